Context: an optimization exercise on an open-source flow, tuned for small area and a short achievable clock period. The choices shown serve that exercise and are no tape-out recipe. RTL that was checked went through simulation tests only; none was proved equivalent to the original. Runs are listed by start time; runs that overlapped did not see each other's results, and the first one shown may already differ from the original design. Not every run is shown, and edits may drop behaviour that the tests do not exercise. Function not checked in runs 1 to 6, 10, 11, 14, 17, 18 and 22 to 24: the RTL went through the layout flow alone.

<file path="flow/design.v">
`timescale 1ns/1ps
module fir(
	input			clk_100k,
	input			rst_n,
	input 	signed [8:0]	samp_in,
	output 	signed [8:0]	fir_out	
);
wire	signed [15:0]	b[0:20];
reg	signed [8:0]	samp[0:20]; 
wire signed [24:0]	mult[0:20];
wire signed [33:0]	sum;
assign b[0] = 16'h0312;
assign b[1] = 16'h03F8;
assign b[2] = 16'h0694;
assign b[3] = 16'h0AAD;
assign b[4] = 16'h0FE6;
assign b[5] = 16'h15BC;
assign b[6] = 16'h1B9F;
assign b[7] = 16'h20F9;
assign b[8] = 16'h2539;
assign b[9] = 16'h27F6;
assign b[10] = 16'h28E9;
assign b[11] = 16'h27F6;
assign b[12] = 16'h2539;
assign b[13] = 16'h20F9;
assign b[14] = 16'h1B9F;
assign b[15] = 16'h15BC;
assign b[16] = 16'h0FE6;
assign b[17] = 16'h0AAD;
assign b[18] = 16'h0694;
assign b[19] = 16'h03F8;
assign b[20] = 16'h0312;
integer i;
always @(posedge clk_100k or negedge rst_n) begin
	if(!rst_n) begin
		for(i=20;i>=0;i=i-1)begin
			samp[i] <= 0;
		end
	end
	else begin  
		for(i=20;i>0;i=i-1)begin
			samp[i] <= samp[i-1];
		end
		samp[0] <= samp_in;
	end
end
genvar j;
for(j=0;j<=20;j=j+1)begin
	assign mult[j] = $signed(samp[j])*$signed(b[j]);
end
assign sum = mult[0]+mult[1]+mult[2]+mult[3]+mult[4]+mult[5]+mult[6]+mult[7]+mult[8]+mult[9]+mult[10]+mult[11]+mult[12]+mult[13]+mult[14]+mult[15]+mult[16]+mult[17]+mult[18]+mult[19]+mult[20];
assign fir_out = sum[24:16];
endmodule
</file>
<file path="flow/run.sh">
#!/bin/bash
# synth_recipe.tcl (not shown) runs the flow's synth.tcl, then flattens the netlist and writes it again
# the make line also repeats each setting of config.mk as NAME=value (left out here)
make -C /OpenROAD-flow-scripts/flow DESIGN_CONFIG=/design/flow/config.mk WORK_HOME=/design/flow/orfs CLKGATE_MAP_FILE= SYNTH_SCRIPT=/design/flow/synth_recipe.tcl finish
</file>
<file path="flow/config.mk">
export PLATFORM = sky130hd
export DESIGN_NAME = fir
export DESIGN_NICKNAME = fir
export VERILOG_FILES = /design/flow/design.v
export SDC_FILE = /design/flow/constraint.sdc
export NUM_CORES = 4
export LEC_CHECK = 0
export CAP_MARGIN = 20
export CORE_MARGIN = 2
export CORE_UTILIZATION = 40
export SLEW_MARGIN = 20
</file>
<file path="flow/constraint.sdc">
create_clock -name core_clock -period 16.0 [get_ports {clk_100k}]
set_input_delay 3.2000 -clock core_clock [delete_from_list [all_inputs] [get_ports {clk_100k}]]
set_output_delay 3.2000 -clock core_clock [all_outputs]
set_load 0.01 [all_outputs]
</file>
==> results of run 1 <==
per-layer routing:
layer / GRT usage, % / vias up / routed length (microns)
met4: 5.26 / 0 / 3830
met5: 0 / - / 0
met1: 29.1 / 16900 / 62000
met2: 35.5 / 638 / 65900
met3: 2.68 / 134 / 5960
li1: - / 15400 / -
timing repair:
action	4_1_cts	5_1_grt
pin swaps	6	71
gates resized for setup	20	144
buffers inserted	5	38
setup endpoints to repair	8	9
final cells by class:
cell class / instances / share of cell area, %
timing repair buffer: 108 / 1.51
clock buffer: 17 / 0.735
multi-input combinational: 3204 / 75.2
tap: 1768 / 3.82
clock inverter: 13 / 0.231
sequential: 189 / 8.21
inverter: 1579 / 10.3
cells in the mapped netlist (19+ instances only):
cell type / n / area share [%]
sky130_fd_sc_hd__nor2b_1: 20 / 0.23
sky130_fd_sc_hd__o21ai_0: 54 / 0.50
sky130_fd_sc_hd__xnor2_1: 118 / 1.9
sky130_fd_sc_hd__nand3_1: 26 / 0.24
sky130_fd_sc_hd__a21oi_1: 127 / 1.2
sky130_fd_sc_hd__inv_1: 1579 / 11
sky130_fd_sc_hd__fa_1: 1108 / 41
sky130_fd_sc_hd__o21a_1: 30 / 0.42
sky130_fd_sc_hd__nand2_1: 58 / 0.41
sky130_fd_sc_hd__nand2b_1: 21 / 0.24
sky130_fd_sc_hd__nor3_1: 19 / 0.18
sky130_fd_sc_hd__nor2_1: 85 / 0.59
sky130_fd_sc_hd__a21o_1: 58 / 0.81
sky130_fd_sc_hd__or2_2: 27 / 0.31
sky130_fd_sc_hd__xor2_1: 87 / 1.4
sky130_fd_sc_hd__ha_1: 1175 / 27
sky130_fd_sc_hd__dfrtp_1: 189 / 8.8
cells by family after synthesis:
group           count (synthesis)
compound gates                392
xor+xnor                      205
fa+ha+maj                    2284
buf+inv                      1585
flops                         189
mux                             7
simple gates                  316
stage by stage:
stage          TNS [ns]  worst slack (ns)  utilization [%]
2_1_floorplan         0              1.27                -
6_report              0             0.319             43.4
5_1_grt          -0.249           -0.0890             43.4
4_1_cts         -0.0680           -0.0680             42.8
3_3_place_gp          0             0.182             42.3
3_5_place_dp          0           0.00339             42.3
final timing paths:
path	to	slack [ns]	cells past startpoint
worst max-delay path	fir_out[8]	0.32	40
worst min-delay path	samp[16][5]	0.44	0
worst max register to register	samp[11][1]	14.89	0
worst min register to register	samp[16][5]	0.44	0
max in group asynchronous	samp[11][3]	11.24	3
min in group asynchronous	samp[0][6]	2.61	1
cell usage in the layout, fill, tap and decap left out, types with 25 or more instances in the layout:
cell and instances:
sky130_fd_sc_hd__nand3_1 25, sky130_fd_sc_hd__nand2_1 58, sky130_fd_sc_hd__fa_1 1081, sky130_fd_sc_hd__xor2_1 84, sky130_fd_sc_hd__or2_2 27, sky130_fd_sc_hd__dfrtp_1 168
sky130_fd_sc_hd__a21o_1 58, sky130_fd_sc_hd__buf_4 85, sky130_fd_sc_hd__o21a_1 30, sky130_fd_sc_hd__xnor2_1 107, sky130_fd_sc_hd__ha_1 1151, sky130_fd_sc_hd__o21ai_0 48
sky130_fd_sc_hd__fa_2 27, sky130_fd_sc_hd__inv_1 1569, sky130_fd_sc_hd__a21oi_1 114, sky130_fd_sc_hd__nor2_1 85
critical path, delay by kind of cell (launching register included):
kind | cells | cell delay [ns]
buffers and inverters | 10 | 0.86
XOR/XNOR | 2 | 0.26
AND/OR/NAND/NOR | 1 | 0.10
flip-flops | 1 | 0.41
adder cells (fa/ha/maj) | 18 | 8.50
AO/OA/AOI/OAI | 9 | 1.80
==> impl.org, run 1 <==
** Floorplanning
- The initial utilization of the core area, before any placement, comes to 40.2%.
- The die covers roughly 0.14 sq mm.
- Die outline width :: ~370 microns
- In this run the vertical extent of the chip is 370 microns.
- The region available for standard cell placement spans 0.133 sq mm.
- IO Pins :: 20
- Number of rows in the core area :: between 100 and 150

** Placed design
- RD Place Congestion :: ~0.93
- Port Buffer Count :: 19
- The HPWL after detailed placement is between 100 and 150 mm.
- # placed instances :: 6805
- In this run the cell area measured after placement is approximately 0.056 sq mm.

** Worst setup path
- STA puts the critical path data arrival time at 12.48 ns.
- Worst path most repeated cell :: sky130_fd_sc_hd__fa_1
- Critical Path Start Type :: flop
- Required time of the worst setup path :: 12.80 ns
- Crit Path Category :: flop to output port
- The worst register-to-register path begins at samp[10][1].
- Slowest stage cell on the critical path :: sky130_fd_sc_hd__fa_2
- In this design, the stage delay of the slowest critical-path cell is 0.65 ns.
- Tracing the worst setup path back leads to its startpoint at samp[9][0].
- The worst setup path is captured at an output port.
- Largest driver fanout on the critical path :: 4

** Synthesis
- Of the total synthesized cell area, the portion taken by AND, OR, NAND and NOR gates is under 10%.
- The cell count after synthesis came out at 4978.
- Of the post-synthesis cell area, the part taken by muxes is less than 1%.
- Dominant combinational cell family by area after synthesis :: adder cells
- In this run, synthesis produced a sequential element count of between 150 and 200.
- Yosys printed 2 warnings.
- Post-synthesis compound-gate area fraction :: 4.82%
- Sequential-to-total area share from yosys stat :: under 10%
- Main synth FF type :: sky130_fd_sc_hd__dfrtp_1
- The synthesized netlist occupies a cell area of between 0.05 and 0.06 sq mm.
- The synthesized netlist devotes approximately 3.3% of its cell area to XOR and XNOR gates.
- Number of enable flip-flop cells after synthesis :: 0
- Yosys mapped the design onto 71 distinct sky130hd cell types.
- Mean area per synthesized cell :: 10.8 sq um
- In the synthesized netlist the async set-or-reset flop fraction comes to between 90% and 100%.
- Synthesized-area fraction occupied by adder cells :: 68.8%

** Cells and area
- Final #Nets :: 7393
- 0 antenna diodes ended up in the layout.
- Summing all multi-input logic gate instances after layout gives around 0.044 sq mm.
- Total non-filler cell area in the finished layout :: between 0.05 and 0.06 sq mm
- Area Overhead vs Synth :: 7.95%
- Layout cells sized above 1 :: 5.87%
- Biggest register :: samp
- Largest registers :: samp: 189 flops
- Register area :: between 0.004 and 0.005 sq mm
- Total of fill cells in the finished design :: around 13000
- The register with the most flip-flops in the layout has roughly 190 of them.
- Once layout is complete, the cells apart from fillers number between 6000 and 7000.

** Route
- Detailed routing inserted a total of about 33000 vias.
- The detail route stage leaves a number of antenna-violating nets equal to 0.
- WL/cell :: roughly 20 microns
- Number of DRC violations after detailed-routing iteration 0 :: between 1500 and 2000
- In the routed design, unresolved DRC markers number 0.
- Final Routed Wirelength :: approximately 140 mm
- For this run, the detailed router's first-pass iteration total came to 5.
- Ratio of routed vias to standard cells :: slightly below 5

** STA
- In the finished design, the share of the clock period the worst path needs comes to a little over nine tenths.
- Transition time of the tightest slew-check pin :: around 0.89 ns
- Setup repair after global routing could not meet its margin everywhere.
- Maximum frequency from static timing analysis :: ~64 MHz
- On the final layout, the worst clock skew is 0.0213 ns.
- The worst path needs 15.68 ns of the cycle, external delays included.
- The final count of pins violating max slew was 0.
- Number of setup violations in the final report :: 0
- Worst-case headroom to the max-slew limit :: 40.9%
- Worst Hold Slack :: between 0.4 and 0.5 ns
- The hold violation count in the final report came to 0.

** Worst hold path
- Class of the most critical hold timing path :: flop to flop
- HP Start :: samp[15][5]

** Clocking
- CTS built an H-tree with a depth of 4.
- TritonCTS clock tree :: done
- Clock Path Buffers :: 2
- TritonCTS buffer count :: 17
- Clock-pin slew was measured on the worst setup and hold paths at approximately 0.090 ns.
- CTS Root Buffer Type :: sky130_fd_sc_hd__clkbuf_16
- CTS Sinks :: approximately 190
- In this run, post-CTS hold repair placed 0 buffers.
- At the later pin of the worst-skew pair, clock insertion delay measures between 0.5 and 0.6 ns.

** Job
- Max_cap viols :: 0

** Global routing
- Via count of the first global-routing pass :: 36600
- Entering global routing, the biggest net connects between 70 and 80 pins.
- After global routing the overflow that remains totals 0.
- Antenna violations before repair :: 6
- Global-route wire length before repair :: roughly 220 mm
- Global-route usage over all layers :: 21.2%

** Run status
- Status :: no timing/DRC/antenna violations
Power of run 1 is not shown: default switching activity piles up to over one toggle a cycle in this logic, so the estimate is an artifact.
==> run 2: changes to the inputs <==
==> flow/design.v (replaced) <==
`timescale 1ns/1ps
module fir(
	input			clk_100k,
	input			rst_n,
	input 	signed [8:0]	samp_in,
	output 	signed [8:0]	fir_out
);
reg [8:0] x0, x1, x2, x3, x4, x5, x6, x7, x8, x9, x10, x11, x12, x13, x14, x15, x16, x17, x18;
reg [24:0] ra, rb;
wire [9:0] u2 = {x0[8],x0} + {x16[8],x16};
wire [9:0] u3 = {x1[8],x1} + {x15[8],x15};
wire [9:0] u4 = {x2[8],x2} + {x14[8],x14};
wire [9:0] u5 = {x3[8],x3} + {x13[8],x13};
wire [9:0] u6 = {x4[8],x4} + {x12[8],x12};
wire [9:0] u7 = {x5[8],x5} + {x11[8],x11};
wire [9:0] u8 = {x6[8],x6} + {x10[8],x10};
wire [9:0] u9 = {x7[8],x7} + {x9[8],x9};
wire r1_s = 1'b1 ^ x8[0] ^ u3[0];
wire r1_c = (1'b1 & x8[0]) | (1'b1 & u3[0]) | (x8[0] & u3[0]);
wire r2_s = ~u6[0] ^ u7[0] ^ u8[0];
wire r2_c = (~u6[0] & u7[0]) | (~u6[0] & u8[0]) | (u7[0] & u8[0]);
wire r3_s = x18[0] ^ x8[1] ^ u3[1];
wire r3_c = (x18[0] & x8[1]) | (x18[0] & u3[1]) | (x8[1] & u3[1]);
wire r4_s = ~u4[0] ^ ~u6[1] ^ u7[1];
wire r4_c = (~u4[0] & ~u6[1]) | (~u4[0] & u7[1]) | (~u6[1] & u7[1]);
wire r5_s = u8[1] ^ ~u9[0] ^ r1_c;
wire r5_c = (u8[1] & ~u9[0]) | (u8[1] & r1_c) | (~u9[0] & r1_c);
wire r6_s = r2_c ^ r3_s ^ r4_s;
wire r6_c = (r2_c & r3_s) | (r2_c & r4_s) | (r3_s & r4_s);
wire r7_s = 1'b1 ^ x18[1] ^ x8[2];
wire r7_c = (1'b1 & x18[1]) | (1'b1 & x8[2]) | (x18[1] & x8[2]);
wire r8_s = r7_s ^ u2[0] ^ u3[2];
wire r8_c = (r7_s & u2[0]) | (r7_s & u3[2]) | (u2[0] & u3[2]);
wire r9_s = ~u3[0] ^ ~u4[1] ^ ~u5[0];
wire r9_c = (~u3[0] & ~u4[1]) | (~u3[0] & ~u5[0]) | (~u4[1] & ~u5[0]);
wire r10_s = ~u6[2] ^ u7[2] ^ u8[2];
wire r10_c = (~u6[2] & u7[2]) | (~u6[2] & u8[2]) | (u7[2] & u8[2]);
wire r11_s = ~u9[1] ^ r3_c ^ r4_c;
wire r11_c = (~u9[1] & r3_c) | (~u9[1] & r4_c) | (r3_c & r4_c);
wire r12_s = r8_s ^ r9_s ^ r10_s;
wire r12_c = (r8_s & r9_s) | (r8_s & r10_s) | (r9_s & r10_s);
wire r13_s = r5_c ^ r6_c ^ r11_s;
wire r13_c = (r5_c & r6_c) | (r5_c & r11_s) | (r6_c & r11_s);
wire r14_s = ~x17[0] ^ x18[2] ^ x8[3];
wire r14_c = (~x17[0] & x18[2]) | (~x17[0] & x8[3]) | (x18[2] & x8[3]);
wire r15_s = x8[0] ^ r7_c ^ r14_s;
wire r15_c = (x8[0] & r7_c) | (x8[0] & r14_s) | (r7_c & r14_s);
wire r16_s = u2[1] ^ u3[3] ^ ~u3[1];
wire r16_c = (u2[1] & u3[3]) | (u2[1] & ~u3[1]) | (u3[3] & ~u3[1]);
wire r17_s = ~u4[2] ^ u4[0] ^ ~u5[1];
wire r17_c = (~u4[2] & u4[0]) | (~u4[2] & ~u5[1]) | (u4[0] & ~u5[1]);
wire r18_s = ~u6[3] ^ u7[3] ^ ~u7[0];
wire r18_c = (~u6[3] & u7[3]) | (~u6[3] & ~u7[0]) | (u7[3] & ~u7[0]);
wire r19_s = u8[3] ^ ~u8[0] ^ ~u9[2];
wire r19_c = (u8[3] & ~u8[0]) | (u8[3] & ~u9[2]) | (~u8[0] & ~u9[2]);
wire r20_s = ~u9[0] ^ r15_s ^ r8_c;
wire r20_c = (~u9[0] & r15_s) | (~u9[0] & r8_c) | (r15_s & r8_c);
wire r21_s = r9_c ^ r10_c ^ r16_s;
wire r21_c = (r9_c & r10_c) | (r9_c & r16_s) | (r10_c & r16_s);
wire r22_s = r17_s ^ r18_s ^ r19_s;
wire r22_c = (r17_s & r18_s) | (r17_s & r19_s) | (r18_s & r19_s);
wire r23_s = r11_c ^ r12_c ^ r20_s;
wire r23_c = (r11_c & r12_c) | (r11_c & r20_s) | (r12_c & r20_s);
wire r24_s = r21_s ^ r22_s ^ r13_c;
wire r24_c = (r21_s & r22_s) | (r21_s & r13_c) | (r22_s & r13_c);
wire r25_s = r23_s ^ r24_s ^ ~samp_in[0];
wire r25_c = (r23_s & r24_s) | (r23_s & ~samp_in[0]) | (r24_s & ~samp_in[0]);
wire r26_s = ~x17[1] ^ x18[3] ^ x18[0];
wire r26_c = (~x17[1] & x18[3]) | (~x17[1] & x18[0]) | (x18[3] & x18[0]);
wire r27_s = x8[4] ^ x8[1] ^ r14_c;
wire r27_c = (x8[4] & x8[1]) | (x8[4] & r14_c) | (x8[1] & r14_c);
wire r28_s = r26_s ^ r15_c ^ r27_s;
wire r28_c = (r26_s & r15_c) | (r26_s & r27_s) | (r15_c & r27_s);
wire r29_s = u2[2] ^ u2[0] ^ u3[4];
wire r29_c = (u2[2] & u2[0]) | (u2[2] & u3[4]) | (u2[0] & u3[4]);
wire r30_s = ~u3[2] ^ ~u3[0] ^ ~u4[3];
wire r30_c = (~u3[2] & ~u3[0]) | (~u3[2] & ~u4[3]) | (~u3[0] & ~u4[3]);
wire r31_s = u4[1] ^ ~u5[2] ^ ~u6[4];
wire r31_c = (u4[1] & ~u5[2]) | (u4[1] & ~u6[4]) | (~u5[2] & ~u6[4]);
wire r32_s = u7[4] ^ ~u7[1] ^ u8[4];
wire r32_c = (u7[4] & ~u7[1]) | (u7[4] & u8[4]) | (~u7[1] & u8[4]);
wire r33_s = ~u8[1] ^ ~u9[3] ^ ~u9[1];
wire r33_c = (~u8[1] & ~u9[3]) | (~u8[1] & ~u9[1]) | (~u9[3] & ~u9[1]);
wire r34_s = r28_s ^ r16_c ^ r17_c;
wire r34_c = (r28_s & r16_c) | (r28_s & r17_c) | (r16_c & r17_c);
wire r35_s = r18_c ^ r19_c ^ r29_s;
wire r35_c = (r18_c & r19_c) | (r18_c & r29_s) | (r19_c & r29_s);
wire r36_s = r30_s ^ r31_s ^ r32_s;
wire r36_c = (r30_s & r31_s) | (r30_s & r32_s) | (r31_s & r32_s);
wire r37_s = r33_s ^ r20_c ^ r21_c;
wire r37_c = (r33_s & r20_c) | (r33_s & r21_c) | (r20_c & r21_c);
wire r38_s = r22_c ^ r34_s ^ r35_s;
wire r38_c = (r22_c & r34_s) | (r22_c & r35_s) | (r34_s & r35_s);
wire r39_s = r36_s ^ r23_c ^ r37_s;
wire r39_c = (r36_s & r23_c) | (r36_s & r37_s) | (r23_c & r37_s);
wire r40_s = r38_s ^ r24_c ^ r39_s;
wire r40_c = (r38_s & r24_c) | (r38_s & r39_s) | (r24_c & r39_s);
wire r41_s = ~samp_in[1] ^ r40_s ^ r25_c;
wire r41_c = (~samp_in[1] & r40_s) | (~samp_in[1] & r25_c) | (r40_s & r25_c);
wire r42_s = ~x17[2] ^ x18[4] ^ x18[1];
wire r42_c = (~x17[2] & x18[4]) | (~x17[2] & x18[1]) | (x18[4] & x18[1]);
wire r43_s = x8[5] ^ x8[2] ^ ~x8[0];
wire r43_c = (x8[5] & x8[2]) | (x8[5] & ~x8[0]) | (x8[2] & ~x8[0]);
wire r44_s = r26_c ^ r42_s ^ r43_s;
wire r44_c = (r26_c & r42_s) | (r26_c & r43_s) | (r42_s & r43_s);
wire r45_s = r27_c ^ u2[3] ^ u2[1];
wire r45_c = (r27_c & u2[3]) | (r27_c & u2[1]) | (u2[3] & u2[1]);
wire r46_s = u3[5] ^ ~u3[3] ^ ~u3[1];
wire r46_c = (u3[5] & ~u3[3]) | (u3[5] & ~u3[1]) | (~u3[3] & ~u3[1]);
wire r47_s = ~u4[4] ^ u4[2] ^ ~u4[0];
wire r47_c = (~u4[4] & u4[2]) | (~u4[4] & ~u4[0]) | (u4[2] & ~u4[0]);
wire r48_s = ~u5[3] ^ ~u6[5] ^ u6[0];
wire r48_c = (~u5[3] & ~u6[5]) | (~u5[3] & u6[0]) | (~u6[5] & u6[0]);
wire r49_s = u7[5] ^ ~u7[2] ^ u8[5];
wire r49_c = (u7[5] & ~u7[2]) | (u7[5] & u8[5]) | (~u7[2] & u8[5]);
wire r50_s = ~u8[2] ^ ~u9[4] ^ ~u9[2];
wire r50_c = (~u8[2] & ~u9[4]) | (~u8[2] & ~u9[2]) | (~u9[4] & ~u9[2]);
wire r51_s = r44_s ^ r28_c ^ r29_c;
wire r51_c = (r44_s & r28_c) | (r44_s & r29_c) | (r28_c & r29_c);
wire r52_s = r30_c ^ r31_c ^ r32_c;
wire r52_c = (r30_c & r31_c) | (r30_c & r32_c) | (r31_c & r32_c);
wire r53_s = r33_c ^ r45_s ^ r46_s;
wire r53_c = (r33_c & r45_s) | (r33_c & r46_s) | (r45_s & r46_s);
wire r54_s = r47_s ^ r48_s ^ r49_s;
wire r54_c = (r47_s & r48_s) | (r47_s & r49_s) | (r48_s & r49_s);
wire r55_s = r50_s ^ r34_c ^ r35_c;
wire r55_c = (r50_s & r34_c) | (r50_s & r35_c) | (r34_c & r35_c);
wire r56_s = r36_c ^ r51_s ^ r52_s;
wire r56_c = (r36_c & r51_s) | (r36_c & r52_s) | (r51_s & r52_s);
wire r57_s = r53_s ^ r54_s ^ r37_c;
wire r57_c = (r53_s & r54_s) | (r53_s & r37_c) | (r54_s & r37_c);
wire r58_s = r38_c ^ r55_s ^ r56_s;
wire r58_c = (r38_c & r55_s) | (r38_c & r56_s) | (r55_s & r56_s);
wire r59_s = r39_c ^ r57_s ^ r58_s;
wire r59_c = (r39_c & r57_s) | (r39_c & r58_s) | (r57_s & r58_s);
wire r60_s = ~samp_in[2] ^ r40_c ^ r59_s;
wire r60_c = (~samp_in[2] & r40_c) | (~samp_in[2] & r59_s) | (r40_c & r59_s);
wire r61_s = ~x17[3] ^ x18[5] ^ x18[2];
wire r61_c = (~x17[3] & x18[5]) | (~x17[3] & x18[2]) | (x18[5] & x18[2]);
wire r62_s = x8[6] ^ x8[3] ^ ~x8[1];
wire r62_c = (x8[6] & x8[3]) | (x8[6] & ~x8[1]) | (x8[3] & ~x8[1]);
wire r63_s = r42_c ^ r43_c ^ r61_s;
wire r63_c = (r42_c & r43_c) | (r42_c & r61_s) | (r43_c & r61_s);
wire r64_s = r62_s ^ r44_c ^ u2[4];
wire r64_c = (r62_s & r44_c) | (r62_s & u2[4]) | (r44_c & u2[4]);
wire r65_s = u2[2] ^ u3[6] ^ ~u3[4];
wire r65_c = (u2[2] & u3[6]) | (u2[2] & ~u3[4]) | (u3[6] & ~u3[4]);
wire r66_s = ~u3[2] ^ ~u3[0] ^ ~u4[5];
wire r66_c = (~u3[2] & ~u3[0]) | (~u3[2] & ~u4[5]) | (~u3[0] & ~u4[5]);
wire r67_s = u4[3] ^ ~u4[1] ^ ~u5[4];
wire r67_c = (u4[3] & ~u4[1]) | (u4[3] & ~u5[4]) | (~u4[1] & ~u5[4]);
wire r68_s = ~u5[0] ^ ~u6[6] ^ u6[1];
wire r68_c = (~u5[0] & ~u6[6]) | (~u5[0] & u6[1]) | (~u6[6] & u6[1]);
wire r69_s = u7[6] ^ ~u7[3] ^ u8[6];
wire r69_c = (u7[6] & ~u7[3]) | (u7[6] & u8[6]) | (~u7[3] & u8[6]);
wire r70_s = ~u8[3] ^ u8[0] ^ ~u9[5];
wire r70_c = (~u8[3] & u8[0]) | (~u8[3] & ~u9[5]) | (u8[0] & ~u9[5]);
wire r71_s = ~u9[3] ^ r63_s ^ r45_c;
wire r71_c = (~u9[3] & r63_s) | (~u9[3] & r45_c) | (r63_s & r45_c);
wire r72_s = r46_c ^ r47_c ^ r48_c;
wire r72_c = (r46_c & r47_c) | (r46_c & r48_c) | (r47_c & r48_c);
wire r73_s = r49_c ^ r50_c ^ r64_s;
wire r73_c = (r49_c & r50_c) | (r49_c & r64_s) | (r50_c & r64_s);
wire r74_s = r65_s ^ r66_s ^ r67_s;
wire r74_c = (r65_s & r66_s) | (r65_s & r67_s) | (r66_s & r67_s);
wire r75_s = r68_s ^ r69_s ^ r70_s;
wire r75_c = (r68_s & r69_s) | (r68_s & r70_s) | (r69_s & r70_s);
wire r76_s = r51_c ^ r52_c ^ r53_c;
wire r76_c = (r51_c & r52_c) | (r51_c & r53_c) | (r52_c & r53_c);
wire r77_s = r54_c ^ r71_s ^ r72_s;
wire r77_c = (r54_c & r71_s) | (r54_c & r72_s) | (r71_s & r72_s);
wire r78_s = r73_s ^ r74_s ^ r75_s;
wire r78_c = (r73_s & r74_s) | (r73_s & r75_s) | (r74_s & r75_s);
wire r79_s = r55_c ^ r56_c ^ r76_s;
wire r79_c = (r55_c & r56_c) | (r55_c & r76_s) | (r56_c & r76_s);
wire r80_s = r77_s ^ r78_s ^ r57_c;
wire r80_c = (r77_s & r78_s) | (r77_s & r57_c) | (r78_s & r57_c);
wire r81_s = r58_c ^ r79_s ^ ~samp_in[3];
wire r81_c = (r58_c & r79_s) | (r58_c & ~samp_in[3]) | (r79_s & ~samp_in[3]);
wire r82_s = r80_s ^ r59_c ^ r81_s;
wire r82_c = (r80_s & r59_c) | (r80_s & r81_s) | (r59_c & r81_s);
wire r83_s = 1'b1 ^ ~x17[4] ^ x18[6];
wire r83_c = (1'b1 & ~x17[4]) | (1'b1 & x18[6]) | (~x17[4] & x18[6]);
wire r84_s = x18[3] ^ x8[7] ^ x8[4];
wire r84_c = (x18[3] & x8[7]) | (x18[3] & x8[4]) | (x8[7] & x8[4]);
wire r85_s = ~x8[2] ^ r61_c ^ r62_c;
wire r85_c = (~x8[2] & r61_c) | (~x8[2] & r62_c) | (r61_c & r62_c);
wire r86_s = r83_s ^ r84_s ^ r63_c;
wire r86_c = (r83_s & r84_s) | (r83_s & r63_c) | (r84_s & r63_c);
wire r87_s = r85_s ^ u2[5] ^ u2[3];
wire r87_c = (r85_s & u2[5]) | (r85_s & u2[3]) | (u2[5] & u2[3]);
wire r88_s = u2[0] ^ u3[7] ^ ~u3[5];
wire r88_c = (u2[0] & u3[7]) | (u2[0] & ~u3[5]) | (u3[7] & ~u3[5]);
wire r89_s = ~u3[3] ^ ~u3[1] ^ ~u4[6];
wire r89_c = (~u3[3] & ~u3[1]) | (~u3[3] & ~u4[6]) | (~u3[1] & ~u4[6]);
wire r90_s = u4[4] ^ ~u4[2] ^ ~u5[5];
wire r90_c = (u4[4] & ~u4[2]) | (u4[4] & ~u5[5]) | (~u4[2] & ~u5[5]);
wire r91_s = ~u5[1] ^ ~u6[7] ^ u6[2];
wire r91_c = (~u5[1] & ~u6[7]) | (~u5[1] & u6[2]) | (~u6[7] & u6[2]);
wire r92_s = ~u6[0] ^ u7[7] ^ ~u7[4];
wire r92_c = (~u6[0] & u7[7]) | (~u6[0] & ~u7[4]) | (u7[7] & ~u7[4]);
wire r93_s = u8[7] ^ ~u8[4] ^ u8[1];
wire r93_c = (u8[7] & ~u8[4]) | (u8[7] & u8[1]) | (~u8[4] & u8[1]);
wire r94_s = ~u9[6] ^ ~u9[4] ^ r86_s;
wire r94_c = (~u9[6] & ~u9[4]) | (~u9[6] & r86_s) | (~u9[4] & r86_s);
wire r95_s = r64_c ^ r65_c ^ r66_c;
wire r95_c = (r64_c & r65_c) | (r64_c & r66_c) | (r65_c & r66_c);
wire r96_s = r67_c ^ r68_c ^ r69_c;
wire r96_c = (r67_c & r68_c) | (r67_c & r69_c) | (r68_c & r69_c);
wire r97_s = r70_c ^ r87_s ^ r88_s;
wire r97_c = (r70_c & r87_s) | (r70_c & r88_s) | (r87_s & r88_s);
wire r98_s = r89_s ^ r90_s ^ r91_s;
wire r98_c = (r89_s & r90_s) | (r89_s & r91_s) | (r90_s & r91_s);
wire r99_s = r92_s ^ r93_s ^ r71_c;
wire r99_c = (r92_s & r93_s) | (r92_s & r71_c) | (r93_s & r71_c);
wire r100_s = r72_c ^ r73_c ^ r74_c;
wire r100_c = (r72_c & r73_c) | (r72_c & r74_c) | (r73_c & r74_c);
wire r101_s = r75_c ^ r94_s ^ r95_s;
wire r101_c = (r75_c & r94_s) | (r75_c & r95_s) | (r94_s & r95_s);
wire r102_s = r96_s ^ r97_s ^ r98_s;
wire r102_c = (r96_s & r97_s) | (r96_s & r98_s) | (r97_s & r98_s);
wire r103_s = r76_c ^ r77_c ^ r99_s;
wire r103_c = (r76_c & r77_c) | (r76_c & r99_s) | (r77_c & r99_s);
wire r104_s = r78_c ^ r100_s ^ r101_s;
wire r104_c = (r78_c & r100_s) | (r78_c & r101_s) | (r100_s & r101_s);
wire r105_s = r102_s ^ r79_c ^ r103_s;
wire r105_c = (r102_s & r79_c) | (r102_s & r103_s) | (r79_c & r103_s);
wire r106_s = r104_s ^ r80_c ^ ~samp_in[4];
wire r106_c = (r104_s & r80_c) | (r104_s & ~samp_in[4]) | (r80_c & ~samp_in[4]);
wire r107_s = r105_s ^ r81_c ^ r106_s;
wire r107_c = (r105_s & r81_c) | (r105_s & r106_s) | (r81_c & r106_s);
wire r108_s = ~x17[5] ^ x18[7] ^ x18[4];
wire r108_c = (~x17[5] & x18[7]) | (~x17[5] & x18[4]) | (x18[7] & x18[4]);
wire r109_s = ~x18[0] ^ ~x8[8] ^ x8[5];
wire r109_c = (~x18[0] & ~x8[8]) | (~x18[0] & x8[5]) | (~x8[8] & x8[5]);
wire r110_s = ~x8[3] ^ x8[0] ^ r83_c;
wire r110_c = (~x8[3] & x8[0]) | (~x8[3] & r83_c) | (x8[0] & r83_c);
wire r111_s = r84_c ^ r108_s ^ r109_s;
wire r111_c = (r84_c & r108_s) | (r84_c & r109_s) | (r108_s & r109_s);
wire r112_s = r85_c ^ r110_s ^ u2[6];
wire r112_c = (r85_c & r110_s) | (r85_c & u2[6]) | (r110_s & u2[6]);
wire r113_s = u2[4] ^ u2[1] ^ u3[8];
wire r113_c = (u2[4] & u2[1]) | (u2[4] & u3[8]) | (u2[1] & u3[8]);
wire r114_s = ~u3[6] ^ ~u3[4] ^ ~u3[2];
wire r114_c = (~u3[6] & ~u3[4]) | (~u3[6] & ~u3[2]) | (~u3[4] & ~u3[2]);
wire r115_s = ~u3[0] ^ ~u4[7] ^ u4[5];
wire r115_c = (~u3[0] & ~u4[7]) | (~u3[0] & u4[5]) | (~u4[7] & u4[5]);
wire r116_s = ~u4[3] ^ ~u5[6] ^ ~u5[2];
wire r116_c = (~u4[3] & ~u5[6]) | (~u4[3] & ~u5[2]) | (~u5[6] & ~u5[2]);
wire r117_s = ~u6[8] ^ u6[3] ^ ~u6[1];
wire r117_c = (~u6[8] & u6[3]) | (~u6[8] & ~u6[1]) | (u6[3] & ~u6[1]);
wire r118_s = u7[8] ^ ~u7[5] ^ u7[0];
wire r118_c = (u7[8] & ~u7[5]) | (u7[8] & u7[0]) | (~u7[5] & u7[0]);
wire r119_s = u8[8] ^ ~u8[5] ^ u8[2];
wire r119_c = (u8[8] & ~u8[5]) | (u8[8] & u8[2]) | (~u8[5] & u8[2]);
wire r120_s = u8[0] ^ ~u9[7] ^ ~u9[5];
wire r120_c = (u8[0] & ~u9[7]) | (u8[0] & ~u9[5]) | (~u9[7] & ~u9[5]);
wire r121_s = r111_s ^ r86_c ^ r87_c;
wire r121_c = (r111_s & r86_c) | (r111_s & r87_c) | (r86_c & r87_c);
wire r122_s = r88_c ^ r89_c ^ r90_c;
wire r122_c = (r88_c & r89_c) | (r88_c & r90_c) | (r89_c & r90_c);
wire r123_s = r91_c ^ r92_c ^ r93_c;
wire r123_c = (r91_c & r92_c) | (r91_c & r93_c) | (r92_c & r93_c);
wire r124_s = r112_s ^ r113_s ^ r114_s;
wire r124_c = (r112_s & r113_s) | (r112_s & r114_s) | (r113_s & r114_s);
wire r125_s = r115_s ^ r116_s ^ r117_s;
wire r125_c = (r115_s & r116_s) | (r115_s & r117_s) | (r116_s & r117_s);
wire r126_s = r118_s ^ r119_s ^ r120_s;
wire r126_c = (r118_s & r119_s) | (r118_s & r120_s) | (r119_s & r120_s);
wire r127_s = r94_c ^ r95_c ^ r96_c;
wire r127_c = (r94_c & r95_c) | (r94_c & r96_c) | (r95_c & r96_c);
wire r128_s = r97_c ^ r98_c ^ r121_s;
wire r128_c = (r97_c & r98_c) | (r97_c & r121_s) | (r98_c & r121_s);
wire r129_s = r122_s ^ r123_s ^ r124_s;
wire r129_c = (r122_s & r123_s) | (r122_s & r124_s) | (r123_s & r124_s);
wire r130_s = r125_s ^ r126_s ^ r99_c;
wire r130_c = (r125_s & r126_s) | (r125_s & r99_c) | (r126_s & r99_c);
wire r131_s = r100_c ^ r101_c ^ r127_s;
wire r131_c = (r100_c & r101_c) | (r100_c & r127_s) | (r101_c & r127_s);
wire r132_s = r102_c ^ r128_s ^ r129_s;
wire r132_c = (r102_c & r128_s) | (r102_c & r129_s) | (r128_s & r129_s);
wire r133_s = r103_c ^ r130_s ^ r104_c;
wire r133_c = (r103_c & r130_s) | (r103_c & r104_c) | (r130_s & r104_c);
wire r134_s = r131_s ^ r132_s ^ ~samp_in[5];
wire r134_c = (r131_s & r132_s) | (r131_s & ~samp_in[5]) | (r132_s & ~samp_in[5]);
wire r135_s = r105_c ^ r133_s ^ r106_c;
wire r135_c = (r105_c & r133_s) | (r105_c & r106_c) | (r133_s & r106_c);
wire r136_s = r134_s ^ r107_c ^ r135_s;
wire r136_c = (r134_s & r107_c) | (r134_s & r135_s) | (r107_c & r135_s);
wire r137_s = ~x17[6] ^ ~x18[8] ^ x18[5];
wire r137_c = (~x17[6] & ~x18[8]) | (~x17[6] & x18[5]) | (~x18[8] & x18[5]);
wire r138_s = ~x18[1] ^ x8[6] ^ ~x8[4];
wire r138_c = (~x18[1] & x8[6]) | (~x18[1] & ~x8[4]) | (x8[6] & ~x8[4]);
wire r139_s = x8[1] ^ r108_c ^ r109_c;
wire r139_c = (x8[1] & r108_c) | (x8[1] & r109_c) | (r108_c & r109_c);
wire r140_s = r137_s ^ r138_s ^ r110_c;
wire r140_c = (r137_s & r138_s) | (r137_s & r110_c) | (r138_s & r110_c);
wire r141_s = r111_c ^ r139_s ^ u2[7];
wire r141_c = (r111_c & r139_s) | (r111_c & u2[7]) | (r139_s & u2[7]);
wire r142_s = u2[5] ^ u2[2] ^ ~u2[0];
wire r142_c = (u2[5] & u2[2]) | (u2[5] & ~u2[0]) | (u2[2] & ~u2[0]);
wire r143_s = ~u3[9] ^ ~u3[7] ^ ~u3[5];
wire r143_c = (~u3[9] & ~u3[7]) | (~u3[9] & ~u3[5]) | (~u3[7] & ~u3[5]);
wire r144_s = ~u3[3] ^ ~u3[1] ^ ~u4[8];
wire r144_c = (~u3[3] & ~u3[1]) | (~u3[3] & ~u4[8]) | (~u3[1] & ~u4[8]);
wire r145_s = u4[6] ^ ~u4[4] ^ ~u5[7];
wire r145_c = (u4[6] & ~u4[4]) | (u4[6] & ~u5[7]) | (~u4[4] & ~u5[7]);
wire r146_s = ~u5[3] ^ ~u5[0] ^ u6[9];
wire r146_c = (~u5[3] & ~u5[0]) | (~u5[3] & u6[9]) | (~u5[0] & u6[9]);
wire r147_s = u6[4] ^ ~u6[2] ^ ~u7[9];
wire r147_c = (u6[4] & ~u6[2]) | (u6[4] & ~u7[9]) | (~u6[2] & ~u7[9]);
wire r148_s = ~u7[6] ^ u7[1] ^ ~u8[9];
wire r148_c = (~u7[6] & u7[1]) | (~u7[6] & ~u8[9]) | (u7[1] & ~u8[9]);
wire r149_s = ~u8[6] ^ u8[3] ^ u8[1];
wire r149_c = (~u8[6] & u8[3]) | (~u8[6] & u8[1]) | (u8[3] & u8[1]);
wire r150_s = ~u9[8] ^ ~u9[6] ^ r140_s;
wire r150_c = (~u9[8] & ~u9[6]) | (~u9[8] & r140_s) | (~u9[6] & r140_s);
wire r151_s = r112_c ^ r113_c ^ r114_c;
wire r151_c = (r112_c & r113_c) | (r112_c & r114_c) | (r113_c & r114_c);
wire r152_s = r115_c ^ r116_c ^ r117_c;
wire r152_c = (r115_c & r116_c) | (r115_c & r117_c) | (r116_c & r117_c);
wire r153_s = r118_c ^ r119_c ^ r120_c;
wire r153_c = (r118_c & r119_c) | (r118_c & r120_c) | (r119_c & r120_c);
wire r154_s = r141_s ^ r142_s ^ r143_s;
wire r154_c = (r141_s & r142_s) | (r141_s & r143_s) | (r142_s & r143_s);
wire r155_s = r144_s ^ r145_s ^ r146_s;
wire r155_c = (r144_s & r145_s) | (r144_s & r146_s) | (r145_s & r146_s);
wire r156_s = r147_s ^ r148_s ^ r149_s;
wire r156_c = (r147_s & r148_s) | (r147_s & r149_s) | (r148_s & r149_s);
wire r157_s = r121_c ^ r122_c ^ r123_c;
wire r157_c = (r121_c & r122_c) | (r121_c & r123_c) | (r122_c & r123_c);
wire r158_s = r150_s ^ r124_c ^ r125_c;
wire r158_c = (r150_s & r124_c) | (r150_s & r125_c) | (r124_c & r125_c);
wire r159_s = r126_c ^ r151_s ^ r152_s;
wire r159_c = (r126_c & r151_s) | (r126_c & r152_s) | (r151_s & r152_s);
wire r160_s = r153_s ^ r154_s ^ r155_s;
wire r160_c = (r153_s & r154_s) | (r153_s & r155_s) | (r154_s & r155_s);
wire r161_s = r156_s ^ r127_c ^ r128_c;
wire r161_c = (r156_s & r127_c) | (r156_s & r128_c) | (r127_c & r128_c);
wire r162_s = r157_s ^ r129_c ^ r158_s;
wire r162_c = (r157_s & r129_c) | (r157_s & r158_s) | (r129_c & r158_s);
wire r163_s = r159_s ^ r160_s ^ r130_c;
wire r163_c = (r159_s & r160_s) | (r159_s & r130_c) | (r160_s & r130_c);
wire r164_s = r131_c ^ r161_s ^ r132_c;
wire r164_c = (r131_c & r161_s) | (r131_c & r132_c) | (r161_s & r132_c);
wire r165_s = r162_s ^ r163_s ^ ~samp_in[6];
wire r165_c = (r162_s & r163_s) | (r162_s & ~samp_in[6]) | (r163_s & ~samp_in[6]);
wire r166_s = r133_c ^ r164_s ^ r134_c;
wire r166_c = (r133_c & r164_s) | (r133_c & r134_c) | (r164_s & r134_c);
wire r167_s = r165_s ^ r135_c ^ r166_s;
wire r167_c = (r165_s & r135_c) | (r165_s & r166_s) | (r135_c & r166_s);
wire r168_s = 1'b1 ^ ~x17[7] ^ x17[0];
wire r168_c = (1'b1 & ~x17[7]) | (1'b1 & x17[0]) | (~x17[7] & x17[0]);
wire r169_s = x18[6] ^ ~x18[2] ^ x18[0];
wire r169_c = (x18[6] & ~x18[2]) | (x18[6] & x18[0]) | (~x18[2] & x18[0]);
wire r170_s = x8[7] ^ ~x8[5] ^ x8[2];
wire r170_c = (x8[7] & ~x8[5]) | (x8[7] & x8[2]) | (~x8[5] & x8[2]);
wire r171_s = r137_c ^ r138_c ^ r168_s;
wire r171_c = (r137_c & r138_c) | (r137_c & r168_s) | (r138_c & r168_s);
wire r172_s = r169_s ^ r170_s ^ r139_c;
wire r172_c = (r169_s & r170_s) | (r169_s & r139_c) | (r170_s & r139_c);
wire r173_s = u2[8] ^ u2[6] ^ u2[3];
wire r173_c = (u2[8] & u2[6]) | (u2[8] & u2[3]) | (u2[6] & u2[3]);
wire r174_s = ~u2[1] ^ ~u3[8] ^ ~u3[6];
wire r174_c = (~u2[1] & ~u3[8]) | (~u2[1] & ~u3[6]) | (~u3[8] & ~u3[6]);
wire r175_s = ~u3[4] ^ ~u3[2] ^ ~u3[0];
wire r175_c = (~u3[4] & ~u3[2]) | (~u3[4] & ~u3[0]) | (~u3[2] & ~u3[0]);
wire r176_s = u4[9] ^ u4[7] ^ ~u4[5];
wire r176_c = (u4[9] & u4[7]) | (u4[9] & ~u4[5]) | (u4[7] & ~u4[5]);
wire r177_s = ~u5[8] ^ ~u5[4] ^ ~u5[1];
wire r177_c = (~u5[8] & ~u5[4]) | (~u5[8] & ~u5[1]) | (~u5[4] & ~u5[1]);
wire r178_s = u6[5] ^ ~u6[3] ^ ~u6[0];
wire r178_c = (u6[5] & ~u6[3]) | (u6[5] & ~u6[0]) | (~u6[3] & ~u6[0]);
wire r179_s = ~u7[7] ^ u7[2] ^ ~u8[7];
wire r179_c = (~u7[7] & u7[2]) | (~u7[7] & ~u8[7]) | (u7[2] & ~u8[7]);
wire r180_s = u8[4] ^ u8[2] ^ u8[0];
wire r180_c = (u8[4] & u8[2]) | (u8[4] & u8[0]) | (u8[2] & u8[0]);
wire r181_s = u9[9] ^ ~u9[7] ^ r171_s;
wire r181_c = (u9[9] & ~u9[7]) | (u9[9] & r171_s) | (~u9[7] & r171_s);
wire r182_s = r140_c ^ r172_s ^ r141_c;
wire r182_c = (r140_c & r172_s) | (r140_c & r141_c) | (r172_s & r141_c);
wire r183_s = r142_c ^ r143_c ^ r144_c;
wire r183_c = (r142_c & r143_c) | (r142_c & r144_c) | (r143_c & r144_c);
wire r184_s = r145_c ^ r146_c ^ r147_c;
wire r184_c = (r145_c & r146_c) | (r145_c & r147_c) | (r146_c & r147_c);
wire r185_s = r148_c ^ r149_c ^ r173_s;
wire r185_c = (r148_c & r149_c) | (r148_c & r173_s) | (r149_c & r173_s);
wire r186_s = r174_s ^ r175_s ^ r176_s;
wire r186_c = (r174_s & r175_s) | (r174_s & r176_s) | (r175_s & r176_s);
wire r187_s = r177_s ^ r178_s ^ r179_s;
wire r187_c = (r177_s & r178_s) | (r177_s & r179_s) | (r178_s & r179_s);
wire r188_s = r180_s ^ r181_s ^ r150_c;
wire r188_c = (r180_s & r181_s) | (r180_s & r150_c) | (r181_s & r150_c);
wire r189_s = r151_c ^ r152_c ^ r153_c;
wire r189_c = (r151_c & r152_c) | (r151_c & r153_c) | (r152_c & r153_c);
wire r190_s = r154_c ^ r155_c ^ r156_c;
wire r190_c = (r154_c & r155_c) | (r154_c & r156_c) | (r155_c & r156_c);
wire r191_s = r182_s ^ r183_s ^ r184_s;
wire r191_c = (r182_s & r183_s) | (r182_s & r184_s) | (r183_s & r184_s);
wire r192_s = r185_s ^ r186_s ^ r187_s;
wire r192_c = (r185_s & r186_s) | (r185_s & r187_s) | (r186_s & r187_s);
wire r193_s = r157_c ^ r188_s ^ r158_c;
wire r193_c = (r157_c & r188_s) | (r157_c & r158_c) | (r188_s & r158_c);
wire r194_s = r159_c ^ r189_s ^ r160_c;
wire r194_c = (r159_c & r189_s) | (r159_c & r160_c) | (r189_s & r160_c);
wire r195_s = r190_s ^ r191_s ^ r192_s;
wire r195_c = (r190_s & r191_s) | (r190_s & r192_s) | (r191_s & r192_s);
wire r196_s = r161_c ^ r162_c ^ r193_s;
wire r196_c = (r161_c & r162_c) | (r161_c & r193_s) | (r162_c & r193_s);
wire r197_s = r194_s ^ r195_s ^ r163_c;
wire r197_c = (r194_s & r195_s) | (r194_s & r163_c) | (r195_s & r163_c);
wire r198_s = ~samp_in[7] ^ samp_in[0] ^ r164_c;
wire r198_c = (~samp_in[7] & samp_in[0]) | (~samp_in[7] & r164_c) | (samp_in[0] & r164_c);
wire r199_s = r196_s ^ r197_s ^ r165_c;
wire r199_c = (r196_s & r197_s) | (r196_s & r165_c) | (r197_s & r165_c);
wire r200_s = r198_s ^ r166_c ^ r199_s;
wire r200_c = (r198_s & r166_c) | (r198_s & r199_s) | (r166_c & r199_s);
wire r201_s = x17[8] ^ x17[1] ^ x18[7];
wire r201_c = (x17[8] & x17[1]) | (x17[8] & x18[7]) | (x17[1] & x18[7]);
wire r202_s = ~x18[3] ^ x18[1] ^ ~x8[8];
wire r202_c = (~x18[3] & x18[1]) | (~x18[3] & ~x8[8]) | (x18[1] & ~x8[8]);
wire r203_s = ~x8[6] ^ x8[3] ^ x8[0];
wire r203_c = (~x8[6] & x8[3]) | (~x8[6] & x8[0]) | (x8[3] & x8[0]);
wire r204_s = r168_c ^ r169_c ^ r170_c;
wire r204_c = (r168_c & r169_c) | (r168_c & r170_c) | (r169_c & r170_c);
wire r205_s = r201_s ^ r202_s ^ r203_s;
wire r205_c = (r201_s & r202_s) | (r201_s & r203_s) | (r202_s & r203_s);
wire r206_s = r171_c ^ r204_s ^ ~u2[9];
wire r206_c = (r171_c & r204_s) | (r171_c & ~u2[9]) | (r204_s & ~u2[9]);
wire r207_s = u2[7] ^ u2[4] ^ ~u2[2];
wire r207_c = (u2[7] & u2[4]) | (u2[7] & ~u2[2]) | (u2[4] & ~u2[2]);
wire r208_s = u2[0] ^ u3[9] ^ ~u3[7];
wire r208_c = (u2[0] & u3[9]) | (u2[0] & ~u3[7]) | (u3[9] & ~u3[7]);
wire r209_s = ~u3[5] ^ ~u3[3] ^ ~u3[1];
wire r209_c = (~u3[5] & ~u3[3]) | (~u3[5] & ~u3[1]) | (~u3[3] & ~u3[1]);
wire r210_s = u4[8] ^ ~u4[6] ^ u5[9];
wire r210_c = (u4[8] & ~u4[6]) | (u4[8] & u5[9]) | (~u4[6] & u5[9]);
wire r211_s = ~u5[5] ^ ~u5[2] ^ ~u5[0];
wire r211_c = (~u5[5] & ~u5[2]) | (~u5[5] & ~u5[0]) | (~u5[2] & ~u5[0]);
wire r212_s = u6[6] ^ ~u6[4] ^ ~u6[1];
wire r212_c = (u6[6] & ~u6[4]) | (u6[6] & ~u6[1]) | (~u6[4] & ~u6[1]);
wire r213_s = ~u7[8] ^ u7[3] ^ ~u8[8];
wire r213_c = (~u7[8] & u7[3]) | (~u7[8] & ~u8[8]) | (u7[3] & ~u8[8]);
wire r214_s = u8[5] ^ u8[3] ^ u8[1];
wire r214_c = (u8[5] & u8[3]) | (u8[5] & u8[1]) | (u8[3] & u8[1]);
wire r215_s = ~u9[8] ^ u9[0] ^ r205_s;
wire r215_c = (~u9[8] & u9[0]) | (~u9[8] & r205_s) | (u9[0] & r205_s);
wire r216_s = r172_c ^ r173_c ^ r174_c;
wire r216_c = (r172_c & r173_c) | (r172_c & r174_c) | (r173_c & r174_c);
wire r217_s = r175_c ^ r176_c ^ r177_c;
wire r217_c = (r175_c & r176_c) | (r175_c & r177_c) | (r176_c & r177_c);
wire r218_s = r178_c ^ r179_c ^ r180_c;
wire r218_c = (r178_c & r179_c) | (r178_c & r180_c) | (r179_c & r180_c);
wire r219_s = r181_c ^ r206_s ^ r207_s;
wire r219_c = (r181_c & r206_s) | (r181_c & r207_s) | (r206_s & r207_s);
wire r220_s = r208_s ^ r209_s ^ r210_s;
wire r220_c = (r208_s & r209_s) | (r208_s & r210_s) | (r209_s & r210_s);
wire r221_s = r211_s ^ r212_s ^ r213_s;
wire r221_c = (r211_s & r212_s) | (r211_s & r213_s) | (r212_s & r213_s);
wire r222_s = r214_s ^ r215_s ^ r182_c;
wire r222_c = (r214_s & r215_s) | (r214_s & r182_c) | (r215_s & r182_c);
wire r223_s = r183_c ^ r184_c ^ r185_c;
wire r223_c = (r183_c & r184_c) | (r183_c & r185_c) | (r184_c & r185_c);
wire r224_s = r186_c ^ r187_c ^ r216_s;
wire r224_c = (r186_c & r187_c) | (r186_c & r216_s) | (r187_c & r216_s);
wire r225_s = r217_s ^ r218_s ^ r219_s;
wire r225_c = (r217_s & r218_s) | (r217_s & r219_s) | (r218_s & r219_s);
wire r226_s = r220_s ^ r221_s ^ r188_c;
wire r226_c = (r220_s & r221_s) | (r220_s & r188_c) | (r221_s & r188_c);
wire r227_s = r189_c ^ r190_c ^ r191_c;
wire r227_c = (r189_c & r190_c) | (r189_c & r191_c) | (r190_c & r191_c);
wire r228_s = r222_s ^ r192_c ^ r223_s;
wire r228_c = (r222_s & r192_c) | (r222_s & r223_s) | (r192_c & r223_s);
wire r229_s = r224_s ^ r225_s ^ r226_s;
wire r229_c = (r224_s & r225_s) | (r224_s & r226_s) | (r225_s & r226_s);
wire r230_s = r193_c ^ r194_c ^ r227_s;
wire r230_c = (r193_c & r194_c) | (r193_c & r227_s) | (r194_c & r227_s);
wire r231_s = r195_c ^ r228_s ^ r229_s;
wire r231_c = (r195_c & r228_s) | (r195_c & r229_s) | (r228_s & r229_s);
wire r232_s = samp_in[8] ^ samp_in[1] ^ r196_c;
wire r232_c = (samp_in[8] & samp_in[1]) | (samp_in[8] & r196_c) | (samp_in[1] & r196_c);
wire r233_s = r230_s ^ r197_c ^ r231_s;
wire r233_c = (r230_s & r197_c) | (r230_s & r231_s) | (r197_c & r231_s);
wire r234_s = r198_c ^ r232_s ^ r199_c;
wire r234_c = (r198_c & r232_s) | (r198_c & r199_c) | (r232_s & r199_c);
wire r235_s = r233_s ^ r200_c ^ r234_s;
wire r235_c = (r233_s & r200_c) | (r233_s & r234_s) | (r200_c & r234_s);
wire r236_s = x17[2] ^ ~x18[8] ^ ~x18[4];
wire r236_c = (x17[2] & ~x18[8]) | (x17[2] & ~x18[4]) | (~x18[8] & ~x18[4]);
wire r237_s = x18[2] ^ ~x8[7] ^ x8[4];
wire r237_c = (x18[2] & ~x8[7]) | (x18[2] & x8[4]) | (~x8[7] & x8[4]);
wire r238_s = x8[1] ^ r201_c ^ r202_c;
wire r238_c = (x8[1] & r201_c) | (x8[1] & r202_c) | (r201_c & r202_c);
wire r239_s = r203_c ^ r236_s ^ r237_s;
wire r239_c = (r203_c & r236_s) | (r203_c & r237_s) | (r236_s & r237_s);
wire r240_s = r204_c ^ r205_c ^ r238_s;
wire r240_c = (r204_c & r205_c) | (r204_c & r238_s) | (r205_c & r238_s);
wire r241_s = u2[8] ^ u2[5] ^ ~u2[3];
wire r241_c = (u2[8] & u2[5]) | (u2[8] & ~u2[3]) | (u2[5] & ~u2[3]);
wire r242_s = u2[1] ^ ~u3[8] ^ ~u3[6];
wire r242_c = (u2[1] & ~u3[8]) | (u2[1] & ~u3[6]) | (~u3[8] & ~u3[6]);
wire r243_s = ~u3[4] ^ ~u3[2] ^ u3[0];
wire r243_c = (~u3[4] & ~u3[2]) | (~u3[4] & u3[0]) | (~u3[2] & u3[0]);
wire r244_s = ~u4[9] ^ ~u4[7] ^ u4[0];
wire r244_c = (~u4[9] & ~u4[7]) | (~u4[9] & u4[0]) | (~u4[7] & u4[0]);
wire r245_s = ~u5[6] ^ ~u5[3] ^ ~u5[1];
wire r245_c = (~u5[6] & ~u5[3]) | (~u5[6] & ~u5[1]) | (~u5[3] & ~u5[1]);
wire r246_s = u6[7] ^ ~u6[5] ^ ~u6[2];
wire r246_c = (u6[7] & ~u6[5]) | (u6[7] & ~u6[2]) | (~u6[5] & ~u6[2]);
wire r247_s = u7[9] ^ u7[4] ^ u8[9];
wire r247_c = (u7[9] & u7[4]) | (u7[9] & u8[9]) | (u7[4] & u8[9]);
wire r248_s = u8[6] ^ u8[4] ^ u8[2];
wire r248_c = (u8[6] & u8[4]) | (u8[6] & u8[2]) | (u8[4] & u8[2]);
wire r249_s = u9[9] ^ u9[1] ^ r239_s;
wire r249_c = (u9[9] & u9[1]) | (u9[9] & r239_s) | (u9[1] & r239_s);
wire r250_s = r240_s ^ r206_c ^ r207_c;
wire r250_c = (r240_s & r206_c) | (r240_s & r207_c) | (r206_c & r207_c);
wire r251_s = r208_c ^ r209_c ^ r210_c;
wire r251_c = (r208_c & r209_c) | (r208_c & r210_c) | (r209_c & r210_c);
wire r252_s = r211_c ^ r212_c ^ r213_c;
wire r252_c = (r211_c & r212_c) | (r211_c & r213_c) | (r212_c & r213_c);
wire r253_s = r214_c ^ r215_c ^ r241_s;
wire r253_c = (r214_c & r215_c) | (r214_c & r241_s) | (r215_c & r241_s);
wire r254_s = r242_s ^ r243_s ^ r244_s;
wire r254_c = (r242_s & r243_s) | (r242_s & r244_s) | (r243_s & r244_s);
wire r255_s = r245_s ^ r246_s ^ r247_s;
wire r255_c = (r245_s & r246_s) | (r245_s & r247_s) | (r246_s & r247_s);
wire r256_s = r248_s ^ r249_s ^ r216_c;
wire r256_c = (r248_s & r249_s) | (r248_s & r216_c) | (r249_s & r216_c);
wire r257_s = r217_c ^ r218_c ^ r219_c;
wire r257_c = (r217_c & r218_c) | (r217_c & r219_c) | (r218_c & r219_c);
wire r258_s = r220_c ^ r221_c ^ r250_s;
wire r258_c = (r220_c & r221_c) | (r220_c & r250_s) | (r221_c & r250_s);
wire r259_s = r251_s ^ r252_s ^ r253_s;
wire r259_c = (r251_s & r252_s) | (r251_s & r253_s) | (r252_s & r253_s);
wire r260_s = r254_s ^ r255_s ^ r222_c;
wire r260_c = (r254_s & r255_s) | (r254_s & r222_c) | (r255_s & r222_c);
wire r261_s = r223_c ^ r224_c ^ r256_s;
wire r261_c = (r223_c & r224_c) | (r223_c & r256_s) | (r224_c & r256_s);
wire r262_s = r225_c ^ r257_s ^ r258_s;
wire r262_c = (r225_c & r257_s) | (r225_c & r258_s) | (r257_s & r258_s);
wire r263_s = r259_s ^ r226_c ^ r227_c;
wire r263_c = (r259_s & r226_c) | (r259_s & r227_c) | (r226_c & r227_c);
wire r264_s = r260_s ^ r228_c ^ r261_s;
wire r264_c = (r260_s & r228_c) | (r260_s & r261_s) | (r228_c & r261_s);
wire r265_s = r262_s ^ r229_c ^ samp_in[2];
wire r265_c = (r262_s & r229_c) | (r262_s & samp_in[2]) | (r229_c & samp_in[2]);
wire r266_s = r230_c ^ r263_s ^ r264_s;
wire r266_c = (r230_c & r263_s) | (r230_c & r264_s) | (r263_s & r264_s);
wire r267_s = r231_c ^ r232_c ^ r265_s;
wire r267_c = (r231_c & r232_c) | (r231_c & r265_s) | (r232_c & r265_s);
wire r268_s = r266_s ^ r233_c ^ r267_s;
wire r268_c = (r266_s & r233_c) | (r266_s & r267_s) | (r233_c & r267_s);
wire r269_s = r234_c ^ r268_s ^ r235_c;
wire r269_c = (r234_c & r268_s) | (r234_c & r235_c) | (r268_s & r235_c);
wire r270_s = 1'b1 ^ x17[3] ^ ~x18[5];
wire r270_c = (1'b1 & x17[3]) | (1'b1 & ~x18[5]) | (x17[3] & ~x18[5]);
wire r271_s = x18[3] ^ x8[8] ^ x8[5];
wire r271_c = (x18[3] & x8[8]) | (x18[3] & x8[5]) | (x8[8] & x8[5]);
wire r272_s = x8[2] ^ x8[0] ^ r236_c;
wire r272_c = (x8[2] & x8[0]) | (x8[2] & r236_c) | (x8[0] & r236_c);
wire r273_s = r237_c ^ r270_s ^ r271_s;
wire r273_c = (r237_c & r270_s) | (r237_c & r271_s) | (r270_s & r271_s);
wire r274_s = r238_c ^ r239_c ^ r272_s;
wire r274_c = (r238_c & r239_c) | (r238_c & r272_s) | (r239_c & r272_s);
wire r275_s = ~u2[9] ^ u2[6] ^ ~u2[4];
wire r275_c = (~u2[9] & u2[6]) | (~u2[9] & ~u2[4]) | (u2[6] & ~u2[4]);
wire r276_s = u2[2] ^ u3[9] ^ ~u3[7];
wire r276_c = (u2[2] & u3[9]) | (u2[2] & ~u3[7]) | (u3[9] & ~u3[7]);
wire r277_s = ~u3[5] ^ ~u3[3] ^ u3[1];
wire r277_c = (~u3[5] & ~u3[3]) | (~u3[5] & u3[1]) | (~u3[3] & u3[1]);
wire r278_s = ~u4[8] ^ u4[1] ^ ~u5[7];
wire r278_c = (~u4[8] & u4[1]) | (~u4[8] & ~u5[7]) | (u4[1] & ~u5[7]);
wire r279_s = ~u5[4] ^ ~u5[2] ^ u5[0];
wire r279_c = (~u5[4] & ~u5[2]) | (~u5[4] & u5[0]) | (~u5[2] & u5[0]);
wire r280_s = u6[8] ^ ~u6[6] ^ ~u6[3];
wire r280_c = (u6[8] & ~u6[6]) | (u6[8] & ~u6[3]) | (~u6[6] & ~u6[3]);
wire r281_s = u6[0] ^ u7[5] ^ u7[0];
wire r281_c = (u6[0] & u7[5]) | (u6[0] & u7[0]) | (u7[5] & u7[0]);
wire r282_s = u8[7] ^ u8[5] ^ u8[3];
wire r282_c = (u8[7] & u8[5]) | (u8[7] & u8[3]) | (u8[5] & u8[3]);
wire r283_s = u8[0] ^ u9[2] ^ u9[0];
wire r283_c = (u8[0] & u9[2]) | (u8[0] & u9[0]) | (u9[2] & u9[0]);
wire r284_s = r273_s ^ r240_c ^ r274_s;
wire r284_c = (r273_s & r240_c) | (r273_s & r274_s) | (r240_c & r274_s);
wire r285_s = r241_c ^ r242_c ^ r243_c;
wire r285_c = (r241_c & r242_c) | (r241_c & r243_c) | (r242_c & r243_c);
wire r286_s = r244_c ^ r245_c ^ r246_c;
wire r286_c = (r244_c & r245_c) | (r244_c & r246_c) | (r245_c & r246_c);
wire r287_s = r247_c ^ r248_c ^ r249_c;
wire r287_c = (r247_c & r248_c) | (r247_c & r249_c) | (r248_c & r249_c);
wire r288_s = r275_s ^ r276_s ^ r277_s;
wire r288_c = (r275_s & r276_s) | (r275_s & r277_s) | (r276_s & r277_s);
wire r289_s = r278_s ^ r279_s ^ r280_s;
wire r289_c = (r278_s & r279_s) | (r278_s & r280_s) | (r279_s & r280_s);
wire r290_s = r281_s ^ r282_s ^ r283_s;
wire r290_c = (r281_s & r282_s) | (r281_s & r283_s) | (r282_s & r283_s);
wire r291_s = r250_c ^ r251_c ^ r252_c;
wire r291_c = (r250_c & r251_c) | (r250_c & r252_c) | (r251_c & r252_c);
wire r292_s = r253_c ^ r254_c ^ r255_c;
wire r292_c = (r253_c & r254_c) | (r253_c & r255_c) | (r254_c & r255_c);
wire r293_s = r284_s ^ r285_s ^ r286_s;
wire r293_c = (r284_s & r285_s) | (r284_s & r286_s) | (r285_s & r286_s);
wire r294_s = r287_s ^ r288_s ^ r289_s;
wire r294_c = (r287_s & r288_s) | (r287_s & r289_s) | (r288_s & r289_s);
wire r295_s = r290_s ^ r256_c ^ r257_c;
wire r295_c = (r290_s & r256_c) | (r290_s & r257_c) | (r256_c & r257_c);
wire r296_s = r258_c ^ r291_s ^ r259_c;
wire r296_c = (r258_c & r291_s) | (r258_c & r259_c) | (r291_s & r259_c);
wire r297_s = r292_s ^ r293_s ^ r294_s;
wire r297_c = (r292_s & r293_s) | (r292_s & r294_s) | (r293_s & r294_s);
wire r298_s = r260_c ^ r261_c ^ r295_s;
wire r298_c = (r260_c & r261_c) | (r260_c & r295_s) | (r261_c & r295_s);
wire r299_s = r262_c ^ r296_s ^ r297_s;
wire r299_c = (r262_c & r296_s) | (r262_c & r297_s) | (r296_s & r297_s);
wire r300_s = r263_c ^ samp_in[3] ^ r264_c;
wire r300_c = (r263_c & samp_in[3]) | (r263_c & r264_c) | (samp_in[3] & r264_c);
wire r301_s = r298_s ^ r299_s ^ r265_c;
wire r301_c = (r298_s & r299_s) | (r298_s & r265_c) | (r299_s & r265_c);
wire r302_s = r266_c ^ r300_s ^ r267_c;
wire r302_c = (r266_c & r300_s) | (r266_c & r267_c) | (r300_s & r267_c);
wire r303_s = r301_s ^ r268_c ^ r302_s;
wire r303_c = (r301_s & r268_c) | (r301_s & r302_s) | (r268_c & r302_s);
wire r304_s = x17[4] ^ ~x18[6] ^ x18[4];
wire r304_c = (x17[4] & ~x18[6]) | (x17[4] & x18[4]) | (~x18[6] & x18[4]);
wire r305_s = x8[6] ^ x8[3] ^ x8[1];
wire r305_c = (x8[6] & x8[3]) | (x8[6] & x8[1]) | (x8[3] & x8[1]);
wire r306_s = r270_c ^ r271_c ^ r304_s;
wire r306_c = (r270_c & r271_c) | (r270_c & r304_s) | (r271_c & r304_s);
wire r307_s = r305_s ^ r272_c ^ r273_c;
wire r307_c = (r305_s & r272_c) | (r305_s & r273_c) | (r272_c & r273_c);
wire r308_s = u2[7] ^ ~u2[5] ^ u2[3];
wire r308_c = (u2[7] & ~u2[5]) | (u2[7] & u2[3]) | (~u2[5] & u2[3]);
wire r309_s = ~u3[8] ^ ~u3[6] ^ ~u3[4];
wire r309_c = (~u3[8] & ~u3[6]) | (~u3[8] & ~u3[4]) | (~u3[6] & ~u3[4]);
wire r310_s = u3[2] ^ u4[9] ^ u4[2];
wire r310_c = (u3[2] & u4[9]) | (u3[2] & u4[2]) | (u4[9] & u4[2]);
wire r311_s = ~u5[8] ^ ~u5[5] ^ ~u5[3];
wire r311_c = (~u5[8] & ~u5[5]) | (~u5[8] & ~u5[3]) | (~u5[5] & ~u5[3]);
wire r312_s = u5[1] ^ ~u6[9] ^ ~u6[7];
wire r312_c = (u5[1] & ~u6[9]) | (u5[1] & ~u6[7]) | (~u6[9] & ~u6[7]);
wire r313_s = ~u6[4] ^ u6[1] ^ u7[6];
wire r313_c = (~u6[4] & u6[1]) | (~u6[4] & u7[6]) | (u6[1] & u7[6]);
wire r314_s = u7[1] ^ u8[8] ^ u8[6];
wire r314_c = (u7[1] & u8[8]) | (u7[1] & u8[6]) | (u8[8] & u8[6]);
wire r315_s = u8[4] ^ u8[1] ^ u9[3];
wire r315_c = (u8[4] & u8[1]) | (u8[4] & u9[3]) | (u8[1] & u9[3]);
wire r316_s = u9[1] ^ r306_s ^ r274_c;
wire r316_c = (u9[1] & r306_s) | (u9[1] & r274_c) | (r306_s & r274_c);
wire r317_s = r307_s ^ r275_c ^ r276_c;
wire r317_c = (r307_s & r275_c) | (r307_s & r276_c) | (r275_c & r276_c);
wire r318_s = r277_c ^ r278_c ^ r279_c;
wire r318_c = (r277_c & r278_c) | (r277_c & r279_c) | (r278_c & r279_c);
wire r319_s = r280_c ^ r281_c ^ r282_c;
wire r319_c = (r280_c & r281_c) | (r280_c & r282_c) | (r281_c & r282_c);
wire r320_s = r283_c ^ r308_s ^ r309_s;
wire r320_c = (r283_c & r308_s) | (r283_c & r309_s) | (r308_s & r309_s);
wire r321_s = r310_s ^ r311_s ^ r312_s;
wire r321_c = (r310_s & r311_s) | (r310_s & r312_s) | (r311_s & r312_s);
wire r322_s = r313_s ^ r314_s ^ r315_s;
wire r322_c = (r313_s & r314_s) | (r313_s & r315_s) | (r314_s & r315_s);
wire r323_s = r284_c ^ r285_c ^ r286_c;
wire r323_c = (r284_c & r285_c) | (r284_c & r286_c) | (r285_c & r286_c);
wire r324_s = r287_c ^ r316_s ^ r288_c;
wire r324_c = (r287_c & r316_s) | (r287_c & r288_c) | (r316_s & r288_c);
wire r325_s = r289_c ^ r290_c ^ r317_s;
wire r325_c = (r289_c & r290_c) | (r289_c & r317_s) | (r290_c & r317_s);
wire r326_s = r318_s ^ r319_s ^ r320_s;
wire r326_c = (r318_s & r319_s) | (r318_s & r320_s) | (r319_s & r320_s);
wire r327_s = r321_s ^ r322_s ^ r291_c;
wire r327_c = (r321_s & r322_s) | (r321_s & r291_c) | (r322_s & r291_c);
wire r328_s = r292_c ^ r293_c ^ r323_s;
wire r328_c = (r292_c & r293_c) | (r292_c & r323_s) | (r293_c & r323_s);
wire r329_s = r294_c ^ r324_s ^ r325_s;
wire r329_c = (r294_c & r324_s) | (r294_c & r325_s) | (r324_s & r325_s);
wire r330_s = r326_s ^ r295_c ^ r327_s;
wire r330_c = (r326_s & r295_c) | (r326_s & r327_s) | (r295_c & r327_s);
wire r331_s = r296_c ^ r328_s ^ r297_c;
wire r331_c = (r296_c & r328_s) | (r296_c & r297_c) | (r328_s & r297_c);
wire r332_s = r329_s ^ samp_in[4] ^ r298_c;
wire r332_c = (r329_s & samp_in[4]) | (r329_s & r298_c) | (samp_in[4] & r298_c);
wire r333_s = r330_s ^ r299_c ^ r331_s;
wire r333_c = (r330_s & r299_c) | (r330_s & r331_s) | (r299_c & r331_s);
wire r334_s = r300_c ^ r332_s ^ r333_s;
wire r334_c = (r300_c & r332_s) | (r300_c & r333_s) | (r332_s & r333_s);
wire r335_s = r301_c ^ r334_s ^ r302_c;
wire r335_c = (r301_c & r334_s) | (r301_c & r302_c) | (r334_s & r302_c);
wire r336_s = x17[5] ^ ~x18[7] ^ x18[5];
wire r336_c = (x17[5] & ~x18[7]) | (x17[5] & x18[5]) | (~x18[7] & x18[5]);
wire r337_s = x8[7] ^ x8[4] ^ x8[2];
wire r337_c = (x8[7] & x8[4]) | (x8[7] & x8[2]) | (x8[4] & x8[2]);
wire r338_s = r304_c ^ r305_c ^ r336_s;
wire r338_c = (r304_c & r305_c) | (r304_c & r336_s) | (r305_c & r336_s);
wire r339_s = r337_s ^ r306_c ^ u2[8];
wire r339_c = (r337_s & r306_c) | (r337_s & u2[8]) | (r306_c & u2[8]);
wire r340_s = ~u2[6] ^ u2[4] ^ u3[9];
wire r340_c = (~u2[6] & u2[4]) | (~u2[6] & u3[9]) | (u2[4] & u3[9]);
wire r341_s = ~u3[7] ^ ~u3[5] ^ u3[3];
wire r341_c = (~u3[7] & ~u3[5]) | (~u3[7] & u3[3]) | (~u3[5] & u3[3]);
wire r342_s = u4[3] ^ u5[9] ^ ~u5[6];
wire r342_c = (u4[3] & u5[9]) | (u4[3] & ~u5[6]) | (u5[9] & ~u5[6]);
wire r343_s = ~u5[4] ^ u5[2] ^ ~u6[8];
wire r343_c = (~u5[4] & u5[2]) | (~u5[4] & ~u6[8]) | (u5[2] & ~u6[8]);
wire r344_s = ~u6[5] ^ u6[2] ^ u7[7];
wire r344_c = (~u6[5] & u6[2]) | (~u6[5] & u7[7]) | (u6[2] & u7[7]);
wire r345_s = u7[2] ^ ~u8[9] ^ u8[7];
wire r345_c = (u7[2] & ~u8[9]) | (u7[2] & u8[7]) | (~u8[9] & u8[7]);
wire r346_s = u8[5] ^ u8[2] ^ u9[4];
wire r346_c = (u8[5] & u8[2]) | (u8[5] & u9[4]) | (u8[2] & u9[4]);
wire r347_s = u9[2] ^ r338_s ^ r307_c;
wire r347_c = (u9[2] & r338_s) | (u9[2] & r307_c) | (r338_s & r307_c);
wire r348_s = r308_c ^ r309_c ^ r310_c;
wire r348_c = (r308_c & r309_c) | (r308_c & r310_c) | (r309_c & r310_c);
wire r349_s = r311_c ^ r312_c ^ r313_c;
wire r349_c = (r311_c & r312_c) | (r311_c & r313_c) | (r312_c & r313_c);
wire r350_s = r314_c ^ r315_c ^ r339_s;
wire r350_c = (r314_c & r315_c) | (r314_c & r339_s) | (r315_c & r339_s);
wire r351_s = r340_s ^ r341_s ^ r342_s;
wire r351_c = (r340_s & r341_s) | (r340_s & r342_s) | (r341_s & r342_s);
wire r352_s = r343_s ^ r344_s ^ r345_s;
wire r352_c = (r343_s & r344_s) | (r343_s & r345_s) | (r344_s & r345_s);
wire r353_s = r346_s ^ r316_c ^ r317_c;
wire r353_c = (r346_s & r316_c) | (r346_s & r317_c) | (r316_c & r317_c);
wire r354_s = r318_c ^ r319_c ^ r347_s;
wire r354_c = (r318_c & r319_c) | (r318_c & r347_s) | (r319_c & r347_s);
wire r355_s = r320_c ^ r321_c ^ r322_c;
wire r355_c = (r320_c & r321_c) | (r320_c & r322_c) | (r321_c & r322_c);
wire r356_s = r348_s ^ r349_s ^ r350_s;
wire r356_c = (r348_s & r349_s) | (r348_s & r350_s) | (r349_s & r350_s);
wire r357_s = r351_s ^ r352_s ^ r323_c;
wire r357_c = (r351_s & r352_s) | (r351_s & r323_c) | (r352_s & r323_c);
wire r358_s = r324_c ^ r325_c ^ r353_s;
wire r358_c = (r324_c & r325_c) | (r324_c & r353_s) | (r325_c & r353_s);
wire r359_s = r354_s ^ r326_c ^ r355_s;
wire r359_c = (r354_s & r326_c) | (r354_s & r355_s) | (r326_c & r355_s);
wire r360_s = r356_s ^ r327_c ^ r328_c;
wire r360_c = (r356_s & r327_c) | (r356_s & r328_c) | (r327_c & r328_c);
wire r361_s = r357_s ^ r329_c ^ r358_s;
wire r361_c = (r357_s & r329_c) | (r357_s & r358_s) | (r329_c & r358_s);
wire r362_s = r359_s ^ r330_c ^ samp_in[5];
wire r362_c = (r359_s & r330_c) | (r359_s & samp_in[5]) | (r330_c & samp_in[5]);
wire r363_s = r360_s ^ r331_c ^ r361_s;
wire r363_c = (r360_s & r331_c) | (r360_s & r361_s) | (r331_c & r361_s);
wire r364_s = r332_c ^ r362_s ^ r333_c;
wire r364_c = (r332_c & r362_s) | (r332_c & r333_c) | (r362_s & r333_c);
wire r365_s = r363_s ^ r334_c ^ r364_s;
wire r365_c = (r363_s & r334_c) | (r363_s & r364_s) | (r334_c & r364_s);
wire r366_s = 1'b1 ^ x17[6] ^ x18[8];
wire r366_c = (1'b1 & x17[6]) | (1'b1 & x18[8]) | (x17[6] & x18[8]);
wire r367_s = x18[6] ^ ~x8[8] ^ x8[5];
wire r367_c = (x18[6] & ~x8[8]) | (x18[6] & x8[5]) | (~x8[8] & x8[5]);
wire r368_s = x8[3] ^ r336_c ^ r337_c;
wire r368_c = (x8[3] & r336_c) | (x8[3] & r337_c) | (r336_c & r337_c);
wire r369_s = r366_s ^ r367_s ^ r338_c;
wire r369_c = (r366_s & r367_s) | (r366_s & r338_c) | (r367_s & r338_c);
wire r370_s = r368_s ^ ~u2[9] ^ ~u2[7];
wire r370_c = (r368_s & ~u2[9]) | (r368_s & ~u2[7]) | (~u2[9] & ~u2[7]);
wire r371_s = u2[5] ^ ~u3[8] ^ ~u3[6];
wire r371_c = (u2[5] & ~u3[8]) | (u2[5] & ~u3[6]) | (~u3[8] & ~u3[6]);
wire r372_s = u3[4] ^ u4[4] ^ ~u5[7];
wire r372_c = (u3[4] & u4[4]) | (u3[4] & ~u5[7]) | (u4[4] & ~u5[7]);
wire r373_s = ~u5[5] ^ u5[3] ^ u6[9];
wire r373_c = (~u5[5] & u5[3]) | (~u5[5] & u6[9]) | (u5[3] & u6[9]);
wire r374_s = ~u6[6] ^ u6[3] ^ u7[8];
wire r374_c = (~u6[6] & u6[3]) | (~u6[6] & u7[8]) | (u6[3] & u7[8]);
wire r375_s = u7[3] ^ u8[8] ^ u8[6];
wire r375_c = (u7[3] & u8[8]) | (u7[3] & u8[6]) | (u8[8] & u8[6]);
wire r376_s = u8[3] ^ u9[5] ^ u9[3];
wire r376_c = (u8[3] & u9[5]) | (u8[3] & u9[3]) | (u9[5] & u9[3]);
wire r377_s = r369_s ^ r339_c ^ r340_c;
wire r377_c = (r369_s & r339_c) | (r369_s & r340_c) | (r339_c & r340_c);
wire r378_s = r341_c ^ r342_c ^ r343_c;
wire r378_c = (r341_c & r342_c) | (r341_c & r343_c) | (r342_c & r343_c);
wire r379_s = r344_c ^ r345_c ^ r346_c;
wire r379_c = (r344_c & r345_c) | (r344_c & r346_c) | (r345_c & r346_c);
wire r380_s = r370_s ^ r371_s ^ r372_s;
wire r380_c = (r370_s & r371_s) | (r370_s & r372_s) | (r371_s & r372_s);
wire r381_s = r373_s ^ r374_s ^ r375_s;
wire r381_c = (r373_s & r374_s) | (r373_s & r375_s) | (r374_s & r375_s);
wire r382_s = r376_s ^ r347_c ^ r348_c;
wire r382_c = (r376_s & r347_c) | (r376_s & r348_c) | (r347_c & r348_c);
wire r383_s = r349_c ^ r350_c ^ r351_c;
wire r383_c = (r349_c & r350_c) | (r349_c & r351_c) | (r350_c & r351_c);
wire r384_s = r352_c ^ r377_s ^ r378_s;
wire r384_c = (r352_c & r377_s) | (r352_c & r378_s) | (r377_s & r378_s);
wire r385_s = r379_s ^ r380_s ^ r381_s;
wire r385_c = (r379_s & r380_s) | (r379_s & r381_s) | (r380_s & r381_s);
wire r386_s = r353_c ^ r354_c ^ r355_c;
wire r386_c = (r353_c & r354_c) | (r353_c & r355_c) | (r354_c & r355_c);
wire r387_s = r382_s ^ r356_c ^ r383_s;
wire r387_c = (r382_s & r356_c) | (r382_s & r383_s) | (r356_c & r383_s);
wire r388_s = r384_s ^ r385_s ^ r357_c;
wire r388_c = (r384_s & r385_s) | (r384_s & r357_c) | (r385_s & r357_c);
wire r389_s = r358_c ^ r359_c ^ r386_s;
wire r389_c = (r358_c & r359_c) | (r358_c & r386_s) | (r359_c & r386_s);
wire r390_s = r387_s ^ r360_c ^ r388_s;
wire r390_c = (r387_s & r360_c) | (r387_s & r388_s) | (r360_c & r388_s);
wire r391_s = samp_in[6] ^ r361_c ^ r389_s;
wire r391_c = (samp_in[6] & r361_c) | (samp_in[6] & r389_s) | (r361_c & r389_s);
wire r392_s = r362_c ^ r390_s ^ r363_c;
wire r392_c = (r362_c & r390_s) | (r362_c & r363_c) | (r390_s & r363_c);
wire r393_s = r391_s ^ r364_c ^ r392_s;
wire r393_c = (r391_s & r364_c) | (r391_s & r392_s) | (r364_c & r392_s);
wire r394_s = 1'b1 ^ x17[7] ^ x18[7];
wire r394_c = (1'b1 & x17[7]) | (1'b1 & x18[7]) | (x17[7] & x18[7]);
wire r395_s = x8[6] ^ x8[4] ^ r366_c;
wire r395_c = (x8[6] & x8[4]) | (x8[6] & r366_c) | (x8[4] & r366_c);
wire r396_s = r367_c ^ r394_s ^ r368_c;
wire r396_c = (r367_c & r394_s) | (r367_c & r368_c) | (r394_s & r368_c);
wire r397_s = r395_s ^ ~u2[8] ^ u2[6];
wire r397_c = (r395_s & ~u2[8]) | (r395_s & u2[6]) | (~u2[8] & u2[6]);
wire r398_s = u3[9] ^ ~u3[7] ^ u3[5];
wire r398_c = (u3[9] & ~u3[7]) | (u3[9] & u3[5]) | (~u3[7] & u3[5]);
wire r399_s = u4[5] ^ ~u5[8] ^ ~u5[6];
wire r399_c = (u4[5] & ~u5[8]) | (u4[5] & ~u5[6]) | (~u5[8] & ~u5[6]);
wire r400_s = u5[4] ^ ~u6[7] ^ u6[4];
wire r400_c = (u5[4] & ~u6[7]) | (u5[4] & u6[4]) | (~u6[7] & u6[4]);
wire r401_s = ~u7[9] ^ u7[4] ^ ~u8[9];
wire r401_c = (~u7[9] & u7[4]) | (~u7[9] & ~u8[9]) | (u7[4] & ~u8[9]);
wire r402_s = u8[7] ^ u8[4] ^ u9[6];
wire r402_c = (u8[7] & u8[4]) | (u8[7] & u9[6]) | (u8[4] & u9[6]);
wire r403_s = u9[4] ^ r369_c ^ r396_s;
wire r403_c = (u9[4] & r369_c) | (u9[4] & r396_s) | (r369_c & r396_s);
wire r404_s = r370_c ^ r371_c ^ r372_c;
wire r404_c = (r370_c & r371_c) | (r370_c & r372_c) | (r371_c & r372_c);
wire r405_s = r373_c ^ r374_c ^ r375_c;
wire r405_c = (r373_c & r374_c) | (r373_c & r375_c) | (r374_c & r375_c);
wire r406_s = r376_c ^ r397_s ^ r398_s;
wire r406_c = (r376_c & r397_s) | (r376_c & r398_s) | (r397_s & r398_s);
wire r407_s = r399_s ^ r400_s ^ r401_s;
wire r407_c = (r399_s & r400_s) | (r399_s & r401_s) | (r400_s & r401_s);
wire r408_s = r402_s ^ r377_c ^ r378_c;
wire r408_c = (r402_s & r377_c) | (r402_s & r378_c) | (r377_c & r378_c);
wire r409_s = r379_c ^ r403_s ^ r380_c;
wire r409_c = (r379_c & r403_s) | (r379_c & r380_c) | (r403_s & r380_c);
wire r410_s = r381_c ^ r404_s ^ r405_s;
wire r410_c = (r381_c & r404_s) | (r381_c & r405_s) | (r404_s & r405_s);
wire r411_s = r406_s ^ r407_s ^ r382_c;
wire r411_c = (r406_s & r407_s) | (r406_s & r382_c) | (r407_s & r382_c);
wire r412_s = r383_c ^ r384_c ^ r408_s;
wire r412_c = (r383_c & r384_c) | (r383_c & r408_s) | (r384_c & r408_s);
wire r413_s = r385_c ^ r409_s ^ r410_s;
wire r413_c = (r385_c & r409_s) | (r385_c & r410_s) | (r409_s & r410_s);
wire r414_s = r386_c ^ r411_s ^ r387_c;
wire r414_c = (r386_c & r411_s) | (r386_c & r387_c) | (r411_s & r387_c);
wire r415_s = r412_s ^ r413_s ^ r388_c;
wire r415_c = (r412_s & r413_s) | (r412_s & r388_c) | (r413_s & r388_c);
wire r416_s = samp_in[7] ^ r389_c ^ r414_s;
wire r416_c = (samp_in[7] & r389_c) | (samp_in[7] & r414_s) | (r389_c & r414_s);
wire r417_s = r390_c ^ r415_s ^ r391_c;
wire r417_c = (r390_c & r415_s) | (r390_c & r391_c) | (r415_s & r391_c);
wire r418_s = r416_s ^ r392_c ^ r417_s;
wire r418_c = (r416_s & r392_c) | (r416_s & r417_s) | (r392_c & r417_s);
wire r419_s = 1'b1 ^ ~x17[8] ^ ~x18[8];
wire r419_c = (1'b1 & ~x17[8]) | (1'b1 & ~x18[8]) | (~x17[8] & ~x18[8]);
wire r420_s = x8[7] ^ x8[5] ^ r394_c;
wire r420_c = (x8[7] & x8[5]) | (x8[7] & r394_c) | (x8[5] & r394_c);
wire r421_s = r419_s ^ r395_c ^ r420_s;
wire r421_c = (r419_s & r395_c) | (r419_s & r420_s) | (r395_c & r420_s);
wire r422_s = u2[9] ^ u2[7] ^ ~u3[8];
wire r422_c = (u2[9] & u2[7]) | (u2[9] & ~u3[8]) | (u2[7] & ~u3[8]);
wire r423_s = u3[6] ^ u4[6] ^ u5[9];
wire r423_c = (u3[6] & u4[6]) | (u3[6] & u5[9]) | (u4[6] & u5[9]);
wire r424_s = ~u5[7] ^ u5[5] ^ ~u6[8];
wire r424_c = (~u5[7] & u5[5]) | (~u5[7] & ~u6[8]) | (u5[5] & ~u6[8]);
wire r425_s = u6[5] ^ u7[5] ^ u8[8];
wire r425_c = (u6[5] & u7[5]) | (u6[5] & u8[8]) | (u7[5] & u8[8]);
wire r426_s = u8[5] ^ u9[7] ^ u9[5];
wire r426_c = (u8[5] & u9[7]) | (u8[5] & u9[5]) | (u9[7] & u9[5]);
wire r427_s = r396_c ^ r421_s ^ r397_c;
wire r427_c = (r396_c & r421_s) | (r396_c & r397_c) | (r421_s & r397_c);
wire r428_s = r398_c ^ r399_c ^ r400_c;
wire r428_c = (r398_c & r399_c) | (r398_c & r400_c) | (r399_c & r400_c);
wire r429_s = r401_c ^ r402_c ^ r422_s;
wire r429_c = (r401_c & r402_c) | (r401_c & r422_s) | (r402_c & r422_s);
wire r430_s = r423_s ^ r424_s ^ r425_s;
wire r430_c = (r423_s & r424_s) | (r423_s & r425_s) | (r424_s & r425_s);
wire r431_s = r426_s ^ r403_c ^ r404_c;
wire r431_c = (r426_s & r403_c) | (r426_s & r404_c) | (r403_c & r404_c);
wire r432_s = r405_c ^ r406_c ^ r407_c;
wire r432_c = (r405_c & r406_c) | (r405_c & r407_c) | (r406_c & r407_c);
wire r433_s = r427_s ^ r428_s ^ r429_s;
wire r433_c = (r427_s & r428_s) | (r427_s & r429_s) | (r428_s & r429_s);
wire r434_s = r430_s ^ r408_c ^ r409_c;
wire r434_c = (r430_s & r408_c) | (r430_s & r409_c) | (r408_c & r409_c);
wire r435_s = r410_c ^ r431_s ^ r432_s;
wire r435_c = (r410_c & r431_s) | (r410_c & r432_s) | (r431_s & r432_s);
wire r436_s = r433_s ^ r411_c ^ r412_c;
wire r436_c = (r433_s & r411_c) | (r433_s & r412_c) | (r411_c & r412_c);
wire r437_s = r434_s ^ r413_c ^ r435_s;
wire r437_c = (r434_s & r413_c) | (r434_s & r435_s) | (r413_c & r435_s);
wire r438_s = ~samp_in[8] ^ r414_c ^ r436_s;
wire r438_c = (~samp_in[8] & r414_c) | (~samp_in[8] & r436_s) | (r414_c & r436_s);
wire r439_s = r437_s ^ r415_c ^ r416_c;
wire r439_c = (r437_s & r415_c) | (r437_s & r416_c) | (r415_c & r416_c);
wire r440_s = r438_s ^ r417_c ^ r439_s;
wire r440_c = (r438_s & r417_c) | (r438_s & r439_s) | (r417_c & r439_s);
wire r441_s = 1'b1 ^ ~x8[8] ^ x8[6];
wire r441_c = (1'b1 & ~x8[8]) | (1'b1 & x8[6]) | (~x8[8] & x8[6]);
wire r442_s = r419_c ^ r441_s ^ r420_c;
wire r442_c = (r419_c & r441_s) | (r419_c & r420_c) | (r441_s & r420_c);
wire r443_s = u2[8] ^ u3[9] ^ u3[7];
wire r443_c = (u2[8] & u3[9]) | (u2[8] & u3[7]) | (u3[9] & u3[7]);
wire r444_s = u4[7] ^ ~u5[8] ^ u5[6];
wire r444_c = (u4[7] & ~u5[8]) | (u4[7] & u5[6]) | (~u5[8] & u5[6]);
wire r445_s = u6[9] ^ u6[6] ^ u7[6];
wire r445_c = (u6[9] & u6[6]) | (u6[9] & u7[6]) | (u6[6] & u7[6]);
wire r446_s = ~u8[9] ^ u8[6] ^ u9[8];
wire r446_c = (~u8[9] & u8[6]) | (~u8[9] & u9[8]) | (u8[6] & u9[8]);
wire r447_s = u9[6] ^ r421_c ^ r442_s;
wire r447_c = (u9[6] & r421_c) | (u9[6] & r442_s) | (r421_c & r442_s);
wire r448_s = r422_c ^ r423_c ^ r424_c;
wire r448_c = (r422_c & r423_c) | (r422_c & r424_c) | (r423_c & r424_c);
wire r449_s = r425_c ^ r426_c ^ r443_s;
wire r449_c = (r425_c & r426_c) | (r425_c & r443_s) | (r426_c & r443_s);
wire r450_s = r444_s ^ r445_s ^ r446_s;
wire r450_c = (r444_s & r445_s) | (r444_s & r446_s) | (r445_s & r446_s);
wire r451_s = r427_c ^ r428_c ^ r447_s;
wire r451_c = (r427_c & r428_c) | (r427_c & r447_s) | (r428_c & r447_s);
wire r452_s = r429_c ^ r430_c ^ r448_s;
wire r452_c = (r429_c & r430_c) | (r429_c & r448_s) | (r430_c & r448_s);
wire r453_s = r449_s ^ r450_s ^ r431_c;
wire r453_c = (r449_s & r450_s) | (r449_s & r431_c) | (r450_s & r431_c);
wire r454_s = r432_c ^ r451_s ^ r433_c;
wire r454_c = (r432_c & r451_s) | (r432_c & r433_c) | (r451_s & r433_c);
wire r455_s = r452_s ^ r434_c ^ r453_s;
wire r455_c = (r452_s & r434_c) | (r452_s & r453_s) | (r434_c & r453_s);
wire r456_s = r435_c ^ r454_s ^ r436_c;
wire r456_c = (r435_c & r454_s) | (r435_c & r436_c) | (r454_s & r436_c);
wire r457_s = r455_s ^ r437_c ^ r438_c;
wire r457_c = (r455_s & r437_c) | (r455_s & r438_c) | (r437_c & r438_c);
wire r458_s = r456_s ^ r439_c ^ r457_s;
wire r458_c = (r456_s & r439_c) | (r456_s & r457_s) | (r439_c & r457_s);
wire r459_s = x8[7] ^ r441_c ^ ~u2[9];
wire r459_c = (x8[7] & r441_c) | (x8[7] & ~u2[9]) | (r441_c & ~u2[9]);
wire r460_s = u3[8] ^ u4[8] ^ u5[9];
wire r460_c = (u3[8] & u4[8]) | (u3[8] & u5[9]) | (u4[8] & u5[9]);
wire r461_s = u5[7] ^ u6[7] ^ u7[7];
wire r461_c = (u5[7] & u6[7]) | (u5[7] & u7[7]) | (u6[7] & u7[7]);
wire r462_s = u8[7] ^ ~u9[9] ^ u9[7];
wire r462_c = (u8[7] & ~u9[9]) | (u8[7] & u9[7]) | (~u9[9] & u9[7]);
wire r463_s = r442_c ^ r443_c ^ r444_c;
wire r463_c = (r442_c & r443_c) | (r442_c & r444_c) | (r443_c & r444_c);
wire r464_s = r445_c ^ r446_c ^ r459_s;
wire r464_c = (r445_c & r446_c) | (r445_c & r459_s) | (r446_c & r459_s);
wire r465_s = r460_s ^ r461_s ^ r462_s;
wire r465_c = (r460_s & r461_s) | (r460_s & r462_s) | (r461_s & r462_s);
wire r466_s = r447_c ^ r448_c ^ r449_c;
wire r466_c = (r447_c & r448_c) | (r447_c & r449_c) | (r448_c & r449_c);
wire r467_s = r450_c ^ r463_s ^ r464_s;
wire r467_c = (r450_c & r463_s) | (r450_c & r464_s) | (r463_s & r464_s);
wire r468_s = r465_s ^ r451_c ^ r452_c;
wire r468_c = (r465_s & r451_c) | (r465_s & r452_c) | (r451_c & r452_c);
wire r469_s = r466_s ^ r467_s ^ r453_c;
wire r469_c = (r466_s & r467_s) | (r466_s & r453_c) | (r467_s & r453_c);
wire r470_s = r454_c ^ r468_s ^ r455_c;
wire r470_c = (r454_c & r468_s) | (r454_c & r455_c) | (r468_s & r455_c);
wire r471_s = r469_s ^ r456_c ^ r470_s;
wire r471_c = (r469_s & r456_c) | (r469_s & r470_s) | (r456_c & r470_s);
wire r472_s = r457_c ^ r471_s ^ r458_c;
wire r472_c = (r457_c & r471_s) | (r457_c & r458_c) | (r471_s & r458_c);
wire r473_s = 1'b1 ^ ~x8[8] ^ ~u3[9];
wire r473_c = (1'b1 & ~x8[8]) | (1'b1 & ~u3[9]) | (~x8[8] & ~u3[9]);
wire r474_s = ~u4[9] ^ u5[8] ^ u6[8];
wire r474_c = (~u4[9] & u5[8]) | (~u4[9] & u6[8]) | (u5[8] & u6[8]);
wire r475_s = u7[8] ^ u8[8] ^ u9[8];
wire r475_c = (u7[8] & u8[8]) | (u7[8] & u9[8]) | (u8[8] & u9[8]);
wire r476_s = r459_c ^ r460_c ^ r461_c;
wire r476_c = (r459_c & r460_c) | (r459_c & r461_c) | (r460_c & r461_c);
wire r477_s = r462_c ^ r473_s ^ r474_s;
wire r477_c = (r462_c & r473_s) | (r462_c & r474_s) | (r473_s & r474_s);
wire r478_s = r475_s ^ r463_c ^ r464_c;
wire r478_c = (r475_s & r463_c) | (r475_s & r464_c) | (r463_c & r464_c);
wire r479_s = r465_c ^ r476_s ^ r477_s;
wire r479_c = (r465_c & r476_s) | (r465_c & r477_s) | (r476_s & r477_s);
wire r480_s = r466_c ^ r467_c ^ r478_s;
wire r480_c = (r466_c & r467_c) | (r466_c & r478_s) | (r467_c & r478_s);
wire r481_s = r479_s ^ r468_c ^ r480_s;
wire r481_c = (r479_s & r468_c) | (r479_s & r480_s) | (r468_c & r480_s);
wire r482_s = r469_c ^ r481_s ^ r470_c;
wire r482_c = (r469_c & r481_s) | (r469_c & r470_c) | (r481_s & r470_c);
wire r483_s = r482_s ^ r471_c ^ r472_c;
wire r483_c = (r482_s & r471_c) | (r482_s & r472_c) | (r471_c & r472_c);
wire r484_s = 1'b1 ^ ~u5[9] ^ ~u6[9];
wire r484_c = (1'b1 & ~u5[9]) | (1'b1 & ~u6[9]) | (~u5[9] & ~u6[9]);
wire r485_s = ~u7[9] ^ ~u8[9] ^ ~u9[9];
wire r485_c = (~u7[9] & ~u8[9]) | (~u7[9] & ~u9[9]) | (~u8[9] & ~u9[9]);
wire r486_s = r473_c ^ r474_c ^ r475_c;
wire r486_c = (r473_c & r474_c) | (r473_c & r475_c) | (r474_c & r475_c);
wire r487_s = r484_s ^ r485_s ^ r476_c;
wire r487_c = (r484_s & r485_s) | (r484_s & r476_c) | (r485_s & r476_c);
wire r488_s = r477_c ^ r486_s ^ r478_c;
wire r488_c = (r477_c & r486_s) | (r477_c & r478_c) | (r486_s & r478_c);
wire r489_s = r487_s ^ r479_c ^ r480_c;
wire r489_c = (r487_s & r479_c) | (r487_s & r480_c) | (r479_c & r480_c);
wire r490_s = r488_s ^ r481_c ^ r489_s;
wire r490_c = (r488_s & r481_c) | (r488_s & r489_s) | (r481_c & r489_s);
wire r491_s = r490_s ^ r482_c ^ r483_c;
wire r491_c = (r490_s & r482_c) | (r490_s & r483_c) | (r482_c & r483_c);
wire r492_s = 1'b1 ^ r484_c ^ r485_c;
wire r492_c = (1'b1 & r484_c) | (1'b1 & r485_c) | (r484_c & r485_c);
wire r493_s = r486_c ^ r492_s ^ r487_c;
wire r493_c = (r486_c & r492_s) | (r486_c & r487_c) | (r492_s & r487_c);
wire r494_s = r488_c ^ r493_s ^ r489_c;
wire r494_c = (r488_c & r493_s) | (r488_c & r489_c) | (r493_s & r489_c);
wire r495_s = r490_c ^ r494_s ^ r491_c;
wire r495_c = (r490_c & r494_s) | (r490_c & r491_c) | (r494_s & r491_c);
wire r496_s = 1'b1 ^ r492_c ^ r493_c;
wire r497_s = r496_s ^ r494_c ^ r495_c;
wire [24:0] na = {r497_s, r495_s, r491_s, r483_s, r472_s, r440_c, r418_c, r393_c, r365_c, r365_s, r303_c, r303_s, r269_s, r235_s, r167_c, r136_c, r136_s, r82_c, r60_c, r60_s, r41_s, r25_s, r12_s, r5_s, r1_s};
wire [24:0] nb = {1'b0, 1'b0, 1'b0, 1'b0, 1'b0, r458_s, r440_s, r418_s, r393_s, r335_c, r335_s, r269_c, 1'b0, 1'b0, r200_s, r167_s, 1'b0, r107_s, r82_s, r41_c, 1'b0, 1'b0, r13_s, r6_s, r2_s};
wire f1_s = ra[1] ^ rb[1] ^ samp_in[0];
wire f1_c = (ra[1] & rb[1]) | (ra[1] & samp_in[0]) | (rb[1] & samp_in[0]);
wire f2_s = ra[2] ^ rb[2] ^ samp_in[1];
wire f2_c = (ra[2] & rb[2]) | (ra[2] & samp_in[1]) | (rb[2] & samp_in[1]);
wire f3_s = ra[3] ^ samp_in[2] ^ f2_c;
wire f3_c = (ra[3] & samp_in[2]) | (ra[3] & f2_c) | (samp_in[2] & f2_c);
wire f4_s = ra[4] ^ samp_in[3] ^ samp_in[0];
wire f4_c = (ra[4] & samp_in[3]) | (ra[4] & samp_in[0]) | (samp_in[3] & samp_in[0]);
wire f5_s = ra[5] ^ rb[5] ^ samp_in[4];
wire f5_c = (ra[5] & rb[5]) | (ra[5] & samp_in[4]) | (rb[5] & samp_in[4]);
wire f6_s = samp_in[1] ^ f4_c ^ f5_s;
wire f6_c = (samp_in[1] & f4_c) | (samp_in[1] & f5_s) | (f4_c & f5_s);
wire f7_s = ra[6] ^ rb[6] ^ samp_in[5];
wire f7_c = (ra[6] & rb[6]) | (ra[6] & samp_in[5]) | (rb[6] & samp_in[5]);
wire f8_s = samp_in[2] ^ f5_c ^ f7_s;
wire f8_c = (samp_in[2] & f5_c) | (samp_in[2] & f7_s) | (f5_c & f7_s);
wire f9_s = ra[7] ^ rb[7] ^ samp_in[6];
wire f9_c = (ra[7] & rb[7]) | (ra[7] & samp_in[6]) | (rb[7] & samp_in[6]);
wire f10_s = samp_in[3] ^ f7_c ^ f9_s;
wire f10_c = (samp_in[3] & f7_c) | (samp_in[3] & f9_s) | (f7_c & f9_s);
wire f11_s = 1'b1 ^ ra[8] ^ samp_in[7];
wire f11_c = (1'b1 & ra[8]) | (1'b1 & samp_in[7]) | (ra[8] & samp_in[7]);
wire f12_s = samp_in[4] ^ ~samp_in[0] ^ f9_c;
wire f12_c = (samp_in[4] & ~samp_in[0]) | (samp_in[4] & f9_c) | (~samp_in[0] & f9_c);
wire f13_s = f11_s ^ f10_c ^ f12_s;
wire f13_c = (f11_s & f10_c) | (f11_s & f12_s) | (f10_c & f12_s);
wire f14_s = 1'b1 ^ ra[9] ^ rb[9];
wire f14_c = (1'b1 & ra[9]) | (1'b1 & rb[9]) | (ra[9] & rb[9]);
wire f15_s = f14_s ^ ~samp_in[8] ^ samp_in[5];
wire f15_c = (f14_s & ~samp_in[8]) | (f14_s & samp_in[5]) | (~samp_in[8] & samp_in[5]);
wire f16_s = ~samp_in[1] ^ f11_c ^ f15_s;
wire f16_c = (~samp_in[1] & f11_c) | (~samp_in[1] & f15_s) | (f11_c & f15_s);
wire f17_s = f12_c ^ f16_s ^ f13_c;
wire f17_c = (f12_c & f16_s) | (f12_c & f13_c) | (f16_s & f13_c);
wire f18_s = 1'b1 ^ ra[10] ^ rb[10];
wire f18_c = (1'b1 & ra[10]) | (1'b1 & rb[10]) | (ra[10] & rb[10]);
wire f19_s = f14_c ^ f18_s ^ samp_in[6];
wire f19_c = (f14_c & f18_s) | (f14_c & samp_in[6]) | (f18_s & samp_in[6]);
wire f20_s = ~samp_in[2] ^ samp_in[0] ^ f15_c;
wire f20_c = (~samp_in[2] & samp_in[0]) | (~samp_in[2] & f15_c) | (samp_in[0] & f15_c);
wire f21_s = f19_s ^ f16_c ^ f20_s;
wire f21_c = (f19_s & f16_c) | (f19_s & f20_s) | (f16_c & f20_s);
wire f22_s = 1'b1 ^ ra[11] ^ f18_c;
wire f22_c = (1'b1 & ra[11]) | (1'b1 & f18_c) | (ra[11] & f18_c);
wire f23_s = f22_s ^ samp_in[7] ^ ~samp_in[3];
wire f23_c = (f22_s & samp_in[7]) | (f22_s & ~samp_in[3]) | (samp_in[7] & ~samp_in[3]);
wire f24_s = samp_in[1] ^ f19_c ^ f23_s;
wire f24_c = (samp_in[1] & f19_c) | (samp_in[1] & f23_s) | (f19_c & f23_s);
wire f25_s = f20_c ^ f24_s ^ f21_c;
wire f25_c = (f20_c & f24_s) | (f20_c & f21_c) | (f24_s & f21_c);
wire f26_s = ra[12] ^ f22_c ^ ~samp_in[8];
wire f26_c = (ra[12] & f22_c) | (ra[12] & ~samp_in[8]) | (f22_c & ~samp_in[8]);
wire f27_s = ~samp_in[4] ^ samp_in[2] ^ f23_c;
wire f27_c = (~samp_in[4] & samp_in[2]) | (~samp_in[4] & f23_c) | (samp_in[2] & f23_c);
wire f28_s = f26_s ^ f24_c ^ f27_s;
wire f28_c = (f26_s & f24_c) | (f26_s & f27_s) | (f24_c & f27_s);
wire f29_s = 1'b1 ^ ra[13] ^ rb[13];
wire f29_c = (1'b1 & ra[13]) | (1'b1 & rb[13]) | (ra[13] & rb[13]);
wire f30_s = f29_s ^ ~samp_in[5] ^ samp_in[3];
wire f30_c = (f29_s & ~samp_in[5]) | (f29_s & samp_in[3]) | (~samp_in[5] & samp_in[3]);
wire f31_s = f26_c ^ f30_s ^ f27_c;
wire f31_c = (f26_c & f30_s) | (f26_c & f27_c) | (f30_s & f27_c);
wire f32_s = 1'b1 ^ ra[14] ^ rb[14];
wire f32_c = (1'b1 & ra[14]) | (1'b1 & rb[14]) | (ra[14] & rb[14]);
wire f33_s = f29_c ^ f32_s ^ ~samp_in[6];
wire f33_c = (f29_c & f32_s) | (f29_c & ~samp_in[6]) | (f32_s & ~samp_in[6]);
wire f34_s = samp_in[4] ^ f30_c ^ f33_s;
wire f34_c = (samp_in[4] & f30_c) | (samp_in[4] & f33_s) | (f30_c & f33_s);
wire f35_s = 1'b1 ^ ra[15] ^ rb[15];
wire f35_c = (1'b1 & ra[15]) | (1'b1 & rb[15]) | (ra[15] & rb[15]);
wire f36_s = f32_c ^ f35_s ^ ~samp_in[7];
wire f36_c = (f32_c & f35_s) | (f32_c & ~samp_in[7]) | (f35_s & ~samp_in[7]);
wire f37_s = samp_in[5] ^ f33_c ^ f36_s;
wire f37_c = (samp_in[5] & f33_c) | (samp_in[5] & f36_s) | (f33_c & f36_s);
wire f38_s = ra[16] ^ rb[16] ^ f35_c;
wire f38_c = (ra[16] & rb[16]) | (ra[16] & f35_c) | (rb[16] & f35_c);
wire f39_s = f38_s ^ samp_in[8] ^ samp_in[6];
wire f39_c = (f38_s & samp_in[8]) | (f38_s & samp_in[6]) | (samp_in[8] & samp_in[6]);
wire f40_s = f36_c ^ f39_s ^ f37_c;
wire f40_c = (f36_c & f39_s) | (f36_c & f37_c) | (f39_s & f37_c);
wire f41_s = 1'b1 ^ ra[17] ^ rb[17];
wire f41_c = (1'b1 & ra[17]) | (1'b1 & rb[17]) | (ra[17] & rb[17]);
wire f42_s = f41_s ^ f38_c ^ samp_in[7];
wire f42_c = (f41_s & f38_c) | (f41_s & samp_in[7]) | (f38_c & samp_in[7]);
wire f43_s = f39_c ^ f42_s ^ f40_c;
wire f43_c = (f39_c & f42_s) | (f39_c & f40_c) | (f42_s & f40_c);
wire f44_s = ra[18] ^ rb[18] ^ f41_c;
wire f44_c = (ra[18] & rb[18]) | (ra[18] & f41_c) | (rb[18] & f41_c);
wire f45_s = f44_s ^ ~samp_in[8] ^ f42_c;
wire f45_c = (f44_s & ~samp_in[8]) | (f44_s & f42_c) | (~samp_in[8] & f42_c);
wire f46_s = 1'b1 ^ ra[19] ^ rb[19];
wire f46_c = (1'b1 & ra[19]) | (1'b1 & rb[19]) | (ra[19] & rb[19]);
wire f47_s = f46_s ^ f44_c ^ f45_c;
wire f47_c = (f46_s & f44_c) | (f46_s & f45_c) | (f44_c & f45_c);
wire f48_s = 1'b1 ^ ra[20] ^ f46_c;
wire f48_c = (1'b1 & ra[20]) | (1'b1 & f46_c) | (ra[20] & f46_c);
wire f49_s = 1'b1 ^ ra[21] ^ f48_c;
wire f49_c = (1'b1 & ra[21]) | (1'b1 & f48_c) | (ra[21] & f48_c);
wire f50_s = 1'b1 ^ ra[22] ^ f49_c;
wire f50_c = (1'b1 & ra[22]) | (1'b1 & f49_c) | (ra[22] & f49_c);
wire f51_s = 1'b1 ^ ra[23] ^ f50_c;
wire f51_c = (1'b1 & ra[23]) | (1'b1 & f50_c) | (ra[23] & f50_c);
wire f52_s = 1'b1 ^ ra[24] ^ f51_c;
wire [24:0] fa = {f52_s, f51_s, f50_s, f49_s, f48_s, f47_s, f45_s, f43_s, f40_s, f34_c, f34_s, f28_c, f28_s, f25_s, f21_s, f17_s, f13_s, f8_c, f6_c, f6_s, f4_s, f3_s, f1_c, f1_s, ra[0]};
wire [24:0] fb = {1'b0, 1'b0, 1'b0, 1'b0, f47_c, 1'b0, f43_c, 1'b0, 1'b0, f37_s, f31_c, f31_s, f25_c, 1'b0, f17_c, 1'b0, 1'b0, f10_s, f8_s, 1'b0, f3_c, 1'b0, f2_s, 1'b0, rb[0]};
wire [8:0] lo = {1'b0, fa[7:0]} + {1'b0, fb[7:0]};
wire cK = lo[8];
reg [16:0] oa, ob;
reg oc;
always @(posedge clk_100k or negedge rst_n) begin
	if (!rst_n) begin
		x0 <= 9'd0; x1 <= 9'd0; x2 <= 9'd0; x3 <= 9'd0; x4 <= 9'd0; x5 <= 9'd0; x6 <= 9'd0; x7 <= 9'd0; x8 <= 9'd0; x9 <= 9'd0; x10 <= 9'd0; x11 <= 9'd0; x12 <= 9'd0; x13 <= 9'd0; x14 <= 9'd0; x15 <= 9'd0; x16 <= 9'd0; x17 <= 9'd0; x18 <= 9'd0;
		ra <= 25'd0; rb <= 25'd0; oc <= 1'b0;
		oa <= 17'd0; ob <= 17'd0;
	end else begin
		x0 <= samp_in; x1 <= x0; x2 <= x1; x3 <= x2; x4 <= x3; x5 <= x4; x6 <= x5; x7 <= x6; x8 <= x7; x9 <= x8; x10 <= x9; x11 <= x10; x12 <= x11; x13 <= x12; x14 <= x13; x15 <= x14; x16 <= x15; x17 <= x16; x18 <= x17;
		ra <= na; rb <= nb; oc <= cK;
		oa <= fa[24:8]; ob <= fb[24:8];
	end
end
wire [16:0] s = oa + ob + {{16{1'b0}}, oc};
assign fir_out = s[16:8];
endmodule
==> run 2 against run 1 <==
Highest routed layer unchanged; clock-buffer cell count is 20 higher; global-route usage up 3.4 points; largest cell class unchanged; core utilization is 1.3 points higher; still clean; worst hold slack worse by 0.071 ns; area after synthesis shrank 59%; sequential share of layout area rose by 16 points; via count decreased by 62%; register-to-register slack lost 7.2 ns; cell count fell by 62%; synthesized cell count down 64%; first-iteration DRC count fell by 50%; setup slack gained 7.4 ns.
==> impl.org, run 2 <==
** Global routing
- Antenna violations before repair :: 1
- Via count of the first global-routing pass :: around 14000
- GRT Residual Overflow :: 0
- Pin count of the biggest net entering global routing :: 105
- The first global-routing pass estimated between 90 and 100 mm of wire.
- Global-route usage over all layers :: roughly 25%

** Worst setup path
- Critical Path End Type :: flop
- Critical Path Start Type :: flop
- WP data arrival :: 8.75 ns
- Largest driver fanout on the critical path :: 5
- The critical path in this run is classified as flop to flop.
- Data on the critical path is required at its endpoint by approximately 16 ns.

** Route
- Highest metal layer with signal wires :: met4
- In the routed layout, each cell is associated on average with a via count of roughly 4.7.
- In the routed design, unresolved DRC markers number 0.
- The first detailed-routing pass took 5 iterations.
- The final route contains about 12000 vias.
- For this block, wires on met1 add up to around 27 mm.
- Antenna Violating Nets Remaining :: 0
- In the final routed layout, each cell accounts on average for about 25 microns.
- Wires add up to 66.7 mm.
- Routed length on met3 :: 5.22 mm
- Detail Route met2 WL :: 31.9 mm
- Number of DRC violations after detailed-routing iteration 0 :: 865

** Cells and area
- The register with the most flip-flops in the final layout is ra.
- Leaving out fill and tap cells, the most frequent cell in the layout is sky130_fd_sc_hd__inv_1.
- Finished Layout Cells :: between 2000 and 3000
- Final #Nets :: 2527
- Area Overhead vs Synth :: 10.7%
- Measured on the finished design, the core utilization comes to 44.7%.
- Cells with a size suffix above 1 make up under 10% of the layout.
- Count of inserted antenna diode cells :: 0
- Leaving out fill and tap cells, the most frequent cells in the layout are sky130_fd_sc_hd__inv_1, sky130_fd_sc_hd__fa_1, sky130_fd_sc_hd__dfrtp_1, sky130_fd_sc_hd__ha_1, sky130_fd_sc_hd__xnor2_1.
- Largest register FFs :: 25
- The largest registers in the layout are ra: 25 flops, oa: 17 flops, rb: 14 flops.

** STA
- Crit share post-route :: 51.9%
- The worst pin sits at a relative slew slack of 20.2%.
- Setup violations remaining at the end of the flow were counted as 0.
- For this run, the top clock speed supported by timing is 120 MHz.
- Final setup skew :: approximately 0.026 ns
- Transition time of the tightest slew-check pin :: ~1.2 ns
- Setup repair after global routing left no endpoint under its margin.
- Final hold violation count :: 0
- In the final timing run, aggregate negative setup slack is 0 ns.
- Final max-slew violation count :: 0
- The routed design could run at a clock period as short as between 8 and 9 ns.

** Clocking
- In this run the clock root is driven by a sky130_fd_sc_hd__clkbuf_16.
- Number of H-tree levels :: 1
- The clock net in this run drives a total of between 200 and 250 sinks.
- Clock insertion delay at the later pin of the skew report :: 0.59 ns
- TritonCTS built the clock tree.
- Clock slew at the register clock pins of the worst setup and hold paths :: 0.06 ns
- TritonCTS buffer count :: 27
- Post-CTS setup buffer count :: 0
- Hold Buf Count CTS :: 0
- Number of gates resized after cts :: 0
- Clock Path Buffers :: 3

** Synthesis
- Ranked by instance count, the synthesized netlist is headed by sky130_fd_sc_hd__inv_1, sky130_fd_sc_hd__fa_1, sky130_fd_sc_hd__dfrtp_1, sky130_fd_sc_hd__ha_1, sky130_fd_sc_hd__xnor2_1.
- After synthesis the netlist holds a flip-flop and latch count of between 200 and 250.
- Mean area per synthesized cell :: between 10 and 15 sq um
- Summed over its instances, the top area cell type makes up 46.9% of the synthesized netlist area.
- Sequential elements use a little over a quarter of the synthesized area.
- Yosys warnings :: 1
- Yosys top cell by area :: sky130_fd_sc_hd__fa_1
- Top area cells in the synthesized netlist :: sky130_fd_sc_hd__fa_1, sky130_fd_sc_hd__dfrtp_1, sky130_fd_sc_hd__inv_1, sky130_fd_sc_hd__ha_1, sky130_fd_sc_hd__xnor2_1
- Counting flops with a built-in enable in the synthesized netlist gives 0.
- Cell area after synthesis :: roughly 0.022 sq mm
- Share of synthesized flip-flops with an asynchronous set or reset :: 100%
- By instance count, the leading cell after synthesis is sky130_fd_sc_hd__inv_1.
- Main synth FF type :: sky130_fd_sc_hd__dfrtp_1
- Counting every instance in the synthesized netlist gives about 1800.
- Synthesis instantiated between 50 and 60 different standard cells from the library.

** Floorplanning
- The die covers ~0.057 sq mm.
- Die Height :: between 200 and 250 microns
- Core Box Area :: approximately 0.055 sq mm
- Starting density of the core :: 40.4%
- The floorplan has 86 rows.
- Die outline width :: roughly 240 microns
- 20 I/O pins were placed.

** Placed design
- In this run the tool buffered the top-level ports with 19 buffer cells.
- The congestion estimate from routability-driven global placement came to about 1.
- After legalization and detailed placement, the total HPWL measured ~60 mm.
- Counting tap cells, the placed design contains a total of around 2600 instances.

** Run status
- Status :: no timing/DRC/antenna violations

** Worst hold path
- Class of the most critical hold timing path :: flop to flop

** Job
- Max_cap viols :: 0
run 2: worst paths after layout:
kind                        start      to  slack, ns  depth (start not counted)
min in group asynchronous   rst_n   oa[3]       2.67                          1
hold / removal             x17[6]  x18[6]       0.37                          0
max in group asynchronous   rst_n  x18[3]      11.06                          3
setup / recovery            x6[0]  ra[23]       7.69                         24
hold reg to reg            x17[6]  x18[6]       0.37                          0
setup reg to reg            x6[0]  ra[23]       7.69                         24
run 2: cell families after synthesis:
kind of cell             Yosys count  synth area share, %
buffers and inverters            648                 10.9
adder cells (fa/ha/maj)          638                 53.5
flip-flops                       236                 26.6
AO/OA/AOI/OAI                    141                 4.31
XOR/XNOR                          84                 3.38
AND/OR/NAND/NOR                   54                 1.11
multiplexers                       2                0.169
run 2: metal layers:
| layer | GRT usage (%) | up-vias |
|---|---|---|
| li1 | - | 5259 |
| met5 | 0 | - |
| met3 | 6.97 | 99 |
| met4 | 7.18 | 0 |
| met2 | 40.0 | 380 |
| met1 | 32.2 | 6661 |
run 2: critical path, cell delays in order, from the launching register on:
cell,delay (ns)
sky130_fd_sc_hd__dfrtp_1,0.38
sky130_fd_sc_hd__ha_1,0.25
sky130_fd_sc_hd__fa_1,0.42
sky130_fd_sc_hd__a21o_1,0.18
sky130_fd_sc_hd__a21oi_1,0.23
sky130_fd_sc_hd__o21bai_1,0.13
sky130_fd_sc_hd__a21oi_1,0.22
sky130_fd_sc_hd__o21ai_0,0.14
sky130_fd_sc_hd__xor2_1,0.87
sky130_fd_sc_hd__inv_1,0.26
sky130_fd_sc_hd__fa_1,0.56
sky130_fd_sc_hd__fa_1,0.45
sky130_fd_sc_hd__fa_1,0.43
sky130_fd_sc_hd__fa_1,0.43
sky130_fd_sc_hd__fa_1,0.52
sky130_fd_sc_hd__fa_1,0.41
sky130_fd_sc_hd__fa_1,0.38
sky130_fd_sc_hd__inv_1,0.09
sky130_fd_sc_hd__fa_1,0.16
sky130_fd_sc_hd__inv_1,0.04
sky130_fd_sc_hd__fa_1,0.37
sky130_fd_sc_hd__fa_1,0.39
sky130_fd_sc_hd__fa_1,0.38
sky130_fd_sc_hd__inv_1,0.08
sky130_fd_sc_hd__fa_1,0.41
run 2: stage by stage:
step	hold WS (ns)	setup WS [ns]	instance area, sq um
3_3_place_gp	0.360	7.88	23600
3_5_place_dp	0.362	7.69	23600
2_1_floorplan	0.354	8.67	22200
5_1_grt	0.373	7.22	24600
6_report	0.367	7.69	24600
4_1_cts	0.365	7.65	24600
run 2: area by class of cell:
class / count / area [sq um]
clock buffers: 37 / 753
clock inverters: 13 / 265
fillers: 5044 / 30400
inverters: 647 / 2430
multi-input cells: 919 / 13900
flip-flops and latches: 236 / 5910
well taps: 748 / 936
repair buffers: 47 / 405
Power of run 2 is left out for the same reason.
==> run 3: changes to the inputs <==
==> flow/design.v (replaced) <==
`timescale 1ns/1ps
module fir(
	input			clk_100k,
	input			rst_n,
	input 	signed [8:0]	samp_in,
	output 	signed [8:0]	fir_out
);
reg [8:0] x0, x1, x2, x3, x4, x5, x6, x7, x8, x9, x10, x11, x12, x13, x14, x15, x16, x17, x18;
reg rq0_0, rq0_1, rq1_0, rq1_1, rq2_0, rq2_1, rq3_0, rq4_0, rq5_0, rq5_1, rq6_0, rq6_1, rq7_0, rq7_1, rq8_0, rq9_0, rq9_1, rq10_0, rq10_1, rq11_0, rq12_0, rq13_0, rq13_1, rq14_0, rq14_1, rq15_0, rq15_1, rq16_0, rq16_1, rq17_0, rq17_1, rq18_0, rq18_1, rq19_0, rq19_1, rq20_0, rq21_0, rq22_0, rq23_0, rq24_0;
wire [9:0] u2 = {x0[8],x0} + {x16[8],x16};
wire [9:0] u3 = {x1[8],x1} + {x15[8],x15};
wire [9:0] u4 = {x2[8],x2} + {x14[8],x14};
wire [9:0] u5 = {x3[8],x3} + {x13[8],x13};
wire [9:0] u6 = {x4[8],x4} + {x12[8],x12};
wire [9:0] u7 = {x5[8],x5} + {x11[8],x11};
wire [9:0] u8 = {x6[8],x6} + {x10[8],x10};
wire [9:0] u9 = {x7[8],x7} + {x9[8],x9};
wire r1_s, r1_c;
fir_fa r1_fa (1'b1, x8[0], u3[0], r1_s, r1_c);
wire r2_s, r2_c;
fir_fa r2_fa ({~u6[0]}, u7[0], u8[0], r2_s, r2_c);
wire r3_s, r3_c;
fir_fa r3_fa (x18[0], x8[1], u3[1], r3_s, r3_c);
wire r4_s, r4_c;
fir_fa r4_fa (u4[0], u6[1], u9[0], r4_s, r4_c);
wire r5_s, r5_c;
fir_fa r5_fa (u7[1], u8[1], r1_c, r5_s, r5_c);
wire r6_s, r6_c;
fir_fa r6_fa (r2_c, r3_s, {~r4_s}, r6_s, r6_c);
wire r7_s, r7_c;
fir_fa r7_fa (1'b1, x18[1], x8[2], r7_s, r7_c);
wire r8_s, r8_c;
fir_fa r8_fa (r7_s, u2[0], u3[2], r8_s, r8_c);
wire r9_s, r9_c;
fir_fa r9_fa (u3[0], u4[1], u5[0], r9_s, r9_c);
wire r10_s, r10_c;
fir_fa r10_fa ({~u6[2]}, u7[2], u8[2], r10_s, r10_c);
wire r11_s, r11_c;
fir_fa r11_fa (r3_c, r8_s, r10_s, r11_s, r11_c);
wire r12_s, r12_c;
fir_fa r12_fa (u9[1], r4_c, r9_s, r12_s, r12_c);
wire r13_s, r13_c;
fir_fa r13_fa (r5_c, r6_c, r11_s, r13_s, r13_c);
wire r14_s, r14_c;
fir_fa r14_fa (x18[2], x8[3], x8[0], r14_s, r14_c);
wire r15_s, r15_c;
fir_fa r15_fa ({~x17[0]}, r7_c, r14_s, r15_s, r15_c);
wire r16_s, r16_c;
fir_fa r16_fa (r15_s, u2[1], u3[3], r16_s, r16_c);
wire r17_s, r17_c;
fir_fa r17_fa (u4[0], u7[3], u8[3], r17_s, r17_c);
wire r18_s, r18_c;
fir_fa r18_fa (u3[1], u4[2], u5[1], r18_s, r18_c);
wire r19_s, r19_c;
fir_fa r19_fa (u6[3], u7[0], u8[0], r19_s, r19_c);
wire r20_s, r20_c;
fir_fa r20_fa (u9[2], u9[0], r9_c, r20_s, r20_c);
wire r21_s, r21_c;
fir_fa r21_fa (r8_c, r10_c, r16_s, r21_s, r21_c);
wire r22_s, r22_c;
fir_fa r22_fa ({~r17_s}, r18_s, r19_s, r22_s, r22_c);
wire r23_s, r23_c;
fir_fa r23_fa (r12_c, r20_s, r22_s, r23_s, r23_c);
wire r24_s, r24_c;
fir_fa r24_fa (r11_c, r21_s, r13_c, r24_s, r24_c);
wire r25_s, r25_c;
fir_fa r25_fa (r23_s, {~r24_s}, samp_in[0], r25_s, r25_c);
wire r26_s, r26_c;
fir_fa r26_fa (x18[3], x18[0], x8[4], r26_s, r26_c);
wire r27_s, r27_c;
fir_fa r27_fa (x8[1], r14_c, r26_s, r27_s, r27_c);
wire r28_s, r28_c;
fir_fa r28_fa (r15_c, r27_s, u2[2], r28_s, r28_c);
wire r29_s, r29_c;
fir_fa r29_fa (u2[0], u3[4], u4[1], r29_s, r29_c);
wire r30_s, r30_c;
fir_fa r30_fa (x17[1], u3[2], u3[0], r30_s, r30_c);
wire r31_s, r31_c;
fir_fa r31_fa (u4[3], u5[2], u6[4], r31_s, r31_c);
wire r32_s, r32_c;
fir_fa r32_fa (u7[1], u8[1], u9[3], r32_s, r32_c);
wire r33_s, r33_c;
fir_fa r33_fa (u7[4], u8[4], {~u9[1]}, r33_s, r33_c);
wire r34_s, r34_c;
fir_fa r34_fa (r16_c, r17_c, r28_s, r34_s, r34_c);
wire r35_s, r35_c;
fir_fa r35_fa (r18_c, r19_c, r30_s, r35_s, r35_c);
wire r36_s, r36_c;
fir_fa r36_fa ({~r29_s}, r31_s, r32_s, r36_s, r36_c);
wire r37_s, r37_c;
fir_fa r37_fa (r33_s, r21_c, r34_s, r37_s, r37_c);
wire r38_s, r38_c;
fir_fa r38_fa (r20_c, r22_c, r35_s, r38_s, r38_c);
wire r39_s, r39_c;
fir_fa r39_fa (r36_s, r23_c, r38_s, r39_s, r39_c);
wire r40_s, r40_c;
fir_fa r40_fa (r37_s, r24_c, {~r39_s}, r40_s, r40_c);
wire r41_s, r41_c;
fir_fa r41_fa (samp_in[1], {~r40_s}, r25_c, r41_s, r41_c);
wire r42_s, r42_c;
fir_fa r42_fa (x18[4], x18[1], x8[5], r42_s, r42_c);
wire r43_s, r43_c;
fir_fa r43_fa (x17[2], {~x8[2]}, x8[0], r43_s, r43_c);
wire r44_s, r44_c;
fir_fa r44_fa (r26_c, r42_s, {~r43_s}, r44_s, r44_c);
wire r45_s, r45_c;
fir_fa r45_fa (r27_c, r44_s, u2[3], r45_s, r45_c);
wire r46_s, r46_c;
fir_fa r46_fa (u2[1], u3[5], u4[2], r46_s, r46_c);
wire r47_s, r47_c;
fir_fa r47_fa (u6[0], u7[5], u8[5], r47_s, r47_c);
wire r48_s, r48_c;
fir_fa r48_fa (u3[3], u3[1], u4[4], r48_s, r48_c);
wire r49_s, r49_c;
fir_fa r49_fa (u4[0], u5[3], u6[5], r49_s, r49_c);
wire r50_s, r50_c;
fir_fa r50_fa (u7[2], u8[2], u9[4], r50_s, r50_c);
wire r51_s, r51_c;
fir_fa r51_fa (r28_c, r29_c, r33_c, r51_s, r51_c);
wire r52_s, r52_c;
fir_fa r52_fa (u9[2], r30_c, r31_c, r52_s, r52_c);
wire r53_s, r53_c;
fir_fa r53_fa (r45_s, r46_s, r47_s, r53_s, r53_c);
wire r54_s, r54_c;
fir_fa r54_fa (r32_c, r48_s, r49_s, r54_s, r54_c);
wire r55_s, r55_c;
fir_fa r55_fa (r50_s, r35_c, r36_c, r55_s, r55_c);
wire r56_s, r56_c;
fir_fa r56_fa (r34_c, r51_s, r53_s, r56_s, r56_c);
wire r57_s, r57_c;
fir_fa r57_fa (r52_s, r54_s, r38_c, r57_s, r57_c);
wire r58_s, r58_c;
fir_fa r58_fa (r37_c, {~r55_s}, r56_s, r58_s, r58_c);
wire r59_s, r59_c;
fir_fa r59_fa (r39_c, r57_s, samp_in[2], r59_s, r59_c);
wire r60_s, r60_c;
fir_fa r60_fa (r58_s, r40_c, {~r59_s}, r60_s, r60_c);
wire r61_s, r61_c;
fir_fa r61_fa (x18[5], x18[2], x8[6], r61_s, r61_c);
wire r62_s, r62_c;
fir_fa r62_fa (x17[3], {~x8[3]}, x8[1], r62_s, r62_c);
wire r63_s, r63_c;
fir_fa r63_fa (r42_c, {~r43_c}, r61_s, r63_s, r63_c);
wire r64_s, r64_c;
fir_fa r64_fa (r44_c, r63_s, u2[4], r64_s, r64_c);
wire r65_s, r65_c;
fir_fa r65_fa (u2[2], u3[6], u4[3], r65_s, r65_c);
wire r66_s, r66_c;
fir_fa r66_fa (u6[1], u7[6], u8[6], r66_s, r66_c);
wire r67_s, r67_c;
fir_fa r67_fa (r62_s, u3[4], u3[2], r67_s, r67_c);
wire r68_s, r68_c;
fir_fa r68_fa (u3[0], u4[5], u4[1], r68_s, r68_c);
wire r69_s, r69_c;
fir_fa r69_fa (u5[4], u5[0], u6[6], r69_s, r69_c);
wire r70_s, r70_c;
fir_fa r70_fa (u7[3], u8[3], u9[5], r70_s, r70_c);
wire r71_s, r71_c;
fir_fa r71_fa (u8[0], r45_c, r46_c, r71_s, r71_c);
wire r72_s, r72_c;
fir_fa r72_fa (u9[3], r48_c, r49_c, r72_s, r72_c);
wire r73_s, r73_c;
fir_fa r73_fa (r47_c, r64_s, r65_s, r73_s, r73_c);
wire r74_s, r74_c;
fir_fa r74_fa (r50_c, r67_s, r68_s, r74_s, r74_c);
wire r75_s, r75_c;
fir_fa r75_fa ({~r66_s}, r69_s, r70_s, r75_s, r75_c);
wire r76_s, r76_c;
fir_fa r76_fa (r51_c, r53_c, r71_s, r76_s, r76_c);
wire r77_s, r77_c;
fir_fa r77_fa (r52_c, r54_c, r72_s, r77_s, r77_c);
wire r78_s, r78_c;
fir_fa r78_fa ({~r73_s}, r74_s, r75_s, r78_s, r78_c);
wire r79_s, r79_c;
fir_fa r79_fa (r55_c, r77_s, r78_s, r79_s, r79_c);
wire r80_s, r80_c;
fir_fa r80_fa (r56_c, r76_s, r58_c, r80_s, r80_c);
wire r81_s, r81_c;
fir_fa r81_fa (r57_c, r79_s, samp_in[3], r81_s, r81_c);
wire r82_s, r82_c;
fir_fa r82_fa ({~r80_s}, r59_c, r81_s, r82_s, r82_c);
wire r83_s, r83_c;
fir_fa r83_fa (1'b1, x18[6], x18[3], r83_s, r83_c);
wire r84_s, r84_c;
fir_fa r84_fa ({~x17[4]}, x8[7], x8[4], r84_s, r84_c);
wire r85_s, r85_c;
fir_fa r85_fa (r61_c, r83_s, r84_s, r85_s, r85_c);
wire r86_s, r86_c;
fir_fa r86_fa (x8[2], r62_c, {~r63_c}, r86_s, r86_c);
wire r87_s, r87_c;
fir_fa r87_fa (r85_s, u2[5], u2[3], r87_s, r87_c);
wire r88_s, r88_c;
fir_fa r88_fa (u2[0], u3[7], u4[4], r88_s, r88_c);
wire r89_s, r89_c;
fir_fa r89_fa (u6[2], u7[7], u8[7], r89_s, r89_c);
wire r90_s, r90_c;
fir_fa r90_fa (u3[5], u3[3], u3[1], r90_s, r90_c);
wire r91_s, r91_c;
fir_fa r91_fa (u4[6], u4[2], u5[5], r91_s, r91_c);
wire r92_s, r92_c;
fir_fa r92_fa (u5[1], u6[7], u6[0], r92_s, r92_c);
wire r93_s, r93_c;
fir_fa r93_fa (u7[4], u8[4], u9[6], r93_s, r93_c);
wire r94_s, r94_c;
fir_fa r94_fa (u8[1], r64_c, r65_c, r94_s, r94_c);
wire r95_s, r95_c;
fir_fa r95_fa (u9[4], r86_s, r67_c, r95_s, r95_c);
wire r96_s, r96_c;
fir_fa r96_fa (r68_c, r69_c, r70_c, r96_s, r96_c);
wire r97_s, r97_c;
fir_fa r97_fa (r66_c, r87_s, r88_s, r97_s, r97_c);
wire r98_s, r98_c;
fir_fa r98_fa (r90_s, r91_s, r92_s, r98_s, r98_c);
wire r99_s, r99_c;
fir_fa r99_fa (r89_s, r71_c, r73_c, r99_s, r99_c);
wire r100_s, r100_c;
fir_fa r100_fa (r93_s, r72_c, r74_c, r100_s, r100_c);
wire r101_s, r101_c;
fir_fa r101_fa (r75_c, r95_s, r96_s, r101_s, r101_c);
wire r102_s, r102_c;
fir_fa r102_fa (r94_s, r97_s, {~r98_s}, r102_s, r102_c);
wire r103_s, r103_c;
fir_fa r103_fa (r77_c, r78_c, r100_s, r103_s, r103_c);
wire r104_s, r104_c;
fir_fa r104_fa (r76_c, r99_s, r102_s, r104_s, r104_c);
wire r105_s, r105_c;
fir_fa r105_fa (r101_s, r79_c, r103_s, r105_s, r105_c);
wire r106_s, r106_c;
fir_fa r106_fa (r104_s, {~samp_in[4]}, r80_c, r106_s, r106_c);
wire r107_s, r107_c;
fir_fa r107_fa (r105_s, r81_c, {~r106_s}, r107_s, r107_c);
wire r108_s, r108_c;
fir_fa r108_fa (x18[7], x18[4], x8[5], r108_s, r108_c);
wire r109_s, r109_c;
fir_fa r109_fa (x17[5], x18[0], x8[8], r109_s, r109_c);
wire r110_s, r110_c;
fir_fa r110_fa (x8[0], r83_c, r84_c, r110_s, r110_c);
wire r111_s, r111_c;
fir_fa r111_fa (x8[3], {~r108_s}, r109_s, r111_s, r111_c);
wire r112_s, r112_c;
fir_fa r112_fa (r85_c, r110_s, u2[6], r112_s, r112_c);
wire r113_s, r113_c;
fir_fa r113_fa (u2[4], u2[1], u3[8], r113_s, r113_c);
wire r114_s, r114_c;
fir_fa r114_fa (u4[5], u6[3], u7[8], r114_s, r114_c);
wire r115_s, r115_c;
fir_fa r115_fa (u7[0], u8[8], u8[2], r115_s, r115_c);
wire r116_s, r116_c;
fir_fa r116_fa (r111_s, u3[6], u3[4], r116_s, r116_c);
wire r117_s, r117_c;
fir_fa r117_fa (u3[2], u3[0], u4[7], r117_s, r117_c);
wire r118_s, r118_c;
fir_fa r118_fa (u4[3], u5[6], u5[2], r118_s, r118_c);
wire r119_s, r119_c;
fir_fa r119_fa (u6[8], u6[1], u7[5], r119_s, r119_c);
wire r120_s, r120_c;
fir_fa r120_fa (u8[5], u9[7], u9[5], r120_s, r120_c);
wire r121_s, r121_c;
fir_fa r121_fa (u8[0], r87_c, r88_c, r121_s, r121_c);
wire r122_s, r122_c;
fir_fa r122_fa (r86_c, r90_c, r91_c, r122_s, r122_c);
wire r123_s, r123_c;
fir_fa r123_fa (r89_c, r112_s, r113_s, r123_s, r123_c);
wire r124_s, r124_c;
fir_fa r124_fa (r92_c, r93_c, r116_s, r124_s, r124_c);
wire r125_s, r125_c;
fir_fa r125_fa (r117_s, r118_s, r119_s, r125_s, r125_c);
wire r126_s, r126_c;
fir_fa r126_fa (r114_s, r115_s, {~r120_s}, r126_s, r126_c);
wire r127_s, r127_c;
fir_fa r127_fa (r94_c, r97_c, r121_s, r127_s, r127_c);
wire r128_s, r128_c;
fir_fa r128_fa (r95_c, r96_c, r98_c, r128_s, r128_c);
wire r129_s, r129_c;
fir_fa r129_fa (r122_s, r124_s, r125_s, r129_s, r129_c);
wire r130_s, r130_c;
fir_fa r130_fa (r123_s, r126_s, r99_c, r130_s, r130_c);
wire r131_s, r131_c;
fir_fa r131_fa (r100_c, r101_c, r128_s, r131_s, r131_c);
wire r132_s, r132_c;
fir_fa r132_fa (r102_c, r127_s, {~r129_s}, r132_s, r132_c);
wire r133_s, r133_c;
fir_fa r133_fa (r130_s, r104_c, r132_s, r133_s, r133_c);
wire r134_s, r134_c;
fir_fa r134_fa (r103_c, r131_s, samp_in[5], r134_s, r134_c);
wire r135_s, r135_c;
fir_fa r135_fa (r105_c, {~r133_s}, r134_s, r135_s, r135_c);
wire r136_s, r136_c;
fir_fa r136_fa ({~r106_c}, r135_s, r107_c, r136_s, r136_c);
wire r137_s, r137_c;
fir_fa r137_fa (x18[5], x8[6], x8[1], r137_s, r137_c);
wire r138_s, r138_c;
fir_fa r138_fa (x17[6], x18[8], x18[1], r138_s, r138_c);
wire r139_s, r139_c;
fir_fa r139_fa (x8[4], r109_c, r138_s, r139_s, r139_c);
wire r140_s, r140_c;
fir_fa r140_fa (r108_c, r137_s, r110_c, r140_s, r140_c);
wire r141_s, r141_c;
fir_fa r141_fa (u2[7], u2[5], u2[2], r141_s, r141_c);
wire r142_s, r142_c;
fir_fa r142_fa (u4[6], u6[9], u6[4], r142_s, r142_c);
wire r143_s, r143_c;
fir_fa r143_fa (u7[1], u8[3], u8[1], r143_s, r143_c);
wire r144_s, r144_c;
fir_fa r144_fa (r111_c, r139_s, u2[0], r144_s, r144_c);
wire r145_s, r145_c;
fir_fa r145_fa (u3[9], u3[7], u3[5], r145_s, r145_c);
wire r146_s, r146_c;
fir_fa r146_fa (u3[3], u3[1], u4[8], r146_s, r146_c);
wire r147_s, r147_c;
fir_fa r147_fa (u4[4], u5[7], u5[3], r147_s, r147_c);
wire r148_s, r148_c;
fir_fa r148_fa (u5[0], u6[2], u7[9], r148_s, r148_c);
wire r149_s, r149_c;
fir_fa r149_fa (u7[6], u8[9], u8[6], r149_s, r149_c);
wire r150_s, r150_c;
fir_fa r150_fa (u9[8], u9[6], {~r140_s}, r150_s, r150_c);
wire r151_s, r151_c;
fir_fa r151_fa (r112_c, r113_c, r114_c, r151_s, r151_c);
wire r152_s, r152_c;
fir_fa r152_fa (r116_c, r117_c, r118_c, r152_s, r152_c);
wire r153_s, r153_c;
fir_fa r153_fa (r115_c, r141_s, r142_s, r153_s, r153_c);
wire r154_s, r154_c;
fir_fa r154_fa (r119_c, r120_c, r144_s, r154_s, r154_c);
wire r155_s, r155_c;
fir_fa r155_fa (r145_s, r146_s, r147_s, r155_s, r155_c);
wire r156_s, r156_c;
fir_fa r156_fa ({~r143_s}, r148_s, r149_s, r156_s, r156_c);
wire r157_s, r157_c;
fir_fa r157_fa (r121_c, r123_c, r126_c, r157_s, r157_c);
wire r158_s, r158_c;
fir_fa r158_fa (r150_s, r122_c, r124_c, r158_s, r158_c);
wire r159_s, r159_c;
fir_fa r159_fa (r125_c, r152_s, r154_s, r159_s, r159_c);
wire r160_s, r160_c;
fir_fa r160_fa (r151_s, r153_s, {~r155_s}, r160_s, r160_c);
wire r161_s, r161_c;
fir_fa r161_fa (r156_s, r128_c, r129_c, r161_s, r161_c);
wire r162_s, r162_c;
fir_fa r162_fa (r127_c, r157_s, r160_s, r162_s, r162_c);
wire r163_s, r163_c;
fir_fa r163_fa (r158_s, r159_s, r131_c, r163_s, r163_c);
wire r164_s, r164_c;
fir_fa r164_fa (r130_c, r132_c, r162_s, r164_s, r164_c);
wire r165_s, r165_c;
fir_fa r165_fa (r161_s, samp_in[6], r163_s, r165_s, r165_c);
wire r166_s, r166_c;
fir_fa r166_fa (r133_c, r164_s, {~r134_c}, r166_s, r166_c);
wire r167_s, r167_c;
fir_fa r167_fa (r165_s, r135_c, {~r166_s}, r167_s, r167_c);
wire r168_s, r168_c;
fir_fa r168_fa (1'b1, x17[0], x18[6], r168_s, r168_c);
wire r169_s, r169_c;
fir_fa r169_fa (x18[0], x8[7], x8[2], r169_s, r169_c);
wire r170_s, r170_c;
fir_fa r170_fa (x17[7], x18[2], x8[5], r170_s, r170_c);
wire r171_s, r171_c;
fir_fa r171_fa (r137_c, r168_s, r169_s, r171_s, r171_c);
wire r172_s, r172_c;
fir_fa r172_fa (r138_c, r170_s, r139_c, r172_s, r172_c);
wire r173_s, r173_c;
fir_fa r173_fa (r171_s, u2[8], u2[6], r173_s, r173_c);
wire r174_s, r174_c;
fir_fa r174_fa (u2[3], u4[9], u4[7], r174_s, r174_c);
wire r175_s, r175_c;
fir_fa r175_fa (u6[5], u7[2], u8[4], r175_s, r175_c);
wire r176_s, r176_c;
fir_fa r176_fa (u8[2], u8[0], u9[9], r176_s, r176_c);
wire r177_s, r177_c;
fir_fa r177_fa (u2[1], u3[8], u3[6], r177_s, r177_c);
wire r178_s, r178_c;
fir_fa r178_fa (u3[4], u3[2], u3[0], r178_s, r178_c);
wire r179_s, r179_c;
fir_fa r179_fa (u4[5], u5[8], u5[4], r179_s, r179_c);
wire r180_s, r180_c;
fir_fa r180_fa (u5[1], u6[3], u6[0], r180_s, r180_c);
wire r181_s, r181_c;
fir_fa r181_fa (u7[7], u8[7], u9[7], r181_s, r181_c);
wire r182_s, r182_c;
fir_fa r182_fa (r140_c, r141_c, r142_c, r182_s, r182_c);
wire r183_s, r183_c;
fir_fa r183_fa (r172_s, r144_c, r145_c, r183_s, r183_c);
wire r184_s, r184_c;
fir_fa r184_fa (r146_c, r147_c, r148_c, r184_s, r184_c);
wire r185_s, r185_c;
fir_fa r185_fa (r143_c, r173_s, r174_s, r185_s, r185_c);
wire r186_s, r186_c;
fir_fa r186_fa (r149_c, r177_s, r178_s, r186_s, r186_c);
wire r187_s, r187_c;
fir_fa r187_fa (r179_s, r180_s, r181_s, r187_s, r187_c);
wire r188_s, r188_c;
fir_fa r188_fa (r175_s, r176_s, {~r150_c}, r188_s, r188_c);
wire r189_s, r189_c;
fir_fa r189_fa (r151_c, r153_c, r182_s, r189_s, r189_c);
wire r190_s, r190_c;
fir_fa r190_fa (r152_c, r154_c, r155_c, r190_s, r190_c);
wire r191_s, r191_c;
fir_fa r191_fa (r156_c, r183_s, r184_s, r191_s, r191_c);
wire r192_s, r192_c;
fir_fa r192_fa ({~r185_s}, r186_s, r187_s, r192_s, r192_c);
wire r193_s, r193_c;
fir_fa r193_fa (r188_s, r157_c, r160_c, r193_s, r193_c);
wire r194_s, r194_c;
fir_fa r194_fa (r158_c, r159_c, r190_s, r194_s, r194_c);
wire r195_s, r195_c;
fir_fa r195_fa ({~r189_s}, r191_s, r192_s, r195_s, r195_c);
wire r196_s, r196_c;
fir_fa r196_fa (r161_c, r194_s, r195_s, r196_s, r196_c);
wire r197_s, r197_c;
fir_fa r197_fa (r162_c, r193_s, samp_in[0], r197_s, r197_c);
wire r198_s, r198_c;
fir_fa r198_fa (samp_in[7], r163_c, r196_s, r198_s, r198_c);
wire r199_s, r199_c;
fir_fa r199_fa (r164_c, r197_s, {~r165_c}, r199_s, r199_c);
wire r200_s, r200_c;
fir_fa r200_fa (r166_c, {~r198_s}, r199_s, r200_s, r200_c);
wire r201_s, r201_c;
fir_fa r201_fa (x17[8], x17[1], x18[7], r201_s, r201_c);
wire r202_s, r202_c;
fir_fa r202_fa (x18[1], x8[3], x8[0], r202_s, r202_c);
wire r203_s, r203_c;
fir_fa r203_fa (x18[3], x8[8], x8[6], r203_s, r203_c);
wire r204_s, r204_c;
fir_fa r204_fa (r168_c, r169_c, r201_s, r204_s, r204_c);
wire r205_s, r205_c;
fir_fa r205_fa (r170_c, {~r202_s}, r203_s, r205_s, r205_c);
wire r206_s, r206_c;
fir_fa r206_fa (r171_c, r204_s, u2[7], r206_s, r206_c);
wire r207_s, r207_c;
fir_fa r207_fa (u2[4], u2[0], u3[9], r207_s, r207_c);
wire r208_s, r208_c;
fir_fa r208_fa (u4[8], u5[9], u6[6], r208_s, r208_c);
wire r209_s, r209_c;
fir_fa r209_fa (u7[3], u8[5], u8[3], r209_s, r209_c);
wire r210_s, r210_c;
fir_fa r210_fa (r205_s, u2[9], u2[2], r210_s, r210_c);
wire r211_s, r211_c;
fir_fa r211_fa (u3[7], u3[5], u3[3], r211_s, r211_c);
wire r212_s, r212_c;
fir_fa r212_fa (u3[1], u4[6], u5[5], r212_s, r212_c);
wire r213_s, r213_c;
fir_fa r213_fa (u5[2], u5[0], u6[4], r213_s, r213_c);
wire r214_s, r214_c;
fir_fa r214_fa (u6[1], u7[8], u8[8], r214_s, r214_c);
wire r215_s, r215_c;
fir_fa r215_fa (u8[1], {~u9[8]}, u9[0], r215_s, r215_c);
wire r216_s, r216_c;
fir_fa r216_fa (r173_c, r174_c, r175_c, r216_s, r216_c);
wire r217_s, r217_c;
fir_fa r217_fa (r172_c, r177_c, r178_c, r217_s, r217_c);
wire r218_s, r218_c;
fir_fa r218_fa (r179_c, r180_c, r181_c, r218_s, r218_c);
wire r219_s, r219_c;
fir_fa r219_fa (r176_c, r206_s, r207_s, r219_s, r219_c);
wire r220_s, r220_c;
fir_fa r220_fa (r208_s, r209_s, r215_s, r220_s, r220_c);
wire r221_s, r221_c;
fir_fa r221_fa (r210_s, r211_s, r212_s, r221_s, r221_c);
wire r222_s, r222_c;
fir_fa r222_fa (r213_s, r214_s, r183_c, r222_s, r222_c);
wire r223_s, r223_c;
fir_fa r223_fa (r182_c, r185_c, r216_s, r223_s, r223_c);
wire r224_s, r224_c;
fir_fa r224_fa (r184_c, r186_c, r187_c, r224_s, r224_c);
wire r225_s, r225_c;
fir_fa r225_fa (r217_s, r218_s, r221_s, r225_s, r225_c);
wire r226_s, r226_c;
fir_fa r226_fa (r219_s, r220_s, r188_c, r226_s, r226_c);
wire r227_s, r227_c;
fir_fa r227_fa (r190_c, r191_c, r222_s, r227_s, r227_c);
wire r228_s, r228_c;
fir_fa r228_fa (r192_c, r224_s, r225_s, r228_s, r228_c);
wire r229_s, r229_c;
fir_fa r229_fa (r189_c, r223_s, r226_s, r229_s, r229_c);
wire r230_s, r230_c;
fir_fa r230_fa (r194_c, r227_s, r195_c, r230_s, r230_c);
wire r231_s, r231_c;
fir_fa r231_fa (r193_c, r229_s, samp_in[8], r231_s, r231_c);
wire r232_s, r232_c;
fir_fa r232_fa (r228_s, r196_c, r230_s, r232_s, r232_c);
wire r233_s, r233_c;
fir_fa r233_fa (samp_in[1], r197_c, r231_s, r233_s, r233_c);
wire r234_s, r234_c;
fir_fa r234_fa (r198_c, r232_s, {~r233_s}, r234_s, r234_c);
wire r235_s, r235_c;
fir_fa r235_fa (r199_c, {~r234_s}, r200_c, r235_s, r235_c);
wire r236_s, r236_c;
fir_fa r236_fa (x17[2], x18[2], x8[4], r236_s, r236_c);
wire r237_s, r237_c;
fir_fa r237_fa (x18[8], x18[4], x8[7], r237_s, r237_c);
wire r238_s, r238_c;
fir_fa r238_fa (x8[1], r201_c, r202_c, r238_s, r238_c);
wire r239_s, r239_c;
fir_fa r239_fa (r203_c, {~r236_s}, r237_s, r239_s, r239_c);
wire r240_s, r240_c;
fir_fa r240_fa (r204_c, {~r205_c}, r238_s, r240_s, r240_c);
wire r241_s, r241_c;
fir_fa r241_fa (u2[8], u2[5], u2[1], r241_s, r241_c);
wire r242_s, r242_c;
fir_fa r242_fa (u3[0], u4[0], u6[7], r242_s, r242_c);
wire r243_s, r243_c;
fir_fa r243_fa (u7[9], u7[4], u8[9], r243_s, r243_c);
wire r244_s, r244_c;
fir_fa r244_fa (u8[6], u8[4], u8[2], r244_s, r244_c);
wire r245_s, r245_c;
fir_fa r245_fa (r239_s, u2[3], u3[8], r245_s, r245_c);
wire r246_s, r246_c;
fir_fa r246_fa (u3[6], u3[4], u3[2], r246_s, r246_c);
wire r247_s, r247_c;
fir_fa r247_fa (u4[9], u4[7], u5[6], r247_s, r247_c);
wire r248_s, r248_c;
fir_fa r248_fa (u5[3], u5[1], u6[5], r248_s, r248_c);
wire r249_s, r249_c;
fir_fa r249_fa ({~u6[2]}, u9[9], u9[1], r249_s, r249_c);
wire r250_s, r250_c;
fir_fa r250_fa (r240_s, r206_c, r207_c, r250_s, r250_c);
wire r251_s, r251_c;
fir_fa r251_fa (r208_c, r209_c, r215_c, r251_s, r251_c);
wire r252_s, r252_c;
fir_fa r252_fa (r210_c, r211_c, r212_c, r252_s, r252_c);
wire r253_s, r253_c;
fir_fa r253_fa (r241_s, r242_s, r243_s, r253_s, r253_c);
wire r254_s, r254_c;
fir_fa r254_fa (r213_c, r214_c, r245_s, r254_s, r254_c);
wire r255_s, r255_c;
fir_fa r255_fa (r246_s, r247_s, r248_s, r255_s, r255_c);
wire r256_s, r256_c;
fir_fa r256_fa (r244_s, r249_s, r216_c, r256_s, r256_c);
wire r257_s, r257_c;
fir_fa r257_fa (r219_c, r220_c, r250_s, r257_s, r257_c);
wire r258_s, r258_c;
fir_fa r258_fa (r217_c, r218_c, r221_c, r258_s, r258_c);
wire r259_s, r259_c;
fir_fa r259_fa (r252_s, r254_s, r255_s, r259_s, r259_c);
wire r260_s, r260_c;
fir_fa r260_fa (r251_s, r253_s, r223_c, r260_s, r260_c);
wire r261_s, r261_c;
fir_fa r261_fa (r222_c, r224_c, r225_c, r261_s, r261_c);
wire r262_s, r262_c;
fir_fa r262_fa (r256_s, r257_s, r226_c, r262_s, r262_c);
wire r263_s, r263_c;
fir_fa r263_fa (r258_s, r259_s, r227_c, r263_s, r263_c);
wire r264_s, r264_c;
fir_fa r264_fa (r260_s, r229_c, r262_s, r264_s, r264_c);
wire r265_s, r265_c;
fir_fa r265_fa (r228_c, r261_s, {~samp_in[2]}, r265_s, r265_c);
wire r266_s, r266_c;
fir_fa r266_fa (r263_s, r230_c, r265_s, r266_s, r266_c);
wire r267_s, r267_c;
fir_fa r267_fa (r264_s, r231_c, {~r232_c}, r267_s, r267_c);
wire r268_s, r268_c;
fir_fa r268_fa (r233_c, {~r266_s}, r267_s, r268_s, r268_c);
wire r269_s, r269_c;
fir_fa r269_fa ({~r234_c}, r268_s, r235_c, r269_s, r269_c);
wire r270_s, r270_c;
fir_fa r270_fa (1'b1, x17[3], x18[3], r270_s, r270_c);
wire r271_s, r271_c;
fir_fa r271_fa (x8[8], x8[5], x8[2], r271_s, r271_c);
wire r272_s, r272_c;
fir_fa r272_fa (x8[0], r236_c, r270_s, r272_s, r272_c);
wire r273_s, r273_c;
fir_fa r273_fa (x18[5], r237_c, {~r271_s}, r273_s, r273_c);
wire r274_s, r274_c;
fir_fa r274_fa (r238_c, r272_s, u2[6], r274_s, r274_c);
wire r275_s, r275_c;
fir_fa r275_fa (u2[2], u3[9], u3[1], r275_s, r275_c);
wire r276_s, r276_c;
fir_fa r276_fa (u4[1], u5[0], u6[8], r276_s, r276_c);
wire r277_s, r277_c;
fir_fa r277_fa (u6[0], u7[5], u7[0], r277_s, r277_c);
wire r278_s, r278_c;
fir_fa r278_fa (u8[7], u8[5], u8[3], r278_s, r278_c);
wire r279_s, r279_c;
fir_fa r279_fa (u8[0], u9[2], u9[0], r279_s, r279_c);
wire r280_s, r280_c;
fir_fa r280_fa (r239_c, r273_s, u2[9], r280_s, r280_c);
wire r281_s, r281_c;
fir_fa r281_fa (u2[4], u3[7], u3[5], r281_s, r281_c);
wire r282_s, r282_c;
fir_fa r282_fa (u3[3], u4[8], u5[7], r282_s, r282_c);
wire r283_s, r283_c;
fir_fa r283_fa (u5[4], u5[2], u6[6], r283_s, r283_c);
wire r284_s, r284_c;
fir_fa r284_fa (r240_c, r241_c, r242_c, r284_s, r284_c);
wire r285_s, r285_c;
fir_fa r285_fa (r243_c, r244_c, r249_c, r285_s, r285_c);
wire r286_s, r286_c;
fir_fa r286_fa (u6[3], r245_c, r246_c, r286_s, r286_c);
wire r287_s, r287_c;
fir_fa r287_fa (r274_s, r275_s, r276_s, r287_s, r287_c);
wire r288_s, r288_c;
fir_fa r288_fa (r277_s, r278_s, r279_s, r288_s, r288_c);
wire r289_s, r289_c;
fir_fa r289_fa (r247_c, r248_c, r280_s, r289_s, r289_c);
wire r290_s, r290_c;
fir_fa r290_fa (r281_s, r282_s, r283_s, r290_s, r290_c);
wire r291_s, r291_c;
fir_fa r291_fa (r250_c, r251_c, r253_c, r291_s, r291_c);
wire r292_s, r292_c;
fir_fa r292_fa (r252_c, r254_c, r255_c, r292_s, r292_c);
wire r293_s, r293_c;
fir_fa r293_fa (r284_s, r285_s, r287_s, r293_s, r293_c);
wire r294_s, r294_c;
fir_fa r294_fa (r286_s, r289_s, r290_s, r294_s, r294_c);
wire r295_s, r295_c;
fir_fa r295_fa (r288_s, r256_c, r257_c, r295_s, r295_c);
wire r296_s, r296_c;
fir_fa r296_fa (r258_c, r259_c, r292_s, r296_s, r296_c);
wire r297_s, r297_c;
fir_fa r297_fa (r291_s, r293_s, {~r294_s}, r297_s, r297_c);
wire r298_s, r298_c;
fir_fa r298_fa (r260_c, r295_s, r262_c, r298_s, r298_c);
wire r299_s, r299_c;
fir_fa r299_fa (r261_c, r296_s, {~r297_s}, r299_s, r299_c);
wire r300_s, r300_c;
fir_fa r300_fa (samp_in[3], r264_c, r298_s, r300_s, r300_c);
wire r301_s, r301_c;
fir_fa r301_fa (r263_c, r299_s, r265_c, r301_s, r301_c);
wire r302_s, r302_c;
fir_fa r302_fa ({~r300_s}, r266_c, r301_s, r302_s, r302_c);
wire r303_s, r303_c;
fir_fa r303_fa (r267_c, {~r302_s}, r268_c, r303_s, r303_c);
wire r304_s, r304_c;
fir_fa r304_fa (x17[4], x18[4], x8[6], r304_s, r304_c);
wire r305_s, r305_c;
fir_fa r305_fa ({~x18[6]}, x8[3], x8[1], r305_s, r305_c);
wire r306_s, r306_c;
fir_fa r306_fa (r270_c, r271_c, r304_s, r306_s, r306_c);
wire r307_s, r307_c;
fir_fa r307_fa (r305_s, r272_c, r306_s, r307_s, r307_c);
wire r308_s, r308_c;
fir_fa r308_fa (u2[7], u2[3], u3[2], r308_s, r308_c);
wire r309_s, r309_c;
fir_fa r309_fa (u4[9], u4[2], u5[1], r309_s, r309_c);
wire r310_s, r310_c;
fir_fa r310_fa (u6[1], u7[6], u7[1], r310_s, r310_c);
wire r311_s, r311_c;
fir_fa r311_fa (u8[8], u8[6], u8[4], r311_s, r311_c);
wire r312_s, r312_c;
fir_fa r312_fa (u8[1], u9[3], u9[1], r312_s, r312_c);
wire r313_s, r313_c;
fir_fa r313_fa (r273_c, u2[5], u3[8], r313_s, r313_c);
wire r314_s, r314_c;
fir_fa r314_fa (u3[6], u3[4], u5[8], r314_s, r314_c);
wire r315_s, r315_c;
fir_fa r315_fa (u5[5], u5[3], u6[9], r315_s, r315_c);
wire r316_s, r316_c;
fir_fa r316_fa (r307_s, r274_c, r275_c, r316_s, r316_c);
wire r317_s, r317_c;
fir_fa r317_fa (r276_c, r277_c, r278_c, r317_s, r317_c);
wire r318_s, r318_c;
fir_fa r318_fa (u6[7], u6[4], r280_c, r318_s, r318_c);
wire r319_s, r319_c;
fir_fa r319_fa (r281_c, r282_c, r283_c, r319_s, r319_c);
wire r320_s, r320_c;
fir_fa r320_fa (r279_c, r308_s, r309_s, r320_s, r320_c);
wire r321_s, r321_c;
fir_fa r321_fa (r310_s, r311_s, r312_s, r321_s, r321_c);
wire r322_s, r322_c;
fir_fa r322_fa (r313_s, r314_s, r315_s, r322_s, r322_c);
wire r323_s, r323_c;
fir_fa r323_fa (r284_c, r285_c, r287_c, r323_s, r323_c);
wire r324_s, r324_c;
fir_fa r324_fa (r288_c, r316_s, r317_s, r324_s, r324_c);
wire r325_s, r325_c;
fir_fa r325_fa (r286_c, r289_c, r290_c, r325_s, r325_c);
wire r326_s, r326_c;
fir_fa r326_fa (r318_s, r319_s, r322_s, r326_s, r326_c);
wire r327_s, r327_c;
fir_fa r327_fa (r320_s, r321_s, r291_c, r327_s, r327_c);
wire r328_s, r328_c;
fir_fa r328_fa (r293_c, r323_s, r324_s, r328_s, r328_c);
wire r329_s, r329_c;
fir_fa r329_fa (r292_c, r294_c, r325_s, r329_s, r329_c);
wire r330_s, r330_c;
fir_fa r330_fa (r295_c, r327_s, r297_c, r330_s, r330_c);
wire r331_s, r331_c;
fir_fa r331_fa (r326_s, r296_c, r329_s, r331_s, r331_c);
wire r332_s, r332_c;
fir_fa r332_fa (r328_s, samp_in[4], r298_c, r332_s, r332_c);
wire r333_s, r333_c;
fir_fa r333_fa (r299_c, {~r330_s}, r331_s, r333_s, r333_c);
wire r334_s, r334_c;
fir_fa r334_fa (r300_c, r332_s, {~r333_s}, r334_s, r334_c);
wire r335_s, r335_c;
fir_fa r335_fa (r301_c, {~r334_s}, r302_c, r335_s, r335_c);
wire r336_s, r336_c;
fir_fa r336_fa (x17[5], x18[5], x8[7], r336_s, r336_c);
wire r337_s, r337_c;
fir_fa r337_fa ({~x18[7]}, x8[4], x8[2], r337_s, r337_c);
wire r338_s, r338_c;
fir_fa r338_fa (r304_c, r305_c, r336_s, r338_s, r338_c);
wire r339_s, r339_c;
fir_fa r339_fa (r337_s, r306_c, r338_s, r339_s, r339_c);
wire r340_s, r340_c;
fir_fa r340_fa (u2[8], u2[4], u3[9], r340_s, r340_c);
wire r341_s, r341_c;
fir_fa r341_fa (u3[3], u4[3], u5[9], r341_s, r341_c);
wire r342_s, r342_c;
fir_fa r342_fa (u5[2], u6[2], u7[7], r342_s, r342_c);
wire r343_s, r343_c;
fir_fa r343_fa (u7[2], u8[7], u8[5], r343_s, r343_c);
wire r344_s, r344_c;
fir_fa r344_fa (u8[2], u9[4], u9[2], r344_s, r344_c);
wire r345_s, r345_c;
fir_fa r345_fa (u2[6], u3[7], u3[5], r345_s, r345_c);
wire r346_s, r346_c;
fir_fa r346_fa (u5[6], u5[4], u6[8], r346_s, r346_c);
wire r347_s, r347_c;
fir_fa r347_fa (r307_c, r339_s, r308_c, r347_s, r347_c);
wire r348_s, r348_c;
fir_fa r348_fa (r309_c, r310_c, r311_c, r348_s, r348_c);
wire r349_s, r349_c;
fir_fa r349_fa (u6[5], u8[9], r313_c, r349_s, r349_c);
wire r350_s, r350_c;
fir_fa r350_fa (r312_c, r340_s, r341_s, r350_s, r350_c);
wire r351_s, r351_c;
fir_fa r351_fa (r342_s, r343_s, r344_s, r351_s, r351_c);
wire r352_s, r352_c;
fir_fa r352_fa (r314_c, r315_c, r345_s, r352_s, r352_c);
wire r353_s, r353_c;
fir_fa r353_fa (r346_s, r318_c, r319_c, r353_s, r353_c);
wire r354_s, r354_c;
fir_fa r354_fa (r316_c, r317_c, r320_c, r354_s, r354_c);
wire r355_s, r355_c;
fir_fa r355_fa (r321_c, r347_s, r348_s, r355_s, r355_c);
wire r356_s, r356_c;
fir_fa r356_fa (r322_c, r349_s, r352_s, r356_s, r356_c);
wire r357_s, r357_c;
fir_fa r357_fa (r350_s, r351_s, r323_c, r357_s, r357_c);
wire r358_s, r358_c;
fir_fa r358_fa (r325_c, r353_s, r326_c, r358_s, r358_c);
wire r359_s, r359_c;
fir_fa r359_fa (r324_c, r354_s, r355_s, r359_s, r359_c);
wire r360_s, r360_c;
fir_fa r360_fa (r327_c, r328_c, r357_s, r360_s, r360_c);
wire r361_s, r361_c;
fir_fa r361_fa (r356_s, r329_c, r358_s, r361_s, r361_c);
wire r362_s, r362_c;
fir_fa r362_fa (r359_s, samp_in[5], r330_c, r362_s, r362_c);
wire r363_s, r363_c;
fir_fa r363_fa (r331_c, {~r360_s}, r361_s, r363_s, r363_c);
wire r364_s, r364_c;
fir_fa r364_fa (r332_c, r362_s, {~r333_c}, r364_s, r364_c);
wire r365_s, r365_c;
fir_fa r365_fa ({~r363_s}, r334_c, r364_s, r365_s, r365_c);
wire r366_s, r366_c;
fir_fa r366_fa (1'b1, x17[6], x18[8], r366_s, r366_c);
wire r367_s, r367_c;
fir_fa r367_fa (x18[6], x8[5], x8[3], r367_s, r367_c);
wire r368_s, r368_c;
fir_fa r368_fa (r336_c, r337_c, r366_s, r368_s, r368_c);
wire r369_s, r369_c;
fir_fa r369_fa (r367_s, r338_c, r368_s, r369_s, r369_c);
wire r370_s, r370_c;
fir_fa r370_fa (u2[5], u3[4], u4[4], r370_s, r370_c);
wire r371_s, r371_c;
fir_fa r371_fa (u5[3], u6[9], u6[3], r371_s, r371_c);
wire r372_s, r372_c;
fir_fa r372_fa (u7[8], u7[3], u8[8], r372_s, r372_c);
wire r373_s, r373_c;
fir_fa r373_fa (u8[6], u8[3], u9[5], r373_s, r373_c);
wire r374_s, r374_c;
fir_fa r374_fa (x8[8], u2[9], u2[7], r374_s, r374_c);
wire r375_s, r375_c;
fir_fa r375_fa (u3[8], u3[6], u5[7], r375_s, r375_c);
wire r376_s, r376_c;
fir_fa r376_fa (u5[5], u6[6], {~u9[3]}, r376_s, r376_c);
wire r377_s, r377_c;
fir_fa r377_fa (r339_c, r369_s, r340_c, r377_s, r377_c);
wire r378_s, r378_c;
fir_fa r378_fa (r341_c, r342_c, r343_c, r378_s, r378_c);
wire r379_s, r379_c;
fir_fa r379_fa (r344_c, r370_s, r371_s, r379_s, r379_c);
wire r380_s, r380_c;
fir_fa r380_fa (r345_c, r346_c, r374_s, r380_s, r380_c);
wire r381_s, r381_c;
fir_fa r381_fa (r372_s, r373_s, {~r375_s}, r381_s, r381_c);
wire r382_s, r382_c;
fir_fa r382_fa (r347_c, r348_c, r350_c, r382_s, r382_c);
wire r383_s, r383_c;
fir_fa r383_fa (r351_c, r377_s, r378_s, r383_s, r383_c);
wire r384_s, r384_c;
fir_fa r384_fa (r376_s, r349_c, r352_c, r384_s, r384_c);
wire r385_s, r385_c;
fir_fa r385_fa (r379_s, {~r380_s}, r381_s, r385_s, r385_c);
wire r386_s, r386_c;
fir_fa r386_fa (r354_c, r355_c, r382_s, r386_s, r386_c);
wire r387_s, r387_c;
fir_fa r387_fa (r353_c, r356_c, r384_s, r387_s, r387_c);
wire r388_s, r388_c;
fir_fa r388_fa (r383_s, r385_s, r357_c, r388_s, r388_c);
wire r389_s, r389_c;
fir_fa r389_fa ({~r358_c}, r359_c, r386_s, r389_s, r389_c);
wire r390_s, r390_c;
fir_fa r390_fa (samp_in[6], r360_c, r388_s, r390_s, r390_c);
wire r391_s, r391_c;
fir_fa r391_fa (r387_s, r361_c, {~r389_s}, r391_s, r391_c);
wire r392_s, r392_c;
fir_fa r392_fa (r362_c, r390_s, {~r363_c}, r392_s, r392_c);
wire r393_s, r393_c;
fir_fa r393_fa ({~r391_s}, r364_c, r392_s, r393_s, r393_c);
wire r394_s, r394_c;
fir_fa r394_fa (1'b1, x17[7], x18[7], r394_s, r394_c);
wire r395_s, r395_c;
fir_fa r395_fa (x8[6], x8[4], r366_c, r395_s, r395_c);
wire r396_s, r396_c;
fir_fa r396_fa (r367_c, r394_s, r368_c, r396_s, r396_c);
wire r397_s, r397_c;
fir_fa r397_fa (r395_s, u2[6], u3[9], r397_s, r397_c);
wire r398_s, r398_c;
fir_fa r398_fa (u3[5], u4[5], u5[4], r398_s, r398_c);
wire r399_s, r399_c;
fir_fa r399_fa (u6[4], u7[4], u8[7], r399_s, r399_c);
wire r400_s, r400_c;
fir_fa r400_fa (u8[4], u9[6], u9[4], r400_s, r400_c);
wire r401_s, r401_c;
fir_fa r401_fa (u2[8], u3[7], u5[8], r401_s, r401_c);
wire r402_s, r402_c;
fir_fa r402_fa (u5[6], u6[7], u7[9], r402_s, r402_c);
wire r403_s, r403_c;
fir_fa r403_fa (r396_s, r369_c, r370_c, r403_s, r403_c);
wire r404_s, r404_c;
fir_fa r404_fa (r371_c, r372_c, r373_c, r404_s, r404_c);
wire r405_s, r405_c;
fir_fa r405_fa (u8[9], r374_c, r375_c, r405_s, r405_c);
wire r406_s, r406_c;
fir_fa r406_fa (r397_s, r398_s, r399_s, r406_s, r406_c);
wire r407_s, r407_c;
fir_fa r407_fa (r376_c, r401_s, r402_s, r407_s, r407_c);
wire r408_s, r408_c;
fir_fa r408_fa (r400_s, r377_c, r378_c, r408_s, r408_c);
wire r409_s, r409_c;
fir_fa r409_fa (r379_c, r381_c, r403_s, r409_s, r409_c);
wire r410_s, r410_c;
fir_fa r410_fa (r380_c, r405_s, r407_s, r410_s, r410_c);
wire r411_s, r411_c;
fir_fa r411_fa (r404_s, r406_s, r382_c, r411_s, r411_c);
wire r412_s, r412_c;
fir_fa r412_fa (r383_c, r408_s, r385_c, r412_s, r412_c);
wire r413_s, r413_c;
fir_fa r413_fa (r384_c, {~r409_s}, r410_s, r413_s, r413_c);
wire r414_s, r414_c;
fir_fa r414_fa (r386_c, r411_s, r412_s, r414_s, r414_c);
wire r415_s, r415_c;
fir_fa r415_fa (r387_c, r413_s, {~samp_in[7]}, r415_s, r415_c);
wire r416_s, r416_c;
fir_fa r416_fa (r388_c, r389_c, r414_s, r416_s, r416_c);
wire r417_s, r417_c;
fir_fa r417_fa (r415_s, {~r390_c}, r391_c, r417_s, r417_c);
wire r418_s, r418_c;
fir_fa r418_fa (r416_s, r392_c, {~r417_s}, r418_s, r418_c);
wire r419_s, r419_c;
fir_fa r419_fa (1'b1, x8[7], x8[5], r419_s, r419_c);
wire r420_s, r420_c;
fir_fa r420_fa (x17[8], x18[8], {~r394_c}, r420_s, r420_c);
wire r421_s, r421_c;
fir_fa r421_fa (r419_s, r395_c, {~r420_s}, r421_s, r421_c);
wire r422_s, r422_c;
fir_fa r422_fa (u2[9], u2[7], u3[6], r422_s, r422_c);
wire r423_s, r423_c;
fir_fa r423_fa (u4[6], u5[9], u5[5], r423_s, r423_c);
wire r424_s, r424_c;
fir_fa r424_fa (u6[5], u7[5], u8[8], r424_s, r424_c);
wire r425_s, r425_c;
fir_fa r425_fa (u8[5], u9[7], u9[5], r425_s, r425_c);
wire r426_s, r426_c;
fir_fa r426_fa (u3[8], u5[7], u6[8], r426_s, r426_c);
wire r427_s, r427_c;
fir_fa r427_fa (r396_c, r421_s, r397_c, r427_s, r427_c);
wire r428_s, r428_c;
fir_fa r428_fa (r398_c, r399_c, r400_c, r428_s, r428_c);
wire r429_s, r429_c;
fir_fa r429_fa (r422_s, r423_s, r424_s, r429_s, r429_c);
wire r430_s, r430_c;
fir_fa r430_fa (r401_c, r402_c, r426_s, r430_s, r430_c);
wire r431_s, r431_c;
fir_fa r431_fa (r425_s, r403_c, r404_c, r431_s, r431_c);
wire r432_s, r432_c;
fir_fa r432_fa (r406_c, r427_s, r428_s, r432_s, r432_c);
wire r433_s, r433_c;
fir_fa r433_fa (r405_c, r407_c, r430_s, r433_s, r433_c);
wire r434_s, r434_c;
fir_fa r434_fa (r429_s, r408_c, r409_c, r434_s, r434_c);
wire r435_s, r435_c;
fir_fa r435_fa (r431_s, {~r410_c}, r432_s, r435_s, r435_c);
wire r436_s, r436_c;
fir_fa r436_fa (r411_c, r412_c, r434_s, r436_s, r436_c);
wire r437_s, r437_c;
fir_fa r437_fa (r433_s, r413_c, {~r435_s}, r437_s, r437_c);
wire r438_s, r438_c;
fir_fa r438_fa ({~samp_in[8]}, r414_c, r436_s, r438_s, r438_c);
wire r439_s, r439_c;
fir_fa r439_fa (r437_s, r415_c, {~r416_c}, r439_s, r439_c);
wire r440_s, r440_c;
fir_fa r440_fa ({~r438_s}, r417_c, r439_s, r440_s, r440_c);
wire r441_s, r441_c;
fir_fa r441_fa (1'b1, {~x8[8]}, x8[6], r441_s, r441_c);
wire r442_s, r442_c;
fir_fa r442_fa (r419_c, r441_s, {~r420_c}, r442_s, r442_c);
wire r443_s, r443_c;
fir_fa r443_fa (u2[8], u3[9], u3[7], r443_s, r443_c);
wire r444_s, r444_c;
fir_fa r444_fa (u4[7], u5[6], u6[9], r444_s, r444_c);
wire r445_s, r445_c;
fir_fa r445_fa (u6[6], u7[6], u8[6], r445_s, r445_c);
wire r446_s, r446_c;
fir_fa r446_fa (u5[8], u8[9], {~u9[8]}, r446_s, r446_c);
wire r447_s, r447_c;
fir_fa r447_fa (u9[6], r421_c, r442_s, r447_s, r447_c);
wire r448_s, r448_c;
fir_fa r448_fa (r422_c, r423_c, r424_c, r448_s, r448_c);
wire r449_s, r449_c;
fir_fa r449_fa (r425_c, r443_s, r444_s, r449_s, r449_c);
wire r450_s, r450_c;
fir_fa r450_fa (r426_c, {~r445_s}, r446_s, r450_s, r450_c);
wire r451_s, r451_c;
fir_fa r451_fa (r447_s, r427_c, r428_c, r451_s, r451_c);
wire r452_s, r452_c;
fir_fa r452_fa (r429_c, r448_s, r449_s, r452_s, r452_c);
wire r453_s, r453_c;
fir_fa r453_fa (r431_c, r432_c, r451_s, r453_s, r453_c);
wire r454_s, r454_c;
fir_fa r454_fa (r430_c, r450_s, r433_c, r454_s, r454_c);
wire r455_s, r455_c;
fir_fa r455_fa (r452_s, r434_c, r435_c, r455_s, r455_c);
wire r456_s, r456_c;
fir_fa r456_fa (r453_s, r436_c, r455_s, r456_s, r456_c);
wire r457_s, r457_c;
fir_fa r457_fa (r454_s, r437_c, {~r438_c}, r457_s, r457_c);
wire r458_s, r458_c;
fir_fa r458_fa ({~r456_s}, r439_c, r457_s, r458_s, r458_c);
wire r459_s, r459_c;
fir_fa r459_fa (x8[7], r441_c, u3[8], r459_s, r459_c);
wire r460_s, r460_c;
fir_fa r460_fa (u4[8], u5[9], u5[7], r460_s, r460_c);
wire r461_s, r461_c;
fir_fa r461_fa (u6[7], u7[7], u8[7], r461_s, r461_c);
wire r462_s, r462_c;
fir_fa r462_fa (u2[9], u9[9], {~u9[7]}, r462_s, r462_c);
wire r463_s, r463_c;
fir_fa r463_fa (r442_c, r443_c, r444_c, r463_s, r463_c);
wire r464_s, r464_c;
fir_fa r464_fa (r445_c, r459_s, r460_s, r464_s, r464_c);
wire r465_s, r465_c;
fir_fa r465_fa (r446_c, {~r461_s}, r462_s, r465_s, r465_c);
wire r466_s, r466_c;
fir_fa r466_fa (r447_c, r448_c, r449_c, r466_s, r466_c);
wire r467_s, r467_c;
fir_fa r467_fa ({~r450_c}, r463_s, r464_s, r467_s, r467_c);
wire r468_s, r468_c;
fir_fa r468_fa (r451_c, r452_c, r466_s, r468_s, r468_c);
wire r469_s, r469_c;
fir_fa r469_fa ({~r465_s}, r467_s, r453_c, r469_s, r469_c);
wire r470_s, r470_c;
fir_fa r470_fa (r468_s, r455_c, r469_s, r470_s, r470_c);
wire r471_s, r471_c;
fir_fa r471_fa ({~r454_c}, r456_c, r470_s, r471_s, r471_c);
wire r472_s, r472_c;
fir_fa r472_fa (r457_c, {~r471_s}, r458_c, r472_s, r472_c);
wire r473_s, r473_c;
fir_fa r473_fa (1'b1, u5[8], u6[8], r473_s, r473_c);
wire r474_s, r474_c;
fir_fa r474_fa (u7[8], u8[8], u9[8], r474_s, r474_c);
wire r475_s, r475_c;
fir_fa r475_fa (x8[8], u3[9], u4[9], r475_s, r475_c);
wire r476_s, r476_c;
fir_fa r476_fa (r459_c, r460_c, r461_c, r476_s, r476_c);
wire r477_s, r477_c;
fir_fa r477_fa ({~r462_c}, r473_s, r474_s, r477_s, r477_c);
wire r478_s, r478_c;
fir_fa r478_fa (r463_c, r464_c, r476_s, r478_s, r478_c);
wire r479_s, r479_c;
fir_fa r479_fa (r475_s, r465_c, {~r477_s}, r479_s, r479_c);
wire r480_s, r480_c;
fir_fa r480_fa (r466_c, r467_c, r478_s, r480_s, r480_c);
wire r481_s, r481_c;
fir_fa r481_fa ({~r479_s}, r468_c, r480_s, r481_s, r481_c);
wire r482_s, r482_c;
fir_fa r482_fa (r469_c, r481_s, r470_c, r482_s, r482_c);
wire r483_s, r483_c;
fir_fa r483_fa (r482_s, r471_c, {~r472_c}, r483_s, r483_c);
wire r484_s, r484_c;
fir_fa r484_fa (1'b0, u5[9], u6[9], r484_s, r484_c);
wire r485_s, r485_c;
fir_fa r485_fa (u7[9], u8[9], u9[9], r485_s, r485_c);
wire r486_s, r486_c;
fir_fa r486_fa (r475_c, r484_s, r485_s, r486_s, r486_c);
wire r487_s, r487_c;
fir_fa r487_fa (r473_c, r474_c, r476_c, r487_s, r487_c);
wire r488_s, r488_c;
fir_fa r488_fa (r477_c, r478_c, r487_s, r488_s, r488_c);
wire r489_s, r489_c;
fir_fa r489_fa (r486_s, r479_c, {~r480_c}, r489_s, r489_c);
wire r490_s, r490_c;
fir_fa r490_fa (r488_s, r481_c, {~r489_s}, r490_s, r490_c);
wire r491_s, r491_c;
fir_fa r491_fa (r490_s, r482_c, r483_c, r491_s, r491_c);
wire r492_s, r492_c;
fir_fa r492_fa (1'b0, r484_c, r485_c, r492_s, r492_c);
wire r493_s, r493_c;
fir_fa r493_fa (r486_c, r492_s, {~r487_c}, r493_s, r493_c);
wire r494_s, r494_c;
fir_fa r494_fa ({~r488_c}, r493_s, r489_c, r494_s, r494_c);
wire r495_s, r495_c;
fir_fa r495_fa (r490_c, {~r494_s}, r491_c, r495_s, r495_c);
wire r496_s = 1'b0 ^ r492_c ^ r493_c;
wire r497_s = r496_s ^ r494_c ^ {~r495_c};
wire f1_s, f1_c;
fir_fa f1_fa (rq1_0, rq1_1, samp_in[0], f1_s, f1_c);
wire f2_s, f2_c;
fir_fa f2_fa ({~rq2_0}, rq2_1, samp_in[1], f2_s, f2_c);
wire f3_s, f3_c;
fir_fa f3_fa ({~rq3_0}, samp_in[2], f2_c, f3_s, f3_c);
wire f4_s, f4_c;
fir_fa f4_fa ({~rq4_0}, samp_in[3], samp_in[0], f4_s, f4_c);
wire f5_s, f5_c;
fir_fa f5_fa (rq5_1, samp_in[4], samp_in[1], f5_s, f5_c);
wire f6_s, f6_c;
fir_fa f6_fa ({~rq5_0}, f4_c, f5_s, f6_s, f6_c);
wire f7_s, f7_c;
fir_fa f7_fa (rq6_0, samp_in[5], samp_in[2], f7_s, f7_c);
wire f8_s, f8_c;
fir_fa f8_fa ({~rq6_1}, f5_c, f7_s, f8_s, f8_c);
wire f9_s, f9_c;
fir_fa f9_fa (rq7_0, rq7_1, {~samp_in[6]}, f9_s, f9_c);
wire f10_s, f10_c;
fir_fa f10_fa (samp_in[3], f7_c, {~f9_s}, f10_s, f10_c);
wire f11_s, f11_c;
fir_fa f11_fa (1'b1, samp_in[7], samp_in[4], f11_s, f11_c);
wire f12_s, f12_c;
fir_fa f12_fa (rq8_0, samp_in[0], f9_c, f12_s, f12_c);
wire f13_s, f13_c;
fir_fa f13_fa (f11_s, f10_c, {~f12_s}, f13_s, f13_c);
wire f14_s, f14_c;
fir_fa f14_fa (1'b0, rq9_0, rq9_1, f14_s, f14_c);
wire f15_s, f15_c;
fir_fa f15_fa (f14_s, samp_in[8], samp_in[1], f15_s, f15_c);
wire f16_s, f16_c;
fir_fa f16_fa (samp_in[5], f11_c, {~f15_s}, f16_s, f16_c);
wire f17_s, f17_c;
fir_fa f17_fa ({~f12_c}, f16_s, f13_c, f17_s, f17_c);
wire f18_s, f18_c;
fir_fa f18_fa (1'b1, {~rq10_0}, rq10_1, f18_s, f18_c);
wire f19_s, f19_c;
fir_fa f19_fa (f18_s, samp_in[6], samp_in[0], f19_s, f19_c);
wire f20_s, f20_c;
fir_fa f20_fa (f14_c, samp_in[2], f15_c, f20_s, f20_c);
wire f21_s, f21_c;
fir_fa f21_fa (f19_s, f16_c, {~f20_s}, f21_s, f21_c);
wire f22_s, f22_c;
fir_fa f22_fa (1'b1, rq11_0, f18_c, f22_s, f22_c);
wire f23_s, f23_c;
fir_fa f23_fa (f22_s, samp_in[7], samp_in[1], f23_s, f23_c);
wire f24_s, f24_c;
fir_fa f24_fa ({~samp_in[3]}, f19_c, f23_s, f24_s, f24_c);
wire f25_s, f25_c;
fir_fa f25_fa ({~f20_c}, f24_s, f21_c, f25_s, f25_c);
wire f26_s, f26_c;
fir_fa f26_fa (rq12_0, f22_c, samp_in[2], f26_s, f26_c);
wire f27_s, f27_c;
fir_fa f27_fa (samp_in[8], samp_in[4], {~f23_c}, f27_s, f27_c);
wire f28_s, f28_c;
fir_fa f28_fa (f26_s, f24_c, {~f27_s}, f28_s, f28_c);
wire f29_s, f29_c;
fir_fa f29_fa (1'b1, rq13_0, rq13_1, f29_s, f29_c);
wire f30_s, f30_c;
fir_fa f30_fa (f29_s, {~samp_in[5]}, samp_in[3], f30_s, f30_c);
wire f31_s, f31_c;
fir_fa f31_fa (f26_c, f30_s, {~f27_c}, f31_s, f31_c);
wire f32_s, f32_c;
fir_fa f32_fa (1'b1, {~rq14_0}, rq14_1, f32_s, f32_c);
wire f33_s, f33_c;
fir_fa f33_fa (f29_c, f32_s, samp_in[4], f33_s, f33_c);
wire f34_s, f34_c;
fir_fa f34_fa ({~samp_in[6]}, f30_c, f33_s, f34_s, f34_c);
wire f35_s, f35_c;
fir_fa f35_fa (1'b1, rq15_0, {~rq15_1}, f35_s, f35_c);
wire f36_s, f36_c;
fir_fa f36_fa (f32_c, f35_s, samp_in[5], f36_s, f36_c);
wire f37_s, f37_c;
fir_fa f37_fa ({~samp_in[7]}, f33_c, f36_s, f37_s, f37_c);
wire f38_s, f38_c;
fir_fa f38_fa (rq16_0, rq16_1, f35_c, f38_s, f38_c);
wire f39_s, f39_c;
fir_fa f39_fa (f38_s, samp_in[8], samp_in[6], f39_s, f39_c);
wire f40_s, f40_c;
fir_fa f40_fa (f36_c, f39_s, f37_c, f40_s, f40_c);
wire f41_s, f41_c;
fir_fa f41_fa (1'b1, rq17_0, rq17_1, f41_s, f41_c);
wire f42_s, f42_c;
fir_fa f42_fa (f41_s, f38_c, samp_in[7], f42_s, f42_c);
wire f43_s, f43_c;
fir_fa f43_fa (f39_c, f42_s, f40_c, f43_s, f43_c);
wire f44_s, f44_c;
fir_fa f44_fa (rq18_0, {~rq18_1}, f41_c, f44_s, f44_c);
wire f45_s, f45_c;
fir_fa f45_fa (f44_s, {~samp_in[8]}, f42_c, f45_s, f45_c);
wire f46_s, f46_c;
fir_fa f46_fa (1'b0, rq19_0, rq19_1, f46_s, f46_c);
wire f47_s, f47_c;
fir_fa f47_fa ({~f46_s}, f44_c, f45_c, f47_s, f47_c);
wire f48_s, f48_c;
fir_fa f48_fa (1'b0, rq20_0, f46_c, f48_s, f48_c);
wire f49_s, f49_c;
fir_fa f49_fa (1'b1, rq21_0, {~f48_c}, f49_s, f49_c);
wire f50_s, f50_c;
fir_fa f50_fa (1'b1, rq22_0, f49_c, f50_s, f50_c);
wire f51_s, f51_c;
fir_fa f51_fa (1'b1, rq23_0, f50_c, f51_s, f51_c);
wire f52_s = 1'b1 ^ {~rq24_0} ^ f51_c;
wire [24:0] fa = {f52_s, f51_s, f50_s, f49_s, {~f48_s}, f47_s, f45_s, f43_s, f40_s, f34_c, f34_s, f28_c, f28_s, f25_s, f21_s, f17_s, f13_s, f8_c, f6_c, f6_s, f4_s, f3_s, f1_c, f1_s, rq0_0};
wire [24:0] fb = {1'b0, 1'b0, 1'b0, 1'b0, f47_c, 1'b0, f43_c, 1'b0, 1'b0, f37_s, f31_c, f31_s, f25_c, 1'b0, f17_c, 1'b0, 1'b0, f10_s, f8_s, 1'b0, f3_c, 1'b0, f2_s, 1'b0, rq0_1};
wire [8:0] lo = {1'b0, fa[7:0]} + {1'b0, fb[7:0]};
reg [16:0] oa, ob;
reg oc;
always @(posedge clk_100k or negedge rst_n) begin
	if (!rst_n) begin
		x0 <= 9'd0; x1 <= 9'd0; x2 <= 9'd0; x3 <= 9'd0; x4 <= 9'd0; x5 <= 9'd0; x6 <= 9'd0; x7 <= 9'd0; x8 <= 9'd0; x9 <= 9'd0; x10 <= 9'd0; x11 <= 9'd0; x12 <= 9'd0; x13 <= 9'd0; x14 <= 9'd0; x15 <= 9'd0; x16 <= 9'd0; x17 <= 9'd0; x18 <= 9'd0;
		rq0_0 <= 1'b0;
		rq0_1 <= 1'b0;
		rq1_0 <= 1'b0;
		rq1_1 <= 1'b0;
		rq2_0 <= 1'b1;
		rq2_1 <= 1'b0;
		rq3_0 <= 1'b1;
		rq4_0 <= 1'b1;
		rq5_0 <= 1'b1;
		rq5_1 <= 1'b0;
		rq6_0 <= 1'b0;
		rq6_1 <= 1'b1;
		rq7_0 <= 1'b1;
		rq7_1 <= 1'b1;
		rq8_0 <= 1'b1;
		rq9_0 <= 1'b1;
		rq9_1 <= 1'b1;
		rq10_0 <= 1'b1;
		rq10_1 <= 1'b0;
		rq11_0 <= 1'b0;
		rq12_0 <= 1'b0;
		rq13_0 <= 1'b0;
		rq13_1 <= 1'b0;
		rq14_0 <= 1'b1;
		rq14_1 <= 1'b0;
		rq15_0 <= 1'b0;
		rq15_1 <= 1'b1;
		rq16_0 <= 1'b0;
		rq16_1 <= 1'b0;
		rq17_0 <= 1'b0;
		rq17_1 <= 1'b0;
		rq18_0 <= 1'b0;
		rq18_1 <= 1'b1;
		rq19_0 <= 1'b1;
		rq19_1 <= 1'b1;
		rq20_0 <= 1'b1;
		rq21_0 <= 1'b0;
		rq22_0 <= 1'b0;
		rq23_0 <= 1'b0;
		rq24_0 <= 1'b1;
		oa <= 17'd0; ob <= 17'd0; oc <= 1'b0;
	end else begin
		x0 <= samp_in; x1 <= x0; x2 <= x1; x3 <= x2; x4 <= x3; x5 <= x4; x6 <= x5; x7 <= x6; x8 <= x7; x9 <= x8; x10 <= x9; x11 <= x10; x12 <= x11; x13 <= x12; x14 <= x13; x15 <= x14; x16 <= x15; x17 <= x16; x18 <= x17;
		rq0_0 <= r1_s;
		rq0_1 <= r2_s;
		rq1_0 <= r5_s;
		rq1_1 <= r6_s;
		rq2_0 <= r12_s;
		rq2_1 <= r13_s;
		rq3_0 <= r25_s;
		rq4_0 <= r41_s;
		rq5_0 <= r41_c;
		rq5_1 <= r60_s;
		rq6_0 <= r60_c;
		rq6_1 <= r82_s;
		rq7_0 <= r82_c;
		rq7_1 <= r107_s;
		rq8_0 <= r136_s;
		rq9_0 <= r167_s;
		rq9_1 <= r136_c;
		rq10_0 <= r167_c;
		rq10_1 <= r200_s;
		rq11_0 <= r235_s;
		rq12_0 <= r269_s;
		rq13_0 <= r303_s;
		rq13_1 <= r269_c;
		rq14_0 <= r335_s;
		rq14_1 <= r303_c;
		rq15_0 <= r365_s;
		rq15_1 <= r335_c;
		rq16_0 <= r365_c;
		rq16_1 <= r393_s;
		rq17_0 <= r393_c;
		rq17_1 <= r418_s;
		rq18_0 <= r418_c;
		rq18_1 <= r440_s;
		rq19_0 <= r440_c;
		rq19_1 <= r458_s;
		rq20_0 <= r472_s;
		rq21_0 <= r483_s;
		rq22_0 <= r491_s;
		rq23_0 <= r495_s;
		rq24_0 <= r497_s;
		oa <= fa[24:8]; ob <= fb[24:8]; oc <= lo[8];
	end
end
wire [16:0] s = oa + ob + {{16{1'b0}}, oc};
assign fir_out = s[16:8];
endmodule
module fir_fa(input a, input b, input c, output s, output co);
assign {co, s} = a + b + c;
endmodule
--- a/flow/config.mk
+++ b/flow/config.mk
@@ -9,3 +9,5 @@
 export CORE_MARGIN = 2
-export CORE_UTILIZATION = 40
+export CORE_UTILIZATION = 65
 export SLEW_MARGIN = 20
+export SYNTH_HIERARCHICAL = 1
+export SYNTH_MINIMUM_KEEP_SIZE = 0
==> run 3 against run 2 <==
Critical path depth rose by 2; clock skew is 0.0054 ns lower; design area decreased by 7.7%; die area is 42% lower; fmax rose by 9.0%.
==> impl.org, run 3 <==
** Floorplanning
- The initialized floorplan defines 65 standard-cell rows.
- Area of the die :: 0.0330 sq mm
- Die Height :: ~180 microns
- Core Box Area :: ~0.031 sq mm
- Pin placement for this block handled 20 I/O pins.
- For this configuration, the core starts out at a cell density of between 60% and 70%.
- From left edge to right edge, the die measures about 180 microns.

** Clocking
- Hold Buf Count CTS :: 0
- In this run the post-CTS setup repair buffer count came out at 0.
- Clock Path Buffers :: 3
- The number of gates resized after CTS was 0.
- TritonCTS clock tree :: done
- CTS Sinks :: approximately 240
- At the later pin of the worst-skew pair, clock insertion delay measures between 0.5 and 0.6 ns.
- Number of H-tree levels :: 1
- TritonCTS buffer count :: 26
- The root buffer cell chosen for the clock tree is sky130_fd_sc_hd__clkbuf_16.
- After clock tree synthesis, the clock-pin slew on the worst setup and hold paths is 0.07 ns.

** Synthesis
- Averaged over all synthesized cells, the footprint is around 15 sq um.
- After synthesis, the share of flip-flops with an asynchronous set or reset is 100%.
- Most frequently used cell type in the post-synthesis netlist :: sky130_fd_sc_hd__fa_1
- For this run, the number of Yosys warnings is 7.
- Commonest cells post-synth :: sky130_fd_sc_hd__fa_1, sky130_fd_sc_hd__dfrtp_1, sky130_fd_sc_hd__inv_1, sky130_fd_sc_hd__ha_1, sky130_fd_sc_hd__nor2_1
- For this run, the leading register cell type out of synthesis is sky130_fd_sc_hd__dfrtp_1.
- Yosys attributes the largest share of cell area to sky130_fd_sc_hd__fa_1, sky130_fd_sc_hd__dfrtp_1, sky130_fd_sc_hd__ha_1, sky130_fd_sc_hd__inv_1, sky130_fd_sc_hd__dfstp_2.
- The synthesized design spends more area on one cell type than any other, namely sky130_fd_sc_hd__fa_1.
- After synthesis, the largest area contributor takes up between 50% and 60% of total cell area.
- In this run, synthesis inferred 0 flip-flops with an integrated enable.
- Number of flip-flops and latches in the synthesized netlist :: 236
- Of the synthesized area, sequential elements account for 28.9%.
- After synthesis, the netlist uses 37 different library cells.
- Number of standard cells after synthesis :: around 1300
- The mapped netlist covers slightly above 0.02 sq mm.

** Global routing
- Global routing consumed, over all layers together, 35.8% of the routing resources.
- Entering global routing, the biggest net connects 89 pins.
- Via count of the first global-routing pass :: 12800
- Antenna violations before repair :: 3
- The first global-routing pass estimated 81.2 mm of wire.
- GRT Residual Overflow :: 0

** STA
- The hold violation count in the final report came to 0.
- Worst-case headroom to the max-slew limit :: 20.3%
- Number of setup violations in the final report :: 0
- Setup repair after global routing left no endpoint under its margin.
- Maximum frequency from static timing analysis :: between 100 and 150 MHz
- Subtracting the final worst setup slack from the clock period gives between 7 and 8 ns.
- Accumulated negative setup slack :: 0 ns
- Clock skew on the completed layout was measured at roughly 0.021 ns.
- Crit share post-route :: between 40% and 50%
- At the pin with the least slew margin, the transition time is about 1.2 ns.
- The final count of pins violating max slew is 0.

** Route
- For this run, design rule violations remaining after detail routing come to 0.
- Dividing the detail-routed wire length by the instance count gives approximately 29 microns.
- For this run, the detailed router's first-pass iteration total came to 5.
- Number of DRC violations after detailed-routing iteration 0 :: approximately 850
- Final Routed Wirelength :: between 50 and 60 mm
- Dividing the detail-routed via count by the number of cells gives just under 6.
- Summing over every cut layer, the via total after detailed routing is between 10000 and 15000.
- Antenna Violating Nets Remaining :: 0

** Cells and area
- Final #Nets :: around 2100
- Biggest register :: oa
- The number of antenna diodes in the final layout is 0.
- Leaving out fill and tap cells, the most frequent cell in the layout is sky130_fd_sc_hd__fa_1.
- Layout cells sized above 1 :: 10.6%
- Leading cell types in the layout, fill and taps excluded :: sky130_fd_sc_hd__fa_1, sky130_fd_sc_hd__dfrtp_1, sky130_fd_sc_hd__inv_1, sky130_fd_sc_hd__ha_1, sky130_fd_sc_hd__nor2_1
- The register with the most flip-flops in the layout has 17 of them.
- After filler insertion, the fill cell instance count of the layout stands at approximately 2100.
- Relative to the synthesized area, the layout overhead comes to 10.6%.

** Worst hold path
- The worst hold path passes through 0 cells.
- Min-Delay Endpoint :: x16[7]
- HP Start :: x15[7]
- The worst hold path belongs to the class flop to flop.

** Worst setup path
- The worst setup path is captured at a flop.
- R2r endpoint :: rq24_0
- Largest driver fanout on the critical path :: 7
- Crit Path Category :: flop to flop
- For the worst setup path, the data required time is 16.49 ns.
- Register-to-register setup slack :: 8.38 ns
- Data on the critical path arrives at its endpoint at 8.11 ns.
- Launching point of the worst reg2reg path :: x1[0]
- The worst setup path is launched from a flop.
- FF-to-FF path depth :: 26

** Placed design
- DP Wirelength :: approximately 44 mm
- Port Buffer Count :: 19
- RD Place Congestion :: 1.02

** Job
- Max-cap violations in this run came to 0.

** Run status
- Status :: no timing/DRC/antenna violations
==> run 3: cell types whose count changed after synthesis, sizes merged, moves of 22 or more <==
cell,change
a21oi,-35
ha,-35
nor3,+22
inv,-489
fa,+34
nor2,+46
==> run 3: routing by layer <==
metal / vias up / track usage [%] / share of wire [%]
li1: 4371 / - / -
met1: 5957 / 48.4 / 38
met5: - / 0 / 0
met3: 135 / 11.7 / 10
met4: 0 / 12.5 / 4.7
met2: 466 / 55.9 / 47
==> run 3: critical path, stage by stage, from the launching register on <==
cell and delay, ns:
sky130_fd_sc_hd__dfrtp_1 0.36, sky130_fd_sc_hd__ha_1 0.20, sky130_fd_sc_hd__inv_1 0.07, sky130_fd_sc_hd__fa_1 0.40, sky130_fd_sc_hd__nor2b_1 0.22, sky130_fd_sc_hd__o21ai_2 0.09, sky130_fd_sc_hd__a21boi_1 0.23, sky130_fd_sc_hd__o21a_1 0.17
sky130_fd_sc_hd__o41a_1 0.18, sky130_fd_sc_hd__xor2_2 0.72, sky130_fd_sc_hd__fa_1 0.53, sky130_fd_sc_hd__inv_1 0.08, sky130_fd_sc_hd__fa_1 0.43, sky130_fd_sc_hd__fa_1 0.39, sky130_fd_sc_hd__fa_1 0.40, sky130_fd_sc_hd__fa_1 0.54
sky130_fd_sc_hd__fa_1 0.17, sky130_fd_sc_hd__inv_1 0.05, sky130_fd_sc_hd__fa_1 0.49, sky130_fd_sc_hd__fa_1 0.18, sky130_fd_sc_hd__fa_1 0.16, sky130_fd_sc_hd__inv_1 0.04, sky130_fd_sc_hd__fa_1 0.37, sky130_fd_sc_hd__fa_1 0.38
sky130_fd_sc_hd__fa_1 0.38, sky130_fd_sc_hd__xnor2_1 0.19, sky130_fd_sc_hd__xnor2_1 0.13
==> run 3: per-stage QoR <==
stage | utilization (%) | setup WS (ns) | area [sq um] | instances | hold slack, ns
2_1_floorplan | - | 8.90 | 20600 | 1353 | 0.357
4_1_cts | 72.5 | 8.20 | 22700 | 1872 | 0.372
6_report | 72.6 | 8.38 | 22700 | 1872 | 0.377
3_3_place_gp | 69.7 | 8.26 | 21800 | 1825 | 0.359
3_5_place_dp | 69.7 | 8.19 | 21800 | 1825 | 0.366
5_1_grt | 72.6 | 7.97 | 22700 | 1872 | 0.382
==> run 3: kinds of logic (layout without fill, tap and decap cells) <==
logic type / after synthesis / count (layout) / synth area share, %
AOI/OAI and AO/OA: 98 / 98 / 3.58
xor gates and xnor gates: 60 / 60 / 2.56
adders and majority gates: 637 / 637 / 59.0
buffers and inverters: 158 / 275 / 2.89
DFF: 236 / 236 / 28.9
other: 2 / 25 / 0.0366
and+or+nand+nor: 139 / 139 / 3.03
==> run 3: worst max path at each step <==
stage	start	to
finish	x1[0]	rq24_0
global route	x5[1]	rq24_0
CTS	x6[1]	rq24_0
detailed placement	x6[1]	rq24_0
global placement	x6[1]	rq24_0
floorplan	x1[1]	rq24_0
==> run 3: layout make-up <==
cell class                 count  area (sq um)  area share (%)
clock buffer                  31           709            3.12
inverter                     158           593            2.61
clock inverter                16           154           0.677
timing repair buffer          70           578            2.54
tap                          402           503            2.21
multi-input combinational    959         14300            62.7
sequential                   236          5930            26.1
==> run 3: modules after synthesis (local to each module, per instance) <==
module,cells,times used
fir,784,1
fir_fa,1,546
Power of run 3 is left out for the same reason.
==> run 4: changes to the inputs <==
--- a/flow/config.mk
+++ b/flow/config.mk
@@ -9,3 +9,3 @@
 export CORE_MARGIN = 2
-export CORE_UTILIZATION = 65
+export CORE_UTILIZATION = 40
 export SLEW_MARGIN = 20
==> run 4 against run 3 <==
Still clean on timing, DRC and antenna; routed wire length increased by 6.0%; cell count increased by 15%; critical path depth unchanged; first-iteration DRC count decreased by 10%; register-to-register slack got worse by 0.05 ns; synthesized cell count unchanged; sequential share of layout area decreased by 0.53 points; setup slack got worse by 0.049 ns; area after synthesis unchanged; critical path type unchanged.
==> impl.org, run 4 <==
** Floorplanning
- Area of the die :: approximately 0.053 sq mm
- For this configuration, the core starts out at a cell density of around two fifths.
- Die Height :: 231 microns
- IO Pins :: 20
- In this run the core area contains 83 standard-cell rows.
- In this run the standard cell core region covers about 0.051 sq mm.
- Die outline width :: around 230 microns

** Synthesis
- Number of standard cells after synthesis :: ~1300
- In this run the mean area of a mapped cell was 15.4 sq um.
- Cell area after synthesis :: just over 0.02 sq mm
- Main synth FF type :: sky130_fd_sc_hd__dfrtp_1
- Yosys warnings :: 7
- In this run, synthesis produced a sequential element count of ~240.
- Sequential-to-total area share from yosys stat :: roughly 29%
- Share of synthesized flip-flops with an asynchronous set or reset :: between 90% and 100%
- The number of different library cells used by synthesis comes to 37.
- Number of enable flip-flop cells after synthesis :: 0
- Top area cells in the synthesized netlist :: sky130_fd_sc_hd__fa_1, sky130_fd_sc_hd__dfrtp_1, sky130_fd_sc_hd__ha_1, sky130_fd_sc_hd__inv_1, sky130_fd_sc_hd__dfstp_2
- Commonest cells post-synth :: sky130_fd_sc_hd__fa_1, sky130_fd_sc_hd__dfrtp_1, sky130_fd_sc_hd__inv_1, sky130_fd_sc_hd__ha_1, sky130_fd_sc_hd__nor2_1
- Of the post-synthesis cell area, the dominant cell type holds between 50% and 60%.
- Most frequently used cell type in the post-synthesis netlist :: sky130_fd_sc_hd__fa_1
- Of all cell types, the one taking the most synthesized area is sky130_fd_sc_hd__fa_1.

** Clocking
- Clock slew at the register clock pins of the worst setup and hold paths :: 0.06 ns
- Clock Path Buffers :: 3
- The later pin in the worst-skew pair is clocked with a latency of between 0.5 and 0.6 ns.
- The number of hold buffers added after CTS was 0.
- TritonCTS buffer count :: 27
- In this run the number of H-tree levels came out at 1.
- Post-CTS setup buffer count :: 0
- CTS placed an instance of sky130_fd_sc_hd__clkbuf_16 at the clock tree root.
- In this run, post-CTS repair resized a total of 0 instances.
- CTS Sinks :: 236
- TritonCTS clock tree :: done

** Route
- For this run, design rule violations remaining after detail routing come to 0.
- Detailed routing inserted a total of 10900 vias.
- After detailed routing, the average wire length per cell comes to 26.6 microns.
- The first detailed-routing pass ran for 5 iterations.
- For this block, the routed nets add up to between 50 and 60 mm of wire.
- Number of DRC violations after detailed-routing iteration 0 :: roughly 760
- Ratio of routed vias to standard cells :: around 5
- Antenna Violating Nets Remaining :: 0

** STA
- Worst Hold Slack :: around 0.37 ns
- In this run the tightest slew margin relative to its limit is between 20 and 25%.
- Accumulated negative setup slack :: 0 ns
- Final max-slew violation count :: 0
- On the final layout, the worst clock skew is ~0.015 ns.
- In the finished design, the share of the clock period the worst path needs comes to between 40% and 50%.
- Setup repair after global routing left no endpoint under its margin.
- Setup violations remaining at the end of the flow were counted as 0.
- Maximum frequency from static timing analysis :: about 130 MHz
- Final critical path time including I/O delays and setup :: 7.67 ns
- After layout, the worst setup slack is 8.33 ns.
- Transition time of the tightest slew-check pin :: 1.13 ns
- Final hold violation count :: 0

** Worst setup path
- For the worst flop-to-flop path, the logic depth is 26.
- Launching point of the worst reg2reg path :: x1[0]
- Critical Path Start Type :: flop
- Largest driver fanout on the critical path :: 7
- Required time of the worst setup path :: around 16 ns
- STA classifies the critical path endpoint as a flop.
- The critical path starts at x1[0].
- WP data arrival :: between 8 and 9 ns
- Crit Path Category :: flop to flop

** Cells and area
- Commonest non-fill, non-tap cell in the layout :: sky130_fd_sc_hd__fa_1
- The top cell types in the final layout, fill and taps aside, are sky130_fd_sc_hd__fa_1, sky130_fd_sc_hd__dfrtp_1, sky130_fd_sc_hd__inv_1, sky130_fd_sc_hd__ha_1, sky130_fd_sc_hd__nor2_1.
- Layout cells sized above 1 :: a little over a tenth
- Area Overhead vs Synth :: 12.9%
- Registers take just under 0.006 sq mm.
- Total of fill cells in the finished design :: approximately 4500
- The register with the most flip-flops in the layout has 17 of them.
- Count of inserted antenna diode cells :: 0
- Counting flops per register, the top entry is oa.
- After the last flow step, the layout net total stands at approximately 2100.
- Measured on the finished design, the core utilization comes to 45.5%.
- Combined area of the multi-input logic cells :: ~0.014 sq mm

** Worst hold path
- Number of stages on the worst hold path :: 0
- HP Start :: x16[4]
- The tightest min-delay check is of the flop to flop type.

** Job
- The tool flagged a number of max-cap violations equal to 0.

** Global routing
- The number of antenna violations at the first check in global routing came to 1.
- Via count of the first global-routing pass :: between 10000 and 15000
- Pin count of the biggest net entering global routing :: approximately 100
- The first global-routing pass estimated about 85 mm of wire.
- Global-route usage over all layers :: a little under a quarter
- GRT Residual Overflow :: 0

** Placed design
- RD Place Congestion :: around 1
- DP Wirelength :: approximately 47 mm
- Input and output buffers added on the ports amount to 19.
- Worst setup slack before clock tree synthesis :: 8.36 ns

** Run status
- The flow ran to the end and the layout has no timing, DRC or antenna violations.
==> run 4: changes by cell type in the layout (fill, tap and decap cells not counted), sizes merged <==
cell | previous run | this run
inv | 158 | 159
clkinvlp | 2 | 1
buf | 52 | 53
bufinv | 2 | 3
clkinv | 12 | 6
clkbuf | 31 | 38
==> run 4: layer usage <==
layer / vias to the layer above / wire (microns) / track usage [%]
li1: 4366 / - / -
met1: 6159 / 24500 / 32.1
met2: 310 / 27600 / 36.7
met3: 83 / 3140 / 4.31
met4: 0 / 1900 / 6.27
met5: - / 0 / 0
==> run 4: modules after synthesis (local to each module, per instance) <==
| module | area [sq um] | times used | flops+latches |
|---|---|---|---|
| fir | 9610 | 1 | 236 |
| fir_fa | 20.0 | 546 | 0 |
==> run 4: critical path: stages (launching register included) <==
cell	delay [ns]
sky130_fd_sc_hd__dfrtp_1	0.35
sky130_fd_sc_hd__ha_1	0.20
sky130_fd_sc_hd__inv_1	0.06
sky130_fd_sc_hd__fa_1	0.41
sky130_fd_sc_hd__nor2b_1	0.17
sky130_fd_sc_hd__o21ai_2	0.08
sky130_fd_sc_hd__a21boi_1	0.23
sky130_fd_sc_hd__o21a_1	0.19
sky130_fd_sc_hd__o41a_1	0.18
sky130_fd_sc_hd__xor2_2	0.73
sky130_fd_sc_hd__fa_1	0.54
sky130_fd_sc_hd__inv_1	0.08
sky130_fd_sc_hd__fa_1	0.43
sky130_fd_sc_hd__fa_1	0.40
sky130_fd_sc_hd__fa_1	0.40
sky130_fd_sc_hd__fa_1	0.55
sky130_fd_sc_hd__fa_1	0.17
sky130_fd_sc_hd__inv_1	0.05
sky130_fd_sc_hd__fa_1	0.50
sky130_fd_sc_hd__fa_1	0.20
sky130_fd_sc_hd__fa_1	0.17
sky130_fd_sc_hd__inv_1	0.05
sky130_fd_sc_hd__fa_1	0.37
sky130_fd_sc_hd__fa_1	0.38
sky130_fd_sc_hd__fa_1	0.39
sky130_fd_sc_hd__xnor2_1	0.17
sky130_fd_sc_hd__xnor2_1	0.14
==> run 4: cells by family (layout without fill, tap and decap cells) <==
| family | count (synthesis) | in the layout | synth area share, % |
|---|---|---|---|
| compound gates | 98 | 98 | 3.58 |
| xor+xnor | 60 | 60 | 2.56 |
| fa+ha+maj | 637 | 637 | 59.0 |
| buf+inv | 158 | 278 | 2.89 |
| flops | 236 | 236 | 28.9 |
| other cells | 2 | 25 | 0.0366 |
| simple gates | 139 | 139 | 3.03 |
==> run 4: worst paths after layout <==
| kind | to | slack (ns) |
|---|---|---|
| worst min register to register | x17[4] | 0.37 |
| worst max register to register | rq24_0 | 8.33 |
| min in group asynchronous | ob[5] | 2.64 |
| worst min-delay path | x17[4] | 0.37 |
| worst max-delay path | rq24_0 | 8.33 |
| max in group asynchronous | x4[3] | 12.04 |
==> run 4: cell type report <==
cell class	count	share of cell area, %
Clock buffer	38	3.35
Clock inverter	11	0.637
Timing Repair Buffer	71	2.57
Tap cell	680	3.67
Multi-Input combinational cell	959	61.6
Inverter	158	2.56
Sequential cell	236	25.6
==> run 4: per-stage QoR <==
step                cell area [sq um]  instances
floorplan                       20600       1353
finish                          23200       2153
CTS                             23200       2152
global route                    23200       2153
global placement                22200       2103
detailed placement              22200       2103
Power of run 4 is left out for the same reason.
## Run 5: large edit since run 4, in outline
flow/design.v: 1212 -> 1357 lines; modules unchanged: 1
  fir: edited, 1208 -> 1350 lines, shown in part
  fir_ha: new, 3 lines
==> module fir as of run 5, first 27 of 1350 lines <==
module fir(
	input			clk_100k,
	input			rst_n,
	input 	signed [8:0]	samp_in,
	output 	signed [8:0]	fir_out
);
reg [8:0] x0, x1, x2, x3, x4, x5, x6, x7, x8, x9, x10, x11, x12, x13, x14, x15, x16, x17;
reg rq2_0_0, rq2_0_1, rq2_1_0, rq2_2_0, rq2_2_1, rq2_3_0, rq2_4_0, rq2_5_0, rq2_6_0, rq2_6_1, rq2_7_0, rq2_7_1, rq2_8_0, rq2_8_1, rq2_9_0, rq2_10_0, rq2_10_1, rq2_11_0, rq2_11_1, rq2_12_0, rq2_12_1, rq2_13_0, rq2_13_1, rq2_14_0, rq2_14_1, rq2_15_0, rq2_16_0, rq2_16_1, rq2_17_0, rq2_17_1, rq2_18_0, rq2_18_1, rq2_19_0, rq2_19_1, rq2_20_0, rq2_20_1, rq2_21_0, rq2_21_1, rq2_22_0, rq2_22_1, rq2_23_0, rq2_23_1, rq2_24_0, rq2_24_1, rq1_0_0, rq1_0_1, rq1_1_0, rq1_2_0, rq1_3_0, rq1_3_1, rq1_4_0, rq1_5_0, rq1_5_1, rq1_6_0, rq1_7_0, rq1_8_0, rq1_8_1, rq1_9_0, rq1_9_1, rq1_10_0, rq1_11_0, rq1_12_0, rq1_12_1, rq1_13_0, rq1_13_1, rq1_14_0, rq1_14_1, rq1_15_0, rq1_15_1, rq1_16_0, rq1_16_1, rq1_17_0, rq1_17_1, rq1_18_0, rq1_18_1, rq1_19_0, rq1_20_0, rq1_20_1, rq1_21_0, rq1_21_1, rq1_22_0, rq1_22_1, rq1_23_0, rq1_23_1, rq1_24_0;
wire [9:0] u2_6 = {x3[8],x3} + {x11[8],x11};
wire [9:0] u2_7 = {x4[8],x4} + {x10[8],x10};
wire [9:0] u2_8 = {x5[8],x5} + {x9[8],x9};
wire [9:0] u2_9 = {x6[8],x6} + {x8[8],x8};
wire [9:0] u1_2 = {x0[8],x0} + {x16[8],x16};
wire [9:0] u1_3 = {x1[8],x1} + {x15[8],x15};
wire [9:0] u1_4 = {x2[8],x2} + {x14[8],x14};
wire [9:0] u1_5 = {x3[8],x3} + {x13[8],x13};
wire h2_1_s, h2_1_c;
fir_fa h2_1_fa (1'b1, x7[0], u2_7[0], h2_1_s, h2_1_c);
wire h2_2_s, h2_2_c;
fir_ha h2_2_ha ({~u2_6[0]}, u2_8[0], h2_2_s, h2_2_c);
wire h2_3_s, h2_3_c;
fir_fa h2_3_fa (1'b1, x7[1], x17[0], h2_3_s, h2_3_c);
wire h2_4_s, h2_4_c;
fir_fa h2_4_fa (h2_3_s, u2_7[1], u2_8[1], h2_4_s, h2_4_c);
wire h2_5_s, h2_5_c;
fir_fa h2_5_fa (u2_6[1], u2_9[0], {~h2_2_c}, h2_5_s, h2_5_c);
wire h2_6_s, h2_6_c;
==> module fir_ha as of run 5 <==
module fir_ha(input a, input b, output s, output co);
assign {co, s} = a + b;
endmodule
--- a/flow/config.mk
+++ b/flow/config.mk
@@ -9,3 +9,3 @@
 export CORE_MARGIN = 2
-export CORE_UTILIZATION = 40
+export CORE_UTILIZATION = 65
 export SLEW_MARGIN = 20
==> run 5 against run 4 <==
First-iteration DRC count is 25% lower; sequential cell count is 41 higher; design area is 7.0% higher; synthesized cell count is 9.9% higher; critical endpoint is now fir_out[8]; fmax is 25% higher; still clean.
==> impl.org, run 5 <==
** Run status
- The run finished with no timing, DRC or antenna violations.

** Floorplanning
- Starting density of the core :: between 60% and 70%
- The floorplan step defined a die boundary enclosing approximately 0.036 sq mm.
- The die is 190 microns wide.
- IO Pins :: 20
- The core region is about 0.034 sq mm.
- Die Height :: roughly 190 microns
- The initialized floorplan defines 68 standard-cell rows.

** Synthesis
- The synthesized netlist devotes about 4.7% of its cell area to compound gates.
- Number of standard cells after synthesis :: approximately 1500
- Proportion of netlist area held by the largest area contributor :: 50.0%
- Synthesis instantiated 48 different standard cells from the library.
- Yosys warnings :: 7
- Of the synthesized area, sequential elements account for a little under a third.
- The synthesized netlist devotes 2.61% of its cell area to XOR and XNOR gates.
- Among all flip-flop cells after synthesis, the most frequent one is sky130_fd_sc_hd__dfrtp_1.
- Number of enable flip-flop cells after synthesis :: 0
- A synthesized cell averages 15.4 sq um.
- Synthesized-area fraction occupied by adder cells :: a little under three fifths
- By area, the combinational part of the netlist is dominated by adder cells.
- Portion of netlist area occupied by mux cells :: 0%
- In the post-synthesis netlist, the cell with the most instances is sky130_fd_sc_hd__fa_1.
- Summing the areas of all and, or, nand and nor instances in the mapped netlist gives roughly 2.4% of the synthesized area.
- In this run, synthesis produced a sequential element count of roughly 280.
- Of all cell types, the one taking the most synthesized area is sky130_fd_sc_hd__fa_1.
- Top area cells in the synthesized netlist :: sky130_fd_sc_hd__fa_1, sky130_fd_sc_hd__dfrtp_1, sky130_fd_sc_hd__ha_1, sky130_fd_sc_hd__dfstp_2, sky130_fd_sc_hd__inv_1
- After synthesis, the most frequently instantiated cells are sky130_fd_sc_hd__fa_1, sky130_fd_sc_hd__dfrtp_1, sky130_fd_sc_hd__inv_1, sky130_fd_sc_hd__ha_1, sky130_fd_sc_hd__nor2_1.
- Cell area after synthesis :: about 0.022 sq mm
- Of all flip-flops after synthesis, the portion carrying an async set or reset was 100%.

** Worst hold path
- Min-Delay Endpoint :: x13[5]
- The tightest min-delay check is of the flop to flop type.
- HP Start :: x12[5]
- Along the worst hold path, the cell count comes to 0.

** Global routing
- Antenna violations before repair :: 0
- Pin count of the biggest net entering global routing :: between 100 and 150
- Via count of the first global-routing pass :: between 10000 and 15000
- Global-route usage over all layers :: between 30% and 40%
- The first global-routing pass estimated a little over 80 mm of wire.
- Global routing finished with a remaining overflow of 0.

** Worst setup path
- Crit Path Category :: flop to output port
- In this run the critical register-to-register path is launched from x5[1].
- For flop-to-flop paths, the worst setup slack is 10.03 ns.
- Largest driver fanout on the critical path :: 5
- Critical Path End Type :: output port
- R2r endpoint :: rq2_15_0
- The worst setup path is launched from a flop.
- Required time of the worst setup path :: between 10 and 15 ns
- FF-to-FF path depth :: 13
- WP data arrival :: 2.96 ns

** Route
- The routed layout has roughly 12000 vias.
- The final layout contains routed wiring with a total length of ~53 mm.
- Ratio of routed vias to standard cells :: ~5.7
- Once detail routing completed, the nets flagged for antenna violations numbered 0.
- WL/cell :: ~26 microns
- The pre-antenna-repair detailed-routing pass consisted of 5 iterations.
- After the first detailed-routing iteration, the DRC count stood at between 500 and 600.
- In the routed design, unresolved DRC markers number 0.

** Cells and area
- Biggest register :: oa
- Final #Nets :: 2267
- The finished cells cover about 0.025 sq mm.
- Layout cells sized above 1 :: approximately a tenth
- Leaving out fill and tap cells, the most frequent cell in the layout is sky130_fd_sc_hd__fa_1.
- Largest register FFs :: 17
- Largest registers :: oa: 17 flops, ob: 12 flops
- Leading cell types in the layout, fill and taps excluded :: sky130_fd_sc_hd__fa_1, sky130_fd_sc_hd__dfrtp_1, sky130_fd_sc_hd__inv_1, sky130_fd_sc_hd__ha_1, sky130_fd_sc_hd__nor2_1
- Relative to the synthesized area, the layout overhead comes to 10.5%.
- The repair_antennas step left the layout with diodes totalling 0.
- Leaving out filler cells and counting taps, the final layout contains 2067.
- Final core area utilization :: around 72%

** Job
- Max_cap viols :: 0

** STA
- Setup repair after global routing left no endpoint under its margin.
- Timing would allow up to 162 MHz.
- Final setup skew :: between 0.02 and 0.025 ns
- The hold violation count in the final report came to 0.
- Subtracting the final worst setup slack from the clock period gives just over 6 ns.
- The final count of pins violating max slew was 0.
- Number of setup violations in the final report :: 0
- Measured against its own limit, the worst slew margin works out to a little under a quarter.
- Crit share post-route :: between 30% and 40%
- Accumulated negative setup slack :: 0 ns
- At the pin with the least slew margin, the transition time is between 1 and 1.5 ns.

** Clocking
- TritonCTS created 34 clock buffers.
- The clock net in this run drives a total of 277 sinks.
- The number of gates resized after CTS was 0.
- After clock tree synthesis, the setup repair step added 0 buffers.
- Number of H-tree levels :: 2
- Clock slew at the register clock pins of the worst setup and hold paths :: about 0.060 ns
- The number of hold buffers added after CTS was 0.
- TritonCTS clock tree :: done
- Clock insertion delay at the later pin of the skew report :: between 0.5 and 0.6 ns
- CTS Root Buffer Type :: sky130_fd_sc_hd__clkbuf_16
- Clock Path Buffers :: 3

** Placed design
- In this run, placement finished with an instance count of 2007.
- Routability-driven placement finished with a final weighted congestion of about 1.0.
- Buffers placed on the I/O ports in this run total 19.
- Summed over all nets, the half-perimeter wirelength after detailed placement is around 44 mm.
- In this run the cell area measured after placement is about 0.024 sq mm.
-- run 5: cell count changes after synthesis, moves of 12 or more --
cell and change:
sky130_fd_sc_hd__a21oi_1 +17, sky130_fd_sc_hd__dfrtp_1 +28, sky130_fd_sc_hd__dfstp_2 +13, sky130_fd_sc_hd__ha_1 +24, sky130_fd_sc_hd__inv_1 +38, sky130_fd_sc_hd__nand2_1 -12, sky130_fd_sc_hd__nor3_1 -13
-- run 5: worst max path at each step --
stage	startpoint	endpoint	slack, ns
CTS	oa[0]	fir_out[8]	9.78
finish	oa[0]	fir_out[8]	9.84
global placement	x3[1]	rq1_11_0	10.20
floorplan	x1[1]	rq1_11_0	10.28
detailed placement	x0[0]	rq1_11_0	10.15
global route	oa[0]	fir_out[8]	9.71
-- run 5: logic make-up after synthesis --
logic type,after synthesis
other,2
AOI/OAI and AO/OA,135
adders and majority gates,668
buffers and inverters,197
and+or+nand+nor,116
DFF,277
xor gates and xnor gates,67
-- run 5: final cells by class --
type | instances | area [sq um]
Clock inverter | 17 | 268
Multi-Input combinational cell | 1024 | 14900
Clock buffer | 43 | 915
Tap cell | 455 | 569
Inverter | 196 | 736
Timing Repair Buffer | 55 | 465
Sequential cell | 277 | 6970
Fill cell | 2268 | 9480
-- run 5: routing by layer --
layer  track usage (%)  up-vias  routed length [microns]
li1                  -     4821                        -
met1              40.2     6456                    20300
met2              55.7      350                    27300
met3              6.42      147                     2670
met4              16.0        0                     3070
met5                 0        -                        0
-- run 5: critical path, stage by stage, from the launching register on --
cell                              delay, ns
sky130_fd_sc_hd__dfrtp_1               0.36
sky130_fd_sc_hd__ha_1                  0.30
sky130_fd_sc_hd__a211oi_2              0.36
sky130_fd_sc_hd__o31ai_4               0.17
sky130_fd_sc_hd__a2111oi_2             0.38
sky130_fd_sc_hd__nor3_1                0.12
sky130_fd_sc_hd__xnor2_1               0.16
sky130_fd_sc_hd__clkdlybuf4s50_1       0.56
-- run 5: per-stage QoR --
| stage | hold WS (ns) | worst slack [ns] |
|---|---|---|
| after floorplan | 0.331 | 10.28 |
| after global placement | 0.332 | 10.20 |
| after detailed placement | 0.338 | 10.15 |
| after CTS | 0.351 | 9.78 |
| after global routing | 0.354 | 9.71 |
| final | 0.349 | 9.84 |
-- run 5: Yosys stat by module (local to each module, per instance) --
module	copies in the design	flip-flops and latches
fir_fa	553	0
fir_ha	19	0
fir	1	277
Power of run 5 is left out for the same reason.
==> run 6: changes to the inputs <==
==> flow/flow/run.sh (new file) <==
#!/bin/bash
# The standard layout (standard.sh), with repair_timing asked to keep a setup margin:
# the constraints are unchanged, the margin only makes the timing repair work harder.
set -euo pipefail
MARGIN=${MARGIN:-11}
sed "s|\"\${@:-finish}\"|SETUP_SLACK_MARGIN=$MARGIN \"\${@:-finish}\"|" standard.sh > margin.sh
grep -q "SETUP_SLACK_MARGIN=$MARGIN" margin.sh
bash margin.sh > layout.log 2>&1
==> flow/standard.sh (new file) <==
#!/bin/bash
# synth_recipe.tcl (not shown) runs the flow's synth.tcl, then flattens the netlist and writes it again
# the make line also repeats each setting of config.mk as NAME=value (left out here)
make -C /OpenROAD-flow-scripts/flow DESIGN_CONFIG=/design/flow/config.mk WORK_HOME=/design/flow/orfs CLKGATE_MAP_FILE= SYNTH_SCRIPT=/design/flow/synth_recipe.tcl "${@:-finish}"
removed: flow/run.sh
==> run 6 against run 5 <==
Synthesized cell count stayed put; routed wire length rose by 3.2%; highest routed layer unchanged; sequential share of layout area shrank 1.7 points; still clean on timing, DRC and antenna; non-clock buffer count rose by 64; die area did not move; via count grew 3.0%; worst hold slack barely moved; fmax increased by 10%.
==> impl.org, run 6 <==
** Synthesis
- During synthesis, Yosys emitted a total of 7 warnings.
- Cell area after synthesis :: roughly 0.022 sq mm
- Synth cell types :: 48
- Yosys instantiated no cell more often than sky130_fd_sc_hd__fa_1.
- sky130_fd_sc_hd__fa_1 takes more of the synthesized area than any other cell.
- Counting flops with an async set or reset pin after synthesis yields a share of 100%.
- Top area cells in the synthesized netlist :: sky130_fd_sc_hd__fa_1, sky130_fd_sc_hd__dfrtp_1, sky130_fd_sc_hd__ha_1, sky130_fd_sc_hd__dfstp_2, sky130_fd_sc_hd__inv_1
- Commonest cells post-synth :: sky130_fd_sc_hd__fa_1, sky130_fd_sc_hd__dfrtp_1, sky130_fd_sc_hd__inv_1, sky130_fd_sc_hd__ha_1, sky130_fd_sc_hd__nor2_1
- Number of standard cells after synthesis :: around 1500
- Yosys mapped a number of flops with a built-in enable equal to 0.
- Each instance of the synthesized netlist takes up on average 15.4 sq um.
- After synthesis the netlist holds a flip-flop and latch count of approximately 280.
- Main synth FF type :: sky130_fd_sc_hd__dfrtp_1
- Proportion of netlist area held by the largest area contributor :: between 50% and 60%
- Sequential-to-total area share from yosys stat :: between 30 and 40%

** Floorplanning
- In this run the core area contains 68 standard-cell rows.
- Once the floorplan was initialized, standard cells occupied 65.5% of the core.
- In this run the horizontal extent of the chip is 190 microns.
- IO Pins :: 20
- In this run the standard cell core region covers around 0.034 sq mm.
- In this run the vertical extent of the chip is 190 microns.
- Area of the die :: 0.0361 sq mm

** Clocking
- TritonCTS buffer count :: 29
- After clock tree synthesis, the clock-pin slew on the worst setup and hold paths is about 0.060 ns.
- The root buffer cell chosen for the clock tree is sky130_fd_sc_hd__clkbuf_16.
- Hold Buf Count CTS :: 0
- CTS Sinks :: approximately 280
- TritonCTS clock tree :: done
- Clock latency on the worst-skew pair, taken at its later pin, is about 0.59 ns.
- Number of H-tree levels :: 1
- Clock Path Buffers :: 3

** Cells and area
- Of the cells placed in the final design, the portion with a size suffix greater than 1 is between 20 and 30%.
- Area Overhead vs Synth :: 17.8%
- Largest registers :: oa: 17 flops, ob: 12 flops
- Biggest register :: oa
- Total of fill cells in the finished design :: 1997
- The library cell used most frequently in the layout, excluding fill and tap cells, is sky130_fd_sc_hd__fa_1.
- Largest register FFs :: 17
- Final #Nets :: between 2000 and 2500
- In the layout the commonest cells are sky130_fd_sc_hd__fa_1, sky130_fd_sc_hd__dfrtp_1, sky130_fd_sc_hd__inv_1, sky130_fd_sc_hd__fa_2, sky130_fd_sc_hd__ha_1.
- 0 antenna diodes ended up in the layout.

** Route
- The detailed router placed ~12000 vias in this run.
- In this run the remaining antenna-violating nets after routing total 0.
- Final Routed Wirelength :: between 50 and 60 mm
- WL/cell :: around 26 microns
- Using the TritonRoute via totals, the vias-per-cell ratio works out to about 5.7.
- Number of DRC violations after detailed routing :: 0
- The pre-antenna-repair detailed-routing pass consisted of 7 iterations.
- Number of DRC violations after detailed-routing iteration 0 :: 665

** Worst setup path
- Required time of the worst setup path :: roughly 13 ns
- Largest driver fanout on the critical path :: 5
- The critical path is of the flop to output port type.
- Data arrives at the worst endpoint at approximately 2.4 ns.
- STA classifies the critical path startpoint as a flop.
- Critical Path End Type :: output port

** STA
- For the final database, setup skew stands at 0.0473 ns.
- Static timing analysis puts the maximum clock frequency at 179 MHz.
- Hold timing on the final database bottoms out at a slack of roughly 0.35 ns.
- For the finished layout, the period the worst path requires is 5.59 ns.
- Accumulated negative setup slack :: 0 ns
- The final count of pins violating max slew was 0.
- Setup violations remaining at the end of the flow were counted as 0.
- At the pin with the least slew margin, the transition time is 1.06 ns.
- Worst-case headroom to the max-slew limit :: between 20 and 30%
- Of the available clock period, the critical path in the final layout requires a little over a third.
- RSZ-0062 raised after global routing :: true
- The hold violation count in the final report is 0.

** Global routing
- The first global-routing pass estimated approximately 84 mm of wire.
- Entering global routing, the biggest net connects around 180 pins.
- Global-route usage over all layers :: around a third
- Via count of the first global-routing pass :: 14300
- Antenna violations before repair :: 2
- Global routing finished with a remaining overflow of 0.

** Run status
- Status :: no timing/DRC/antenna violations

** Placed design
- The congestion estimate from routability-driven global placement came to roughly 1.0.
- Port Buffer Count :: 19
- Summed over all nets, the half-perimeter wirelength after detailed placement is around 44 mm.

** Job
- Max_cap viols :: 0

** Worst hold path
- Class of the most critical hold timing path :: flop to flop
-- run 6: cell counts after synthesis --
Identical to the previous run, type by type.
-- run 6: final cells by class --
cell class | instances | area, sq um | area share (%)
Clock buffer | 38 | 800 | 3.02
Sequential cell | 277 | 6980 | 26.4
Tap cell | 455 | 569 | 2.15
Inverter | 196 | 736 | 2.78
Timing Repair Buffer | 119 | 1000 | 3.79
Clock inverter | 16 | 168 | 0.634
Multi-Input combinational cell | 1024 | 16200 | 61.3
-- run 6: worst max-delay path, cell delays in order (launching register included) --
cell and delay, ns:
sky130_fd_sc_hd__dfrtp_1 0.36, sky130_fd_sc_hd__ha_1 0.30, sky130_fd_sc_hd__a211oi_2 0.25, sky130_fd_sc_hd__o31ai_4 0.08, sky130_fd_sc_hd__buf_6 0.15, sky130_fd_sc_hd__a2111oi_4 0.30
sky130_fd_sc_hd__nor3_2 0.08, sky130_fd_sc_hd__xnor2_1 0.13, sky130_fd_sc_hd__buf_2 0.14
-- run 6: kinds of logic after synthesis --
family	count (synthesis)	synth area share [%]
fa+ha+maj	668	56.0
flops	277	31.0
buf+inv	197	3.30
compound gates	135	4.71
simple gates	116	2.36
xor+xnor	67	2.61
other cells	2	0.0334
-- run 6: stage by stage --
step	setup WS (ns)	area (sq um)	utilization (%)	cells
3_5_place_dp	10.24	23700	69.0	1993
5_1_grt	10.31	26500	77.2	2125
4_1_cts	10.40	26000	75.8	2097
3_3_place_gp	10.26	23700	69.0	1993
6_report	10.41	26500	77.2	2125
2_1_floorplan	10.69	22700	-	1498
-- run 6: worst paths after layout --
kind / from / end / slack (ns) / depth (start not counted)
max: ob[0] / fir_out[8] / 10.41 / 8
min: x12[5] / x13[5] / 0.35 / 0
max reg2reg: x1[0] / rq1_11_0 / 10.59 / 17
min reg2reg: x12[5] / x13[5] / 0.35 / 0
max in group asynchronous: rst_n / x3[1] / 11.90 / 2
min in group asynchronous: rst_n / oa[14] / 2.63 / 1
-- run 6: Yosys stat by module, one instance, submodules excluded --
module / copies in the design / cells / flip-flops and latches / cell area (sq um)
fir_fa: 553 / 1 / 0 / 20.0
fir_ha: 19 / 1 / 0 / 12.5
fir: 1 / 890 / 277 / 11200
-- run 6: timing repair --
item,4_1_cts,5_1_grt
hold endpoints to repair,0,0
buffers inserted,50,28
pin swaps,100,55
endpoints found under the setup margin,62,53
cloned,0,0
gates resized for setup,261,59
-- run 6: routing by layer --
metal	wire (microns)	part of all wire, %	track usage, %	up-vias
met5	0	0	0	-
met2	27900	51	55.8	431
met3	2990	5.4	5.28	162
li1	-	-	-	4938
met4	3490	6.4	16.8	0
met1	20500	37	41.2	6601
Power of run 6 is left out for the same reason.
==> run 7: changes to the inputs <==
--- a/flow/design.v
+++ b/flow/design.v
@@ -18,3 +18,3 @@
 wire h2_1_s, h2_1_c;
-fir_fa h2_1_fa (1'b1, x7[0], u2_7[0], h2_1_s, h2_1_c);
+assign {h2_1_c, h2_1_s} = 1'b1 + x7[0] + u2_7[0];
 wire h2_2_s, h2_2_c;
@@ -22,3 +22,3 @@
 wire h2_3_s, h2_3_c;
-fir_fa h2_3_fa (1'b1, x7[1], x17[0], h2_3_s, h2_3_c);
+assign {h2_3_c, h2_3_s} = 1'b1 + x7[1] + x17[0];
 wire h2_4_s, h2_4_c;
@@ -92,3 +92,3 @@
 wire h2_38_s, h2_38_c;
-fir_fa h2_38_fa (1'b1, x7[6], x7[3], h2_38_s, h2_38_c);
+assign {h2_38_c, h2_38_s} = 1'b1 + x7[6] + x7[3];
 wire h2_39_s, h2_39_c;
@@ -118,3 +118,3 @@
 wire h2_51_s, h2_51_c;
-fir_fa h2_51_fa (1'b1, x7[7], x7[4], h2_51_s, h2_51_c);
+assign {h2_51_c, h2_51_s} = 1'b1 + x7[7] + x7[4];
 wire h2_52_s, h2_52_c;
@@ -246,3 +246,3 @@
 wire h2_115_s, h2_115_c;
-fir_fa h2_115_fa (1'b1, x7[3], x7[0], h2_115_s, h2_115_c);
+assign {h2_115_c, h2_115_s} = 1'b1 + x7[3] + x7[0];
 wire h2_116_s, h2_116_c;
@@ -350,3 +350,3 @@
 wire h2_167_s, h2_167_c;
-fir_fa h2_167_fa (1'b1, x7[6], x7[3], h2_167_s, h2_167_c);
+assign {h2_167_c, h2_167_s} = 1'b1 + x7[6] + x7[3];
 wire h2_168_s, h2_168_c;
@@ -384,3 +384,3 @@
 wire h2_184_s, h2_184_c;
-fir_fa h2_184_fa (1'b1, x7[7], x7[4], h2_184_s, h2_184_c);
+assign {h2_184_c, h2_184_s} = 1'b1 + x7[7] + x7[4];
 wire h2_185_s, h2_185_c;
@@ -418,3 +418,3 @@
 wire h2_201_s, h2_201_c;
-fir_fa h2_201_fa (1'b1, x7[5], x7[3], h2_201_s, h2_201_c);
+assign {h2_201_c, h2_201_s} = 1'b1 + x7[5] + x7[3];
 wire h2_202_s, h2_202_c;
@@ -450,3 +450,3 @@
 wire h2_217_s, h2_217_c;
-fir_fa h2_217_fa (1'b1, x7[6], x7[4], h2_217_s, h2_217_c);
+assign {h2_217_c, h2_217_s} = 1'b1 + x7[6] + x7[4];
 wire h2_218_s, h2_218_c;
@@ -478,3 +478,3 @@
 wire h2_231_s, h2_231_c;
-fir_fa h2_231_fa (1'b1, x7[7], x7[5], h2_231_s, h2_231_c);
+assign {h2_231_c, h2_231_s} = 1'b1 + x7[7] + x7[5];
 wire h2_232_s, h2_232_c;
@@ -536,3 +536,3 @@
 wire h2_260_s, h2_260_c;
-fir_fa h2_260_fa (1'b1, u2_6[8], u2_7[8], h2_260_s, h2_260_c);
+assign {h2_260_c, h2_260_s} = 1'b1 + u2_6[8] + u2_7[8];
 wire h2_261_s, h2_261_c;
@@ -556,3 +556,3 @@
 wire h2_270_s, h2_270_c;
-fir_fa h2_270_fa (1'b1, {~h2_266_c}, h2_267_c, h2_270_s, h2_270_c);
+assign {h2_270_c, h2_270_s} = 1'b1 + {~h2_266_c} + h2_267_c;
 wire h2_271_s, h2_271_c;
@@ -562,3 +562,3 @@
 wire h1_2_s, h1_2_c;
-fir_fa h1_2_fa (1'b1, rq2_1_0, h1_1_c, h1_2_s, h1_2_c);
+assign {h1_2_c, h1_2_s} = 1'b1 + rq2_1_0 + h1_1_c;
 wire h1_3_s, h1_3_c;
@@ -574,3 +574,3 @@
 wire h1_8_s, h1_8_c;
-fir_fa h1_8_fa (1'b1, u1_2[1], u1_3[3], h1_8_s, h1_8_c);
+assign {h1_8_c, h1_8_s} = 1'b1 + u1_2[1] + u1_3[3];
 wire h1_9_s, h1_9_c;
@@ -584,3 +584,3 @@
 wire h1_13_s, h1_13_c;
-fir_fa h1_13_fa (1'b1, u1_2[2], u1_2[0], h1_13_s, h1_13_c);
+assign {h1_13_c, h1_13_s} = 1'b1 + u1_2[2] + u1_2[0];
 wire h1_14_s, h1_14_c;
@@ -598,3 +598,3 @@
 wire h1_20_s, h1_20_c;
-fir_fa h1_20_fa (1'b1, u1_2[3], u1_2[1], h1_20_s, h1_20_c);
+assign {h1_20_c, h1_20_s} = 1'b1 + u1_2[3] + u1_2[1];
 wire h1_21_s, h1_21_c;
@@ -634,3 +634,3 @@
 wire h1_38_s, h1_38_c;
-fir_fa h1_38_fa (1'b1, rq2_7_0, {~rq2_7_1}, h1_38_s, h1_38_c);
+assign {h1_38_c, h1_38_s} = 1'b1 + rq2_7_0 + {~rq2_7_1};
 wire h1_39_s, h1_39_c;
@@ -658,3 +658,3 @@
 wire h1_50_s, h1_50_c;
-fir_fa h1_50_fa (1'b0, rq2_8_0, rq2_8_1, h1_50_s, h1_50_c);
+assign {h1_50_c, h1_50_s} = 1'b0 + rq2_8_0 + rq2_8_1;
 wire h1_51_s, h1_51_c;
@@ -684,3 +684,3 @@
 wire h1_63_s, h1_63_c;
-fir_fa h1_63_fa (1'b0, rq2_9_0, h1_50_c, h1_63_s, h1_63_c);
+assign {h1_63_c, h1_63_s} = 1'b0 + rq2_9_0 + h1_50_c;
 wire h1_64_s, h1_64_c;
@@ -806,3 +806,3 @@
 wire h1_124_s, h1_124_c;
-fir_fa h1_124_fa (1'b1, rq2_13_0, {~rq2_13_1}, h1_124_s, h1_124_c);
+assign {h1_124_c, h1_124_s} = 1'b1 + rq2_13_0 + {~rq2_13_1};
 wire h1_125_s, h1_125_c;
@@ -838,3 +838,3 @@
 wire h1_140_s, h1_140_c;
-fir_fa h1_140_fa (1'b1, {~rq2_14_0}, rq2_14_1, h1_140_s, h1_140_c);
+assign {h1_140_c, h1_140_s} = 1'b1 + {~rq2_14_0} + rq2_14_1;
 wire h1_141_s, h1_141_c;
@@ -894,3 +894,3 @@
 wire h1_168_s, h1_168_c;
-fir_fa h1_168_fa (1'b1, rq2_16_0, rq2_16_1, h1_168_s, h1_168_c);
+assign {h1_168_c, h1_168_s} = 1'b1 + rq2_16_0 + rq2_16_1;
 wire h1_169_s, h1_169_c;
@@ -918,3 +918,3 @@
 wire h1_180_s, h1_180_c;
-fir_fa h1_180_fa (1'b1, rq2_17_0, rq2_17_1, h1_180_s, h1_180_c);
+assign {h1_180_c, h1_180_s} = 1'b1 + rq2_17_0 + rq2_17_1;
 wire h1_181_s, h1_181_c;
@@ -960,3 +960,3 @@
 wire h1_201_s, h1_201_c;
-fir_fa h1_201_fa (1'b1, rq2_19_0, rq2_19_1, h1_201_s, h1_201_c);
+assign {h1_201_c, h1_201_s} = 1'b1 + rq2_19_0 + rq2_19_1;
 wire h1_202_s, h1_202_c;
@@ -1002,3 +1002,3 @@
 wire h1_222_s, h1_222_c;
-fir_fa h1_222_fa (1'b1, rq2_22_0, rq2_22_1, h1_222_s, h1_222_c);
+assign {h1_222_c, h1_222_s} = 1'b1 + rq2_22_0 + rq2_22_1;
 wire h1_223_s, h1_223_c;
@@ -1016,3 +1016,3 @@
 wire h0_1_s, h0_1_c;
-fir_fa h0_1_fa (1'b0, x0[0], rq1_3_1, h0_1_s, h0_1_c);
+assign {h0_1_c, h0_1_s} = 1'b0 + x0[0] + rq1_3_1;
 wire h0_2_s, h0_2_c;
@@ -1042,3 +1042,3 @@
 wire h0_14_s, h0_14_c;
-fir_fa h0_14_fa (1'b0, x0[5], rq1_8_1, h0_14_s, h0_14_c);
+assign {h0_14_c, h0_14_s} = 1'b0 + x0[5] + rq1_8_1;
 wire h0_15_s, h0_15_c;
@@ -1050,3 +1050,3 @@
 wire h0_18_s, h0_18_c;
-fir_fa h0_18_fa (1'b0, x0[6], rq1_9_0, h0_18_s, h0_18_c);
+assign {h0_18_c, h0_18_s} = 1'b0 + x0[6] + rq1_9_0;
 wire h0_19_s, h0_19_c;
@@ -1060,3 +1060,3 @@
 wire h0_23_s, h0_23_c;
-fir_fa h0_23_fa (1'b0, x0[7], rq1_10_0, h0_23_s, h0_23_c);
+assign {h0_23_c, h0_23_s} = 1'b0 + x0[7] + rq1_10_0;
 wire h0_24_s, h0_24_c;
@@ -1090,3 +1090,3 @@
 wire h0_38_s, h0_38_c;
-fir_fa h0_38_fa (1'b1, x0[3], rq1_13_0, h0_38_s, h0_38_c);
+assign {h0_38_c, h0_38_s} = 1'b1 + x0[3] + rq1_13_0;
 wire h0_39_s, h0_39_c;
@@ -1100,3 +1100,3 @@
 wire h0_43_s, h0_43_c;
-fir_fa h0_43_fa (1'b1, x0[4], rq1_14_1, h0_43_s, h0_43_c);
+assign {h0_43_c, h0_43_s} = 1'b1 + x0[4] + rq1_14_1;
 wire h0_44_s, h0_44_c;
@@ -1110,3 +1110,3 @@
 wire h0_48_s, h0_48_c;
-fir_fa h0_48_fa (1'b0, rq1_15_0, rq1_15_1, h0_48_s, h0_48_c);
+assign {h0_48_c, h0_48_s} = 1'b0 + rq1_15_0 + rq1_15_1;
 wire h0_49_s, h0_49_c;
@@ -1128,3 +1128,3 @@
 wire h0_57_s, h0_57_c;
-fir_fa h0_57_fa (1'b0, rq1_17_0, rq1_17_1, h0_57_s, h0_57_c);
+assign {h0_57_c, h0_57_s} = 1'b0 + rq1_17_0 + rq1_17_1;
 wire h0_58_s, h0_58_c;
@@ -1136,3 +1136,3 @@
 wire h0_61_s, h0_61_c;
-fir_fa h0_61_fa (1'b0, x0[8], rq1_18_1, h0_61_s, h0_61_c);
+assign {h0_61_c, h0_61_s} = 1'b0 + x0[8] + rq1_18_1;
 wire h0_62_s, h0_62_c;
@@ -1148,3 +1148,3 @@
 wire h0_67_s, h0_67_c;
-fir_fa h0_67_fa (1'b1, {~rq1_20_0}, rq1_20_1, h0_67_s, h0_67_c);
+assign {h0_67_c, h0_67_s} = 1'b1 + {~rq1_20_0} + rq1_20_1;
 wire h0_68_s, h0_68_c;
@@ -1152,3 +1152,3 @@
 wire h0_69_s, h0_69_c;
-fir_fa h0_69_fa (1'b1, rq1_21_0, {~rq1_21_1}, h0_69_s, h0_69_c);
+assign {h0_69_c, h0_69_s} = 1'b1 + rq1_21_0 + {~rq1_21_1};
 wire h0_70_s, h0_70_c;
@@ -1156,3 +1156,3 @@
 wire h0_71_s, h0_71_c;
-fir_fa h0_71_fa (1'b1, rq1_22_0, rq1_22_1, h0_71_s, h0_71_c);
+assign {h0_71_c, h0_71_s} = 1'b1 + rq1_22_0 + rq1_22_1;
 wire h0_72_s, h0_72_c;
@@ -1160,3 +1160,3 @@
 wire h0_73_s, h0_73_c;
-fir_fa h0_73_fa (1'b1, rq1_23_0, rq1_23_1, h0_73_s, h0_73_c);
+assign {h0_73_c, h0_73_s} = 1'b1 + rq1_23_0 + rq1_23_1;
 wire h0_74_s, h0_74_c;
@@ -1166,4 +1166,5 @@
 wire [24:0] fb = {h0_75_s, h0_72_c, 1'b0, h0_68_c, h0_66_c, {~h0_64_c}, 1'b0, h0_56_c, h0_56_s, h0_47_c, 1'b0, {~h0_37_c}, 1'b0, h0_27_c, h0_27_s, 1'b0, h0_13_c, 1'b0, h0_7_c, 1'b0, h0_4_s, samp_in[2], samp_in[1], samp_in[0], rq1_0_1};
-wire [8:0] lo = {1'b0, fa[7:0]} + {1'b0, fb[7:0]};
-reg [16:0] oa, ob;
+wire [16:0] lo = {1'b0, fa[15:0]} + {1'b0, fb[15:0]};
+wire [8:0] hs = fa[24:16] + fb[24:16];
+reg [8:0] oh;
 reg oc;
@@ -1257,3 +1258,3 @@
 		rq1_24_0 <= 1'b0;
-		oa <= 17'd0; ob <= 17'd0; oc <= 1'b0;
+		oh <= 9'd0; oc <= 1'b0;
 	end else begin
@@ -1345,7 +1346,7 @@
 		rq1_24_0 <= h1_229_s;
-		oa <= fa[24:8]; ob <= fb[24:8]; oc <= lo[8];
+		oh <= hs; oc <= lo[16];
 	end
 end
-wire [16:0] s = oa + ob + {{16{1'b0}}, oc};
-assign fir_out = s[16:8];
+wire [8:0] s = oh + {{8{1'b0}}, oc};
+assign fir_out = s[8:0];
 endmodule
--- a/flow/config.mk
+++ b/flow/config.mk
@@ -10,2 +10,3 @@
 export CORE_UTILIZATION = 65
+export CTS_BUF_LIST = sky130_fd_sc_hd__clkbuf_4 sky130_fd_sc_hd__clkbuf_8
 export SLEW_MARGIN = 20
==> run 7 against run 6 <==
Still clean on timing, DRC and antenna; core utilization rose by 0.75 points; clock skew fell by 0.018 ns; synthesized cell count rose by 6.6%; critical endpoint is now rq2_15_0.
==> impl.org, run 7 <==
** Worst setup path
- Of all nets on the critical path, the largest fanout is 5.
- STA classifies the critical path endpoint as a flop.
- Startpoint of the most critical setup path :: x3[1]
- Critical Path Start Type :: flop
- The worst register-to-register path begins at x3[1].
- The endpoint identified for the worst register-to-register timing path is rq2_15_0.
- Data on the critical path arrives at its endpoint at between 5 and 6 ns.
- Crit Path Category :: flop to flop
- Endpoint of the worst setup timing path :: rq2_15_0
- Measured in cells, the most critical reg-to-reg path has a length of 15.
- Worst path most repeated cell :: sky130_fd_sc_hd__fa_2
- Slowest stage cell on the critical path :: sky130_fd_sc_hd__fa_2
- Chain of cells forming the critical path :: buf_6 > fa_2 > a21oi_2 > o211ai_1 > or3_4 > a31oi_4 > xnor2_4 > fa_2 > fa_2 > inv_2 > fa_2 > fa_1 > inv_1 > fa_2 > fa_2
- STA puts the critical path data required time at 16.56 ns.
- Register-to-register setup slack :: about 11 ns
- The largest single stage delay on the critical path is around 0.54 ns.

** Synthesis
- Proportion of netlist area held by the largest area contributor :: a little under half
- Mean area per synthesized cell :: approximately 14 sq um
- Number of flip-flops and latches in the synthesized netlist :: ~260
- The synthesized netlist occupies a cell area of between 0.02 and 0.025 sq mm.
- Top area cells in the synthesized netlist :: sky130_fd_sc_hd__fa_1, sky130_fd_sc_hd__dfrtp_1, sky130_fd_sc_hd__ha_1, sky130_fd_sc_hd__inv_1, sky130_fd_sc_hd__dfstp_2
- After synthesis, the share of flip-flops with an asynchronous set or reset is 100%.
- Yosys warnings :: 7
- Yosys top cell by area :: sky130_fd_sc_hd__fa_1
- Most frequently used cell type in the post-synthesis netlist :: sky130_fd_sc_hd__fa_1
- Synthesis handed over a netlist of approximately 1600 instances.
- By count the netlist is led by sky130_fd_sc_hd__fa_1, sky130_fd_sc_hd__inv_1, sky130_fd_sc_hd__dfrtp_1, sky130_fd_sc_hd__ha_1, sky130_fd_sc_hd__xnor2_1.
- Sequential-to-total area share from yosys stat :: ~30%
- Among all flip-flop cells after synthesis, the most frequent one is sky130_fd_sc_hd__dfrtp_1.
- Number of enable flip-flop cells after synthesis :: 0
- Synth cell types :: between 40 and 50

** Global routing
- Via count of the first global-routing pass :: about 15000
- Global-route usage over all layers :: about a third
- Global-route wire length before repair :: ~85 mm
- The total overflow left after global routing is 0.
- Entering global routing, the biggest net connects 80 pins.
- The number of antenna violations at the first check in global routing is 0.

** STA
- Setup slack closes at about 11 ns.
- Of the available clock period, the critical path in the final layout requires roughly a third.
- For the pin with the worst max-slew slack, the measured transition is around 1.0 ns.
- Final max-slew violation count :: 0
- Maximum frequency from static timing analysis :: around 190 MHz
- The worst path needs ~5.4 ns of the cycle, external delays included.
- Number of setup violations in the final report :: 0
- RSZ-0062 raised after global routing :: true
- For the final database, setup skew stands at between 0.02 and 0.03 ns.
- Final hold violation count :: 0
- The worst pin sits at a relative slew slack of between 30% and 40%.
- Setup total negative slack on the finished layout was measured at 0 ns.

** Placed design
- Port Buffer Count :: 19
- The congestion estimate from routability-driven global placement came to approximately 1.0.
- DP Wirelength :: 43.9 mm
- Worst setup slack before clock tree synthesis :: around 9.2 ns

** Worst hold path
- Class of the most critical hold timing path :: flop to flop
- The startpoint identified for the worst hold timing path is x12[8].

** Cells and area
- Commonest non-fill, non-tap cell in the layout :: sky130_fd_sc_hd__fa_1
- Final #Nets :: around 2400
- In the final layout, the share of cells above drive strength 1 is between 20% and 30%.
- Combined area of the multi-input logic cells :: 0.0156 sq mm
- From synthesis to final layout, the design area changed by 18.3%.
- Total of fill cells in the finished design :: ~2000
- Summing all flip-flop and latch instances after layout gives roughly 0.0065 sq mm.
- Leading cell types in the layout, fill and taps excluded :: sky130_fd_sc_hd__fa_1, sky130_fd_sc_hd__inv_1, sky130_fd_sc_hd__dfrtp_1, sky130_fd_sc_hd__ha_1, sky130_fd_sc_hd__buf_4
- Cells fill ~78% of the core in the end.

** Clocking
- Clock-pin slew was measured on the worst setup and hold paths at 0.07 ns.
- The clock passes through at most 3 buffers.
- TritonCTS built the clock tree.
- At the later pin of the worst-skew pair, clock insertion delay measures ~0.64 ns.
- TritonCTS created 47 clock buffers.
- Number of H-tree levels :: 2
- CTS Root Buffer Type :: sky130_fd_sc_hd__clkbuf_8
- The tree built by TritonCTS fans out to roughly 260 sinks.

** Run status
- The run finished with no timing, DRC or antenna violations.

** Floorplanning
- In this run the horizontal extent of the chip is ~190 microns.
- IO Pins :: 20
- The die covers ~0.035 sq mm.
- Core Box Area :: approximately 0.033 sq mm
- Die Height :: 188 microns
- Row generation in the floorplan step produced 67 rows.
- For this configuration, the core starts out at a cell density of 65.9%.

** Job
- Max_cap viols :: 0

** Route
- Count of vias placed by the detailed router :: ~13000
- Number of detailed-routing iterations run before antenna repair :: 4
- Ratio of routed vias to standard cells :: approximately 5.7
- Antenna Violating Nets Remaining :: 0
- Summed over all layers, the routed wires come to about 55 mm.
- Number of DRC violations after detailed-routing iteration 0 :: 630
- WL/cell :: 24.7 microns
- In the routed design, unresolved DRC markers number 0.
-- run 7: changes by cell type after synthesis, moves of 7 or more --
cell                       before  now
sky130_fd_sc_hd__and3_1         0   10
sky130_fd_sc_hd__o41ai_2        7    0
sky130_fd_sc_hd__inv_1        196  300
sky130_fd_sc_hd__nand3_1        3   26
sky130_fd_sc_hd__dfrtp_1      246  226
sky130_fd_sc_hd__ha_1         107  145
sky130_fd_sc_hd__o211ai_1       1   11
sky130_fd_sc_hd__or3_1          9    1
sky130_fd_sc_hd__a21o_1        20   12
sky130_fd_sc_hd__a21oi_1       26   33
sky130_fd_sc_hd__fa_1         561  524
-- run 7: through the flow --
step	instance area, sq um	hold WS, ns	instances
6_report	26100	0.337	2238
5_1_grt	26100	0.352	2237
3_5_place_dp	23200	0.336	2056
3_3_place_gp	23200	0.332	2056
4_1_cts	25500	0.339	2200
2_1_floorplan	22200	0.331	1558
-- run 7: layout make-up --
class | count | area share, %
multi-input cells | 1001 | 60.0
clock inverters | 12 | 0.552
clock buffers | 72 | 3.51
inverters | 300 | 4.34
flip-flops and latches | 257 | 24.9
repair buffers | 147 | 4.57
well taps | 448 | 2.15
diodes | 1 | 0.00960
-- run 7: cells by family after synthesis --
kind of cell | share of synthesized area (%)
adders and majority gates | 55.8
buffers and inverters | 5.11
DFF | 29.4
and+or+nand+nor | 2.84
AOI/OAI and AO/OA | 3.87
xor gates and xnor gates | 2.98
-- run 7: repair_timing --
action,in CTS,in global routing
hold buffers,0,0
cloned,0,0
endpoints found under the setup margin,69,55
setup buffers,60,37
gates resized for setup,263,66
pin swaps,110,88
-- run 7: per-module statistics from Yosys (local to each module, per instance) --
module  cell area, sq um  flops+latches  times used  cells
fir                11500            257           1   1024
fir_fa              20.0              0         515      1
fir_ha              12.5              0          19      1
-- run 7: how the worst min path moves through the flow --
stage / cells after the start / to / slack [ns]
2_1_floorplan: 0 / x13[0] / 0.33
3_3_place_gp: 0 / x13[5] / 0.33
3_5_place_dp: 0 / x13[8] / 0.34
4_1_cts: 0 / x13[8] / 0.34
5_1_grt: 0 / x13[0] / 0.35
6_report: 0 / x13[8] / 0.34
-- run 7: metal layers --
layer	vias to the layer above	share of wire, %	track usage, %
met1	6803	36	40.2
met4	0	6.4	19.1
met2	461	52	58.0
met5	-	0	0
met3	179	4.9	5.41
li1	5213	-	-
-- run 7: worst max-delay path, delay by kind of cell (launching register included) --
family / cells / cell delay [ns]
adder cells (fa/ha/maj): 7 / 3.20
AO/OA/AOI/OAI: 3 / 0.71
flip-flops: 1 / 0.49
AND/OR/NAND/NOR: 1 / 0.43
buffers and inverters: 3 / 0.24
XOR/XNOR: 1 / 0.19
Power of run 7 is left out for the same reason.
==> run 8: changes to the inputs <==
--- a/flow/flow/run.sh
+++ b/flow/flow/run.sh
@@ -4,3 +4,3 @@
 set -euo pipefail
-MARGIN=${MARGIN:-11}
+MARGIN=${MARGIN:-11.5}
 sed "s|\"\${@:-finish}\"|SETUP_SLACK_MARGIN=$MARGIN \"\${@:-finish}\"|" standard.sh > margin.sh
==> run 8 against run 7 <==
Global-route usage grew 1.2 points; die area is the same; area after synthesis is the same; worst hold slack gained 0.015 ns; cell count shrank 0.45%; sequential share of layout area shrank 0.44 points; design area grew 1.8%; clock skew grew 0.012 ns; non-clock buffer count shrank 13; critical path type is now primary input to flop; highest routed layer unchanged.
==> impl.org, run 8 <==
** STA
- In this run the tightest slew margin relative to its limit is between 40% and 50%.
- Final setup skew :: between 0.04 and 0.05 ns
- Crit share post-route :: roughly a third
- The final count of pins violating max slew came to 0.
- Number of setup violations in the final report :: 0
- Accumulated negative setup slack :: 0 ns
- The hold violation count in the final report is 0.
- Maximum frequency from static timing analysis :: roughly 180 MHz
- Setup repair after global routing could not meet its margin everywhere.
- At the pin with the least slew margin, the transition time is between 0.8 and 0.9 ns.
- For the finished layout, the period the worst path requires is 5.42 ns.

** Synthesis
- Mean area per synthesized cell :: 14.1 sq um
- The synthesized design contains 0 enable-type register cells.
- Of the synthesized area, sequential elements account for between 20% and 30%.
- Of the post-synthesis cell area, the dominant cell type holds 47.6%.
- Of all flip-flops after synthesis, the portion carrying an async set or reset was 100%.
- Cell area after synthesis :: 0.0220 sq mm
- Number of flip-flops and latches in the synthesized netlist :: roughly 260
- Sorting the synthesized cells by how often they occur yields sky130_fd_sc_hd__fa_1, sky130_fd_sc_hd__inv_1, sky130_fd_sc_hd__dfrtp_1, sky130_fd_sc_hd__ha_1, sky130_fd_sc_hd__xnor2_1.
- Among all flip-flop cells after synthesis, the most frequent one is sky130_fd_sc_hd__dfrtp_1.
- In the post-synthesis netlist, the biggest area contributors are sky130_fd_sc_hd__fa_1, sky130_fd_sc_hd__dfrtp_1, sky130_fd_sc_hd__ha_1, sky130_fd_sc_hd__inv_1, sky130_fd_sc_hd__dfstp_2.
- Yosys top cell by area :: sky130_fd_sc_hd__fa_1
- Yosys warnings :: 7
- Number of standard cells after synthesis :: between 1500 and 2000
- Synth cell types :: between 40 and 50
- Most frequently used cell type in the post-synthesis netlist :: sky130_fd_sc_hd__fa_1

** Global routing
- Across every metal layer, demand over resource in global routing totals a little over a third.
- GRT Residual Overflow :: 0
- Global-route wire length before repair :: 87.5 mm
- Antenna violations before repair :: 0
- Via count of the first global-routing pass :: between 15000 and 20000
- Pin count of the biggest net entering global routing :: 75

** Placed design
- Cell area reported after detailed placement :: roughly 0.024 sq mm
- The HPWL after detailed placement is 44.5 mm.
- Routability-driven placement finished with a final weighted congestion of just under 1.
- In this run the tool buffered the top-level ports with 19 buffer cells.

** Cells and area
- The library cell used most frequently in the layout, excluding fill and tap cells, is sky130_fd_sc_hd__fa_1.
- The net count of the finished layout is roughly 2400.
- Compared with the post-synthesis result, the final layout area differs by 20.4%.
- The number of antenna diodes in the final layout is 0.
- Total non-filler cell area in the finished layout :: approximately 0.027 sq mm
- Leading cell types in the layout, fill and taps excluded :: sky130_fd_sc_hd__fa_1, sky130_fd_sc_hd__inv_1, sky130_fd_sc_hd__dfrtp_1, sky130_fd_sc_hd__fa_2, sky130_fd_sc_hd__ha_1
- Final core area utilization :: 79.3%
- Layout cells sized above 1 :: ~32%

** Route
- Detail Route met2 WL :: 29.5 mm
- Routed length on met3 :: around 2.6 mm
- Number of DRC violations after detailed-routing iteration 0 :: 813
- Total routed wire length on the met1 layer :: just over 20 mm
- WL/cell :: 25.5 microns
- Number of DRC violations after detailed routing :: 0
- The first TritonRoute pass finished after 5 iterations.
- Ratio of routed vias to standard cells :: 5.68
- After detailed routing, no signal wire sits above met4.
- Summing over every cut layer, the via total after detailed routing is approximately 13000.
- Final Routed Wirelength :: around 57 mm
- In this run the remaining antenna-violating nets after routing total 0.

** Worst setup path
- Chain of cells forming the critical path :: buf_12 > fa_1 > fa_2 > fa_1 > ha_2 > inv_2 > fa_2 > nor2_4 > a2111oi_4 > nor3_2 > buf_4 > a31oi_2 > xnor2_1
- Crit Path Category :: primary input to flop
- WP data arrival :: 5.97 ns
- STA puts the critical path data required time at between 15 and 20 ns.
- Largest driver fanout on the critical path :: 2
- Critical Path Start Type :: primary input
- CP delay by family, top :: adder cells
- CP Buf/Inv Count :: 3
- The worst setup path is captured at a flop.
- The slowest stage of the critical path is the sky130_fd_sc_hd__fa_1 cell.
- The largest single stage delay on the critical path is 0.49 ns.

** Job
- Max-cap violations in this run came to 0.

** Clocking
- Hold Buf Count CTS :: 0
- CTS Sinks :: between 200 and 300
- TritonCTS built the clock tree.
- After clock tree synthesis, the clock-pin slew on the worst setup and hold paths is about 0.06 ns.
- The H-tree was split into 2 levels.
- Clock Path Buffers :: 3
- CTS Root Buffer Type :: sky130_fd_sc_hd__clkbuf_8
- Clock insertion delay at the later pin of the skew report :: roughly 0.65 ns
- TritonCTS buffer count :: 47

** Floorplanning
- Area of the die :: approximately 0.035 sq mm
- The floorplan step defined a core boundary enclosing between 0.03 and 0.04 sq mm.
- The die is between 150 and 200 microns tall.
- IO Pins :: 20
- Starting density of the core :: about two thirds
- Number of rows in the core area :: 67
- Die outline width :: 188 microns

** Run status
- The run finished with no timing, DRC or antenna violations.

** Worst hold path
- The worst hold path belongs to the class flop to flop.
[run 8: cell counts after synthesis]
Identical to the previous run, type by type.
[run 8: path summary, 6_finish.rpt]
path                       startpoint        to  slack, ns  depth (start not counted)
max reg2reg                     x4[0]  rq2_12_1      10.67                         16
min                            x12[0]    x13[0]       0.35                          0
min reg2reg                    x12[0]    x13[0]       0.35                          0
max in group asynchronous       rst_n     x3[3]      11.92                          3
min in group asynchronous       rst_n     oh[8]       2.51                          1
max                        samp_in[5]     oh[8]      10.58                         13
[run 8: kinds of logic (layout without fill, tap and decap cells)]
| group | Yosys count | count (layout) | share of synthesized area [%] |
|---|---|---|---|
| adders and majority gates | 669 | 669 | 55.8 |
| DFF | 257 | 257 | 29.4 |
| buffers and inverters | 300 | 522 | 5.11 |
| xor gates and xnor gates | 75 | 75 | 2.98 |
| and+or+nand+nor | 135 | 135 | 2.84 |
| AOI/OAI and AO/OA | 122 | 122 | 3.87 |
[run 8: metrics by stage]
stage	hold WS [ns]	setup slack [ns]	cells
floorplan	0.331	10.18	1558
global placement	0.332	9.25	2046
finish	0.353	10.58	2228
CTS	0.349	10.58	2200
detailed placement	0.336	9.20	2046
global route	0.364	10.46	2228
[run 8: per-layer routing]
layer	track usage (%)	vias up
met5	0	-
met4	22.4	0
met3	5.24	214
met2	59.3	449
met1	41.6	6784
li1	-	5203
[run 8: area by class of cell]
| cell class | count | area, sq um |
|---|---|---|
| clock buffers | 71 | 933 |
| clock inverters | 17 | 163 |
| fillers | 1833 | 6920 |
| inverters | 300 | 1130 |
| multi-input cells | 1001 | 16100 |
| flip-flops and latches | 257 | 6480 |
| well taps | 448 | 561 |
| repair buffers | 134 | 1180 |
[run 8: Yosys stat by module, one instance, submodules excluded]
module,times used,cells inside,flops+latches
fir_ha,19,1,0
fir_fa,515,1,0
fir,1,1024,257
[run 8: what timing repair did]
item / CTS / global route
buffers inserted: 66 / 28
pin swaps: 129 / 73
endpoints found under the setup margin: 131 / 133
gates resized for setup: 271 / 56
Power of run 8 is left out for the same reason.
==> run 9: changes to the inputs <==
--- a/flow/flow/run.sh
+++ b/flow/flow/run.sh
@@ -4,3 +4,3 @@
 set -euo pipefail
-MARGIN=${MARGIN:-11.5}
+MARGIN=${MARGIN:-11}
 sed "s|\"\${@:-finish}\"|SETUP_SLACK_MARGIN=$MARGIN \"\${@:-finish}\"|" standard.sh > margin.sh
--- a/flow/config.mk
+++ b/flow/config.mk
@@ -10,3 +10,5 @@
 export CORE_UTILIZATION = 65
-export CTS_BUF_LIST = sky130_fd_sc_hd__clkbuf_4 sky130_fd_sc_hd__clkbuf_8
+export CTS_BUF_LIST = sky130_fd_sc_hd__clkbuf_8 sky130_fd_sc_hd__clkbuf_16
+export CTS_CLUSTER_DIAMETER = 80
+export CTS_CLUSTER_SIZE = 30
 export SLEW_MARGIN = 20
==> run 9 against run 8 <==
Synthesized cell count unchanged; die area unchanged; sequential cell count unchanged; routed wire length down 4.0%; critical path type unchanged; critical endpoint unchanged.
==> impl.org, run 9 <==
** Run status
- The flow ran to the end and the layout has no timing, DRC or antenna violations.

** Placed design
- RD Place Congestion :: 0.996
- At the placement stage, the worst setup path has a slack of about 9 ns.
- DP Wirelength :: between 40 and 50 mm
- Port Buffer Count :: 19

** Clocking
- TritonCTS clock tree :: done
- The cell sitting at the root of the clock tree is a sky130_fd_sc_hd__clkbuf_16.
- CTS built an H-tree with a depth of 1.
- TritonCTS created 19 clock buffers.
- After clock tree synthesis, the clock-pin slew on the worst setup and hold paths is approximately 0.10 ns.
- The longest clock path from root to sink contains 3 buffers.
- The tree built by TritonCTS fans out to ~260 sinks.
- Clock insertion delay at the later pin of the skew report :: 0.54 ns

** Synthesis
- Mean area per synthesized cell :: about 14 sq um
- Yosys warnings :: 7
- Summed over all instances, the cell type with the most area after synthesis is sky130_fd_sc_hd__fa_1.
- Number of standard cells after synthesis :: approximately 1600
- Cell area after synthesis :: roughly 0.022 sq mm
- The share of the Yosys chip area taken by registers is roughly 30%.
- The netlist uses 42 different library cells.
- After synthesis, the largest area contributor takes up a little under half of total cell area.
- In this run, synthesis produced a sequential element count of 257.
- Yosys instantiated no cell more often than sky130_fd_sc_hd__fa_1.
- Among all flip-flop cells after synthesis, the most frequent one is sky130_fd_sc_hd__dfrtp_1.
- Number of enable flip-flop cells after synthesis :: 0
- By count the netlist is led by sky130_fd_sc_hd__fa_1, sky130_fd_sc_hd__inv_1, sky130_fd_sc_hd__dfrtp_1, sky130_fd_sc_hd__ha_1, sky130_fd_sc_hd__xnor2_1.
- Ranked by total cell area, the synthesized netlist is headed by sky130_fd_sc_hd__fa_1, sky130_fd_sc_hd__dfrtp_1, sky130_fd_sc_hd__ha_1, sky130_fd_sc_hd__inv_1, sky130_fd_sc_hd__dfstp_2.
- Share of synthesized flip-flops with an asynchronous set or reset :: between 90% and 100%

** Route
- The detailed router finished its first iteration with about 700 violations.
- Antenna Violating Nets Remaining :: 0
- The first detailed-routing pass ran for 5 iterations.
- Count of vias placed by the detailed router :: approximately 13000
- Final Routed Wirelength :: around 55 mm
- After detailed routing, the average wire length per cell comes to 24.9 microns.
- For this run, design rule violations remaining after detail routing come to 0.
- After detailed routing, the number of vias per cell comes to approximately 5.7.

** Worst hold path
- The path class of the tightest hold or removal check is flop to flop.
- The path with the worst hold slack has its endpoint at x13[8].
- Number of stages on the worst hold path :: 0
- In this run the most critical hold path is launched from x12[8].

** STA
- The final critical path takes up between 30% and 40% of the cycle.
- Accumulated negative setup slack :: 0 ns
- Timing would allow up to 185 MHz.
- Final critical path time including I/O delays and setup :: 5.40 ns
- Setup violations remaining at the end of the flow were counted as 0.
- The final count of pins violating max slew came to 0.
- The hold violation count in the final report was 0.
- RSZ-0062 raised after global routing :: true
- Worst-case headroom to the max-slew limit :: between 30% and 40%
- The worst path meets setup with around 11 ns of slack.
- Final setup skew :: 0.0365 ns
- Transition time of the tightest slew-check pin :: between 0.9 and 1 ns

** Cells and area
- Compared with the post-synthesis result, the final layout area differs by 16.9%.
- Final #Nets :: between 2000 and 2500
- Summing all multi-input logic gate instances after layout gives approximately 0.016 sq mm.
- In the final layout, the share of cells above drive strength 1 is 26.7%.
- Leading cell types in the layout, fill and taps excluded :: sky130_fd_sc_hd__fa_1, sky130_fd_sc_hd__inv_1, sky130_fd_sc_hd__dfrtp_1, sky130_fd_sc_hd__ha_1, sky130_fd_sc_hd__fa_2
- Total of fill cells in the finished design :: just over 2000
- Register area :: between 0.006 and 0.007 sq mm
- Leaving out fill and tap cells, the most frequent cell in the layout is sky130_fd_sc_hd__fa_1.

** Worst setup path
- The critical path in this run is classified as primary input to flop.
- Launching point of the worst reg2reg path :: x3[0]
- FF-to-FF path depth :: 15
- Register-to-register setup slack :: roughly 11 ns
- Critical Path End Type :: flop
- For the worst setup path, the data arrival time is 5.82 ns.
- Critical Path Start Type :: primary input
- R2r endpoint :: rq2_15_0
- Largest driver fanout on the critical path :: 2
- Tracing the worst setup path back leads to its startpoint at samp_in[5].
- Required time of the worst setup path :: approximately 16 ns

** Floorplanning
- Die outline width :: between 150 and 200 microns
- The initial utilization of the core area, before any placement, comes to about two thirds.
- Area of the die :: ~0.035 sq mm
- Row generation in the floorplan step produced 67 rows.
- Die Height :: approximately 190 microns
- Pin placement for this block handled 20 I/O pins.
- The core region is roughly 0.033 sq mm.

** Global routing
- The via count of the first global-routing pass is 14300.
- The first global-routing pass estimated 83.9 mm of wire.
- For met2 alone, demand over resource in global routing was around three fifths.
- Global routing consumed, on the met1 layer, about two fifths of the routing resources.
- Global-route usage over all layers :: roughly a third
- For this run the aggregate overflow at the end of global routing stands at 0.
- Antenna violations before repair :: 0
- M3 GR Usage :: just under 4%
- GR peak layer :: met2
- Entering global routing, the biggest net connects 80 pins.

** Job
- Max_cap viols :: 0
## run 9: cell counts after synthesis
No cell type changed its count.
## run 9: per-module statistics from Yosys, one instance, submodules excluded
module  times used  cells  area [sq um]  flops+latches
fir              1   1024         11500            257
fir_fa         515      1          20.0              0
fir_ha          19      1          12.5              0
## run 9: final cells by class
| type | instances | area share [%] |
|---|---|---|
| multi-input cells | 1001 | 60.7 |
| flip-flops and latches | 257 | 25.2 |
| repair buffers | 148 | 4.86 |
| inverters | 300 | 4.39 |
| well taps | 448 | 2.18 |
| clock buffers | 19 | 1.85 |
| clock inverters | 14 | 0.845 |
| diodes | 1 | 0.00971 |
## run 9: worst max-delay path, cell delays in order
cell                        delay (ns)
sky130_fd_sc_hd__buf_12           0.10
sky130_fd_sc_hd__fa_1             0.45
sky130_fd_sc_hd__fa_2             0.35
sky130_fd_sc_hd__fa_1             0.49
sky130_fd_sc_hd__ha_2             0.19
sky130_fd_sc_hd__inv_2            0.04
sky130_fd_sc_hd__fa_2             0.36
sky130_fd_sc_hd__nor2_4           0.15
sky130_fd_sc_hd__a2111oi_4        0.08
sky130_fd_sc_hd__nor3_2           0.15
sky130_fd_sc_hd__a31oi_1          0.12
sky130_fd_sc_hd__xnor2_1          0.14
## run 9: through the flow
stage                     cell area (sq um)  util (%)  cells  hold slack, ns
after floorplan                       22200         -   1558           0.331
after global placement                23200      69.4   2056           0.332
after detailed placement              23200      69.4   2056           0.336
after CTS                             25300      75.5   2147           0.359
after global routing                  25800      77.0   2187           0.366
final                                 25800      77.0   2188           0.355
## run 9: logic make-up after synthesis
logic type | share of synthesized area [%]
fa+ha+maj | 55.8
buf+inv | 5.11
flops | 29.4
simple gates | 2.84
compound gates | 3.87
xor+xnor | 2.98
## run 9: timing repair
action | 4_1_cts | 5_1_grt
pin swaps | 123 | 83
resized for setup | 285 | 53
hold buffers | 0 | 0
setup endpoints to repair | 68 | 55
buffers inserted | 58 | 40
## run 9: worst max path at each step
stage / to / slack (ns) / depth (start not counted)
after floorplan: oh[8] / 10.18 / 11
after global placement: oh[8] / 9.27 / 12
after detailed placement: oh[8] / 9.24 / 12
after CTS: oh[8] / 10.54 / 12
after global routing: oh[6] / 10.48 / 12
final: oh[8] / 10.60 / 12
## run 9: layer usage
| layer | wire [microns] | part of all wire (%) |
|---|---|---|
| met3 | 2610 | 4.8 |
| met2 | 28400 | 52 |
| met5 | 0 | 0 |
| met4 | 3700 | 6.8 |
| met1 | 19800 | 36 |
Power of run 9 is left out for the same reason.
==> run 10: changes to the inputs <==
--- a/flow/design.v
+++ b/flow/design.v
@@ -1018,150 +1018,160 @@
 wire h0_2_s, h0_2_c;
-fir_ha h0_2_ha (rq1_3_0, {~h0_1_s}, h0_2_s, h0_2_c);
+fir_ha h0_2_ha ({~x0[1]}, {~rq1_4_0}, h0_2_s, h0_2_c);
 wire h0_3_s, h0_3_c;
-fir_fa h0_3_fa (x0[1], rq1_4_0, h0_1_c, h0_3_s, h0_3_c);
+fir_fa h0_3_fa (x0[2], rq1_5_0, {~rq1_5_1}, h0_3_s, h0_3_c);
 wire h0_4_s, h0_4_c;
-fir_fa h0_4_fa (h0_2_c, samp_in[3], samp_in[0], h0_4_s, h0_4_c);
+fir_ha h0_4_ha ({~x0[3]}, rq1_6_0, h0_4_s, h0_4_c);
 wire h0_5_s, h0_5_c;
-fir_fa h0_5_fa (x0[2], rq1_5_0, {~rq1_5_1}, h0_5_s, h0_5_c);
+fir_fa h0_5_fa ({~x0[4]}, rq1_7_0, h0_4_c, h0_5_s, h0_5_c);
 wire h0_6_s, h0_6_c;
-fir_fa h0_6_fa (h0_5_s, h0_3_c, {~samp_in[4]}, h0_6_s, h0_6_c);
+fir_fa h0_6_fa (x0[5], {~rq1_8_0}, rq1_8_1, h0_6_s, h0_6_c);
 wire h0_7_s, h0_7_c;
-fir_fa h0_7_fa (samp_in[1], h0_4_c, {~h0_6_s}, h0_7_s, h0_7_c);
+fir_fa h0_7_fa (x0[6], rq1_9_0, rq1_9_1, h0_7_s, h0_7_c);
 wire h0_8_s, h0_8_c;
-fir_fa h0_8_fa (x0[3], {~rq1_6_0}, h0_5_c, h0_8_s, h0_8_c);
+fir_fa h0_8_fa (x0[7], {~x0[0]}, rq1_10_0, h0_8_s, h0_8_c);
 wire h0_9_s, h0_9_c;
-fir_fa h0_9_fa ({~h0_8_s}, samp_in[5], samp_in[2], h0_9_s, h0_9_c);
+assign {h0_9_c, h0_9_s} = 1'b1 + x0[8] + x0[1];
 wire h0_10_s, h0_10_c;
-fir_ha h0_10_ha ({~h0_6_c}, h0_9_s, h0_10_s, h0_10_c);
+fir_fa h0_10_fa (rq1_11_0, h0_8_c, {~h0_9_s}, h0_10_s, h0_10_c);
 wire h0_11_s, h0_11_c;
-fir_fa h0_11_fa (x0[4], {~rq1_7_0}, h0_8_c, h0_11_s, h0_11_c);
+assign {h0_11_c, h0_11_s} = 1'b1 + x0[2] + rq1_12_0;
 wire h0_12_s, h0_12_c;
-fir_fa h0_12_fa ({~h0_11_s}, samp_in[6], samp_in[3], h0_12_s, h0_12_c);
+fir_fa h0_12_fa ({~rq1_12_1}, h0_9_c, h0_11_s, h0_12_s, h0_12_c);
 wire h0_13_s, h0_13_c;
-fir_fa h0_13_fa (h0_9_c, h0_12_s, h0_10_c, h0_13_s, h0_13_c);
+assign {h0_13_c, h0_13_s} = 1'b1 + x0[3] + rq1_13_0;
 wire h0_14_s, h0_14_c;
-assign {h0_14_c, h0_14_s} = 1'b0 + x0[5] + rq1_8_1;
+fir_fa h0_14_fa (rq1_13_1, h0_11_c, h0_13_s, h0_14_s, h0_14_c);
 wire h0_15_s, h0_15_c;
-fir_fa h0_15_fa ({~rq1_8_0}, h0_14_s, h0_11_c, h0_15_s, h0_15_c);
+assign {h0_15_c, h0_15_s} = 1'b1 + x0[4] + rq1_14_1;
 wire h0_16_s, h0_16_c;
-fir_fa h0_16_fa ({~h0_15_s}, samp_in[7], samp_in[4], h0_16_s, h0_16_c);
+fir_fa h0_16_fa ({~rq1_14_0}, h0_13_c, h0_15_s, h0_16_s, h0_16_c);
 wire h0_17_s, h0_17_c;
-fir_fa h0_17_fa ({~samp_in[0]}, h0_12_c, h0_16_s, h0_17_s, h0_17_c);
+assign {h0_17_c, h0_17_s} = 1'b0 + rq1_15_0 + rq1_15_1;
 wire h0_18_s, h0_18_c;
-assign {h0_18_c, h0_18_s} = 1'b0 + x0[6] + rq1_9_0;
+fir_fa h0_18_fa (x0[5], h0_15_c, {~h0_17_s}, h0_18_s, h0_18_c);
 wire h0_19_s, h0_19_c;
-fir_fa h0_19_fa (rq1_9_1, h0_14_c, h0_18_s, h0_19_s, h0_19_c);
+assign {h0_19_c, h0_19_s} = 1'b0 + rq1_16_0 + rq1_16_1;
 wire h0_20_s, h0_20_c;
-fir_fa h0_20_fa (h0_19_s, h0_15_c, samp_in[8], h0_20_s, h0_20_c);
+fir_fa h0_20_fa ({~x0[6]}, h0_17_c, h0_19_s, h0_20_s, h0_20_c);
 wire h0_21_s, h0_21_c;
-fir_fa h0_21_fa (samp_in[5], {~samp_in[1]}, h0_16_c, h0_21_s, h0_21_c);
+assign {h0_21_c, h0_21_s} = 1'b0 + rq1_17_0 + rq1_17_1;
 wire h0_22_s, h0_22_c;
-fir_fa h0_22_fa ({~h0_20_s}, h0_17_c, h0_21_s, h0_22_s, h0_22_c);
+fir_fa h0_22_fa ({~x0[7]}, h0_19_c, h0_21_s, h0_22_s, h0_22_c);
 wire h0_23_s, h0_23_c;
-assign {h0_23_c, h0_23_s} = 1'b0 + x0[7] + rq1_10_0;
+fir_fa h0_23_fa (x0[8], {~rq1_18_0}, rq1_18_1, h0_23_s, h0_23_c);
 wire h0_24_s, h0_24_c;
-fir_fa h0_24_fa ({~x0[0]}, h0_18_c, h0_23_s, h0_24_s, h0_24_c);
+fir_ha h0_24_ha ({~h0_21_c}, {~h0_23_s}, h0_24_s, h0_24_c);
 wire h0_25_s, h0_25_c;
-fir_fa h0_25_fa (h0_19_c, h0_24_s, samp_in[2], h0_25_s, h0_25_c);
+assign {h0_25_c, h0_25_s} = 1'b1 + rq1_19_0 + {~h0_23_c};
 wire h0_26_s, h0_26_c;
-fir_fa h0_26_fa (samp_in[6], samp_in[0], {~h0_20_c}, h0_26_s, h0_26_c);
+assign {h0_26_c, h0_26_s} = 1'b1 + {~rq1_20_0} + rq1_20_1;
 wire h0_27_s, h0_27_c;
-fir_fa h0_27_fa ({~h0_25_s}, h0_21_c, h0_26_s, h0_27_s, h0_27_c);
+assign {h0_27_c, h0_27_s} = 1'b1 + rq1_21_0 + {~rq1_21_1};
 wire h0_28_s, h0_28_c;
-fir_fa h0_28_fa (x0[8], x0[1], {~rq1_11_0}, h0_28_s, h0_28_c);
+assign {h0_28_c, h0_28_s} = 1'b1 + rq1_22_0 + rq1_22_1;
 wire h0_29_s, h0_29_c;
-fir_fa h0_29_fa (h0_23_c, {~h0_28_s}, h0_24_c, h0_29_s, h0_29_c);
-wire h0_30_s, h0_30_c;
-fir_fa h0_30_fa (h0_29_s, {~samp_in[7]}, samp_in[3], h0_30_s, h0_30_c);
-wire h0_31_s, h0_31_c;
-fir_fa h0_31_fa ({~samp_in[1]}, h0_25_c, h0_30_s, h0_31_s, h0_31_c);
-wire h0_32_s, h0_32_c;
-fir_ha h0_32_ha (h0_26_c, {~h0_31_s}, h0_32_s, h0_32_c);
-wire h0_33_s, h0_33_c;
-fir_fa h0_33_fa (x0[2], rq1_12_0, {~rq1_12_1}, h0_33_s, h0_33_c);
-wire h0_34_s, h0_34_c;
-fir_fa h0_34_fa (h0_28_c, h0_33_s, {~h0_29_c}, h0_34_s, h0_34_c);
-wire h0_35_s, h0_35_c;
-fir_fa h0_35_fa ({~h0_34_s}, samp_in[8], samp_in[4], h0_35_s, h0_35_c);
-wire h0_36_s, h0_36_c;
-fir_fa h0_36_fa ({~samp_in[2]}, h0_30_c, h0_35_s, h0_36_s, h0_36_c);
-wire h0_37_s, h0_37_c;
-fir_fa h0_37_fa (h0_31_c, h0_36_s, {~h0_32_c}, h0_37_s, h0_37_c);
-wire h0_38_s, h0_38_c;
-assign {h0_38_c, h0_38_s} = 1'b1 + x0[3] + rq1_13_0;
-wire h0_39_s, h0_39_c;
-fir_fa h0_39_fa (rq1_13_1, h0_33_c, h0_38_s, h0_39_s, h0_39_c);
-wire h0_40_s, h0_40_c;
-fir_fa h0_40_fa (h0_39_s, h0_34_c, samp_in[3], h0_40_s, h0_40_c);
-wire h0_41_s, h0_41_c;
-fir_fa h0_41_fa (samp_in[5], h0_35_c, {~h0_40_s}, h0_41_s, h0_41_c);
-wire h0_42_s, h0_42_c;
-fir_ha h0_42_ha ({~h0_36_c}, {~h0_41_s}, h0_42_s, h0_42_c);
-wire h0_43_s, h0_43_c;
-assign {h0_43_c, h0_43_s} = 1'b1 + x0[4] + rq1_14_1;
-wire h0_44_s, h0_44_c;
-fir_fa h0_44_fa ({~rq1_14_0}, h0_38_c, h0_43_s, h0_44_s, h0_44_c);
-wire h0_45_s, h0_45_c;
-fir_fa h0_45_fa (h0_39_c, h0_44_s, samp_in[4], h0_45_s, h0_45_c);
-wire h0_46_s, h0_46_c;
-fir_fa h0_46_fa ({~samp_in[6]}, h0_40_c, h0_45_s, h0_46_s, h0_46_c);
-wire h0_47_s, h0_47_c;
-fir_fa h0_47_fa ({~h0_41_c}, h0_46_s, h0_42_c, h0_47_s, h0_47_c);
-wire h0_48_s, h0_48_c;
-assign {h0_48_c, h0_48_s} = 1'b0 + rq1_15_0 + rq1_15_1;
-wire h0_49_s, h0_49_c;
-fir_fa h0_49_fa (x0[5], h0_43_c, {~h0_48_s}, h0_49_s, h0_49_c);
-wire h0_50_s, h0_50_c;
-fir_fa h0_50_fa (h0_44_c, h0_49_s, samp_in[5], h0_50_s, h0_50_c);
-wire h0_51_s, h0_51_c;
-fir_fa h0_51_fa ({~samp_in[7]}, h0_45_c, h0_50_s, h0_51_s, h0_51_c);
-wire h0_52_s, h0_52_c;
-fir_ha h0_52_ha (h0_46_c, h0_51_s, h0_52_s, h0_52_c);
-wire h0_53_s, h0_53_c;
-fir_fa h0_53_fa ({~x0[6]}, rq1_16_0, rq1_16_1, h0_53_s, h0_53_c);
-wire h0_54_s, h0_54_c;
-fir_fa h0_54_fa (h0_48_c, h0_53_s, {~h0_49_c}, h0_54_s, h0_54_c);
-wire h0_55_s, h0_55_c;
-fir_fa h0_55_fa ({~h0_54_s}, samp_in[8], samp_in[6], h0_55_s, h0_55_c);
-wire h0_56_s, h0_56_c;
-fir_fa h0_56_fa (h0_50_c, h0_55_s, h0_51_c, h0_56_s, h0_56_c);
-wire h0_57_s, h0_57_c;
-assign {h0_57_c, h0_57_s} = 1'b0 + rq1_17_0 + rq1_17_1;
-wire h0_58_s, h0_58_c;
-fir_fa h0_58_fa ({~x0[7]}, h0_53_c, h0_57_s, h0_58_s, h0_58_c);
-wire h0_59_s, h0_59_c;
-fir_fa h0_59_fa (h0_58_s, h0_54_c, {~samp_in[7]}, h0_59_s, h0_59_c);
-wire h0_60_s, h0_60_c;
-fir_ha h0_60_ha (h0_55_c, {~h0_59_s}, h0_60_s, h0_60_c);
-wire h0_61_s, h0_61_c;
-assign {h0_61_c, h0_61_s} = 1'b0 + x0[8] + rq1_18_1;
-wire h0_62_s, h0_62_c;
-fir_fa h0_62_fa ({~rq1_18_0}, h0_57_c, h0_61_s, h0_62_s, h0_62_c);
-wire h0_63_s, h0_63_c;
-fir_fa h0_63_fa (h0_58_c, h0_62_s, samp_in[8], h0_63_s, h0_63_c);
-wire h0_64_s, h0_64_c;
-fir_fa h0_64_fa (h0_59_c, h0_63_s, {~h0_60_c}, h0_64_s, h0_64_c);
-wire h0_65_s, h0_65_c;
-fir_fa h0_65_fa ({~rq1_19_0}, h0_61_c, h0_62_c, h0_65_s, h0_65_c);
-wire h0_66_s, h0_66_c;
-fir_ha h0_66_ha ({~h0_65_s}, {~h0_63_c}, h0_66_s, h0_66_c);
-wire h0_67_s, h0_67_c;
-assign {h0_67_c, h0_67_s} = 1'b1 + {~rq1_20_0} + rq1_20_1;
-wire h0_68_s, h0_68_c;
-fir_ha h0_68_ha (h0_67_s, {~h0_65_c}, h0_68_s, h0_68_c);
-wire h0_69_s, h0_69_c;
-assign {h0_69_c, h0_69_s} = 1'b1 + rq1_21_0 + {~rq1_21_1};
-wire h0_70_s, h0_70_c;
-fir_ha h0_70_ha (h0_67_c, h0_69_s, h0_70_s, h0_70_c);
-wire h0_71_s, h0_71_c;
-assign {h0_71_c, h0_71_s} = 1'b1 + rq1_22_0 + rq1_22_1;
-wire h0_72_s, h0_72_c;
-fir_fa h0_72_fa (h0_69_c, h0_71_s, h0_70_c, h0_72_s, h0_72_c);
-wire h0_73_s, h0_73_c;
-assign {h0_73_c, h0_73_s} = 1'b1 + rq1_23_0 + rq1_23_1;
-wire h0_74_s, h0_74_c;
-fir_ha h0_74_ha (h0_71_c, h0_73_s, h0_74_s, h0_74_c);
-wire h0_75_s = 1'b1 ^ rq1_24_0 ^ h0_73_c;
-wire [24:0] fa = {h0_74_c, h0_74_s, h0_72_s, h0_70_s, h0_68_s, h0_66_s, {~h0_64_s}, h0_60_s, h0_52_c, h0_52_s, h0_47_s, h0_42_s, {~h0_37_s}, h0_32_s, h0_22_c, h0_22_s, h0_17_s, h0_13_s, h0_10_s, h0_7_s, {~h0_3_s}, h0_2_s, rq1_2_0, rq1_1_0, rq1_0_0};
-wire [24:0] fb = {h0_75_s, h0_72_c, 1'b0, h0_68_c, h0_66_c, {~h0_64_c}, 1'b0, h0_56_c, h0_56_s, h0_47_c, 1'b0, {~h0_37_c}, 1'b0, h0_27_c, h0_27_s, 1'b0, h0_13_c, 1'b0, h0_7_c, 1'b0, h0_4_s, samp_in[2], samp_in[1], samp_in[0], rq1_0_1};
+assign {h0_29_c, h0_29_s} = 1'b1 + rq1_23_0 + rq1_23_1;
+wire h0_30_s = 1'b1 ^ rq1_24_0 ^ h0_29_c;
+wire [24:0] e0 = {h0_30_s, h0_28_c, h0_27_c, h0_26_c, h0_26_s, h0_24_c, h0_24_s, {~h0_20_c}, h0_18_c, h0_16_c, h0_14_c, h0_12_c, {~h0_10_c}, {~h0_10_s}, {~h0_7_c}, {~h0_6_c}, {~h0_6_s}, h0_5_s, h0_4_s, h0_2_c, h0_2_s, rq1_3_0, rq1_2_0, rq1_1_0, rq1_0_0} + {1'b0, h0_29_s, h0_28_s, h0_27_s, h0_25_c, h0_25_s, {~h0_22_c}, {~h0_22_s}, {~h0_20_s}, h0_18_s, h0_16_s, h0_14_s, h0_12_s, 1'b0, {~h0_8_s}, {~h0_7_s}, h0_5_c, 1'b0, {~h0_3_c}, {~h0_3_s}, {~h0_1_c}, {~h0_1_s}, 1'b0, 1'b0, rq1_0_1};
+reg [13:0] tl;
+always @* begin
+	case (samp_in[3:0])
+	4'd0: tl = 14'd0;
+	4'd1: tl = 14'd786;
+	4'd2: tl = 14'd1572;
+	4'd3: tl = 14'd2358;
+	4'd4: tl = 14'd3144;
+	4'd5: tl = 14'd3930;
+	4'd6: tl = 14'd4716;
+	4'd7: tl = 14'd5502;
+	4'd8: tl = 14'd6288;
+	4'd9: tl = 14'd7074;
+	4'd10: tl = 14'd7860;
+	4'd11: tl = 14'd8646;
+	4'd12: tl = 14'd9432;
+	4'd13: tl = 14'd10218;
+	4'd14: tl = 14'd11004;
+	4'd15: tl = 14'd11790;
+	endcase
+end
+reg [14:0] th;
+always @* begin
+	case (samp_in[8:4])
+	5'd0: th = 15'd0;
+	5'd1: th = 15'd786;
+	5'd2: th = 15'd1572;
+	5'd3: th = 15'd2358;
+	5'd4: th = 15'd3144;
+	5'd5: th = 15'd3930;
+	5'd6: th = 15'd4716;
+	5'd7: th = 15'd5502;
+	5'd8: th = 15'd6288;
+	5'd9: th = 15'd7074;
+	5'd10: th = 15'd7860;
+	5'd11: th = 15'd8646;
+	5'd12: th = 15'd9432;
+	5'd13: th = 15'd10218;
+	5'd14: th = 15'd11004;
+	5'd15: th = 15'd11790;
+	5'd16: th = 15'd20192;
+	5'd17: th = 15'd20978;
+	5'd18: th = 15'd21764;
+	5'd19: th = 15'd22550;
+	5'd20: th = 15'd23336;
+	5'd21: th = 15'd24122;
+	5'd22: th = 15'd24908;
+	5'd23: th = 15'd25694;
+	5'd24: th = 15'd26480;
+	5'd25: th = 15'd27266;
+	5'd26: th = 15'd28052;
+	5'd27: th = 15'd28838;
+	5'd28: th = 15'd29624;
+	5'd29: th = 15'd30410;
+	5'd30: th = 15'd31196;
+	5'd31: th = 15'd31982;
+	endcase
+end
+wire g_1_s, g_1_c;
+fir_fa g_1_fa (e0[4], tl[4], th[0], g_1_s, g_1_c);
+wire g_2_s, g_2_c;
+fir_fa g_2_fa (e0[5], tl[5], th[1], g_2_s, g_2_c);
+wire g_3_s, g_3_c;
+fir_fa g_3_fa (e0[6], tl[6], th[2], g_3_s, g_3_c);
+wire g_4_s, g_4_c;
+fir_fa g_4_fa (e0[7], tl[7], th[3], g_4_s, g_4_c);
+wire g_5_s, g_5_c;
+fir_fa g_5_fa (e0[8], tl[8], th[4], g_5_s, g_5_c);
+wire g_6_s, g_6_c;
+fir_fa g_6_fa (e0[9], tl[9], th[5], g_6_s, g_6_c);
+wire g_7_s, g_7_c;
+fir_fa g_7_fa (e0[10], tl[10], th[6], g_7_s, g_7_c);
+wire g_8_s, g_8_c;
+fir_fa g_8_fa (e0[11], tl[11], th[7], g_8_s, g_8_c);
+wire g_9_s, g_9_c;
+fir_fa g_9_fa (e0[12], tl[12], th[8], g_9_s, g_9_c);
+wire g_10_s, g_10_c;
+fir_fa g_10_fa (e0[13], tl[13], th[9], g_10_s, g_10_c);
+wire g_11_s, g_11_c;
+fir_ha g_11_ha (e0[14], th[10], g_11_s, g_11_c);
+wire g_12_s, g_12_c;
+fir_fa g_12_fa (e0[15], th[11], g_11_c, g_12_s, g_12_c);
+wire g_13_s, g_13_c;
+fir_ha g_13_ha (e0[16], th[12], g_13_s, g_13_c);
+wire g_14_s, g_14_c;
+fir_fa g_14_fa (e0[17], th[13], g_13_c, g_14_s, g_14_c);
+wire g_15_s, g_15_c;
+assign {g_15_c, g_15_s} = 1'b1 + e0[18] + {~th[14]};
+wire g_16_s, g_16_c;
+assign {g_16_c, g_16_s} = 1'b1 + e0[19];
+wire g_17_s, g_17_c;
+assign {g_17_c, g_17_s} = 1'b1 + e0[20] + g_16_c;
+wire g_18_s, g_18_c;
+assign {g_18_c, g_18_s} = 1'b1 + e0[21];
+wire g_19_s, g_19_c;
+assign {g_19_c, g_19_s} = 1'b1 + e0[22] + g_18_c;
+wire g_20_s, g_20_c;
+assign {g_20_c, g_20_s} = 1'b1 + e0[23];
+wire g_21_s = 1'b1 ^ e0[24] ^ g_20_c;
+wire [24:0] fa = {g_21_s, g_20_s, g_19_s, g_18_s, g_17_s, g_16_s, g_15_s, g_14_s, g_13_s, g_12_s, g_11_s, g_9_c, g_8_c, g_7_c, g_6_c, g_5_c, g_4_c, g_3_c, g_2_c, g_1_c, g_1_s, e0[3], e0[2], e0[1], e0[0]};
+wire [24:0] fb = {1'b0, g_19_c, 1'b0, g_17_c, 1'b0, g_15_c, g_14_c, 1'b0, g_12_c, 1'b0, g_10_c, g_10_s, g_9_s, g_8_s, g_7_s, g_6_s, g_5_s, g_4_s, g_3_s, g_2_s, 1'b0, tl[3], tl[2], tl[1], tl[0]};
 wire [16:0] lo = {1'b0, fa[15:0]} + {1'b0, fb[15:0]};
==> run 10 against run 9 <==
Non-clock buffer count rose by 61; routed wire length grew 9.0%; fmax decreased by 0.76%; highest routed layer unchanged; setup slack worse by 0.041 ns; first-iteration DRC count fell by 7.8%; sequential share of layout area fell by 1.6 points.
==> impl.org, run 10 <==
** Run status
- The run finished with no timing, DRC or antenna violations.

** Clocking
- For the worst-skew pair, the clock arrives at the later sink with an insertion delay of approximately 0.57 ns.
- CTS Root Buffer Type :: sky130_fd_sc_hd__clkbuf_16
- The clock passes through at most 3 buffers.
- Number of H-tree levels :: 1
- TritonCTS built the clock tree.
- CTS Sinks :: 257
- Clock slew at the register clock pins of the worst setup and hold paths :: around 0.11 ns
- Hold Buf Count CTS :: 0
- TritonCTS buffer count :: 18

** Cells and area
- Layout cells sized above 1 :: around 31%
- Count of inserted antenna diode cells :: 0
- The top cell types in the final layout, fill and taps aside, are sky130_fd_sc_hd__fa_1, sky130_fd_sc_hd__inv_1, sky130_fd_sc_hd__dfrtp_1, sky130_fd_sc_hd__buf_4, sky130_fd_sc_hd__ha_1.
- Final #Nets :: 2627
- Area Overhead vs Synth :: 20.0%
- Cells fill between 70% and 80% of the core in the end.
- The filler cells instantiated in the layout total between 1500 and 2000.
- Commonest non-fill, non-tap cell in the layout :: sky130_fd_sc_hd__fa_1

** STA
- Setup repair after global routing could not meet its margin everywhere.
- Timing would allow up to roughly 180 MHz.
- Worst-case headroom to the max-slew limit :: under 10%
- Final setup skew :: between 0.06 and 0.07 ns
- Setup violations remaining at the end of the flow were counted as 0.
- The final count of pins violating max slew came to 0.
- Crit share post-route :: ~34%
- After layout, the minimum clock period comes to approximately 5.4 ns.
- Accumulated negative setup slack :: 0 ns
- The hold violation count in the final report is 0.
- Transition time of the tightest slew-check pin :: 1.36 ns

** Global routing
- GRT Residual Overflow :: 0
- In the global route stage, overall resource usage came out at 34.4%.
- The number of antenna violations at the first check in global routing came to 0.
- The via count of the first global-routing pass was roughly 16000.
- The first global-routing pass estimated just over 90 mm of wire.
- Pin count of the biggest net entering global routing :: approximately 120

** Floorplanning
- Row generation in the floorplan step produced 68 rows.
- Die Height :: 192 microns
- IO Pins :: 20
- Starting density of the core :: ~66%
- The core region is around 0.035 sq mm.
- Measured along the x axis, the die boundary spans about 190 microns.
- The floorplan step defined a die boundary enclosing around 0.037 sq mm.

** Synthesis
- The synthesized design contains approximately 260 register bits.
- Most frequently used cell type in the post-synthesis netlist :: sky130_fd_sc_hd__fa_1
- Number of enable flip-flop cells after synthesis :: 0
- Among all flip-flop cells after synthesis, the most frequent one is sky130_fd_sc_hd__dfrtp_1.
- Share of synthesized flip-flops with an asynchronous set or reset :: 100%
- Yosys printed 7 warnings.
- Yosys top cell by area :: sky130_fd_sc_hd__fa_1
- After synthesis the cells add up to about 0.023 sq mm.
- Sequential cells were found to cover 28.3% of the synthesized design area.
- Number of standard cells after synthesis :: 1717
- Mean area per synthesized cell :: 13.3 sq um
- Synth cell types :: 59
- After synthesis, the cell types taking the most area are sky130_fd_sc_hd__fa_1, sky130_fd_sc_hd__dfrtp_1, sky130_fd_sc_hd__ha_1, sky130_fd_sc_hd__inv_1, sky130_fd_sc_hd__dfstp_2.
- Of the post-synthesis cell area, the dominant cell type holds a little over two fifths.
- In the synthesized netlist, the cells that appear most often are sky130_fd_sc_hd__fa_1, sky130_fd_sc_hd__inv_1, sky130_fd_sc_hd__dfrtp_1, sky130_fd_sc_hd__ha_1, sky130_fd_sc_hd__a21oi_1.

** Route
- The detailed router finished its first iteration with 628 violations.
- WL/cell :: 24.7 microns
- Number of DRC violations after detailed routing :: 0
- Count of vias placed by the detailed router :: roughly 14000
- For this block, the routed nets add up to ~59 mm of wire.
- Ratio of routed vias to standard cells :: roughly 5.7
- Number of detailed-routing iterations run before antenna repair :: 5
- Once detail routing completed, the nets flagged for antenna violations numbered 0.

** Worst setup path
- In this run the worst path has a maximum fanout of 4.
- CP Buf/Inv Count :: 6
- Data on the critical path is required at its endpoint by 16.40 ns.
- The worst setup path is captured at a flop.
- By startpoint and endpoint, the worst setup path is classified as flop to flop.
- Worst path most repeated cell :: sky130_fd_sc_hd__fa_2
- The slowest stage of the critical path belongs to the cell sky130_fd_sc_hd__fa_1.
- The worst setup path is launched from a flop.
- WP data arrival :: 5.84 ns
- In this design, the stage delay of the slowest critical-path cell is 0.49 ns.
- The signal on the critical path passes through ha_4 > inv_2 > fa_2 > inv_2 > a21oi_2 > o21bai_2 > a21oi_2 > o21bai_2 > a21o_1 > a21oi_4 > xnor2_4 > buf_4 > buf_6 > buf_6 > fa_2 > fa_2 > fa_2 > fa_1 > inv_1 > fa_1 > ha_2 > fa_1.
- CP delay by family, top :: adder cells

** Placed design
- RD Place Congestion :: ~1
- The HPWL after detailed placement is approximately 44 mm.
- Port Buffer Count :: 19

** Worst hold path
- The path class of the tightest hold or removal check is flop to flop.

** Job
- Max_cap viols :: 0
==> run 10: cell type report <==
class,instances,area (sq um),share of cell area (%)
timing repair buffer,209,1780,6.49
tap,455,569,2.07
multi-input combinational,1106,16600,60.5
clock buffer,18,450,1.64
sequential,257,6480,23.6
inverter,347,1320,4.79
clock inverter,14,240,0.875
==> run 10: path summary, 6_finish.rpt <==
| kind | startpoint | to | slack (ns) | cells after the start |
|---|---|---|---|---|
| worst min register to register | x12[6] | x13[6] | 0.36 | 0 |
| min in group asynchronous | rst_n | x0[0] | 2.72 | 1 |
| worst max-delay path | x1[0] | rq1_19_0 | 10.56 | 22 |
| worst max register to register | x1[0] | rq1_19_0 | 10.56 | 22 |
| max in group asynchronous | rst_n | x1[6] | 11.75 | 2 |
| worst min-delay path | x12[6] | x13[6] | 0.36 | 0 |
==> run 10: logic make-up (layout without fill, tap and decap cells) <==
kind of cell    after synthesis  after routing  share of synthesized area (%)
flops                       257            257                           28.3
simple gates                109            109                           2.39
compound gates              208            208                           5.85
buf+inv                     354            588                           5.81
other cells                   1              1                         0.0164
fa+ha+maj                   677            677                           53.3
mux                          11             11                          0.509
xor+xnor                    100            100                           3.83
==> run 10: metal layers <==
metal	track usage [%]	part of all wire, %	wire length (microns)
met1	42.0	37	21900
met2	61.2	52	30900
met3	4.33	4.5	2700
met4	16.4	6.6	3910
met5	0	0	0
==> run 10: timing repair <==
item | 4_1_cts | 5_1_grt
setup endpoints to repair | 75 | 57
pin swaps | 120 | 104
buffers inserted | 106 | 53
gates resized for setup | 289 | 117
gates cloned | 1 | 0
==> run 10: metrics by stage <==
step | std cells | hold WS (ns) | area, sq um | setup slack [ns]
finish | 2406 | 0.359 | 27500 | 10.56
floorplan | 1717 | 0.331 | 23200 | 10.70
CTS | 2353 | 0.360 | 26600 | 10.63
global placement | 2214 | 0.331 | 24200 | 9.30
global route | 2406 | 0.367 | 27500 | 10.43
detailed placement | 2214 | 0.335 | 24200 | 9.27
==> run 10: modules after synthesis, one instance, submodules excluded <==
module	cells inside	area [sq um]
fir_ha	1	12.5
fir_fa	1	20.0
fir	1214	12900
Power of run 10 is left out for the same reason.
==> run 11: changes to the inputs <==
--- a/flow/design.v
+++ b/flow/design.v
@@ -1060,7 +1060,7 @@
 wire h0_23_s, h0_23_c;
-fir_fa h0_23_fa (x0[8], {~rq1_18_0}, rq1_18_1, h0_23_s, h0_23_c);
+assign {h0_23_c, h0_23_s} = 1'b0 + x0[8] + rq1_18_1;
 wire h0_24_s, h0_24_c;
-fir_ha h0_24_ha ({~h0_21_c}, {~h0_23_s}, h0_24_s, h0_24_c);
+fir_fa h0_24_fa ({~rq1_18_0}, h0_21_c, h0_23_s, h0_24_s, h0_24_c);
 wire h0_25_s, h0_25_c;
-assign {h0_25_c, h0_25_s} = 1'b1 + rq1_19_0 + {~h0_23_c};
+fir_ha h0_25_ha (rq1_19_0, {~h0_23_c}, h0_25_s, h0_25_c);
 wire h0_26_s, h0_26_c;
@@ -1074,3 +1074,3 @@
 wire h0_30_s = 1'b1 ^ rq1_24_0 ^ h0_29_c;
-wire [24:0] e0 = {h0_30_s, h0_28_c, h0_27_c, h0_26_c, h0_26_s, h0_24_c, h0_24_s, {~h0_20_c}, h0_18_c, h0_16_c, h0_14_c, h0_12_c, {~h0_10_c}, {~h0_10_s}, {~h0_7_c}, {~h0_6_c}, {~h0_6_s}, h0_5_s, h0_4_s, h0_2_c, h0_2_s, rq1_3_0, rq1_2_0, rq1_1_0, rq1_0_0} + {1'b0, h0_29_s, h0_28_s, h0_27_s, h0_25_c, h0_25_s, {~h0_22_c}, {~h0_22_s}, {~h0_20_s}, h0_18_s, h0_16_s, h0_14_s, h0_12_s, 1'b0, {~h0_8_s}, {~h0_7_s}, h0_5_c, 1'b0, {~h0_3_c}, {~h0_3_s}, {~h0_1_c}, {~h0_1_s}, 1'b0, 1'b0, rq1_0_1};
+wire [24:0] e0 = {h0_30_s, h0_28_c, h0_27_c, h0_26_c, h0_26_s, h0_25_s, {~h0_22_c}, {~h0_20_c}, h0_18_c, h0_16_c, h0_14_c, h0_12_c, {~h0_10_c}, {~h0_10_s}, {~h0_7_c}, {~h0_6_c}, {~h0_6_s}, h0_5_s, h0_4_s, h0_2_c, h0_2_s, rq1_3_0, rq1_2_0, rq1_1_0, rq1_0_0} + {1'b0, h0_29_s, h0_28_s, h0_27_s, h0_25_c, {~h0_24_c}, {~h0_24_s}, {~h0_22_s}, {~h0_20_s}, h0_18_s, h0_16_s, h0_14_s, h0_12_s, 1'b0, {~h0_8_s}, {~h0_7_s}, h0_5_c, 1'b0, {~h0_3_c}, {~h0_3_s}, {~h0_1_c}, {~h0_1_s}, 1'b0, 1'b0, rq1_0_1};
 reg [13:0] tl;
@@ -1099,79 +1099,68 @@
 	case (samp_in[8:4])
-	5'd0: th = 15'd0;
-	5'd1: th = 15'd786;
-	5'd2: th = 15'd1572;
-	5'd3: th = 15'd2358;
-	5'd4: th = 15'd3144;
-	5'd5: th = 15'd3930;
-	5'd6: th = 15'd4716;
-	5'd7: th = 15'd5502;
-	5'd8: th = 15'd6288;
-	5'd9: th = 15'd7074;
-	5'd10: th = 15'd7860;
-	5'd11: th = 15'd8646;
-	5'd12: th = 15'd9432;
-	5'd13: th = 15'd10218;
-	5'd14: th = 15'd11004;
-	5'd15: th = 15'd11790;
-	5'd16: th = 15'd20192;
-	5'd17: th = 15'd20978;
-	5'd18: th = 15'd21764;
-	5'd19: th = 15'd22550;
-	5'd20: th = 15'd23336;
-	5'd21: th = 15'd24122;
-	5'd22: th = 15'd24908;
-	5'd23: th = 15'd25694;
-	5'd24: th = 15'd26480;
-	5'd25: th = 15'd27266;
-	5'd26: th = 15'd28052;
-	5'd27: th = 15'd28838;
-	5'd28: th = 15'd29624;
-	5'd29: th = 15'd30410;
-	5'd30: th = 15'd31196;
-	5'd31: th = 15'd31982;
+	5'd0: th = 15'd16384;
+	5'd1: th = 15'd17170;
+	5'd2: th = 15'd17956;
+	5'd3: th = 15'd18742;
+	5'd4: th = 15'd19528;
+	5'd5: th = 15'd20314;
+	5'd6: th = 15'd21100;
+	5'd7: th = 15'd21886;
+	5'd8: th = 15'd22672;
+	5'd9: th = 15'd23458;
+	5'd10: th = 15'd24244;
+	5'd11: th = 15'd25030;
+	5'd12: th = 15'd25816;
+	5'd13: th = 15'd26602;
+	5'd14: th = 15'd27388;
+	5'd15: th = 15'd28174;
+	5'd16: th = 15'd3808;
+	5'd17: th = 15'd4594;
+	5'd18: th = 15'd5380;
+	5'd19: th = 15'd6166;
+	5'd20: th = 15'd6952;
+	5'd21: th = 15'd7738;
+	5'd22: th = 15'd8524;
+	5'd23: th = 15'd9310;
+	5'd24: th = 15'd10096;
+	5'd25: th = 15'd10882;
+	5'd26: th = 15'd11668;
+	5'd27: th = 15'd12454;
+	5'd28: th = 15'd13240;
+	5'd29: th = 15'd14026;
+	5'd30: th = 15'd14812;
+	5'd31: th = 15'd15598;
 	endcase
 end
-wire g_1_s, g_1_c;
-fir_fa g_1_fa (e0[4], tl[4], th[0], g_1_s, g_1_c);
-wire g_2_s, g_2_c;
-fir_fa g_2_fa (e0[5], tl[5], th[1], g_2_s, g_2_c);
-wire g_3_s, g_3_c;
-fir_fa g_3_fa (e0[6], tl[6], th[2], g_3_s, g_3_c);
 wire g_4_s, g_4_c;
-fir_fa g_4_fa (e0[7], tl[7], th[3], g_4_s, g_4_c);
+fir_fa g_4_fa (e0[4], tl[4], th[0], g_4_s, g_4_c);
 wire g_5_s, g_5_c;
-fir_fa g_5_fa (e0[8], tl[8], th[4], g_5_s, g_5_c);
+fir_fa g_5_fa (e0[5], tl[5], th[1], g_5_s, g_5_c);
 wire g_6_s, g_6_c;
-fir_fa g_6_fa (e0[9], tl[9], th[5], g_6_s, g_6_c);
+fir_fa g_6_fa (e0[6], tl[6], th[2], g_6_s, g_6_c);
 wire g_7_s, g_7_c;
-fir_fa g_7_fa (e0[10], tl[10], th[6], g_7_s, g_7_c);
+fir_fa g_7_fa (e0[7], tl[7], th[3], g_7_s, g_7_c);
 wire g_8_s, g_8_c;
-fir_fa g_8_fa (e0[11], tl[11], th[7], g_8_s, g_8_c);
+fir_fa g_8_fa (e0[8], tl[8], th[4], g_8_s, g_8_c);
 wire g_9_s, g_9_c;
-fir_fa g_9_fa (e0[12], tl[12], th[8], g_9_s, g_9_c);
+fir_fa g_9_fa (e0[9], tl[9], th[5], g_9_s, g_9_c);
 wire g_10_s, g_10_c;
-fir_fa g_10_fa (e0[13], tl[13], th[9], g_10_s, g_10_c);
+fir_fa g_10_fa (e0[10], tl[10], th[6], g_10_s, g_10_c);
 wire g_11_s, g_11_c;
-fir_ha g_11_ha (e0[14], th[10], g_11_s, g_11_c);
+fir_fa g_11_fa (e0[11], tl[11], th[7], g_11_s, g_11_c);
 wire g_12_s, g_12_c;
-fir_fa g_12_fa (e0[15], th[11], g_11_c, g_12_s, g_12_c);
+fir_fa g_12_fa (e0[12], tl[12], th[8], g_12_s, g_12_c);
 wire g_13_s, g_13_c;
-fir_ha g_13_ha (e0[16], th[12], g_13_s, g_13_c);
+fir_fa g_13_fa (e0[13], tl[13], th[9], g_13_s, g_13_c);
 wire g_14_s, g_14_c;
-fir_fa g_14_fa (e0[17], th[13], g_13_c, g_14_s, g_14_c);
+fir_ha g_14_ha (e0[14], th[10], g_14_s, g_14_c);
 wire g_15_s, g_15_c;
-assign {g_15_c, g_15_s} = 1'b1 + e0[18] + {~th[14]};
+fir_ha g_15_ha (e0[15], th[11], g_15_s, g_15_c);
 wire g_16_s, g_16_c;
-assign {g_16_c, g_16_s} = 1'b1 + e0[19];
+fir_ha g_16_ha (e0[16], th[12], g_16_s, g_16_c);
 wire g_17_s, g_17_c;
-assign {g_17_c, g_17_s} = 1'b1 + e0[20] + g_16_c;
+fir_ha g_17_ha (e0[17], th[13], g_17_s, g_17_c);
 wire g_18_s, g_18_c;
-assign {g_18_c, g_18_s} = 1'b1 + e0[21];
-wire g_19_s, g_19_c;
-assign {g_19_c, g_19_s} = 1'b1 + e0[22] + g_18_c;
-wire g_20_s, g_20_c;
-assign {g_20_c, g_20_s} = 1'b1 + e0[23];
-wire g_21_s = 1'b1 ^ e0[24] ^ g_20_c;
-wire [24:0] fa = {g_21_s, g_20_s, g_19_s, g_18_s, g_17_s, g_16_s, g_15_s, g_14_s, g_13_s, g_12_s, g_11_s, g_9_c, g_8_c, g_7_c, g_6_c, g_5_c, g_4_c, g_3_c, g_2_c, g_1_c, g_1_s, e0[3], e0[2], e0[1], e0[0]};
-wire [24:0] fb = {1'b0, g_19_c, 1'b0, g_17_c, 1'b0, g_15_c, g_14_c, 1'b0, g_12_c, 1'b0, g_10_c, g_10_s, g_9_s, g_8_s, g_7_s, g_6_s, g_5_s, g_4_s, g_3_s, g_2_s, 1'b0, tl[3], tl[2], tl[1], tl[0]};
+fir_ha g_18_ha (e0[18], th[14], g_18_s, g_18_c);
+wire [24:0] fa = {e0[24], e0[23], e0[22], e0[21], e0[20], e0[19], g_18_s, g_17_s, g_16_s, g_15_s, g_14_s, g_13_s, g_12_s, g_11_s, g_10_s, g_9_s, g_8_s, g_7_s, g_6_s, g_5_s, g_4_s, e0[3], e0[2], e0[1], e0[0]};
+wire [24:0] fb = {1'b0, 1'b0, 1'b0, 1'b0, 1'b0, g_18_c, g_17_c, g_16_c, g_15_c, g_14_c, g_13_c, g_12_c, g_11_c, g_10_c, g_9_c, g_8_c, g_7_c, g_6_c, g_5_c, g_4_c, 1'b0, tl[3], tl[2], tl[1], tl[0]};
 wire [16:0] lo = {1'b0, fa[15:0]} + {1'b0, fb[15:0]};
--- a/flow/config.mk
+++ b/flow/config.mk
@@ -11,4 +11,4 @@
 export CTS_BUF_LIST = sky130_fd_sc_hd__clkbuf_8 sky130_fd_sc_hd__clkbuf_16
-export CTS_CLUSTER_DIAMETER = 80
-export CTS_CLUSTER_SIZE = 30
+export CTS_CLUSTER_DIAMETER = 60
+export CTS_CLUSTER_SIZE = 20
 export SLEW_MARGIN = 20
==> run 11 against run 10 <==
Setup slack lost 0.068 ns; area after synthesis grew 0.13%; critical path depth shrank 9; register-to-register slack lost 0.07 ns; largest cell class unchanged.
==> impl.org, run 11 <==
** Clocking
- Buffers inserted during clock tree synthesis total 27.
- Number of H-tree levels :: 1
- Buffers inserted to repair hold after CTS numbered 0.
- CTS Root Buffer Type :: sky130_fd_sc_hd__clkbuf_16
- CTS Sinks :: 257
- Clock Path Buffers :: 3
- Clock insertion delay at the later pin of the skew report :: approximately 0.58 ns
- Clock-pin slew was measured on the worst setup and hold paths at about 0.08 ns.
- TritonCTS built the clock tree.

** Placed design
- Detailed placement finished with a half-perimeter wire length of around 45 mm.
- RD Place Congestion :: just over 1
- Before CTS, the worst setup slack after placement is 9.23 ns.
- During placement, the flow inserted port buffers numbering 19.

** Synthesis
- Most frequently used cell type in the post-synthesis netlist :: sky130_fd_sc_hd__fa_1
- The cell count after synthesis came out at ~1700.
- Sequential-to-total area share from yosys stat :: between 20% and 30%
- Number of enable flip-flop cells after synthesis :: 0
- During synthesis, Yosys emitted a total of 7 warnings.
- After synthesis, the cell types taking the most area are sky130_fd_sc_hd__fa_1, sky130_fd_sc_hd__dfrtp_1, sky130_fd_sc_hd__ha_1, sky130_fd_sc_hd__inv_1, sky130_fd_sc_hd__dfstp_2.
- Yosys top cell by area :: sky130_fd_sc_hd__fa_1
- The synthesized netlist contains 58 unique library cells.
- Of all flip-flops after synthesis, the portion carrying an async set or reset was between 90% and 100%.
- Proportion of netlist area held by the largest area contributor :: 43.3%
- Commonest cells post-synth :: sky130_fd_sc_hd__fa_1, sky130_fd_sc_hd__inv_1, sky130_fd_sc_hd__dfrtp_1, sky130_fd_sc_hd__ha_1, sky130_fd_sc_hd__a21oi_1
- Mean area per synthesized cell :: 13.3 sq um
- The synthesized design contains approximately 260 register bits.
- For this run, the leading register cell type out of synthesis is sky130_fd_sc_hd__dfrtp_1.
- The mapped netlist covers 0.0229 sq mm.

** Global routing
- Entering global routing, the biggest net connects around 130 pins.
- The number of antenna violations at the first check in global routing is 2.
- The via count of the first global-routing pass was roughly 16000.
- Global routing consumed, over all layers together, about a third of the routing resources.
- The first global-routing pass estimated 90.1 mm of wire.
- GRT Residual Overflow :: 0

** Floorplanning
- Die outline width :: 192 microns
- Die Height :: 192 microns
- Number of rows in the core area :: just under 70
- The core region is between 0.03 and 0.04 sq mm.
- Starting density of the core :: 66.2%
- The floorplan step defined a die boundary enclosing approximately 0.037 sq mm.
- 20 I/O pins were placed.

** Cells and area
- Area Overhead vs Synth :: 18.0%
- The multi-input combinational cells in the finished layout cover a total of between 0.015 and 0.02 sq mm.
- Count of inserted antenna diode cells :: 0
- Across the whole layout, storage elements account for 0.00648 sq mm.
- The net count of the finished layout is 2606.
- The filler cells instantiated in the layout total about 2000.
- Layout cells sized above 1 :: about 29%
- The library cell used most frequently in the layout, excluding fill and tap cells, is sky130_fd_sc_hd__fa_1.
- In the layout the commonest cells are sky130_fd_sc_hd__fa_1, sky130_fd_sc_hd__inv_1, sky130_fd_sc_hd__dfrtp_1, sky130_fd_sc_hd__ha_1, sky130_fd_sc_hd__buf_4.

** Route
- The count of nets left with antenna violations once routing finished came out at 0.
- Final Routed Wirelength :: roughly 59 mm
- The first detailed-routing pass ran for 5 iterations.
- Dividing the detail-routed via count by the number of cells gives 5.73.
- In the final routed layout, each cell accounts on average for between 20 and 25 microns.
- Number of DRC violations after detailed routing :: 0
- Detailed routing inserted a total of around 14000 vias.
- After the first detailed-routing iteration, the DRC count stood at between 800 and 900.

** Worst setup path
- Worst path most repeated cell :: sky130_fd_sc_hd__fa_2
- STA classifies the critical path endpoint as a flop.
- Crit Path Category :: flop to flop
- Largest driver fanout on the critical path :: 5
- Required time of the worst setup path :: 16.50 ns
- Largest stage delay, worst path :: roughly 0.87 ns
- Slowest stage cell on the critical path :: sky130_fd_sc_hd__xnor2_1
- Data arrives at the worst endpoint at around 6.0 ns.
- Critical Path Start Type :: flop
- Counting both buffers and inverters, the worst setup path holds a total of 2.
- Chain of cells forming the critical path :: ha_1 > inv_1 > nor2_1 > nor2_1 > xnor2_1 > fa_1 > fa_1 > fa_1 > fa_2 > inv_2 > fa_2 > fa_2 > fa_2
- CP delay by family, top :: adder cells

** STA
- Final hold violation count :: 0
- Across all setup checks in the final design, the least slack found is roughly 10 ns.
- Crit share post-route :: between 30% and 40%
- Between clock sinks in the finished design, the worst skew comes to around 0.019 ns.
- Accumulated negative setup slack :: 0 ns
- Setup repair after global routing could not meet its margin everywhere.
- Final critical path time including I/O delays and setup :: between 5 and 6 ns
- The final count of pins violating max slew is 0.
- Transition time of the tightest slew-check pin :: ~1.1 ns
- For this run, the top clock speed supported by timing is between 150 and 200 MHz.
- Number of setup violations in the final report :: 0
- Worst-case headroom to the max-slew limit :: between 20% and 30%

** Worst hold path
- The tightest min-delay check is of the flop to flop type.

** Job
- Max_cap viols :: 0

** Run status
- The run finished with no timing, DRC or antenna violations.
## run 11: final cells by class
type	count	area share [%]
clock buffer	29	2.60
clock inverter	20	0.870
inverter	347	4.83
multi-input combinational	1114	60.2
sequential	257	24.0
tap	455	2.11
timing repair buffer	172	5.44
## run 11: cells by family (layout without fill, tap and decap cells)
family                     after synthesis  count (layout)  synth area share [%]
adders and majority gates              676             676                  53.2
AOI/OAI and AO/OA                      207             207                  5.87
other                                    1               1                0.0164
muxes                                    9               9                 0.415
xor gates and xnor gates               101             101                  3.89
buffers and inverters                  358             568                  5.88
DFF                                    257             257                  28.2
and+or+nand+nor                        120             120                  2.51
## run 11: worst register-to-register path, cell delays in order, from the launching register on
cell and delay, ns:
sky130_fd_sc_hd__dfrtp_1 0.52, sky130_fd_sc_hd__ha_1 0.39, sky130_fd_sc_hd__inv_1 0.06, sky130_fd_sc_hd__nor2_1 0.10, sky130_fd_sc_hd__nor2_1 0.07, sky130_fd_sc_hd__xnor2_1 0.87, sky130_fd_sc_hd__fa_1 0.60, sky130_fd_sc_hd__fa_1 0.43
sky130_fd_sc_hd__fa_1 0.52, sky130_fd_sc_hd__fa_2 0.56, sky130_fd_sc_hd__inv_2 0.04, sky130_fd_sc_hd__fa_2 0.40, sky130_fd_sc_hd__fa_2 0.36, sky130_fd_sc_hd__fa_2 0.53
## run 11: repair_timing
item | CTS | global route
setup buffers | 87 | 35
setup endpoints to repair | 78 | 60
pin swaps | 129 | 76
gates resized for setup | 308 | 62
## run 11: stage by stage
step	area, sq um	std cells	hold slack [ns]	util [%]
2_1_floorplan	23200	1729	0.331	-
6_report	27000	2394	0.349	78.0
5_1_grt	27000	2394	0.356	78.0
3_5_place_dp	24100	2222	0.336	69.7
3_3_place_gp	24100	2222	0.333	69.7
4_1_cts	26600	2358	0.352	76.8
## run 11: metal layers
layer	part of all wire, %	track usage (%)	wire (microns)	up-vias
met4	6.1	17.0	3630	0
met2	53	60.3	31200	429
met1	37	40.9	21900	7353
met5	0	0	0	-
li1	-	-	-	5740
met3	4.4	5.06	2610	190
## run 11: per-module statistics from Yosys, one instance, submodules excluded
| module | flops+latches | cell area [sq um] |
|---|---|---|
| fir | 257 | 12900 |
| fir_fa | 0 | 20.0 |
| fir_ha | 0 | 12.5 |
## run 11: worst paths after layout
kind	from	end	slack [ns]	cells past startpoint
worst max-delay path	x16[3]	rq1_11_0	10.49	13
worst min-delay path	x12[2]	x13[2]	0.35	0
worst max register to register	x16[3]	rq1_11_0	10.49	13
worst min register to register	x12[2]	x13[2]	0.35	0
max in group asynchronous	rst_n	x16[1]	11.75	2
min in group asynchronous	rst_n	oh[8]	2.75	1
Power of run 11 is left out for the same reason.
==> run 12: changes to the inputs <==
==> flow/design.v: back to that of run 7 <==
--- a/flow/config.mk
+++ b/flow/config.mk
@@ -16 +16,2 @@
 export SYNTH_MINIMUM_KEEP_SIZE = 0
+export TNS_END_PERCENT = 10
==> run 12 against run 11 <==
Still clean on timing, DRC and antenna; core utilization fell by 3.4 points; register-to-register slack improved by 0.09 ns; setup slack better by 0.093 ns; largest cell class unchanged.
==> impl.org, run 12 <==
** Run status
- Status :: no timing/DRC/antenna violations

** STA
- Maximum frequency from static timing analysis :: about 180 MHz
- For the pin with the worst max-slew slack, the measured transition is around 1.2 ns.
- Number of setup violations in the final report :: 0
- Setup repair after global routing could not meet its margin everywhere.
- Summed over all failing endpoints, the final setup total negative slack is 0 ns.
- The worst pin sits at a relative slew slack of 22.2%.
- Crit share post-route :: 33.9%
- The final count of pins violating max slew came to 0.
- Final setup skew :: between 0.02 and 0.025 ns
- Final hold violation count :: 0
- Final critical path time including I/O delays and setup :: about 5.4 ns

** Synthesis
- Mean area per synthesized cell :: 14.1 sq um
- Among all flip-flop cells after synthesis, the most frequent one is sky130_fd_sc_hd__dfrtp_1.
- After synthesis, the netlist uses 42 different library cells.
- After synthesis, the share of flip-flops with an asynchronous set or reset is between 90% and 100%.
- Number of standard cells after synthesis :: around 1600
- Yosys warnings :: 7
- Yosys top cell by area :: sky130_fd_sc_hd__fa_1
- The synthesized design contains between 200 and 300 register bits.
- Number of enable flip-flop cells after synthesis :: 0
- By area the synthesized netlist is led by sky130_fd_sc_hd__fa_1, sky130_fd_sc_hd__dfrtp_1, sky130_fd_sc_hd__ha_1, sky130_fd_sc_hd__inv_1, sky130_fd_sc_hd__dfstp_2.
- Sequential cells were found to cover 29.4% of the synthesized design area.
- Among all cell types in the netlist, the one instantiated most often is sky130_fd_sc_hd__fa_1.
- Cell area after synthesis :: between 0.02 and 0.025 sq mm
- The top cell type by area accounts for a little under half of the synthesized area.
- Commonest cells post-synth :: sky130_fd_sc_hd__fa_1, sky130_fd_sc_hd__inv_1, sky130_fd_sc_hd__dfrtp_1, sky130_fd_sc_hd__ha_1, sky130_fd_sc_hd__xnor2_1

** Floorplanning
- In this run the horizontal extent of the chip is between 150 and 200 microns.
- Die Height :: approximately 190 microns
- For this configuration, the core starts out at a cell density of between 60 and 70%.
- Pin placement for this block handled 20 I/O pins.
- In this run the standard cell core region covers 0.0334 sq mm.
- The die covers about 0.035 sq mm.
- Row generation in the floorplan step produced 67 rows.

** Clocking
- TritonCTS buffer count :: 23
- Buffers inserted to repair hold after CTS numbered 0.
- Number of H-tree levels :: 1
- Clock insertion delay at the later pin of the skew report :: 0.54 ns
- Clock Path Buffers :: 3
- TritonCTS clock tree :: done
- CTS Sinks :: around 260
- Clock slew at the register clock pins of the worst setup and hold paths :: around 0.080 ns
- CTS placed an instance of sky130_fd_sc_hd__clkbuf_16 at the clock tree root.

** Worst setup path
- Largest stage delay, worst path :: between 0.4 and 0.5 ns
- STA classifies the critical path startpoint as a flop.
- Walking the worst path, the cells encountered are ha_2 > fa_2 > a21oi_2 > o211ai_1 > or3_4 > a31oi_4 > xnor2_4 > buf_4 > fa_1 > fa_1 > fa_1 > fa_1 > inv_1 > fa_1 > fa_1.
- R2r endpoint :: rq2_11_1
- The critical path is of the flop to flop type.
- FF-to-FF path depth :: 15
- The startpoint identified for the worst register-to-register timing path is x3[0].
- Required time of the worst setup path :: 16.41 ns
- In this run the worst path has a maximum fanout of 3.
- In this run the number of cells on the critical path is 15.
- For flop-to-flop paths, the worst setup slack is around 11 ns.
- Critical Path End Type :: flop
- CP delay by family, top :: adder cells
- Slowest stage cell on the critical path :: sky130_fd_sc_hd__fa_1
- Counting stages on the worst path, the most repeated cell is sky130_fd_sc_hd__fa_1.
- STA puts the critical path data arrival time at 5.83 ns.
- The critical path contains buffers and inverters numbering 2 combined.

** Route
- Count of vias placed by the detailed router :: ~12000
- The detailed router finished its first iteration with 594 violations.
- Ratio of routed vias to standard cells :: approximately 5.7
- The first detailed-routing pass ran for 5 iterations.
- Final Routed Wirelength :: 53.5 mm
- In this run the remaining antenna-violating nets after routing total 0.
- In the routed design, unresolved DRC markers number 0.
- WL/cell :: ~25 microns

** Worst hold path
- Min-Delay Endpoint :: x13[6]
- The tightest min-delay check is of the flop to flop type.
- The worst hold path begins at x12[6].
- Along the worst hold path, the cell count comes to 0.

** Global routing
- Pin count of the biggest net entering global routing :: roughly 170
- Via count of the first global-routing pass :: between 10000 and 15000
- After global routing the overflow that remains totals 0.
- The first global-routing pass estimated 82.4 mm of wire.
- Antenna violations before repair :: 1
- Global-route usage over all layers :: between 30% and 40%

** Cells and area
- The top cell types in the final layout, fill and taps aside, are sky130_fd_sc_hd__fa_1, sky130_fd_sc_hd__inv_1, sky130_fd_sc_hd__dfrtp_1, sky130_fd_sc_hd__ha_1, sky130_fd_sc_hd__buf_4.
- Area Overhead vs Synth :: 13.3%
- Count of inserted antenna diode cells :: 0
- Commonest non-fill, non-tap cell in the layout :: sky130_fd_sc_hd__fa_1
- Total of fill cells in the finished design :: 2078
- The post-route netlist has 19.0% of its cells at a drive strength greater than 1.
- Final #Nets :: approximately 2400

** Job
- Across the run, the number of max-cap violations was 0.

** Placed design
- DP Wirelength :: ~44 mm
- Port Buffer Count :: 19
- RD Place Congestion :: 1.05
[run 12: changes by cell type after synthesis, sizes merged, moves of 8 or more]
cell and delta:
inv -47, a21oi -36, ha -35, fa +28, o21bai -26, o21ai -23
nand3 +15, xnor2 -13, xor2 -13, nand2 -12, nor2 +11, clkbuf -9
a21o -8, and3 +8
[run 12: stage by stage]
| stage | hold slack, ns | instance area [sq um] | cells | setup WS, ns | utilization [%] |
|---|---|---|---|---|---|
| 3_3_place_gp | 0.332 | 23100 | 2060 | 9.27 | 69.0 |
| 3_5_place_dp | 0.335 | 23100 | 2060 | 9.24 | 69.0 |
| 2_1_floorplan | 0.331 | 22000 | 1558 | 10.18 | - |
| 4_1_cts | 0.353 | 24400 | 2120 | 10.48 | 72.8 |
| 6_report | 0.351 | 25000 | 2155 | 10.58 | 74.7 |
| 5_1_grt | 0.360 | 25000 | 2155 | 10.49 | 74.7 |
[run 12: routing by layer]
layer | vias up | share of wire (%) | global-route usage (%)
met5 | - | 0 | 0
met4 | 0 | 6.2 | 16.3
met3 | 157 | 5.0 | 4.51
met2 | 395 | 52 | 56.7
met1 | 6581 | 37 | 40.0
li1 | 5075 | - | -
[run 12: kinds of logic (layout without fill, tap and decap cells)]
family	after synthesis	count (layout)	share of synthesized area [%]
adders and majority gates	669	669	55.8
buffers and inverters	300	449	5.11
DFF	257	257	29.4
and+or+nand+nor	135	135	2.84
AOI/OAI and AO/OA	122	122	3.87
xor gates and xnor gates	75	75	2.98
[run 12: worst max path at each step]
stage / slack (ns) / from / endpoint
final: 10.58 / x3[0] / rq2_11_1
after CTS: 10.48 / x2[0] / rq1_13_1
after global placement: 9.27 / samp_in[5] / oh[8]
after detailed placement: 9.24 / samp_in[5] / oh[8]
after global routing: 10.49 / samp_in[5] / oh[6]
after floorplan: 10.18 / samp_in[5] / oh[8]
[run 12: modules after synthesis, one instance, submodules excluded]
module  times used  flip-flops and latches  cells inside  cell area [sq um]
fir_fa         515                       0             1               20.0
fir              1                     257          1024              11500
fir_ha          19                       0             1               12.5
[run 12: area by class of cell]
| class | instances | area (sq um) | area share (%) |
|---|---|---|---|
| Sequential cell | 257 | 6480 | 25.9 |
| Multi-Input combinational cell | 1001 | 15100 | 60.6 |
| Clock inverter | 17 | 170 | 0.681 |
| Inverter | 300 | 1130 | 4.53 |
| Tap cell | 448 | 561 | 2.24 |
| Timing Repair Buffer | 108 | 921 | 3.69 |
| Clock buffer | 24 | 589 | 2.36 |
[run 12: timing repair]
action / 4_1_cts / 5_1_grt
resized for setup: 128 / 85
setup buffers: 19 / 35
setup endpoints to repair: 67 / 61
pin swaps: 37 / 50
Power of run 12 is left out for the same reason.
## Run 13: large edit since run 12, in outline
flow/design.v: 1358 -> 1346 lines; modules unchanged: 2
  fir: edited, 1351 -> 1339 lines, shown in part
==> module fir as of run 13, first 27 of 1339 lines <==
module fir(
	input			clk_100k,
	input			rst_n,
	input 	signed [8:0]	samp_in,
	output 	signed [8:0]	fir_out
);
reg [8:0] x0, x1, x2, x3, x4, x5, x6, x7, x8, x9, x10, x11, x12, x13, x14, x15, x16, x17;
reg rq2_0_0, rq2_0_1, rq2_1_0, rq2_2_0, rq2_2_1, rq2_3_0, rq2_4_0, rq2_5_0, rq2_6_0, rq2_7_0, rq2_7_1, rq2_8_0, rq2_8_1, rq2_9_0, rq2_10_0, rq2_10_1, rq2_11_0, rq2_11_1, rq2_12_0, rq2_12_1, rq2_13_0, rq2_13_1, rq2_14_0, rq2_14_1, rq2_15_0, rq2_16_0, rq2_16_1, rq2_17_0, rq2_17_1, rq2_18_0, rq2_18_1, rq2_19_0, rq2_20_0, rq2_20_1, rq2_21_0, rq2_21_1, rq2_22_0, rq2_22_1, rq2_23_0, rq2_23_1, rq2_24_0, rq2_24_1, rq1_0_0, rq1_1_0, rq1_2_0, rq1_3_0, rq1_3_1, rq1_4_0, rq1_5_0, rq1_5_1, rq1_6_0, rq1_6_1, rq1_7_0, rq1_7_1, rq1_8_0, rq1_9_0, rq1_9_1, rq1_10_0, rq1_11_0, rq1_12_0, rq1_12_1, rq1_13_0, rq1_13_1, rq1_14_0, rq1_14_1, rq1_15_0, rq1_15_1, rq1_16_0, rq1_16_1, rq1_17_0, rq1_17_1, rq1_18_0, rq1_19_0, rq1_19_1, rq1_20_0, rq1_20_1, rq1_21_0, rq1_21_1, rq1_22_0, rq1_22_1, rq1_23_0, rq1_23_1, rq1_24_0;
wire [9:0] u2_6 = {x3[8],x3} + {x11[8],x11};
wire [9:0] u2_7 = {x4[8],x4} + {x10[8],x10};
wire [9:0] u2_8 = {x5[8],x5} + {x9[8],x9};
wire [9:0] u2_9 = {x6[8],x6} + {x8[8],x8};
wire [9:0] u1_2 = {x0[8],x0} + {x16[8],x16};
wire [9:0] u1_3 = {x1[8],x1} + {x15[8],x15};
wire [9:0] u1_4 = {x2[8],x2} + {x14[8],x14};
wire [9:0] u1_5 = {x3[8],x3} + {x13[8],x13};
wire h2_1_s, h2_1_c;
assign {h2_1_c, h2_1_s} = 1'b1 + x7[0] + u2_7[0];
wire h2_2_s, h2_2_c;
fir_ha h2_2_ha ({~u2_6[0]}, u2_8[0], h2_2_s, h2_2_c);
wire h2_3_s, h2_3_c;
assign {h2_3_c, h2_3_s} = 1'b1 + x7[1] + x17[0];
wire h2_4_s, h2_4_c;
fir_fa h2_4_fa (u2_7[1], u2_8[1], h2_3_s, h2_4_s, h2_4_c);
wire h2_5_s, h2_5_c;
fir_fa h2_5_fa (u2_9[0], u2_6[1], {~h2_2_c}, h2_5_s, h2_5_c);
wire h2_6_s, h2_6_c;
--- a/flow/config.mk
+++ b/flow/config.mk
@@ -10,3 +10,3 @@
 export CORE_UTILIZATION = 65
-export CTS_BUF_LIST = sky130_fd_sc_hd__clkbuf_8 sky130_fd_sc_hd__clkbuf_16
+export CTS_BUF_LIST = sky130_fd_sc_hd__clkbuf_8
 export CTS_CLUSTER_DIAMETER = 60
==> run 13 against run 12 <==
Largest cell class unchanged; synthesized cell count fell by 0.96%; cell count fell by 0.14%; sequential share of layout area rose by 0.19 points; routed wire length rose by 2.1%; setup slack improved by 0.044 ns; critical endpoint is now oh[8]; design area fell by 1.9%; still clean.
==> impl.org, run 13 <==
** Cells and area
- The library cell used most frequently in the layout, excluding fill and tap cells, is sky130_fd_sc_hd__fa_1.
- Area Overhead vs Synth :: 11.9%
- Count of inserted antenna diode cells :: 0
- Leaving out fill and tap cells, the most frequent cells in the layout are sky130_fd_sc_hd__fa_1, sky130_fd_sc_hd__inv_1, sky130_fd_sc_hd__dfrtp_1, sky130_fd_sc_hd__ha_1, sky130_fd_sc_hd__buf_4.
- In the final layout, the share of cells above drive strength 1 is approximately 16%.
- The layout has around 2300 filler cells.
- Final #Nets :: 2358

** Worst setup path
- Largest driver fanout on the critical path :: 2
- In this run the worst setup path begins at samp_in[7].
- Launching point of the worst reg2reg path :: x0[0]
- R2r endpoint :: rq1_11_0
- Required time of the worst setup path :: ~17 ns
- Register-to-register setup slack :: 10.71 ns
- The critical path is of the primary input to flop type.
- The most critical setup path has its endpoint at oh[8].
- For the worst setup path, the data arrival time is ~5.9 ns.
- Critical Path Start Type :: primary input
- The worst setup path is captured at a flop.
- Counting cells, the worst reg-to-reg path comes to 12.

** Global routing
- Via count of the first global-routing pass :: 14300
- The number of antenna violations at the first check in global routing came to 1.
- GRT Residual Overflow :: 0
- The first global-routing pass estimated 84.2 mm of wire.
- Pin count of the biggest net entering global routing :: 109
- Global-route usage over all layers :: between 30% and 40%

** Clocking
- Clock slew at the register clock pins of the worst setup and hold paths :: 0.10 ns
- In this run the number of H-tree levels came out at 1.
- Hold Buf Count CTS :: 0
- CTS Root Buffer Type :: sky130_fd_sc_hd__clkbuf_8
- Clock insertion delay at the later pin of the skew report :: between 0.6 and 0.7 ns
- Clock tree synthesis found a total of ~250 sinks.
- TritonCTS clock tree :: done
- The clock passes through at most 3 buffers.
- TritonCTS buffer count :: 29

** Job
- The tool flagged a number of max-cap violations equal to 0.

** STA
- Transition time of the tightest slew-check pin :: roughly 1.1 ns
- The worst path in the final design needs a cycle of 5.38 ns, including I/O delays and setup.
- On the final layout, the worst clock skew is around 0.035 ns.
- RSZ-0062 raised after global routing :: true
- Worst-case headroom to the max-slew limit :: between 20% and 30%
- In the finished design, the share of the clock period the worst path needs comes to approximately a third.
- Accumulated negative setup slack :: 0 ns
- Setup violations remaining at the end of the flow were counted as 0.
- Derived from the worst setup path, the maximum achievable clock frequency is between 150 and 200 MHz.
- The hold violation count in the final report was 0.
- Final max-slew violation count :: 0

** Synthesis
- sky130_fd_sc_hd__fa_1 takes more of the synthesized area than any other cell.
- The cell count after synthesis came out at between 1500 and 2000.
- Synthesis instantiated 40 different standard cells from the library.
- Number of enable flip-flop cells after synthesis :: 0
- Cell area after synthesis :: around 0.022 sq mm
- Proportion of netlist area held by the largest area contributor :: between 40% and 50%
- Main synth FF type :: sky130_fd_sc_hd__dfrtp_1
- By count the netlist is led by sky130_fd_sc_hd__fa_1, sky130_fd_sc_hd__inv_1, sky130_fd_sc_hd__dfrtp_1, sky130_fd_sc_hd__ha_1, sky130_fd_sc_hd__xnor2_1.
- After synthesis, the share of flip-flops with an asynchronous set or reset is 100%.
- Sorting the synthesized cells by area gives the leading types as sky130_fd_sc_hd__fa_1, sky130_fd_sc_hd__dfrtp_1, sky130_fd_sc_hd__ha_1, sky130_fd_sc_hd__inv_1, sky130_fd_sc_hd__dfstp_2.
- Number of flip-flops and latches in the synthesized netlist :: 254
- Sequential cells were found to cover between 20% and 30% of the synthesized design area.
- Mean area per synthesized cell :: approximately 14 sq um
- Most frequently used cell type in the post-synthesis netlist :: sky130_fd_sc_hd__fa_1
- During synthesis, Yosys emitted a total of 7 warnings.

** Route
- WL/cell :: roughly 25 microns
- In this run the remaining antenna-violating nets after routing total 0.
- Number of detailed-routing iterations run before antenna repair :: 4
- Ratio of routed vias to standard cells :: approximately 5.7
- Count of vias placed by the detailed router :: ~12000
- Number of DRC violations after detailed routing :: 0
- The final layout contains routed wiring with a total length of between 50 and 60 mm.
- Number of DRC violations after detailed-routing iteration 0 :: around 660

** Floorplanning
- The die covers ~0.035 sq mm.
- IO Pins :: 20
- Core Box Area :: 0.0334 sq mm
- Die Height :: 188 microns
- Die outline width :: roughly 190 microns
- In this run the core area contains 67 standard-cell rows.
- For this configuration, the core starts out at a cell density of 65.6%.

** Placed design
- Once detailed placement completed, the half-perimeter wirelength came to roughly 45 mm.
- Port Buffer Count :: 19
- At the end of routability-driven placement, the weighted congestion stood at around 1.

** Run status
- The flow ran to the end and the layout has no timing, DRC or antenna violations.

** Worst hold path
- Class of the most critical hold timing path :: flop to flop
run 13: cell count changes after synthesis, moves of 4 or more:
cell and change:
sky130_fd_sc_hd__inv_1 -24, sky130_fd_sc_hd__o21ai_0 +11, sky130_fd_sc_hd__nand2_1 +5, sky130_fd_sc_hd__dfstp_2 -4
sky130_fd_sc_hd__nor2_1 +4, sky130_fd_sc_hd__a21oi_1 +4, sky130_fd_sc_hd__nand3_1 -8, sky130_fd_sc_hd__a211oi_1 +4
run 13: layer usage:
| metal | vias to the layer above | global-route usage (%) | wire [microns] |
|---|---|---|---|
| met5 | - | 0 | 18 |
| met4 | 2 | 16.2 | 3060 |
| met3 | 147 | 3.82 | 2390 |
| met2 | 362 | 57.7 | 28300 |
| met1 | 6657 | 42.9 | 20900 |
| li1 | 5067 | - | - |
run 13: layout make-up:
cell class / instances / area (sq um) / area share [%]
clock buffers: 30 / 413 / 1.69
flip-flops and latches: 254 / 6400 / 26.1
clock inverters: 24 / 251 / 1.03
repair buffers: 107 / 886 / 3.62
well taps: 448 / 561 / 2.29
multi-input cells: 1013 / 14900 / 61.0
inverters: 276 / 1050 / 4.29
run 13: timing repair:
action	CTS	global route
setup buffers	35	12
pin swaps	35	23
gates resized for setup	94	52
endpoints found under the setup margin	55	56
run 13: worst min-delay path by stage:
| stage | from | end | slack (ns) | depth (start not counted) |
|---|---|---|---|---|
| floorplan | x12[0] | x13[0] | 0.33 | 0 |
| global placement | x12[2] | x13[2] | 0.33 | 0 |
| detailed placement | x12[3] | x13[3] | 0.33 | 0 |
| CTS | x12[7] | x13[7] | 0.36 | 0 |
| global route | x12[7] | x13[7] | 0.36 | 0 |
| finish | x12[7] | x13[7] | 0.36 | 0 |
run 13: cells by family after synthesis:
kind of cell    Yosys count  synth area share, %
fa+ha+maj               666                 56.0
buf+inv                 276                 4.73
flops                   254                 29.2
compound gates          138                 4.24
simple gates            135                 2.87
xor+xnor                 74                 2.96
run 13: Yosys stat by module, one instance, submodules excluded:
module	cells	area (sq um)	flops+latches	copies in the design
fir_ha	1	12.5	0	16
fir	1013	11400	254	1
fir_fa	1	20.0	0	514
run 13: worst max-delay path: stages:
cell and delay [ns]:
sky130_fd_sc_hd__buf_12 0.10, sky130_fd_sc_hd__fa_1 0.49, sky130_fd_sc_hd__inv_2 0.04, sky130_fd_sc_hd__fa_2 0.34, sky130_fd_sc_hd__fa_1 0.45, sky130_fd_sc_hd__ha_2 0.22, sky130_fd_sc_hd__fa_2 0.37, sky130_fd_sc_hd__a211oi_2 0.19
sky130_fd_sc_hd__o21bai_1 0.10, sky130_fd_sc_hd__a21oi_2 0.17, sky130_fd_sc_hd__o21bai_1 0.09, sky130_fd_sc_hd__xnor2_1 0.13
run 13: through the flow:
| step | setup slack [ns] | utilization, % | hold slack [ns] | instance area, sq um | std cells |
|---|---|---|---|---|---|
| 3_5_place_dp | 9.32 | 68.9 | 0.335 | 23000 | 2051 |
| 6_report | 10.62 | 73.4 | 0.357 | 24500 | 2152 |
| 5_1_grt | 10.53 | 73.4 | 0.363 | 24500 | 2152 |
| 3_3_place_gp | 9.39 | 68.9 | 0.331 | 23000 | 2051 |
| 2_1_floorplan | 10.17 | - | 0.331 | 21900 | 1543 |
| 4_1_cts | 10.63 | 72.6 | 0.360 | 24200 | 2140 |
Power of run 13 is left out for the same reason.
==> run 14: changes to the inputs <==
--- a/flow/design.v
+++ b/flow/design.v
@@ -1012,148 +1012,149 @@
 wire h0_2_s, h0_2_c;
-fir_ha h0_2_ha (rq1_3_0, {~h0_1_s}, h0_2_s, h0_2_c);
+fir_ha h0_2_ha ({~x0[1]}, {~rq1_4_0}, h0_2_s, h0_2_c);
 wire h0_3_s, h0_3_c;
-fir_fa h0_3_fa (x0[1], rq1_4_0, h0_1_c, h0_3_s, h0_3_c);
+fir_fa h0_3_fa (x0[2], {~rq1_5_0}, rq1_5_1, h0_3_s, h0_3_c);
 wire h0_4_s, h0_4_c;
-fir_fa h0_4_fa (h0_2_c, samp_in[3], samp_in[0], h0_4_s, h0_4_c);
+fir_fa h0_4_fa (x0[3], rq1_6_0, {~rq1_6_1}, h0_4_s, h0_4_c);
 wire h0_5_s, h0_5_c;
-fir_fa h0_5_fa (x0[2], {~rq1_5_0}, rq1_5_1, h0_5_s, h0_5_c);
+fir_fa h0_5_fa ({~x0[4]}, rq1_7_0, rq1_7_1, h0_5_s, h0_5_c);
 wire h0_6_s, h0_6_c;
-fir_fa h0_6_fa (h0_5_s, h0_3_c, {~samp_in[4]}, h0_6_s, h0_6_c);
+fir_ha h0_6_ha ({~x0[5]}, rq1_8_0, h0_6_s, h0_6_c);
 wire h0_7_s, h0_7_c;
-fir_fa h0_7_fa (samp_in[1], h0_4_c, {~h0_6_s}, h0_7_s, h0_7_c);
+fir_fa h0_7_fa ({~x0[6]}, rq1_9_0, rq1_9_1, h0_7_s, h0_7_c);
 wire h0_8_s, h0_8_c;
-fir_fa h0_8_fa (x0[3], rq1_6_0, {~rq1_6_1}, h0_8_s, h0_8_c);
+fir_fa h0_8_fa ({~x0[7]}, x0[0], rq1_10_0, h0_8_s, h0_8_c);
 wire h0_9_s, h0_9_c;
-fir_fa h0_9_fa (h0_5_c, h0_8_s, {~samp_in[5]}, h0_9_s, h0_9_c);
+assign {h0_9_c, h0_9_s} = 1'b1 + x0[8] + x0[1];
 wire h0_10_s, h0_10_c;
-fir_fa h0_10_fa ({~samp_in[2]}, h0_6_c, h0_9_s, h0_10_s, h0_10_c);
+fir_fa h0_10_fa (rq1_11_0, h0_8_c, h0_9_s, h0_10_s, h0_10_c);
 wire h0_11_s, h0_11_c;
-fir_fa h0_11_fa ({~x0[4]}, rq1_7_0, rq1_7_1, h0_11_s, h0_11_c);
+assign {h0_11_c, h0_11_s} = 1'b1 + x0[2] + rq1_12_0;
 wire h0_12_s, h0_12_c;
-fir_fa h0_12_fa (h0_11_s, samp_in[6], samp_in[3], h0_12_s, h0_12_c);
+fir_fa h0_12_fa (rq1_12_1, h0_9_c, h0_11_s, h0_12_s, h0_12_c);
 wire h0_13_s, h0_13_c;
-fir_fa h0_13_fa (h0_8_c, h0_9_c, {~h0_12_s}, h0_13_s, h0_13_c);
+assign {h0_13_c, h0_13_s} = 1'b1 + x0[3] + rq1_13_0;
 wire h0_14_s, h0_14_c;
-assign {h0_14_c, h0_14_s} = 1'b1 + {~x0[5]} + rq1_8_0;
+fir_fa h0_14_fa ({~rq1_13_1}, h0_11_c, h0_13_s, h0_14_s, h0_14_c);
 wire h0_15_s, h0_15_c;
-fir_fa h0_15_fa (h0_11_c, h0_14_s, samp_in[7], h0_15_s, h0_15_c);
+assign {h0_15_c, h0_15_s} = 1'b0 + rq1_14_0 + rq1_14_1;
 wire h0_16_s, h0_16_c;
-fir_fa h0_16_fa (samp_in[4], h0_12_c, h0_15_s, h0_16_s, h0_16_c);
+fir_fa h0_16_fa (x0[4], h0_13_c, {~h0_15_s}, h0_16_s, h0_16_c);
 wire h0_17_s, h0_17_c;
-fir_fa h0_17_fa (samp_in[0], h0_13_c, {~h0_16_s}, h0_17_s, h0_17_c);
+assign {h0_17_c, h0_17_s} = 1'b0 + rq1_15_0 + rq1_15_1;
 wire h0_18_s, h0_18_c;
-assign {h0_18_c, h0_18_s} = 1'b1 + rq1_9_0 + rq1_9_1;
+fir_fa h0_18_fa ({~x0[5]}, h0_15_c, h0_17_s, h0_18_s, h0_18_c);
 wire h0_19_s, h0_19_c;
-fir_fa h0_19_fa ({~x0[6]}, h0_14_c, h0_18_s, h0_19_s, h0_19_c);
+assign {h0_19_c, h0_19_s} = 1'b0 + rq1_16_0 + rq1_16_1;
 wire h0_20_s, h0_20_c;
-fir_fa h0_20_fa (h0_19_s, {~samp_in[8]}, samp_in[5], h0_20_s, h0_20_c);
+fir_fa h0_20_fa ({~x0[6]}, h0_17_c, h0_19_s, h0_20_s, h0_20_c);
 wire h0_21_s, h0_21_c;
-fir_fa h0_21_fa ({~samp_in[1]}, h0_15_c, h0_20_s, h0_21_s, h0_21_c);
+assign {h0_21_c, h0_21_s} = 1'b1 + x0[7] + rq1_17_1;
 wire h0_22_s, h0_22_c;
-fir_ha h0_22_ha (h0_16_c, h0_21_s, h0_22_s, h0_22_c);
+fir_fa h0_22_fa (rq1_17_0, h0_19_c, {~h0_21_s}, h0_22_s, h0_22_c);
 wire h0_23_s, h0_23_c;
-assign {h0_23_c, h0_23_s} = 1'b1 + x0[0] + rq1_10_0;
+assign {h0_23_c, h0_23_s} = 1'b1 + {~x0[8]} + rq1_18_0;
 wire h0_24_s, h0_24_c;
-fir_fa h0_24_fa ({~x0[7]}, h0_18_c, h0_23_s, h0_24_s, h0_24_c);
+fir_ha h0_24_ha (h0_21_c, h0_23_s, h0_24_s, h0_24_c);
 wire h0_25_s, h0_25_c;
-fir_fa h0_25_fa (h0_19_c, h0_24_s, samp_in[6], h0_25_s, h0_25_c);
+fir_fa h0_25_fa (rq1_19_0, rq1_19_1, h0_23_c, h0_25_s, h0_25_c);
 wire h0_26_s, h0_26_c;
-fir_fa h0_26_fa (samp_in[0], h0_20_c, h0_25_s, h0_26_s, h0_26_c);
+assign {h0_26_c, h0_26_s} = 1'b1 + rq1_20_0 + rq1_20_1;
 wire h0_27_s, h0_27_c;
-fir_fa h0_27_fa ({~samp_in[2]}, h0_21_c, h0_26_s, h0_27_s, h0_27_c);
+assign {h0_27_c, h0_27_s} = 1'b1 + rq1_21_0 + rq1_21_1;
 wire h0_28_s, h0_28_c;
-fir_fa h0_28_fa (x0[8], x0[1], rq1_11_0, h0_28_s, h0_28_c);
+assign {h0_28_c, h0_28_s} = 1'b1 + rq1_22_0 + rq1_22_1;
 wire h0_29_s, h0_29_c;
-fir_fa h0_29_fa (h0_23_c, h0_28_s, h0_24_c, h0_29_s, h0_29_c);
-wire h0_30_s, h0_30_c;
-fir_fa h0_30_fa (h0_29_s, samp_in[7], samp_in[1], h0_30_s, h0_30_c);
-wire h0_31_s, h0_31_c;
-fir_fa h0_31_fa ({~samp_in[3]}, h0_25_c, h0_30_s, h0_31_s, h0_31_c);
-wire h0_32_s, h0_32_c;
-fir_ha h0_32_ha (h0_26_c, h0_31_s, h0_32_s, h0_32_c);
-wire h0_33_s, h0_33_c;
-fir_fa h0_33_fa (x0[2], rq1_12_0, rq1_12_1, h0_33_s, h0_33_c);
-wire h0_34_s, h0_34_c;
-fir_fa h0_34_fa (h0_28_c, h0_33_s, h0_29_c, h0_34_s, h0_34_c);
-wire h0_35_s, h0_35_c;
-fir_fa h0_35_fa ({~h0_34_s}, samp_in[8], samp_in[4], h0_35_s, h0_35_c);
-wire h0_36_s, h0_36_c;
-fir_fa h0_36_fa (samp_in[2], h0_30_c, {~h0_35_s}, h0_36_s, h0_36_c);
-wire h0_37_s, h0_37_c;
-fir_fa h0_37_fa (h0_31_c, h0_36_s, h0_32_c, h0_37_s, h0_37_c);
-wire h0_38_s, h0_38_c;
-assign {h0_38_c, h0_38_s} = 1'b1 + x0[3] + rq1_13_0;
-wire h0_39_s, h0_39_c;
-fir_fa h0_39_fa ({~rq1_13_1}, h0_33_c, h0_38_s, h0_39_s, h0_39_c);
-wire h0_40_s, h0_40_c;
-fir_fa h0_40_fa (h0_39_s, h0_34_c, samp_in[3], h0_40_s, h0_40_c);
-wire h0_41_s, h0_41_c;
-fir_fa h0_41_fa (samp_in[5], h0_35_c, {~h0_40_s}, h0_41_s, h0_41_c);
-wire h0_42_s, h0_42_c;
-fir_ha h0_42_ha (h0_36_c, {~h0_41_s}, h0_42_s, h0_42_c);
-wire h0_43_s, h0_43_c;
-assign {h0_43_c, h0_43_s} = 1'b0 + rq1_14_0 + rq1_14_1;
-wire h0_44_s, h0_44_c;
-fir_fa h0_44_fa (x0[4], h0_38_c, {~h0_43_s}, h0_44_s, h0_44_c);
-wire h0_45_s, h0_45_c;
-fir_fa h0_45_fa (h0_39_c, h0_44_s, samp_in[4], h0_45_s, h0_45_c);
-wire h0_46_s, h0_46_c;
-fir_fa h0_46_fa ({~samp_in[6]}, h0_40_c, h0_45_s, h0_46_s, h0_46_c);
-wire h0_47_s, h0_47_c;
-fir_fa h0_47_fa ({~h0_41_c}, h0_46_s, h0_42_c, h0_47_s, h0_47_c);
-wire h0_48_s, h0_48_c;
-assign {h0_48_c, h0_48_s} = 1'b0 + rq1_15_0 + rq1_15_1;
-wire h0_49_s, h0_49_c;
-fir_fa h0_49_fa ({~x0[5]}, h0_43_c, h0_48_s, h0_49_s, h0_49_c);
-wire h0_50_s, h0_50_c;
-fir_fa h0_50_fa ({~h0_44_c}, h0_49_s, samp_in[7], h0_50_s, h0_50_c);
-wire h0_51_s, h0_51_c;
-fir_fa h0_51_fa (samp_in[5], h0_45_c, {~h0_50_s}, h0_51_s, h0_51_c);
-wire h0_52_s, h0_52_c;
-fir_ha h0_52_ha (h0_46_c, h0_51_s, h0_52_s, h0_52_c);
-wire h0_53_s, h0_53_c;
-fir_fa h0_53_fa ({~x0[6]}, rq1_16_0, rq1_16_1, h0_53_s, h0_53_c);
-wire h0_54_s, h0_54_c;
-fir_fa h0_54_fa (h0_48_c, h0_53_s, h0_49_c, h0_54_s, h0_54_c);
-wire h0_55_s, h0_55_c;
-fir_fa h0_55_fa ({~h0_54_s}, samp_in[8], samp_in[6], h0_55_s, h0_55_c);
-wire h0_56_s, h0_56_c;
-fir_fa h0_56_fa ({~h0_50_c}, h0_55_s, h0_51_c, h0_56_s, h0_56_c);
-wire h0_57_s, h0_57_c;
-assign {h0_57_c, h0_57_s} = 1'b1 + x0[7] + rq1_17_1;
-wire h0_58_s, h0_58_c;
-fir_fa h0_58_fa (rq1_17_0, h0_53_c, {~h0_57_s}, h0_58_s, h0_58_c);
-wire h0_59_s, h0_59_c;
-fir_fa h0_59_fa (h0_58_s, h0_54_c, {~samp_in[7]}, h0_59_s, h0_59_c);
-wire h0_60_s, h0_60_c;
-fir_ha h0_60_ha (h0_55_c, {~h0_59_s}, h0_60_s, h0_60_c);
-wire h0_61_s, h0_61_c;
-assign {h0_61_c, h0_61_s} = 1'b1 + {~x0[8]} + rq1_18_0;
-wire h0_62_s, h0_62_c;
-fir_fa h0_62_fa (h0_57_c, h0_61_s, {~h0_58_c}, h0_62_s, h0_62_c);
-wire h0_63_s, h0_63_c;
-fir_fa h0_63_fa ({~h0_62_s}, samp_in[8], h0_59_c, h0_63_s, h0_63_c);
-wire h0_64_s, h0_64_c;
-fir_fa h0_64_fa (rq1_19_0, rq1_19_1, h0_61_c, h0_64_s, h0_64_c);
-wire h0_65_s, h0_65_c;
-fir_ha h0_65_ha (h0_64_s, h0_62_c, h0_65_s, h0_65_c);
-wire h0_66_s, h0_66_c;
-assign {h0_66_c, h0_66_s} = 1'b1 + rq1_20_0 + rq1_20_1;
-wire h0_67_s, h0_67_c;
-fir_ha h0_67_ha (h0_66_s, h0_64_c, h0_67_s, h0_67_c);
-wire h0_68_s, h0_68_c;
-assign {h0_68_c, h0_68_s} = 1'b1 + rq1_21_0 + rq1_21_1;
-wire h0_69_s, h0_69_c;
-fir_ha h0_69_ha (h0_66_c, h0_68_s, h0_69_s, h0_69_c);
-wire h0_70_s, h0_70_c;
-assign {h0_70_c, h0_70_s} = 1'b1 + rq1_22_0 + rq1_22_1;
-wire h0_71_s, h0_71_c;
-fir_fa h0_71_fa (h0_68_c, h0_70_s, h0_69_c, h0_71_s, h0_71_c);
-wire h0_72_s, h0_72_c;
-assign {h0_72_c, h0_72_s} = 1'b1 + rq1_23_0 + rq1_23_1;
-wire h0_73_s, h0_73_c;
-fir_ha h0_73_ha (h0_70_c, h0_72_s, h0_73_s, h0_73_c);
-wire h0_74_s = 1'b1 ^ rq1_24_0 ^ h0_72_c;
-wire [24:0] fa = {h0_73_c, h0_73_s, h0_71_s, h0_69_s, h0_67_s, h0_65_s, h0_60_c, h0_60_s, h0_52_c, h0_52_s, h0_47_s, h0_42_s, h0_37_s, h0_32_s, h0_22_c, h0_22_s, {~h0_17_s}, {~h0_10_c}, h0_7_c, h0_7_s, {~h0_3_s}, h0_2_s, rq1_2_0, rq1_1_0, rq1_0_0};
-wire [24:0] fb = {h0_74_s, h0_71_c, 1'b0, h0_67_c, h0_65_c, {~h0_63_c}, {~h0_63_s}, h0_56_c, h0_56_s, h0_47_c, 1'b0, h0_37_c, 1'b0, h0_27_c, h0_27_s, {~h0_17_c}, 1'b0, {~h0_13_s}, {~h0_10_s}, 1'b0, h0_4_s, samp_in[2], samp_in[1], samp_in[0], 1'b0};
+assign {h0_29_c, h0_29_s} = 1'b1 + rq1_23_0 + rq1_23_1;
+wire h0_30_s = 1'b1 ^ rq1_24_0 ^ h0_29_c;
+wire [24:0] e0 = {h0_30_s, h0_28_c, h0_27_c, h0_26_c, h0_26_s, h0_24_c, h0_24_s, {~h0_20_c}, {~h0_18_c}, h0_16_c, h0_14_c, h0_12_c, h0_10_c, h0_10_s, h0_7_c, h0_6_c, h0_6_s, {~h0_4_c}, {~h0_3_c}, h0_2_c, h0_2_s, rq1_3_0, rq1_2_0, rq1_1_0, rq1_0_0} + {1'b0, h0_29_s, h0_28_s, h0_27_s, h0_25_c, h0_25_s, {~h0_22_c}, {~h0_22_s}, {~h0_20_s}, {~h0_18_s}, h0_16_s, h0_14_s, h0_12_s, 1'b0, h0_8_s, h0_7_s, h0_5_c, h0_5_s, {~h0_4_s}, {~h0_3_s}, {~h0_1_c}, {~h0_1_s}, 1'b0, 1'b0, 1'b0};
+reg [13:0] tl;
+always @* begin
+	case (samp_in[3:0])
+	4'd0: tl = 14'd0;
+	4'd1: tl = 14'd786;
+	4'd2: tl = 14'd1572;
+	4'd3: tl = 14'd2358;
+	4'd4: tl = 14'd3144;
+	4'd5: tl = 14'd3930;
+	4'd6: tl = 14'd4716;
+	4'd7: tl = 14'd5502;
+	4'd8: tl = 14'd6288;
+	4'd9: tl = 14'd7074;
+	4'd10: tl = 14'd7860;
+	4'd11: tl = 14'd8646;
+	4'd12: tl = 14'd9432;
+	4'd13: tl = 14'd10218;
+	4'd14: tl = 14'd11004;
+	4'd15: tl = 14'd11790;
+	endcase
+end
+reg [14:0] th;
+always @* begin
+	case (samp_in[8:4])
+	5'd0: th = 15'd16384;
+	5'd1: th = 15'd17170;
+	5'd2: th = 15'd17956;
+	5'd3: th = 15'd18742;
+	5'd4: th = 15'd19528;
+	5'd5: th = 15'd20314;
+	5'd6: th = 15'd21100;
+	5'd7: th = 15'd21886;
+	5'd8: th = 15'd22672;
+	5'd9: th = 15'd23458;
+	5'd10: th = 15'd24244;
+	5'd11: th = 15'd25030;
+	5'd12: th = 15'd25816;
+	5'd13: th = 15'd26602;
+	5'd14: th = 15'd27388;
+	5'd15: th = 15'd28174;
+	5'd16: th = 15'd3808;
+	5'd17: th = 15'd4594;
+	5'd18: th = 15'd5380;
+	5'd19: th = 15'd6166;
+	5'd20: th = 15'd6952;
+	5'd21: th = 15'd7738;
+	5'd22: th = 15'd8524;
+	5'd23: th = 15'd9310;
+	5'd24: th = 15'd10096;
+	5'd25: th = 15'd10882;
+	5'd26: th = 15'd11668;
+	5'd27: th = 15'd12454;
+	5'd28: th = 15'd13240;
+	5'd29: th = 15'd14026;
+	5'd30: th = 15'd14812;
+	5'd31: th = 15'd15598;
+	endcase
+end
+wire g_4_s, g_4_c;
+fir_fa g_4_fa (e0[4], tl[4], th[0], g_4_s, g_4_c);
+wire g_5_s, g_5_c;
+fir_fa g_5_fa (e0[5], tl[5], th[1], g_5_s, g_5_c);
+wire g_6_s, g_6_c;
+fir_fa g_6_fa (e0[6], tl[6], th[2], g_6_s, g_6_c);
+wire g_7_s, g_7_c;
+fir_fa g_7_fa (e0[7], tl[7], th[3], g_7_s, g_7_c);
+wire g_8_s, g_8_c;
+fir_fa g_8_fa (e0[8], tl[8], th[4], g_8_s, g_8_c);
+wire g_9_s, g_9_c;
+fir_fa g_9_fa (e0[9], tl[9], th[5], g_9_s, g_9_c);
+wire g_10_s, g_10_c;
+fir_fa g_10_fa (e0[10], tl[10], th[6], g_10_s, g_10_c);
+wire g_11_s, g_11_c;
+fir_fa g_11_fa (e0[11], tl[11], th[7], g_11_s, g_11_c);
+wire g_12_s, g_12_c;
+fir_fa g_12_fa (e0[12], tl[12], th[8], g_12_s, g_12_c);
+wire g_13_s, g_13_c;
+fir_fa g_13_fa (e0[13], tl[13], th[9], g_13_s, g_13_c);
+wire g_14_s, g_14_c;
+fir_ha g_14_ha (e0[14], th[10], g_14_s, g_14_c);
+wire g_15_s, g_15_c;
+fir_ha g_15_ha (e0[15], th[11], g_15_s, g_15_c);
+wire g_16_s, g_16_c;
+fir_ha g_16_ha (e0[16], th[12], g_16_s, g_16_c);
+wire g_17_s, g_17_c;
+fir_ha g_17_ha (e0[17], th[13], g_17_s, g_17_c);
+wire g_18_s, g_18_c;
+fir_ha g_18_ha (e0[18], th[14], g_18_s, g_18_c);
+wire [24:0] fa = {e0[24], e0[23], e0[22], e0[21], e0[20], e0[19], g_18_s, g_17_s, g_16_s, g_15_s, g_14_s, g_13_s, g_12_s, g_11_s, g_10_s, g_9_s, g_8_s, g_7_s, g_6_s, g_5_s, g_4_s, e0[3], e0[2], e0[1], e0[0]};
+wire [24:0] fb = {1'b0, 1'b0, 1'b0, 1'b0, 1'b0, g_18_c, g_17_c, g_16_c, g_15_c, g_14_c, g_13_c, g_12_c, g_11_c, g_10_c, g_9_c, g_8_c, g_7_c, g_6_c, g_5_c, g_4_c, 1'b0, tl[3], tl[2], tl[1], tl[0]};
 wire [16:0] lo = {1'b0, fa[15:0]} + {1'b0, fb[15:0]};
==> run 14 against run 13 <==
Cell count rose by 7.2%; register-to-register slack got worse by 0.04 ns; design area rose by 5.4%; worst hold slack improved by 0.0044 ns; critical path type is now flop to flop; critical endpoint is now rq1_18_0; largest cell class unchanged.
==> impl.org, run 14 <==
** Run status
- The flow ran to the end and the layout has no timing, DRC or antenna violations.

** Route
- Using the TritonRoute via totals, the vias-per-cell ratio works out to 5.63.
- WL/cell :: approximately 24 microns
- In this run, the number of DRC markers left after iteration 0 of detailed routing was between 700 and 800.
- The routed layout has ~13000 vias.
- Final Routed Wirelength :: 54.7 mm
- Number of DRC violations after detailed routing :: 0
- Antenna Violating Nets Remaining :: 0
- Number of detailed-routing iterations run before antenna repair :: 5

** Clocking
- CTS Sinks :: 254
- Clock tree synthesis inserted a total of 27 buffers.
- Clock slew at the register clock pins of the worst setup and hold paths :: approximately 0.10 ns
- Counting along the longest clock path gives a buffer depth of 3.
- TritonCTS clock tree :: done
- CTS Root Buffer Type :: sky130_fd_sc_hd__clkbuf_8
- Hold Buf Count CTS :: 0
- Clock latency on the worst-skew pair, taken at its later pin, is 0.65 ns.
- In this run the number of H-tree levels came out at 1.

** STA
- RSZ-0062 raised after global routing :: true
- After layout, the worst path uses between 30% and 40% of the clock period.
- The hold violation count in the final report is 0.
- Number of setup violations in the final report :: 0
- Final setup skew :: ~0.066 ns
- Accumulated negative setup slack :: 0 ns
- Maximum frequency from static timing analysis :: approximately 190 MHz
- At the pin with the least slew margin, the transition time is 0.991 ns.
- Measured against its own limit, the worst slew margin works out to about a third.
- Final critical path time including I/O delays and setup :: approximately 5.3 ns
- Worst Hold Slack :: 0.361 ns
- The final count of pins violating max slew is 0.

** Worst hold path
- Counting instances, the worst hold path has a depth of 0.
- Class of the most critical hold timing path :: flop to flop

** Placed design
- DP Wirelength :: 43.4 mm
- RD Place Congestion :: between 0.9 and 1
- Port Buffer Count :: 19

** Worst setup path
- CP delay by family, top :: adder cells
- WP data arrival :: around 5.8 ns
- Critical Path Start Type :: flop
- Critical Path End Type :: flop
- Traced cell by cell, the critical path runs through ha_4 > fa_2 > a21oi_2 > nor2_1 > nor2_2 > o21bai_1 > a21oi_2 > buf_4 > xnor2_4 > fa_2 > fa_1 > fa_1 > fa_1 > inv_1 > fa_1 > fa_1 > fa_1.
- Worst path most repeated cell :: sky130_fd_sc_hd__fa_1
- On the worst path, the slowest cell contributes a delay of roughly 0.51 ns.
- The critical path contains buffers and inverters numbering 2 combined.
- Slowest stage cell on the critical path :: sky130_fd_sc_hd__fa_1
- For the worst setup path, the data required time is about 16 ns.
- Crit Path Category :: flop to flop
- Of all nets on the critical path, the largest fanout is 5.
- FF-to-FF path depth :: 17
- The critical path runs through a total of 17 cells.

** Cells and area
- Count of inserted antenna diode cells :: 0
- Commonest non-fill, non-tap cell in the layout :: sky130_fd_sc_hd__fa_1
- For this run, the share of the core covered by cells in the final layout is about three quarters.
- The net count of the finished layout is 2518.
- Area Overhead vs Synth :: 14.4%
- Leading cell types in the layout, fill and taps excluded :: sky130_fd_sc_hd__fa_1, sky130_fd_sc_hd__inv_1, sky130_fd_sc_hd__dfrtp_1, sky130_fd_sc_hd__ha_1, sky130_fd_sc_hd__buf_4
- The post-route netlist has 21.1% of its cells at a drive strength greater than 1.

** Floorplanning
- IO Pins :: 20
- Starting density of the core :: around two thirds
- Number of rows in the core area :: 68
- The die covers approximately 0.036 sq mm.
- Core Box Area :: between 0.03 and 0.04 sq mm
- Die Height :: 190 microns
- The die is between 150 and 200 microns wide.

** Global routing
- In the global route stage, overall resource usage came out at 32.5%.
- Pin count of the biggest net entering global routing :: 80
- The total overflow left after global routing is 0.
- The first global-routing pass estimated roughly 85 mm of wire.
- Antenna violations before repair :: 2
- The via count of the first global-routing pass came to 15000.

** Synthesis
- In this run, synthesis inferred 0 flip-flops with an integrated enable.
- For this run, the leading register cell type out of synthesis is sky130_fd_sc_hd__dfrtp_1.
- Yosys mapped the design onto 59 distinct sky130hd cell types.
- In the synthesized netlist, the number of instances is roughly 1700.
- Number of flip-flops and latches in the synthesized netlist :: ~250
- Top area cells in the synthesized netlist :: sky130_fd_sc_hd__fa_1, sky130_fd_sc_hd__dfrtp_1, sky130_fd_sc_hd__ha_1, sky130_fd_sc_hd__inv_1, sky130_fd_sc_hd__dfstp_2
- Of all cell types, the one taking the most synthesized area is sky130_fd_sc_hd__fa_1.
- A synthesized cell averages 13.5 sq um.
- In this run the cell area of the synthesized design comes to about 0.023 sq mm.
- The top cell type by area accounts for between 40 and 50% of the synthesized area.
- Counting flops with an async set or reset pin after synthesis yields a share of 100%.
- Yosys warnings :: 7
- sky130_fd_sc_hd__fa_1 is the most common cell in the netlist.
- By count the netlist is led by sky130_fd_sc_hd__fa_1, sky130_fd_sc_hd__inv_1, sky130_fd_sc_hd__dfrtp_1, sky130_fd_sc_hd__ha_1, sky130_fd_sc_hd__a21oi_1.
- Sequential-to-total area share from yosys stat :: 28.3%

** Job
- Max_cap viols :: 0
[run 14: Yosys stat by module (local to each module, per instance)]
module / cells / flops+latches
fir: 1171 / 254
fir_ha: 1 / 0
fir_fa: 1 / 0
[run 14: final timing paths]
| kind | to | slack (ns) | startpoint |
|---|---|---|---|
| min in group asynchronous | rq1_7_1 | 2.46 | rst_n |
| setup / recovery | rq1_18_0 | 10.67 | x0[0] |
| hold reg to reg | x13[6] | 0.36 | x12[6] |
| max in group asynchronous | x11[5] | 11.57 | rst_n |
| setup reg to reg | rq1_18_0 | 10.67 | x0[0] |
| hold / removal | x13[6] | 0.36 | x12[6] |
[run 14: final cells by class]
| cell class | instances | area [sq um] |
|---|---|---|
| flip-flops and latches | 254 | 6390 |
| clock buffers | 27 | 372 |
| well taps | 455 | 569 |
| multi-input cells | 1093 | 15800 |
| repair buffers | 140 | 1120 |
| fillers | 2138 | 8560 |
| inverters | 316 | 1200 |
| clock inverters | 23 | 310 |
[run 14: repair_timing]
item / CTS / global route
setup buffers: 67 / 15
gates resized for setup: 190 / 63
endpoints found under the setup margin: 72 / 58
hold endpoints to repair: 0 / 0
pin swaps: 75 / 44
[run 14: cell families after synthesis]
logic type,share of synthesized area [%]
AOI/OAI and AO/OA,6.11
xor gates and xnor gates,3.87
adders and majority gates,53.9
buffers and inverters,5.41
DFF,28.3
muxes,0.233
other,0.0166
and+or+nand+nor,2.10
[run 14: stage by stage]
step           setup WS (ns)  cells  area, sq um
2_1_floorplan          10.43   1672        22600
3_3_place_gp            9.13   2176        23600
3_5_place_dp            9.02   2176        23600
4_1_cts                10.65   2293        25500
5_1_grt                10.53   2308        25800
6_report               10.67   2308        25800
[run 14: per-layer routing]
metal  routed length [microns]  GRT usage, %  vias up
met5                        16             0        -
met3                      2670          4.97      183
met2                     28700          57.4      408
met1                     19800          38.7     6893
met4                      3460          17.2        2
li1                          -             -     5513
Power of run 14 is left out for the same reason.
==> run 15: changes to the inputs <==
==> flow/design.v: back to that of run 13 <==
--- a/flow/config.mk
+++ b/flow/config.mk
@@ -9,3 +9,3 @@
 export CORE_MARGIN = 2
-export CORE_UTILIZATION = 65
+export CORE_UTILIZATION = 75
 export CTS_BUF_LIST = sky130_fd_sc_hd__clkbuf_8
==> run 15 against run 14 <==
Still clean; non-clock buffer count fell by 42; largest cell class unchanged; critical path depth fell by 5; area after synthesis down 3.0%; sequential share of layout area is 1.5 points higher; core utilization increased by 9.7 points; highest routed layer is now met4; die area decreased by 16%; clock skew is 0.022 ns lower.
==> impl.org, run 15 <==
** Run status
- Status :: no timing/DRC/antenna violations

** Cells and area
- Leading cell types in the layout, fill and taps excluded :: sky130_fd_sc_hd__fa_1, sky130_fd_sc_hd__inv_1, sky130_fd_sc_hd__dfrtp_1, sky130_fd_sc_hd__ha_1, sky130_fd_sc_hd__buf_4
- Total of fill cells in the finished design :: approximately 1400
- Excluding fillers, the count of instances in the completed layout stands at about 2100.
- From synthesis to final layout, the design area changed by 11.2%.
- Of the cells placed in the final design, the portion with a size suffix greater than 1 is 15.2%.
- The library cell used most frequently in the layout, excluding fill and tap cells, is sky130_fd_sc_hd__fa_1.
- Combined area of the multi-input logic cells :: 0.0149 sq mm
- 0 antenna diodes ended up in the layout.
- Final #Nets :: approximately 2300
- Register area :: roughly 0.0064 sq mm

** STA
- Crit share post-route :: between 30% and 40%
- Counting I/O delays and the setup requirement, the final critical path takes around 5.4 ns.
- Measured against its own limit, the worst slew margin works out to 32.3%.
- Final hold violation count :: 0
- The final count of pins violating max slew was 0.
- Setup violations remaining at the end of the flow were counted as 0.
- For the final routed database, the setup TNS stands at 0 ns.
- Clock skew on the completed layout was measured at 0.0437 ns.
- RSZ-0062 raised after global routing :: true
- Based on the critical path, the design can be clocked at up to about 190 MHz.
- Transition time of the tightest slew-check pin :: 1.01 ns

** Worst setup path
- Critical Path Start Type :: primary input
- Required time of the worst setup path :: about 17 ns
- STA classifies the critical path endpoint as a flop.
- In this run the critical register-to-register path is launched from x3[0].
- Of all nets on the critical path, the largest fanout is 2.
- Data arrives at the worst endpoint at about 5.9 ns.
- Startpoint of the most critical setup path :: samp_in[7]
- Crit Path Category :: primary input to flop

** Synthesis
- Synth cell types :: 40
- In the post-synthesis netlist, the cell with the most instances is sky130_fd_sc_hd__fa_1.
- Yosys warnings :: 7
- The commonest cells after synthesis are sky130_fd_sc_hd__fa_1, sky130_fd_sc_hd__inv_1, sky130_fd_sc_hd__dfrtp_1, sky130_fd_sc_hd__ha_1, sky130_fd_sc_hd__xnor2_1.
- In the synthesized netlist the dominant register cell turns out to be sky130_fd_sc_hd__dfrtp_1.
- Number of enable flip-flop cells after synthesis :: 0
- Mean area per synthesized cell :: around 14 sq um
- Counting flops and latches in the post-synthesis netlist gives 254.
- Sequential-to-total area share from yosys stat :: between 20 and 30%
- Sorting the synthesized cells by area gives the leading types as sky130_fd_sc_hd__fa_1, sky130_fd_sc_hd__dfrtp_1, sky130_fd_sc_hd__ha_1, sky130_fd_sc_hd__inv_1, sky130_fd_sc_hd__dfstp_2.
- The largest total area in the synthesized netlist belongs to sky130_fd_sc_hd__fa_1.
- Summed over its instances, the top area cell type makes up 47.8% of the synthesized netlist area.
- Share of synthesized flip-flops with an asynchronous set or reset :: 100%
- Cell area after synthesis :: roughly 0.022 sq mm
- Number of standard cells after synthesis :: 1543

** Global routing
- Entering global routing, the biggest net connects 113 pins.
- The first global-routing pass estimated between 80 and 90 mm of wire.
- The via count of the first global-routing pass is about 16000.
- GRT Residual Overflow :: 0
- Global-route usage over all layers :: about two fifths
- Antenna violations before repair :: 1

** Route
- Number of detailed-routing iterations run before antenna repair :: 5
- After detailed routing, the number of vias per cell comes to roughly 6.2.
- Antenna Violating Nets Remaining :: 0
- Number of DRC violations after detailed-routing iteration 0 :: approximately 900
- WL/cell :: around 28 microns
- After detailed routing, the number of remaining DRC violations is 0.
- After detailed routing, the total wire length is just under 60 mm.
- Detailed routing inserted a total of 12900 vias.

** Placed design
- At the end of routability-driven placement, the weighted congestion stood at ~1.1.
- The number of placed instances, taps included, is roughly 2000.
- Port Buffer Count :: 19
- DP Wirelength :: 44.9 mm

** Floorplanning
- Die Height :: 175 microns
- In this run the standard cell core region covers approximately 0.029 sq mm.
- The initial utilization of the core area, before any placement, comes to roughly 76%.
- Area of the die :: roughly 0.03 sq mm
- Die outline width :: 175 microns
- Pin placement for this block handled 20 I/O pins.
- Number of rows in the core area :: 62

** Worst hold path
- HP Start :: x12[2]
- The tightest min-delay check is of the flop to flop type.

** Clocking
- Number of H-tree levels :: 1
- Clock slew at the register clock pins of the worst setup and hold paths :: 0.11 ns
- Counting every sink on the clock net gives about 250.
- TritonCTS built the clock tree.
- The tree is rooted in a sky130_fd_sc_hd__clkbuf_8.
- Hold Buf Count CTS :: 0
- Clock Path Buffers :: 3
- TritonCTS created 27 clock buffers.
- The clock reaches the later pin of the worst-skew pair after roughly 0.63 ns.

** Job
- Max-cap violations in this run came to 0.
-- run 15: changes by cell type in the layout (fill, tap and decap cells not counted), moves of 18 or more --
cell                      delta
sky130_fd_sc_hd__nor2_1     +25
sky130_fd_sc_hd__xnor2_1    -18
sky130_fd_sc_hd__buf_4      -42
sky130_fd_sc_hd__ha_1       -23
sky130_fd_sc_hd__fa_1       +33
sky130_fd_sc_hd__a21oi_2    -31
sky130_fd_sc_hd__inv_1      -34
-- run 15: critical path: stages --
cell	delay, ns
sky130_fd_sc_hd__buf_12	0.10
sky130_fd_sc_hd__fa_1	0.49
sky130_fd_sc_hd__inv_2	0.05
sky130_fd_sc_hd__fa_2	0.35
sky130_fd_sc_hd__fa_2	0.44
sky130_fd_sc_hd__ha_4	0.18
sky130_fd_sc_hd__fa_2	0.36
sky130_fd_sc_hd__a211oi_2	0.23
sky130_fd_sc_hd__o21bai_1	0.11
sky130_fd_sc_hd__a21oi_2	0.15
sky130_fd_sc_hd__o21bai_1	0.10
sky130_fd_sc_hd__xnor2_1	0.13
-- run 15: kinds of logic after synthesis --
| logic type | Yosys count | synth area share [%] |
|---|---|---|
| AOI/OAI and AO/OA | 138 | 4.24 |
| xor gates and xnor gates | 74 | 2.96 |
| adders and majority gates | 666 | 56.0 |
| buffers and inverters | 276 | 4.73 |
| DFF | 254 | 29.2 |
| and+or+nand+nor | 135 | 2.87 |
-- run 15: per-layer routing --
| layer | up-vias | track usage [%] | share of wire [%] |
|---|---|---|---|
| met5 | - | 0 | 0 |
| met4 | 0 | 26.2 | 8.3 |
| met3 | 284 | 7.14 | 6.9 |
| met2 | 674 | 69.6 | 51 |
| met1 | 6898 | 48.6 | 34 |
| li1 | 5049 | - | - |
-- run 15: worst paths after layout --
kind / to / slack, ns / depth (start not counted)
worst max-delay path: oh[8] / 10.61 / 12
worst max register to register: rq1_18_0 / 10.67 / 13
min in group asynchronous: rq1_23_1 / 2.61 / 1
worst min register to register: x13[2] / 0.36 / 0
max in group asynchronous: x2[6] / 11.76 / 2
worst min-delay path: x13[2] / 0.36 / 0
-- run 15: modules after synthesis, one instance, submodules excluded --
module	flops+latches	copies in the design	cells inside
fir_ha	0	16	1
fir_fa	0	514	1
fir	254	1	1013
-- run 15: layout make-up --
type                       count  share of cell area, %
clock buffer                  28                   1.58
multi-input combinational   1013                   61.4
clock inverter                21                   1.10
sequential                   254                   26.3
timing repair buffer          98                   3.37
inverter                     276                   4.30
tap                          384                   1.97
-- run 15: metrics by stage --
stage / hold slack (ns) / util, % / setup WS (ns) / area [sq um]
6_report: 0.358 / 84.8 / 10.61 / 24300
5_1_grt: 0.360 / 84.8 / 10.53 / 24300
4_1_cts: 0.352 / 84.6 / 10.60 / 24300
3_5_place_dp: 0.335 / 79.6 / 9.30 / 22800
3_3_place_gp: 0.332 / 79.6 / 9.38 / 22800
2_1_floorplan: 0.331 / - / 10.17 / 21900
-- run 15: what timing repair did --
action,CTS,global route
pin swaps,49,12
endpoints found under the setup margin,68,57
gates resized for setup,122,8
buffers inserted,40,4
cloned,0,0
Power of run 15 is left out for the same reason.
==> run 16: changes to the inputs <==
--- a/flow/flow/run.sh
+++ b/flow/flow/run.sh
@@ -4,3 +4,3 @@
 set -euo pipefail
-MARGIN=${MARGIN:-11}
+MARGIN=${MARGIN:-10.5}
 sed "s|\"\${@:-finish}\"|SETUP_SLACK_MARGIN=$MARGIN \"\${@:-finish}\"|" standard.sh > margin.sh
--- a/flow/config.mk
+++ b/flow/config.mk
@@ -9,6 +9,6 @@
 export CORE_MARGIN = 2
-export CORE_UTILIZATION = 75
+export CORE_UTILIZATION = 65
 export CTS_BUF_LIST = sky130_fd_sc_hd__clkbuf_8
 export CTS_CLUSTER_DIAMETER = 60
-export CTS_CLUSTER_SIZE = 20
+export CTS_CLUSTER_SIZE = 16
 export SLEW_MARGIN = 20
==> run 16 against run 15 <==
Core utilization fell by 13 points; die area rose by 15%; design area shrank 2.2%; synthesized cell count did not move; sequential cell count unchanged; fmax decreased by 3.5%; clock-buffer cell count up 4; via count shrank 6.6%; clock skew down 0.019 ns.
==> impl.org, run 16 <==
** Synthesis
- By count the netlist is led by sky130_fd_sc_hd__fa_1, sky130_fd_sc_hd__inv_1, sky130_fd_sc_hd__dfrtp_1, sky130_fd_sc_hd__ha_1, sky130_fd_sc_hd__xnor2_1.
- Yosys warnings :: 7
- Number of flip-flops and latches in the synthesized netlist :: 254
- Number of enable flip-flop cells after synthesis :: 0
- By instance count, the leading cell after synthesis is sky130_fd_sc_hd__fa_1.
- Among all flip-flop cells after synthesis, the most frequent one is sky130_fd_sc_hd__dfrtp_1.
- In this run the cell area of the synthesized design comes to 0.0219 sq mm.
- A synthesized cell averages between 10 and 15 sq um.
- Synth cell types :: 40
- For this run, asynchronously set or reset flops after synthesis account for 100%.
- Ranked by total cell area, the synthesized netlist is headed by sky130_fd_sc_hd__fa_1, sky130_fd_sc_hd__dfrtp_1, sky130_fd_sc_hd__ha_1, sky130_fd_sc_hd__inv_1, sky130_fd_sc_hd__dfstp_2.
- Sequential-to-total area share from yosys stat :: 29.2%
- Yosys top cell by area :: sky130_fd_sc_hd__fa_1
- In the synthesized netlist, the number of instances is between 1500 and 2000.
- Proportion of netlist area held by the largest area contributor :: around 48%

** STA
- For the pin with the worst max-slew slack, the measured transition is around 1.1 ns.
- Final setup skew :: about 0.025 ns
- Setup repair after global routing could not meet its margin everywhere.
- Accumulated negative setup slack :: 0 ns
- Crit share post-route :: about a third
- Number of setup violations in the final report :: 0
- The final count of pins violating max slew was 0.
- Worst-case headroom to the max-slew limit :: a little over a quarter
- Subtracting the final worst setup slack from the clock period gives approximately 5.6 ns.
- For this run, the top clock speed supported by timing is 179 MHz.
- Final hold violation count :: 0

** Worst setup path
- In this design, the largest share of critical-path delay is due to adder cells.
- Required time of the worst setup path :: 16.49 ns
- Largest driver fanout on the critical path :: 5
- Largest stage delay, worst path :: 0.69 ns
- Chain of cells forming the critical path :: ha_1 > fa_1 > fa_1 > fa_1 > fa_1 > fa_1 > fa_1 > inv_1 > fa_1 > inv_1 > fa_1 > fa_1
- Critical Path Start Type :: flop
- Slowest stage cell on the critical path :: sky130_fd_sc_hd__fa_1
- Critical Path End Type :: flop
- The critical path is of the flop to flop type.
- Counting both buffers and inverters, the worst setup path holds a total of 2.
- WP data arrival :: 6.08 ns
- Worst path most repeated cell :: sky130_fd_sc_hd__fa_1

** Route
- In this run, the number of DRC markers left after iteration 0 of detailed routing was 674.
- Ratio of routed vias to standard cells :: roughly 5.7
- Final Routed Wirelength :: between 50 and 60 mm
- Number of DRC violations after detailed routing :: 0
- In this run the remaining antenna-violating nets after routing total 0.
- After detailed routing, the average wire length per cell comes to between 20 and 30 microns.
- The first TritonRoute pass finished after 5 iterations.
- Count of vias placed by the detailed router :: approximately 12000

** Cells and area
- The library cells used most frequently in the layout, excluding fill and tap cells, are sky130_fd_sc_hd__fa_1, sky130_fd_sc_hd__inv_1, sky130_fd_sc_hd__dfrtp_1, sky130_fd_sc_hd__ha_1, sky130_fd_sc_hd__nor2_1.
- Count of inserted antenna diode cells :: 0
- Final #Nets :: about 2300
- Commonest non-fill, non-tap cell in the layout :: sky130_fd_sc_hd__fa_1
- Finished Layout Cells :: around 2100
- Final core area utilization :: between 70% and 80%
- Layout cells sized above 1 :: a little under a tenth
- The area growth from synthesis to layout is 8.69%.
- Counting the fill cells in the layout gives roughly 2300.

** Global routing
- Pin count of the biggest net entering global routing :: between 100 and 150
- Global-route usage over all layers :: 32.8%
- Global-route wire length before repair :: 82.7 mm
- The number of antenna violations at the first check in global routing is 1.
- GRT Residual Overflow :: 0
- The via count of the first global-routing pass was ~14000.

** Floorplanning
- The floorplan has 67 rows.
- Area of the die :: around 0.035 sq mm
- The floorplan step set the die height to around 190 microns.
- From left edge to right edge, the die measures ~190 microns.
- The region available for standard cell placement spans ~0.033 sq mm.
- During I/O placement, the number of pins put on the boundary was 20.
- Starting density of the core :: 65.6%

** Placed design
- Counting tap cells, the placed design contains a total of 2051 instances.
- During placement, the flow inserted port buffers numbering 19.
- Detailed placement ended at an HPWL of 44.7 mm.
- RD Place Congestion :: around 1

** Run status
- Status :: no timing/DRC/antenna violations

** Clocking
- In this run the number of H-tree levels came out at 1.
- CTS Root Buffer Type :: sky130_fd_sc_hd__clkbuf_8
- TritonCTS built the clock tree.
- Clock Path Buffers :: 3
- The clock reaches the later pin of the worst-skew pair after 0.63 ns.
- Clock slew at the register clock pins of the worst setup and hold paths :: ~0.09 ns
- Buffers inserted during clock tree synthesis total 29.
- The clock drives between 200 and 300 sinks.

** Worst hold path
- The min-delay analysis places its worst path in the category flop to flop.

** Job
- Max-cap violations in this run came to 0.
-- run 16: cell counts after synthesis --
No cell type changed its count.
-- run 16: final timing paths --
kind | slack (ns) | endpoint | depth (start not counted) | startpoint
max | 10.41 | rq1_11_0 | 12 | x0[0]
min | 0.36 | x13[3] | 0 | x12[3]
max reg2reg | 10.41 | rq1_11_0 | 12 | x0[0]
min reg2reg | 0.36 | x13[3] | 0 | x12[3]
max in group asynchronous | 11.81 | x16[8] | 2 | rst_n
min in group asynchronous | 2.58 | oh[8] | 1 | rst_n
-- run 16: cell families after synthesis --
family	synth area share, %
buf+inv	4.73
flops	29.2
fa+ha+maj	56.0
compound gates	4.24
xor+xnor	2.96
simple gates	2.87
-- run 16: per-stage QoR --
stage	instance area (sq um)	hold slack (ns)	setup slack, ns
5_1_grt	23800	0.363	10.31
3_3_place_gp	23000	0.331	9.39
4_1_cts	23700	0.357	10.33
6_report	23800	0.356	10.41
3_5_place_dp	23000	0.335	9.32
2_1_floorplan	21900	0.331	10.17
-- run 16: area by class of cell --
class / count / area, sq um / area share [%]
Clock buffer: 32 / 440 / 1.85
Multi-Input combinational cell: 1013 / 14600 / 61.3
Timing Repair Buffer: 61 / 517 / 2.17
Clock inverter: 20 / 249 / 1.05
Sequential cell: 254 / 6390 / 26.9
Inverter: 276 / 1040 / 4.35
Tap cell: 448 / 561 / 2.36
-- run 16: routing by layer --
metal / share of wire, % / track usage, %
met1: 39 / 42.3
met2: 51 / 56.3
met3: 4.2 / 3.97
met4: 5.8 / 15.7
met5: 0 / 0
-- run 16: per-module statistics from Yosys, one instance, submodules excluded --
module | flops+latches | cell area (sq um)
fir_fa | 0 | 20.0
fir | 254 | 11400
fir_ha | 0 | 12.5
-- run 16: timing repair --
item	4_1_cts	5_1_grt
resized for setup	5	18
pin swaps	0	1
hold buffers	0	0
buffers inserted	0	1
endpoints found under the setup margin	15	23
Power of run 16 is left out for the same reason.
==> run 17: changes to the inputs <==
--- a/flow/design.v
+++ b/flow/design.v
@@ -1012,148 +1012,113 @@
 wire h0_2_s, h0_2_c;
-fir_ha h0_2_ha (rq1_3_0, {~h0_1_s}, h0_2_s, h0_2_c);
+fir_ha h0_2_ha ({~x0[1]}, {~rq1_4_0}, h0_2_s, h0_2_c);
 wire h0_3_s, h0_3_c;
-fir_fa h0_3_fa (x0[1], rq1_4_0, h0_1_c, h0_3_s, h0_3_c);
+fir_fa h0_3_fa (x0[2], {~rq1_5_0}, rq1_5_1, h0_3_s, h0_3_c);
 wire h0_4_s, h0_4_c;
-fir_fa h0_4_fa (h0_2_c, samp_in[3], samp_in[0], h0_4_s, h0_4_c);
+fir_fa h0_4_fa (x0[3], rq1_6_0, {~rq1_6_1}, h0_4_s, h0_4_c);
 wire h0_5_s, h0_5_c;
-fir_fa h0_5_fa (x0[2], {~rq1_5_0}, rq1_5_1, h0_5_s, h0_5_c);
+fir_fa h0_5_fa ({~x0[4]}, rq1_7_0, rq1_7_1, h0_5_s, h0_5_c);
 wire h0_6_s, h0_6_c;
-fir_fa h0_6_fa (h0_5_s, h0_3_c, {~samp_in[4]}, h0_6_s, h0_6_c);
+assign {h0_6_c, h0_6_s} = 1'b1 + {~x0[5]} + rq1_8_0;
 wire h0_7_s, h0_7_c;
-fir_fa h0_7_fa (samp_in[1], h0_4_c, {~h0_6_s}, h0_7_s, h0_7_c);
+assign {h0_7_c, h0_7_s} = 1'b1 + rq1_9_0 + rq1_9_1;
 wire h0_8_s, h0_8_c;
-fir_fa h0_8_fa (x0[3], rq1_6_0, {~rq1_6_1}, h0_8_s, h0_8_c);
+fir_fa h0_8_fa ({~x0[6]}, h0_6_c, h0_7_s, h0_8_s, h0_8_c);
 wire h0_9_s, h0_9_c;
-fir_fa h0_9_fa (h0_5_c, h0_8_s, {~samp_in[5]}, h0_9_s, h0_9_c);
+assign {h0_9_c, h0_9_s} = 1'b1 + x0[0] + rq1_10_0;
 wire h0_10_s, h0_10_c;
-fir_fa h0_10_fa ({~samp_in[2]}, h0_6_c, h0_9_s, h0_10_s, h0_10_c);
+fir_fa h0_10_fa ({~x0[7]}, h0_7_c, h0_9_s, h0_10_s, h0_10_c);
 wire h0_11_s, h0_11_c;
-fir_fa h0_11_fa ({~x0[4]}, rq1_7_0, rq1_7_1, h0_11_s, h0_11_c);
+fir_fa h0_11_fa (x0[8], x0[1], rq1_11_0, h0_11_s, h0_11_c);
 wire h0_12_s, h0_12_c;
-fir_fa h0_12_fa (h0_11_s, samp_in[6], samp_in[3], h0_12_s, h0_12_c);
+fir_ha h0_12_ha (h0_9_c, h0_11_s, h0_12_s, h0_12_c);
 wire h0_13_s, h0_13_c;
-fir_fa h0_13_fa (h0_8_c, h0_9_c, {~h0_12_s}, h0_13_s, h0_13_c);
+fir_fa h0_13_fa (x0[2], rq1_12_0, rq1_12_1, h0_13_s, h0_13_c);
 wire h0_14_s, h0_14_c;
-assign {h0_14_c, h0_14_s} = 1'b1 + {~x0[5]} + rq1_8_0;
+fir_fa h0_14_fa (h0_11_c, h0_13_s, h0_12_c, h0_14_s, h0_14_c);
 wire h0_15_s, h0_15_c;
-fir_fa h0_15_fa (h0_11_c, h0_14_s, samp_in[7], h0_15_s, h0_15_c);
+assign {h0_15_c, h0_15_s} = 1'b1 + x0[3] + rq1_13_0;
 wire h0_16_s, h0_16_c;
-fir_fa h0_16_fa (samp_in[4], h0_12_c, h0_15_s, h0_16_s, h0_16_c);
+fir_fa h0_16_fa ({~rq1_13_1}, h0_13_c, h0_15_s, h0_16_s, h0_16_c);
 wire h0_17_s, h0_17_c;
-fir_fa h0_17_fa (samp_in[0], h0_13_c, {~h0_16_s}, h0_17_s, h0_17_c);
+assign {h0_17_c, h0_17_s} = 1'b0 + rq1_14_0 + rq1_14_1;
 wire h0_18_s, h0_18_c;
-assign {h0_18_c, h0_18_s} = 1'b1 + rq1_9_0 + rq1_9_1;
+fir_fa h0_18_fa (x0[4], h0_15_c, {~h0_17_s}, h0_18_s, h0_18_c);
 wire h0_19_s, h0_19_c;
-fir_fa h0_19_fa ({~x0[6]}, h0_14_c, h0_18_s, h0_19_s, h0_19_c);
+assign {h0_19_c, h0_19_s} = 1'b0 + rq1_15_0 + rq1_15_1;
 wire h0_20_s, h0_20_c;
-fir_fa h0_20_fa (h0_19_s, {~samp_in[8]}, samp_in[5], h0_20_s, h0_20_c);
+fir_fa h0_20_fa ({~x0[5]}, h0_17_c, h0_19_s, h0_20_s, h0_20_c);
 wire h0_21_s, h0_21_c;
-fir_fa h0_21_fa ({~samp_in[1]}, h0_15_c, h0_20_s, h0_21_s, h0_21_c);
+fir_fa h0_21_fa ({~x0[6]}, rq1_16_0, rq1_16_1, h0_21_s, h0_21_c);
 wire h0_22_s, h0_22_c;
-fir_ha h0_22_ha (h0_16_c, h0_21_s, h0_22_s, h0_22_c);
+fir_ha h0_22_ha ({~h0_19_c}, {~h0_21_s}, h0_22_s, h0_22_c);
 wire h0_23_s, h0_23_c;
-assign {h0_23_c, h0_23_s} = 1'b1 + x0[0] + rq1_10_0;
+assign {h0_23_c, h0_23_s} = 1'b1 + x0[7] + rq1_17_1;
 wire h0_24_s, h0_24_c;
-fir_fa h0_24_fa ({~x0[7]}, h0_18_c, h0_23_s, h0_24_s, h0_24_c);
+fir_fa h0_24_fa (rq1_17_0, h0_21_c, {~h0_23_s}, h0_24_s, h0_24_c);
 wire h0_25_s, h0_25_c;
-fir_fa h0_25_fa (h0_19_c, h0_24_s, samp_in[6], h0_25_s, h0_25_c);
+assign {h0_25_c, h0_25_s} = 1'b1 + {~x0[8]} + rq1_18_0;
 wire h0_26_s, h0_26_c;
-fir_fa h0_26_fa (samp_in[0], h0_20_c, h0_25_s, h0_26_s, h0_26_c);
+fir_ha h0_26_ha (h0_23_c, h0_25_s, h0_26_s, h0_26_c);
 wire h0_27_s, h0_27_c;
-fir_fa h0_27_fa ({~samp_in[2]}, h0_21_c, h0_26_s, h0_27_s, h0_27_c);
+fir_fa h0_27_fa (rq1_19_0, rq1_19_1, h0_25_c, h0_27_s, h0_27_c);
 wire h0_28_s, h0_28_c;
-fir_fa h0_28_fa (x0[8], x0[1], rq1_11_0, h0_28_s, h0_28_c);
+assign {h0_28_c, h0_28_s} = 1'b1 + rq1_20_0 + rq1_20_1;
 wire h0_29_s, h0_29_c;
-fir_fa h0_29_fa (h0_23_c, h0_28_s, h0_24_c, h0_29_s, h0_29_c);
+assign {h0_29_c, h0_29_s} = 1'b1 + rq1_21_0 + rq1_21_1;
 wire h0_30_s, h0_30_c;
-fir_fa h0_30_fa (h0_29_s, samp_in[7], samp_in[1], h0_30_s, h0_30_c);
+assign {h0_30_c, h0_30_s} = 1'b1 + rq1_22_0 + rq1_22_1;
 wire h0_31_s, h0_31_c;
-fir_fa h0_31_fa ({~samp_in[3]}, h0_25_c, h0_30_s, h0_31_s, h0_31_c);
-wire h0_32_s, h0_32_c;
-fir_ha h0_32_ha (h0_26_c, h0_31_s, h0_32_s, h0_32_c);
-wire h0_33_s, h0_33_c;
-fir_fa h0_33_fa (x0[2], rq1_12_0, rq1_12_1, h0_33_s, h0_33_c);
-wire h0_34_s, h0_34_c;
-fir_fa h0_34_fa (h0_28_c, h0_33_s, h0_29_c, h0_34_s, h0_34_c);
-wire h0_35_s, h0_35_c;
-fir_fa h0_35_fa ({~h0_34_s}, samp_in[8], samp_in[4], h0_35_s, h0_35_c);
-wire h0_36_s, h0_36_c;
-fir_fa h0_36_fa (samp_in[2], h0_30_c, {~h0_35_s}, h0_36_s, h0_36_c);
-wire h0_37_s, h0_37_c;
-fir_fa h0_37_fa (h0_31_c, h0_36_s, h0_32_c, h0_37_s, h0_37_c);
-wire h0_38_s, h0_38_c;
-assign {h0_38_c, h0_38_s} = 1'b1 + x0[3] + rq1_13_0;
-wire h0_39_s, h0_39_c;
-fir_fa h0_39_fa ({~rq1_13_1}, h0_33_c, h0_38_s, h0_39_s, h0_39_c);
-wire h0_40_s, h0_40_c;
-fir_fa h0_40_fa (h0_39_s, h0_34_c, samp_in[3], h0_40_s, h0_40_c);
-wire h0_41_s, h0_41_c;
-fir_fa h0_41_fa (samp_in[5], h0_35_c, {~h0_40_s}, h0_41_s, h0_41_c);
-wire h0_42_s, h0_42_c;
-fir_ha h0_42_ha (h0_36_c, {~h0_41_s}, h0_42_s, h0_42_c);
-wire h0_43_s, h0_43_c;
-assign {h0_43_c, h0_43_s} = 1'b0 + rq1_14_0 + rq1_14_1;
-wire h0_44_s, h0_44_c;
-fir_fa h0_44_fa (x0[4], h0_38_c, {~h0_43_s}, h0_44_s, h0_44_c);
-wire h0_45_s, h0_45_c;
-fir_fa h0_45_fa (h0_39_c, h0_44_s, samp_in[4], h0_45_s, h0_45_c);
-wire h0_46_s, h0_46_c;
-fir_fa h0_46_fa ({~samp_in[6]}, h0_40_c, h0_45_s, h0_46_s, h0_46_c);
-wire h0_47_s, h0_47_c;
-fir_fa h0_47_fa ({~h0_41_c}, h0_46_s, h0_42_c, h0_47_s, h0_47_c);
-wire h0_48_s, h0_48_c;
-assign {h0_48_c, h0_48_s} = 1'b0 + rq1_15_0 + rq1_15_1;
-wire h0_49_s, h0_49_c;
-fir_fa h0_49_fa ({~x0[5]}, h0_43_c, h0_48_s, h0_49_s, h0_49_c);
-wire h0_50_s, h0_50_c;
-fir_fa h0_50_fa ({~h0_44_c}, h0_49_s, samp_in[7], h0_50_s, h0_50_c);
-wire h0_51_s, h0_51_c;
-fir_fa h0_51_fa (samp_in[5], h0_45_c, {~h0_50_s}, h0_51_s, h0_51_c);
-wire h0_52_s, h0_52_c;
-fir_ha h0_52_ha (h0_46_c, h0_51_s, h0_52_s, h0_52_c);
-wire h0_53_s, h0_53_c;
-fir_fa h0_53_fa ({~x0[6]}, rq1_16_0, rq1_16_1, h0_53_s, h0_53_c);
-wire h0_54_s, h0_54_c;
-fir_fa h0_54_fa (h0_48_c, h0_53_s, h0_49_c, h0_54_s, h0_54_c);
-wire h0_55_s, h0_55_c;
-fir_fa h0_55_fa ({~h0_54_s}, samp_in[8], samp_in[6], h0_55_s, h0_55_c);
-wire h0_56_s, h0_56_c;
-fir_fa h0_56_fa ({~h0_50_c}, h0_55_s, h0_51_c, h0_56_s, h0_56_c);
-wire h0_57_s, h0_57_c;
-assign {h0_57_c, h0_57_s} = 1'b1 + x0[7] + rq1_17_1;
-wire h0_58_s, h0_58_c;
-fir_fa h0_58_fa (rq1_17_0, h0_53_c, {~h0_57_s}, h0_58_s, h0_58_c);
-wire h0_59_s, h0_59_c;
-fir_fa h0_59_fa (h0_58_s, h0_54_c, {~samp_in[7]}, h0_59_s, h0_59_c);
-wire h0_60_s, h0_60_c;
-fir_ha h0_60_ha (h0_55_c, {~h0_59_s}, h0_60_s, h0_60_c);
-wire h0_61_s, h0_61_c;
-assign {h0_61_c, h0_61_s} = 1'b1 + {~x0[8]} + rq1_18_0;
-wire h0_62_s, h0_62_c;
-fir_fa h0_62_fa (h0_57_c, h0_61_s, {~h0_58_c}, h0_62_s, h0_62_c);
-wire h0_63_s, h0_63_c;
-fir_fa h0_63_fa ({~h0_62_s}, samp_in[8], h0_59_c, h0_63_s, h0_63_c);
-wire h0_64_s, h0_64_c;
-fir_fa h0_64_fa (rq1_19_0, rq1_19_1, h0_61_c, h0_64_s, h0_64_c);
-wire h0_65_s, h0_65_c;
-fir_ha h0_65_ha (h0_64_s, h0_62_c, h0_65_s, h0_65_c);
-wire h0_66_s, h0_66_c;
-assign {h0_66_c, h0_66_s} = 1'b1 + rq1_20_0 + rq1_20_1;
-wire h0_67_s, h0_67_c;
-fir_ha h0_67_ha (h0_66_s, h0_64_c, h0_67_s, h0_67_c);
-wire h0_68_s, h0_68_c;
-assign {h0_68_c, h0_68_s} = 1'b1 + rq1_21_0 + rq1_21_1;
-wire h0_69_s, h0_69_c;
-fir_ha h0_69_ha (h0_66_c, h0_68_s, h0_69_s, h0_69_c);
-wire h0_70_s, h0_70_c;
-assign {h0_70_c, h0_70_s} = 1'b1 + rq1_22_0 + rq1_22_1;
-wire h0_71_s, h0_71_c;
-fir_fa h0_71_fa (h0_68_c, h0_70_s, h0_69_c, h0_71_s, h0_71_c);
-wire h0_72_s, h0_72_c;
-assign {h0_72_c, h0_72_s} = 1'b1 + rq1_23_0 + rq1_23_1;
-wire h0_73_s, h0_73_c;
-fir_ha h0_73_ha (h0_70_c, h0_72_s, h0_73_s, h0_73_c);
-wire h0_74_s = 1'b1 ^ rq1_24_0 ^ h0_72_c;
-wire [24:0] fa = {h0_73_c, h0_73_s, h0_71_s, h0_69_s, h0_67_s, h0_65_s, h0_60_c, h0_60_s, h0_52_c, h0_52_s, h0_47_s, h0_42_s, h0_37_s, h0_32_s, h0_22_c, h0_22_s, {~h0_17_s}, {~h0_10_c}, h0_7_c, h0_7_s, {~h0_3_s}, h0_2_s, rq1_2_0, rq1_1_0, rq1_0_0};
-wire [24:0] fb = {h0_74_s, h0_71_c, 1'b0, h0_67_c, h0_65_c, {~h0_63_c}, {~h0_63_s}, h0_56_c, h0_56_s, h0_47_c, 1'b0, h0_37_c, 1'b0, h0_27_c, h0_27_s, {~h0_17_c}, 1'b0, {~h0_13_s}, {~h0_10_s}, 1'b0, h0_4_s, samp_in[2], samp_in[1], samp_in[0], 1'b0};
+assign {h0_31_c, h0_31_s} = 1'b1 + rq1_23_0 + rq1_23_1;
+wire h0_32_s = 1'b1 ^ rq1_24_0 ^ h0_31_c;
+wire [24:0] e0 = {h0_32_s, h0_30_c, h0_29_c, h0_28_c, h0_28_s, h0_26_c, h0_26_s, h0_22_c, h0_22_s, h0_18_c, h0_16_c, h0_16_s, h0_14_s, h0_12_s, h0_8_c, h0_8_s, h0_5_c, {~h0_4_c}, {~h0_3_c}, h0_2_c, h0_2_s, rq1_3_0, rq1_2_0, rq1_1_0, rq1_0_0} + {1'b0, h0_31_s, h0_30_s, h0_29_s, h0_27_c, h0_27_s, {~h0_24_c}, {~h0_24_s}, {~h0_20_c}, {~h0_20_s}, h0_18_s, h0_14_c, 1'b0, h0_10_c, h0_10_s, 1'b0, h0_6_s, h0_5_s, {~h0_4_s}, {~h0_3_s}, {~h0_1_c}, {~h0_1_s}, 1'b0, 1'b0, 1'b0};
+wire g_1_s, g_1_c;
+fir_fa g_1_fa (e0[4], samp_in[3], samp_in[0], g_1_s, g_1_c);
+wire g_2_s, g_2_c;
+fir_fa g_2_fa (e0[5], samp_in[4], samp_in[1], g_2_s, g_2_c);
+wire g_3_s, g_3_c;
+fir_fa g_3_fa (e0[6], samp_in[5], samp_in[2], g_3_s, g_3_c);
+wire g_4_s, g_4_c;
+fir_fa g_4_fa (e0[7], samp_in[6], samp_in[3], g_4_s, g_4_c);
+wire g_5_s, g_5_c;
+fir_fa g_5_fa (e0[8], samp_in[7], samp_in[4], g_5_s, g_5_c);
+wire g_6_s, g_6_c;
+fir_fa g_6_fa ({~samp_in[0]}, g_4_c, g_5_s, g_6_s, g_6_c);
+wire g_7_s, g_7_c;
+fir_fa g_7_fa (e0[9], {~samp_in[8]}, samp_in[5], g_7_s, g_7_c);
+wire g_8_s, g_8_c;
+fir_fa g_8_fa ({~samp_in[1]}, g_5_c, g_7_s, g_8_s, g_8_c);
+wire g_9_s, g_9_c;
+fir_fa g_9_fa (e0[10], samp_in[6], samp_in[0], g_9_s, g_9_c);
+wire g_10_s, g_10_c;
+fir_fa g_10_fa ({~samp_in[2]}, g_7_c, g_9_s, g_10_s, g_10_c);
+wire g_11_s, g_11_c;
+fir_fa g_11_fa (e0[11], samp_in[7], samp_in[1], g_11_s, g_11_c);
+wire g_12_s, g_12_c;
+fir_fa g_12_fa ({~samp_in[3]}, g_9_c, g_11_s, g_12_s, g_12_c);
+wire g_13_s, g_13_c;
+fir_fa g_13_fa ({~e0[12]}, samp_in[8], samp_in[4], g_13_s, g_13_c);
+wire g_14_s, g_14_c;
+fir_fa g_14_fa (samp_in[2], g_11_c, {~g_13_s}, g_14_s, g_14_c);
+wire g_15_s, g_15_c;
+fir_fa g_15_fa (e0[13], {~samp_in[5]}, samp_in[3], g_15_s, g_15_c);
+wire g_16_s, g_16_c;
+fir_ha g_16_ha ({~g_13_c}, g_15_s, g_16_s, g_16_c);
+wire g_17_s, g_17_c;
+fir_fa g_17_fa (e0[14], {~samp_in[6]}, samp_in[4], g_17_s, g_17_c);
+wire g_18_s, g_18_c;
+fir_fa g_18_fa (g_15_c, g_17_s, g_16_c, g_18_s, g_18_c);
+wire g_19_s, g_19_c;
+fir_fa g_19_fa (e0[15], {~samp_in[7]}, samp_in[5], g_19_s, g_19_c);
+wire g_20_s, g_20_c;
+fir_ha g_20_ha (g_17_c, g_19_s, g_20_s, g_20_c);
+wire g_21_s, g_21_c;
+fir_fa g_21_fa (e0[16], samp_in[8], samp_in[6], g_21_s, g_21_c);
+wire g_22_s, g_22_c;
+fir_fa g_22_fa (g_19_c, g_21_s, g_20_c, g_22_s, g_22_c);
+wire g_23_s, g_23_c;
+fir_fa g_23_fa (e0[17], samp_in[7], g_21_c, g_23_s, g_23_c);
+wire g_24_s, g_24_c;
+fir_ha g_24_ha (e0[18], {~samp_in[8]}, g_24_s, g_24_c);
+wire [24:0] fa = {e0[24], e0[23], e0[22], e0[21], e0[20], e0[19], g_24_s, g_23_s, g_22_s, g_20_s, g_18_s, g_16_s, g_12_c, g_10_c, g_8_c, g_6_c, g_6_s, g_3_c, g_2_c, g_1_c, g_1_s, e0[3], e0[2], e0[1], e0[0]};
+wire [24:0] fb = {1'b0, 1'b0, 1'b0, 1'b0, 1'b0, g_24_c, g_23_c, g_22_c, 1'b0, g_18_c, 1'b0, g_14_c, g_14_s, g_12_s, g_10_s, g_8_s, 1'b0, g_4_s, g_3_s, g_2_s, 1'b0, samp_in[2], samp_in[1], samp_in[0], 1'b0};
 wire [16:0] lo = {1'b0, fa[15:0]} + {1'b0, fb[15:0]};
--- a/flow/flow/run.sh
+++ b/flow/flow/run.sh
@@ -4,3 +4,3 @@
 set -euo pipefail
-MARGIN=${MARGIN:-10.5}
+MARGIN=${MARGIN:-11}
 sed "s|\"\${@:-finish}\"|SETUP_SLACK_MARGIN=$MARGIN \"\${@:-finish}\"|" standard.sh > margin.sh
==> run 17 against run 16 <==
Fmax grew 6.9%; still clean on timing, DRC and antenna; clock skew grew 0.0072 ns; core utilization grew 4.5 points.
==> impl.org, run 17 <==
** Synthesis
- In the post-synthesis netlist, the cell with the most instances is sky130_fd_sc_hd__fa_1.
- Averaged over all synthesized cells, the footprint is roughly 14 sq um.
- Number of enable flip-flop cells after synthesis :: 0
- Cell area after synthesis :: 0.0220 sq mm
- Top area cells in the synthesized netlist :: sky130_fd_sc_hd__fa_1, sky130_fd_sc_hd__dfrtp_1, sky130_fd_sc_hd__ha_1, sky130_fd_sc_hd__inv_1, sky130_fd_sc_hd__dfstp_2
- Sequential-to-total area share from yosys stat :: about 29%
- Counting flops with an async set or reset pin after synthesis yields a share of 100%.
- Yosys warnings :: 7
- sky130_fd_sc_hd__fa_1 takes more of the synthesized area than any other cell.
- The commonest cells after synthesis are sky130_fd_sc_hd__fa_1, sky130_fd_sc_hd__inv_1, sky130_fd_sc_hd__dfrtp_1, sky130_fd_sc_hd__ha_1, sky130_fd_sc_hd__xnor2_1.
- Of the post-synthesis cell area, the dominant cell type holds 46.3%.
- Synth cell types :: 48
- For this run, the leading register cell type out of synthesis is sky130_fd_sc_hd__dfrtp_1.
- In the synthesized netlist, the number of instances is ~1600.
- Synthesis inferred between 200 and 300 register bits.

** STA
- The hold violation count in the final report was 0.
- Setup slack closes at roughly 11 ns.
- Setup repair after global routing could not meet its margin everywhere.
- For the finished layout, the period the worst path requires is between 5 and 6 ns.
- Accumulated negative setup slack :: 0 ns
- Maximum frequency from static timing analysis :: between 150 and 200 MHz
- Final setup skew :: roughly 0.032 ns
- Final max-slew violation count :: 0
- At the pin with the least slew margin, the transition time is between 0.9 and 1 ns.
- Setup violations remaining at the end of the flow were counted as 0.
- After layout, the worst path uses between 30% and 40% of the clock period.
- Worst-case headroom to the max-slew limit :: between 30% and 40%

** Route
- The routed layout has around 12000 vias.
- The detailed router finished its first iteration with 547 violations.
- The count of nets left with antenna violations once routing finished came out at 0.
- Number of DRC violations after detailed routing :: 0
- Number of detailed-routing iterations run before antenna repair :: 5
- In the routed layout, each cell is associated on average with a via count of about 5.6.
- WL/cell :: ~25 microns
- The routed design has approximately 54 mm of wire.

** Worst setup path
- R2r endpoint :: rq1_11_0
- Largest driver fanout on the critical path :: 2
- The worst setup path is of the flop to flop kind.
- Traced cell by cell, the critical path runs through ha_4 > fa_2 > a21oi_2 > nor2_1 > nor2_2 > buf_4 > xnor2_4 > inv_1 > fa_1 > fa_2 > fa_1 > inv_2 > fa_1 > inv_1 > fa_1 > inv_1 > fa_2 > fa_2.
- Register-to-register setup slack :: ~11 ns
- For the worst flop-to-flop path, the logic depth is 18.
- The worst setup path is launched from a flop.
- On the worst path, the slowest cell contributes a delay of 0.53 ns.
- In this run the critical register-to-register path is launched from x0[0].
- Required time of the worst setup path :: ~17 ns
- WP data arrival :: about 5.8 ns
- The slowest stage of the critical path belongs to the cell sky130_fd_sc_hd__fa_1.
- The worst setup path is captured at a flop.

** Floorplanning
- The total area inside the core boundary comes to roughly 0.033 sq mm.
- The floorplan step defined a die boundary enclosing ~0.035 sq mm.
- Die Height :: around 190 microns
- Once the floorplan was initialized, standard cells occupied 65.8% of the core.
- 20 I/O pins were placed.
- Number of rows in the core area :: 67
- The floorplan step set the die width to around 190 microns.

** Clocking
- The longest clock path from root to sink contains 3 buffers.
- Clock slew at the register clock pins of the worst setup and hold paths :: 0.09 ns
- Number of H-tree levels :: 1
- TritonCTS buffer count :: 25
- The tree built by TritonCTS fans out to 254 sinks.
- TritonCTS clock tree :: done
- The later pin in the worst-skew pair is clocked with a latency of 0.62 ns.
- Hold Buf Count CTS :: 0
- CTS Root Buffer Type :: sky130_fd_sc_hd__clkbuf_8

** Placed design
- Cell area reported after detailed placement :: ~0.023 sq mm
- The wire-length estimate of the detail-placed layout is ~43 mm.
- In this run the tool buffered the top-level ports with 19 buffer cells.
- # placed instances :: 2052
- RD Place Congestion :: approximately 0.95
- OpenSTA, run right after detailed placement, puts the worst setup slack at approximately 10 ns.

** Cells and area
- Commonest non-fill, non-tap cell in the layout :: sky130_fd_sc_hd__fa_1
- The repair_antennas step left the layout with diodes totalling 0.
- Cells with a size suffix above 1 make up between 20% and 30% of the layout.
- Total of fill cells in the finished design :: just over 2000
- From synthesis to final layout, the design area changed by 15.2%.
- The finished layout holds around 2200 standard cells, fillers aside.
- After the last flow step, the layout net total stands at about 2400.
- Total non-filler cell area in the finished layout :: ~0.025 sq mm
- Leading cell types in the layout, fill and taps excluded :: sky130_fd_sc_hd__fa_1, sky130_fd_sc_hd__inv_1, sky130_fd_sc_hd__dfrtp_1, sky130_fd_sc_hd__ha_1, sky130_fd_sc_hd__buf_4

** Global routing
- The number of antenna violations at the first check in global routing came to 0.
- Global-route usage over all layers :: between 30% and 40%
- Via count of the first global-routing pass :: between 10000 and 15000
- Entering global routing, the biggest net connects approximately 110 pins.
- GRT Residual Overflow :: 0
- The first global-routing pass estimated about 84 mm of wire.

** Job
- Max_cap viols :: 0

** Run status
- Status :: no timing/DRC/antenna violations

** Worst hold path
- In this run the most critical hold path is launched from x12[7].
- Number of stages on the worst hold path :: 0
- The min-delay analysis places its worst path in the category flop to flop.
- Min-Delay Endpoint :: x13[7]
run 17: cell types whose count changed after synthesis, moves of 6 or more:
cell and delta:
sky130_fd_sc_hd__a211oi_1 -6, sky130_fd_sc_hd__a21o_1 +8, sky130_fd_sc_hd__a21oi_1 +16, sky130_fd_sc_hd__fa_1 -14, sky130_fd_sc_hd__ha_1 +14, sky130_fd_sc_hd__inv_1 +25
sky130_fd_sc_hd__nand2_1 -8, sky130_fd_sc_hd__nand2b_1 +9, sky130_fd_sc_hd__nand3_1 -9, sky130_fd_sc_hd__nor2_1 -25, sky130_fd_sc_hd__o211ai_1 -11, sky130_fd_sc_hd__o21bai_1 +14
sky130_fd_sc_hd__xnor2_1 +11
run 17: cells by family after synthesis:
family | count (synthesis) | synth area share (%)
xor gates and xnor gates | 90 | 3.61
buffers and inverters | 302 | 5.18
DFF | 254 | 29.0
AOI/OAI and AO/OA | 162 | 4.78
adders and majority gates | 666 | 55.2
and+or+nand+nor | 92 | 2.22
run 17: worst max path at each step:
stage,from,cells after the start,endpoint,slack (ns)
after global placement,samp_in[6],10,oh[6],10.09
after floorplan,samp_in[6],9,oh[5],10.90
after global routing,x14[0],20,rq1_11_0,10.62
after CTS,oc,6,fir_out[8],10.71
final,x0[0],18,rq1_11_0,10.77
after detailed placement,samp_in[7],10,oh[6],10.01
run 17: per-module statistics from Yosys (local to each module, per instance):
| module | times used | flip-flops and latches | cells inside |
|---|---|---|---|
| fir | 1 | 254 | 1054 |
| fir_ha | 13 | 0 | 1 |
| fir_fa | 499 | 0 | 1 |
run 17: per-stage QoR:
stage,hold WS [ns],util (%)
6_report,0.356,75.8
5_1_grt,0.365,75.8
4_1_cts,0.356,75.0
3_5_place_dp,0.335,69.1
3_3_place_gp,0.333,69.1
2_1_floorplan,0.331,-
run 17: worst max-delay path, delay by kind of cell, from the launching register on:
family / cells / cell delay (ns)
AOI/OAI and AO/OA: 1 / 0.15
and+or+nand+nor: 2 / 0.18
adders and majority gates: 9 / 3.86
DFF: 1 / 0.46
xor gates and xnor gates: 1 / 0.13
buffers and inverters: 5 / 0.38
run 17: metal layers:
metal	global-route usage, %	routed length [microns]	vias up
li1	-	-	5160
met1	40.7	20000	6650
met2	59.9	29200	402
met3	4.29	2330	165
met4	13.2	2680	0
met5	0	0	-
run 17: cell type report:
cell class                      count  area, sq um  share of cell area (%)
Sequential cell                   254         6400                    25.2
Timing Repair Buffer              136         1130                    4.47
Inverter                          301         1140                    4.51
Multi-Input combinational cell   1010        15600                    61.4
Tap cell                          448          561                    2.21
Clock buffer                       30          413                    1.63
Clock inverter                     15          134                   0.528
run 17: repair_timing:
action	CTS	global route
cloned	0	0
setup endpoints to repair	146	58
pin swaps	83	23
setup buffers	76	21
resized for setup	177	38
Power of run 17 is left out for the same reason.
==> run 18: changes to the inputs <==
--- a/flow/design.v
+++ b/flow/design.v
@@ -1125,3 +1125,4 @@
 wire [8:0] hs = fa[24:16] + fb[24:16];
-reg [8:0] oh;
+wire [8:0] hs1 = fa[24:16] + fb[24:16] + 9'd1;
+reg [8:0] oh, oh1;
 reg oc;
@@ -1213,3 +1214,3 @@
 		rq1_24_0 <= 1'b0;
-		oh <= 9'd0; oc <= 1'b0;
+		oh <= 9'd0; oh1 <= 9'd0; oc <= 1'b0;
 	end else begin
@@ -1299,6 +1300,6 @@
 		rq1_24_0 <= h1_226_s;
-		oh <= hs; oc <= lo[16];
+		oh <= hs; oh1 <= hs1; oc <= lo[16];
 	end
 end
-wire [8:0] s = oh + {{8{1'b0}}, oc};
+wire [8:0] s = oc ? oh1 : oh;
 assign fir_out = s[8:0];
==> run 18 against run 17 <==
Design area is 2.4% higher; sequential cell count is 9 higher; critical path depth decreased by 5; global-route usage is 0.91 points lower; clock skew rose by 0.012 ns; via count increased by 2.4%; routed wire length is 0.30% higher; clock-buffer cell count unchanged; sequential share of layout area is 0.27 points higher; setup slack worse by 0.16 ns; first-iteration DRC count shrank 1.6%; core utilization shrank 0.062 points; critical path type is now primary input to flop; critical endpoint is now oh1[7]; largest cell class unchanged; highest routed layer unchanged.
==> impl.org, run 18 <==
** Global routing
- Pin count of the biggest net entering global routing :: approximately 160
- Global-route usage over all layers :: between 30 and 40%
- The number of antenna violations at the first check in global routing came to 1.
- The via count of the first global-routing pass is ~15000.
- GRT Residual Overflow :: 0
- The first global-routing pass estimated ~83 mm of wire.

** Worst hold path
- Min-Delay Endpoint :: x13[7]
- Class of the most critical hold timing path :: flop to flop
- Number of stages on the worst hold path :: 0
- HP Start :: x12[7]

** Worst setup path
- The worst setup path is launched from a primary input.
- WP data arrival :: 5.93 ns
- Startpoint of the most critical setup path :: samp_in[7]
- Worst path most repeated cell :: sky130_fd_sc_hd__fa_2
- Traced cell by cell, the critical path runs through buf_12 > inv_8 > fa_1 > ha_2 > fa_2 > ha_4 > fa_2 > a21oi_2 > nor3_2 > xnor2_2 > buf_6 > nor4_4 > xor2_1.
- Largest stage delay, worst path :: approximately 0.47 ns
- FF-to-FF path depth :: 18
- Required time of the worst setup path :: about 17 ns
- Of all nets on the critical path, the largest fanout is 5.
- The slowest stage of the critical path belongs to the cell sky130_fd_sc_hd__fa_1.
- Broken down by cell family, the worst path's largest delay share belongs to adder cells.
- The worst setup path is captured at a flop.
- CP Buf/Inv Count :: 3
- The worst register-to-register path ends at rq1_11_0.
- The worst register-to-register path begins at x1[0].
- Register-to-register setup slack :: around 11 ns
- The setup path with the least slack is of type primary input to flop.

** STA
- The final critical path takes up between 30 and 40% of the cycle.
- On the final layout, the worst clock skew is between 0.04 and 0.05 ns.
- Accumulated negative setup slack :: 0 ns
- Setup repair after global routing could not meet its margin everywhere.
- Measured against its own limit, the worst slew margin works out to between 20 and 30%.
- The final count of pins violating max slew came to 0.
- At the pin with the least slew margin, the transition time is between 1 and 1.5 ns.
- Static timing analysis puts the maximum clock frequency at around 190 MHz.
- Number of setup violations in the final report :: 0
- Final hold violation count :: 0
- The routed design could run at a clock period as short as approximately 5.4 ns.

** Route
- Number of DRC violations after detailed-routing iteration 0 :: approximately 540
- The first TritonRoute pass finished after 4 iterations.
- Count of vias placed by the detailed router :: roughly 13000
- Final Routed Wirelength :: 54.4 mm
- The count of nets left with antenna violations once routing finished came out at 0.
- Ratio of routed vias to standard cells :: about 5.6
- After detailed routing, the average wire length per cell comes to ~24 microns.
- Number of DRC violations after detailed routing :: 0

** Placed design
- Port Buffer Count :: 19
- DP Wirelength :: approximately 43 mm
- The congestion estimate from routability-driven global placement came to roughly 0.98.

** Synthesis
- Sorting the synthesized cells by area gives the leading types as sky130_fd_sc_hd__fa_1, sky130_fd_sc_hd__dfrtp_1, sky130_fd_sc_hd__ha_1, sky130_fd_sc_hd__inv_1, sky130_fd_sc_hd__dfstp_2.
- Yosys top cell by area :: sky130_fd_sc_hd__fa_1
- Number of enable flip-flop cells after synthesis :: 0
- Share of synthesized flip-flops with an asynchronous set or reset :: 100%
- The most used flip-flop cell after synthesis is sky130_fd_sc_hd__dfrtp_1.
- Number of standard cells after synthesis :: around 1600
- Yosys warnings :: 7
- Sequential cells were found to cover 29.4% of the synthesized design area.
- Most frequently used cell type in the post-synthesis netlist :: sky130_fd_sc_hd__fa_1
- Proportion of netlist area held by the largest area contributor :: a little under half
- The synthesized design contains 263 register bits.
- Mean area per synthesized cell :: approximately 14 sq um
- Synth cell types :: 54
- Cell area after synthesis :: between 0.02 and 0.025 sq mm
- By count the netlist is led by sky130_fd_sc_hd__fa_1, sky130_fd_sc_hd__inv_1, sky130_fd_sc_hd__dfrtp_1, sky130_fd_sc_hd__ha_1, sky130_fd_sc_hd__xnor2_1.

** Clocking
- Number of H-tree levels :: 1
- TritonCTS clock tree :: done
- Buffers inserted during clock tree synthesis total 27.
- Clock-pin slew was measured on the worst setup and hold paths at 0.10 ns.
- CTS Root Buffer Type :: sky130_fd_sc_hd__clkbuf_8
- Clock insertion delay at the later pin of the skew report :: 0.64 ns
- The clock net in this run drives a total of 263 sinks.
- Counting along the longest clock path gives a buffer depth of 3.

** Run status
- Status :: no timing/DRC/antenna violations

** Floorplanning
- Number of rows in the core area :: approximately 70
- The floorplan step defined a die boundary enclosing approximately 0.036 sq mm.
- The floorplan step defined a core boundary enclosing about 0.034 sq mm.
- The floorplan step set the die width to 190 microns.
- The initial utilization of the core area, before any placement, comes to approximately 66%.
- In this run the vertical extent of the chip is ~190 microns.
- For this design the top-level I/O count stands at 20.

** Cells and area
- The top cell types in the final layout, fill and taps aside, are sky130_fd_sc_hd__fa_1, sky130_fd_sc_hd__inv_1, sky130_fd_sc_hd__dfrtp_1, sky130_fd_sc_hd__ha_1, sky130_fd_sc_hd__buf_4.
- Leaving out fill and tap cells, the most frequent cell in the layout is sky130_fd_sc_hd__fa_1.
- From synthesis to final layout, the design area changed by 15.7%.
- Layout cells sized above 1 :: a little under a quarter
- Final #Nets :: 2460

** Job
- Max_cap viols :: 0
[run 18: cell count changes after synthesis, sizes merged, moves of 4 or more]
cell,change
o22ai,+4
nand2b,-4
dfrtp,+9
o21bai,+4
inv,+7
o211ai,+8
mux2,+9
nand2,+4
a21oi,+4
nand4,+6
[run 18: per-stage QoR]
stage                     hold WS, ns  utilization [%]  cells  setup WS, ns  cell area (sq um)
after detailed placement        0.337             68.7   2114          9.32              23500
after floorplan                 0.331                -   1610         10.31              22500
after global routing            0.362             75.8   2260         10.51              26000
final                           0.356             75.8   2261         10.61              26000
after CTS                       0.360             73.5   2209         10.66              25200
after global placement          0.332             68.7   2114          9.42              23500
[run 18: worst max path at each step]
stage	endpoint	slack [ns]	depth (start not counted)
floorplan	oh1[7]	10.31	10
global placement	oh1[7]	9.42	11
detailed placement	oh1[7]	9.32	11
CTS	oh1[7]	10.66	21
global route	rq1_11_0	10.51	18
finish	oh1[7]	10.61	13
[run 18: layout make-up]
cell class                      instances  area, sq um
Tap cell                              455          569
Clock buffer                           30          413
Fill cell                            2119         8310
Timing Repair Buffer                  150         1270
Antenna cell                            1         2.50
Multi-Input combinational cell       1034        15700
Clock inverter                         20          223
Inverter                              308         1170
Sequential cell                       263         6620
[run 18: cells by family after synthesis]
family | Yosys count | share of synthesized area, %
AND/OR/NAND/NOR | 100 | 2.28
AO/OA/AOI/OAI | 172 | 5.00
adder cells (fa/ha/maj) | 665 | 54.0
XOR/XNOR | 88 | 3.49
multiplexers | 9 | 0.451
buffers and inverters | 313 | 5.29
flip-flops | 263 | 29.4
[run 18: modules after synthesis (local to each module, per instance)]
module / area (sq um) / cells / copies in the design
fir_fa: 20.0 / 1 / 499
fir: 12300 / 1098 / 1
fir_ha: 12.5 / 1 / 13
[run 18: timing repair]
item                       in CTS  in global routing
setup endpoints to repair      76                 68
resized for setup             160                104
buffers inserted               45                 51
pin swaps                      49                 82
hold buffers                    0                  0
[run 18: layer usage]
layer	wire, microns	vias to the layer above	global-route usage (%)
li1	-	5343	-
met1	20700	6795	40.2
met2	28200	400	56.1
met3	2690	142	5.35
met4	2890	0	14.3
met5	0	-	0
[run 18: worst register-to-register path, stage by stage (launching register included)]
cell	delay [ns]
sky130_fd_sc_hd__dfrtp_1	0.43
sky130_fd_sc_hd__ha_4	0.18
sky130_fd_sc_hd__fa_2	0.37
sky130_fd_sc_hd__a21oi_2	0.16
sky130_fd_sc_hd__nor2_1	0.07
sky130_fd_sc_hd__nor2_2	0.10
sky130_fd_sc_hd__buf_4	0.12
sky130_fd_sc_hd__xnor2_1	0.10
sky130_fd_sc_hd__buf_4	0.24
sky130_fd_sc_hd__fa_1	0.47
sky130_fd_sc_hd__fa_1	0.51
sky130_fd_sc_hd__fa_1	0.53
sky130_fd_sc_hd__inv_1	0.06
sky130_fd_sc_hd__fa_1	0.53
sky130_fd_sc_hd__inv_1	0.05
sky130_fd_sc_hd__fa_1	0.47
sky130_fd_sc_hd__inv_1	0.05
sky130_fd_sc_hd__fa_2	0.34
sky130_fd_sc_hd__fa_2	0.52
Power of run 18 is left out for the same reason.
==> run 19: changes to the inputs <==
==> flow/design.v: back to that of run 13 <==
--- a/flow/flow/run.sh
+++ b/flow/flow/run.sh
@@ -4,3 +4,3 @@
 set -euo pipefail
-MARGIN=${MARGIN:-11}
+MARGIN=${MARGIN:-11.3}
 sed "s|\"\${@:-finish}\"|SETUP_SLACK_MARGIN=$MARGIN \"\${@:-finish}\"|" standard.sh > margin.sh
==> run 19 against run 18 <==
Area after synthesis decreased by 2.6%; non-clock buffer count decreased by 38; worst hold slack got worse by 0.0015 ns; still clean on timing, DRC and antenna; global-route usage increased by 1.4 points; clock skew increased by 0.0054 ns; cell count decreased by 4.7%; design area decreased by 5.2%; via count decreased by 2.9%; largest cell class unchanged; register-to-register slack improved by 0.11 ns; sequential cell count decreased by 9; core utilization decreased by 1.9 points.
==> impl.org, run 19 <==
** STA
- Headroom to the max-slew limit came out at a little over a third.
- Final setup skew :: just under 0.05 ns
- Setup repair after global routing could not meet its margin everywhere.
- Number of setup violations in the final report :: 0
- After routing, the total negative slack on setup checks comes to 0 ns.
- Crit share post-route :: 33.3%
- At the pin with the least slew margin, the transition time is between 0.9 and 1 ns.
- The final count of pins violating max slew is 0.
- For this run, the top clock speed supported by timing is approximately 190 MHz.
- Final critical path time including I/O delays and setup :: 5.33 ns
- Final hold violation count :: 0

** Cells and area
- Leaving out fill and tap cells, the most frequent cells in the layout are sky130_fd_sc_hd__fa_1, sky130_fd_sc_hd__inv_1, sky130_fd_sc_hd__dfrtp_1, sky130_fd_sc_hd__ha_1, sky130_fd_sc_hd__buf_4.
- Total non-filler cell area in the finished layout :: 0.0246 sq mm
- The filler cells instantiated in the layout total 2212.
- Layout cells sized above 1 :: between 10% and 20%
- Leaving out fill and tap cells, the most frequent cell in the layout is sky130_fd_sc_hd__fa_1.
- In the final design database the tool counted about 2400 nets.
- Final core area utilization :: about three quarters
- Compared with the post-synthesis result, the final layout area differs by 12.6%.

** Synthesis
- Number of standard cells after synthesis :: 1543
- The average instance in the mapped netlist occupies around 14 sq um.
- Post-synthesis simple-gate area fraction :: under 10%
- Synth cell types :: 40
- Portion of netlist area occupied by mux cells :: 0%
- Number of enable flip-flop cells after synthesis :: 0
- Commonest cells post-synth :: sky130_fd_sc_hd__fa_1, sky130_fd_sc_hd__inv_1, sky130_fd_sc_hd__dfrtp_1, sky130_fd_sc_hd__ha_1, sky130_fd_sc_hd__xnor2_1
- After synthesis, the largest family of logic cells by area is adder cells.
- Sequential elements use about 29% of the synthesized area.
- The synthesized netlist devotes around 4.2% of its cell area to compound gates.
- Share of synthesized flip-flops with an asynchronous set or reset :: 100%
- Number of flip-flops and latches in the synthesized netlist :: around 250
- Synthesized-area fraction occupied by adder cells :: 56.0%
- Yosys warnings :: 7
- After synthesis, the cell types taking the most area are sky130_fd_sc_hd__fa_1, sky130_fd_sc_hd__dfrtp_1, sky130_fd_sc_hd__ha_1, sky130_fd_sc_hd__inv_1, sky130_fd_sc_hd__dfstp_2.
- Yosys instantiated no cell more often than sky130_fd_sc_hd__fa_1.
- Parity-gate share of the synthesized area counting xor and xnor cells :: under 10%
- Proportion of netlist area held by the largest area contributor :: between 40% and 50%
- Main synth FF type :: sky130_fd_sc_hd__dfrtp_1
- Yosys top cell by area :: sky130_fd_sc_hd__fa_1
- Summing every instance area after synthesis gives approximately 0.022 sq mm.

** Clocking
- Clock insertion delay at the later pin of the skew report :: 0.64 ns
- In this run the number of H-tree levels came out at 1.
- Counting the buffers created by CTS gives 27.
- Hold Buf Count CTS :: 0
- Clock Path Buffers :: 3
- The cell sitting at the root of the clock tree is a sky130_fd_sc_hd__clkbuf_8.
- Clock slew at the register clock pins of the worst setup and hold paths :: roughly 0.09 ns
- CTS Sinks :: 254
- TritonCTS built the clock tree.

** Floorplanning
- 20 I/O pins were placed.
- The region available for standard cell placement spans around 0.033 sq mm.
- Area of the die :: between 0.03 and 0.04 sq mm
- Once the floorplan was initialized, standard cells occupied roughly 66% of the core.
- The initialized floorplan defines 67 standard-cell rows.
- The die is 188 microns tall.
- Die outline width :: 188 microns

** Worst setup path
- In this run the worst path has a maximum fanout of 2.
- Critical Path Start Type :: primary input
- Critical Path End Type :: flop
- For the worst setup path, the data required time is 16.50 ns.
- Data arrives at the worst endpoint at 5.82 ns.
- Crit Path Category :: primary input to flop

** Route
- Number of DRC violations after detailed routing :: 0
- For this block, the initial DRC count from the detailed router was 697.
- Antenna Violating Nets Remaining :: 0
- The pre-antenna-repair detailed-routing pass consisted of 5 iterations.
- Detailed routing inserted a total of between 10000 and 15000 vias.
- After detailed routing, the average wire length per cell comes to about 26 microns.
- Dividing the detail-routed via count by the number of cells gives ~5.7.
- Wires add up to ~55 mm.

** Global routing
- Global-route wire length before repair :: 84.7 mm
- After global routing the overflow that remains totals 0.
- Antenna violations before repair :: 1
- Global-route usage over all layers :: around a third
- Entering global routing, the biggest net connects 109 pins.
- Via count of the first global-routing pass :: between 10000 and 15000

** Placed design
- DP Wirelength :: between 40 and 50 mm
- RD Place Congestion :: roughly 0.97
- Cell area reported after detailed placement :: between 0.02 and 0.025 sq mm
- Input and output buffers added on the ports amount to 19.

** Run status
- Status :: no timing/DRC/antenna violations

** Worst hold path
- The tightest min-delay check is of the flop to flop type.

** Job
- Max_cap viols :: 0
run 19: changes by cell type after synthesis, moves of 9 or more:
cell                       delta
sky130_fd_sc_hd__o21ai_1     -14
sky130_fd_sc_hd__nand3_1     +12
sky130_fd_sc_hd__inv_1       -32
sky130_fd_sc_hd__fa_1        +14
sky130_fd_sc_hd__ha_1        -13
sky130_fd_sc_hd__a21oi_1     -21
sky130_fd_sc_hd__xnor2_1     -11
sky130_fd_sc_hd__dfrtp_1      -9
sky130_fd_sc_hd__o21bai_1    -18
sky130_fd_sc_hd__o21ai_0     +17
sky130_fd_sc_hd__mux2_2       -9
sky130_fd_sc_hd__nor2_1      +23
run 19: modules after synthesis, one instance, submodules excluded:
module  times used  cells
fir_fa         514      1
fir              1   1013
fir_ha          16      1
run 19: worst max-delay path, cell delays in order:
cell and delay, ns:
sky130_fd_sc_hd__buf_12 0.10, sky130_fd_sc_hd__fa_1 0.47, sky130_fd_sc_hd__inv_1 0.05, sky130_fd_sc_hd__fa_2 0.34, sky130_fd_sc_hd__fa_2 0.44, sky130_fd_sc_hd__ha_4 0.18
sky130_fd_sc_hd__fa_2 0.35, sky130_fd_sc_hd__a211oi_2 0.19, sky130_fd_sc_hd__o21bai_1 0.11, sky130_fd_sc_hd__a21oi_2 0.17, sky130_fd_sc_hd__o21bai_1 0.09, sky130_fd_sc_hd__xnor2_1 0.12
run 19: cell families (layout without fill, tap and decap cells):
group           count (synthesis)  after routing
flops                         254            254
xor+xnor                       74             74
other cells                     0              1
fa+ha+maj                     666            666
compound gates                138            138
buf+inv                       276            438
simple gates                  135            135
run 19: through the flow:
step,cells,hold slack (ns),setup slack (ns)
after floorplan,1543,0.331,10.17
after global placement,2051,0.331,9.39
after detailed placement,2051,0.335,9.37
after CTS,2130,0.351,10.62
after global routing,2153,0.361,10.59
final,2154,0.355,10.67
run 19: final cells by class:
cell class / count / area [sq um] / share of cell area, %
multi-input cells: 1013 / 15100 / 61.1
flip-flops and latches: 254 / 6400 / 26.0
inverters: 276 / 1050 / 4.28
repair buffers: 112 / 923 / 3.75
well taps: 448 / 561 / 2.28
clock buffers: 30 / 413 / 1.68
clock inverters: 20 / 229 / 0.929
diodes: 1 / 2.50 / 0.0102
run 19: path summary, 6_finish.rpt:
check | end | slack (ns) | start | cells past startpoint
worst max-delay path | oh[8] | 10.67 | samp_in[7] | 12
worst min-delay path | x13[3] | 0.35 | x12[3] | 0
worst max register to register | rq1_11_0 | 10.75 | x1[0] | 18
worst min register to register | x13[3] | 0.35 | x12[3] | 0
max in group asynchronous | x1[8] | 11.76 | rst_n | 2
min in group asynchronous | oh[8] | 2.56 | rst_n | 1
run 19: what timing repair did:
item,CTS,global route
pin swaps,42,35
endpoints found under the hold margin,0,0
cloned,0,0
buffers inserted,29,23
setup endpoints to repair,75,72
gates resized for setup,121,74
run 19: layer usage:
metal	wire length (microns)	vias to the layer above	GRT usage [%]
met3	2770	145	4.53
met5	0	-	0
met2	28800	395	59.1
li1	-	5085	-
met4	3260	0	15.2
met1	20600	6690	42.4
Power of run 19 is left out for the same reason.
==> run 20: changes to the inputs <==
--- a/flow/config.mk
+++ b/flow/config.mk
@@ -7,2 +7,3 @@
 export LEC_CHECK = 0
+export ABC_AREA = 1
 export CAP_MARGIN = 20
==> run 20 against run 19 <==
Setup slack improved by 0.067 ns; routed wire length rose by 2.8%; sequential cell count did not move; non-clock buffer count fell by 34; critical endpoint is now rq1_11_0; design area rose by 2.3%; clock-buffer cell count did not move; critical path type is now flop to flop; die area rose by 3.8%; global-route usage rose by 0.27 points.
==> impl.org, run 20 <==
** Run status
- The flow ran to the end and the layout has no timing, DRC or antenna violations.

** Route
- After detailed routing, the number of remaining DRC violations is 0.
- Final Routed Wirelength :: 56.9 mm
- The detailed router placed 13600 vias in this run.
- WL/cell :: between 20 and 25 microns
- The count of nets left with antenna violations once routing finished came out at 0.
- Number of DRC violations after detailed-routing iteration 0 :: between 700 and 800
- Dividing the detail-routed via count by the number of cells gives between 5 and 6.
- Number of detailed-routing iterations run before antenna repair :: 7

** Global routing
- Pin count of the biggest net entering global routing :: roughly 120
- In the global route stage, overall resource usage came out at 33.9%.
- The first global-routing pass estimated just under 90 mm of wire.
- GRT Residual Overflow :: 0
- The number of antenna violations at the first check in global routing was 1.
- Via count of the first global-routing pass :: 15500

** Clocking
- TritonCTS built the clock tree.
- The longest clock path from root to sink contains 3 buffers.
- In this run the number of H-tree levels came out at 1.
- CTS Root Buffer Type :: sky130_fd_sc_hd__clkbuf_8
- Clock-pin slew was measured on the worst setup and hold paths at roughly 0.10 ns.
- TritonCTS buffer count :: 27
- Hold repair after CTS inserted 0 buffers.
- The clock reaches the later pin of the worst-skew pair after roughly 0.66 ns.
- The clock drives ~250 sinks.

** Worst setup path
- R2r endpoint :: rq1_11_0
- Crit Path Category :: flop to flop
- The worst register-to-register path has a depth of 14.
- WP data arrival :: roughly 5.7 ns
- The number of buffers and inverters on the critical path is 4.
- Among all stages on the critical path, the largest delay is contributed by sky130_fd_sc_hd__fa_2.
- The worst register-to-register path has a setup slack of between 10 and 15 ns.
- In this design, the stage delay of the slowest critical-path cell is just over 0.6 ns.
- Launching point of the worst reg2reg path :: x15[0]
- The worst setup path is launched from a flop.
- The cell family contributing the most delay on the critical path is adder cells.
- Worst path most repeated cell :: sky130_fd_sc_hd__fa_2
- Required time of the worst setup path :: approximately 16 ns
- Largest driver fanout on the critical path :: 4
- Critical Path End Type :: flop
- Traced cell by cell, the critical path runs through ha_4 > inv_2 > fa_2 > clkinvlp_4 > buf_6 > fa_2 > fa_2 > fa_2 > fa_1 > inv_2 > fa_1 > fa_2 > fa_2 > fa_1.

** Cells and area
- Commonest non-fill, non-tap cell in the layout :: sky130_fd_sc_hd__fa_1
- The finished layout holds around 2400 standard cells, fillers aside.
- Combined area of the multi-input logic cells :: between 0.015 and 0.02 sq mm
- Layout cells sized above 1 :: a little over an eighth
- Total non-filler cell area in the finished layout :: roughly 0.025 sq mm
- Leading cell types in the layout, fill and taps excluded :: sky130_fd_sc_hd__fa_1, sky130_fd_sc_hd__inv_1, sky130_fd_sc_hd__nand2_1, sky130_fd_sc_hd__dfrtp_1, sky130_fd_sc_hd__ha_1
- The number of antenna diodes in the final layout is 0.
- The layout has between 2000 and 2500 filler cells.
- Across the whole layout, storage elements account for 0.00640 sq mm.
- The net count of the finished layout is around 2600.
- Area Overhead vs Synth :: 10.9%

** STA
- Transition time of the tightest slew-check pin :: around 0.93 ns
- Number of setup violations in the final report :: 0
- The hold violation count in the final report came to 0.
- Summed over all failing endpoints, the final setup total negative slack is 0 ns.
- RSZ-0062 raised after global routing :: true
- Final critical path time including I/O delays and setup :: approximately 5.3 ns
- Crit share post-route :: 32.9%
- Final max-slew violation count :: 0
- The clock arrives with roughly 0.064 ns of skew.
- Headroom to the max-slew limit came out at a little under two fifths.
- For this run, the top clock speed supported by timing is roughly 190 MHz.

** Placed design
- Routability-driven placement finished with a final weighted congestion of about 0.96.
- Counting tap cells, the placed design contains a total of about 2300 instances.
- The HPWL after detailed placement is around 48 mm.
- Summing all placed instances gives a cell area of approximately 0.024 sq mm.
- The count of buffers added on input and output ports is 19.

** Worst hold path
- The min-delay analysis places its worst path in the category flop to flop.
- For hold timing, the worst endpoint is x13[3].
- The startpoint identified for the worst hold timing path is x12[3].
- The worst hold path was traced through 0 stages.

** Floorplanning
- Core Box Area :: 0.0345 sq mm
- The initial utilization of the core area, before any placement, comes to about 66%.
- 20 I/O pins were placed.
- In this run the core area contains 68 standard-cell rows.
- Die outline width :: approximately 190 microns
- The floorplan step defined a die boundary enclosing 0.0365 sq mm.
- The floorplan step set the die height to 191 microns.

** Synthesis
- Yosys top cell by area :: sky130_fd_sc_hd__fa_1
- Synthesis produced a netlist whose cell count is between 1500 and 2000.
- Commonest cells post-synth :: sky130_fd_sc_hd__fa_1, sky130_fd_sc_hd__inv_1, sky130_fd_sc_hd__nand2_1, sky130_fd_sc_hd__dfrtp_1, sky130_fd_sc_hd__ha_1
- In this run the cell area of the synthesized design comes to about 0.023 sq mm.
- Among all flip-flop cells after synthesis, the most frequent one is sky130_fd_sc_hd__dfrtp_1.
- Yosys printed 7 warnings.
- After synthesis, the netlist uses 26 different library cells.
- The most common cell in the synthesized netlist is sky130_fd_sc_hd__fa_1.
- Share of synthesized flip-flops with an asynchronous set or reset :: 100%
- Synthesis inferred between 200 and 300 register bits.
- Mean area per synthesized cell :: about 12 sq um
- Top area cells in the synthesized netlist :: sky130_fd_sc_hd__fa_1, sky130_fd_sc_hd__dfrtp_1, sky130_fd_sc_hd__ha_1, sky130_fd_sc_hd__inv_1, sky130_fd_sc_hd__nand2_1
- The top cell type by area accounts for 46.1% of the synthesized area.
- The synthesized design contains 0 enable-type register cells.
- Sequential-to-total area share from yosys stat :: around 28%

** Job
- Max_cap viols :: 0
==> run 20: cell count changes in the layout (fill, tap and decap cells not counted), moves of 8 or more <==
cell	before	now
sky130_fd_sc_hd__xor2_1	11	19
sky130_fd_sc_hd__nor3_1	9	0
sky130_fd_sc_hd__inv_1	272	359
sky130_fd_sc_hd__buf_4	86	48
sky130_fd_sc_hd__o211ai_1	11	0
sky130_fd_sc_hd__nand4_1	2	16
sky130_fd_sc_hd__a21o_1	14	1
sky130_fd_sc_hd__o21ai_0	22	0
sky130_fd_sc_hd__xnor2_1	42	10
sky130_fd_sc_hd__o21bai_1	11	3
sky130_fd_sc_hd__nand2_1	27	308
sky130_fd_sc_hd__nand3_1	17	71
sky130_fd_sc_hd__xor2_4	3	14
==> run 20: how the worst max path moves through the flow <==
| stage | end | cells past startpoint | slack, ns | start |
|---|---|---|---|---|
| 6_report | rq1_11_0 | 14 | 10.74 | x15[0] |
| 3_3_place_gp | oh[8] | 13 | 9.69 | samp_in[7] |
| 5_1_grt | rq1_11_0 | 14 | 10.65 | x15[0] |
| 2_1_floorplan | oh[6] | 11 | 10.47 | samp_in[7] |
| 4_1_cts | fir_out[7] | 7 | 10.66 | oc |
| 3_5_place_dp | oh[6] | 12 | 9.64 | samp_in[7] |
==> run 20: per-stage QoR <==
stage                     worst slack (ns)  hold WS (ns)  utilization (%)
after floorplan                      10.47         0.331                -
after global placement                9.69         0.332             68.6
after detailed placement              9.64         0.336             68.7
after CTS                            10.66         0.353             72.6
after global routing                 10.65         0.357             73.2
final                                10.74         0.349             73.2
==> run 20: area by class of cell <==
| type | count | area share (%) |
|---|---|---|
| well taps | 455 | 2.26 |
| inverters | 362 | 5.45 |
| clock buffers | 30 | 1.64 |
| flip-flops and latches | 254 | 25.4 |
| clock inverters | 19 | 0.854 |
| repair buffers | 78 | 2.52 |
| multi-input cells | 1238 | 61.9 |
==> run 20: kinds of logic after synthesis <==
family          share of synthesized area (%)
compound gates                           1.41
flops                                    28.1
simple gates                             8.54
buf+inv                                  5.98
xor+xnor                                 2.04
fa+ha+maj                                53.9
==> run 20: repair_timing <==
item / in CTS / in global routing
pin swaps: 36 / 25
resized for setup: 122 / 58
buffers inserted: 31 / 11
cloned: 0 / 0
setup endpoints to repair: 79 / 72
==> run 20: per-module statistics from Yosys, one instance, submodules excluded <==
| module | copies in the design | flops+latches |
|---|---|---|
| fir_ha | 16 | 0 |
| fir_fa | 514 | 0 |
| fir | 1 | 254 |
==> run 20: metal layers <==
metal / vias up / routed length (microns) / global-route usage (%)
met2: 472 / 29700 / 59.7
met1: 7181 / 20200 / 39.8
met5: - / 0 / 0
li1: 5766 / - / -
met4: 0 / 3710 / 17.4
met3: 183 / 3270 / 6.55
Power of run 20 is left out for the same reason.
==> run 21: changes to the inputs <==
--- a/flow/config.mk
+++ b/flow/config.mk
@@ -7,3 +7,2 @@
 export LEC_CHECK = 0
-export ABC_AREA = 1
 export CAP_MARGIN = 20
@@ -17,2 +16,2 @@
 export SYNTH_MINIMUM_KEEP_SIZE = 0
-export TNS_END_PERCENT = 10
+export TNS_END_PERCENT = 5
==> run 21 against run 20 <==
Clock skew shrank 0.032 ns; core utilization up 0.26 points; non-clock buffer count is 28 higher; worst hold slack improved by 0.0055 ns; critical path depth is 2 lower; area after synthesis down 3.7%; fmax down 1.9%; routed wire length decreased by 4.5%; design area fell by 2.8%; setup slack got worse by 0.10 ns; cell count fell by 12%; clock-buffer cell count grew 2; critical path type is now primary input to flop; highest routed layer is now met5.
==> impl.org, run 21 <==
** Run status
- Status :: no timing/DRC/antenna violations

** STA
- Setup repair after global routing could not meet its margin everywhere.
- In the final timing run, aggregate negative setup slack is 0 ns.
- Worst-case headroom to the max-slew limit :: roughly a quarter
- Maximum frequency from static timing analysis :: ~190 MHz
- Final max-slew violation count :: 0
- The clock arrives with about 0.032 ns of skew.
- In the finished design, the share of the clock period the worst path needs comes to 33.5%.
- Transition time of the tightest slew-check pin :: about 1.1 ns
- Final critical path time including I/O delays and setup :: roughly 5.4 ns
- Setup violations remaining at the end of the flow were counted as 0.
- Final hold violation count :: 0

** Worst setup path
- STA puts the critical path data required time at about 17 ns.
- The critical path is of the primary input to flop type.
- STA classifies the critical path endpoint as a flop.
- Critical Path Start Type :: primary input
- In this run the worst path has a maximum fanout of 2.
- Data arrives at the worst endpoint at roughly 6 ns.

** Clocking
- CTS built an H-tree with a depth of 1.
- CTS Sinks :: between 200 and 300
- TritonCTS buffer count :: 29
- At the later pin of the worst-skew pair, clock insertion delay measures 0.64 ns.
- The clock passes through at most 3 buffers.
- Hold repair after CTS inserted 0 buffers.
- The tree is rooted in a sky130_fd_sc_hd__clkbuf_8.
- Clock-pin slew was measured on the worst setup and hold paths at about 0.09 ns.
- TritonCTS built the clock tree.

** Placed design
- At the end of routability-driven placement, the weighted congestion stood at a little under 1.
- In this run the tool buffered the top-level ports with 19 buffer cells.
- Counting tap cells, the placed design contains a total of between 2000 and 2500 instances.
- Once detailed placement completed, the half-perimeter wirelength came to 44.7 mm.

** Synthesis
- Synthesis handed over a netlist of ~1500 instances.
- Among all flip-flop cells after synthesis, the most frequent one is sky130_fd_sc_hd__dfrtp_1.
- Portion of netlist area occupied by mux cells :: 0%
- Post-synthesis simple-gate area fraction :: under 10%
- Post-synthesis compound-gate area fraction :: around 4.2%
- Number of flip-flops and latches in the synthesized netlist :: between 200 and 300
- Yosys warnings :: 7
- Ranked by instance count, the synthesized netlist is headed by sky130_fd_sc_hd__fa_1, sky130_fd_sc_hd__inv_1, sky130_fd_sc_hd__dfrtp_1, sky130_fd_sc_hd__ha_1, sky130_fd_sc_hd__xnor2_1.
- Yosys top cell by area :: sky130_fd_sc_hd__fa_1
- Synth cell types :: 40
- Counting flops with an async set or reset pin after synthesis yields a share of between 90% and 100%.
- Dominant combinational cell family by area after synthesis :: adder cells
- Summing every instance area after synthesis gives 0.0219 sq mm.
- Top area cells in the synthesized netlist :: sky130_fd_sc_hd__fa_1, sky130_fd_sc_hd__dfrtp_1, sky130_fd_sc_hd__ha_1, sky130_fd_sc_hd__inv_1, sky130_fd_sc_hd__dfstp_2
- Proportion of netlist area held by the largest area contributor :: a little under half
- Of the synthesized area, sequential elements account for 29.2%.
- Most frequently used cell type in the post-synthesis netlist :: sky130_fd_sc_hd__fa_1
- Parity-gate share of the synthesized area counting xor and xnor cells :: just under 3%
- Mean area per synthesized cell :: 14.2 sq um
- Synthesized-area fraction occupied by adder cells :: between 50 and 60%
- In this run, synthesis inferred 0 flip-flops with an integrated enable.

** Cells and area
- 0 antenna diodes ended up in the layout.
- In the final design database the tool counted approximately 2400 nets.
- The top cell types in the final layout, fill and taps aside, are sky130_fd_sc_hd__fa_1, sky130_fd_sc_hd__inv_1, sky130_fd_sc_hd__dfrtp_1, sky130_fd_sc_hd__ha_1, sky130_fd_sc_hd__buf_4.
- Layout cells sized above 1 :: 15.6%
- The count of cells in the finished layout, fillers not included, comes to around 2100.
- Commonest non-fill, non-tap cell in the layout :: sky130_fd_sc_hd__fa_1
- Area Overhead vs Synth :: 11.9%

** Route
- Number of detailed-routing iterations run before antenna repair :: 8
- Number of DRC violations after detailed-routing iteration 0 :: roughly 700
- Ratio of routed vias to standard cells :: ~5.7
- The count of nets left with antenna violations once routing finished came out at 0.
- Count of vias placed by the detailed router :: 12300
- Number of DRC violations after detailed routing :: 0
- WL/cell :: between 20 and 30 microns
- Final Routed Wirelength :: roughly 54 mm

** Floorplanning
- Core Box Area :: between 0.03 and 0.04 sq mm
- Die Height :: about 190 microns
- The floorplan has 67 rows.
- Die outline width :: ~190 microns
- The die covers approximately 0.035 sq mm.
- The initial utilization of the core area, before any placement, comes to between 60% and 70%.
- In this run the count of I/O pins placed on the die edge is 20.

** Job
- Max_cap viols :: 0

** Worst hold path
- In this run the worst hold path is classified as flop to flop.

** Global routing
- Antenna violations before repair :: 1
- Global-route usage over all layers :: between 30% and 40%
- Entering global routing, the biggest net connects 109 pins.
- Via count of the first global-routing pass :: between 10000 and 15000
- The first global-routing pass estimated between 80 and 90 mm of wire.
- GRT Residual Overflow :: 0
==> run 21: cell count changes after synthesis, moves of 8 or more <==
cell                       previous run  this run
sky130_fd_sc_hd__xnor2_1             14        55
sky130_fd_sc_hd__nor3_1               0         9
sky130_fd_sc_hd__inv_1              361       276
sky130_fd_sc_hd__xor2_1              39        19
sky130_fd_sc_hd__a211oi_1             0        10
sky130_fd_sc_hd__nand2_1            314        27
sky130_fd_sc_hd__o21bai_1             3        11
sky130_fd_sc_hd__a31oi_1              0         8
sky130_fd_sc_hd__nand3_1             74        18
sky130_fd_sc_hd__nand4_1             16         2
sky130_fd_sc_hd__o21ai_0              0        25
sky130_fd_sc_hd__nor2b_1              0         9
sky130_fd_sc_hd__o211ai_1             0        11
sky130_fd_sc_hd__a21o_1               1        14
==> run 21: cells by family after synthesis <==
family | count (synthesis)
AND/OR/NAND/NOR | 135
XOR/XNOR | 74
buffers and inverters | 276
flip-flops | 254
AO/OA/AOI/OAI | 138
adder cells (fa/ha/maj) | 666
==> run 21: path summary, 6_finish.rpt <==
kind,from,end,slack [ns],cells past startpoint
setup / recovery,samp_in[7],oh[8],10.64,12
max in group asynchronous,rst_n,x16[8],11.82,2
hold / removal,x12[3],x13[3],0.35,0
hold reg to reg,x12[3],x13[3],0.35,0
min in group asynchronous,rst_n,oh[8],2.58,1
setup reg to reg,x3[0],rq2_15_0,10.68,13
==> run 21: layer usage <==
| metal | global-route usage, % | wire length [microns] | vias up |
|---|---|---|---|
| li1 | - | - | 5057 |
| met1 | 42.7 | 20600 | 6700 |
| met2 | 56.7 | 28100 | 410 |
| met3 | 3.63 | 2560 | 161 |
| met4 | 15.5 | 3120 | 2 |
| met5 | 0 | 16 | - |
==> run 21: critical path, cell delays in order <==
cell	delay, ns
sky130_fd_sc_hd__buf_12	0.10
sky130_fd_sc_hd__fa_1	0.48
sky130_fd_sc_hd__inv_1	0.05
sky130_fd_sc_hd__fa_2	0.34
sky130_fd_sc_hd__fa_1	0.45
sky130_fd_sc_hd__ha_2	0.22
sky130_fd_sc_hd__fa_2	0.36
sky130_fd_sc_hd__a211oi_2	0.19
sky130_fd_sc_hd__o21bai_1	0.10
sky130_fd_sc_hd__a21oi_2	0.17
sky130_fd_sc_hd__o21bai_1	0.09
sky130_fd_sc_hd__xnor2_1	0.13
==> run 21: layout make-up <==
class,count,area [sq um]
clock buffers,32,440
clock inverters,20,249
fillers,2265,8870
inverters,276,1040
multi-input cells,1013,14900
flip-flops and latches,254,6400
well taps,448,561
repair buffers,106,883
==> run 21: timing repair <==
| action | 4_1_cts | 5_1_grt |
|---|---|---|
| setup buffers | 12 | 34 |
| endpoints found under the setup margin | 73 | 70 |
| pin swaps | 10 | 44 |
| gates resized for setup | 54 | 87 |
| cloned | 0 | 0 |
| hold endpoints to repair | 0 | 0 |
==> run 21: per-module statistics from Yosys (local to each module, per instance) <==
module	area [sq um]	times used	cells inside	flops+latches
fir_fa	20.0	514	1	0
fir_ha	12.5	16	1	0
fir	11400	1	1013	254
==> run 21: metrics by stage <==
| step | setup WS, ns | hold slack [ns] | instance area [sq um] | utilization [%] |
|---|---|---|---|---|
| 6_report | 10.64 | 0.355 | 24500 | 73.4 |
| 5_1_grt | 10.51 | 0.363 | 24500 | 73.4 |
| 4_1_cts | 10.63 | 0.357 | 23900 | 71.7 |
| 3_5_place_dp | 9.32 | 0.335 | 23000 | 68.9 |
| 3_3_place_gp | 9.39 | 0.331 | 23000 | 68.9 |
| 2_1_floorplan | 10.17 | 0.331 | 21900 | - |
Power of run 21 is left out for the same reason.
==> run 22: changes to the inputs <==
==> flow/design.v: back to that of run 17 <==
--- a/flow/config.mk
+++ b/flow/config.mk
@@ -16,2 +16,2 @@
 export SYNTH_MINIMUM_KEEP_SIZE = 0
-export TNS_END_PERCENT = 5
+export TNS_END_PERCENT = 10
==> run 22 against run 21 <==
Synthesized cell count up 1.5%; core utilization up 3.0 points; design area up 4.4%; global-route usage up 0.051 points; clock-buffer cell count down 6; area after synthesis up 0.60%; register-to-register slack better by 0.09 ns; cell count up 2.9%; highest routed layer is now met4.
==> impl.org, run 22 <==
** Worst setup path
- Register-to-register setup slack :: between 10 and 15 ns
- STA classifies the critical path startpoint as a flop.
- The worst setup path is captured at a flop.
- Crit Path Category :: flop to flop
- Largest driver fanout on the critical path :: 3
- Required time of the worst setup path :: 16.48 ns
- WP data arrival :: 5.71 ns

** Clocking
- CTS Sinks :: 254
- The clock passes through at most 3 buffers.
- In this run, CTS created clock tree buffers numbering 26.
- In this run, post-CTS hold repair placed 0 buffers.
- Clock insertion delay at the later pin of the skew report :: approximately 0.62 ns
- Number of H-tree levels :: 1
- Clock slew at the register clock pins of the worst setup and hold paths :: ~0.10 ns
- The root buffer cell chosen for the clock tree is sky130_fd_sc_hd__clkbuf_8.
- TritonCTS built the clock tree.

** Synthesis
- The share of the Yosys chip area taken by registers is between 20 and 30%.
- Proportion of netlist area held by the largest area contributor :: a little under half
- Mean area per synthesized cell :: roughly 14 sq um
- Yosys mapped a number of flops with a built-in enable equal to 0.
- Cell area after synthesis :: ~0.022 sq mm
- Synthesis produced a netlist whose cell count is approximately 1600.
- Top area cells in the synthesized netlist :: sky130_fd_sc_hd__fa_1, sky130_fd_sc_hd__dfrtp_1, sky130_fd_sc_hd__ha_1, sky130_fd_sc_hd__inv_1, sky130_fd_sc_hd__dfstp_2
- Among all cell types in the netlist, the one instantiated most often is sky130_fd_sc_hd__fa_1.
- Yosys warnings :: 7
- The synthesized design spends more area on one cell type than any other, namely sky130_fd_sc_hd__fa_1.
- In the synthesized netlist the async set-or-reset flop fraction comes to 100%.
- Main synth FF type :: sky130_fd_sc_hd__dfrtp_1
- Counting flops and latches in the post-synthesis netlist gives 254.
- Commonest cells post-synth :: sky130_fd_sc_hd__fa_1, sky130_fd_sc_hd__inv_1, sky130_fd_sc_hd__dfrtp_1, sky130_fd_sc_hd__ha_1, sky130_fd_sc_hd__xnor2_1
- Synth cell types :: between 40 and 50

** Cells and area
- The number of antenna diodes in the final layout is 0.
- Total of fill cells in the finished design :: 2037
- Register area :: 0.00640 sq mm
- Compared with the post-synthesis result, the final layout area differs by 16.1%.
- Commonest non-fill, non-tap cell in the layout :: sky130_fd_sc_hd__fa_1
- Final #Nets :: ~2400
- Combined area of the multi-input logic cells :: ~0.016 sq mm
- Leading cell types in the layout, fill and taps excluded :: sky130_fd_sc_hd__fa_1, sky130_fd_sc_hd__inv_1, sky130_fd_sc_hd__dfrtp_1, sky130_fd_sc_hd__ha_1, sky130_fd_sc_hd__buf_4
- Of the cells placed in the final design, the portion with a size suffix greater than 1 is about 22%.

** Global routing
- GRT Residual Overflow :: 0
- The first global-routing pass estimated ~84 mm of wire.
- The number of antenna violations at the first check in global routing was 1.
- In the global route stage, overall resource usage came out at roughly 33%.
- The via count of the first global-routing pass came to about 14000.
- Entering global routing, the biggest net connects between 100 and 150 pins.

** Route
- For this run, design rule violations remaining after detail routing come to 0.
- The detailed router placed 12500 vias in this run.
- Dividing the detail-routed wire length by the instance count gives around 25 microns.
- The pre-antenna-repair detailed-routing pass consisted of 5 iterations.
- Number of DRC violations after detailed-routing iteration 0 :: 703
- After detailed routing, the number of vias per cell comes to about 5.6.
- Final Routed Wirelength :: 54.2 mm
- In this run the remaining antenna-violating nets after routing total 0.

** STA
- Setup violations remaining at the end of the flow were counted as 0.
- The hold violation count in the final report was 0.
- Crit share post-route :: approximately 33%
- The final count of pins violating max slew is 0.
- Final critical path time including I/O delays and setup :: ~5.2 ns
- Transition time of the tightest slew-check pin :: roughly 0.9 ns
- Worst-case headroom to the max-slew limit :: a little under two fifths
- RSZ-0062 raised after global routing :: true
- Final setup skew :: ~0.04 ns
- Accumulated negative setup slack :: 0 ns
- Derived from the worst setup path, the maximum achievable clock frequency is about 190 MHz.

** Worst hold path
- Class of the most critical hold timing path :: flop to flop

** Floorplanning
- In this run the horizontal extent of the chip is around 190 microns.
- For this configuration, the core starts out at a cell density of 65.8%.
- The core region is roughly 0.033 sq mm.
- The floorplan step defined a die boundary enclosing 0.0354 sq mm.
- Die Height :: 188 microns
- IO Pins :: 20
- Row generation in the floorplan step produced 67 rows.

** Run status
- The run finished with no timing, DRC or antenna violations.

** Job
- Max_cap viols :: 0

** Placed design
- Port Buffer Count :: 19
- Routability-driven placement finished with a final weighted congestion of around 1.
- DP Wirelength :: 42.7 mm
run 22: changes by cell type after synthesis, moves of 8 or more:
cell / change
sky130_fd_sc_hd__a21o_1: +8
sky130_fd_sc_hd__a21oi_1: +16
sky130_fd_sc_hd__fa_1: -14
sky130_fd_sc_hd__ha_1: +14
sky130_fd_sc_hd__inv_1: +25
sky130_fd_sc_hd__nand2_1: -8
sky130_fd_sc_hd__nand2b_1: +9
sky130_fd_sc_hd__nand3_1: -9
sky130_fd_sc_hd__nor2_1: -25
sky130_fd_sc_hd__o211ai_1: -11
sky130_fd_sc_hd__o21bai_1: +14
sky130_fd_sc_hd__xnor2_1: +11
run 22: logic make-up (layout without fill, tap and decap cells):
logic type	Yosys count	count (layout)	share of synthesized area [%]
DFF	254	254	29.0
AOI/OAI and AO/OA	162	162	4.78
xor gates and xnor gates	90	90	3.61
adders and majority gates	666	666	55.2
and+or+nand+nor	92	92	2.22
buffers and inverters	302	500	5.18
run 22: layer usage:
metal,track usage [%],up-vias,wire length [microns]
li1,-,5204,-
met1,41.6,6723,20200
met2,57.8,398,28600
met3,3.41,149,2470
met4,15.9,0,3000
met5,0,-,0
run 22: timing repair:
action | CTS | global route
pin swaps | 93 | 36
buffers inserted | 93 | 20
gates resized for setup | 182 | 26
endpoints found under the setup margin | 78 | 70
run 22: stage by stage:
stage / hold WS (ns) / util (%) / setup WS (ns) / instances / instance area [sq um]
after detailed placement: 0.335 / 69.2 / 10.03 / 2052 / 23200
after floorplan: 0.331 / - / 10.90 / 1566 / 22300
final: 0.357 / 76.4 / 10.77 / 2212 / 25600
after global routing: 0.370 / 76.4 / 10.57 / 2212 / 25600
after global placement: 0.333 / 69.2 / 10.09 / 2052 / 23200
after CTS: 0.357 / 75.7 / 10.77 / 2192 / 25300
run 22: layout make-up:
class                      count  area share (%)
multi-input combinational   1010            61.0
sequential                   254            25.0
timing repair buffer         152            5.09
inverter                     301            4.48
tap                          448            2.19
clock buffer                  26            1.40
clock inverter                21           0.783
run 22: modules after synthesis (local to each module, per instance):
module / flops+latches / cells / area, sq um / times used
fir_fa: 0 / 1 / 20.0 / 499
fir: 254 / 1054 / 11900 / 1
fir_ha: 0 / 1 / 12.5 / 13
run 22: worst max-delay path, cell delays in order (launching register included):
cell,delay (ns)
sky130_fd_sc_hd__dfrtp_1,0.38
sky130_fd_sc_hd__ha_2,0.19
sky130_fd_sc_hd__inv_1,0.06
sky130_fd_sc_hd__fa_2,0.36
sky130_fd_sc_hd__nor2b_1,0.12
sky130_fd_sc_hd__o21ai_1,0.10
sky130_fd_sc_hd__a21boi_1,0.22
sky130_fd_sc_hd__o21ai_1,0.11
sky130_fd_sc_hd__nand2b_1,0.12
sky130_fd_sc_hd__buf_12,0.13
sky130_fd_sc_hd__buf_12,0.10
sky130_fd_sc_hd__xor2_4,0.25
sky130_fd_sc_hd__fa_1,0.49
sky130_fd_sc_hd__fa_1,0.58
sky130_fd_sc_hd__fa_1,0.44
sky130_fd_sc_hd__fa_1,0.49
sky130_fd_sc_hd__inv_1,0.05
sky130_fd_sc_hd__fa_1,0.51
sky130_fd_sc_hd__fa_1,0.41
run 22: worst paths after layout:
check | startpoint | to | cells past startpoint
max | x2[0] | rq1_11_0 | 18
min reg2reg | x12[8] | x13[8] | 0
max in group asynchronous | rst_n | x4[5] | 2
min | x12[8] | x13[8] | 0
max reg2reg | x2[0] | rq1_11_0 | 18
min in group asynchronous | rst_n | oh[8] | 1
Power of run 22 is left out for the same reason.
## Run 23: large edit since run 22, in outline
flow/design.v: 1311 -> 1410 lines; modules unchanged: 2
  fir: edited, 1304 -> 1403 lines, shown in part
==> module fir as of run 23, first 17 of 1403 lines <==
module fir(
	input			clk_100k,
	input			rst_n,
	input 	signed [8:0]	samp_in,
	output 	signed [8:0]	fir_out
);
reg [8:0] x0, x1, x2, x3, x4, x5, x6, x7, x8, x9, x10, x11, x12, x13, x14, x15, x16;
reg rq3_0_0, rq3_0_1, rq3_1_0, rq3_2_0, rq3_2_1, rq3_3_0, rq3_4_0, rq3_5_0, rq3_5_1, rq3_6_0, rq3_7_0, rq3_7_1, rq3_8_0, rq3_9_0, rq3_9_1, rq3_10_0, rq3_11_0, rq3_11_1, rq3_12_0, rq3_13_0, rq3_13_1, rq3_14_0, rq3_14_1, rq3_15_0, rq3_15_1, rq3_16_0, rq3_17_0, rq3_17_1, rq3_18_0, rq3_18_1, rq3_19_0, rq3_19_1, rq3_20_0, rq3_20_1, rq3_21_0, rq3_22_0, rq3_22_1, rq3_23_0, rq3_23_1, rq3_24_0, rq2_0_0, rq2_1_0, rq2_2_0, rq2_2_1, rq2_3_0, rq2_4_0, rq2_5_0, rq2_6_0, rq2_6_1, rq2_7_0, rq2_7_1, rq2_8_0, rq2_9_0, rq2_9_1, rq2_10_0, rq2_10_1, rq2_11_0, rq2_11_1, rq2_12_0, rq2_13_0, rq2_14_0, rq2_14_1, rq2_15_0, rq2_15_1, rq2_16_0, rq2_16_1, rq2_17_0, rq2_17_1, rq2_18_0, rq2_18_1, rq2_19_0, rq2_19_1, rq2_20_0, rq2_21_0, rq2_21_1, rq2_22_0, rq2_22_1, rq2_23_0, rq2_23_1, rq2_24_0, rq2_24_1, rq1_0_0, rq1_0_1, rq1_1_0, rq1_1_1, rq1_2_0, rq1_2_1, rq1_3_0, rq1_4_0, rq1_5_0, rq1_5_1, rq1_6_0, rq1_7_0, rq1_8_0, rq1_8_1, rq1_9_0, rq1_9_1, rq1_10_0, rq1_11_0, rq1_11_1, rq1_12_0, rq1_13_0, rq1_13_1, rq1_14_0, rq1_15_0, rq1_15_1, rq1_16_0, rq1_16_1, rq1_17_0, rq1_17_1, rq1_18_0, rq1_18_1, rq1_19_0, rq1_19_1, rq1_20_0, rq1_21_0, rq1_21_1, rq1_22_0, rq1_22_1, rq1_23_0, rq1_23_1, rq1_24_0;
wire [9:0] u3_8 = {x4[8],x4} + {x8[8],x8};
wire [9:0] u3_9 = {x5[8],x5} + {x7[8],x7};
wire [9:0] u2_3 = {x0[8],x0} + {x14[8],x14};
wire [9:0] u2_5 = {x2[8],x2} + {x12[8],x12};
wire [9:0] u2_6 = {x3[8],x3} + {x11[8],x11};
wire [9:0] u1_2 = {x0[8],x0} + {x16[8],x16};
wire [9:0] u1_4 = {x2[8],x2} + {x14[8],x14};
wire [9:0] u1_7 = {x5[8],x5} + {x11[8],x11};
wire h3_1_s, h3_1_c;
==> run 23 against run 22 <==
Cell count rose by 5.7%; synthesized cell count rose by 6.6%; register-to-register slack improved by 0.16 ns; setup slack improved by 0.061 ns; critical path depth fell by 12; routed wire length barely moved; worst hold slack got worse by 0.016 ns; non-clock buffer count rose by 4; first-iteration DRC count fell by 8.8%; sequential share of layout area rose by 2.0 points; area after synthesis rose by 5.0%; largest cell class unchanged.
==> impl.org, run 23 <==
** Run status
- The flow ran to the end and the layout has no timing, DRC or antenna violations.

** Synthesis
- sky130_fd_sc_hd__fa_1 is the most common cell in the netlist.
- Multiplexer cells account for less than 1% of the synthesized area.
- Cell area after synthesis :: between 0.02 and 0.025 sq mm
- The synthesized netlist devotes roughly 4.5% of its cell area to compound gates.
- In the synthesized netlist the async set-or-reset flop fraction comes to 100%.
- The netlist uses between 40 and 50 different library cells.
- The most used flip-flop cell after synthesis is sky130_fd_sc_hd__dfrtp_1.
- Averaged over all synthesized cells, the footprint is 13.8 sq um.
- Synthesized-area fraction occupied by adder cells :: a little over half
- Post-synthesis simple-gate area fraction :: under 10%
- The largest total area in the synthesized netlist belongs to sky130_fd_sc_hd__fa_1.
- After Yosys synthesis, XOR and XNOR cells account for approximately 3.7% of the synthesized area.
- Sequential-to-total area share from yosys stat :: between 30% and 40%
- Dominant combinational cell family by area after synthesis :: adder cells
- Proportion of netlist area held by the largest area contributor :: between 40 and 50%
- Yosys warnings :: 7
- Synthesis produced about 1700 cells.
- Number of flip-flops and latches in the synthesized netlist :: 284
- Counting flops with a built-in enable in the synthesized netlist gives 0.
- Commonest cells post-synth :: sky130_fd_sc_hd__fa_1, sky130_fd_sc_hd__inv_1, sky130_fd_sc_hd__dfrtp_1, sky130_fd_sc_hd__ha_1, sky130_fd_sc_hd__xnor2_1
- Ranked by total cell area, the synthesized netlist is headed by sky130_fd_sc_hd__fa_1, sky130_fd_sc_hd__dfrtp_1, sky130_fd_sc_hd__ha_1, sky130_fd_sc_hd__inv_1, sky130_fd_sc_hd__dfstp_2.

** Floorplanning
- The region available for standard cell placement spans ~0.035 sq mm.
- Die outline width :: around 190 microns
- The die covers ~0.037 sq mm.
- IO Pins :: 20
- Die Height :: a little under 200 microns
- Starting density of the core :: between 60 and 70%
- The floorplan has 69 rows.

** Worst setup path
- Critical Path Start Type :: flop
- The critical path is of the flop to output port type.
- Register-to-register setup slack :: 10.93 ns
- In this run the worst setup path begins at oc.
- Following the worst setup path forward leads to its endpoint at fir_out[7].
- Data arrives at the worst endpoint at 1.97 ns.
- FF-to-FF path depth :: 14
- Required time of the worst setup path :: approximately 13 ns
- Largest driver fanout on the critical path :: 3
- The worst register-to-register path begins at x0[0].
- Critical Path End Type :: output port
- R2r endpoint :: rq1_12_0

** Clocking
- Number of H-tree levels :: 1
- After clock tree synthesis, the clock-pin slew on the worst setup and hold paths is roughly 0.10 ns.
- The later pin in the worst-skew pair is clocked with a latency of roughly 0.65 ns.
- CTS Sinks :: ~280
- TritonCTS clock tree :: done
- In this run the deepest clock path goes through 3 buffers.
- Counting the buffers created by CTS gives 28.
- CTS Root Buffer Type :: sky130_fd_sc_hd__clkbuf_8

** STA
- Final hold analysis gives a worst-case slack of 0.341 ns.
- The hold violation count in the final report came to 0.
- For the pin with the worst max-slew slack, the measured transition is between 0.9 and 1 ns.
- Setup violations remaining at the end of the flow were counted as 0.
- Summed over all failing endpoints, the final setup total negative slack is 0 ns.
- The worst pin sits at a relative slew slack of between 30% and 40%.
- Crit share post-route :: 32.3%
- Maximum frequency from static timing analysis :: 193 MHz
- RSZ-0062 raised after global routing :: true
- Final setup skew :: between 0.07 and 0.08 ns
- Final max-slew violation count :: 0
- The clock period could shrink to 5.17 ns.

** Placed design
- Routability-driven placement finished with a final weighted congestion of ~0.95.
- Summed over all nets, the half-perimeter wirelength after detailed placement is around 44 mm.
- During placement, the flow inserted port buffers numbering 19.
- # placed instances :: approximately 2200

** Cells and area
- Total of fill cells in the finished design :: roughly 2200
- Final #Nets :: between 2000 and 3000
- Finished Layout Cells :: roughly 2300
- Final core area utilization :: between 70% and 80%
- Layout cells sized above 1 :: 20.6%
- Leaving out fill and tap cells, the most frequent cell in the layout is sky130_fd_sc_hd__fa_1.
- Leaving out fill and tap cells, the most frequent cells in the layout are sky130_fd_sc_hd__fa_1, sky130_fd_sc_hd__inv_1, sky130_fd_sc_hd__dfrtp_1, sky130_fd_sc_hd__ha_1, sky130_fd_sc_hd__buf_4.
- Count of inserted antenna diode cells :: 0
- The area growth from synthesis to layout is 14.3%.

** Route
- Antenna Violating Nets Remaining :: 0
- After detailed routing, the number of remaining DRC violations is 0.
- For this block, the via count after detailed routing is ~13000.
- In this run, the number of DRC markers left after iteration 0 of detailed routing was 641.
- Ratio of routed vias to standard cells :: 5.54
- The first TritonRoute pass finished after 5 iterations.
- WL/cell :: 23.2 microns
- Final Routed Wirelength :: 54.3 mm

** Global routing
- Entering global routing, the biggest net connects 78 pins.
- The number of antenna violations at the first check in global routing was 0.
- The via count of the first global-routing pass came to 14400.
- GRT Residual Overflow :: 0
- Global-route usage over all layers :: 31.2%
- The first global-routing pass estimated slightly above 80 mm of wire.

** Job
- Across the run, the number of max-cap violations was 0.

** Worst hold path
- Class of the most critical hold timing path :: flop to flop
- Number of stages on the worst hold path :: 0
[run 23: cell count changes in the layout (fill, tap and decap cells not counted), moves of 7 or more]
cell	previous run	this run
sky130_fd_sc_hd__inv_1	297	375
sky130_fd_sc_hd__a21oi_2	30	42
sky130_fd_sc_hd__fa_2	51	33
sky130_fd_sc_hd__buf_4	117	125
sky130_fd_sc_hd__dfrtp_1	220	246
sky130_fd_sc_hd__o21bai_1	16	28
sky130_fd_sc_hd__xor2_1	11	18
sky130_fd_sc_hd__ha_1	144	154
sky130_fd_sc_hd__o211ai_1	0	7
sky130_fd_sc_hd__fa_1	458	476
[run 23: worst min path at each step]
stage | from | endpoint | slack [ns]
final | x9[5] | x10[5] | 0.34
after floorplan | rq2_0_0 | rq1_0_0 | 0.33
after global placement | x13[0] | x14[0] | 0.33
after CTS | x9[5] | x10[5] | 0.34
after global routing | x9[5] | x10[5] | 0.35
after detailed placement | rq2_0_0 | rq1_0_0 | 0.33
[run 23: layer usage]
layer | routed length [microns] | GRT usage, % | part of all wire [%] | up-vias
li1 | - | - | - | 5455
met1 | 19900 | 38.3 | 37 | 6926
met2 | 28600 | 53.9 | 53 | 394
met3 | 2810 | 5.53 | 5.2 | 169
met4 | 3000 | 15.3 | 5.5 | 0
met5 | 0 | 0 | 0 | -
[run 23: logic make-up after synthesis]
group	count (synthesis)
adder cells (fa/ha/maj)	674
buffers and inverters	370
flip-flops	284
AO/OA/AOI/OAI	159
XOR/XNOR	98
AND/OR/NAND/NOR	79
multiplexers	4
other	1
[run 23: per-stage QoR]
stage               worst slack, ns  area, sq um
CTS                           10.75        25100
global placement               9.87        24200
global route                  10.74        26400
floorplan                     10.79        23100
finish                        10.83        26400
detailed placement             9.80        24200
[run 23: layout make-up]
class                           instances  area, sq um  share of cell area [%]
Timing Repair Buffer                  156         1260                    4.76
Inverter                              370         1390                    5.27
Clock buffer                           28          385                    1.46
Multi-Input combinational cell       1015        15400                    58.5
Tap cell                              461          577                    2.18
Clock inverter                         24          211                   0.800
Sequential cell                       284         7150                    27.1
[run 23: Yosys stat by module (local to each module, per instance)]
module | area, sq um | times used
fir | 12900 | 1
fir_ha | 12.5 | 19
fir_fa | 20.0 | 499
[run 23: worst max-delay path: stages, from the launching register on]
cell,delay [ns]
sky130_fd_sc_hd__dfrtp_1,0.41
sky130_fd_sc_hd__ha_4,0.18
sky130_fd_sc_hd__and3_4,0.20
sky130_fd_sc_hd__nand3_4,0.08
sky130_fd_sc_hd__or2_4,0.25
sky130_fd_sc_hd__xnor2_2,0.12
sky130_fd_sc_hd__buf_2,0.14
[run 23: what timing repair did]
item	4_1_cts	5_1_grt
endpoints found under the setup margin	72	81
resized for setup	91	143
setup buffers	13	87
pin swaps	14	61
hold buffers	0	0
Power of run 23 is left out for the same reason.
==> run 24: too many edits to list; what changed since run 23 <==
flow/design.v: 1410 -> 1350 lines; modules unchanged: 2
  fir: edited, 1403 -> 1343 lines, shown in part
==> module fir as of run 24, first 27 of 1343 lines <==
module fir(
	input			clk_100k,
	input			rst_n,
	input 	signed [8:0]	samp_in,
	output 	signed [8:0]	fir_out
);
reg [8:0] x0, x1, x2, x3, x4, x5, x6, x7, x8, x9, x10, x11, x12, x13, x14, x15, x16, x17;
reg rq2_0_0, rq2_0_1, rq2_1_0, rq2_2_0, rq2_2_1, rq2_3_0, rq2_4_0, rq2_5_0, rq2_6_0, rq2_7_0, rq2_7_1, rq2_8_0, rq2_8_1, rq2_9_0, rq2_10_0, rq2_10_1, rq2_11_0, rq2_11_1, rq2_12_0, rq2_12_1, rq2_13_0, rq2_13_1, rq2_14_0, rq2_14_1, rq2_15_0, rq2_16_0, rq2_16_1, rq2_17_0, rq2_17_1, rq2_18_0, rq2_18_1, rq2_19_0, rq2_20_0, rq2_20_1, rq2_21_0, rq2_21_1, rq2_22_0, rq2_22_1, rq2_23_0, rq2_23_1, rq2_24_0, rq2_24_1, rq1_0_0, rq1_1_0, rq1_2_0, rq1_3_0, rq1_3_1, rq1_4_0, rq1_5_0, rq1_5_1, rq1_6_0, rq1_6_1, rq1_7_0, rq1_7_1, rq1_8_0, rq1_9_0, rq1_9_1, rq1_10_0, rq1_11_0, rq1_12_0, rq1_12_1, rq1_13_0, rq1_13_1, rq1_14_0, rq1_14_1, rq1_15_0, rq1_15_1, rq1_16_0, rq1_16_1, rq1_17_0, rq1_17_1, rq1_18_0, rq1_18_1, rq1_19_0, rq1_19_1, rq1_20_0, rq1_20_1, rq1_21_0, rq1_21_1, rq1_22_0, rq1_22_1, rq1_23_0, rq1_23_1, rq1_24_0;
wire [9:0] u2_6 = {x3[8],x3} + {x11[8],x11};
wire [9:0] u2_7 = {x4[8],x4} + {x10[8],x10};
wire [9:0] u2_8 = {x5[8],x5} + {x9[8],x9};
wire [9:0] u2_9 = {x6[8],x6} + {x8[8],x8};
wire [9:0] u1_2 = {x0[8],x0} + {x16[8],x16};
wire [9:0] u1_3 = {x1[8],x1} + {x15[8],x15};
wire [9:0] u1_4 = {x2[8],x2} + {x14[8],x14};
wire [9:0] u1_5 = {x3[8],x3} + {x13[8],x13};
wire h2_1_s, h2_1_c;
assign {h2_1_c, h2_1_s} = 1'b1 + x7[0] + u2_7[0];
wire h2_2_s, h2_2_c;
fir_ha h2_2_ha ({~u2_6[0]}, u2_8[0], h2_2_s, h2_2_c);
wire h2_3_s, h2_3_c;
assign {h2_3_c, h2_3_s} = 1'b1 + x7[1] + x17[0];
wire h2_4_s, h2_4_c;
fir_fa h2_4_fa (u2_7[1], u2_8[1], h2_3_s, h2_4_s, h2_4_c);
wire h2_5_s, h2_5_c;
fir_fa h2_5_fa (u2_9[0], u2_6[1], {~h2_2_c}, h2_5_s, h2_5_c);
wire h2_6_s, h2_6_c;
==> run 24 against run 23 <==
Register-to-register slack worse by 0.31 ns; first-iteration DRC count grew 7.8%; cell count decreased by 8.6%; fmax shrank 4.1%; design area shrank 6.8%; die area is 5.4% lower; routed wire length shrank 0.23%; global-route usage rose by 2.3 points; largest cell class unchanged.
==> impl.org, run 24 <==
** Run status
- The flow ran to the end and the layout has no timing, DRC or antenna violations.

** STA
- The hold violation count in the final report was 0.
- Transition time of the tightest slew-check pin :: just under 1 ns
- Setup repair after global routing could not meet its margin everywhere.
- Setup violations remaining at the end of the flow were counted as 0.
- Worst-case headroom to the max-slew limit :: 34.8%
- The worst path needs between 5 and 6 ns of the cycle, external delays included.
- Maximum frequency from static timing analysis :: about 190 MHz
- Final max-slew violation count :: 0
- In the final timing run, aggregate negative setup slack is 0 ns.
- Of the available clock period, the critical path in the final layout requires between 30% and 40%.
- Final setup skew :: roughly 0.039 ns

** Synthesis
- Commonest cells post-synth :: sky130_fd_sc_hd__fa_1, sky130_fd_sc_hd__inv_1, sky130_fd_sc_hd__dfrtp_1, sky130_fd_sc_hd__ha_1, sky130_fd_sc_hd__xnor2_1
- Synthesis produced 1523 cells.
- Mean area per synthesized cell :: between 10 and 15 sq um
- For this run, the number of Yosys warnings is 7.
- After synthesis the netlist holds a flip-flop and latch count of approximately 260.
- In this run, synthesis inferred 0 flip-flops with an integrated enable.
- Of the synthesized area, sequential elements account for 29.4%.
- Top area cells in the synthesized netlist :: sky130_fd_sc_hd__fa_1, sky130_fd_sc_hd__dfrtp_1, sky130_fd_sc_hd__ha_1, sky130_fd_sc_hd__inv_1, sky130_fd_sc_hd__dfstp_2
- Of the post-synthesis cell area, the dominant cell type holds 48.1%.
- Counting distinct cell types in the post-synthesis netlist gives 38.
- The synthesized design spends more area on one cell type than any other, namely sky130_fd_sc_hd__fa_1.
- Of all flip-flops after synthesis, the portion carrying an async set or reset was 100%.
- In the synthesized netlist the dominant register cell turns out to be sky130_fd_sc_hd__dfrtp_1.
- Cell area after synthesis :: 0.0218 sq mm
- The most common cell in the synthesized netlist is sky130_fd_sc_hd__fa_1.

** Clocking
- Hold Buf Count CTS :: 0
- TritonCTS built the clock tree.
- TritonCTS buffer count :: 27
- The root buffer cell chosen for the clock tree is sky130_fd_sc_hd__clkbuf_8.
- The clock passes through at most 3 buffers.
- Clock tree synthesis found a total of 255 sinks.
- After clock tree synthesis, the clock-pin slew on the worst setup and hold paths is ~0.1 ns.
- Number of H-tree levels :: 1
- Clock latency on the worst-skew pair, taken at its later pin, is between 0.6 and 0.7 ns.

** Global routing
- The first global-routing pass estimated 83.9 mm of wire.
- Pin count of the biggest net entering global routing :: ~110
- GRT Residual Overflow :: 0
- Antenna violations before repair :: 0
- The via count of the first global-routing pass is between 10000 and 15000.
- Global routing used about a third of the available tracks.

** Floorplanning
- Once the floorplan was initialized, standard cells occupied between 60 and 70% of the core.
- The floorplan has between 60 and 70 rows.
- Die outline width :: ~190 microns
- The die is about 190 microns tall.
- IO Pins :: 20
- Area of the die :: between 0.03 and 0.04 sq mm
- After floorplanning, the core was sized to cover around 0.033 sq mm.

** Worst setup path
- The setup check on the worst reg-to-reg path leaves a slack of 10.62 ns.
- In this run the worst path has a maximum fanout of 2.
- In this run the worst setup path begins at samp_in[5].
- Required time of the worst setup path :: roughly 17 ns
- Crit Path Category :: primary input to flop
- Launching point of the worst reg2reg path :: x3[0]
- The worst setup path is captured at a flop.
- The worst setup path is launched from a primary input.
- FF-to-FF path depth :: 15
- The endpoint identified for the worst register-to-register timing path is rq2_15_0.
- At the worst endpoint, the arrival time is slightly below 6 ns.

** Job
- Max-cap violations in this run came to 0.

** Route
- Count of vias placed by the detailed router :: around 12000
- After detailed routing, the average wire length per cell comes to about 25 microns.
- Number of detailed-routing iterations run before antenna repair :: 7
- Final Routed Wirelength :: 54.2 mm
- Number of DRC violations after detailed routing :: 0
- The detailed router finished its first iteration with 691 violations.
- Dividing the detail-routed via count by the number of cells gives between 5 and 6.
- The count of nets left with antenna violations once routing finished came out at 0.

** Placed design
- Cell area reported after detailed placement :: ~0.023 sq mm
- Port Buffer Count :: 19
- The congestion estimate from routability-driven global placement came to between 0.9 and 1.
- DP Wirelength :: approximately 44 mm

** Worst hold path
- The path with the worst hold slack has its endpoint at x13[1].
- Counting instances, the worst hold path has a depth of 0.
- In this run the worst hold path is classified as flop to flop.
- The worst hold path begins at x12[1].

** Cells and area
- Area Overhead vs Synth :: 12.9%
- The library cells used most frequently in the layout, excluding fill and tap cells, are sky130_fd_sc_hd__fa_1, sky130_fd_sc_hd__inv_1, sky130_fd_sc_hd__dfrtp_1, sky130_fd_sc_hd__ha_1, sky130_fd_sc_hd__buf_4.
- The number of antenna diodes in the final layout is 0.
- Total non-filler cell area in the finished layout :: 0.0246 sq mm
- Of the cells placed in the final design, the portion with a size suffix greater than 1 is a little under a fifth.
- For this run, the post-layout net count is between 2000 and 2500.
- The library cell used most frequently in the layout, excluding fill and tap cells, is sky130_fd_sc_hd__fa_1.
-- run 24: cell count changes in the layout (fill, tap and decap cells not counted), moves of 25 or more --
cell	previous run	this run
sky130_fd_sc_hd__nor2_1	18	51
sky130_fd_sc_hd__a21oi_2	42	0
sky130_fd_sc_hd__buf_4	125	82
sky130_fd_sc_hd__inv_1	375	250
sky130_fd_sc_hd__ha_1	154	129
sky130_fd_sc_hd__dfrtp_1	246	219
-- run 24: how the worst max path moves through the flow --
stage                 end
finish              oh[8]
global route        oh[8]
CTS                 oh[8]
detailed placement  oh[8]
global placement    oh[8]
floorplan           oh[8]
-- run 24: modules after synthesis (local to each module, per instance) --
module	copies in the design	flip-flops and latches
fir_ha	16	0
fir_fa	515	0
fir	1	255
-- run 24: per-layer routing --
metal  wire, microns  vias to the layer above  track usage [%]
met5               0                        -                0
met4            3250                        0             17.7
met3            3010                      162             5.93
met2           28100                      401             58.2
met1           19800                     6588             40.6
li1                -                     5027                -
-- run 24: final cells by class --
type	instances	area, sq um
sequential	255	6430
timing repair buffer	115	983
inverter	261	1010
clock buffer	28	385
tap	448	561
multi-input combinational	1007	15000
clock inverter	22	312
fill	2193	8640
-- run 24: per-stage QoR --
stage	hold slack [ns]	setup slack [ns]	cells	util [%]
3_5_place_dp	0.336	9.39	2032	68.9
6_report	0.355	10.61	2136	74.0
2_1_floorplan	0.331	10.12	1523	-
3_3_place_gp	0.335	9.41	2032	68.9
4_1_cts	0.357	10.47	2130	73.6
5_1_grt	0.365	10.54	2136	74.0
-- run 24: kinds of logic after synthesis --
group           count (synthesis)  synth area share, %
compound gates                134                 4.16
xor+xnor                       72                 2.89
fa+ha+maj                     666                 56.2
buf+inv                       261                 4.49
flops                         255                 29.4
simple gates                  135                 2.89
-- run 24: timing repair --
item | 4_1_cts | 5_1_grt
setup endpoints to repair | 78 | 74
gates resized for setup | 122 | 61
pin swaps | 38 | 32
buffers inserted | 48 | 6
-- run 24: critical path, cell delays in order --
cell and delay [ns]:
sky130_fd_sc_hd__buf_8 0.10, sky130_fd_sc_hd__fa_1 0.46, sky130_fd_sc_hd__fa_2 0.38, sky130_fd_sc_hd__fa_2 0.45
sky130_fd_sc_hd__ha_4 0.19, sky130_fd_sc_hd__fa_2 0.33, sky130_fd_sc_hd__a31o_1 0.20, sky130_fd_sc_hd__a21o_1 0.16
sky130_fd_sc_hd__a21o_1 0.17, sky130_fd_sc_hd__a31oi_2 0.18, sky130_fd_sc_hd__xnor2_1 0.13
Power of run 24 is left out for the same reason.
==> run 25: changes to the inputs <==
==> flow/design.v: back to that of run 13 <==
==> flow/run.sh (new file) <==
#!/bin/bash
# synth_recipe.tcl (not shown) runs the flow's synth.tcl, then flattens the netlist and writes it again
# the make line also repeats each setting of config.mk as NAME=value (left out here)
make -C /OpenROAD-flow-scripts/flow DESIGN_CONFIG=/design/flow/config.mk WORK_HOME=/design/flow/orfs CLKGATE_MAP_FILE= SYNTH_SCRIPT=/design/flow/synth_recipe.tcl finish
removed: flow/flow/run.sh
removed: flow/standard.sh
==> run 25 against run 24 <==
Still clean; critical path depth grew 1; clock skew shrank 0.0054 ns; global-route usage shrank 0.69 points; cell count shrank 1.6%; setup slack lost 0.77 ns; sequential cell count shrank 1; clock-buffer cell count grew 2; critical endpoint unchanged.
==> impl.org, run 25 <==
** Run status
- Status :: no timing/DRC/antenna violations

** Global routing
- Global-route wire length before repair :: between 80 and 90 mm
- The via count of the first global-routing pass came to 14000.
- Pin count of the biggest net entering global routing :: 105
- Antenna violations before repair :: 0
- For this run, the total global-route usage over all layers was measured as around 33%.
- After global routing the overflow that remains totals 0.

** Synthesis
- Number of standard cells after synthesis :: between 1500 and 2000
- In the post-synthesis netlist, the cell with the most instances is sky130_fd_sc_hd__fa_1.
- Yosys mapped the design onto 40 distinct sky130hd cell types.
- Summing every instance area after synthesis gives between 0.02 and 0.025 sq mm.
- Counting flops and latches in the post-synthesis netlist gives approximately 250.
- Proportion of netlist area held by the largest area contributor :: 47.8%
- Counting flops with an async set or reset pin after synthesis yields a share of between 90% and 100%.
- Main synth FF type :: sky130_fd_sc_hd__dfrtp_1
- Summed over all instances, the cell type with the most area after synthesis is sky130_fd_sc_hd__fa_1.
- For this run, the register share of the synthesized area comes to ~29%.
- During synthesis, Yosys emitted a total of 7 warnings.
- After synthesis, the cell types taking the most area are sky130_fd_sc_hd__fa_1, sky130_fd_sc_hd__dfrtp_1, sky130_fd_sc_hd__ha_1, sky130_fd_sc_hd__inv_1, sky130_fd_sc_hd__dfstp_2.
- Mean area per synthesized cell :: 14.2 sq um
- Number of enable flip-flop cells after synthesis :: 0
- The commonest cells after synthesis are sky130_fd_sc_hd__fa_1, sky130_fd_sc_hd__inv_1, sky130_fd_sc_hd__dfrtp_1, sky130_fd_sc_hd__ha_1, sky130_fd_sc_hd__xnor2_1.

** Worst setup path
- CP delay by family, top :: adder cells
- Logic depth of the worst setup path including buffers :: 12
- Required time of the worst setup path :: between 15 and 20 ns
- FF-to-FF path depth :: 13
- Largest stage delay, worst path :: about 0.58 ns
- Slowest stage cell on the critical path :: sky130_fd_sc_hd__clkdlybuf4s50_1
- WP data arrival :: between 6 and 7 ns
- Chain of cells forming the critical path :: clkdlybuf4s50_1 > fa_1 > inv_1 > fa_1 > fa_1 > ha_1 > fa_1 > a211oi_1 > o21bai_1 > a21oi_1 > o21bai_1 > xnor2_1
- CP Buf/Inv Count :: 2
- The worst setup path is launched from a primary input.
- Worst path most repeated cell :: sky130_fd_sc_hd__fa_1
- The critical path is of the primary input to flop type.
- Largest driver fanout on the critical path :: 5
- Critical Path End Type :: flop

** Cells and area
- Of the cells placed in the final design, the portion with a size suffix greater than 1 is a little under 8%.
- Final #Nets :: between 2000 and 2500
- Area Overhead vs Synth :: 7.73%
- Leading cell types in the layout, fill and taps excluded :: sky130_fd_sc_hd__fa_1, sky130_fd_sc_hd__inv_1, sky130_fd_sc_hd__dfrtp_1, sky130_fd_sc_hd__ha_1, sky130_fd_sc_hd__xnor2_1
- Commonest non-fill, non-tap cell in the layout :: sky130_fd_sc_hd__fa_1
- Measured on the finished design, the core utilization comes to roughly 71%.

** STA
- Setup repair after global routing left no endpoint under its margin.
- The hold violation count in the final report was 0.
- Across the routed clock network, the largest skew measured is between 0.03 and 0.04 ns.
- Worst-case headroom to the max-slew limit :: between 20% and 30%
- Adding up every negative setup slack in the final design gives 0 ns.
- Final max-slew violation count :: 0
- Number of setup violations in the final report :: 0
- The worst path needs approximately 6.2 ns of the cycle, external delays included.
- After layout, the worst path uses roughly two fifths of the clock period.
- Based on the critical path, the design can be clocked at up to ~160 MHz.
- After layout, the worst setup slack is a little under 10 ns.
- For the pin with the worst max-slew slack, the measured transition is 1.16 ns.

** Floorplanning
- In this run the vertical extent of the chip is 188 microns.
- The core region is approximately 0.033 sq mm.
- The floorplan step set the die width to 188 microns.
- During I/O placement, the number of pins put on the boundary was 20.
- Number of rows in the core area :: 67
- The floorplan step defined a die boundary enclosing about 0.035 sq mm.
- For this configuration, the core starts out at a cell density of between 60% and 70%.

** Clocking
- Post-CTS setup buffer count :: 0
- CTS Sinks :: 254
- TritonCTS built the clock tree.
- Number of gates resized after cts :: 0
- In this run the clock root is driven by a sky130_fd_sc_hd__clkbuf_8.
- In this run the deepest clock path goes through 3 buffers.
- Hold Buf Count CTS :: 0
- Clock insertion delay at the later pin of the skew report :: ~0.63 ns
- TritonCTS buffer count :: 26
- In this run the number of H-tree levels came out at 1.
- Clock-pin slew was measured on the worst setup and hold paths at 0.09 ns.

** Route
- Number of DRC violations after detailed routing :: 0
- Number of detailed-routing iterations run before antenna repair :: 5
- Count of vias placed by the detailed router :: about 12000
- Number of DRC violations after detailed-routing iteration 0 :: around 550
- After detailed routing, the number of vias per cell comes to roughly 5.7.
- After detailed routing, the total wire length is 52.5 mm.
- After detailed routing, the average wire length per cell comes to 25.0 microns.
- Antenna Violating Nets Remaining :: 0

** Job
- Max_cap viols :: 0

** Worst hold path
- Number of stages on the worst hold path :: 0
- The tightest min-delay check is of the flop to flop type.

** Placed design
- DP Wirelength :: about 44 mm
- RD Place Congestion :: around 0.98
- Worst setup slack before clock tree synthesis :: around 9.2 ns
- During placement, the flow inserted port buffers numbering 19.
run 25: layer usage:
| layer | part of all wire, % | routed length (microns) | track usage [%] |
|---|---|---|---|
| met5 | 0 | 0 | 0 |
| met4 | 5.2 | 2730 | 14.5 |
| met1 | 38 | 20000 | 41.6 |
| met3 | 5.0 | 2620 | 5.32 |
| met2 | 52 | 27200 | 56.9 |
run 25: logic make-up (layout without fill, tap and decap cells):
group,Yosys count,in the layout,synth area share [%]
AO/OA/AOI/OAI,138,138,4.24
XOR/XNOR,74,74,2.96
adder cells (fa/ha/maj),666,666,56.0
buffers and inverters,276,385,4.73
flip-flops,254,254,29.2
other,0,1,0
AND/OR/NAND/NOR,135,135,2.87
run 25: area by class of cell:
cell class                 instances  area, sq um
multi-input combinational       1013        14500
clock inverter                    18          184
antenna                            1         2.50
fill                            2368         9780
clock buffer                      30          413
sequential                       254         6390
timing repair buffer              61          510
inverter                         276         1040
tap                              448          561
run 25: stage by stage:
| stage | hold WS, ns | instance area, sq um | instances |
|---|---|---|---|
| after global routing | 0.360 | 23600 | 2100 |
| after global placement | 0.331 | 23000 | 2052 |
| after detailed placement | 0.335 | 23000 | 2052 |
| after floorplan | 0.331 | 21900 | 1543 |
| after CTS | 0.356 | 23600 | 2100 |
| final | 0.354 | 23600 | 2101 |
run 25: per-module statistics from Yosys (local to each module, per instance):
module / flops+latches / times used / area (sq um) / cells inside
fir: 254 / 1 / 11400 / 1013
fir_fa: 0 / 514 / 20.0 / 1
fir_ha: 0 / 16 / 12.5 / 1
run 25: path summary, 6_finish.rpt:
kind / end / slack [ns] / from
max: oh[8] / 9.84 / samp_in[7]
min: x13[3] / 0.35 / x12[3]
max reg2reg: rq1_11_0 / 10.02 / x16[0]
min reg2reg: x13[3] / 0.35 / x12[3]
max in group asynchronous: x1[7] / 11.79 / rst_n
min in group asynchronous: oh[8] / 2.52 / rst_n
Power of run 25 is left out for the same reason.

## afterwards: timing with drivers on the ports
Ports are ideal in the flow. The routed layouts listed here were re-timed in OpenROAD. Step 1 assumes that a clkbuf_16 drives the clock port and a buf_2 every other input. Step 2 moves the port delays by t, midway between the first and last clock arrival at a register: inputs arrive t later, outputs are due t later. That takes back most of the time a late clock gives input paths. Three values: ideal, step 1, step 2; two values: the first two.
| run | shift t [ns] | slack for setup (ns) | worst hold slack (ns) | clock arrival spread, ns |
|---|---|---|---|---|
| run 1 | 0.589 | 0.319 / 0.245 / 0.835 | 0.438 / 0.438 / 0.438 | 0.022 / 0.023 |
| run 2 | 0.641 | 7.695 / 7.695 / 7.695 | 0.367 / 0.367 / 0.367 | 0.027 / 0.027 |
| run 3 | 0.603 | 8.377 / 8.377 / 8.377 | 0.377 / 0.377 / 0.377 | 0.023 / 0.022 |
| run 4 | 0.617 | 8.329 / 8.329 / 8.329 | 0.372 / 0.372 / 0.372 | 0.015 / 0.015 |
| run 5 | 0.599 | 9.842 / 9.785 / 10.027 | 0.349 / 0.349 / 0.349 | 0.026 / 0.026 |
| run 6 | 0.625 | 10.414 / 10.357 / 10.497 | 0.348 / 0.348 / 0.348 | 0.048 / 0.047 |
| run 7 | 0.676 | 10.646 / 10.646 / 10.042 | 0.337 / 0.337 / 0.337 | 0.030 / 0.030 |
| run 8 | 0.680 | 10.579 / 10.580 / 9.900 | 0.353 / 0.353 / 0.353 | 0.042 / 0.042 |
| run 9 | 0.580 | 10.597 / 10.600 / 10.020 | 0.355 / 0.355 / 0.355 | 0.039 / 0.040 |
| run 10 | 0.599 | 10.555 / 10.555 / 10.236 | 0.359 / 0.359 / 0.359 | 0.067 / 0.067 |
| run 11 | 0.621 | 10.488 / 10.488 / 10.288 | 0.349 / 0.349 / 0.349 | 0.019 / 0.019 |
| run 12 | 0.589 | 10.580 / 10.580 / 10.016 | 0.351 / 0.351 / 0.351 | 0.023 / 0.023 |
| run 13 | 0.675 | 10.625 / 10.623 / 9.948 | 0.357 / 0.357 / 0.357 | 0.038 / 0.038 |
| run 14 | 0.668 | 10.674 / 10.653 / 10.113 | 0.361 / 0.361 / 0.361 | 0.069 / 0.068 |
| run 15 | 0.651 | 10.606 / 10.604 / 9.953 | 0.358 / 0.358 / 0.358 | 0.044 / 0.044 |
| run 16 | 0.671 | 10.411 / 10.411 / 9.794 | 0.356 / 0.356 / 0.356 | 0.026 / 0.026 |
| run 17 | 0.659 | 10.771 / 10.754 / 10.317 | 0.356 / 0.356 / 0.356 | 0.043 / 0.043 |
| run 18 | 0.671 | 10.608 / 10.590 / 9.919 | 0.356 / 0.356 / 0.356 | 0.050 / 0.050 |
| run 19 | 0.664 | 10.674 / 10.678 / 10.014 | 0.355 / 0.355 / 0.355 | 0.050 / 0.050 |
| run 20 | 0.675 | 10.741 / 10.740 / 10.112 | 0.349 / 0.349 / 0.349 | 0.067 / 0.067 |
| run 21 | 0.673 | 10.639 / 10.640 / 9.967 | 0.355 / 0.355 / 0.355 | 0.034 / 0.034 |
| run 22 | 0.652 | 10.768 / 10.768 / 10.187 | 0.357 / 0.357 / 0.357 | 0.044 / 0.044 |
| run 23 | 0.666 | 10.829 / 10.778 / 10.265 | 0.341 / 0.341 / 0.341 | 0.077 / 0.076 |
| run 24 | 0.690 | 10.609 / 10.594 / 9.930 | 0.355 / 0.355 / 0.355 | 0.040 / 0.040 |
| run 25 | 0.664 | 9.836 / 9.862 / 9.198 | 0.354 / 0.354 / 0.354 | 0.033 / 0.034 |
After both steps every run listed still meets setup and hold. The setup slack of run 18, which loses most, moves by -0.018 ns with the drivers and by -0.689 ns with both steps.
